Background: an optimization exercise with open tools, aiming at small area. Do not read the settings as production practice.
In this exercise RTL edits were held to simulation tests only and were not proved equivalent to the original.
Runs are listed by start time; runs that overlapped did not see each other's results, and the first one shown may already differ from the original design.
The series may have gaps, and a smaller design here may also do less where the tests do not look.

==> flow/run.sh <==
#!/bin/bash
# synth_recipe.tcl (not shown) runs the flow's synth.tcl, then flattens the netlist and writes it again
# the make line also repeats each setting of config.mk as NAME=value (left out here)
make -C /OpenROAD-flow-scripts/flow DESIGN_CONFIG=/design/flow/config.mk WORK_HOME=/design/flow/orfs CLKGATE_MAP_FILE= SYNTH_SCRIPT=/design/flow/synth_recipe.tcl finish
==> flow/config.mk <==
export PLATFORM = sky130hd
export DESIGN_NAME = FFT
export DESIGN_NICKNAME = FFT
export VERILOG_FILES = /design/flow/design.v
export SDC_FILE = /design/flow/constraint.sdc
export NUM_CORES = 4
export LEC_CHECK = 0
export ABC_AREA = 1
export CAP_MARGIN = 20
export CORE_MARGIN = 2
export CORE_UTILIZATION = 40
export SLEW_MARGIN = 20
==> flow/constraint.sdc <==
create_clock -name core_clock -period 36.0 [get_ports {clk}]
set_input_delay 7.2000 -clock core_clock [delete_from_list [all_inputs] [get_ports {clk}]]
set_output_delay 7.2000 -clock core_clock [all_outputs]
set_load 0.01 [all_outputs]
==> flow/design.v <==
module FFT(
input clk,
input rst_n,
input in_valid,
input signed [11:0] din_r,
input signed [11:0] din_i,
output out_valid,
output signed [15:0] dout_r,
output signed [15:0] dout_i
);
reg [31:0] R [0:31];       
reg [7:0]  t;              
reg        ov;
wire run = in_valid | (t != 8'd0);
always @(posedge clk or negedge rst_n) begin
	if (!rst_n) begin
		t  <= 8'd0;
		ov <= 1'b0;
	end else begin
		if (run && t != 8'd150) t <= t + 8'd1;
		ov <= (t >= 8'd111) && (t <= 8'd142);
	end
end
assign out_valid = ov;
assign dout_r = R[15][31:16];
assign dout_i = R[15][15:0];
function [31:0] cadd(input [31:0] a, input [31:0] b);
	cadd = {a[31:16] + b[31:16], a[15:0] + b[15:0]};
endfunction
function [31:0] csub(input [31:0] a, input [31:0] b);
	csub = {a[31:16] - b[31:16], a[15:0] - b[15:0]};
endfunction
wire [31:0] din = {{4{din_r[11]}}, din_r, {4{din_i[11]}}, din_i};
wire [7:0] t2 = t - 8'd23;
wire [7:0] t3 = t - 8'd46;
wire [7:0] t3f = t - 8'd50;
wire [7:0] t4 = t - 8'd50;
wire [7:0] t4f = t - 8'd52;
wire [7:0] t5 = t - 8'd52;
wire [7:0] tB = t - 8'd84;
wire [7:0] tA = t - 8'd110;
wire s1_in = (t < 8'd16);
wire s1_bf = (t >= 8'd16) && (t < 8'd32);
wire bf2  = (t2 < 8'd32) && t2[3];
wire tw2  = bf2 && (t2[2:0] != 3'd0);
wire bf3  = (t3 < 8'd32) && t3[2];
wire tw3  = (t3f < 8'd32) && t3f[2] && (t3f[1:0] != 2'd0);
wire bf4  = (t4 < 8'd32) && t4[1];
wire w84  = (t4f < 8'd32) && t4f[1] && t4f[0];
wire bf5  = (t5 < 8'd32) && t5[0];
wire exB  = (tB < 8'd32) && tB[1] && !tB[3];
wire exA  = (tA < 8'd32) && tA[0] && !tA[4];
reg  [31:0] mz;
reg  [3:0]  mk;
always @(*) begin
	if (t < 8'd32) begin
		mz = csub(R[15], din);
		mk = t[3:0];
	end else if (t < 8'd55) begin
		mz = csub(R[30], R[22]);
		mk = {t2[2:0], 1'b0};
	end else begin
		mz = R[17];
		mk = {t3f[1:0], 2'b00};
	end
end
wire [31:0] mo;
Twiddle TW(.k(mk), .z(mz), .o(mo));
wire [31:0] c1 = cadd(R[15], din);
wire [31:0] d2 = csub(R[30], R[22]);
wire [31:0] c2 = cadd(R[30], R[22]);
wire [31:0] d3 = csub(R[17], R[13]);
wire [31:0] c3 = cadd(R[17], R[13]);
wire [31:0] fw3 = bf3 ? c3 : (tw3 ? mo : R[17]);
wire [31:0] d4 = csub(R[19], fw3);
wire [31:0] c4 = cadd(R[19], fw3);
wire [31:0] fw4 = bf4 ? c4 : (w84 ? {R[19][15:0], 16'd0 - R[19][31:16]} : R[19]);
wire [31:0] d5 = csub(R[20], fw4);
wire [31:0] c5 = cadd(R[20], fw4);
integer i;
always @(posedge clk) begin
	for (i = 1; i < 32; i = i + 1) R[i] <= R[i-1];
	R[0]  <= s1_in ? din : (s1_bf ? mo : R[31]);
	R[16] <= s1_bf ? c1 : R[15];
	R[23] <= bf2 ? (tw2 ? mo : d2) : R[22];
	R[31] <= bf2 ? c2 : (exA ? R[13] : R[30]);
	R[14] <= bf3 ? d3 : (exB ? R[19] : (exA ? R[30] : R[13]));
	R[18] <= bf4 ? d4 : fw3;
	R[20] <= bf5 ? d5 : (exB ? R[13] : fw4);
	R[21] <= bf5 ? c5 : R[20];
end
endmodule
module Twiddle(
	input  [3:0]  k,
	input  [31:0] z,
	output [31:0] o
);
	reg signed [7:0] wr, wi;
	always @(*) begin
		case (k)
			4'd1:  begin wr = 8'sd125;  wi = -8'sd25;  end
			4'd2:  begin wr = 8'sd118;  wi = -8'sd49;  end
			4'd3:  begin wr = 8'sd106;  wi = -8'sd72;  end
			4'd4:  begin wr = 8'sd90;   wi = -8'sd91;  end
			4'd5:  begin wr = 8'sd71;   wi = -8'sd107; end
			4'd6:  begin wr = 8'sd48;   wi = -8'sd119; end
			4'd7:  begin wr = 8'sd24;   wi = -8'sd126; end
			4'd8:  begin wr = 8'sd0;    wi = -8'sd128; end
			4'd9:  begin wr = -8'sd25;  wi = -8'sd126; end
			4'd10: begin wr = -8'sd49;  wi = -8'sd119; end
			4'd11: begin wr = -8'sd72;  wi = -8'sd107; end
			4'd12: begin wr = -8'sd91;  wi = -8'sd91;  end
			4'd13: begin wr = -8'sd107; wi = -8'sd72;  end
			4'd14: begin wr = -8'sd119; wi = -8'sd49;  end
			4'd15: begin wr = -8'sd126; wi = -8'sd25;  end
			default: begin wr = 8'sd0; wi = 8'sd0; end
		endcase
	end
	wire signed [15:0] a = z[31:16];
	wire signed [15:0] b = z[15:0];
	wire signed [23:0] pr = a * wr - b * wi;
	wire signed [23:0] pi = a * wi + b * wr;
	assign o = (k == 4'd0) ? z : {pr[22:7], pi[22:7]};
endmodule
==> qor.txt, run 1 <==
Initial antenna violation count = 7
Port Buf Inserts = 59
Detailed placer's ending HPWL = 133700 um
Tightest Pin Transition = 1.175 ns
Syn_nets = 7694
CP max-delay cell = o21ai_0
Die footprint = 149000 um^2
CP startpoint kind = input pin
Root Buffer = clkbuf_16
Final Wtd Congestion = 0.9400
Total Routed Length = 174900 um
Number of global-route vias before repair = 43750
Cell family with most CP delay = adder cells
# Post-CTS Setup Buffers = 0
Post-synth cell types = 69
DIE HEIGHT = 386.0 um
Final net count = 7725
Core Rows = 140
Minimum clock period = 19.83 ns
H-tree depth = 3
Clock Skews = 0.05946 ns
Setup crit end kind = flip-flop
Flop and latch count out of synthesis = 1033
Slew HR = 0.2081
Vias per inst = 5.107
P&R area growth vs syn = 11.27%
Tcrit/Tclk final = 0.5509
Placed insts = 8553
Final Hold Fails = 0
Worst path arrival time = 20.46 ns
Post-synth ARST share = 0.008712
Sequential area share after synthesis = 0.3550
Resize count post-CTS = 0
Final setup TNS = 0 ns
Setup violators final = 0
Num CTS Buffers = 105
Clock-pin slew on the worst setup and hold paths = 0.07 ns
Largest net degree at the start of global routing = 81
Post-Synthesis Cells = 6714
Status = complete, no violations
GRT Util Overall = 0.2354
Layout cells sized above 1 = 0.05880
Post-synth EDFFs = 0
DR iter-0 viols = 3892
Post-CTS Hold Buffers = 0
RSZ-0062 raised after global routing = false
CP Class = in2reg
DRC viols = 0
CTS Buffer Depth = 3
Core area = 145200 um^2
DRT Pass-1 Iters = 8
Starting Density = 0.4020
Vias = 44710
Buffers & Inverters on Critical Path = 12
TritonCTS clock tree = built
# IOs = 60
Final non-filler cell total = 8755
CP max FO = 11
Slew Limit Fails = 0
Critical Path RT = 36.62 ns
Fmax = 50.43 MHz
Detail Route Antenna Nets = 0
First-pass GRT wire length = 264500 um
Synthesized cell area = 58370 um^2
Worst-Skew Late Latency = 0.76 ns
Most frequent CP cell = nand2_1
Total of max-cap violations = 0
Synthesis Warnings = 3
Overflow left after global routing = 0
Chip width = 386.0 um
Delay of the slowest cell on the worst path = 0.78 ns
Hold crit path type = reg2reg
Mean Syn Cell Area = 8.694 um^2
Post-synth top flop = dfxtp_1
Clock sink count = 1033
Wire per inst = 19.98 um
-- cell families (layout without fill, tap and decap cells) --
logic type                 Yosys count  after routing  synth area share
DFF                               1033           1033            0.3550
buffers and inverters             1368           1491           0.08876
AOI/OAI and AO/OA                 1147           1147            0.1160
and+or+nand+nor                   1991           1991            0.1397
other                                0              1                 0
xor gates and xnor gates           222            222           0.03331
adders and majority gates          953            953            0.2672
-- metrics by stage --
stage,setup WS [ns],hold slack [ns],instance area (um^2),utilization
after floorplan,18.92,0.3096,58370,-
after global placement,15.66,0.3097,61140,0.4210
after detailed placement,15.40,0.3121,61140,0.4210
after CTS,16.12,0.2777,64930,0.4472
after global routing,15.30,0.2782,64950,0.4473
final,16.17,0.2946,64950,0.4473
-- per-layer routing --
layer / routed length [um] / up-vias / track usage / share of wire
met2: 76760 / 1625 / 0.3649 / 0.44
met4: 7221 / 2 / 0.09656 / 0.041
met1: 77480 / 21670 / 0.3256 / 0.44
met5: 13 / - / 0 / 0.000074
li1: - / 21100 / - / -
met3: 13420 / 320 / 0.03870 / 0.077
-- cell type report --
cell class	count	area, um^2
Timing Repair Buffer	128	1109
Fill cell	14030	80260
Multi-Input combinational cell	4313	32550
Inverter	1164	4372
Tap cell	1917	2399
Antenna cell	1	2.502
Clock buffer	135	2910
Sequential cell	1033	20720
Clock inverter	64	888.4
-- worst paths after layout --
| path | startpoint | to | slack, ns | depth (start not counted) |
|---|---|---|---|---|
| min in group asynchronous | rst_n | ov | 6.78 | 1 |
| worst min-delay path | R[21][15] | R[22][15] | 0.29 | 0 |
| worst min register to register | R[21][15] | R[22][15] | 0.29 | 0 |
| max in group asynchronous | rst_n | t[7] | 28.88 | 1 |
| worst max register to register | t[7] | R[20][14] | 22.30 | 61 |
| worst max-delay path | din_r[0] | R[21][15] | 16.17 | 66 |
-- sequential cells by signal (all words and copies together) (netlist names) --
name	flops
ov	1
R	1024
t	8
-- cell usage in the layout (no fill, tap or decap), drive strengths merged, types with 175 or more instances in the layout --
cell type  synthesis  routed
nand3            175     175
o21ai            426     426
nand2           1161    1161
ha               464     464
xor2             182     182
inv             1148    1168
fa               489     489
nor2             572     572
a21oi            353     353
dfxtp           1024    1024
-- Yosys cell counts, types with 9 or more instances --
library cell / n / area (um^2)
nor2_1: 565 / 2121
o21ai_2: 10 / 87.58
o21bai_1: 62 / 465.5
o221ai_1: 42 / 367.9
o32ai_1: 10 / 87.58
o211ai_1: 81 / 608.1
o31ai_1: 37 / 277.8
clkbuf_1: 162 / 608.1
dfxtp_1: 1024 / 20500
o21a_1: 13 / 97.59
or2_2: 21 / 131.4
clkinv_1: 16 / 60.06
a211oi_1: 15 / 112.6
dfrtp_1: 9 / 225.2
o22ai_1: 47 / 294.0
buf_2: 14 / 70.07
nand3_2: 14 / 140.1
a21oi_1: 350 / 1752
o21ai_0: 370 / 1852
xnor2_1: 40 / 350.3
fa_1: 489 / 9789
nor3_1: 26 / 130.1
inv_1: 1123 / 4215
and2_1: 10 / 62.56
a31oi_1: 18 / 112.6
ha_1: 464 / 5806
buf_1: 24 / 90.09
o21ai_1: 44 / 220.2
nand2_1: 1126 / 4227
nand2_2: 29 / 181.4
nand4_1: 10 / 62.56
nand3_1: 159 / 795.8
xor2_1: 182 / 1594
inv_2: 24 / 90.09
Power of run 1 is not shown: the default activity estimate is doubtful for this run.
==> run 2, diff against run 1 <==
==> flow/design.v (replaced) <==
module FFT(
input clk,
input rst_n,
input in_valid,
input signed [11:0] din_r,
input signed [11:0] din_i,
output out_valid,
output signed [15:0] dout_r,
output signed [15:0] dout_i
);
reg [31:0] R [0:31];       
reg [7:0]  t;              
reg        ov;             
reg        osel;           
wire run = in_valid | (t != 8'd0);
wire [7:0] tn = t + 8'd1;
wire [7:0] on1 = tn - 8'd103;
wire [7:0] on2 = tn - 8'd120;
always @(posedge clk or negedge rst_n) begin
	if (!rst_n) begin
		t    <= 8'd0;
		ov   <= 1'b0;
		osel <= 1'b0;
	end else begin
		if (run && t != 8'd160) t <= tn;
		ov   <= (on1 < 8'd16) || (on2 >= 8'd16 && on2 < 8'd32);
		osel <= (on1 < 8'd16) ? on1[0] : on2[0];
	end
end
assign out_valid = ov;
assign dout_r = osel ? R[23][31:16] : R[6][31:16];
assign dout_i = osel ? R[23][15:0]  : R[6][15:0];
function [15:0] radd(input [15:0] a, input [15:0] b, input ci);
	integer j;
	reg c;
	begin
		c = ci;
		for (j = 0; j < 16; j = j + 1) begin
			radd[j] = a[j] ^ b[j] ^ c;
			c = (a[j] & b[j]) | (a[j] & c) | (b[j] & c);
		end
	end
endfunction
function [31:0] cadd(input [31:0] a, input [31:0] b);
	cadd = {radd(a[31:16], b[31:16], 1'b0), radd(a[15:0], b[15:0], 1'b0)};
endfunction
function [31:0] csub(input [31:0] a, input [31:0] b);
	csub = {radd(a[31:16], ~b[31:16], 1'b1), radd(a[15:0], ~b[15:0], 1'b1)};
endfunction
wire [31:0] din = {{4{din_r[11]}}, din_r, {4{din_i[11]}}, din_i};
wire [7:0] t2  = t - 8'd24;
wire [7:0] t3  = t - 8'd47;
wire [7:0] t3f = t - 8'd51;
wire [7:0] t4  = t - 8'd51;
wire [7:0] t4f = t - 8'd53;
wire [7:0] t5  = t - 8'd53;
wire [7:0] tB  = t - 8'd85;
wire s1_in = (t < 8'd16);
wire s1_bf = (t >= 8'd16) && (t < 8'd32);
wire bf2  = (t2 < 8'd32) && t2[3];
wire bf3  = (t3 < 8'd32) && t3[2];
wire tw3  = (t3f < 8'd32) && t3f[2] && (t3f[1:0] != 2'd0);
wire bf4  = (t4 < 8'd32) && t4[1];
wire w84  = (t4f < 8'd32) && t4f[1] && t4f[0];
wire bf5  = (t5 < 8'd32) && t5[0];
wire exB  = (tB < 8'd32) && tB[1] && !tB[3];
wire [31:0] d1 = csub(R[15], din);
wire [31:0] d2 = csub(R[31], R[23]);
reg  [31:0] mz;
reg  [3:0]  mk;
always @(*) begin
	if (t < 8'd32) begin
		mz = d1;
		mk = t[3:0];
	end else if (t < 8'd56) begin
		mz = d2;
		mk = {t2[2:0], 1'b0};
	end else begin
		mz = R[18];
		mk = {t3f[1:0], 2'b00};
	end
end
wire [31:0] mo;
Twiddle TW(.k(mk), .z(mz), .o(mo));
wire [31:0] c1 = cadd(R[15], din);
wire [31:0] c2 = cadd(R[31], R[23]);
wire [31:0] d3 = csub(R[18], R[14]);
wire [31:0] c3 = cadd(R[18], R[14]);
wire [31:0] fw3 = bf3 ? c3 : (tw3 ? mo : R[18]);
wire [31:0] d4 = csub(R[20], fw3);
wire [31:0] c4 = cadd(R[20], fw3);
wire [31:0] fw4 = bf4 ? c4 : (w84 ? {R[20][15:0], radd(~R[20][31:16], 16'd0, 1'b1)} : R[20]);
wire [31:0] d5 = csub(R[21], fw4);
wire [31:0] c5 = cadd(R[21], fw4);
integer i;
always @(posedge clk) begin
	for (i = 1; i < 32; i = i + 1) R[i] <= R[i-1];
	R[0]  <= s1_in ? din : (s1_bf ? mo : (bf2 ? c2 : R[31]));
	R[16] <= s1_bf ? c1 : R[15];
	R[24] <= bf2 ? mo : R[23];
	R[15] <= bf3 ? d3 : (exB ? R[20] : R[14]);
	R[19] <= bf4 ? d4 : fw3;
	R[21] <= bf5 ? d5 : (exB ? R[14] : fw4);
	R[22] <= bf5 ? c5 : R[21];
end
endmodule
module Twiddle(
	input  [3:0]  k,
	input  [31:0] z,
	output [31:0] o
);
wire [15:0] a = z[31:16];
wire [15:0] b = z[15:0];
wire s1_000 = |{(k==4'd1),(k==4'd5),(k==4'd9),(k==4'd10),(k==4'd12),(k==4'd13),(k==4'd14)};
wire s2_000 = |{(k==4'd2),(k==4'd3),(k==4'd4),(k==4'd15)};
wire ng_000 = |{(k==4'd2),(k==4'd5),(k==4'd9),(k==4'd10)};
wire s1_001 = |{(k==4'd1),(k==4'd12),(k==4'd13)};
wire s2_001 = |{(k==4'd2),(k==4'd3),(k==4'd4),(k==4'd5),(k==4'd7),(k==4'd9),(k==4'd11),(k==4'd14)};
wire ng_001 = |{(k==4'd1),(k==4'd2),(k==4'd11)};
wire s1_002 = |{(k==4'd4),(k==4'd6),(k==4'd7),(k==4'd10),(k==4'd13)};
wire s2_002 = |{(k==4'd3),(k==4'd9),(k==4'd12)};
wire ng_002 = |{(k==4'd6),(k==4'd9)};
wire s1_003 = |{(k==4'd3),(k==4'd4),(k==4'd5),(k==4'd6),(k==4'd10),(k==4'd11)};
wire s2_003 = |{(k==4'd0),(k==4'd1),(k==4'd2),(k==4'd12),(k==4'd13),(k==4'd14),(k==4'd15)};
wire ng_003 = |{(k==4'd10),(k==4'd11),(k==4'd12),(k==4'd13),(k==4'd14),(k==4'd15)};
wire s1_010 = |{(k==4'd1),(k==4'd2),(k==4'd4),(k==4'd5),(k==4'd6),(k==4'd10),(k==4'd11),(k==4'd12),(k==4'd14),(k==4'd15)};
wire s2_010 = |{(k==4'd7),(k==4'd9)};
wire ng_010 = |{(k==4'd4),(k==4'd5),(k==4'd6),(k==4'd7),(k==4'd9),(k==4'd10),(k==4'd11),(k==4'd12)};
wire s1_011 = |{(k==4'd4),(k==4'd5),(k==4'd11),(k==4'd12)};
wire s2_011 = |{(k==4'd1),(k==4'd3),(k==4'd6),(k==4'd10),(k==4'd13),(k==4'd15)};
wire ng_011 = |{(k==4'd4),(k==4'd5),(k==4'd6),(k==4'd10),(k==4'd11),(k==4'd12)};
wire s1_012 = |{(k==4'd1),(k==4'd2),(k==4'd5),(k==4'd11),(k==4'd14),(k==4'd15)};
wire s2_012 = |{(k==4'd4),(k==4'd12)};
wire ng_012 = |{(k==4'd2),(k==4'd5),(k==4'd11),(k==4'd14)};
wire s1_013 = |{(k==4'd2),(k==4'd3),(k==4'd4),(k==4'd12),(k==4'd13),(k==4'd14)};
wire s2_013 = |{(k==4'd5),(k==4'd6),(k==4'd7),(k==4'd8),(k==4'd9),(k==4'd10),(k==4'd11)};
wire ng_013 = 1'b0;
wire s1_100 = |{(k==4'd1),(k==4'd2),(k==4'd4),(k==4'd5),(k==4'd6),(k==4'd10),(k==4'd11),(k==4'd12),(k==4'd14),(k==4'd15)};
wire s2_100 = |{(k==4'd7),(k==4'd9)};
wire ng_100 = |{(k==4'd1),(k==4'd2),(k==4'd14),(k==4'd15)};
wire s1_101 = |{(k==4'd4),(k==4'd5),(k==4'd11),(k==4'd12)};
wire s2_101 = |{(k==4'd1),(k==4'd3),(k==4'd6),(k==4'd10),(k==4'd13),(k==4'd15)};
wire ng_101 = |{(k==4'd3),(k==4'd13)};
wire s1_102 = |{(k==4'd2),(k==4'd5),(k==4'd11),(k==4'd14)};
wire s2_102 = |{(k==4'd1),(k==4'd4),(k==4'd12),(k==4'd15)};
wire ng_102 = |{(k==4'd1),(k==4'd15)};
wire s1_103 = |{(k==4'd2),(k==4'd3),(k==4'd13),(k==4'd14)};
wire s2_103 = |{(k==4'd4),(k==4'd5),(k==4'd6),(k==4'd7),(k==4'd8),(k==4'd9),(k==4'd10),(k==4'd11),(k==4'd12)};
wire ng_103 = |{(k==4'd2),(k==4'd3),(k==4'd4),(k==4'd5),(k==4'd6),(k==4'd7),(k==4'd8),(k==4'd9),(k==4'd10),(k==4'd11),(k==4'd12),(k==4'd13),(k==4'd14)};
wire s1_110 = |{(k==4'd1),(k==4'd5),(k==4'd9),(k==4'd10),(k==4'd12),(k==4'd13),(k==4'd14)};
wire s2_110 = |{(k==4'd2),(k==4'd3),(k==4'd4),(k==4'd15)};
wire ng_110 = |{(k==4'd2),(k==4'd5),(k==4'd9),(k==4'd10)};
wire s1_111 = |{(k==4'd1),(k==4'd12),(k==4'd13)};
wire s2_111 = |{(k==4'd2),(k==4'd3),(k==4'd4),(k==4'd5),(k==4'd7),(k==4'd9),(k==4'd11),(k==4'd14)};
wire ng_111 = |{(k==4'd1),(k==4'd2),(k==4'd11)};
wire s1_112 = |{(k==4'd4),(k==4'd6),(k==4'd7),(k==4'd10),(k==4'd13)};
wire s2_112 = |{(k==4'd3),(k==4'd9),(k==4'd12)};
wire ng_112 = |{(k==4'd6),(k==4'd9)};
wire s1_113 = |{(k==4'd3),(k==4'd4),(k==4'd5),(k==4'd6),(k==4'd10),(k==4'd11)};
wire s2_113 = |{(k==4'd0),(k==4'd1),(k==4'd2),(k==4'd12),(k==4'd13),(k==4'd14),(k==4'd15)};
wire ng_113 = |{(k==4'd10),(k==4'd11),(k==4'd12),(k==4'd13),(k==4'd14),(k==4'd15)};
wire n1 = ((s1_000&a[0]))^ng_000;
wire n2 = ((s1_000&a[1])|(s2_000&a[0]))^ng_000;
wire n3 = ((s1_000&a[2])|(s2_000&a[1]))^ng_000;
wire n4 = ((s1_000&a[3])|(s2_000&a[2]))^ng_000;
wire n5 = ((s1_000&a[4])|(s2_000&a[3]))^ng_000;
wire n6 = ((s1_000&a[5])|(s2_000&a[4]))^ng_000;
wire n7 = ((s1_000&a[6])|(s2_000&a[5]))^ng_000;
wire n8 = ((s1_000&a[7])|(s2_000&a[6]))^ng_000;
wire n9 = ((s1_000&a[8])|(s2_000&a[7]))^ng_000;
wire n10 = ((s1_000&a[9])|(s2_000&a[8]))^ng_000;
wire n11 = ((s1_000&a[10])|(s2_000&a[9]))^ng_000;
wire n12 = ((s1_000&a[11])|(s2_000&a[10]))^ng_000;
wire n13 = ((s1_000&a[12])|(s2_000&a[11]))^ng_000;
wire n14 = ((s1_000&a[13])|(s2_000&a[12]))^ng_000;
wire n15 = ((s1_000&a[14])|(s2_000&a[13]))^ng_000;
wire n16 = ((s1_000&a[15])|(s2_000&a[14]))^ng_000;
wire n17 = ((s1_000&a[15])|(s2_000&a[15]))^ng_000;
wire n18 = ~(((s1_000&a[15])|(s2_000&a[15]))^ng_000);
wire n19 = ((s1_001&a[0]))^ng_001;
wire n20 = ((s1_001&a[1])|(s2_001&a[0]))^ng_001;
wire n21 = ((s1_001&a[2])|(s2_001&a[1]))^ng_001;
wire n22 = ((s1_001&a[3])|(s2_001&a[2]))^ng_001;
wire n23 = ((s1_001&a[4])|(s2_001&a[3]))^ng_001;
wire n24 = ((s1_001&a[5])|(s2_001&a[4]))^ng_001;
wire n25 = ((s1_001&a[6])|(s2_001&a[5]))^ng_001;
wire n26 = ((s1_001&a[7])|(s2_001&a[6]))^ng_001;
wire n27 = ((s1_001&a[8])|(s2_001&a[7]))^ng_001;
wire n28 = ((s1_001&a[9])|(s2_001&a[8]))^ng_001;
wire n29 = ((s1_001&a[10])|(s2_001&a[9]))^ng_001;
wire n30 = ((s1_001&a[11])|(s2_001&a[10]))^ng_001;
wire n31 = ((s1_001&a[12])|(s2_001&a[11]))^ng_001;
wire n32 = ((s1_001&a[13])|(s2_001&a[12]))^ng_001;
wire n33 = ((s1_001&a[14])|(s2_001&a[13]))^ng_001;
wire n34 = ((s1_001&a[15])|(s2_001&a[14]))^ng_001;
wire n35 = ((s1_001&a[15])|(s2_001&a[15]))^ng_001;
wire n36 = ~(((s1_001&a[15])|(s2_001&a[15]))^ng_001);
wire n37 = ((s1_002&a[0]))^ng_002;
wire n38 = ((s1_002&a[1])|(s2_002&a[0]))^ng_002;
wire n39 = ((s1_002&a[2])|(s2_002&a[1]))^ng_002;
wire n40 = ((s1_002&a[3])|(s2_002&a[2]))^ng_002;
wire n41 = ((s1_002&a[4])|(s2_002&a[3]))^ng_002;
wire n42 = ((s1_002&a[5])|(s2_002&a[4]))^ng_002;
wire n43 = ((s1_002&a[6])|(s2_002&a[5]))^ng_002;
wire n44 = ((s1_002&a[7])|(s2_002&a[6]))^ng_002;
wire n45 = ((s1_002&a[8])|(s2_002&a[7]))^ng_002;
wire n46 = ((s1_002&a[9])|(s2_002&a[8]))^ng_002;
wire n47 = ((s1_002&a[10])|(s2_002&a[9]))^ng_002;
wire n48 = ((s1_002&a[11])|(s2_002&a[10]))^ng_002;
wire n49 = ((s1_002&a[12])|(s2_002&a[11]))^ng_002;
wire n50 = ((s1_002&a[13])|(s2_002&a[12]))^ng_002;
wire n51 = ((s1_002&a[14])|(s2_002&a[13]))^ng_002;
wire n52 = ((s1_002&a[15])|(s2_002&a[14]))^ng_002;
wire n53 = ((s1_002&a[15])|(s2_002&a[15]))^ng_002;
wire n54 = ~(((s1_002&a[15])|(s2_002&a[15]))^ng_002);
wire n55 = ((s1_003&a[0]))^ng_003;
wire n56 = ((s1_003&a[1])|(s2_003&a[0]))^ng_003;
wire n57 = ((s1_003&a[2])|(s2_003&a[1]))^ng_003;
wire n58 = ((s1_003&a[3])|(s2_003&a[2]))^ng_003;
wire n59 = ((s1_003&a[4])|(s2_003&a[3]))^ng_003;
wire n60 = ((s1_003&a[5])|(s2_003&a[4]))^ng_003;
wire n61 = ((s1_003&a[6])|(s2_003&a[5]))^ng_003;
wire n62 = ((s1_003&a[7])|(s2_003&a[6]))^ng_003;
wire n63 = ((s1_003&a[8])|(s2_003&a[7]))^ng_003;
wire n64 = ((s1_003&a[9])|(s2_003&a[8]))^ng_003;
wire n65 = ((s1_003&a[10])|(s2_003&a[9]))^ng_003;
wire n66 = ((s1_003&a[11])|(s2_003&a[10]))^ng_003;
wire n67 = ((s1_003&a[12])|(s2_003&a[11]))^ng_003;
wire n68 = ((s1_003&a[13])|(s2_003&a[12]))^ng_003;
wire n69 = ((s1_003&a[14])|(s2_003&a[13]))^ng_003;
wire n70 = ((s1_003&a[15])|(s2_003&a[14]))^ng_003;
wire n71 = ((s1_003&a[15])|(s2_003&a[15]))^ng_003;
wire n72 = ((s1_010&b[0]))^ng_010;
wire n73 = ((s1_010&b[1])|(s2_010&b[0]))^ng_010;
wire n74 = ((s1_010&b[2])|(s2_010&b[1]))^ng_010;
wire n75 = ((s1_010&b[3])|(s2_010&b[2]))^ng_010;
wire n76 = ((s1_010&b[4])|(s2_010&b[3]))^ng_010;
wire n77 = ((s1_010&b[5])|(s2_010&b[4]))^ng_010;
wire n78 = ((s1_010&b[6])|(s2_010&b[5]))^ng_010;
wire n79 = ((s1_010&b[7])|(s2_010&b[6]))^ng_010;
wire n80 = ((s1_010&b[8])|(s2_010&b[7]))^ng_010;
wire n81 = ((s1_010&b[9])|(s2_010&b[8]))^ng_010;
wire n82 = ((s1_010&b[10])|(s2_010&b[9]))^ng_010;
wire n83 = ((s1_010&b[11])|(s2_010&b[10]))^ng_010;
wire n84 = ((s1_010&b[12])|(s2_010&b[11]))^ng_010;
wire n85 = ((s1_010&b[13])|(s2_010&b[12]))^ng_010;
wire n86 = ((s1_010&b[14])|(s2_010&b[13]))^ng_010;
wire n87 = ((s1_010&b[15])|(s2_010&b[14]))^ng_010;
wire n88 = ((s1_010&b[15])|(s2_010&b[15]))^ng_010;
wire n89 = ~(((s1_010&b[15])|(s2_010&b[15]))^ng_010);
wire n90 = ((s1_011&b[0]))^ng_011;
wire n91 = ((s1_011&b[1])|(s2_011&b[0]))^ng_011;
wire n92 = ((s1_011&b[2])|(s2_011&b[1]))^ng_011;
wire n93 = ((s1_011&b[3])|(s2_011&b[2]))^ng_011;
wire n94 = ((s1_011&b[4])|(s2_011&b[3]))^ng_011;
wire n95 = ((s1_011&b[5])|(s2_011&b[4]))^ng_011;
wire n96 = ((s1_011&b[6])|(s2_011&b[5]))^ng_011;
wire n97 = ((s1_011&b[7])|(s2_011&b[6]))^ng_011;
wire n98 = ((s1_011&b[8])|(s2_011&b[7]))^ng_011;
wire n99 = ((s1_011&b[9])|(s2_011&b[8]))^ng_011;
wire n100 = ((s1_011&b[10])|(s2_011&b[9]))^ng_011;
wire n101 = ((s1_011&b[11])|(s2_011&b[10]))^ng_011;
wire n102 = ((s1_011&b[12])|(s2_011&b[11]))^ng_011;
wire n103 = ((s1_011&b[13])|(s2_011&b[12]))^ng_011;
wire n104 = ((s1_011&b[14])|(s2_011&b[13]))^ng_011;
wire n105 = ((s1_011&b[15])|(s2_011&b[14]))^ng_011;
wire n106 = ((s1_011&b[15])|(s2_011&b[15]))^ng_011;
wire n107 = ~(((s1_011&b[15])|(s2_011&b[15]))^ng_011);
wire n108 = ((s1_012&b[0]))^ng_012;
wire n109 = ((s1_012&b[1])|(s2_012&b[0]))^ng_012;
wire n110 = ((s1_012&b[2])|(s2_012&b[1]))^ng_012;
wire n111 = ((s1_012&b[3])|(s2_012&b[2]))^ng_012;
wire n112 = ((s1_012&b[4])|(s2_012&b[3]))^ng_012;
wire n113 = ((s1_012&b[5])|(s2_012&b[4]))^ng_012;
wire n114 = ((s1_012&b[6])|(s2_012&b[5]))^ng_012;
wire n115 = ((s1_012&b[7])|(s2_012&b[6]))^ng_012;
wire n116 = ((s1_012&b[8])|(s2_012&b[7]))^ng_012;
wire n117 = ((s1_012&b[9])|(s2_012&b[8]))^ng_012;
wire n118 = ((s1_012&b[10])|(s2_012&b[9]))^ng_012;
wire n119 = ((s1_012&b[11])|(s2_012&b[10]))^ng_012;
wire n120 = ((s1_012&b[12])|(s2_012&b[11]))^ng_012;
wire n121 = ((s1_012&b[13])|(s2_012&b[12]))^ng_012;
wire n122 = ((s1_012&b[14])|(s2_012&b[13]))^ng_012;
wire n123 = ((s1_012&b[15])|(s2_012&b[14]))^ng_012;
wire n124 = ((s1_012&b[15])|(s2_012&b[15]))^ng_012;
wire n125 = ~(((s1_012&b[15])|(s2_012&b[15]))^ng_012);
wire n126 = ((s1_013&b[0]))^ng_013;
wire n127 = ((s1_013&b[1])|(s2_013&b[0]))^ng_013;
wire n128 = ((s1_013&b[2])|(s2_013&b[1]))^ng_013;
wire n129 = ((s1_013&b[3])|(s2_013&b[2]))^ng_013;
wire n130 = ((s1_013&b[4])|(s2_013&b[3]))^ng_013;
wire n131 = ((s1_013&b[5])|(s2_013&b[4]))^ng_013;
wire n132 = ((s1_013&b[6])|(s2_013&b[5]))^ng_013;
wire n133 = ((s1_013&b[7])|(s2_013&b[6]))^ng_013;
wire n134 = ((s1_013&b[8])|(s2_013&b[7]))^ng_013;
wire n135 = ((s1_013&b[9])|(s2_013&b[8]))^ng_013;
wire n136 = ((s1_013&b[10])|(s2_013&b[9]))^ng_013;
wire n137 = ((s1_013&b[11])|(s2_013&b[10]))^ng_013;
wire n138 = ((s1_013&b[12])|(s2_013&b[11]))^ng_013;
wire n139 = ((s1_013&b[13])|(s2_013&b[12]))^ng_013;
wire n140 = ((s1_013&b[14])|(s2_013&b[13]))^ng_013;
wire n141 = ((s1_013&b[15])|(s2_013&b[14]))^ng_013;
wire n142 = ((s1_013&b[15])|(s2_013&b[15]))^ng_013;
wire n143 = ng_013^n126;
wire n144 = ng_013&n126;
wire n145 = ng_012^n108^n92;
wire n146 = (ng_012&n108)|(ng_012&n92)|(n108&n92);
wire n147 = n109^n93;
wire n148 = n109&n93;
wire n149 = n110^n94^n78;
wire n150 = (n110&n94)|(n110&n78)|(n94&n78);
wire n151 = ng_003^n55^n39;
wire n152 = (ng_003&n55)|(ng_003&n39)|(n55&n39);
wire n153 = n127^n111^n95;
wire n154 = (n127&n111)|(n127&n95)|(n111&n95);
wire n155 = n79^n56^n40;
wire n156 = (n79&n56)|(n79&n40)|(n56&n40);
wire n157 = n24^n8;
wire n158 = n24&n8;
wire n159 = n128^n112^n96;
wire n160 = (n128&n112)|(n128&n96)|(n112&n96);
wire n161 = n80^n57^n41;
wire n162 = (n80&n57)|(n80&n41)|(n57&n41);
wire n163 = n25^n9;
wire n164 = n25&n9;
wire n165 = n129^n113^n97;
wire n166 = (n129&n113)|(n129&n97)|(n113&n97);
wire n167 = n81^n58^n42;
wire n168 = (n81&n58)|(n81&n42)|(n58&n42);
wire n169 = n26^n10;
wire n170 = n26&n10;
wire n171 = n130^n114^n98;
wire n172 = (n130&n114)|(n130&n98)|(n114&n98);
wire n173 = n82^n59^n43;
wire n174 = (n82&n59)|(n82&n43)|(n59&n43);
wire n175 = n27^n11;
wire n176 = n27&n11;
wire n177 = n131^n115^n99;
wire n178 = (n131&n115)|(n131&n99)|(n115&n99);
wire n179 = n83^n60^n44;
wire n180 = (n83&n60)|(n83&n44)|(n60&n44);
wire n181 = n28^n12;
wire n182 = n28&n12;
wire n183 = n132^n116^n100;
wire n184 = (n132&n116)|(n132&n100)|(n116&n100);
wire n185 = n84^n61^n45;
wire n186 = (n84&n61)|(n84&n45)|(n61&n45);
wire n187 = n29^n13;
wire n188 = n29&n13;
wire n189 = n133^n117^n101;
wire n190 = (n133&n117)|(n133&n101)|(n117&n101);
wire n191 = n85^n62^n46;
wire n192 = (n85&n62)|(n85&n46)|(n62&n46);
wire n193 = n30^n14;
wire n194 = n30&n14;
wire n195 = n134^n118^n102;
wire n196 = (n134&n118)|(n134&n102)|(n118&n102);
wire n197 = n86^n63^n47;
wire n198 = (n86&n63)|(n86&n47)|(n63&n47);
wire n199 = n31^n15;
wire n200 = n31&n15;
wire n201 = n135^n119^n103;
wire n202 = (n135&n119)|(n135&n103)|(n119&n103);
wire n203 = n87^n64^n48;
wire n204 = (n87&n64)|(n87&n48)|(n64&n48);
wire n205 = n32^n16;
wire n206 = n32&n16;
wire n207 = n136^n120^n104;
wire n208 = (n136&n120)|(n136&n104)|(n120&n104);
wire n209 = n88^n65^n49;
wire n210 = (n88&n65)|(n88&n49)|(n65&n49);
wire n211 = n33^n17;
wire n212 = n33&n17;
wire n213 = n137^n121^n105;
wire n214 = (n137&n121)|(n137&n105)|(n121&n105);
wire n215 = n89^n66^n50;
wire n216 = (n89&n66)|(n89&n50)|(n66&n50);
wire n217 = n34^n18;
wire n218 = n34&n18;
wire n219 = 1'b1^n138^n122;
wire n220 = (1'b1&n138)|(1'b1&n122)|(n138&n122);
wire n221 = n106^n67^n51;
wire n222 = (n106&n67)|(n106&n51)|(n67&n51);
wire n223 = 1'b1^n139^n123;
wire n224 = (1'b1&n139)|(1'b1&n123)|(n139&n123);
wire n225 = n107^n68;
wire n226 = n107&n68;
wire n227 = ng_011^n90^n74;
wire n228 = (ng_011&n90)|(ng_011&n74)|(n90&n74);
wire n229 = n91^n75;
wire n230 = n91&n75;
wire n231 = n76^ng_002^n37;
wire n232 = (n76&ng_002)|(n76&n37)|(ng_002&n37);
wire n233 = n21^n5;
wire n234 = n21&n5;
wire n235 = n77^n38^n22;
wire n236 = (n77&n38)|(n77&n22)|(n38&n22);
wire n237 = n6^n147^n146;
wire n238 = (n6&n147)|(n6&n146)|(n147&n146);
wire n239 = n23^n7^n143;
wire n240 = (n23&n7)|(n23&n143)|(n7&n143);
wire n241 = n151^n149^n148;
wire n242 = (n151&n149)|(n151&n148)|(n149&n148);
wire n243 = n144^n157^n155;
wire n244 = (n144&n157)|(n144&n155)|(n157&n155);
wire n245 = n153^n152^n150;
wire n246 = (n153&n152)|(n153&n150)|(n152&n150);
wire n247 = n163^n161^n159;
wire n248 = (n163&n161)|(n163&n159)|(n161&n159);
wire n249 = n158^n156^n154;
wire n250 = (n158&n156)|(n158&n154)|(n156&n154);
wire n251 = n169^n167^n165;
wire n252 = (n169&n167)|(n169&n165)|(n167&n165);
wire n253 = n164^n162^n160;
wire n254 = (n164&n162)|(n164&n160)|(n162&n160);
wire n255 = n175^n173^n171;
wire n256 = (n175&n173)|(n175&n171)|(n173&n171);
wire n257 = n170^n168^n166;
wire n258 = (n170&n168)|(n170&n166)|(n168&n166);
wire n259 = n181^n179^n177;
wire n260 = (n181&n179)|(n181&n177)|(n179&n177);
wire n261 = n176^n174^n172;
wire n262 = (n176&n174)|(n176&n172)|(n174&n172);
wire n263 = n187^n185^n183;
wire n264 = (n187&n185)|(n187&n183)|(n185&n183);
wire n265 = n182^n180^n178;
wire n266 = (n182&n180)|(n182&n178)|(n180&n178);
wire n267 = n193^n191^n189;
wire n268 = (n193&n191)|(n193&n189)|(n191&n189);
wire n269 = n188^n186^n184;
wire n270 = (n188&n186)|(n188&n184)|(n186&n184);
wire n271 = n199^n197^n195;
wire n272 = (n199&n197)|(n199&n195)|(n197&n195);
wire n273 = n194^n192^n190;
wire n274 = (n194&n192)|(n194&n190)|(n192&n190);
wire n275 = n205^n203^n201;
wire n276 = (n205&n203)|(n205&n201)|(n203&n201);
wire n277 = n200^n198^n196;
wire n278 = (n200&n198)|(n200&n196)|(n198&n196);
wire n279 = n211^n209^n207;
wire n280 = (n211&n209)|(n211&n207)|(n209&n207);
wire n281 = n206^n204^n202;
wire n282 = (n206&n204)|(n206&n202)|(n204&n202);
wire n283 = n217^n215^n213;
wire n284 = (n217&n215)|(n217&n213)|(n215&n213);
wire n285 = n212^n210^n208;
wire n286 = (n212&n210)|(n212&n208)|(n210&n208);
wire n287 = n35^n221^n219;
wire n288 = (n35&n221)|(n35&n219)|(n221&n219);
wire n289 = n218^n216^n214;
wire n290 = (n218&n216)|(n218&n214)|(n216&n214);
wire n291 = n52^n36^n225;
wire n292 = (n52&n36)|(n52&n225)|(n36&n225);
wire n293 = n223^n222^n220;
wire n294 = (n223&n222)|(n223&n220)|(n222&n220);
wire n295 = n140^n124^n69;
wire n296 = (n140&n124)|(n140&n69)|(n124&n69);
wire n297 = n53^n226^n224;
wire n298 = (n53&n226)|(n53&n224)|(n226&n224);
wire n299 = 1'b1^n141^n125;
wire n300 = (1'b1&n141)|(1'b1&n125)|(n141&n125);
wire n301 = n70^n54;
wire n302 = n70&n54;
wire n303 = ng_010^n72;
wire n304 = ng_010&n72;
wire n305 = ng_001^n19;
wire n306 = ng_001&n19;
wire n307 = n20^n4^n229;
wire n308 = (n20&n4)|(n20&n229)|(n4&n229);
wire n309 = n145^n233^n231;
wire n310 = (n145&n233)|(n145&n231)|(n233&n231);
wire n311 = n237^n235^n234;
wire n312 = (n237&n235)|(n237&n234)|(n235&n234);
wire n313 = n241^n239^n238;
wire n314 = (n241&n239)|(n241&n238)|(n239&n238);
wire n315 = n245^n243^n242;
wire n316 = (n245&n243)|(n245&n242)|(n243&n242);
wire n317 = n249^n247^n246;
wire n318 = (n249&n247)|(n249&n246)|(n247&n246);
wire n319 = n253^n251^n250;
wire n320 = (n253&n251)|(n253&n250)|(n251&n250);
wire n321 = n257^n255^n254;
wire n322 = (n257&n255)|(n257&n254)|(n255&n254);
wire n323 = n261^n259^n258;
wire n324 = (n261&n259)|(n261&n258)|(n259&n258);
wire n325 = n265^n263^n262;
wire n326 = (n265&n263)|(n265&n262)|(n263&n262);
wire n327 = n269^n267^n266;
wire n328 = (n269&n267)|(n269&n266)|(n267&n266);
wire n329 = n273^n271^n270;
wire n330 = (n273&n271)|(n273&n270)|(n271&n270);
wire n331 = n277^n275^n274;
wire n332 = (n277&n275)|(n277&n274)|(n275&n274);
wire n333 = n281^n279^n278;
wire n334 = (n281&n279)|(n281&n278)|(n279&n278);
wire n335 = n285^n283^n282;
wire n336 = (n285&n283)|(n285&n282)|(n283&n282);
wire n337 = n289^n287^n286;
wire n338 = (n289&n287)|(n289&n286)|(n287&n286);
wire n339 = n293^n291^n290;
wire n340 = (n293&n291)|(n293&n290)|(n291&n290);
wire n341 = n297^n295^n294;
wire n342 = (n297&n295)|(n297&n294)|(n295&n294);
wire n343 = n301^n299^n298;
wire n344 = (n301&n299)|(n301&n298)|(n299&n298);
wire n345 = n142^n71^n302;
wire n346 = (n142&n71)|(n142&n302)|(n71&n302);
wire n347 = ng_000^n1;
wire n348 = ng_000&n1;
wire n349 = n73^n2^n304;
wire n350 = (n73&n2)|(n73&n304)|(n2&n304);
wire n351 = n3^n227^n305;
wire n352 = (n3&n227)|(n3&n305)|(n227&n305);
wire n353 = n228^n307^n306;
wire n354 = (n228&n307)|(n228&n306)|(n307&n306);
wire n355 = n230^n309^n308;
wire n356 = (n230&n309)|(n230&n308)|(n309&n308);
wire n357 = n232^n311^n310;
wire n358 = (n232&n311)|(n232&n310)|(n311&n310);
wire n359 = n236^n313^n312;
wire n360 = (n236&n313)|(n236&n312)|(n313&n312);
wire n361 = n240^n315^n314;
wire n362 = (n240&n315)|(n240&n314)|(n315&n314);
wire n363 = n244^n317^n316;
wire n364 = (n244&n317)|(n244&n316)|(n317&n316);
wire n365 = n248^n319^n318;
wire n366 = (n248&n319)|(n248&n318)|(n319&n318);
wire n367 = n252^n321^n320;
wire n368 = (n252&n321)|(n252&n320)|(n321&n320);
wire n369 = n256^n323^n322;
wire n370 = (n256&n323)|(n256&n322)|(n323&n322);
wire n371 = n260^n325^n324;
wire n372 = (n260&n325)|(n260&n324)|(n325&n324);
wire n373 = n264^n327^n326;
wire n374 = (n264&n327)|(n264&n326)|(n327&n326);
wire n375 = n268^n329^n328;
wire n376 = (n268&n329)|(n268&n328)|(n329&n328);
wire n377 = n272^n331^n330;
wire n378 = (n272&n331)|(n272&n330)|(n331&n330);
wire n379 = n276^n333^n332;
wire n380 = (n276&n333)|(n276&n332)|(n333&n332);
wire n381 = n280^n335^n334;
wire n382 = (n280&n335)|(n280&n334)|(n335&n334);
wire n383 = n284^n337^n336;
wire n384 = (n284&n337)|(n284&n336)|(n337&n336);
wire n385 = n288^n339^n338;
wire n386 = (n288&n339)|(n288&n338)|(n339&n338);
wire n387 = n292^n341^n340;
wire n388 = (n292&n341)|(n292&n340)|(n341&n340);
wire n389 = n296^n343^n342;
wire n390 = (n296&n343)|(n296&n342)|(n343&n342);
wire n391 = n300^n345^n344;
wire n392 = (n300&n345)|(n300&n344)|(n345&n344);
wire n393 = n347^n303;
wire n394 = n347&n303;
wire n395 = n348^n349^n394;
wire n396 = (n348&n349)|(n348&n394)|(n349&n394);
wire n397 = n350^n351^n396;
wire n398 = (n350&n351)|(n350&n396)|(n351&n396);
wire n399 = n352^n353^n398;
wire n400 = (n352&n353)|(n352&n398)|(n353&n398);
wire n401 = n354^n355^n400;
wire n402 = (n354&n355)|(n354&n400)|(n355&n400);
wire n403 = n356^n357^n402;
wire n404 = (n356&n357)|(n356&n402)|(n357&n402);
wire n405 = n358^n359^n404;
wire n406 = (n358&n359)|(n358&n404)|(n359&n404);
wire n407 = n360^n361^n406;
wire n408 = (n360&n361)|(n360&n406)|(n361&n406);
wire n409 = n362^n363^n408;
wire n410 = (n362&n363)|(n362&n408)|(n363&n408);
wire n411 = n364^n365^n410;
wire n412 = (n364&n365)|(n364&n410)|(n365&n410);
wire n413 = n366^n367^n412;
wire n414 = (n366&n367)|(n366&n412)|(n367&n412);
wire n415 = n368^n369^n414;
wire n416 = (n368&n369)|(n368&n414)|(n369&n414);
wire n417 = n370^n371^n416;
wire n418 = (n370&n371)|(n370&n416)|(n371&n416);
wire n419 = n372^n373^n418;
wire n420 = (n372&n373)|(n372&n418)|(n373&n418);
wire n421 = n374^n375^n420;
wire n422 = (n374&n375)|(n374&n420)|(n375&n420);
wire n423 = n376^n377^n422;
wire n424 = (n376&n377)|(n376&n422)|(n377&n422);
wire n425 = n378^n379^n424;
wire n426 = (n378&n379)|(n378&n424)|(n379&n424);
wire n427 = n380^n381^n426;
wire n428 = (n380&n381)|(n380&n426)|(n381&n426);
wire n429 = n382^n383^n428;
wire n430 = (n382&n383)|(n382&n428)|(n383&n428);
wire n431 = n384^n385^n430;
wire n432 = (n384&n385)|(n384&n430)|(n385&n430);
wire n433 = n386^n387^n432;
wire n434 = (n386&n387)|(n386&n432)|(n387&n432);
wire n435 = n388^n389^n434;
wire n436 = (n388&n389)|(n388&n434)|(n389&n434);
wire n437 = n390^n391^n436;
wire n438 = (n390&n391)|(n390&n436)|(n391&n436);
wire n439 = ((s1_100&a[0]))^ng_100;
wire n440 = ((s1_100&a[1])|(s2_100&a[0]))^ng_100;
wire n441 = ((s1_100&a[2])|(s2_100&a[1]))^ng_100;
wire n442 = ((s1_100&a[3])|(s2_100&a[2]))^ng_100;
wire n443 = ((s1_100&a[4])|(s2_100&a[3]))^ng_100;
wire n444 = ((s1_100&a[5])|(s2_100&a[4]))^ng_100;
wire n445 = ((s1_100&a[6])|(s2_100&a[5]))^ng_100;
wire n446 = ((s1_100&a[7])|(s2_100&a[6]))^ng_100;
wire n447 = ((s1_100&a[8])|(s2_100&a[7]))^ng_100;
wire n448 = ((s1_100&a[9])|(s2_100&a[8]))^ng_100;
wire n449 = ((s1_100&a[10])|(s2_100&a[9]))^ng_100;
wire n450 = ((s1_100&a[11])|(s2_100&a[10]))^ng_100;
wire n451 = ((s1_100&a[12])|(s2_100&a[11]))^ng_100;
wire n452 = ((s1_100&a[13])|(s2_100&a[12]))^ng_100;
wire n453 = ((s1_100&a[14])|(s2_100&a[13]))^ng_100;
wire n454 = ((s1_100&a[15])|(s2_100&a[14]))^ng_100;
wire n455 = ((s1_100&a[15])|(s2_100&a[15]))^ng_100;
wire n456 = ~(((s1_100&a[15])|(s2_100&a[15]))^ng_100);
wire n457 = ((s1_101&a[0]))^ng_101;
wire n458 = ((s1_101&a[1])|(s2_101&a[0]))^ng_101;
wire n459 = ((s1_101&a[2])|(s2_101&a[1]))^ng_101;
wire n460 = ((s1_101&a[3])|(s2_101&a[2]))^ng_101;
wire n461 = ((s1_101&a[4])|(s2_101&a[3]))^ng_101;
wire n462 = ((s1_101&a[5])|(s2_101&a[4]))^ng_101;
wire n463 = ((s1_101&a[6])|(s2_101&a[5]))^ng_101;
wire n464 = ((s1_101&a[7])|(s2_101&a[6]))^ng_101;
wire n465 = ((s1_101&a[8])|(s2_101&a[7]))^ng_101;
wire n466 = ((s1_101&a[9])|(s2_101&a[8]))^ng_101;
wire n467 = ((s1_101&a[10])|(s2_101&a[9]))^ng_101;
wire n468 = ((s1_101&a[11])|(s2_101&a[10]))^ng_101;
wire n469 = ((s1_101&a[12])|(s2_101&a[11]))^ng_101;
wire n470 = ((s1_101&a[13])|(s2_101&a[12]))^ng_101;
wire n471 = ((s1_101&a[14])|(s2_101&a[13]))^ng_101;
wire n472 = ((s1_101&a[15])|(s2_101&a[14]))^ng_101;
wire n473 = ((s1_101&a[15])|(s2_101&a[15]))^ng_101;
wire n474 = ~(((s1_101&a[15])|(s2_101&a[15]))^ng_101);
wire n475 = ((s1_102&a[0]))^ng_102;
wire n476 = ((s1_102&a[1])|(s2_102&a[0]))^ng_102;
wire n477 = ((s1_102&a[2])|(s2_102&a[1]))^ng_102;
wire n478 = ((s1_102&a[3])|(s2_102&a[2]))^ng_102;
wire n479 = ((s1_102&a[4])|(s2_102&a[3]))^ng_102;
wire n480 = ((s1_102&a[5])|(s2_102&a[4]))^ng_102;
wire n481 = ((s1_102&a[6])|(s2_102&a[5]))^ng_102;
wire n482 = ((s1_102&a[7])|(s2_102&a[6]))^ng_102;
wire n483 = ((s1_102&a[8])|(s2_102&a[7]))^ng_102;
wire n484 = ((s1_102&a[9])|(s2_102&a[8]))^ng_102;
wire n485 = ((s1_102&a[10])|(s2_102&a[9]))^ng_102;
wire n486 = ((s1_102&a[11])|(s2_102&a[10]))^ng_102;
wire n487 = ((s1_102&a[12])|(s2_102&a[11]))^ng_102;
wire n488 = ((s1_102&a[13])|(s2_102&a[12]))^ng_102;
wire n489 = ((s1_102&a[14])|(s2_102&a[13]))^ng_102;
wire n490 = ((s1_102&a[15])|(s2_102&a[14]))^ng_102;
wire n491 = ((s1_102&a[15])|(s2_102&a[15]))^ng_102;
wire n492 = ~(((s1_102&a[15])|(s2_102&a[15]))^ng_102);
wire n493 = ((s1_103&a[0]))^ng_103;
wire n494 = ((s1_103&a[1])|(s2_103&a[0]))^ng_103;
wire n495 = ((s1_103&a[2])|(s2_103&a[1]))^ng_103;
wire n496 = ((s1_103&a[3])|(s2_103&a[2]))^ng_103;
wire n497 = ((s1_103&a[4])|(s2_103&a[3]))^ng_103;
wire n498 = ((s1_103&a[5])|(s2_103&a[4]))^ng_103;
wire n499 = ((s1_103&a[6])|(s2_103&a[5]))^ng_103;
wire n500 = ((s1_103&a[7])|(s2_103&a[6]))^ng_103;
wire n501 = ((s1_103&a[8])|(s2_103&a[7]))^ng_103;
wire n502 = ((s1_103&a[9])|(s2_103&a[8]))^ng_103;
wire n503 = ((s1_103&a[10])|(s2_103&a[9]))^ng_103;
wire n504 = ((s1_103&a[11])|(s2_103&a[10]))^ng_103;
wire n505 = ((s1_103&a[12])|(s2_103&a[11]))^ng_103;
wire n506 = ((s1_103&a[13])|(s2_103&a[12]))^ng_103;
wire n507 = ((s1_103&a[14])|(s2_103&a[13]))^ng_103;
wire n508 = ((s1_103&a[15])|(s2_103&a[14]))^ng_103;
wire n509 = ((s1_103&a[15])|(s2_103&a[15]))^ng_103;
wire n510 = ((s1_110&b[0]))^ng_110;
wire n511 = ((s1_110&b[1])|(s2_110&b[0]))^ng_110;
wire n512 = ((s1_110&b[2])|(s2_110&b[1]))^ng_110;
wire n513 = ((s1_110&b[3])|(s2_110&b[2]))^ng_110;
wire n514 = ((s1_110&b[4])|(s2_110&b[3]))^ng_110;
wire n515 = ((s1_110&b[5])|(s2_110&b[4]))^ng_110;
wire n516 = ((s1_110&b[6])|(s2_110&b[5]))^ng_110;
wire n517 = ((s1_110&b[7])|(s2_110&b[6]))^ng_110;
wire n518 = ((s1_110&b[8])|(s2_110&b[7]))^ng_110;
wire n519 = ((s1_110&b[9])|(s2_110&b[8]))^ng_110;
wire n520 = ((s1_110&b[10])|(s2_110&b[9]))^ng_110;
wire n521 = ((s1_110&b[11])|(s2_110&b[10]))^ng_110;
wire n522 = ((s1_110&b[12])|(s2_110&b[11]))^ng_110;
wire n523 = ((s1_110&b[13])|(s2_110&b[12]))^ng_110;
wire n524 = ((s1_110&b[14])|(s2_110&b[13]))^ng_110;
wire n525 = ((s1_110&b[15])|(s2_110&b[14]))^ng_110;
wire n526 = ((s1_110&b[15])|(s2_110&b[15]))^ng_110;
wire n527 = ~(((s1_110&b[15])|(s2_110&b[15]))^ng_110);
wire n528 = ((s1_111&b[0]))^ng_111;
wire n529 = ((s1_111&b[1])|(s2_111&b[0]))^ng_111;
wire n530 = ((s1_111&b[2])|(s2_111&b[1]))^ng_111;
wire n531 = ((s1_111&b[3])|(s2_111&b[2]))^ng_111;
wire n532 = ((s1_111&b[4])|(s2_111&b[3]))^ng_111;
wire n533 = ((s1_111&b[5])|(s2_111&b[4]))^ng_111;
wire n534 = ((s1_111&b[6])|(s2_111&b[5]))^ng_111;
wire n535 = ((s1_111&b[7])|(s2_111&b[6]))^ng_111;
wire n536 = ((s1_111&b[8])|(s2_111&b[7]))^ng_111;
wire n537 = ((s1_111&b[9])|(s2_111&b[8]))^ng_111;
wire n538 = ((s1_111&b[10])|(s2_111&b[9]))^ng_111;
wire n539 = ((s1_111&b[11])|(s2_111&b[10]))^ng_111;
wire n540 = ((s1_111&b[12])|(s2_111&b[11]))^ng_111;
wire n541 = ((s1_111&b[13])|(s2_111&b[12]))^ng_111;
wire n542 = ((s1_111&b[14])|(s2_111&b[13]))^ng_111;
wire n543 = ((s1_111&b[15])|(s2_111&b[14]))^ng_111;
wire n544 = ((s1_111&b[15])|(s2_111&b[15]))^ng_111;
wire n545 = ~(((s1_111&b[15])|(s2_111&b[15]))^ng_111);
wire n546 = ((s1_112&b[0]))^ng_112;
wire n547 = ((s1_112&b[1])|(s2_112&b[0]))^ng_112;
wire n548 = ((s1_112&b[2])|(s2_112&b[1]))^ng_112;
wire n549 = ((s1_112&b[3])|(s2_112&b[2]))^ng_112;
wire n550 = ((s1_112&b[4])|(s2_112&b[3]))^ng_112;
wire n551 = ((s1_112&b[5])|(s2_112&b[4]))^ng_112;
wire n552 = ((s1_112&b[6])|(s2_112&b[5]))^ng_112;
wire n553 = ((s1_112&b[7])|(s2_112&b[6]))^ng_112;
wire n554 = ((s1_112&b[8])|(s2_112&b[7]))^ng_112;
wire n555 = ((s1_112&b[9])|(s2_112&b[8]))^ng_112;
wire n556 = ((s1_112&b[10])|(s2_112&b[9]))^ng_112;
wire n557 = ((s1_112&b[11])|(s2_112&b[10]))^ng_112;
wire n558 = ((s1_112&b[12])|(s2_112&b[11]))^ng_112;
wire n559 = ((s1_112&b[13])|(s2_112&b[12]))^ng_112;
wire n560 = ((s1_112&b[14])|(s2_112&b[13]))^ng_112;
wire n561 = ((s1_112&b[15])|(s2_112&b[14]))^ng_112;
wire n562 = ((s1_112&b[15])|(s2_112&b[15]))^ng_112;
wire n563 = ~(((s1_112&b[15])|(s2_112&b[15]))^ng_112);
wire n564 = ((s1_113&b[0]))^ng_113;
wire n565 = ((s1_113&b[1])|(s2_113&b[0]))^ng_113;
wire n566 = ((s1_113&b[2])|(s2_113&b[1]))^ng_113;
wire n567 = ((s1_113&b[3])|(s2_113&b[2]))^ng_113;
wire n568 = ((s1_113&b[4])|(s2_113&b[3]))^ng_113;
wire n569 = ((s1_113&b[5])|(s2_113&b[4]))^ng_113;
wire n570 = ((s1_113&b[6])|(s2_113&b[5]))^ng_113;
wire n571 = ((s1_113&b[7])|(s2_113&b[6]))^ng_113;
wire n572 = ((s1_113&b[8])|(s2_113&b[7]))^ng_113;
wire n573 = ((s1_113&b[9])|(s2_113&b[8]))^ng_113;
wire n574 = ((s1_113&b[10])|(s2_113&b[9]))^ng_113;
wire n575 = ((s1_113&b[11])|(s2_113&b[10]))^ng_113;
wire n576 = ((s1_113&b[12])|(s2_113&b[11]))^ng_113;
wire n577 = ((s1_113&b[13])|(s2_113&b[12]))^ng_113;
wire n578 = ((s1_113&b[14])|(s2_113&b[13]))^ng_113;
wire n579 = ((s1_113&b[15])|(s2_113&b[14]))^ng_113;
wire n580 = ((s1_113&b[15])|(s2_113&b[15]))^ng_113;
wire n581 = ng_113^n564;
wire n582 = ng_113&n564;
wire n583 = ng_112^n546^n530;
wire n584 = (ng_112&n546)|(ng_112&n530)|(n546&n530);
wire n585 = n547^n531;
wire n586 = n547&n531;
wire n587 = n548^n532^n516;
wire n588 = (n548&n532)|(n548&n516)|(n532&n516);
wire n589 = ng_103^n493^n477;
wire n590 = (ng_103&n493)|(ng_103&n477)|(n493&n477);
wire n591 = n565^n549^n533;
wire n592 = (n565&n549)|(n565&n533)|(n549&n533);
wire n593 = n517^n494^n478;
wire n594 = (n517&n494)|(n517&n478)|(n494&n478);
wire n595 = n462^n446;
wire n596 = n462&n446;
wire n597 = n566^n550^n534;
wire n598 = (n566&n550)|(n566&n534)|(n550&n534);
wire n599 = n518^n495^n479;
wire n600 = (n518&n495)|(n518&n479)|(n495&n479);
wire n601 = n463^n447;
wire n602 = n463&n447;
wire n603 = n567^n551^n535;
wire n604 = (n567&n551)|(n567&n535)|(n551&n535);
wire n605 = n519^n496^n480;
wire n606 = (n519&n496)|(n519&n480)|(n496&n480);
wire n607 = n464^n448;
wire n608 = n464&n448;
wire n609 = n568^n552^n536;
wire n610 = (n568&n552)|(n568&n536)|(n552&n536);
wire n611 = n520^n497^n481;
wire n612 = (n520&n497)|(n520&n481)|(n497&n481);
wire n613 = n465^n449;
wire n614 = n465&n449;
wire n615 = n569^n553^n537;
wire n616 = (n569&n553)|(n569&n537)|(n553&n537);
wire n617 = n521^n498^n482;
wire n618 = (n521&n498)|(n521&n482)|(n498&n482);
wire n619 = n466^n450;
wire n620 = n466&n450;
wire n621 = n570^n554^n538;
wire n622 = (n570&n554)|(n570&n538)|(n554&n538);
wire n623 = n522^n499^n483;
wire n624 = (n522&n499)|(n522&n483)|(n499&n483);
wire n625 = n467^n451;
wire n626 = n467&n451;
wire n627 = n571^n555^n539;
wire n628 = (n571&n555)|(n571&n539)|(n555&n539);
wire n629 = n523^n500^n484;
wire n630 = (n523&n500)|(n523&n484)|(n500&n484);
wire n631 = n468^n452;
wire n632 = n468&n452;
wire n633 = n572^n556^n540;
wire n634 = (n572&n556)|(n572&n540)|(n556&n540);
wire n635 = n524^n501^n485;
wire n636 = (n524&n501)|(n524&n485)|(n501&n485);
wire n637 = n469^n453;
wire n638 = n469&n453;
wire n639 = n573^n557^n541;
wire n640 = (n573&n557)|(n573&n541)|(n557&n541);
wire n641 = n525^n502^n486;
wire n642 = (n525&n502)|(n525&n486)|(n502&n486);
wire n643 = n470^n454;
wire n644 = n470&n454;
wire n645 = n574^n558^n542;
wire n646 = (n574&n558)|(n574&n542)|(n558&n542);
wire n647 = n526^n503^n487;
wire n648 = (n526&n503)|(n526&n487)|(n503&n487);
wire n649 = n471^n455;
wire n650 = n471&n455;
wire n651 = n575^n559^n543;
wire n652 = (n575&n559)|(n575&n543)|(n559&n543);
wire n653 = n527^n504^n488;
wire n654 = (n527&n504)|(n527&n488)|(n504&n488);
wire n655 = n472^n456;
wire n656 = n472&n456;
wire n657 = 1'b1^n576^n560;
wire n658 = (1'b1&n576)|(1'b1&n560)|(n576&n560);
wire n659 = n544^n505^n489;
wire n660 = (n544&n505)|(n544&n489)|(n505&n489);
wire n661 = 1'b1^n577^n561;
wire n662 = (1'b1&n577)|(1'b1&n561)|(n577&n561);
wire n663 = n545^n506;
wire n664 = n545&n506;
wire n665 = ng_111^n528^n512;
wire n666 = (ng_111&n528)|(ng_111&n512)|(n528&n512);
wire n667 = n529^n513;
wire n668 = n529&n513;
wire n669 = n514^ng_102^n475;
wire n670 = (n514&ng_102)|(n514&n475)|(ng_102&n475);
wire n671 = n459^n443;
wire n672 = n459&n443;
wire n673 = n515^n476^n460;
wire n674 = (n515&n476)|(n515&n460)|(n476&n460);
wire n675 = n444^n585^n584;
wire n676 = (n444&n585)|(n444&n584)|(n585&n584);
wire n677 = n461^n445^n581;
wire n678 = (n461&n445)|(n461&n581)|(n445&n581);
wire n679 = n589^n587^n586;
wire n680 = (n589&n587)|(n589&n586)|(n587&n586);
wire n681 = n582^n595^n593;
wire n682 = (n582&n595)|(n582&n593)|(n595&n593);
wire n683 = n591^n590^n588;
wire n684 = (n591&n590)|(n591&n588)|(n590&n588);
wire n685 = n601^n599^n597;
wire n686 = (n601&n599)|(n601&n597)|(n599&n597);
wire n687 = n596^n594^n592;
wire n688 = (n596&n594)|(n596&n592)|(n594&n592);
wire n689 = n607^n605^n603;
wire n690 = (n607&n605)|(n607&n603)|(n605&n603);
wire n691 = n602^n600^n598;
wire n692 = (n602&n600)|(n602&n598)|(n600&n598);
wire n693 = n613^n611^n609;
wire n694 = (n613&n611)|(n613&n609)|(n611&n609);
wire n695 = n608^n606^n604;
wire n696 = (n608&n606)|(n608&n604)|(n606&n604);
wire n697 = n619^n617^n615;
wire n698 = (n619&n617)|(n619&n615)|(n617&n615);
wire n699 = n614^n612^n610;
wire n700 = (n614&n612)|(n614&n610)|(n612&n610);
wire n701 = n625^n623^n621;
wire n702 = (n625&n623)|(n625&n621)|(n623&n621);
wire n703 = n620^n618^n616;
wire n704 = (n620&n618)|(n620&n616)|(n618&n616);
wire n705 = n631^n629^n627;
wire n706 = (n631&n629)|(n631&n627)|(n629&n627);
wire n707 = n626^n624^n622;
wire n708 = (n626&n624)|(n626&n622)|(n624&n622);
wire n709 = n637^n635^n633;
wire n710 = (n637&n635)|(n637&n633)|(n635&n633);
wire n711 = n632^n630^n628;
wire n712 = (n632&n630)|(n632&n628)|(n630&n628);
wire n713 = n643^n641^n639;
wire n714 = (n643&n641)|(n643&n639)|(n641&n639);
wire n715 = n638^n636^n634;
wire n716 = (n638&n636)|(n638&n634)|(n636&n634);
wire n717 = n649^n647^n645;
wire n718 = (n649&n647)|(n649&n645)|(n647&n645);
wire n719 = n644^n642^n640;
wire n720 = (n644&n642)|(n644&n640)|(n642&n640);
wire n721 = n655^n653^n651;
wire n722 = (n655&n653)|(n655&n651)|(n653&n651);
wire n723 = n650^n648^n646;
wire n724 = (n650&n648)|(n650&n646)|(n648&n646);
wire n725 = n473^n659^n657;
wire n726 = (n473&n659)|(n473&n657)|(n659&n657);
wire n727 = n656^n654^n652;
wire n728 = (n656&n654)|(n656&n652)|(n654&n652);
wire n729 = n490^n474^n663;
wire n730 = (n490&n474)|(n490&n663)|(n474&n663);
wire n731 = n661^n660^n658;
wire n732 = (n661&n660)|(n661&n658)|(n660&n658);
wire n733 = n578^n562^n507;
wire n734 = (n578&n562)|(n578&n507)|(n562&n507);
wire n735 = n491^n664^n662;
wire n736 = (n491&n664)|(n491&n662)|(n664&n662);
wire n737 = 1'b1^n579^n563;
wire n738 = (1'b1&n579)|(1'b1&n563)|(n579&n563);
wire n739 = n508^n492;
wire n740 = n508&n492;
wire n741 = ng_110^n510;
wire n742 = ng_110&n510;
wire n743 = ng_101^n457;
wire n744 = ng_101&n457;
wire n745 = n458^n442^n667;
wire n746 = (n458&n442)|(n458&n667)|(n442&n667);
wire n747 = n583^n671^n669;
wire n748 = (n583&n671)|(n583&n669)|(n671&n669);
wire n749 = n675^n673^n672;
wire n750 = (n675&n673)|(n675&n672)|(n673&n672);
wire n751 = n679^n677^n676;
wire n752 = (n679&n677)|(n679&n676)|(n677&n676);
wire n753 = n683^n681^n680;
wire n754 = (n683&n681)|(n683&n680)|(n681&n680);
wire n755 = n687^n685^n684;
wire n756 = (n687&n685)|(n687&n684)|(n685&n684);
wire n757 = n691^n689^n688;
wire n758 = (n691&n689)|(n691&n688)|(n689&n688);
wire n759 = n695^n693^n692;
wire n760 = (n695&n693)|(n695&n692)|(n693&n692);
wire n761 = n699^n697^n696;
wire n762 = (n699&n697)|(n699&n696)|(n697&n696);
wire n763 = n703^n701^n700;
wire n764 = (n703&n701)|(n703&n700)|(n701&n700);
wire n765 = n707^n705^n704;
wire n766 = (n707&n705)|(n707&n704)|(n705&n704);
wire n767 = n711^n709^n708;
wire n768 = (n711&n709)|(n711&n708)|(n709&n708);
wire n769 = n715^n713^n712;
wire n770 = (n715&n713)|(n715&n712)|(n713&n712);
wire n771 = n719^n717^n716;
wire n772 = (n719&n717)|(n719&n716)|(n717&n716);
wire n773 = n723^n721^n720;
wire n774 = (n723&n721)|(n723&n720)|(n721&n720);
wire n775 = n727^n725^n724;
wire n776 = (n727&n725)|(n727&n724)|(n725&n724);
wire n777 = n731^n729^n728;
wire n778 = (n731&n729)|(n731&n728)|(n729&n728);
wire n779 = n735^n733^n732;
wire n780 = (n735&n733)|(n735&n732)|(n733&n732);
wire n781 = n739^n737^n736;
wire n782 = (n739&n737)|(n739&n736)|(n737&n736);
wire n783 = n580^n509^n740;
wire n784 = (n580&n509)|(n580&n740)|(n509&n740);
wire n785 = ng_100^n439;
wire n786 = ng_100&n439;
wire n787 = n511^n440^n742;
wire n788 = (n511&n440)|(n511&n742)|(n440&n742);
wire n789 = n441^n665^n743;
wire n790 = (n441&n665)|(n441&n743)|(n665&n743);
wire n791 = n666^n745^n744;
wire n792 = (n666&n745)|(n666&n744)|(n745&n744);
wire n793 = n668^n747^n746;
wire n794 = (n668&n747)|(n668&n746)|(n747&n746);
wire n795 = n670^n749^n748;
wire n796 = (n670&n749)|(n670&n748)|(n749&n748);
wire n797 = n674^n751^n750;
wire n798 = (n674&n751)|(n674&n750)|(n751&n750);
wire n799 = n678^n753^n752;
wire n800 = (n678&n753)|(n678&n752)|(n753&n752);
wire n801 = n682^n755^n754;
wire n802 = (n682&n755)|(n682&n754)|(n755&n754);
wire n803 = n686^n757^n756;
wire n804 = (n686&n757)|(n686&n756)|(n757&n756);
wire n805 = n690^n759^n758;
wire n806 = (n690&n759)|(n690&n758)|(n759&n758);
wire n807 = n694^n761^n760;
wire n808 = (n694&n761)|(n694&n760)|(n761&n760);
wire n809 = n698^n763^n762;
wire n810 = (n698&n763)|(n698&n762)|(n763&n762);
wire n811 = n702^n765^n764;
wire n812 = (n702&n765)|(n702&n764)|(n765&n764);
wire n813 = n706^n767^n766;
wire n814 = (n706&n767)|(n706&n766)|(n767&n766);
wire n815 = n710^n769^n768;
wire n816 = (n710&n769)|(n710&n768)|(n769&n768);
wire n817 = n714^n771^n770;
wire n818 = (n714&n771)|(n714&n770)|(n771&n770);
wire n819 = n718^n773^n772;
wire n820 = (n718&n773)|(n718&n772)|(n773&n772);
wire n821 = n722^n775^n774;
wire n822 = (n722&n775)|(n722&n774)|(n775&n774);
wire n823 = n726^n777^n776;
wire n824 = (n726&n777)|(n726&n776)|(n777&n776);
wire n825 = n730^n779^n778;
wire n826 = (n730&n779)|(n730&n778)|(n779&n778);
wire n827 = n734^n781^n780;
wire n828 = (n734&n781)|(n734&n780)|(n781&n780);
wire n829 = n738^n783^n782;
wire n830 = (n738&n783)|(n738&n782)|(n783&n782);
wire n831 = n785^n741;
wire n832 = n785&n741;
wire n833 = n786^n787^n832;
wire n834 = (n786&n787)|(n786&n832)|(n787&n832);
wire n835 = n788^n789^n834;
wire n836 = (n788&n789)|(n788&n834)|(n789&n834);
wire n837 = n790^n791^n836;
wire n838 = (n790&n791)|(n790&n836)|(n791&n836);
wire n839 = n792^n793^n838;
wire n840 = (n792&n793)|(n792&n838)|(n793&n838);
wire n841 = n794^n795^n840;
wire n842 = (n794&n795)|(n794&n840)|(n795&n840);
wire n843 = n796^n797^n842;
wire n844 = (n796&n797)|(n796&n842)|(n797&n842);
wire n845 = n798^n799^n844;
wire n846 = (n798&n799)|(n798&n844)|(n799&n844);
wire n847 = n800^n801^n846;
wire n848 = (n800&n801)|(n800&n846)|(n801&n846);
wire n849 = n802^n803^n848;
wire n850 = (n802&n803)|(n802&n848)|(n803&n848);
wire n851 = n804^n805^n850;
wire n852 = (n804&n805)|(n804&n850)|(n805&n850);
wire n853 = n806^n807^n852;
wire n854 = (n806&n807)|(n806&n852)|(n807&n852);
wire n855 = n808^n809^n854;
wire n856 = (n808&n809)|(n808&n854)|(n809&n854);
wire n857 = n810^n811^n856;
wire n858 = (n810&n811)|(n810&n856)|(n811&n856);
wire n859 = n812^n813^n858;
wire n860 = (n812&n813)|(n812&n858)|(n813&n858);
wire n861 = n814^n815^n860;
wire n862 = (n814&n815)|(n814&n860)|(n815&n860);
wire n863 = n816^n817^n862;
wire n864 = (n816&n817)|(n816&n862)|(n817&n862);
wire n865 = n818^n819^n864;
wire n866 = (n818&n819)|(n818&n864)|(n819&n864);
wire n867 = n820^n821^n866;
wire n868 = (n820&n821)|(n820&n866)|(n821&n866);
wire n869 = n822^n823^n868;
wire n870 = (n822&n823)|(n822&n868)|(n823&n868);
wire n871 = n824^n825^n870;
wire n872 = (n824&n825)|(n824&n870)|(n825&n870);
wire n873 = n826^n827^n872;
wire n874 = (n826&n827)|(n826&n872)|(n827&n872);
wire n875 = n828^n829^n874;
wire n876 = (n828&n829)|(n828&n874)|(n829&n874);
assign o = {n437,n435,n433,n431,n429,n427,n425,n423,n421,n419,n417,n415,n413,n411,n409,n407, n875,n873,n871,n869,n867,n865,n863,n861,n859,n857,n855,n853,n851,n849,n847,n845};
endmodule
==> run 2 against run 1 <==
Register-to-register slack got worse by 2.0 ns; sequential share of layout area is 8.2 points higher; utilization grew 0.61 points; first-iteration DRC count shrank 31%; cell area decreased by 20%; area after synthesis fell by 21%; setup slack got worse by 2.1 ns; die area down 21%; via count fell by 30%; clock-buffer cell count is 4 lower; maximum frequency fell by 9.5%; wire length shrank 31%; critical path type unchanged; critical endpoint is now R[22][14].
==> qor.txt, run 2 <==
CP Class = in2reg
Tightest Pin Transition = 1.184 ns (+0.008912 ns)
Top flop regs = R: 1024 flops, t: 8 flops
Slew Limit Fails = 0 (unchanged)
Max reg flops = 1024 (unchanged)
CTS Buffer Depth = 3 (unchanged)
Worst-Skew Late Latency = 0.69 ns (-0.07 ns)
Final Hold Fails = 0 (unchanged)
Total Routed Length = 120500 um (-31%)
R2R depth = 49 (-20%)
Fmax = 45.63 MHz (-9.5%)
Hold crit path type = reg2reg
Most frequent cells in the layout = 1024 x dfxtp_1, 627 x inv_1, 609 x nand2_1
Most common cell in the synthesized netlist = dfxtp_1
Resize count post-CTS = 0 (unchanged)
Detailed placer's ending HPWL = 87930 um (-34%)
Post-synth EDFFs = 0 (unchanged)
DR iter-0 viols = 2686 (-31%)
H-tree depth = 3 (unchanged)
FF-to-FF setup slack = 20.32 ns (-1.98 ns)
Clock sink count = 1034 (+0.097%)
Setup violators final = 0 (unchanged)
Largest net degree at the start of global routing = 94 (+16%)
# Post-CTS Setup Buffers = 0 (unchanged)
Post-Synthesis Cells = 4557 (-32%)
Hold Crit Start = R[5][14]
Slew HR = 0.2105 (+0.002340)
Core area = 114200 um^2 (-21%)
Post-synth top flop = dfxtp_1
Largest reg by FF count = R
Chip width = 343.1 um (-11%)
Post-CTS Hold Buffers = 0 (unchanged)
Vias = 31180 (-30%)
# IOs = 60 (unchanged)
RSZ-0062 raised after global routing = false
Post-synth cell types = 49 (-29%)
DRC viols = 0 (unchanged)
Clock Skews = 0.02752 ns (-0.03194 ns)
Commonest non-fill, non-tap cell in the layout = dfxtp_1
GRT Util Overall = 0.2069 (-0.02851)
DIE HEIGHT = 343.1 um (-11%)
Wire per inst = 19.49 um (-2.4%)
Mean Syn Cell Area = 10.09 um^2 (+16%)
First-pass GRT wire length = 185200 um (-30%)
Flop and latch count out of synthesis = 1034 (+0.097%)
Yosys top cell by area = dfxtp_1
# diodes = 0 (-1)
Root Buffer = clkbuf_16
Most frequent CP cell = fa_1
Synth top area share = 0.4457 (+0.09454)
Initial antenna violation count = 1 (-6)
Synthesized cell area = 45990 um^2 (-21%)
CP startpoint kind = input pin
Vias per inst = 5.043 (-1.3%)
P&R area growth vs syn = 12.58%
TritonCTS clock tree = built
Final Wtd Congestion = 0.9517 (+1.2%)
Layout cells sized above 1 = 0.08201 (+0.02322)
Detail Route Antenna Nets = 0 (unchanged)
Worst setup endpoint = R[22][14]
Delay of the slowest cell on the worst path = 0.54 ns (-0.24 ns)
Most frequent cells after synthesis = 1024 x dfxtp_1, 631 x inv_1, 611 x nand2_1, 445 x fa_1, 285 x o21ai_0
Number of global-route vias before repair = 30490 (-30%)
Final net count = 5173 (-33%)
Final setup TNS = 0 ns (unchanged)
Status = complete, no violations
CP max FO = 16 (+5)
Total of max-cap violations = 0 (unchanged)
Clock-pin slew on the worst setup and hold paths = 0.07 ns (about the same)
Overflow left after global routing = 0 (unchanged)
Minimum clock period = 21.92 ns (+2.085 ns)
Critical Path RT = 36.53 ns (-0.09 ns)
RR Startpoint = R[23][0]
Starting Density = 0.4028 (+0.0007862)
Largest cells by area after synthesis = dfxtp_1 45%, fa_1 19%, inv_1 5.1%
Synthesis Warnings = 2 (-1)
Critical Path Source = din_i[0]
Tcrit/Tclk final = 0.6088 (+0.05791)
Post-synth ARST share = 0.009671 (+0.0009587)
Die footprint = 117700 um^2 (-21%)
Reg-to-Reg End = R[22][14]
Setup crit end kind = flip-flop
DRT Pass-1 Iters = 8 (unchanged)
Core Rows = 124 (-11%)
Port Buf Inserts = 59 (unchanged)
Syn_nets = 5141 (-33%)
Num CTS Buffers = 100 (-4.8%)
CP max-delay cell = fa_1
Worst path arrival time = 22.45 ns (+1.99 ns)
Sequential area share after synthesis = 0.4512 (+0.09612)
## run 2: cell count changes after synthesis, sizes merged, moves of 37 or more
cell / before / now
a21oi: 353 / 175
fa: 489 / 445
ha: 464 / 112
inv: 1148 / 652
nand2: 1161 / 625
nand3: 175 / 99
nor2: 572 / 146
o21ai: 426 / 311
o21bai: 62 / 1
o221ai: 42 / 4
o22ai: 47 / 252
o31ai: 37 / 0
xor2: 182 / 234
## run 2: layer usage
metal | wire length, um | GRT usage
met1 | 52500 | 0.2866
met2 | 53780 | 0.3206
met3 | 8925 | 0.03557
met4 | 5263 | 0.08552
met5 | 13 | 0
## run 2: how the worst min path moves through the flow
stage | endpoint | slack, ns | cells past startpoint
after floorplan | R[10][0] | 0.31 | 0
after global placement | R[4][27] | 0.31 | 0
after detailed placement | R[10][26] | 0.31 | 0
after CTS | R[1][0] | 0.32 | 0
after global routing | R[1][0] | 0.32 | 0
final | R[6][14] | 0.32 | 0
## run 2: cells by family after synthesis
| group | Yosys count | share of synthesized area |
|---|---|---|
| flops | 1034 | 0.4512 |
| simple gates | 927 | 0.08401 |
| compound gates | 878 | 0.1129 |
| buf+inv | 872 | 0.07201 |
| fa+ha+maj | 558 | 0.2244 |
| xor+xnor | 284 | 0.05457 |
| mux | 4 | 0.0009793 |
## run 2: cell type report
class	instances	area, um^2
clock buffer	131	2781
clock inverter	52	588.1
fill	10720	62410
sequential	1034	20750
timing repair buffer	145	1249
tap	1512	1892
inverter	657	2466
multi-input combinational	2651	22050
## run 2: per-stage QoR
stage / setup WS (ns) / hold WS, ns / utilization / std cells / instance area [um^2]
5_1_grt: 13.59 / 0.3151 / 0.4534 / 6182 / 51780
3_3_place_gp: 13.65 / 0.3095 / 0.4239 / 5999 / 48410
2_1_floorplan: 15.04 / 0.3096 / - / 4557 / 45990
6_report: 14.08 / 0.3206 / 0.4534 / 6182 / 51780
4_1_cts: 14.26 / 0.3179 / 0.4534 / 6182 / 51780
3_5_place_dp: 13.54 / 0.3121 / 0.4239 / 5999 / 48410
## run 2: worst max-delay path: cells and delay by family
kind | cells | cell delay (ns)
adder cells (fa/ha/maj) | 28 | 11.91
AO/OA/AOI/OAI | 8 | 1.44
buffers and inverters | 8 | 1.21
AND/OR/NAND/NOR | 4 | 0.47
XOR/XNOR | 1 | 0.17
Power of run 2 is not shown: default switching activity piles up to over one toggle a cycle in this logic, so the estimate is an artifact.
==> run 3, diff against run 2 <==
--- a/flow/design.v
+++ b/flow/design.v
@@ -47,6 +47,26 @@
 function [31:0] csub(input [31:0] a, input [31:0] b);
 	csub = {radd(a[31:16], ~b[31:16], 1'b1), radd(a[15:0], ~b[15:0], 1'b1)};
 endfunction
+function [15:0] nadd(input [15:0] a, input [15:0] b, input ci, input [4:0] w);
+	integer j;
+	reg c;
+	begin
+		c = ci;
+		for (j = 0; j < 16; j = j + 1) begin
+			if (j < w) begin
+				nadd[j] = a[j] ^ b[j] ^ c;
+				c = (a[j] & b[j]) | (a[j] & c) | (b[j] & c);
+			end else
+				nadd[j] = nadd[w - 1];
+		end
+	end
+endfunction
+function [31:0] nsum(input [31:0] a, input [31:0] b, input [4:0] w);
+	nsum = {nadd(a[31:16], b[31:16], 1'b0, w), nadd(a[15:0], b[15:0], 1'b0, w)};
+endfunction
+function [31:0] ndif(input [31:0] a, input [31:0] b, input [4:0] w);
+	ndif = {nadd(a[31:16], ~b[31:16], 1'b1, w), nadd(a[15:0], ~b[15:0], 1'b1, w)};
+endfunction
 wire [31:0] din = {{4{din_r[11]}}, din_r, {4{din_i[11]}}, din_i};
 wire [7:0] t2  = t - 8'd24;
 wire [7:0] t3  = t - 8'd47;
@@ -64,43 +84,41 @@
 wire w84  = (t4f < 8'd32) && t4f[1] && t4f[0];
 wire bf5  = (t5 < 8'd32) && t5[0];
 wire exB  = (tB < 8'd32) && tB[1] && !tB[3];
-wire [31:0] d1 = csub(R[15], din);
-wire [31:0] d2 = csub(R[31], R[23]);
-reg  [31:0] mz;
-reg  [3:0]  mk;
-always @(*) begin
-	if (t < 8'd32) begin
-		mz = d1;
-		mk = t[3:0];
-	end else if (t < 8'd56) begin
-		mz = d2;
-		mk = {t2[2:0], 1'b0};
-	end else begin
-		mz = R[18];
-		mk = {t3f[1:0], 2'b00};
-	end
-end
+wire [31:0] d1 = ndif(R[15], din, 5'd13);
+wire [31:0] d2 = ndif(R[31], R[23], 5'd15);
+wire m1 = (t < 8'd32);
+wire m2 = !m1 && (t < 8'd56);
+wire m3 = !m1 && !m2;
+wire [31:0] mz = ({32{m1}} & d1) | ({32{m2}} & d2) | ({32{m3}} & R[18]);
+wire [3:0]  mk = m1 ? t[3:0] : (m2 ? {t2[2:0], 1'b0} : {t3f[1:0], 2'b00});
 wire [31:0] mo;
 Twiddle TW(.k(mk), .z(mz), .o(mo));
-wire [31:0] c1 = cadd(R[15], din);
-wire [31:0] c2 = cadd(R[31], R[23]);
+wire [31:0] c1 = nsum(R[15], din, 5'd13);
+wire [31:0] c2 = nsum(R[31], R[23], 5'd15);
 wire [31:0] d3 = csub(R[18], R[14]);
 wire [31:0] c3 = cadd(R[18], R[14]);
-wire [31:0] fw3 = bf3 ? c3 : (tw3 ? mo : R[18]);
+wire p3 = !bf3 && !tw3;
+wire [31:0] fw3 = ({32{bf3}} & c3) | ({32{tw3}} & mo) | ({32{p3}} & R[18]);
 wire [31:0] d4 = csub(R[20], fw3);
 wire [31:0] c4 = cadd(R[20], fw3);
-wire [31:0] fw4 = bf4 ? c4 : (w84 ? {R[20][15:0], radd(~R[20][31:16], 16'd0, 1'b1)} : R[20]);
+wire p4 = !bf4 && !w84;
+wire [31:0] fw4 = ({32{bf4}} & c4) | ({32{w84}} & {R[20][15:0], radd(~R[20][31:16], 16'd0, 1'b1)}) | ({32{p4}} & R[20]);
 wire [31:0] d5 = csub(R[21], fw4);
 wire [31:0] c5 = cadd(R[21], fw4);
+wire s0_mo = s1_bf;
+wire s0_c2 = !s1_in && !s1_bf && bf2;
+wire s0_p  = !s1_in && !s1_bf && !bf2;
+wire s15_p = !bf3 && !exB;
+wire s21_p = !bf5 && !exB;
 integer i;
 always @(posedge clk) begin
 	for (i = 1; i < 32; i = i + 1) R[i] <= R[i-1];
-	R[0]  <= s1_in ? din : (s1_bf ? mo : (bf2 ? c2 : R[31]));
+	R[0]  <= ({32{s1_in}} & din) | ({32{s0_mo}} & mo) | ({32{s0_c2}} & c2) | ({32{s0_p}} & R[31]);
 	R[16] <= s1_bf ? c1 : R[15];
 	R[24] <= bf2 ? mo : R[23];
-	R[15] <= bf3 ? d3 : (exB ? R[20] : R[14]);
+	R[15] <= ({32{bf3}} & d3) | ({32{exB}} & R[20]) | ({32{s15_p}} & R[14]);
 	R[19] <= bf4 ? d4 : fw3;
-	R[21] <= bf5 ? d5 : (exB ? R[14] : fw4);
+	R[21] <= ({32{bf5}} & d5) | ({32{exB}} & R[14]) | ({32{s21_p}} & fw4);
 	R[22] <= bf5 ? c5 : R[21];
 end
 endmodule
==> run 3 against run 2 <==
Clock-buffer cell count down 3; highest routed layer is now met4; global-route usage is 1.3 points higher; synthesized cell count shrank 8.9%; critical endpoint is now R[21][14]; still clean on timing, DRC and antenna; wire length up 2.2%; setup slack lost 0.53 ns; non-clock buffer count decreased by 5; worst hold slack worse by 0.014 ns.
==> qor.txt, run 3 <==
CP max FO = 15 (-1)
Number of global-route vias before repair = 29800 (-2.3%)
CP Class = in2reg
Post-synth EDFFs = 0 (unchanged)
Largest reg by FF count = R
Minimum clock period = 22.45 ns (+0.5307 ns)
GRT Util Overall = 0.2202 (+0.01329)
Multi-input gate area = 20660 um^2 (-6.3%)
Post-synth ARST share = 0.009671 (unchanged)
RR Startpoint = t[5]
Synthesized cell area = 44560 um^2 (-3.1%)
Largest net degree at the start of global routing = 63 (-33%)
Hold Crit Start = R[8][20]
Delay of the slowest cell on the worst path = 0.66 ns (+0.12 ns)
Layout fillers = 10300 (-3.9%)
Worst-Skew Late Latency = 0.69 ns (about the same)
# Post-CTS Setup Buffers = 0 (unchanged)
Setup crit end kind = flip-flop
Vias per inst = 5.086 (+0.85%)
Worst path arrival time = 22.96 ns (+0.51 ns)
Fin util = 0.4567 (+0.003275)
Slew HR = 0.2913 (+0.08088)
R2R depth = 52 (+6.1%)
Sequential area share after synthesis = 0.4657 (+0.01450)
First-pass GRT wire length = 186600 um (+0.75%)
Chip width = 337.8 um (-1.6%)
Pre-CTS setup slack = 12.99 ns (-0.5533 ns)
Wire per inst = 21.29 um (+9.2%)
Final instance area = 50470 um^2 (-2.5%)
Most frequent CP cell = fa_1
Most frequent cells in the layout = 1024 x dfxtp_1, 655 x inv_1, 513 x nand2_1
Final Wtd Congestion = 0.9836 (+3.4%)
CP max-delay cell = fa_1
Post-CTS Hold Buffers = 0 (unchanged)
Final net count = 4810 (-7.0%)
Status = complete, no violations
Synth top area share = 0.4600 (+0.01433)
Top flop regs = R: 1024 flops, t: 8 flops
Setup violators final = 0 (unchanged)
Initial antenna violation count = 2 (+1)
Post-DP Area = 47030 um^2 (-2.8%)
RSZ-0062 raised after global routing = false
Detail Route Antenna Nets = 0 (unchanged)
Mean Syn Cell Area = 10.73 um^2 (+6.3%)
Fmax = 44.55 MHz (-2.4%)
Post-synth cell types = 54 (+10%)
Final Hold Fails = 0 (unchanged)
Flop and latch count out of synthesis = 1034 (unchanged)
Hold crit path type = reg2reg
Overflow left after global routing = 0 (unchanged)
Most common cell in the synthesized netlist = dfxtp_1
H-tree depth = 3 (unchanged)
DIE HEIGHT = 337.8 um (-1.6%)
Core Rows = 122 (-1.6%)
Total Routed Length = 123100 um (+2.2%)
P&R area growth vs syn = 13.27%
FF-to-FF setup slack = 20.31 ns (about the same)
Detailed placer's ending HPWL = 89010 um (+1.2%)
DRT Pass-1 Iters = 8 (unchanged)
WHS Path Cells = 0 (unchanged)
Num CTS Buffers = 96 (-4.0%)
Die footprint = 114100 um^2 (-3.1%)
Largest cells by area after synthesis = dfxtp_1 46%, fa_1 22%, inv_1 5.5%
Layout cells sized above 1 = 0.08060 (-0.001417)
Starting Density = 0.4032 (+0.0004251)
Vias = 29420 (-5.6%)
Hold endpoint = R[9][20]
Post-Synthesis Cells = 4153 (-8.9%)
Core area = 110500 um^2 (-3.2%)
TritonCTS clock tree = built
# IOs = 60 (unchanged)
DR iter-0 viols = 2574 (-4.2%)
CP startpoint kind = input pin
Total of max-cap violations = 0 (unchanged)
Clock-pin slew on the worst setup and hold paths = 0.06 ns (about the same)
Tcrit/Tclk final = 0.6235 (+0.01474)
Slew Limit Fails = 0 (unchanged)
Final setup TNS = 0 ns (unchanged)
Clock sink count = 1034 (unchanged)
Syn_nets = 4752 (-7.6%)
Max reg flops = 1024 (unchanged)
Final setup margin = 13.55 ns (-0.5307 ns)
Port Buf Inserts = 59 (unchanged)
CTS Buffer Depth = 3 (unchanged)
Synthesis Warnings = 2 (unchanged)
Tightest Pin Transition = 1.052 ns (-0.1324 ns)
Most frequent cells after synthesis = 1024 x dfxtp_1, 656 x inv_1, 514 x nand2_1, 485 x fa_1, 216 x o22ai_1
Yosys top cell by area = dfxtp_1
Post-synth top flop = dfxtp_1
Reg area = 20750 um^2 (unchanged)
Clock Skews = 0.04168 ns (+0.01417 ns)
Root Buffer = clkbuf_16
Reg-to-Reg End = R[21][31]
Commonest non-fill, non-tap cell in the layout = dfxtp_1
DRC viols = 0 (unchanged)
Resize count post-CTS = 0 (unchanged)
Critical Path RT = 36.51 ns (-0.02 ns)
run 3: changes by cell type in the layout (fill, tap and decap cells not counted), sizes merged, moves of 36 or more:
cell	change
nand2	-91
a21oi	-83
a221oi	+42
fa	+40
o21ai	-148
o22ai	-36
o211ai	-54
o221ai	+77
run 3: metrics by stage:
stage / hold slack (ns) / std cells
floorplan: 0.3096 / 4153
global placement: 0.3095 / 5601
detailed placement: 0.3121 / 5601
CTS: 0.3019 / 5781
global route: 0.3069 / 5781
finish: 0.3061 / 5784
run 3: worst max path at each step:
stage / slack, ns / from / cells after the start / endpoint
6_report: 13.55 / din_i[0] / 49 / R[21][14]
5_1_grt: 12.95 / din_i[0] / 50 / R[22][14]
4_1_cts: 13.70 / din_i[0] / 46 / R[21][14]
3_5_place_dp: 12.99 / din_i[0] / 46 / R[21][14]
3_3_place_gp: 13.16 / din_i[0] / 49 / R[21][15]
2_1_floorplan: 14.80 / din_i[0] / 46 / R[21][31]
run 3: critical path, delay by kind of cell:
family | cells | cell delay (ns)
xor+xnor | 1 | 0.18
buf+inv | 9 | 1.50
compound gates | 9 | 1.66
fa+ha+maj | 28 | 12.21
simple gates | 2 | 0.14
run 3: logic make-up (layout without fill, tap and decap cells):
group | after synthesis | in the layout | synth area share
AND/OR/NAND/NOR | 771 | 771 | 0.07300
multiplexers | 6 | 6 | 0.001516
AO/OA/AOI/OAI | 673 | 673 | 0.09721
buffers and inverters | 860 | 1000 | 0.07371
flip-flops | 1034 | 1034 | 0.4657
XOR/XNOR | 237 | 237 | 0.04658
other | 0 | 3 | 0
adder cells (fa/ha/maj) | 572 | 572 | 0.2423
run 3: final cells by class:
type	count	area share
Antenna cell	3	0.0001487
Clock buffer	128	0.05399
Clock inverter	52	0.01406
Inverter	680	0.05069
Multi-Input combinational cell	2259	0.4093
Sequential cell	1034	0.4111
Tap cell	1488	0.03689
Timing Repair Buffer	140	0.02375
run 3: per-layer routing:
metal,track usage,wire length (um)
met5,0,0
met4,0.1123,6762
met3,0.04457,10830
met2,0.3358,54110
met1,0.2971,51410
Power of run 3 is left out for the same reason.
==> run 4, diff against run 3 <==
--- a/flow/config.mk
+++ b/flow/config.mk
@@ -6,7 +6,10 @@
 export NUM_CORES = 4
 export LEC_CHECK = 0
 export ABC_AREA = 1
-export CAP_MARGIN = 20
+export CAP_MARGIN = 10
 export CORE_MARGIN = 2
 export CORE_UTILIZATION = 40
-export SLEW_MARGIN = 20
+export CTS_BUF_LIST = sky130_fd_sc_hd__clkbuf_16
+export CTS_CLUSTER_DIAMETER = 100
+export CTS_CLUSTER_SIZE = 22
+export SLEW_MARGIN = 10
==> run 4 against run 3 <==
Synthesized cell count unchanged; non-clock buffer count stayed put; final cell count is 2.1% lower; critical path depth unchanged; register-to-register slack better by 0.04 ns.
==> qor.txt, run 4 <==
Detailed placer's ending HPWL = 89010 um (unchanged)
Final net count = 4767 (-0.89%)
Clock-pin slew on the worst setup and hold paths = 0.10 ns (+0.04 ns)
Resize count post-CTS = 0 (unchanged)
Top flop regs = R: 1024 flops, t: 8 flops
Total of max-cap violations = 0 (unchanged)
Tcrit/Tclk final = 0.6229 (about the same)
Initial antenna violation count = 3 (+1)
DRC viols = 0 (unchanged)
Commonest non-fill, non-tap cell in the layout = dfxtp_1
Syn_nets = 4752 (unchanged)
Chip width = 337.8 um (unchanged)
Hold crit path type = reg2reg
Layout cells sized above 1 = 0.05702 (-0.02358)
Worst-Skew Late Latency = 0.67 ns (-0.02 ns)
Root Buffer = clkbuf_16
Final setup TNS = 0 ns (unchanged)
CTS Buffer Depth = 3 (unchanged)
Minimum clock period = 22.43 ns (-0.02160 ns)
CP Class = in2reg
Buffers & Inverters on Critical Path = 9 (unchanged)
Core Rows = 122 (unchanged)
Port Buf Inserts = 59 (unchanged)
Clock Skews = 0.04893 ns (+0.007246 ns)
Tightest Pin Transition = 1.137 ns (+0.08555 ns)
CP max-delay cell = fa_1
DRT Pass-1 Iters = 5 (-3)
Detail Route Antenna Nets = 0 (unchanged)
Overflow left after global routing = 0 (unchanged)
Status = complete, no violations
Post-Synthesis Cells = 4153 (unchanged)
DIE HEIGHT = 337.8 um (unchanged)
Most common cell in the synthesized netlist = dfxtp_1
CP startpoint kind = input pin
Total Routed Length = 121500 um (-1.3%)
# diodes = 0 (-3)
Vias per inst = 5.096 (+0.20%)
RSZ-0062 raised after global routing = false
H-tree depth = 2 (-1)
Slew HR = 0.2337 (-0.05764)
Yosys top cell by area = dfxtp_1
Setup violators final = 0 (unchanged)
Delay of the slowest cell on the worst path = 0.65 ns (about the same)
First-pass GRT wire length = 183400 um (-1.7%)
Most frequent cells in the layout = 1024 x dfxtp_1, 658 x inv_1, 513 x nand2_1
Post-synth top flop = dfxtp_1
Synthesized cell area = 44560 um^2 (unchanged)
Wire per inst = 21.45 um (+0.79%)
Fmax = 44.59 MHz (about the same)
Largest cells by area after synthesis = dfxtp_1 46%, fa_1 22%, inv_1 5.5%
Setup crit end kind = flip-flop
Vias = 28850 (-1.9%)
Largest net degree at the start of global routing = 63 (unchanged)
Post-CTS Hold Buffers = 0 (unchanged)
DR iter-0 viols = 2691 (+4.5%)
Die footprint = 114100 um^2 (unchanged)
GRT Util Overall = 0.2165 (-0.003742)
Num CTS Buffers = 53 (-45%)
Critical Path RT = 36.50 ns (about the same)
# Post-CTS Setup Buffers = 0 (unchanged)
TritonCTS clock tree = built
Sequential area share after synthesis = 0.4657 (unchanged)
Number of global-route vias before repair = 29000 (-2.7%)
Synthesis Warnings = 2 (unchanged)
Worst path arrival time = 22.93 ns (-0.03 ns)
Final Wtd Congestion = 0.9836 (unchanged)
Layout fillers = 10490 (+1.8%)
Largest reg by FF count = R
Slew Limit Fails = 0 (unchanged)
Flop and latch count out of synthesis = 1034 (unchanged)
P&R area growth vs syn = 8.747%
Most frequent CP cell = fa_1
Starting Density = 0.4032 (unchanged)
Post-synth cell types = 54 (unchanged)
# IOs = 60 (unchanged)
Core area = 110500 um^2 (unchanged)
Clock sink count = 1034 (unchanged)
Post-synth EDFFs = 0 (unchanged)
Most frequent cells after synthesis = 1024 x dfxtp_1, 656 x inv_1, 514 x nand2_1, 485 x fa_1, 216 x o22ai_1
Cell family with most CP delay = adder cells
Synth top area share = 0.4600 (unchanged)
Post-synth ARST share = 0.009671 (unchanged)
Mean Syn Cell Area = 10.73 um^2 (unchanged)
Final Hold Fails = 0 (unchanged)
CP max FO = 15 (unchanged)
Max reg flops = 1024 (unchanged)
-- run 4: cell types whose count changed in the layout (fill, tap and decap cells not counted), sizes merged --
cell      before  now
clkinv        34   12
bufinv        11    0
inv          676  675
clkinvlp      11    0
diode          3    0
clkbuf       128   54
-- run 4: worst paths after layout --
check / slack, ns / cells past startpoint / to / start
setup / recovery: 13.58 / 49 / R[21][14] / din_i[0]
hold / removal: 0.31 / 0 / R[17][13] / R[16][13]
setup reg to reg: 20.35 / 48 / R[21][14] / R[23][0]
hold reg to reg: 0.31 / 0 / R[17][13] / R[16][13]
max in group asynchronous: 28.75 / 1 / osel / rst_n
min in group asynchronous: 6.88 / 1 / t[5] / rst_n
-- run 4: per-layer routing --
| metal | GRT usage | share of wire |
|---|---|---|
| met3 | 0.03992 | 0.082 |
| met5 | 0 | 0.000066 |
| met2 | 0.3343 | 0.44 |
| met1 | 0.2940 | 0.42 |
| met4 | 0.1026 | 0.054 |
-- run 4: final cells by class --
| class | instances | area (um^2) | share of cell area |
|---|---|---|---|
| Timing Repair Buffer | 140 | 1199 | 0.02474 |
| Clock inverter | 7 | 75.07 | 0.001549 |
| Sequential cell | 1034 | 20750 | 0.4282 |
| Clock buffer | 54 | 1351 | 0.02789 |
| Tap cell | 1488 | 1862 | 0.03842 |
| Multi-Input combinational cell | 2259 | 20660 | 0.4264 |
| Inverter | 680 | 2559 | 0.05280 |
-- run 4: worst reg2reg max path: cells and delay by family, from the launching register on --
family                   cells  cell delay, ns
buffers and inverters        9            0.96
AO/OA/AOI/OAI                9            1.69
flip-flops                   1            0.41
XOR/XNOR                     1            0.18
adder cells (fa/ha/maj)     28           12.17
AND/OR/NAND/NOR              1            0.07
-- run 4: cell families (layout without fill, tap and decap cells) --
kind of cell,after synthesis,in the layout,synth area share
compound gates,673,673,0.09721
xor+xnor,237,237,0.04658
fa+ha+maj,572,572,0.2423
buf+inv,860,881,0.07371
flops,1034,1034,0.4657
mux,6,6,0.001516
simple gates,771,771,0.07300
-- run 4: stage by stage --
step                setup slack [ns]  instances    util  instance area [um^2]  hold WS [ns]
global route                   12.93       5662  0.4385                 48460        0.3043
floorplan                      14.80       4153       -                 44560        0.3096
finish                         13.58       5662  0.4385                 48460        0.3080
CTS                            13.70       5662  0.4385                 48460        0.3088
detailed placement             12.99       5601  0.4256                 47030        0.3121
global placement               13.16       5601  0.4256                 47030        0.3095
Power of run 4 is left out for the same reason.
==> run 5, diff against run 4 <==
--- a/flow/design.v
+++ b/flow/design.v
@@ -14,8 +14,6 @@
 reg        osel;           
 wire run = in_valid | (t != 8'd0);
 wire [7:0] tn = t + 8'd1;
-wire [7:0] on1 = tn - 8'd103;
-wire [7:0] on2 = tn - 8'd120;
 always @(posedge clk or negedge rst_n) begin
 	if (!rst_n) begin
 		t    <= 8'd0;
@@ -23,8 +21,8 @@
 		osel <= 1'b0;
 	end else begin
 		if (run && t != 8'd160) t <= tn;
-		ov   <= (on1 < 8'd16) || (on2 >= 8'd16 && on2 < 8'd32);
-		osel <= (on1 < 8'd16) ? on1[0] : on2[0];
+		ov   <= (t >= 8'd102 && t < 8'd118) || (t >= 8'd135 && t < 8'd151);
+		osel <= (t < 8'd118) ? t[0] : !t[0];
 	end
 end
 assign out_valid = ov;
@@ -68,29 +66,31 @@
 	ndif = {nadd(a[31:16], ~b[31:16], 1'b1, w), nadd(a[15:0], ~b[15:0], 1'b1, w)};
 endfunction
 wire [31:0] din = {{4{din_r[11]}}, din_r, {4{din_i[11]}}, din_i};
-wire [7:0] t2  = t - 8'd24;
-wire [7:0] t3  = t - 8'd47;
-wire [7:0] t3f = t - 8'd51;
-wire [7:0] t4  = t - 8'd51;
-wire [7:0] t4f = t - 8'd53;
-wire [7:0] t5  = t - 8'd53;
-wire [7:0] tB  = t - 8'd85;
+wire w_s1  = (t < 8'd32);
+wire w2    = (t >= 8'd24) && (t < 8'd56);
+wire w3    = (t >= 8'd47) && (t < 8'd79);
+wire w3f   = (t >= 8'd51) && (t < 8'd83);
+wire w5    = (t >= 8'd53) && (t < 8'd85);
+wire wB    = (t >= 8'd85) && (t < 8'd117);
+wire [2:0] u47 = t[2:0] + 3'd1;     
+wire [2:0] u51 = t[2:0] + 3'd5;     
+wire [3:0] u85 = t[3:0] + 4'd11;    
 wire s1_in = (t < 8'd16);
-wire s1_bf = (t >= 8'd16) && (t < 8'd32);
-wire bf2  = (t2 < 8'd32) && t2[3];
-wire bf3  = (t3 < 8'd32) && t3[2];
-wire tw3  = (t3f < 8'd32) && t3f[2] && (t3f[1:0] != 2'd0);
-wire bf4  = (t4 < 8'd32) && t4[1];
-wire w84  = (t4f < 8'd32) && t4f[1] && t4f[0];
-wire bf5  = (t5 < 8'd32) && t5[0];
-wire exB  = (tB < 8'd32) && tB[1] && !tB[3];
+wire s1_bf = w_s1 && t[4];
+wire bf2  = w2 && !t[3];
+wire bf3  = w3 && u47[2];
+wire tw3  = w3f && u51[2] && (u51[1:0] != 2'd0);
+wire bf4  = w3f && u51[1];
+wire w84  = w5 && (t[1:0] == 2'd0);
+wire bf5  = w5 && !t[0];
+wire exB  = wB && u85[1] && !u85[3];
 wire [31:0] d1 = ndif(R[15], din, 5'd13);
 wire [31:0] d2 = ndif(R[31], R[23], 5'd15);
-wire m1 = (t < 8'd32);
+wire m1 = w_s1;
 wire m2 = !m1 && (t < 8'd56);
 wire m3 = !m1 && !m2;
 wire [31:0] mz = ({32{m1}} & d1) | ({32{m2}} & d2) | ({32{m3}} & R[18]);
-wire [3:0]  mk = m1 ? t[3:0] : (m2 ? {t2[2:0], 1'b0} : {t3f[1:0], 2'b00});
+wire [3:0]  mk = m1 ? t[3:0] : (m2 ? {t[2:0], 1'b0} : {u51[1:0], 2'b00});
 wire [31:0] mo;
 Twiddle TW(.k(mk), .z(mz), .o(mo));
 wire [31:0] c1 = nsum(R[15], din, 5'd13);
==> run 5 against run 4 <==
Worst hold slack gained 0.0064 ns; still clean; final cell count decreased by 2.0%; setup slack better by 0.66 ns; synthesized cell count decreased by 2.5%; cell area down 0.63%; critical path type unchanged; sequential share of layout area increased by 0.28 points; clock skew is 0.021 ns lower; critical path depth down 1; register-to-register slack improved by 0.42 ns; maximum frequency is 3.1% higher.
==> qor.txt, run 5 <==
Mean Syn Cell Area = 10.92 um^2 (+1.8%)
H-tree depth = 2 (unchanged)
Minimum clock period = 21.76 ns (-0.6645 ns)
Layout fillers = 10310 (-1.7%)
Core Rows = 121 (-0.82%)
Post-Synthesis Cells = 4050 (-2.5%)
Final setup TNS = 0 ns (unchanged)
Setup violators final = 0 (unchanged)
DIE HEIGHT = 336.5 um (-0.37%)
Clock Skews = 0.02750 ns (-0.02143 ns)
Overflow left after global routing = 0 (unchanged)
Vias = 27790 (-3.7%)
Resize count post-CTS = 0 (unchanged)
Tcrit/Tclk final = 0.6045 (-0.01846)
Worst path arrival time = 22.30 ns (-0.63 ns)
Post-DP Area = 46590 um^2 (-0.94%)
Largest cells by area after synthesis = dfxtp_1 46%, fa_1 22%, inv_1 5.0%
DRT Pass-1 Iters = 5 (unchanged)
TritonCTS clock tree = built
Setup crit end kind = flip-flop
Most frequent cells in the layout = 1024 x dfxtp_1, 596 x inv_1, 485 x fa_1
Max layer used = met5
Number of global-route vias before repair = 28460 (-1.9%)
Status = complete, no violations
Total of max-cap violations = 0 (unchanged)
Sequential area share after synthesis = 0.4692 (+0.003491)
Root Buffer = clkbuf_16
Largest net degree at the start of global routing = 61 (-3.2%)
Chip width = 336.5 um (-0.37%)
Wire per inst = 19.70 um (-8.2%)
Yosys top cell by area = dfxtp_1
Synth top area share = 0.4635 (+0.003449)
GRT Util Overall = 0.1977 (-0.01875)
Port Buf Inserts = 59 (unchanged)
Die footprint = 113200 um^2 (-0.73%)
Delay of the slowest cell on the worst path = 0.61 ns (-0.04 ns)
Post-synth top flop = dfxtp_1
Wire length on met3 = 8013 um (-20%)
Most frequent cells after synthesis = 1024 x dfxtp_1, 595 x inv_1, 485 x fa_1, 451 x nand2_1, 246 x o22ai_1
Core area = 109300 um^2 (-1.1%)
# IOs = 60 (unchanged)
Top flop regs = R: 1024 flops, t: 8 flops
Most common cell in the synthesized netlist = dfxtp_1
RSZ-0062 raised after global routing = false
Critical Path Source = din_i[0]
CP Class = in2reg
Post-synth EDFFs = 0 (unchanged)
RR Startpoint = R[23][0]
First-pass GRT wire length = 170800 um (-6.8%)
Post-synth ARST share = 0.009671 (unchanged)
Buffers & Inverters on Critical Path = 9 (unchanged)
CP max FO = 16 (+1)
Layout cells sized above 1 = 0.05969 (+0.002671)
Clock sink count = 1034 (unchanged)
Starting Density = 0.4046 (+0.001425)
Cell family with most CP delay = adder cells
# Post-CTS Setup Buffers = 0 (unchanged)
CP startpoint kind = input pin
Max reg flops = 1024 (unchanged)
Critical Path RT = 36.54 ns (+0.04 ns)
Final Hold Fails = 0 (unchanged)
Metal-1 WL = 47380 um (-7.8%)
Clock-pin slew on the worst setup and hold paths = 0.09 ns (about the same)
DR iter-0 viols = 2448 (-9.0%)
Num CTS Buffers = 56 (+5.7%)
Final Wtd Congestion = 0.9566 (-2.7%)
Commonest non-fill, non-tap cell in the layout = dfxtp_1
Hold Crit Start = R[17][1]
Detail Route Antenna Nets = 0 (unchanged)
Slew Limit Fails = 0 (unchanged)
Slew HR = 0.2441 (+0.01038)
Total Routed Length = 109300 um (-10%)
DRC viols = 0 (unchanged)
CP max-delay cell = fa_1
Tightest Pin Transition = 1.127 ns (-0.01051 ns)
Detailed placer's ending HPWL = 80750 um (-9.3%)
Hold crit path type = reg2reg
Vias per inst = 5.009 (-1.7%)
P&R area growth vs syn = 8.869%
CTS Buffer Depth = 3 (unchanged)
Pre-CTS setup slack = 13.45 ns (+0.4643 ns)
DR WL met2 = 49530 um (-7.6%)
Syn_nets = 4647 (-2.2%)
Most frequent CP cell = fa_1
Post-CTS Hold Buffers = 0 (unchanged)
Fin util = 0.4405 (+0.002044)
Synthesized cell area = 44230 um^2 (-0.74%)
Final net count = 4656 (-2.3%)
Final setup margin = 14.24 ns (+0.6645 ns)
Final instance area = 48150 um^2 (-0.63%)
Initial antenna violation count = 7 (+4)
Largest reg by FF count = R
Worst-Skew Late Latency = 0.67 ns (about the same)
Flop and latch count out of synthesis = 1034 (unchanged)
Post-synth cell types = 54 (unchanged)
Synthesis Warnings = 2 (unchanged)
Fmax = 45.95 MHz (+3.1%)
==> run 5: kinds of logic after synthesis <==
family	Yosys count	share of synthesized area
buffers and inverters	804	0.06985
flip-flops	1034	0.4692
adder cells (fa/ha/maj)	570	0.2436
AO/OA/AOI/OAI	687	0.1002
AND/OR/NAND/NOR	708	0.06781
multiplexers	6	0.001528
XOR/XNOR	241	0.04789
==> run 5: final timing paths <==
path | to | slack, ns | cells after the start
min in group asynchronous | ov | 6.85 | 1
max in group asynchronous | osel | 28.80 | 1
hold / removal | R[18][1] | 0.31 | 0
setup / recovery | R[21][15] | 14.24 | 48
hold reg to reg | R[18][1] | 0.31 | 0
setup reg to reg | R[21][15] | 20.77 | 47
==> run 5: final cells by class <==
class | instances | area (um^2) | area share
Multi-Input combinational cell | 2212 | 20480 | 0.4254
Clock buffer | 57 | 1426 | 0.02962
Antenna cell | 1 | 2.502 | 0.00005197
Inverter | 616 | 2312 | 0.04802
Timing Repair Buffer | 139 | 1191 | 0.02474
Sequential cell | 1034 | 20750 | 0.4310
Tap cell | 1476 | 1847 | 0.03835
Clock inverter | 13 | 135.1 | 0.002806
==> run 5: metrics by stage <==
stage / hold WS [ns] / instances
6_report: 0.3143 / 5548
5_1_grt: 0.3161 / 5547
4_1_cts: 0.3156 / 5547
3_5_place_dp: 0.3121 / 5477
3_3_place_gp: 0.3095 / 5477
2_1_floorplan: 0.3096 / 4050
==> run 5: routing by layer <==
| metal | vias up | global-route usage |
|---|---|---|
| met4 | 10 | 0.07428 |
| li1 | 12860 | - |
| met1 | 13810 | 0.2671 |
| met5 | - | 0 |
| met2 | 937 | 0.3119 |
| met3 | 178 | 0.04222 |
Power of run 5 is left out for the same reason.
==> run 6, diff against run 5 <==
--- a/flow/config.mk
+++ b/flow/config.mk
@@ -8,8 +8,9 @@
 export ABC_AREA = 1
 export CAP_MARGIN = 10
 export CORE_MARGIN = 2
-export CORE_UTILIZATION = 40
+export CORE_UTILIZATION = 60
 export CTS_BUF_LIST = sky130_fd_sc_hd__clkbuf_16
 export CTS_CLUSTER_DIAMETER = 100
 export CTS_CLUSTER_SIZE = 22
+export PLACE_DENSITY = 0.75
 export SLEW_MARGIN = 10
==> run 6 against run 5 <==
Still clean on timing, DRC and antenna; critical path depth stayed put; wire length is 3.2% lower; utilization is 21 points higher; area after synthesis stayed put.
==> qor.txt, run 6 <==
Status = complete, no violations
Largest cells by area after synthesis = dfxtp_1 46%, fa_1 22%, inv_1 5.0%
Most frequent cells after synthesis = 1024 x dfxtp_1, 595 x inv_1, 485 x fa_1, 451 x nand2_1, 246 x o22ai_1
Worst path arrival time = 22.28 ns (-0.02 ns)
Worst-Skew Late Latency = 0.65 ns (-0.02 ns)
DRC viols = 0 (unchanged)
Fmax = 45.95 MHz (about the same)
Reg-to-Reg End = R[21][15]
Pre-CTS setup slack = 13.59 ns (+0.1362 ns)
Detail Route Antenna Nets = 0 (unchanged)
Overflow left after global routing = 0 (unchanged)
Delay of the slowest cell on the worst path = 0.57 ns (-0.04 ns)
TritonCTS clock tree = built
CP startpoint kind = input pin
Post-Synthesis Cells = 4050 (unchanged)
Post-synth top flop = dfxtp_1
Largest net degree at the start of global routing = 59 (-3.3%)
Total of max-cap violations = 0 (unchanged)
Final setup TNS = 0 ns (unchanged)
Tcrit/Tclk final = 0.6045 (about the same)
Hold Crit Start = R[19][27]
# IOs = 60 (unchanged)
Top flop regs = R: 1024 flops, t: 8 flops
Vias = 28390 (+2.2%)
Resize count post-CTS = 0 (unchanged)
Most common cell in the synthesized netlist = dfxtp_1
Chip width = 275.5 um (-18%)
# Post-CTS Setup Buffers = 0 (unchanged)
Post-synth cell types = 54 (unchanged)
RSZ-0062 raised after global routing = false
First-pass GRT wire length = 165000 um (-3.4%)
Hold crit path type = reg2reg
Synthesized cell area = 44230 um^2 (unchanged)
Initial antenna violation count = 2 (-5)
DR iter-0 viols = 2670 (+9.1%)
Synthesis Warnings = 2 (unchanged)
# diodes = 0 (-1)
Die footprint = 75900 um^2 (-33%)
Root Buffer = clkbuf_16
Clock-pin slew on the worst setup and hold paths = 0.10 ns (about the same)
Starting Density = 0.6062 (+0.2016)
WHS Path Cells = 0 (unchanged)
Tightest Pin Transition = 1.212 ns (+0.08521 ns)
Vias per inst = 5.651 (+13%)
Wire per inst = 21.06 um (+6.9%)
Sequential area share after synthesis = 0.4692 (unchanged)
CP max-delay cell = fa_1
RR Startpoint = R[23][0]
Post-synth EDFFs = 0 (unchanged)
Number of global-route vias before repair = 28960 (+1.7%)
Yosys top cell by area = dfxtp_1
Syn_nets = 4647 (unchanged)
Final Hold Fails = 0 (unchanged)
DIE HEIGHT = 275.5 um (-18%)
Clock sink count = 1034 (unchanged)
Final net count = 4651 (-0.11%)
Most frequent CP cell = fa_1
Num CTS Buffers = 55 (-1.8%)
Minimum clock period = 21.76 ns (+0.001000 ns)
H-tree depth = 2 (unchanged)
GRT Util Overall = 0.2867 (+0.08901)
Slew HR = 0.1910 (-0.05305)
Slew Limit Fails = 0 (unchanged)
Core Rows = 99 (-18%)
R2R depth = 47 (unchanged)
Setup violators final = 0 (unchanged)
Hold endpoint = R[20][27]
Setup crit end kind = flip-flop
CTS Buffer Depth = 3 (unchanged)
Port Buf Inserts = 59 (unchanged)
Commonest non-fill, non-tap cell in the layout = dfxtp_1
Post-CTS Hold Buffers = 0 (unchanged)
Clock Skews = 0.02557 ns (-0.001935 ns)
Detailed placer's ending HPWL = 77130 um (-4.5%)
CP Class = in2reg
Largest reg by FF count = R
Max reg flops = 1024 (unchanged)
Flop and latch count out of synthesis = 1034 (unchanged)
Final setup margin = 14.24 ns (-0.001000 ns)
CP max FO = 16 (unchanged)
Synth top area share = 0.4635 (unchanged)
FF-to-FF setup slack = 20.75 ns (-0.02 ns)
P&R area growth vs syn = 7.282%
Layout cells sized above 1 = 0.05732 (-0.002372)
DRT Pass-1 Iters = 8 (+3)
Final Wtd Congestion = 1.022 (+6.8%)
Critical Path RT = 36.52 ns (-0.02 ns)
Total Routed Length = 105800 um (-3.2%)
Mean Syn Cell Area = 10.92 um^2 (unchanged)
Post-synth ARST share = 0.009671 (unchanged)
Most frequent cells in the layout = 1024 x dfxtp_1, 596 x inv_1, 485 x fa_1
Core area = 72960 um^2 (-33%)
-- run 6: worst max-delay path by stage --
stage / from / endpoint / depth (start not counted)
6_report: din_i[0] / R[21][15] / 48
5_1_grt: din_i[0] / R[21][31] / 48
4_1_cts: din_i[0] / R[21][15] / 48
3_5_place_dp: din_i[0] / R[21][15] / 48
3_3_place_gp: din_i[0] / R[21][31] / 48
2_1_floorplan: din_i[0] / R[21][31] / 47
-- run 6: cell type report --
type / count / area [um^2]
fillers: 5567 / 25510
flip-flops and latches: 1034 / 20750
multi-input cells: 2212 / 20460
inverters: 616 / 2312
clock buffers: 56 / 1401
well taps: 959 / 1200
repair buffers: 135 / 1161
clock inverters: 12 / 158.9
-- run 6: per-stage QoR --
step / instances / hold slack (ns) / utilization / instance area (um^2)
floorplan: 4050 / 0.3096 / - / 44230
global placement: 4956 / 0.3095 / 0.6290 / 45890
detailed placement: 4956 / 0.3121 / 0.6290 / 45890
CTS: 5024 / 0.3217 / 0.6504 / 47450
global route: 5024 / 0.3233 / 0.6504 / 47450
finish: 5024 / 0.3191 / 0.6504 / 47450
-- run 6: cells by family after synthesis --
logic type | share of synthesized area
XOR/XNOR | 0.04789
multiplexers | 0.001528
AND/OR/NAND/NOR | 0.06781
AO/OA/AOI/OAI | 0.1002
flip-flops | 0.4692
buffers and inverters | 0.06985
adder cells (fa/ha/maj) | 0.2436
-- run 6: metal layers --
layer | track usage | up-vias | part of all wire
met2 | 0.4451 | 1243 | 0.45
met3 | 0.05890 | 321 | 0.083
met1 | 0.3839 | 13960 | 0.41
li1 | - | 12860 | -
met4 | 0.1465 | 2 | 0.058
met5 | 0 | - | 0.00018
-- run 6: worst max-delay path, delay by kind of cell --
family / cells / cell delay, ns
adder cells (fa/ha/maj): 29 / 12.10
XOR/XNOR: 1 / 0.19
AO/OA/AOI/OAI: 6 / 1.26
AND/OR/NAND/NOR: 3 / 0.21
buffers and inverters: 9 / 1.29
Power of run 6 is left out for the same reason.
==> run 7, diff against run 6 <==
==> flow/flow/run.sh (new file) <==
#!/bin/bash
# The standard layout, with Yosys's early ABC pass (in synth's "fine" step) skipped, so that
# the full adders written in the RTL reach extract_fa in their own polarity. The final ABC
# mapping, the registers and their names are as in the standard synthesis.
set -euo pipefail
bash standard.sh SYNTH_ARGS=-noabc finish > flow_make.log 2>&1
==> flow/standard.sh (new file) <==
#!/bin/bash
# synth_recipe.tcl (not shown) runs the flow's synth.tcl, then flattens the netlist and writes it again
# the make line also repeats each setting of config.mk as NAME=value (left out here)
make -C /OpenROAD-flow-scripts/flow DESIGN_CONFIG=/design/flow/config.mk WORK_HOME=/design/flow/orfs CLKGATE_MAP_FILE= SYNTH_SCRIPT=/design/flow/synth_recipe.tcl "${@:-finish}"
--- a/flow/config.mk
+++ b/flow/config.mk
@@ -8,9 +8,8 @@
 export ABC_AREA = 1
 export CAP_MARGIN = 10
 export CORE_MARGIN = 2
-export CORE_UTILIZATION = 60
+export CORE_UTILIZATION = 40
 export CTS_BUF_LIST = sky130_fd_sc_hd__clkbuf_16
 export CTS_CLUSTER_DIAMETER = 100
 export CTS_CLUSTER_SIZE = 22
-export PLACE_DENSITY = 0.75
 export SLEW_MARGIN = 10
removed: flow/run.sh
==> run 7 against run 6 <==
Maximum frequency down 2.7%; first-iteration DRC count down 19%; highest routed layer unchanged; clock-buffer cell count is 2 lower; via count fell by 5.5%.
==> qor.txt, run 7 <==
First-pass GRT wire length = 172500 um (+4.5%)
Largest net degree at the start of global routing = 56 (-5.1%)
CP max-delay cell = fa_1
Yosys top cell by area = dfxtp_1
TritonCTS clock tree = built
Compound-cell area share of the yosys netlist = 0.1016 (+0.001435)
RSZ-0062 raised after global routing = false
Initial antenna violation count = 4 (+2)
P&R area growth vs syn = 8.762%
Post-synth cell types = 52 (-3.7%)
Fmax = 44.73 MHz (-2.7%)
Core area = 107200 um^2 (+47%)
Post-synth ARST share = 0.009671 (unchanged)
Post-Synth Adder-Cell Area = 0.2598 (+0.01624)
Final net count = 4352 (-6.4%)
Setup violators final = 0 (unchanged)
DRC viols = 0 (unchanged)
Setup crit end kind = flip-flop
Post-synth top flop = dfxtp_1
Detailed placer's ending HPWL = 80130 um (+3.9%)
Min Hold Slack = 0.3127 ns (-0.006477 ns)
Overflow left after global routing = 0 (unchanged)
Commonest non-fill, non-tap cell in the layout = dfxtp_1
Core Rows = 120 (+21%)
DR iter-0 viols = 2176 (-19%)
Final setup TNS = 0 ns (unchanged)
Total of max-cap violations = 0 (unchanged)
Max reg flops = 1024 (unchanged)
Final instance area = 47080 um^2 (-0.79%)
Num CTS Buffers = 54 (-1.8%)
Post-synth EDFFs = 0 (unchanged)
Layout cells sized above 1 = 0.07162 (+0.01430)
Port Buf Inserts = 59 (unchanged)
Largest family of logic cells by synthesized area = adder cells
Wire per inst = 21.80 um (+3.5%)
Vias = 26820 (-5.5%)
Most frequent CP cell = fa_1
Number of global-route vias before repair = 27760 (-4.1%)
CTS Buffer Depth = 3 (unchanged)
Starting Density = 0.4038 (-0.2025)
Most frequent cells after synthesis = 1024 x dfxtp_1, 493 x fa_1, 410 x nand2_1, 292 x inv_1, 252 x o22ai_1
Tcrit/Tclk final = 0.6210 (+0.01654)
Worst-Skew Late Latency = 0.66 ns (about the same)
Xor/xnor share of the synthesized area = 0.04726 (-0.0006313)
Die footprint = 110900 um^2 (+46%)
Final Hold Fails = 0 (unchanged)
Synthesis Warnings = 2 (unchanged)
H-tree depth = 2 (unchanged)
Worst path arrival time = 22.89 ns (+0.61 ns)
FF-to-FF setup slack = 20.10 ns (-0.65 ns)
Slew Limit Fails = 0 (unchanged)
Hold crit path type = reg2reg
Mux contribution to synthesized area = 0.007805 (+0.006277)
Post-CTS Hold Buffers = 0 (unchanged)
CP startpoint kind = input pin
Critical Path RT = 36.53 ns (about the same)
Fin util = 0.4391 (-0.2112)
Status = complete, no violations
Clock sink count = 1034 (unchanged)
Synthesized cell area = 43280 um^2 (-2.1%)
Clock-pin slew on the worst setup and hold paths = 0.09 ns (about the same)
Delay of the slowest cell on the worst path = 0.58 ns (about the same)
Largest cells by area after synthesis = dfxtp_1 47%, fa_1 23%, xor2_1 3.8%
Mean Syn Cell Area = 11.70 um^2 (+7.1%)
Flop and latch count out of synthesis = 1034 (unchanged)
# Post-CTS Setup Buffers = 0 (unchanged)
Vias per inst = 5.226 (-7.5%)
Final Wtd Congestion = 0.8758 (-14%)
Syn_nets = 4331 (-6.8%)
Sequential area share after synthesis = 0.4794 (+0.01024)
RR Startpoint = R[31][16]
Hold endpoint = R[13][30]
Tightest Pin Transition = 1.038 ns (-0.1743 ns)
GRT Util Overall = 0.2038 (-0.08293)
CP Class = in2reg
Most frequent cells in the layout = 1024 x dfxtp_1, 493 x fa_1, 410 x nand2_1
Detail Route Antenna Nets = 0 (unchanged)
DRT Pass-1 Iters = 5 (-3)
Slew HR = 0.3081 (+0.1171)
Largest reg by FF count = R
Minimum clock period = 22.36 ns (+0.5956 ns)
# IOs = 60 (unchanged)
Clock Skews = 0.03835 ns (+0.01279 ns)
Post-Synthesis Cells = 3701 (-8.6%)
Total Routed Length = 111900 um (+5.7%)
Simple-Gate Fraction of Synth Area = 0.05949 (-0.008319)
DIE HEIGHT = 333.0 um (+21%)
Resize count post-CTS = 0 (unchanged)
Most common cell in the synthesized netlist = dfxtp_1
Reg-to-Reg End = R[22][15]
Root Buffer = clkbuf_16
Post-DP Area = 45630 um^2 (-0.57%)
WHS Path Cells = 0 (unchanged)
Chip width = 333.0 um (+21%)
CP max FO = 16 (unchanged)
Synth top area share = 0.4736 (+0.01012)
Top flop regs = R: 1024 flops, t: 8 flops
Hold Crit Start = R[12][30]
R2R depth = 43 (-8.5%)
run 7: cell families (layout without fill, tap and decap cells):
family / Yosys count / after routing
muxes: 30 / 30
buffers and inverters: 498 / 525
AOI/OAI and AO/OA: 709 / 709
adders and majority gates: 603 / 603
other: 0 / 1
xor gates and xnor gates: 232 / 232
and+or+nand+nor: 595 / 595
DFF: 1034 / 1034
run 7: layout make-up:
class	count	area (um^2)
Fill cell	9975	60130
Sequential cell	1034	20750
Multi-Input combinational cell	2169	20690
Tap cell	1403	1755
Clock buffer	54	1351
Timing Repair Buffer	146	1244
Inverter	317	1192
Clock inverter	8	93.84
Antenna cell	1	2.502
run 7: per-layer routing:
metal  global-route usage  up-vias  share of wire
li1                     -    12120              -
met1               0.2803    13380           0.43
met2               0.3184     1094           0.45
met3              0.04262      215          0.078
met4              0.07192        4          0.036
met5                    0        -        0.00021
run 7: metrics by stage:
stage,std cells,worst slack (ns)
6_report,5132,13.64
4_1_cts,5131,13.62
3_3_place_gp,5069,13.08
5_1_grt,5131,12.95
2_1_floorplan,3701,14.27
3_5_place_dp,5069,12.94
run 7: critical path, delay by kind of cell:
kind | cells | cell delay (ns)
XOR/XNOR | 1 | 0.19
AO/OA/AOI/OAI | 6 | 1.13
AND/OR/NAND/NOR | 3 | 0.22
adder cells (fa/ha/maj) | 29 | 13.28
buffers and inverters | 4 | 0.85
run 7: worst max path at each step:
stage | startpoint | endpoint | depth (start not counted)
3_3_place_gp | din_i[0] | R[22][31] | 43
2_1_floorplan | din_i[0] | R[22][15] | 41
3_5_place_dp | din_i[0] | R[22][31] | 43
6_report | din_i[0] | R[21][31] | 43
5_1_grt | din_i[0] | R[22][15] | 43
4_1_cts | din_i[0] | R[21][31] | 43
Power of run 7 is left out for the same reason.
==> run 8, diff against run 7 <==
--- a/flow/config.mk
+++ b/flow/config.mk
@@ -11,5 +11,5 @@
 export CORE_UTILIZATION = 40
 export CTS_BUF_LIST = sky130_fd_sc_hd__clkbuf_16
 export CTS_CLUSTER_DIAMETER = 100
-export CTS_CLUSTER_SIZE = 22
+export CTS_CLUSTER_SIZE = 27
 export SLEW_MARGIN = 10
==> run 8 against run 7 <==
Sequential share of layout area up 0.26 points; global-route usage about the same; first-iteration DRC count up 3.5%; final cell count down 0.25%; synthesized cell count unchanged; wire length down 0.15%; register-to-register slack worse by 0.02 ns; worst hold slack better by 0.0021 ns; sequential cell count unchanged; area after synthesis unchanged; clock skew up 0.0022 ns; clock-buffer cell count down 9; critical endpoint is now R[22][15]; highest routed layer unchanged.
==> qor.txt, run 8 <==
CTS Buffer Depth = 3 (unchanged)
Synthesis Warnings = 2 (unchanged)
Flop and latch count out of synthesis = 1034 (unchanged)
Largest cells by area after synthesis = dfxtp_1 47%, fa_1 23%, xor2_1 3.8%
Clock sink count = 1034 (unchanged)
GRT Util Overall = 0.2034 (-0.0004012)
Most common cell in the synthesized netlist = dfxtp_1
# Post-CTS Setup Buffers = 0 (unchanged)
Post-CTS Hold Buffers = 0 (unchanged)
Detail Route Antenna Nets = 0 (unchanged)
Die footprint = 110900 um^2 (unchanged)
Sequential area share after synthesis = 0.4794 (unchanged)
Fmax = 44.69 MHz (about the same)
Final Wtd Congestion = 0.8758 (unchanged)
Yosys top cell by area = dfxtp_1
Chip width = 333.0 um (unchanged)
Vias = 26710 (-0.39%)
FF-to-FF setup slack = 20.08 ns (-0.02 ns)
CP max FO = 16 (unchanged)
Detailed placer's ending HPWL = 80130 um (unchanged)
Most frequent cells after synthesis = 1024 x dfxtp_1, 493 x fa_1, 410 x nand2_1, 292 x inv_1, 252 x o22ai_1
DRC viols = 0 (unchanged)
Largest net degree at the start of global routing = 56 (unchanged)
# IOs = 60 (unchanged)
Largest reg by FF count = R
Max reg flops = 1024 (unchanged)
Final setup TNS = 0 ns (unchanged)
Initial antenna violation count = 7 (+3)
H-tree depth = 2 (unchanged)
Setup violators final = 0 (unchanged)
Synthesized cell area = 43280 um^2 (unchanged)
Wire per inst = 21.82 um (+0.10%)
Tcrit/Tclk final = 0.6215 (about the same)
Post-synth EDFFs = 0 (unchanged)
Post-Synthesis Cells = 3701 (unchanged)
DR iter-0 viols = 2253 (+3.5%)
Total Routed Length = 111700 um (-0.15%)
Resize count post-CTS = 0 (unchanged)
Top flop regs = R: 1024 flops, t: 8 flops
Most frequent CP cell = fa_1
Status = complete, no violations
DIE HEIGHT = 333.0 um (unchanged)
Critical Path RT = 36.53 ns (about the same)
Synth top area share = 0.4736 (unchanged)
Total of max-cap violations = 0 (unchanged)
Clock Skews = 0.04060 ns (+0.002242 ns)
Post-synth top flop = dfxtp_1
CP Class = in2reg
Layout cells sized above 1 = 0.06862 (-0.002998)
Slew Limit Fails = 0 (unchanged)
Mean Syn Cell Area = 11.70 um^2 (unchanged)
Worst-Skew Late Latency = 0.65 ns (about the same)
Post-synth ARST share = 0.009671 (unchanged)
Minimum clock period = 22.38 ns (+0.01790 ns)
First-pass GRT wire length = 171900 um (-0.34%)
DRT Pass-1 Iters = 5 (unchanged)
Delay of the slowest cell on the worst path = 0.58 ns (about the same)
Final net count = 4342 (-0.23%)
Hold crit path type = reg2reg
Root Buffer = clkbuf_16
Worst path arrival time = 22.91 ns (+0.02 ns)
Starting Density = 0.4038 (unchanged)
Core Rows = 120 (unchanged)
Setup crit end kind = flip-flop
Commonest non-fill, non-tap cell in the layout = dfxtp_1
Overflow left after global routing = 0 (unchanged)
TritonCTS clock tree = built
CP max-delay cell = fa_1
Slew HR = 0.3036 (-0.004506)
Layout fillers = 9997 (+0.22%)
Core area = 107200 um^2 (unchanged)
Num CTS Buffers = 44 (-19%)
Clock-pin slew on the worst setup and hold paths = 0.10 ns (about the same)
RSZ-0062 raised after global routing = false
Most frequent cells in the layout = 1024 x dfxtp_1, 493 x fa_1, 410 x nand2_1
# diodes = 0 (-1)
Fin util = 0.4366 (-0.002579)
Final Hold Fails = 0 (unchanged)
Tightest Pin Transition = 1.045 ns (+0.006758 ns)
Syn_nets = 4331 (unchanged)
CP startpoint kind = input pin
Post-synth cell types = 52 (unchanged)
Number of global-route vias before repair = 27590 (-0.62%)
Port Buf Inserts = 59 (unchanged)
Vias per inst = 5.219 (-0.14%)
P&R area growth vs syn = 8.123%
-- run 8: cell types whose count changed in the layout (fill, tap and decap cells not counted) --
cell       before  now
diode_2         1    0
clkinv_8        3    0
clkinv_1        5    6
inv_1         291  290
clkbuf_16      54   45
-- run 8: layer usage --
metal  vias up  routed length [um]  global-route usage
met2      1100               50270              0.3190
met3       225                8613             0.04058
met4         6                4163             0.07067
li1      12100                   -                   -
met1     13280               48620              0.2804
met5         -                  37                   0
-- run 8: worst paths after layout --
| kind | startpoint | end | cells past startpoint |
|---|---|---|---|
| setup reg to reg | R[31][16] | R[22][15] | 43 |
| hold / removal | R[11][11] | R[12][11] | 0 |
| setup / recovery | din_i[0] | R[22][15] | 43 |
| min in group asynchronous | rst_n | t[2] | 1 |
| max in group asynchronous | rst_n | osel | 1 |
| hold reg to reg | R[11][11] | R[12][11] | 0 |
-- run 8: layout make-up --
type                            count  area [um^2]  share of cell area
Clock inverter                      5        45.04           0.0009625
Inverter                          317         1192             0.02548
Multi-Input combinational cell   2169        20690              0.4420
Sequential cell                  1034        20750              0.4434
Timing Repair Buffer              146         1244             0.02657
Clock buffer                       45         1126             0.02406
Tap cell                         1403         1755             0.03751
-- run 8: critical path, delay by kind of cell --
| kind | cells | cell delay [ns] |
|---|---|---|
| xor+xnor | 1 | 0.18 |
| simple gates | 3 | 0.20 |
| fa+ha+maj | 29 | 13.25 |
| buf+inv | 4 | 0.88 |
| compound gates | 6 | 1.16 |
-- run 8: cell families (layout without fill, tap and decap cells) --
| group | after synthesis | count (layout) | synth area share |
|---|---|---|---|
| compound gates | 709 | 709 | 0.1016 |
| xor+xnor | 232 | 232 | 0.04726 |
| fa+ha+maj | 603 | 603 | 0.2598 |
| buf+inv | 498 | 513 | 0.04460 |
| flops | 1034 | 1034 | 0.4794 |
| mux | 30 | 30 | 0.007805 |
| simple gates | 595 | 595 | 0.05949 |
-- run 8: stage by stage --
step | cells | setup WS, ns | hold WS (ns) | cell area (um^2)
2_1_floorplan | 3701 | 14.27 | 0.3096 | 43280
3_3_place_gp | 5069 | 13.08 | 0.3097 | 45630
3_5_place_dp | 5069 | 12.94 | 0.3121 | 45630
4_1_cts | 5119 | 13.60 | 0.3209 | 46800
5_1_grt | 5119 | 12.94 | 0.3228 | 46800
6_report | 5119 | 13.63 | 0.3148 | 46800
Power of run 8 is left out for the same reason.
==> run 9, diff against run 8 <==
==> flow/flow/run.sh (replaced) <==
#!/bin/bash
# The standard layout, with two changes:
# - Yosys's early ABC pass (in synth's "fine" step) is skipped, so that the full adders written
#   in the RTL reach extract_fa in their own polarity. The final ABC mapping, the registers and
#   their names are as in the standard synthesis.
# - every port still gets its own buffer, but the smallest one (buf_1).
set -euo pipefail
bash standard.sh SYNTH_ARGS=-noabc "BUFFER_PORTS_ARGS=-buffer_cell sky130_fd_sc_hd__buf_1" finish > flow_make.log 2>&1
==> run 9 against run 8 <==
Clock-buffer cell count unchanged; synthesized cell count unchanged; maximum frequency increased by 1.3%; clock skew increased by 0.0082 ns; first-iteration DRC count decreased by 0.71%; register-to-register slack got worse by 0.08 ns; utilization decreased by 0.32 points; critical path type unchanged; global-route usage increased by 0.22 points; largest cell class unchanged; cell area decreased by 0.74%; setup slack improved by 0.28 ns.
==> qor.txt, run 9 <==
Status = complete, no violations
Setup crit end kind = flip-flop
Layout cells sized above 1 = 0.06837 (-0.0002507)
Yosys top cell by area = dfxtp_1
Critical Path RT = 36.50 ns (-0.03 ns)
WHS Path Cells = 0 (unchanged)
Post-CTS Hold Buffers = 0 (unchanged)
Post-synth cell types = 52 (unchanged)
P&R area growth vs syn = 7.328%
Synth top area share = 0.4736 (unchanged)
DR iter-0 viols = 2237 (-0.71%)
Hold endpoint = R[29][2]
Chip width = 333.0 um (unchanged)
Synthesis Warnings = 2 (unchanged)
Post-synth EDFFs = 0 (unchanged)
Synthesized cell area = 43280 um^2 (unchanged)
Commonest non-fill, non-tap cell in the layout = dfxtp_1
Delay of the slowest cell on the worst path = 0.61 ns (+0.03 ns)
DRC viols = 0 (unchanged)
Setup violators final = 0 (unchanged)
Most frequent CP cell = fa_1
Most frequent cells in the layout = 1024 x dfxtp_1, 493 x fa_1, 410 x nand2_1
Largest net degree at the start of global routing = 57 (+1.8%)
Core Rows = 120 (unchanged)
Number of global-route vias before repair = 27730 (+0.52%)
TritonCTS clock tree = built
Fmax = 45.27 MHz (+1.3%)
RR Startpoint = R[31][0]
Sequential area share after synthesis = 0.4794 (unchanged)
Hold crit path type = reg2reg
Largest reg by FF count = R
CP max-delay cell = fa_1
FF-to-FF setup slack = 20.00 ns (-0.08 ns)
DRT Pass-1 Iters = 5 (unchanged)
Worst-Skew Late Latency = 0.64 ns (about the same)
Layout fillers = 10010 (+0.15%)
Wire per inst = 22.09 um (+1.2%)
Post-Synthesis Cells = 3701 (unchanged)
Hold Crit Start = R[28][2]
Vias = 26900 (+0.70%)
Final setup TNS = 0 ns (unchanged)
Resize count post-CTS = 0 (unchanged)
Top flop regs = R: 1024 flops, t: 8 flops
Vias per inst = 5.251 (+0.62%)
Tcrit/Tclk final = 0.6136 (-0.007881)
Flop and latch count out of synthesis = 1034 (unchanged)
Num CTS Buffers = 44 (unchanged)
Post-synth top flop = dfxtp_1
CP max FO = 16 (unchanged)
Tightest Pin Transition = 1.041 ns (-0.003442 ns)
Final Wtd Congestion = 0.8811 (+0.61%)
Core area = 107200 um^2 (unchanged)
Largest cells by area after synthesis = dfxtp_1 47%, fa_1 23%, xor2_1 3.8%
Mean Syn Cell Area = 11.70 um^2 (unchanged)
H-tree depth = 2 (unchanged)
Clock Skews = 0.04878 ns (+0.008179 ns)
# Post-CTS Setup Buffers = 0 (unchanged)
Reg-to-Reg End = R[21][31]
Total of max-cap violations = 0 (unchanged)
Post-DP Area = 45270 um^2 (-0.79%)
Total Routed Length = 113200 um (+1.3%)
CP Class = in2reg
Slew Limit Fails = 0 (unchanged)
CTS Buffer Depth = 3 (unchanged)
Max reg flops = 1024 (unchanged)
Final instance area = 46460 um^2 (-0.74%)
Minimum clock period = 22.09 ns (-0.2837 ns)
DIE HEIGHT = 333.0 um (unchanged)
Clock sink count = 1034 (unchanged)
Root Buffer = clkbuf_16
R2R depth = 43 (unchanged)
GRT Util Overall = 0.2056 (+0.002221)
Post-synth ARST share = 0.009671 (unchanged)
Multi-input gate area = 20690 um^2 (unchanged)
Most frequent cells after synthesis = 1024 x dfxtp_1, 493 x fa_1, 410 x nand2_1, 292 x inv_1, 252 x o22ai_1
Clock-pin slew on the worst setup and hold paths = 0.10 ns (about the same)
Reg area = 20750 um^2 (unchanged)
Die footprint = 110900 um^2 (unchanged)
Slew HR = 0.3059 (+0.002295)
Detail Route Antenna Nets = 0 (unchanged)
CP startpoint kind = input pin
RSZ-0062 raised after global routing = false
Most common cell in the synthesized netlist = dfxtp_1
Syn_nets = 4331 (unchanged)
Initial antenna violation count = 15 (+8)
Final Hold Fails = 0 (unchanged)
Overflow left after global routing = 0 (unchanged)
Detailed placer's ending HPWL = 81100 um (+1.2%)
Final net count = 4343 (+0.023%)
First-pass GRT wire length = 173600 um (+0.94%)
Port Buf Inserts = 59 (unchanged)
Worst path arrival time = 22.59 ns (-0.32 ns)
# IOs = 60 (unchanged)
Starting Density = 0.4038 (unchanged)
[run 9: cell counts after synthesis]
Identical to the previous run, type by type.
[run 9: final cells by class]
type / instances / share of cell area
Antenna cell: 5 / 0.0002693
Clock buffer: 45 / 0.02424
Clock inverter: 3 / 0.001077
Inverter: 317 / 0.02567
Multi-Input combinational cell: 2169 / 0.4453
Sequential cell: 1034 / 0.4467
Tap cell: 1403 / 0.03779
Timing Repair Buffer: 147 / 0.01899
[run 9: cells by family after synthesis]
family	count (synthesis)	share of synthesized area
mux	30	0.007805
simple gates	595	0.05949
fa+ha+maj	603	0.2598
flops	1034	0.4794
compound gates	709	0.1016
buf+inv	498	0.04460
xor+xnor	232	0.04726
[run 9: critical path: cells and delay by family]
| kind | cells | cell delay (ns) |
|---|---|---|
| buf+inv | 4 | 0.54 |
| xor+xnor | 1 | 0.19 |
| simple gates | 3 | 0.23 |
| fa+ha+maj | 29 | 13.32 |
| compound gates | 6 | 1.13 |
[run 9: stage by stage]
step / cells / hold slack [ns] / setup WS [ns] / utilization
2_1_floorplan: 3701 / 0.3096 / 14.27 / -
3_3_place_gp: 5070 / 0.3097 / 13.43 / 0.4223
3_5_place_dp: 5070 / 0.3121 / 13.21 / 0.4223
4_1_cts: 5118 / 0.3037 / 13.86 / 0.4332
5_1_grt: 5119 / 0.3268 / 13.23 / 0.4333
6_report: 5123 / 0.2987 / 13.91 / 0.4333
[run 9: worst max-delay path by stage]
stage | start | slack, ns | end
final | din_i[0] | 13.91 | R[21][31]
after floorplan | din_i[0] | 14.27 | R[22][15]
after global routing | din_i[0] | 13.23 | R[21][31]
after global placement | din_i[0] | 13.43 | R[22][31]
after CTS | din_i[0] | 13.86 | R[21][31]
after detailed placement | din_i[0] | 13.21 | R[21][31]
[run 9: layer usage]
metal | share of wire | routed length [um] | vias up | global-route usage
met5 | 0.0016 | 183 | - | 0
met4 | 0.038 | 4289 | 28 | 0.07442
met3 | 0.075 | 8529 | 245 | 0.04326
met2 | 0.45 | 51110 | 1053 | 0.3222
met1 | 0.43 | 49040 | 13450 | 0.2810
li1 | - | - | 12120 | -
Power of run 9 is left out for the same reason.
==> run 10, diff against run 9 <==
==> flow/flow/run.sh (replaced) <==
#!/bin/bash
# The standard layout, with three changes:
# - Yosys's early ABC pass (in synth's "fine" step) is skipped, so that the full adders written
#   in the RTL reach extract_fa in their own polarity. The final ABC mapping, the registers and
#   their names are as in the standard synthesis.
# - every port still gets its own buffer, but the smallest one (buf_1).
# - after global routing, gates with timing slack are sized down (ORFS's RECOVER_POWER step).
set -euo pipefail
bash standard.sh SYNTH_ARGS=-noabc "BUFFER_PORTS_ARGS=-buffer_cell sky130_fd_sc_hd__buf_1" RECOVER_POWER=100 finish > flow_make.log 2>&1
==> run 10 against run 9 <==
Now fails the layout checks on capacitance limit, slew limit; synthesized cell count unchanged; final cell count unchanged; area after synthesis unchanged; sequential share of layout area about the same; register-to-register slack got worse by 0.55 ns; critical endpoint unchanged; worst hold slack got worse by 0.0022 ns.
==> qor.txt, run 10 <==
Worst path arrival time = 23.13 ns (+0.54 ns)
Clock Skews = 0.05234 ns (+0.003563 ns)
Post-synth ARST share = 0.009671 (unchanged)
Layout cells sized above 1 = 0.06380 (-0.004576)
CP max-delay cell = clkbuf_1
Commonest non-fill, non-tap cell in the layout = dfxtp_1
CP max FO = 16 (unchanged)
RSZ-0062 raised after global routing = false
Yosys top cell by area = dfxtp_1
# Post-CTS Setup Buffers = 0 (unchanged)
Core area = 107200 um^2 (unchanged)
Wire length on met3 = 9118 um (+6.9%)
Buffers & Inverters on Critical Path = 4 (unchanged)
Initial antenna violation count = 16 (+1)
Largest cells by area after synthesis = dfxtp_1 47%, fa_1 23%, xor2_1 3.8%
Core Rows = 120 (unchanged)
Syn_nets = 4331 (unchanged)
Post-Synthesis Cells = 3701 (unchanged)
Tightest Pin Transition = 2.632 ns (+1.590 ns)
Final Wtd Congestion = 0.8811 (unchanged)
GRT Util Overall = 0.2056 (unchanged)
Final net count = 4343 (unchanged)
Layout fillers = 10020 (+0.070%)
CP startpoint kind = input pin
Setup violators final = 0 (unchanged)
First-pass GRT wire length = 173600 um (unchanged)
Setup crit end kind = flip-flop
Final setup margin = 13.37 ns (-0.5350 ns)
Vias = 26870 (-0.12%)
Most frequent cells after synthesis = 1024 x dfxtp_1, 493 x fa_1, 410 x nand2_1, 292 x inv_1, 252 x o22ai_1
Mean Syn Cell Area = 11.70 um^2 (unchanged)
CTS Buffer Depth = 3 (unchanged)
Largest net degree at the start of global routing = 57 (unchanged)
Critical Path RT = 36.50 ns (about the same)
Overflow left after global routing = 0 (unchanged)
Slew HR = -0.7544 (-1.060)
Status = complete, but fails checks
Worst-Skew Late Latency = 0.65 ns (about the same)
Detail Route Antenna Nets = 0 (unchanged)
DIE HEIGHT = 333.0 um (unchanged)
Num CTS Buffers = 44 (unchanged)
Post-CTS Hold Buffers = 0 (unchanged)
Cell family with most CP delay = adder cells
Delay of the slowest cell on the worst path = 0.78 ns (+0.17 ns)
Post-synth EDFFs = 0 (unchanged)
Final setup TNS = 0 ns (unchanged)
DR iter-0 viols = 2312 (+3.4%)
CP Class = in2reg
Violated Checks = capacitance limit, slew limit
Metal-1 WL = 48310 um (-1.5%)
Vias per inst = 5.245 (-0.12%)
Hold crit path type = reg2reg
Root Buffer = clkbuf_16
DR WL met2 = 51170 um (+0.11%)
Post-synth cell types = 52 (unchanged)
Max layer used = met5
H-tree depth = 2 (unchanged)
Top flop regs = R: 1024 flops, t: 8 flops
Wire per inst = 22.09 um (about the same)
Fin util = 0.4331 (about the same)
Synthesis Warnings = 2 (unchanged)
Total Routed Length = 113200 um (about the same)
Synthesized cell area = 43280 um^2 (unchanged)
Fmax = 44.20 MHz (-2.4%)
Port Buf Inserts = 59 (unchanged)
Most frequent cells in the layout = 1024 x dfxtp_1, 493 x fa_1, 414 x nand2_1
Clock sink count = 1034 (unchanged)
Pre-CTS setup slack = 13.21 ns (unchanged)
Slew Limit Fails = 98 (+98)
DRT Pass-1 Iters = 6 (+1)
Post-synth top flop = dfxtp_1
TritonCTS clock tree = built
Final Hold Fails = 0 (unchanged)
Tcrit/Tclk final = 0.6285 (+0.01486)
Chip width = 333.0 um (unchanged)
Largest reg by FF count = R
Max reg flops = 1024 (unchanged)
Clock-pin slew on the worst setup and hold paths = 0.10 ns (about the same)
Die footprint = 110900 um^2 (unchanged)
Most frequent CP cell = fa_1
Starting Density = 0.4038 (unchanged)
Synth top area share = 0.4736 (unchanged)
DRC viols = 0 (unchanged)
Detailed placer's ending HPWL = 81100 um (unchanged)
Number of global-route vias before repair = 27730 (unchanged)
Total of max-cap violations = 3 (+3)
P&R area growth vs syn = 7.270% (about the same)
Min Hold Slack = 0.2965 ns (-0.002192 ns)
Minimum clock period = 22.63 ns (+0.5350 ns)
Flop and latch count out of synthesis = 1034 (unchanged)
Sequential area share after synthesis = 0.4794 (unchanged)
Resize count post-CTS = 0 (unchanged)
Most common cell in the synthesized netlist = dfxtp_1
# IOs = 60 (unchanged)
## run 10: worst paths after layout
kind | from | endpoint | cells after the start | slack [ns]
max | din_i[0] | R[21][31] | 44 | 13.37
min | R[28][2] | R[29][2] | 0 | 0.30
max reg2reg | R[31][0] | R[21][31] | 44 | 19.45
min reg2reg | R[28][2] | R[29][2] | 0 | 0.30
max in group asynchronous | rst_n | osel | 1 | 29.04
min in group asynchronous | rst_n | ov | 1 | 6.55
## run 10: cell families (layout without fill, tap and decap cells)
logic type / Yosys count / after routing / share of synthesized area
buffers and inverters: 498 / 512 / 0.04460
XOR/XNOR: 232 / 232 / 0.04726
AND/OR/NAND/NOR: 595 / 595 / 0.05949
AO/OA/AOI/OAI: 709 / 709 / 0.1016
other: 0 / 5 / 0
multiplexers: 30 / 30 / 0.007805
adder cells (fa/ha/maj): 603 / 603 / 0.2598
flip-flops: 1034 / 1034 / 0.4794
## run 10: cell type report
class	count	area (um^2)	area share
antenna	5	12.51	0.0002695
clock buffer	45	1126	0.02425
clock inverter	3	50.05	0.001078
inverter	317	1192	0.02568
multi-input combinational	2169	20680	0.4453
sequential	1034	20750	0.4469
tap	1403	1755	0.03781
timing repair buffer	147	867.1	0.01867
## run 10: worst reg2reg max path, delay by kind of cell, from the launching register on
family,cells,cell delay [ns]
simple gates,4,0.34
buf+inv,4,1.00
compound gates,7,1.42
xor+xnor,1,0.20
flops,1,0.41
fa+ha+maj,28,13.04
## run 10: through the flow
stage | instances | cell area, um^2
finish | 5123 | 46430
global route | 5119 | 46420
CTS | 5118 | 46440
detailed placement | 5070 | 45270
global placement | 5070 | 45270
floorplan | 3701 | 43280
## run 10: layer usage
layer	global-route usage	vias to the layer above
li1	-	12120
met1	0.2810	13370
met2	0.3222	1096
met3	0.04326	253
met4	0.07442	28
met5	0	-
Power of run 10 is left out for the same reason.
==> run 11, diff against run 10 <==
==> flow/flow/run.sh (replaced) <==
#!/bin/bash
# The standard layout, with two changes:
# - Yosys's early ABC pass (in synth's "fine" step) is skipped, so that the full adders written
#   in the RTL reach extract_fa in their own polarity. The final ABC mapping, the registers and
#   their names are as in the standard synthesis.
# - every port still gets its own buffer, but the smallest one (buf_1).
set -euo pipefail
bash standard.sh SYNTH_ARGS=-noabc "BUFFER_PORTS_ARGS=-buffer_cell sky130_fd_sc_hd__buf_1" finish > flow_make.log 2>&1
--- a/flow/config.mk
+++ b/flow/config.mk
@@ -8,8 +8,9 @@
 export ABC_AREA = 1
 export CAP_MARGIN = 10
 export CORE_MARGIN = 2
-export CORE_UTILIZATION = 40
+export CORE_UTILIZATION = 55
 export CTS_BUF_LIST = sky130_fd_sc_hd__clkbuf_16
 export CTS_CLUSTER_DIAMETER = 100
 export CTS_CLUSTER_SIZE = 27
+export PLACE_DENSITY = 0.7
 export SLEW_MARGIN = 10
==> run 11 against run 10 <==
The run now finishes clean; synthesized cell count is the same; maximum frequency grew 2.7%; wire length decreased by 4.5%; global-route usage up 6.5 points; clock-buffer cell count up 1; setup slack improved by 0.59 ns; register-to-register slack improved by 0.55 ns; cell area down 0.86%; utilization grew 16 points; critical endpoint is now R[22][15].
==> qor.txt, run 11 <==
Most frequent cells in the layout = 1024 x dfxtp_1, 493 x fa_1, 410 x nand2_1
Compound-cell area share of the yosys netlist = 0.1016 (unchanged)
CP max-delay cell = fa_1
Most frequent cells after synthesis = 1024 x dfxtp_1, 493 x fa_1, 410 x nand2_1, 292 x inv_1, 252 x o22ai_1
Port Buf Inserts = 59 (unchanged)
H-tree depth = 2 (unchanged)
Detail Route Antenna Nets = 0 (unchanged)
Vias = 27220 (+1.3%)
Multi-input gate area = 20700 um^2 (+0.12%)
Max reg flops = 1024 (unchanged)
Overflow left after global routing = 0 (unchanged)
Die footprint = 80960 um^2 (-27%)
DRT Pass-1 Iters = 8 (+2)
Resize count post-CTS = 0 (unchanged)
Flop and latch count out of synthesis = 1034 (unchanged)
Layout cells sized above 1 = 0.06870 (+0.004901)
Post-synth EDFFs = 0 (unchanged)
Yosys top cell by area = dfxtp_1
Post-synth ARST share = 0.009671 (unchanged)
Most frequent CP cell = fa_1
CP startpoint kind = input pin
Post-synth top flop = dfxtp_1
Worst-Skew Late Latency = 0.64 ns (about the same)
Clock-pin slew on the worst setup and hold paths = 0.10 ns (about the same)
DIE HEIGHT = 284.5 um (-15%)
Final Wtd Congestion = 0.8949 (+1.6%)
Chip width = 284.5 um (-15%)
Commonest non-fill, non-tap cell in the layout = dfxtp_1
DR iter-0 viols = 2823 (+22%)
Root Buffer = clkbuf_16
Critical Path RT = 36.51 ns (about the same)
Detailed placer's ending HPWL = 75800 um (-6.5%)
Minimum clock period = 22.03 ns (-0.5915 ns)
P&R area growth vs syn = 6.351%
Largest family of logic cells by synthesized area = adder cells
Synthesis Warnings = 2 (unchanged)
Largest net degree at the start of global routing = 63 (+11%)
Initial antenna violation count = 7 (-9)
Post-synth cell types = 52 (unchanged)
Largest reg by FF count = R
Sequential area share after synthesis = 0.4794 (unchanged)
TritonCTS clock tree = built
RSZ-0062 raised after global routing = false
Wire per inst = 22.72 um (+2.9%)
Largest cells by area after synthesis = dfxtp_1 47%, fa_1 23%, xor2_1 3.8%
Tcrit/Tclk final = 0.6121 (-0.01643)
Final setup TNS = 0 ns (unchanged)
Layout fillers = 6312 (-37%)
Simple-Gate Fraction of Synth Area = 0.05949 (unchanged)
Starting Density = 0.5569 (+0.1531)
Clock Skews = 0.03481 ns (-0.01753 ns)
Total Routed Length = 108100 um (-4.5%)
# Post-CTS Setup Buffers = 0 (unchanged)
Status = complete, no violations
Reg area = 20750 um^2 (unchanged)
# IOs = 60 (unchanged)
Final non-filler cell total = 4757 (-7.1%)
Syn_nets = 4331 (unchanged)
Post-Synthesis Cells = 3701 (unchanged)
Number of global-route vias before repair = 27940 (+0.76%)
Post-CTS Hold Buffers = 0 (unchanged)
Synth top area share = 0.4736 (unchanged)
CP Class = in2reg
Slew Limit Fails = 0 (-100%)
First-pass GRT wire length = 167800 um (-3.3%)
Top flop regs = R: 1024 flops, t: 8 flops
Delay of the slowest cell on the worst path = 0.56 ns (-0.22 ns)
Post-Synth Adder-Cell Area = 0.2598 (unchanged)
Setup crit end kind = flip-flop
Setup violators final = 0 (unchanged)
Vias per inst = 5.721 (+9.1%)
Clock sink count = 1034 (unchanged)
CTS Buffer Depth = 3 (unchanged)
Placed insts = 4699 (-7.3%)
DRC viols = 0 (unchanged)
Final Hold Fails = 0 (unchanged)
Synthesized cell area = 43280 um^2 (unchanged)
Mean Syn Cell Area = 11.70 um^2 (unchanged)
Most common cell in the synthesized netlist = dfxtp_1
GRT Util Overall = 0.2706 (+0.06502)
Num CTS Buffers = 45 (+2.3%)
Core area = 77720 um^2 (-28%)
Slew HR = 0.1952 (+0.9496)
CP max FO = 16 (unchanged)
Final net count = 4336 (-0.16%)
Tightest Pin Transition = 1.207 ns (-1.424 ns)
Worst path arrival time = 22.55 ns (-0.58 ns)
Total of max-cap violations = 0 (-3)
Mux contribution to synthesized area = 0.007805 (unchanged)
Fmax = 45.38 MHz (+2.7%)
Hold crit path type = reg2reg
Core Rows = 102 (-15%)
Xor/xnor share of the synthesized area = 0.04726 (unchanged)
## run 11: area by class of cell
class                           instances  share of cell area
Timing Repair Buffer                  139             0.01786
Tap cell                             1040             0.02827
Clock inverter                          7            0.002229
Clock buffer                           46             0.02501
Multi-Input combinational cell       2169              0.4497
Antenna cell                            5           0.0002718
Inverter                              317             0.02590
Sequential cell                      1034              0.4508
## run 11: worst max-delay path: cells and delay by family
kind	cells	cell delay (ns)
compound gates	7	1.37
fa+ha+maj	28	12.85
simple gates	4	0.33
buf+inv	4	0.52
xor+xnor	1	0.22
## run 11: kinds of logic (layout without fill, tap and decap cells)
group,after synthesis,count (layout)
flops,1034,1034
compound gates,709,709
fa+ha+maj,603,603
simple gates,595,595
buf+inv,498,509
xor+xnor,232,232
mux,30,30
other cells,0,5
## run 11: through the flow
step	area [um^2]	utilization	setup slack, ns	hold slack, ns
final	46030	0.5923	13.97	0.3194
after global routing	46020	0.5921	13.25	0.3225
after CTS	46020	0.5921	13.98	0.3163
after detailed placement	44770	0.5760	13.36	0.3121
after global placement	44770	0.5760	13.48	0.3097
after floorplan	43280	-	14.27	0.3096
## run 11: final timing paths
kind | slack, ns | depth (start not counted) | to | start
setup / recovery | 13.97 | 44 | R[22][15] | din_i[0]
hold / removal | 0.32 | 0 | R[13][8] | R[12][8]
setup reg to reg | 20.00 | 44 | R[22][15] | R[31][0]
hold reg to reg | 0.32 | 0 | R[13][8] | R[12][8]
max in group asynchronous | 29.03 | 1 | osel | rst_n
min in group asynchronous | 6.55 | 1 | osel | rst_n
## run 11: routing by layer
| metal | track usage | up-vias | wire [um] |
|---|---|---|---|
| met4 | 0.1070 | 2 | 4736 |
| met5 | 0 | - | 13 |
| met2 | 0.4282 | 1377 | 49740 |
| li1 | - | 12110 | - |
| met3 | 0.05610 | 310 | 10080 |
| met1 | 0.3665 | 13420 | 43490 |
Power of run 11 is left out for the same reason.
==> run 12, diff against run 11 <==
==> flow/flow/run.sh (replaced) <==
#!/bin/bash
# The standard layout (standard.sh), with these changes:
# - synthesis: Yosys's early ABC pass (in synth's "fine" step) is skipped (SYNTH_ARGS=-noabc), so
#   the full adders written in the RTL reach extract_fa in their own polarity; the final ABC
#   mapping uses flow/area.abc (area-only mapping) through flow/synth_wrap.tcl, which otherwise
#   runs synth_recipe.tcl unchanged, so the registers and their names are the standard ones.
# - every port still gets its own buffer, but the smallest one (buf_1).
set -euo pipefail
here=$(pwd)
bash standard.sh SYNTH_ARGS=-noabc \
  "BUFFER_PORTS_ARGS=-buffer_cell sky130_fd_sc_hd__buf_1" \
  SYNTH_SCRIPT="$here/flow/synth_wrap.tcl" \
  FLOW_SYNTH_TCL="$here/synth_recipe.tcl" \
  AREA_ABC_SCRIPT="$here/flow/area.abc" \
  finish > flow_make.log 2>&1
==> flow/flow/area.abc (new file) <==
strash
dch
map -a
strash
dch
map -a
topo
dnsize -c
==> flow/flow/synth_wrap.tcl (new file) <==
# The standard flow's synthesis script (synth_recipe.tcl, which sources ORFS's synth.tcl) with one change:
# the final ABC technology mapping runs flow/area.abc, an area-only mapping script, in place of
# ORFS's abc_area.script. Everything else (passes, flattening, renaming, registers) is unchanged.
proc abc {args} {
  set i [lsearch $args -script]
  if {$i >= 0} { set args [lreplace $args $i [expr {$i + 1}] -script $::env(AREA_ABC_SCRIPT)] }
  yosys abc {*}$args
}
source $::env(FLOW_SYNTH_TCL)
--- a/flow/config.mk
+++ b/flow/config.mk
@@ -8,9 +8,8 @@
 export ABC_AREA = 1
 export CAP_MARGIN = 10
 export CORE_MARGIN = 2
-export CORE_UTILIZATION = 55
+export CORE_UTILIZATION = 40
 export CTS_BUF_LIST = sky130_fd_sc_hd__clkbuf_16
 export CTS_CLUSTER_DIAMETER = 100
 export CTS_CLUSTER_SIZE = 27
-export PLACE_DENSITY = 0.7
 export SLEW_MARGIN = 10
==> run 12 against run 11 <==
Final cell count increased by 4.4%; wire length increased by 2.3%; global-route usage decreased by 6.1 points; sequential share of layout area increased by 0.11 points; sequential cell count unchanged; die area increased by 33%; first-iteration DRC count decreased by 18%; synthesized cell count decreased by 8.6%; worst hold slack got worse by 0.026 ns.
==> qor.txt, run 12 <==
GRT Util Overall = 0.2100 (-0.06059)
Largest cells by area after synthesis = dfxtp_1 49%, fa_1 24%, xor2_1 4.7%
Post-Synthesis Cells = 3383 (-8.6%)
Critical Path RT = 36.55 ns (+0.04 ns)
Most frequent cells after synthesis = 1024 x dfxtp_1, 493 x fa_1, 311 x clkinv_1, 249 x o22ai_1, 226 x xor2_1
First-pass GRT wire length = 169900 um (+1.2%)
CP Class = in2reg
Vias = 26080 (-4.2%)
Synthesis Warnings = 2 (unchanged)
Hold crit path type = reg2reg
Core Rows = 118 (+16%)
Wire per inst = 22.27 um (-2.0%)
DRC viols = 0 (unchanged)
Clock Skews = 0.05992 ns (+0.02511 ns)
Setup violators final = 0 (unchanged)
Slew HR = 0.2316 (+0.03640)
Total Routed Length = 110600 um (+2.3%)
Vias per inst = 5.254 (-8.2%)
RSZ-0062 raised after global routing = false
Most frequent cells in the layout = 1024 x dfxtp_1, 493 x fa_1, 309 x clkinv_1
Tightest Pin Transition = 1.145 ns (-0.06168 ns)
Mean Syn Cell Area = 12.38 um^2 (+5.9%)
Layout cells sized above 1 = 0.05830 (-0.01040)
H-tree depth = 2 (unchanged)
CP max FO = 16 (unchanged)
CTS Buffer Depth = 3 (unchanged)
Min Hold Slack = 0.2937 ns (-0.02577 ns)
Starting Density = 0.4042 (-0.1527)
Core area = 103600 um^2 (+33%)
Post-synth ARST share = 0.009671 (unchanged)
Clock sink count = 1034 (unchanged)
Num CTS Buffers = 46 (+2.2%)
DR iter-0 viols = 2324 (-18%)
Post-synth cell types = 33 (-37%)
Sequential area share after synthesis = 0.4953 (+0.01586)
Clock-pin slew on the worst setup and hold paths = 0.10 ns (about the same)
Worst path arrival time = 22.87 ns (+0.32 ns)
DRT Pass-1 Iters = 5 (-3)
Most common cell in the synthesized netlist = dfxtp_1
Chip width = 327.6 um (+15%)
Root Buffer = clkbuf_16
Max reg flops = 1024 (unchanged)
Largest reg by FF count = R
Setup crit end kind = flip-flop
Yosys top cell by area = dfxtp_1
Layout fillers = 9611 (+52%)
M2 GR Usage = 0.3321 (-0.09606)
Delay of the slowest cell on the worst path = 0.59 ns (+0.03 ns)
Die footprint = 107300 um^2 (+33%)
Synth top area share = 0.4893 (+0.01567)
Top flop regs = R: 1024 flops, t: 8 flops
Number of global-route vias before repair = 26780 (-4.2%)
Largest net degree at the start of global routing = 91 (+44%)
Post-CTS Hold Buffers = 0 (unchanged)
Final net count = 4206 (-3.0%)
Met1 usage = 0.2857 (-0.08087)
CP max-delay cell = fa_1
Slew Limit Fails = 0 (unchanged)
Resize count post-CTS = 0 (unchanged)
Minimum clock period = 22.31 ns (+0.2794 ns)
Final setup TNS = 0 ns (unchanged)
# Post-CTS Setup Buffers = 0 (unchanged)
Syn_nets = 4013 (-7.3%)
Fin util = 0.4431 (-0.1492)
Post-synth EDFFs = 0 (unchanged)
Detail Route Antenna Nets = 0 (unchanged)
# IOs = 60 (unchanged)
Initial antenna violation count = 2 (-5)
Final Wtd Congestion = 0.9913 (+11%)
Tcrit/Tclk final = 0.6198 (+0.007761)
Overflow left after global routing = 0 (unchanged)
Port Buf Inserts = 59 (unchanged)
TritonCTS clock tree = built
Total of max-cap violations = 0 (unchanged)
Commonest non-fill, non-tap cell in the layout = dfxtp_1
GR Util met3 = 0.03207 (-0.02403)
Most frequent CP cell = fa_1
Post-synth top flop = dfxtp_1
Worst-Skew Late Latency = 0.64 ns (about the same)
Fmax = 44.81 MHz (-1.3%)
CP startpoint kind = input pin
Gr busiest metal = met2
Synthesized cell area = 41900 um^2 (-3.2%)
DIE HEIGHT = 327.6 um (+15%)
Final Hold Fails = 0 (unchanged)
# diodes = 0 (-5)
Flop and latch count out of synthesis = 1034 (unchanged)
Status = complete, no violations
P&R area growth vs syn = 9.607%
Detailed placer's ending HPWL = 80530 um (+6.2%)
==> run 12: final timing paths <==
path                                 from        end  slack [ns]  cells after the start
worst max register to register       t[5]  R[21][15]       18.23                     48
min in group asynchronous           rst_n         ov        6.54                      1
worst min register to register  R[19][30]  R[20][30]        0.29                      0
worst max-delay path             din_i[0]  R[22][31]       13.69                     42
max in group asynchronous           rst_n       osel       29.05                      1
worst min-delay path            R[19][30]  R[20][30]        0.29                      0
==> run 12: final cells by class <==
cell class	instances	area, um^2	share of cell area
flip-flops and latches	1034	20750	0.4519
clock buffers	47	1176	0.02561
multi-input cells	2034	20080	0.4373
well taps	1380	1727	0.03760
clock inverters	10	108.9	0.002370
inverters	311	1167	0.02542
repair buffers	149	909.6	0.01981
==> run 12: through the flow <==
stage / cells / instance area [um^2] / worst slack (ns)
CTS: 4965 / 45920 / 13.67
floorplan: 3383 / 41900 / 13.53
finish: 4965 / 45920 / 13.69
global route: 4965 / 45920 / 12.94
detailed placement: 4908 / 44640 / 13.04
global placement: 4908 / 44640 / 13.14
==> run 12: cells by family (layout without fill, tap and decap cells) <==
family | count (synthesis) | count (layout) | share of synthesized area
compound gates | 765 | 765 | 0.1133
xor+xnor | 241 | 241 | 0.05038
fa+ha+maj | 603 | 603 | 0.2684
buf+inv | 315 | 517 | 0.02822
flops | 1034 | 1034 | 0.4953
mux | 30 | 30 | 0.008063
simple gates | 395 | 395 | 0.03640
==> run 12: worst max-delay path: cells and delay by family <==
kind | cells | cell delay [ns]
xor+xnor | 2 | 0.36
buf+inv | 3 | 0.49
compound gates | 9 | 1.83
fa+ha+maj | 28 | 12.96
==> run 12: layer usage <==
| layer | vias up | routed length [um] |
|---|---|---|
| met1 | 13120 | 47010 |
| met5 | - | 13 |
| met4 | 2 | 5804 |
| met2 | 976 | 50200 |
| met3 | 220 | 7544 |
| li1 | 11770 | - |
Power of run 12 is left out for the same reason.
==> run 13, diff against run 12 <==
--- a/flow/design.v
+++ b/flow/design.v
@@ -21,13 +21,13 @@
 		osel <= 1'b0;
 	end else begin
 		if (run && t != 8'd160) t <= tn;
-		ov   <= (t >= 8'd102 && t < 8'd118) || (t >= 8'd135 && t < 8'd151);
-		osel <= (t < 8'd118) ? t[0] : !t[0];
+		ov   <= (t >= 8'd106 && t < 8'd122) || (t >= 8'd139 && t < 8'd155);
+		osel <= (t < 8'd122) ? t[0] : !t[0];
 	end
 end
 assign out_valid = ov;
-assign dout_r = osel ? R[23][31:16] : R[6][31:16];
-assign dout_i = osel ? R[23][15:0]  : R[6][15:0];
+assign dout_r = osel ? R[27][31:16] : R[10][31:16];
+assign dout_i = osel ? R[27][15:0]  : R[10][15:0];
 function [15:0] radd(input [15:0] a, input [15:0] b, input ci);
 	integer j;
 	reg c;
@@ -68,58 +68,55 @@
 wire [31:0] din = {{4{din_r[11]}}, din_r, {4{din_i[11]}}, din_i};
 wire w_s1  = (t < 8'd32);
 wire w2    = (t >= 8'd24) && (t < 8'd56);
-wire w3    = (t >= 8'd47) && (t < 8'd79);
-wire w3f   = (t >= 8'd51) && (t < 8'd83);
-wire w5    = (t >= 8'd53) && (t < 8'd85);
-wire wB    = (t >= 8'd85) && (t < 8'd117);
-wire [2:0] u47 = t[2:0] + 3'd1;     
-wire [2:0] u51 = t[2:0] + 3'd5;     
-wire [3:0] u85 = t[3:0] + 4'd11;    
+wire w3    = (t >= 8'd52) && (t < 8'd84);
+wire w4    = (t >= 8'd56) && (t < 8'd88);
+wire w5    = (t >= 8'd58) && (t < 8'd90);
+wire wB    = (t >= 8'd90) && (t < 8'd122);
+wire [3:0] u90 = t[3:0] + 4'd6;     
 wire s1_in = (t < 8'd16);
 wire s1_bf = w_s1 && t[4];
 wire bf2  = w2 && !t[3];
-wire bf3  = w3 && u47[2];
-wire tw3  = w3f && u51[2] && (u51[1:0] != 2'd0);
-wire bf4  = w3f && u51[1];
-wire w84  = w5 && (t[1:0] == 2'd0);
-wire bf5  = w5 && !t[0];
-wire exB  = wB && u85[1] && !u85[3];
+wire bf3  = w3 && !t[2];
+wire bf4  = w4 && t[1];
+wire w84  = w5 && (t[1:0] == 2'd1);
+wire bf5  = w5 && t[0];
+wire exB  = wB && u90[1] && !u90[3];
 wire [31:0] d1 = ndif(R[15], din, 5'd13);
 wire [31:0] d2 = ndif(R[31], R[23], 5'd15);
+wire [31:0] d3 = csub(R[23], R[19]);
 wire m1 = w_s1;
 wire m2 = !m1 && (t < 8'd56);
 wire m3 = !m1 && !m2;
-wire [31:0] mz = ({32{m1}} & d1) | ({32{m2}} & d2) | ({32{m3}} & R[18]);
-wire [3:0]  mk = m1 ? t[3:0] : (m2 ? {t[2:0], 1'b0} : {u51[1:0], 2'b00});
+wire [31:0] mz = ({32{m1}} & d1) | ({32{m2}} & d2) | ({32{m3}} & d3);
+wire [3:0]  mk = m1 ? t[3:0] : (m2 ? {t[2:0], 1'b0} : {t[1:0], 2'b00});
 wire [31:0] mo;
 Twiddle TW(.k(mk), .z(mz), .o(mo));
 wire [31:0] c1 = nsum(R[15], din, 5'd13);
 wire [31:0] c2 = nsum(R[31], R[23], 5'd15);
-wire [31:0] d3 = csub(R[18], R[14]);
-wire [31:0] c3 = cadd(R[18], R[14]);
-wire p3 = !bf3 && !tw3;
-wire [31:0] fw3 = ({32{bf3}} & c3) | ({32{tw3}} & mo) | ({32{p3}} & R[18]);
-wire [31:0] d4 = csub(R[20], fw3);
-wire [31:0] c4 = cadd(R[20], fw3);
+wire [31:0] c3 = cadd(R[23], R[19]);
+wire [31:0] fw3 = bf3 ? c3 : R[23];
+wire [31:0] d4 = csub(R[25], fw3);
+wire [31:0] c4 = cadd(R[25], fw3);
 wire p4 = !bf4 && !w84;
-wire [31:0] fw4 = ({32{bf4}} & c4) | ({32{w84}} & {R[20][15:0], radd(~R[20][31:16], 16'd0, 1'b1)}) | ({32{p4}} & R[20]);
-wire [31:0] d5 = csub(R[21], fw4);
-wire [31:0] c5 = cadd(R[21], fw4);
+wire [31:0] fw4 = ({32{bf4}} & c4) | ({32{w84}} & {R[25][15:0], radd(~R[25][31:16], 16'd0, 1'b1)}) | ({32{p4}} & R[25]);
+wire [31:0] d5 = csub(R[26], fw4);
+wire [31:0] c5 = cadd(R[26], fw4);
 wire s0_mo = s1_bf;
 wire s0_c2 = !s1_in && !s1_bf && bf2;
 wire s0_p  = !s1_in && !s1_bf && !bf2;
-wire s15_p = !bf3 && !exB;
-wire s21_p = !bf5 && !exB;
+wire s20_p = !bf3 && !exB;
+wire s24_d = !bf2 && bf4;
+wire s24_p = !bf2 && !bf4;
+wire s26_p = !bf5 && !exB;
 integer i;
 always @(posedge clk) begin
 	for (i = 1; i < 32; i = i + 1) R[i] <= R[i-1];
 	R[0]  <= ({32{s1_in}} & din) | ({32{s0_mo}} & mo) | ({32{s0_c2}} & c2) | ({32{s0_p}} & R[31]);
 	R[16] <= s1_bf ? c1 : R[15];
-	R[24] <= bf2 ? mo : R[23];
-	R[15] <= ({32{bf3}} & d3) | ({32{exB}} & R[20]) | ({32{s15_p}} & R[14]);
-	R[19] <= bf4 ? d4 : fw3;
-	R[21] <= ({32{bf5}} & d5) | ({32{exB}} & R[14]) | ({32{s21_p}} & fw4);
-	R[22] <= bf5 ? c5 : R[21];
+	R[20] <= ({32{bf3}} & mo) | ({32{exB}} & R[25]) | ({32{s20_p}} & R[19]);
+	R[24] <= ({32{bf2}} & mo) | ({32{s24_d}} & d4) | ({32{s24_p}} & fw3);
+	R[26] <= ({32{bf5}} & d5) | ({32{exB}} & R[19]) | ({32{s26_p}} & fw4);
+	R[27] <= bf5 ? c5 : R[26];
 end
 endmodule
 module Twiddle(
@@ -129,196 +126,262 @@
 );
 wire [15:0] a = z[31:16];
 wire [15:0] b = z[15:0];
+wire [15:0] na = ~a;
+wire [15:0] nb = ~b;
 wire s1_000 = |{(k==4'd1),(k==4'd5),(k==4'd9),(k==4'd10),(k==4'd12),(k==4'd13),(k==4'd14)};
 wire s2_000 = |{(k==4'd2),(k==4'd3),(k==4'd4),(k==4'd15)};
 wire ng_000 = |{(k==4'd2),(k==4'd5),(k==4'd9),(k==4'd10)};
+wire p1_000 = |{(k==4'd1),(k==4'd12),(k==4'd13),(k==4'd14)};
+wire n1_000 = |{(k==4'd5),(k==4'd9),(k==4'd10)};
+wire p2_000 = |{(k==4'd3),(k==4'd4),(k==4'd15)};
+wire n2_000 = |{(k==4'd2)};
 wire s1_001 = |{(k==4'd1),(k==4'd12),(k==4'd13)};
 wire s2_001 = |{(k==4'd2),(k==4'd3),(k==4'd4),(k==4'd5),(k==4'd7),(k==4'd9),(k==4'd11),(k==4'd14)};
 wire ng_001 = |{(k==4'd1),(k==4'd2),(k==4'd11)};
+wire p1_001 = |{(k==4'd12),(k==4'd13)};
+wire n1_001 = |{(k==4'd1)};
+wire p2_001 = |{(k==4'd3),(k==4'd4),(k==4'd5),(k==4'd7),(k==4'd9),(k==4'd14)};
+wire n2_001 = |{(k==4'd2),(k==4'd11)};
 wire s1_002 = |{(k==4'd4),(k==4'd6),(k==4'd7),(k==4'd10),(k==4'd13)};
 wire s2_002 = |{(k==4'd3),(k==4'd9),(k==4'd12)};
 wire ng_002 = |{(k==4'd6),(k==4'd9)};
+wire p1_002 = |{(k==4'd4),(k==4'd7),(k==4'd10),(k==4'd13)};
+wire n1_002 = |{(k==4'd6)};
+wire p2_002 = |{(k==4'd3),(k==4'd12)};
+wire n2_002 = |{(k==4'd9)};
 wire s1_003 = |{(k==4'd3),(k==4'd4),(k==4'd5),(k==4'd6),(k==4'd10),(k==4'd11)};
 wire s2_003 = |{(k==4'd0),(k==4'd1),(k==4'd2),(k==4'd12),(k==4'd13),(k==4'd14),(k==4'd15)};
 wire ng_003 = |{(k==4'd10),(k==4'd11),(k==4'd12),(k==4'd13),(k==4'd14),(k==4'd15)};
+wire p1_003 = |{(k==4'd3),(k==4'd4),(k==4'd5),(k==4'd6)};
+wire n1_003 = |{(k==4'd10),(k==4'd11)};
+wire p2_003 = |{(k==4'd0),(k==4'd1),(k==4'd2)};
+wire n2_003 = |{(k==4'd12),(k==4'd13),(k==4'd14),(k==4'd15)};
 wire s1_010 = |{(k==4'd1),(k==4'd2),(k==4'd4),(k==4'd5),(k==4'd6),(k==4'd10),(k==4'd11),(k==4'd12),(k==4'd14),(k==4'd15)};
 wire s2_010 = |{(k==4'd7),(k==4'd9)};
 wire ng_010 = |{(k==4'd4),(k==4'd5),(k==4'd6),(k==4'd7),(k==4'd9),(k==4'd10),(k==4'd11),(k==4'd12)};
+wire p1_010 = |{(k==4'd1),(k==4'd2),(k==4'd14),(k==4'd15)};
+wire n1_010 = |{(k==4'd4),(k==4'd5),(k==4'd6),(k==4'd10),(k==4'd11),(k==4'd12)};
+wire p2_010 = 1'b0;
+wire n2_010 = |{(k==4'd7),(k==4'd9)};
 wire s1_011 = |{(k==4'd4),(k==4'd5),(k==4'd11),(k==4'd12)};
 wire s2_011 = |{(k==4'd1),(k==4'd3),(k==4'd6),(k==4'd10),(k==4'd13),(k==4'd15)};
 wire ng_011 = |{(k==4'd4),(k==4'd5),(k==4'd6),(k==4'd10),(k==4'd11),(k==4'd12)};
+wire p1_011 = 1'b0;
+wire n1_011 = |{(k==4'd4),(k==4'd5),(k==4'd11),(k==4'd12)};
+wire p2_011 = |{(k==4'd1),(k==4'd3),(k==4'd13),(k==4'd15)};
+wire n2_011 = |{(k==4'd6),(k==4'd10)};
 wire s1_012 = |{(k==4'd1),(k==4'd2),(k==4'd5),(k==4'd11),(k==4'd14),(k==4'd15)};
 wire s2_012 = |{(k==4'd4),(k==4'd12)};
 wire ng_012 = |{(k==4'd2),(k==4'd5),(k==4'd11),(k==4'd14)};
+wire p1_012 = |{(k==4'd1),(k==4'd15)};
+wire n1_012 = |{(k==4'd2),(k==4'd5),(k==4'd11),(k==4'd14)};
+wire p2_012 = |{(k==4'd4),(k==4'd12)};
+wire n2_012 = 1'b0;
 wire s1_013 = |{(k==4'd2),(k==4'd3),(k==4'd4),(k==4'd12),(k==4'd13),(k==4'd14)};
 wire s2_013 = |{(k==4'd5),(k==4'd6),(k==4'd7),(k==4'd8),(k==4'd9),(k==4'd10),(k==4'd11)};
 wire ng_013 = 1'b0;
+wire p1_013 = |{(k==4'd2),(k==4'd3),(k==4'd4),(k==4'd12),(k==4'd13),(k==4'd14)};
+wire n1_013 = 1'b0;
+wire p2_013 = |{(k==4'd5),(k==4'd6),(k==4'd7),(k==4'd8),(k==4'd9),(k==4'd10),(k==4'd11)};
+wire n2_013 = 1'b0;
 wire s1_100 = |{(k==4'd1),(k==4'd2),(k==4'd4),(k==4'd5),(k==4'd6),(k==4'd10),(k==4'd11),(k==4'd12),(k==4'd14),(k==4'd15)};
 wire s2_100 = |{(k==4'd7),(k==4'd9)};
 wire ng_100 = |{(k==4'd1),(k==4'd2),(k==4'd14),(k==4'd15)};
+wire p1_100 = |{(k==4'd4),(k==4'd5),(k==4'd6),(k==4'd10),(k==4'd11),(k==4'd12)};
+wire n1_100 = |{(k==4'd1),(k==4'd2),(k==4'd14),(k==4'd15)};
+wire p2_100 = |{(k==4'd7),(k==4'd9)};
+wire n2_100 = 1'b0;
 wire s1_101 = |{(k==4'd4),(k==4'd5),(k==4'd11),(k==4'd12)};
 wire s2_101 = |{(k==4'd1),(k==4'd3),(k==4'd6),(k==4'd10),(k==4'd13),(k==4'd15)};
 wire ng_101 = |{(k==4'd3),(k==4'd13)};
+wire p1_101 = |{(k==4'd4),(k==4'd5),(k==4'd11),(k==4'd12)};
+wire n1_101 = 1'b0;
+wire p2_101 = |{(k==4'd1),(k==4'd6),(k==4'd10),(k==4'd15)};
+wire n2_101 = |{(k==4'd3),(k==4'd13)};
 wire s1_102 = |{(k==4'd2),(k==4'd5),(k==4'd11),(k==4'd14)};
 wire s2_102 = |{(k==4'd1),(k==4'd4),(k==4'd12),(k==4'd15)};
 wire ng_102 = |{(k==4'd1),(k==4'd15)};
+wire p1_102 = |{(k==4'd2),(k==4'd5),(k==4'd11),(k==4'd14)};
+wire n1_102 = 1'b0;
+wire p2_102 = |{(k==4'd4),(k==4'd12)};
+wire n2_102 = |{(k==4'd1),(k==4'd15)};
 wire s1_103 = |{(k==4'd2),(k==4'd3),(k==4'd13),(k==4'd14)};
 wire s2_103 = |{(k==4'd4),(k==4'd5),(k==4'd6),(k==4'd7),(k==4'd8),(k==4'd9),(k==4'd10),(k==4'd11),(k==4'd12)};
 wire ng_103 = |{(k==4'd2),(k==4'd3),(k==4'd4),(k==4'd5),(k==4'd6),(k==4'd7),(k==4'd8),(k==4'd9),(k==4'd10),(k==4'd11),(k==4'd12),(k==4'd13),(k==4'd14)};
+wire p1_103 = 1'b0;
+wire n1_103 = |{(k==4'd2),(k==4'd3),(k==4'd13),(k==4'd14)};
+wire p2_103 = 1'b0;
+wire n2_103 = |{(k==4'd4),(k==4'd5),(k==4'd6),(k==4'd7),(k==4'd8),(k==4'd9),(k==4'd10),(k==4'd11),(k==4'd12)};
 wire s1_110 = |{(k==4'd1),(k==4'd5),(k==4'd9),(k==4'd10),(k==4'd12),(k==4'd13),(k==4'd14)};
 wire s2_110 = |{(k==4'd2),(k==4'd3),(k==4'd4),(k==4'd15)};
 wire ng_110 = |{(k==4'd2),(k==4'd5),(k==4'd9),(k==4'd10)};
+wire p1_110 = |{(k==4'd1),(k==4'd12),(k==4'd13),(k==4'd14)};
+wire n1_110 = |{(k==4'd5),(k==4'd9),(k==4'd10)};
+wire p2_110 = |{(k==4'd3),(k==4'd4),(k==4'd15)};
+wire n2_110 = |{(k==4'd2)};
 wire s1_111 = |{(k==4'd1),(k==4'd12),(k==4'd13)};
 wire s2_111 = |{(k==4'd2),(k==4'd3),(k==4'd4),(k==4'd5),(k==4'd7),(k==4'd9),(k==4'd11),(k==4'd14)};
 wire ng_111 = |{(k==4'd1),(k==4'd2),(k==4'd11)};
+wire p1_111 = |{(k==4'd12),(k==4'd13)};
+wire n1_111 = |{(k==4'd1)};
+wire p2_111 = |{(k==4'd3),(k==4'd4),(k==4'd5),(k==4'd7),(k==4'd9),(k==4'd14)};
+wire n2_111 = |{(k==4'd2),(k==4'd11)};
 wire s1_112 = |{(k==4'd4),(k==4'd6),(k==4'd7),(k==4'd10),(k==4'd13)};
 wire s2_112 = |{(k==4'd3),(k==4'd9),(k==4'd12)};
 wire ng_112 = |{(k==4'd6),(k==4'd9)};
+wire p1_112 = |{(k==4'd4),(k==4'd7),(k==4'd10),(k==4'd13)};
+wire n1_112 = |{(k==4'd6)};
+wire p2_112 = |{(k==4'd3),(k==4'd12)};
+wire n2_112 = |{(k==4'd9)};
 wire s1_113 = |{(k==4'd3),(k==4'd4),(k==4'd5),(k==4'd6),(k==4'd10),(k==4'd11)};
 wire s2_113 = |{(k==4'd0),(k==4'd1),(k==4'd2),(k==4'd12),(k==4'd13),(k==4'd14),(k==4'd15)};
 wire ng_113 = |{(k==4'd10),(k==4'd11),(k==4'd12),(k==4'd13),(k==4'd14),(k==4'd15)};
-wire n1 = ((s1_000&a[0]))^ng_000;
-wire n2 = ((s1_000&a[1])|(s2_000&a[0]))^ng_000;
-wire n3 = ((s1_000&a[2])|(s2_000&a[1]))^ng_000;
-wire n4 = ((s1_000&a[3])|(s2_000&a[2]))^ng_000;
-wire n5 = ((s1_000&a[4])|(s2_000&a[3]))^ng_000;
-wire n6 = ((s1_000&a[5])|(s2_000&a[4]))^ng_000;
-wire n7 = ((s1_000&a[6])|(s2_000&a[5]))^ng_000;
-wire n8 = ((s1_000&a[7])|(s2_000&a[6]))^ng_000;
-wire n9 = ((s1_000&a[8])|(s2_000&a[7]))^ng_000;
-wire n10 = ((s1_000&a[9])|(s2_000&a[8]))^ng_000;
-wire n11 = ((s1_000&a[10])|(s2_000&a[9]))^ng_000;
-wire n12 = ((s1_000&a[11])|(s2_000&a[10]))^ng_000;
-wire n13 = ((s1_000&a[12])|(s2_000&a[11]))^ng_000;
-wire n14 = ((s1_000&a[13])|(s2_000&a[12]))^ng_000;
-wire n15 = ((s1_000&a[14])|(s2_000&a[13]))^ng_000;
-wire n16 = ((s1_000&a[15])|(s2_000&a[14]))^ng_000;
-wire n17 = ((s1_000&a[15])|(s2_000&a[15]))^ng_000;
-wire n18 = ~(((s1_000&a[15])|(s2_000&a[15]))^ng_000);
-wire n19 = ((s1_001&a[0]))^ng_001;
-wire n20 = ((s1_001&a[1])|(s2_001&a[0]))^ng_001;
-wire n21 = ((s1_001&a[2])|(s2_001&a[1]))^ng_001;
-wire n22 = ((s1_001&a[3])|(s2_001&a[2]))^ng_001;
-wire n23 = ((s1_001&a[4])|(s2_001&a[3]))^ng_001;
-wire n24 = ((s1_001&a[5])|(s2_001&a[4]))^ng_001;
-wire n25 = ((s1_001&a[6])|(s2_001&a[5]))^ng_001;
-wire n26 = ((s1_001&a[7])|(s2_001&a[6]))^ng_001;
-wire n27 = ((s1_001&a[8])|(s2_001&a[7]))^ng_001;
-wire n28 = ((s1_001&a[9])|(s2_001&a[8]))^ng_001;
-wire n29 = ((s1_001&a[10])|(s2_001&a[9]))^ng_001;
-wire n30 = ((s1_001&a[11])|(s2_001&a[10]))^ng_001;
-wire n31 = ((s1_001&a[12])|(s2_001&a[11]))^ng_001;
-wire n32 = ((s1_001&a[13])|(s2_001&a[12]))^ng_001;
-wire n33 = ((s1_001&a[14])|(s2_001&a[13]))^ng_001;
-wire n34 = ((s1_001&a[15])|(s2_001&a[14]))^ng_001;
-wire n35 = ((s1_001&a[15])|(s2_001&a[15]))^ng_001;
-wire n36 = ~(((s1_001&a[15])|(s2_001&a[15]))^ng_001);
-wire n37 = ((s1_002&a[0]))^ng_002;
-wire n38 = ((s1_002&a[1])|(s2_002&a[0]))^ng_002;
-wire n39 = ((s1_002&a[2])|(s2_002&a[1]))^ng_002;
-wire n40 = ((s1_002&a[3])|(s2_002&a[2]))^ng_002;
-wire n41 = ((s1_002&a[4])|(s2_002&a[3]))^ng_002;
-wire n42 = ((s1_002&a[5])|(s2_002&a[4]))^ng_002;
-wire n43 = ((s1_002&a[6])|(s2_002&a[5]))^ng_002;
-wire n44 = ((s1_002&a[7])|(s2_002&a[6]))^ng_002;
-wire n45 = ((s1_002&a[8])|(s2_002&a[7]))^ng_002;
-wire n46 = ((s1_002&a[9])|(s2_002&a[8]))^ng_002;
-wire n47 = ((s1_002&a[10])|(s2_002&a[9]))^ng_002;
-wire n48 = ((s1_002&a[11])|(s2_002&a[10]))^ng_002;
-wire n49 = ((s1_002&a[12])|(s2_002&a[11]))^ng_002;
-wire n50 = ((s1_002&a[13])|(s2_002&a[12]))^ng_002;
-wire n51 = ((s1_002&a[14])|(s2_002&a[13]))^ng_002;
-wire n52 = ((s1_002&a[15])|(s2_002&a[14]))^ng_002;
-wire n53 = ((s1_002&a[15])|(s2_002&a[15]))^ng_002;
-wire n54 = ~(((s1_002&a[15])|(s2_002&a[15]))^ng_002);
-wire n55 = ((s1_003&a[0]))^ng_003;
-wire n56 = ((s1_003&a[1])|(s2_003&a[0]))^ng_003;
-wire n57 = ((s1_003&a[2])|(s2_003&a[1]))^ng_003;
-wire n58 = ((s1_003&a[3])|(s2_003&a[2]))^ng_003;
-wire n59 = ((s1_003&a[4])|(s2_003&a[3]))^ng_003;
-wire n60 = ((s1_003&a[5])|(s2_003&a[4]))^ng_003;
-wire n61 = ((s1_003&a[6])|(s2_003&a[5]))^ng_003;
-wire n62 = ((s1_003&a[7])|(s2_003&a[6]))^ng_003;
-wire n63 = ((s1_003&a[8])|(s2_003&a[7]))^ng_003;
-wire n64 = ((s1_003&a[9])|(s2_003&a[8]))^ng_003;
-wire n65 = ((s1_003&a[10])|(s2_003&a[9]))^ng_003;
-wire n66 = ((s1_003&a[11])|(s2_003&a[10]))^ng_003;
-wire n67 = ((s1_003&a[12])|(s2_003&a[11]))^ng_003;
-wire n68 = ((s1_003&a[13])|(s2_003&a[12]))^ng_003;
-wire n69 = ((s1_003&a[14])|(s2_003&a[13]))^ng_003;
-wire n70 = ((s1_003&a[15])|(s2_003&a[14]))^ng_003;
-wire n71 = ((s1_003&a[15])|(s2_003&a[15]))^ng_003;
-wire n72 = ((s1_010&b[0]))^ng_010;
-wire n73 = ((s1_010&b[1])|(s2_010&b[0]))^ng_010;
-wire n74 = ((s1_010&b[2])|(s2_010&b[1]))^ng_010;
-wire n75 = ((s1_010&b[3])|(s2_010&b[2]))^ng_010;
-wire n76 = ((s1_010&b[4])|(s2_010&b[3]))^ng_010;
-wire n77 = ((s1_010&b[5])|(s2_010&b[4]))^ng_010;
-wire n78 = ((s1_010&b[6])|(s2_010&b[5]))^ng_010;
-wire n79 = ((s1_010&b[7])|(s2_010&b[6]))^ng_010;
-wire n80 = ((s1_010&b[8])|(s2_010&b[7]))^ng_010;
-wire n81 = ((s1_010&b[9])|(s2_010&b[8]))^ng_010;
-wire n82 = ((s1_010&b[10])|(s2_010&b[9]))^ng_010;
-wire n83 = ((s1_010&b[11])|(s2_010&b[10]))^ng_010;
-wire n84 = ((s1_010&b[12])|(s2_010&b[11]))^ng_010;
-wire n85 = ((s1_010&b[13])|(s2_010&b[12]))^ng_010;
-wire n86 = ((s1_010&b[14])|(s2_010&b[13]))^ng_010;
-wire n87 = ((s1_010&b[15])|(s2_010&b[14]))^ng_010;
-wire n88 = ((s1_010&b[15])|(s2_010&b[15]))^ng_010;
-wire n89 = ~(((s1_010&b[15])|(s2_010&b[15]))^ng_010);
-wire n90 = ((s1_011&b[0]))^ng_011;
-wire n91 = ((s1_011&b[1])|(s2_011&b[0]))^ng_011;
-wire n92 = ((s1_011&b[2])|(s2_011&b[1]))^ng_011;
-wire n93 = ((s1_011&b[3])|(s2_011&b[2]))^ng_011;
-wire n94 = ((s1_011&b[4])|(s2_011&b[3]))^ng_011;
-wire n95 = ((s1_011&b[5])|(s2_011&b[4]))^ng_011;
-wire n96 = ((s1_011&b[6])|(s2_011&b[5]))^ng_011;
-wire n97 = ((s1_011&b[7])|(s2_011&b[6]))^ng_011;
-wire n98 = ((s1_011&b[8])|(s2_011&b[7]))^ng_011;
-wire n99 = ((s1_011&b[9])|(s2_011&b[8]))^ng_011;
-wire n100 = ((s1_011&b[10])|(s2_011&b[9]))^ng_011;
-wire n101 = ((s1_011&b[11])|(s2_011&b[10]))^ng_011;
-wire n102 = ((s1_011&b[12])|(s2_011&b[11]))^ng_011;
-wire n103 = ((s1_011&b[13])|(s2_011&b[12]))^ng_011;
-wire n104 = ((s1_011&b[14])|(s2_011&b[13]))^ng_011;
-wire n105 = ((s1_011&b[15])|(s2_011&b[14]))^ng_011;
-wire n106 = ((s1_011&b[15])|(s2_011&b[15]))^ng_011;
-wire n107 = ~(((s1_011&b[15])|(s2_011&b[15]))^ng_011);
-wire n108 = ((s1_012&b[0]))^ng_012;
-wire n109 = ((s1_012&b[1])|(s2_012&b[0]))^ng_012;
-wire n110 = ((s1_012&b[2])|(s2_012&b[1]))^ng_012;
-wire n111 = ((s1_012&b[3])|(s2_012&b[2]))^ng_012;
-wire n112 = ((s1_012&b[4])|(s2_012&b[3]))^ng_012;
-wire n113 = ((s1_012&b[5])|(s2_012&b[4]))^ng_012;
-wire n114 = ((s1_012&b[6])|(s2_012&b[5]))^ng_012;
-wire n115 = ((s1_012&b[7])|(s2_012&b[6]))^ng_012;
-wire n116 = ((s1_012&b[8])|(s2_012&b[7]))^ng_012;
-wire n117 = ((s1_012&b[9])|(s2_012&b[8]))^ng_012;
-wire n118 = ((s1_012&b[10])|(s2_012&b[9]))^ng_012;
-wire n119 = ((s1_012&b[11])|(s2_012&b[10]))^ng_012;
-wire n120 = ((s1_012&b[12])|(s2_012&b[11]))^ng_012;
-wire n121 = ((s1_012&b[13])|(s2_012&b[12]))^ng_012;
-wire n122 = ((s1_012&b[14])|(s2_012&b[13]))^ng_012;
-wire n123 = ((s1_012&b[15])|(s2_012&b[14]))^ng_012;
-wire n124 = ((s1_012&b[15])|(s2_012&b[15]))^ng_012;
-wire n125 = ~(((s1_012&b[15])|(s2_012&b[15]))^ng_012);
-wire n126 = ((s1_013&b[0]))^ng_013;
-wire n127 = ((s1_013&b[1])|(s2_013&b[0]))^ng_013;
-wire n128 = ((s1_013&b[2])|(s2_013&b[1]))^ng_013;
-wire n129 = ((s1_013&b[3])|(s2_013&b[2]))^ng_013;
-wire n130 = ((s1_013&b[4])|(s2_013&b[3]))^ng_013;
-wire n131 = ((s1_013&b[5])|(s2_013&b[4]))^ng_013;
-wire n132 = ((s1_013&b[6])|(s2_013&b[5]))^ng_013;
-wire n133 = ((s1_013&b[7])|(s2_013&b[6]))^ng_013;
-wire n134 = ((s1_013&b[8])|(s2_013&b[7]))^ng_013;
-wire n135 = ((s1_013&b[9])|(s2_013&b[8]))^ng_013;
-wire n136 = ((s1_013&b[10])|(s2_013&b[9]))^ng_013;
-wire n137 = ((s1_013&b[11])|(s2_013&b[10]))^ng_013;
-wire n138 = ((s1_013&b[12])|(s2_013&b[11]))^ng_013;
-wire n139 = ((s1_013&b[13])|(s2_013&b[12]))^ng_013;
-wire n140 = ((s1_013&b[14])|(s2_013&b[13]))^ng_013;
-wire n141 = ((s1_013&b[15])|(s2_013&b[14]))^ng_013;
-wire n142 = ((s1_013&b[15])|(s2_013&b[15]))^ng_013;
+wire p1_113 = |{(k==4'd3),(k==4'd4),(k==4'd5),(k==4'd6)};
+wire n1_113 = |{(k==4'd10),(k==4'd11)};
+wire p2_113 = |{(k==4'd0),(k==4'd1),(k==4'd2)};
+wire n2_113 = |{(k==4'd12),(k==4'd13),(k==4'd14),(k==4'd15)};
+wire n1 = (p1_000&a[0])|(n1_000&na[0])|n2_000;
+wire n2 = (p1_000&a[1])|(n1_000&na[1])|(p2_000&a[0])|(n2_000&na[0]);
+wire n3 = (p1_000&a[2])|(n1_000&na[2])|(p2_000&a[1])|(n2_000&na[1]);
+wire n4 = (p1_000&a[3])|(n1_000&na[3])|(p2_000&a[2])|(n2_000&na[2]);
+wire n5 = (p1_000&a[4])|(n1_000&na[4])|(p2_000&a[3])|(n2_000&na[3]);
+wire n6 = (p1_000&a[5])|(n1_000&na[5])|(p2_000&a[4])|(n2_000&na[4]);
+wire n7 = (p1_000&a[6])|(n1_000&na[6])|(p2_000&a[5])|(n2_000&na[5]);
+wire n8 = (p1_000&a[7])|(n1_000&na[7])|(p2_000&a[6])|(n2_000&na[6]);
+wire n9 = (p1_000&a[8])|(n1_000&na[8])|(p2_000&a[7])|(n2_000&na[7]);
+wire n10 = (p1_000&a[9])|(n1_000&na[9])|(p2_000&a[8])|(n2_000&na[8]);
+wire n11 = (p1_000&a[10])|(n1_000&na[10])|(p2_000&a[9])|(n2_000&na[9]);
+wire n12 = (p1_000&a[11])|(n1_000&na[11])|(p2_000&a[10])|(n2_000&na[10]);
+wire n13 = (p1_000&a[12])|(n1_000&na[12])|(p2_000&a[11])|(n2_000&na[11]);
+wire n14 = (p1_000&a[13])|(n1_000&na[13])|(p2_000&a[12])|(n2_000&na[12]);
+wire n15 = (p1_000&a[14])|(n1_000&na[14])|(p2_000&a[13])|(n2_000&na[13]);
+wire n16 = (p1_000&a[15])|(n1_000&na[15])|(p2_000&a[14])|(n2_000&na[14]);
+wire n17 = (p1_000&a[15])|(n1_000&na[15])|(p2_000&a[15])|(n2_000&na[15]);
+wire n18 = ~((p1_000&a[15])|(n1_000&na[15])|(p2_000&a[15])|(n2_000&na[15]));
+wire n19 = (p1_001&a[0])|(n1_001&na[0])|n2_001;
+wire n20 = (p1_001&a[1])|(n1_001&na[1])|(p2_001&a[0])|(n2_001&na[0]);
+wire n21 = (p1_001&a[2])|(n1_001&na[2])|(p2_001&a[1])|(n2_001&na[1]);
+wire n22 = (p1_001&a[3])|(n1_001&na[3])|(p2_001&a[2])|(n2_001&na[2]);
+wire n23 = (p1_001&a[4])|(n1_001&na[4])|(p2_001&a[3])|(n2_001&na[3]);
+wire n24 = (p1_001&a[5])|(n1_001&na[5])|(p2_001&a[4])|(n2_001&na[4]);
+wire n25 = (p1_001&a[6])|(n1_001&na[6])|(p2_001&a[5])|(n2_001&na[5]);
+wire n26 = (p1_001&a[7])|(n1_001&na[7])|(p2_001&a[6])|(n2_001&na[6]);
+wire n27 = (p1_001&a[8])|(n1_001&na[8])|(p2_001&a[7])|(n2_001&na[7]);
+wire n28 = (p1_001&a[9])|(n1_001&na[9])|(p2_001&a[8])|(n2_001&na[8]);
+wire n29 = (p1_001&a[10])|(n1_001&na[10])|(p2_001&a[9])|(n2_001&na[9]);
+wire n30 = (p1_001&a[11])|(n1_001&na[11])|(p2_001&a[10])|(n2_001&na[10]);
+wire n31 = (p1_001&a[12])|(n1_001&na[12])|(p2_001&a[11])|(n2_001&na[11]);
+wire n32 = (p1_001&a[13])|(n1_001&na[13])|(p2_001&a[12])|(n2_001&na[12]);
+wire n33 = (p1_001&a[14])|(n1_001&na[14])|(p2_001&a[13])|(n2_001&na[13]);
+wire n34 = (p1_001&a[15])|(n1_001&na[15])|(p2_001&a[14])|(n2_001&na[14]);
+wire n35 = (p1_001&a[15])|(n1_001&na[15])|(p2_001&a[15])|(n2_001&na[15]);
+wire n36 = ~((p1_001&a[15])|(n1_001&na[15])|(p2_001&a[15])|(n2_001&na[15]));
+wire n37 = (p1_002&a[0])|(n1_002&na[0])|n2_002;
+wire n38 = (p1_002&a[1])|(n1_002&na[1])|(p2_002&a[0])|(n2_002&na[0]);
+wire n39 = (p1_002&a[2])|(n1_002&na[2])|(p2_002&a[1])|(n2_002&na[1]);
+wire n40 = (p1_002&a[3])|(n1_002&na[3])|(p2_002&a[2])|(n2_002&na[2]);
+wire n41 = (p1_002&a[4])|(n1_002&na[4])|(p2_002&a[3])|(n2_002&na[3]);
+wire n42 = (p1_002&a[5])|(n1_002&na[5])|(p2_002&a[4])|(n2_002&na[4]);
+wire n43 = (p1_002&a[6])|(n1_002&na[6])|(p2_002&a[5])|(n2_002&na[5]);
+wire n44 = (p1_002&a[7])|(n1_002&na[7])|(p2_002&a[6])|(n2_002&na[6]);
+wire n45 = (p1_002&a[8])|(n1_002&na[8])|(p2_002&a[7])|(n2_002&na[7]);
+wire n46 = (p1_002&a[9])|(n1_002&na[9])|(p2_002&a[8])|(n2_002&na[8]);
+wire n47 = (p1_002&a[10])|(n1_002&na[10])|(p2_002&a[9])|(n2_002&na[9]);
+wire n48 = (p1_002&a[11])|(n1_002&na[11])|(p2_002&a[10])|(n2_002&na[10]);
+wire n49 = (p1_002&a[12])|(n1_002&na[12])|(p2_002&a[11])|(n2_002&na[11]);
+wire n50 = (p1_002&a[13])|(n1_002&na[13])|(p2_002&a[12])|(n2_002&na[12]);
+wire n51 = (p1_002&a[14])|(n1_002&na[14])|(p2_002&a[13])|(n2_002&na[13]);
+wire n52 = (p1_002&a[15])|(n1_002&na[15])|(p2_002&a[14])|(n2_002&na[14]);
+wire n53 = (p1_002&a[15])|(n1_002&na[15])|(p2_002&a[15])|(n2_002&na[15]);
+wire n54 = ~((p1_002&a[15])|(n1_002&na[15])|(p2_002&a[15])|(n2_002&na[15]));
+wire n55 = (p1_003&a[0])|(n1_003&na[0])|n2_003;
+wire n56 = (p1_003&a[1])|(n1_003&na[1])|(p2_003&a[0])|(n2_003&na[0]);
+wire n57 = (p1_003&a[2])|(n1_003&na[2])|(p2_003&a[1])|(n2_003&na[1]);
+wire n58 = (p1_003&a[3])|(n1_003&na[3])|(p2_003&a[2])|(n2_003&na[2]);
+wire n59 = (p1_003&a[4])|(n1_003&na[4])|(p2_003&a[3])|(n2_003&na[3]);
+wire n60 = (p1_003&a[5])|(n1_003&na[5])|(p2_003&a[4])|(n2_003&na[4]);
+wire n61 = (p1_003&a[6])|(n1_003&na[6])|(p2_003&a[5])|(n2_003&na[5]);
+wire n62 = (p1_003&a[7])|(n1_003&na[7])|(p2_003&a[6])|(n2_003&na[6]);
+wire n63 = (p1_003&a[8])|(n1_003&na[8])|(p2_003&a[7])|(n2_003&na[7]);
+wire n64 = (p1_003&a[9])|(n1_003&na[9])|(p2_003&a[8])|(n2_003&na[8]);
+wire n65 = (p1_003&a[10])|(n1_003&na[10])|(p2_003&a[9])|(n2_003&na[9]);
+wire n66 = (p1_003&a[11])|(n1_003&na[11])|(p2_003&a[10])|(n2_003&na[10]);
+wire n67 = (p1_003&a[12])|(n1_003&na[12])|(p2_003&a[11])|(n2_003&na[11]);
+wire n68 = (p1_003&a[13])|(n1_003&na[13])|(p2_003&a[12])|(n2_003&na[12]);
+wire n69 = (p1_003&a[14])|(n1_003&na[14])|(p2_003&a[13])|(n2_003&na[13]);
+wire n70 = (p1_003&a[15])|(n1_003&na[15])|(p2_003&a[14])|(n2_003&na[14]);
+wire n71 = (p1_003&a[15])|(n1_003&na[15])|(p2_003&a[15])|(n2_003&na[15]);
+wire n72 = (p1_010&b[0])|(n1_010&nb[0])|n2_010;
+wire n73 = (p1_010&b[1])|(n1_010&nb[1])|(p2_010&b[0])|(n2_010&nb[0]);
+wire n74 = (p1_010&b[2])|(n1_010&nb[2])|(p2_010&b[1])|(n2_010&nb[1]);
+wire n75 = (p1_010&b[3])|(n1_010&nb[3])|(p2_010&b[2])|(n2_010&nb[2]);
+wire n76 = (p1_010&b[4])|(n1_010&nb[4])|(p2_010&b[3])|(n2_010&nb[3]);
+wire n77 = (p1_010&b[5])|(n1_010&nb[5])|(p2_010&b[4])|(n2_010&nb[4]);
+wire n78 = (p1_010&b[6])|(n1_010&nb[6])|(p2_010&b[5])|(n2_010&nb[5]);
+wire n79 = (p1_010&b[7])|(n1_010&nb[7])|(p2_010&b[6])|(n2_010&nb[6]);
+wire n80 = (p1_010&b[8])|(n1_010&nb[8])|(p2_010&b[7])|(n2_010&nb[7]);
+wire n81 = (p1_010&b[9])|(n1_010&nb[9])|(p2_010&b[8])|(n2_010&nb[8]);
+wire n82 = (p1_010&b[10])|(n1_010&nb[10])|(p2_010&b[9])|(n2_010&nb[9]);
+wire n83 = (p1_010&b[11])|(n1_010&nb[11])|(p2_010&b[10])|(n2_010&nb[10]);
+wire n84 = (p1_010&b[12])|(n1_010&nb[12])|(p2_010&b[11])|(n2_010&nb[11]);
+wire n85 = (p1_010&b[13])|(n1_010&nb[13])|(p2_010&b[12])|(n2_010&nb[12]);
+wire n86 = (p1_010&b[14])|(n1_010&nb[14])|(p2_010&b[13])|(n2_010&nb[13]);
+wire n87 = (p1_010&b[15])|(n1_010&nb[15])|(p2_010&b[14])|(n2_010&nb[14]);
+wire n88 = (p1_010&b[15])|(n1_010&nb[15])|(p2_010&b[15])|(n2_010&nb[15]);
+wire n89 = ~((p1_010&b[15])|(n1_010&nb[15])|(p2_010&b[15])|(n2_010&nb[15]));
+wire n90 = (p1_011&b[0])|(n1_011&nb[0])|n2_011;
+wire n91 = (p1_011&b[1])|(n1_011&nb[1])|(p2_011&b[0])|(n2_011&nb[0]);
+wire n92 = (p1_011&b[2])|(n1_011&nb[2])|(p2_011&b[1])|(n2_011&nb[1]);
+wire n93 = (p1_011&b[3])|(n1_011&nb[3])|(p2_011&b[2])|(n2_011&nb[2]);
+wire n94 = (p1_011&b[4])|(n1_011&nb[4])|(p2_011&b[3])|(n2_011&nb[3]);
+wire n95 = (p1_011&b[5])|(n1_011&nb[5])|(p2_011&b[4])|(n2_011&nb[4]);
+wire n96 = (p1_011&b[6])|(n1_011&nb[6])|(p2_011&b[5])|(n2_011&nb[5]);
+wire n97 = (p1_011&b[7])|(n1_011&nb[7])|(p2_011&b[6])|(n2_011&nb[6]);
+wire n98 = (p1_011&b[8])|(n1_011&nb[8])|(p2_011&b[7])|(n2_011&nb[7]);
+wire n99 = (p1_011&b[9])|(n1_011&nb[9])|(p2_011&b[8])|(n2_011&nb[8]);
+wire n100 = (p1_011&b[10])|(n1_011&nb[10])|(p2_011&b[9])|(n2_011&nb[9]);
+wire n101 = (p1_011&b[11])|(n1_011&nb[11])|(p2_011&b[10])|(n2_011&nb[10]);
+wire n102 = (p1_011&b[12])|(n1_011&nb[12])|(p2_011&b[11])|(n2_011&nb[11]);
+wire n103 = (p1_011&b[13])|(n1_011&nb[13])|(p2_011&b[12])|(n2_011&nb[12]);
+wire n104 = (p1_011&b[14])|(n1_011&nb[14])|(p2_011&b[13])|(n2_011&nb[13]);
+wire n105 = (p1_011&b[15])|(n1_011&nb[15])|(p2_011&b[14])|(n2_011&nb[14]);
+wire n106 = (p1_011&b[15])|(n1_011&nb[15])|(p2_011&b[15])|(n2_011&nb[15]);
+wire n107 = ~((p1_011&b[15])|(n1_011&nb[15])|(p2_011&b[15])|(n2_011&nb[15]));
+wire n108 = (p1_012&b[0])|(n1_012&nb[0])|n2_012;
+wire n109 = (p1_012&b[1])|(n1_012&nb[1])|(p2_012&b[0])|(n2_012&nb[0]);
+wire n110 = (p1_012&b[2])|(n1_012&nb[2])|(p2_012&b[1])|(n2_012&nb[1]);
+wire n111 = (p1_012&b[3])|(n1_012&nb[3])|(p2_012&b[2])|(n2_012&nb[2]);
+wire n112 = (p1_012&b[4])|(n1_012&nb[4])|(p2_012&b[3])|(n2_012&nb[3]);
+wire n113 = (p1_012&b[5])|(n1_012&nb[5])|(p2_012&b[4])|(n2_012&nb[4]);
+wire n114 = (p1_012&b[6])|(n1_012&nb[6])|(p2_012&b[5])|(n2_012&nb[5]);
+wire n115 = (p1_012&b[7])|(n1_012&nb[7])|(p2_012&b[6])|(n2_012&nb[6]);
+wire n116 = (p1_012&b[8])|(n1_012&nb[8])|(p2_012&b[7])|(n2_012&nb[7]);
+wire n117 = (p1_012&b[9])|(n1_012&nb[9])|(p2_012&b[8])|(n2_012&nb[8]);
+wire n118 = (p1_012&b[10])|(n1_012&nb[10])|(p2_012&b[9])|(n2_012&nb[9]);
+wire n119 = (p1_012&b[11])|(n1_012&nb[11])|(p2_012&b[10])|(n2_012&nb[10]);
+wire n120 = (p1_012&b[12])|(n1_012&nb[12])|(p2_012&b[11])|(n2_012&nb[11]);
+wire n121 = (p1_012&b[13])|(n1_012&nb[13])|(p2_012&b[12])|(n2_012&nb[12]);
+wire n122 = (p1_012&b[14])|(n1_012&nb[14])|(p2_012&b[13])|(n2_012&nb[13]);
+wire n123 = (p1_012&b[15])|(n1_012&nb[15])|(p2_012&b[14])|(n2_012&nb[14]);
+wire n124 = (p1_012&b[15])|(n1_012&nb[15])|(p2_012&b[15])|(n2_012&nb[15]);
+wire n125 = ~((p1_012&b[15])|(n1_012&nb[15])|(p2_012&b[15])|(n2_012&nb[15]));
+wire n126 = (p1_013&b[0])|(n1_013&nb[0])|n2_013;
+wire n127 = (p1_013&b[1])|(n1_013&nb[1])|(p2_013&b[0])|(n2_013&nb[0]);
+wire n128 = (p1_013&b[2])|(n1_013&nb[2])|(p2_013&b[1])|(n2_013&nb[1]);
+wire n129 = (p1_013&b[3])|(n1_013&nb[3])|(p2_013&b[2])|(n2_013&nb[2]);
+wire n130 = (p1_013&b[4])|(n1_013&nb[4])|(p2_013&b[3])|(n2_013&nb[3]);
+wire n131 = (p1_013&b[5])|(n1_013&nb[5])|(p2_013&b[4])|(n2_013&nb[4]);
+wire n132 = (p1_013&b[6])|(n1_013&nb[6])|(p2_013&b[5])|(n2_013&nb[5]);
+wire n133 = (p1_013&b[7])|(n1_013&nb[7])|(p2_013&b[6])|(n2_013&nb[6]);
+wire n134 = (p1_013&b[8])|(n1_013&nb[8])|(p2_013&b[7])|(n2_013&nb[7]);
+wire n135 = (p1_013&b[9])|(n1_013&nb[9])|(p2_013&b[8])|(n2_013&nb[8]);
+wire n136 = (p1_013&b[10])|(n1_013&nb[10])|(p2_013&b[9])|(n2_013&nb[9]);
+wire n137 = (p1_013&b[11])|(n1_013&nb[11])|(p2_013&b[10])|(n2_013&nb[10]);
+wire n138 = (p1_013&b[12])|(n1_013&nb[12])|(p2_013&b[11])|(n2_013&nb[11]);
+wire n139 = (p1_013&b[13])|(n1_013&nb[13])|(p2_013&b[12])|(n2_013&nb[12]);
+wire n140 = (p1_013&b[14])|(n1_013&nb[14])|(p2_013&b[13])|(n2_013&nb[13]);
+wire n141 = (p1_013&b[15])|(n1_013&nb[15])|(p2_013&b[14])|(n2_013&nb[14]);
+wire n142 = (p1_013&b[15])|(n1_013&nb[15])|(p2_013&b[15])|(n2_013&nb[15]);
 wire n143 = ng_013^n126;
 wire n144 = ng_013&n126;
 wire n145 = ng_012^n108^n92;
@@ -615,148 +678,148 @@
 wire n436 = (n388&n389)|(n388&n434)|(n389&n434);
 wire n437 = n390^n391^n436;
 wire n438 = (n390&n391)|(n390&n436)|(n391&n436);
-wire n439 = ((s1_100&a[0]))^ng_100;
-wire n440 = ((s1_100&a[1])|(s2_100&a[0]))^ng_100;
-wire n441 = ((s1_100&a[2])|(s2_100&a[1]))^ng_100;
-wire n442 = ((s1_100&a[3])|(s2_100&a[2]))^ng_100;
-wire n443 = ((s1_100&a[4])|(s2_100&a[3]))^ng_100;
-wire n444 = ((s1_100&a[5])|(s2_100&a[4]))^ng_100;
-wire n445 = ((s1_100&a[6])|(s2_100&a[5]))^ng_100;
-wire n446 = ((s1_100&a[7])|(s2_100&a[6]))^ng_100;
-wire n447 = ((s1_100&a[8])|(s2_100&a[7]))^ng_100;
-wire n448 = ((s1_100&a[9])|(s2_100&a[8]))^ng_100;
-wire n449 = ((s1_100&a[10])|(s2_100&a[9]))^ng_100;
-wire n450 = ((s1_100&a[11])|(s2_100&a[10]))^ng_100;
-wire n451 = ((s1_100&a[12])|(s2_100&a[11]))^ng_100;
-wire n452 = ((s1_100&a[13])|(s2_100&a[12]))^ng_100;
-wire n453 = ((s1_100&a[14])|(s2_100&a[13]))^ng_100;
-wire n454 = ((s1_100&a[15])|(s2_100&a[14]))^ng_100;
-wire n455 = ((s1_100&a[15])|(s2_100&a[15]))^ng_100;
-wire n456 = ~(((s1_100&a[15])|(s2_100&a[15]))^ng_100);
-wire n457 = ((s1_101&a[0]))^ng_101;
-wire n458 = ((s1_101&a[1])|(s2_101&a[0]))^ng_101;
-wire n459 = ((s1_101&a[2])|(s2_101&a[1]))^ng_101;
-wire n460 = ((s1_101&a[3])|(s2_101&a[2]))^ng_101;
-wire n461 = ((s1_101&a[4])|(s2_101&a[3]))^ng_101;
-wire n462 = ((s1_101&a[5])|(s2_101&a[4]))^ng_101;
-wire n463 = ((s1_101&a[6])|(s2_101&a[5]))^ng_101;
-wire n464 = ((s1_101&a[7])|(s2_101&a[6]))^ng_101;
-wire n465 = ((s1_101&a[8])|(s2_101&a[7]))^ng_101;
-wire n466 = ((s1_101&a[9])|(s2_101&a[8]))^ng_101;
-wire n467 = ((s1_101&a[10])|(s2_101&a[9]))^ng_101;
-wire n468 = ((s1_101&a[11])|(s2_101&a[10]))^ng_101;
-wire n469 = ((s1_101&a[12])|(s2_101&a[11]))^ng_101;
-wire n470 = ((s1_101&a[13])|(s2_101&a[12]))^ng_101;
-wire n471 = ((s1_101&a[14])|(s2_101&a[13]))^ng_101;
-wire n472 = ((s1_101&a[15])|(s2_101&a[14]))^ng_101;
-wire n473 = ((s1_101&a[15])|(s2_101&a[15]))^ng_101;
-wire n474 = ~(((s1_101&a[15])|(s2_101&a[15]))^ng_101);
-wire n475 = ((s1_102&a[0]))^ng_102;
-wire n476 = ((s1_102&a[1])|(s2_102&a[0]))^ng_102;
-wire n477 = ((s1_102&a[2])|(s2_102&a[1]))^ng_102;
-wire n478 = ((s1_102&a[3])|(s2_102&a[2]))^ng_102;
-wire n479 = ((s1_102&a[4])|(s2_102&a[3]))^ng_102;
-wire n480 = ((s1_102&a[5])|(s2_102&a[4]))^ng_102;
-wire n481 = ((s1_102&a[6])|(s2_102&a[5]))^ng_102;
-wire n482 = ((s1_102&a[7])|(s2_102&a[6]))^ng_102;
-wire n483 = ((s1_102&a[8])|(s2_102&a[7]))^ng_102;
-wire n484 = ((s1_102&a[9])|(s2_102&a[8]))^ng_102;
-wire n485 = ((s1_102&a[10])|(s2_102&a[9]))^ng_102;
-wire n486 = ((s1_102&a[11])|(s2_102&a[10]))^ng_102;
-wire n487 = ((s1_102&a[12])|(s2_102&a[11]))^ng_102;
-wire n488 = ((s1_102&a[13])|(s2_102&a[12]))^ng_102;
-wire n489 = ((s1_102&a[14])|(s2_102&a[13]))^ng_102;
-wire n490 = ((s1_102&a[15])|(s2_102&a[14]))^ng_102;
-wire n491 = ((s1_102&a[15])|(s2_102&a[15]))^ng_102;
-wire n492 = ~(((s1_102&a[15])|(s2_102&a[15]))^ng_102);
-wire n493 = ((s1_103&a[0]))^ng_103;
-wire n494 = ((s1_103&a[1])|(s2_103&a[0]))^ng_103;
-wire n495 = ((s1_103&a[2])|(s2_103&a[1]))^ng_103;
-wire n496 = ((s1_103&a[3])|(s2_103&a[2]))^ng_103;
-wire n497 = ((s1_103&a[4])|(s2_103&a[3]))^ng_103;
-wire n498 = ((s1_103&a[5])|(s2_103&a[4]))^ng_103;
-wire n499 = ((s1_103&a[6])|(s2_103&a[5]))^ng_103;
-wire n500 = ((s1_103&a[7])|(s2_103&a[6]))^ng_103;
-wire n501 = ((s1_103&a[8])|(s2_103&a[7]))^ng_103;
-wire n502 = ((s1_103&a[9])|(s2_103&a[8]))^ng_103;
-wire n503 = ((s1_103&a[10])|(s2_103&a[9]))^ng_103;
-wire n504 = ((s1_103&a[11])|(s2_103&a[10]))^ng_103;
-wire n505 = ((s1_103&a[12])|(s2_103&a[11]))^ng_103;
-wire n506 = ((s1_103&a[13])|(s2_103&a[12]))^ng_103;
-wire n507 = ((s1_103&a[14])|(s2_103&a[13]))^ng_103;
-wire n508 = ((s1_103&a[15])|(s2_103&a[14]))^ng_103;
-wire n509 = ((s1_103&a[15])|(s2_103&a[15]))^ng_103;
-wire n510 = ((s1_110&b[0]))^ng_110;
-wire n511 = ((s1_110&b[1])|(s2_110&b[0]))^ng_110;
-wire n512 = ((s1_110&b[2])|(s2_110&b[1]))^ng_110;
-wire n513 = ((s1_110&b[3])|(s2_110&b[2]))^ng_110;
-wire n514 = ((s1_110&b[4])|(s2_110&b[3]))^ng_110;
-wire n515 = ((s1_110&b[5])|(s2_110&b[4]))^ng_110;
-wire n516 = ((s1_110&b[6])|(s2_110&b[5]))^ng_110;
-wire n517 = ((s1_110&b[7])|(s2_110&b[6]))^ng_110;
-wire n518 = ((s1_110&b[8])|(s2_110&b[7]))^ng_110;
-wire n519 = ((s1_110&b[9])|(s2_110&b[8]))^ng_110;
-wire n520 = ((s1_110&b[10])|(s2_110&b[9]))^ng_110;
-wire n521 = ((s1_110&b[11])|(s2_110&b[10]))^ng_110;
-wire n522 = ((s1_110&b[12])|(s2_110&b[11]))^ng_110;
-wire n523 = ((s1_110&b[13])|(s2_110&b[12]))^ng_110;
-wire n524 = ((s1_110&b[14])|(s2_110&b[13]))^ng_110;
-wire n525 = ((s1_110&b[15])|(s2_110&b[14]))^ng_110;
-wire n526 = ((s1_110&b[15])|(s2_110&b[15]))^ng_110;
-wire n527 = ~(((s1_110&b[15])|(s2_110&b[15]))^ng_110);
-wire n528 = ((s1_111&b[0]))^ng_111;
-wire n529 = ((s1_111&b[1])|(s2_111&b[0]))^ng_111;
-wire n530 = ((s1_111&b[2])|(s2_111&b[1]))^ng_111;
-wire n531 = ((s1_111&b[3])|(s2_111&b[2]))^ng_111;
-wire n532 = ((s1_111&b[4])|(s2_111&b[3]))^ng_111;
-wire n533 = ((s1_111&b[5])|(s2_111&b[4]))^ng_111;
-wire n534 = ((s1_111&b[6])|(s2_111&b[5]))^ng_111;
-wire n535 = ((s1_111&b[7])|(s2_111&b[6]))^ng_111;
-wire n536 = ((s1_111&b[8])|(s2_111&b[7]))^ng_111;
-wire n537 = ((s1_111&b[9])|(s2_111&b[8]))^ng_111;
-wire n538 = ((s1_111&b[10])|(s2_111&b[9]))^ng_111;
-wire n539 = ((s1_111&b[11])|(s2_111&b[10]))^ng_111;
-wire n540 = ((s1_111&b[12])|(s2_111&b[11]))^ng_111;
-wire n541 = ((s1_111&b[13])|(s2_111&b[12]))^ng_111;
-wire n542 = ((s1_111&b[14])|(s2_111&b[13]))^ng_111;
-wire n543 = ((s1_111&b[15])|(s2_111&b[14]))^ng_111;
-wire n544 = ((s1_111&b[15])|(s2_111&b[15]))^ng_111;
-wire n545 = ~(((s1_111&b[15])|(s2_111&b[15]))^ng_111);
-wire n546 = ((s1_112&b[0]))^ng_112;
-wire n547 = ((s1_112&b[1])|(s2_112&b[0]))^ng_112;
-wire n548 = ((s1_112&b[2])|(s2_112&b[1]))^ng_112;
-wire n549 = ((s1_112&b[3])|(s2_112&b[2]))^ng_112;
-wire n550 = ((s1_112&b[4])|(s2_112&b[3]))^ng_112;
-wire n551 = ((s1_112&b[5])|(s2_112&b[4]))^ng_112;
-wire n552 = ((s1_112&b[6])|(s2_112&b[5]))^ng_112;
-wire n553 = ((s1_112&b[7])|(s2_112&b[6]))^ng_112;
-wire n554 = ((s1_112&b[8])|(s2_112&b[7]))^ng_112;
-wire n555 = ((s1_112&b[9])|(s2_112&b[8]))^ng_112;
-wire n556 = ((s1_112&b[10])|(s2_112&b[9]))^ng_112;
-wire n557 = ((s1_112&b[11])|(s2_112&b[10]))^ng_112;
-wire n558 = ((s1_112&b[12])|(s2_112&b[11]))^ng_112;
-wire n559 = ((s1_112&b[13])|(s2_112&b[12]))^ng_112;
-wire n560 = ((s1_112&b[14])|(s2_112&b[13]))^ng_112;
-wire n561 = ((s1_112&b[15])|(s2_112&b[14]))^ng_112;
-wire n562 = ((s1_112&b[15])|(s2_112&b[15]))^ng_112;
-wire n563 = ~(((s1_112&b[15])|(s2_112&b[15]))^ng_112);
-wire n564 = ((s1_113&b[0]))^ng_113;
-wire n565 = ((s1_113&b[1])|(s2_113&b[0]))^ng_113;
-wire n566 = ((s1_113&b[2])|(s2_113&b[1]))^ng_113;
-wire n567 = ((s1_113&b[3])|(s2_113&b[2]))^ng_113;
-wire n568 = ((s1_113&b[4])|(s2_113&b[3]))^ng_113;
-wire n569 = ((s1_113&b[5])|(s2_113&b[4]))^ng_113;
-wire n570 = ((s1_113&b[6])|(s2_113&b[5]))^ng_113;
-wire n571 = ((s1_113&b[7])|(s2_113&b[6]))^ng_113;
-wire n572 = ((s1_113&b[8])|(s2_113&b[7]))^ng_113;
-wire n573 = ((s1_113&b[9])|(s2_113&b[8]))^ng_113;
-wire n574 = ((s1_113&b[10])|(s2_113&b[9]))^ng_113;
-wire n575 = ((s1_113&b[11])|(s2_113&b[10]))^ng_113;
-wire n576 = ((s1_113&b[12])|(s2_113&b[11]))^ng_113;
-wire n577 = ((s1_113&b[13])|(s2_113&b[12]))^ng_113;
-wire n578 = ((s1_113&b[14])|(s2_113&b[13]))^ng_113;
-wire n579 = ((s1_113&b[15])|(s2_113&b[14]))^ng_113;
-wire n580 = ((s1_113&b[15])|(s2_113&b[15]))^ng_113;
+wire n439 = (p1_100&a[0])|(n1_100&na[0])|n2_100;
+wire n440 = (p1_100&a[1])|(n1_100&na[1])|(p2_100&a[0])|(n2_100&na[0]);
+wire n441 = (p1_100&a[2])|(n1_100&na[2])|(p2_100&a[1])|(n2_100&na[1]);
+wire n442 = (p1_100&a[3])|(n1_100&na[3])|(p2_100&a[2])|(n2_100&na[2]);
+wire n443 = (p1_100&a[4])|(n1_100&na[4])|(p2_100&a[3])|(n2_100&na[3]);
+wire n444 = (p1_100&a[5])|(n1_100&na[5])|(p2_100&a[4])|(n2_100&na[4]);
+wire n445 = (p1_100&a[6])|(n1_100&na[6])|(p2_100&a[5])|(n2_100&na[5]);
+wire n446 = (p1_100&a[7])|(n1_100&na[7])|(p2_100&a[6])|(n2_100&na[6]);
+wire n447 = (p1_100&a[8])|(n1_100&na[8])|(p2_100&a[7])|(n2_100&na[7]);
+wire n448 = (p1_100&a[9])|(n1_100&na[9])|(p2_100&a[8])|(n2_100&na[8]);
+wire n449 = (p1_100&a[10])|(n1_100&na[10])|(p2_100&a[9])|(n2_100&na[9]);
+wire n450 = (p1_100&a[11])|(n1_100&na[11])|(p2_100&a[10])|(n2_100&na[10]);
+wire n451 = (p1_100&a[12])|(n1_100&na[12])|(p2_100&a[11])|(n2_100&na[11]);
+wire n452 = (p1_100&a[13])|(n1_100&na[13])|(p2_100&a[12])|(n2_100&na[12]);
+wire n453 = (p1_100&a[14])|(n1_100&na[14])|(p2_100&a[13])|(n2_100&na[13]);
+wire n454 = (p1_100&a[15])|(n1_100&na[15])|(p2_100&a[14])|(n2_100&na[14]);
+wire n455 = (p1_100&a[15])|(n1_100&na[15])|(p2_100&a[15])|(n2_100&na[15]);
+wire n456 = ~((p1_100&a[15])|(n1_100&na[15])|(p2_100&a[15])|(n2_100&na[15]));
+wire n457 = (p1_101&a[0])|(n1_101&na[0])|n2_101;
+wire n458 = (p1_101&a[1])|(n1_101&na[1])|(p2_101&a[0])|(n2_101&na[0]);
+wire n459 = (p1_101&a[2])|(n1_101&na[2])|(p2_101&a[1])|(n2_101&na[1]);
+wire n460 = (p1_101&a[3])|(n1_101&na[3])|(p2_101&a[2])|(n2_101&na[2]);
+wire n461 = (p1_101&a[4])|(n1_101&na[4])|(p2_101&a[3])|(n2_101&na[3]);
+wire n462 = (p1_101&a[5])|(n1_101&na[5])|(p2_101&a[4])|(n2_101&na[4]);
+wire n463 = (p1_101&a[6])|(n1_101&na[6])|(p2_101&a[5])|(n2_101&na[5]);
+wire n464 = (p1_101&a[7])|(n1_101&na[7])|(p2_101&a[6])|(n2_101&na[6]);
+wire n465 = (p1_101&a[8])|(n1_101&na[8])|(p2_101&a[7])|(n2_101&na[7]);
+wire n466 = (p1_101&a[9])|(n1_101&na[9])|(p2_101&a[8])|(n2_101&na[8]);
+wire n467 = (p1_101&a[10])|(n1_101&na[10])|(p2_101&a[9])|(n2_101&na[9]);
+wire n468 = (p1_101&a[11])|(n1_101&na[11])|(p2_101&a[10])|(n2_101&na[10]);
+wire n469 = (p1_101&a[12])|(n1_101&na[12])|(p2_101&a[11])|(n2_101&na[11]);
+wire n470 = (p1_101&a[13])|(n1_101&na[13])|(p2_101&a[12])|(n2_101&na[12]);
+wire n471 = (p1_101&a[14])|(n1_101&na[14])|(p2_101&a[13])|(n2_101&na[13]);
+wire n472 = (p1_101&a[15])|(n1_101&na[15])|(p2_101&a[14])|(n2_101&na[14]);
+wire n473 = (p1_101&a[15])|(n1_101&na[15])|(p2_101&a[15])|(n2_101&na[15]);
+wire n474 = ~((p1_101&a[15])|(n1_101&na[15])|(p2_101&a[15])|(n2_101&na[15]));
+wire n475 = (p1_102&a[0])|(n1_102&na[0])|n2_102;
+wire n476 = (p1_102&a[1])|(n1_102&na[1])|(p2_102&a[0])|(n2_102&na[0]);
+wire n477 = (p1_102&a[2])|(n1_102&na[2])|(p2_102&a[1])|(n2_102&na[1]);
+wire n478 = (p1_102&a[3])|(n1_102&na[3])|(p2_102&a[2])|(n2_102&na[2]);
+wire n479 = (p1_102&a[4])|(n1_102&na[4])|(p2_102&a[3])|(n2_102&na[3]);
+wire n480 = (p1_102&a[5])|(n1_102&na[5])|(p2_102&a[4])|(n2_102&na[4]);
+wire n481 = (p1_102&a[6])|(n1_102&na[6])|(p2_102&a[5])|(n2_102&na[5]);
+wire n482 = (p1_102&a[7])|(n1_102&na[7])|(p2_102&a[6])|(n2_102&na[6]);
+wire n483 = (p1_102&a[8])|(n1_102&na[8])|(p2_102&a[7])|(n2_102&na[7]);
+wire n484 = (p1_102&a[9])|(n1_102&na[9])|(p2_102&a[8])|(n2_102&na[8]);
+wire n485 = (p1_102&a[10])|(n1_102&na[10])|(p2_102&a[9])|(n2_102&na[9]);
+wire n486 = (p1_102&a[11])|(n1_102&na[11])|(p2_102&a[10])|(n2_102&na[10]);
+wire n487 = (p1_102&a[12])|(n1_102&na[12])|(p2_102&a[11])|(n2_102&na[11]);
+wire n488 = (p1_102&a[13])|(n1_102&na[13])|(p2_102&a[12])|(n2_102&na[12]);
+wire n489 = (p1_102&a[14])|(n1_102&na[14])|(p2_102&a[13])|(n2_102&na[13]);
+wire n490 = (p1_102&a[15])|(n1_102&na[15])|(p2_102&a[14])|(n2_102&na[14]);
+wire n491 = (p1_102&a[15])|(n1_102&na[15])|(p2_102&a[15])|(n2_102&na[15]);
+wire n492 = ~((p1_102&a[15])|(n1_102&na[15])|(p2_102&a[15])|(n2_102&na[15]));
+wire n493 = (p1_103&a[0])|(n1_103&na[0])|n2_103;
+wire n494 = (p1_103&a[1])|(n1_103&na[1])|(p2_103&a[0])|(n2_103&na[0]);
+wire n495 = (p1_103&a[2])|(n1_103&na[2])|(p2_103&a[1])|(n2_103&na[1]);
+wire n496 = (p1_103&a[3])|(n1_103&na[3])|(p2_103&a[2])|(n2_103&na[2]);
+wire n497 = (p1_103&a[4])|(n1_103&na[4])|(p2_103&a[3])|(n2_103&na[3]);
+wire n498 = (p1_103&a[5])|(n1_103&na[5])|(p2_103&a[4])|(n2_103&na[4]);
+wire n499 = (p1_103&a[6])|(n1_103&na[6])|(p2_103&a[5])|(n2_103&na[5]);
+wire n500 = (p1_103&a[7])|(n1_103&na[7])|(p2_103&a[6])|(n2_103&na[6]);
+wire n501 = (p1_103&a[8])|(n1_103&na[8])|(p2_103&a[7])|(n2_103&na[7]);
+wire n502 = (p1_103&a[9])|(n1_103&na[9])|(p2_103&a[8])|(n2_103&na[8]);
+wire n503 = (p1_103&a[10])|(n1_103&na[10])|(p2_103&a[9])|(n2_103&na[9]);
+wire n504 = (p1_103&a[11])|(n1_103&na[11])|(p2_103&a[10])|(n2_103&na[10]);
+wire n505 = (p1_103&a[12])|(n1_103&na[12])|(p2_103&a[11])|(n2_103&na[11]);
+wire n506 = (p1_103&a[13])|(n1_103&na[13])|(p2_103&a[12])|(n2_103&na[12]);
+wire n507 = (p1_103&a[14])|(n1_103&na[14])|(p2_103&a[13])|(n2_103&na[13]);
+wire n508 = (p1_103&a[15])|(n1_103&na[15])|(p2_103&a[14])|(n2_103&na[14]);
+wire n509 = (p1_103&a[15])|(n1_103&na[15])|(p2_103&a[15])|(n2_103&na[15]);
+wire n510 = (p1_110&b[0])|(n1_110&nb[0])|n2_110;
+wire n511 = (p1_110&b[1])|(n1_110&nb[1])|(p2_110&b[0])|(n2_110&nb[0]);
+wire n512 = (p1_110&b[2])|(n1_110&nb[2])|(p2_110&b[1])|(n2_110&nb[1]);
+wire n513 = (p1_110&b[3])|(n1_110&nb[3])|(p2_110&b[2])|(n2_110&nb[2]);
+wire n514 = (p1_110&b[4])|(n1_110&nb[4])|(p2_110&b[3])|(n2_110&nb[3]);
+wire n515 = (p1_110&b[5])|(n1_110&nb[5])|(p2_110&b[4])|(n2_110&nb[4]);
+wire n516 = (p1_110&b[6])|(n1_110&nb[6])|(p2_110&b[5])|(n2_110&nb[5]);
+wire n517 = (p1_110&b[7])|(n1_110&nb[7])|(p2_110&b[6])|(n2_110&nb[6]);
+wire n518 = (p1_110&b[8])|(n1_110&nb[8])|(p2_110&b[7])|(n2_110&nb[7]);
+wire n519 = (p1_110&b[9])|(n1_110&nb[9])|(p2_110&b[8])|(n2_110&nb[8]);
+wire n520 = (p1_110&b[10])|(n1_110&nb[10])|(p2_110&b[9])|(n2_110&nb[9]);
+wire n521 = (p1_110&b[11])|(n1_110&nb[11])|(p2_110&b[10])|(n2_110&nb[10]);
+wire n522 = (p1_110&b[12])|(n1_110&nb[12])|(p2_110&b[11])|(n2_110&nb[11]);
+wire n523 = (p1_110&b[13])|(n1_110&nb[13])|(p2_110&b[12])|(n2_110&nb[12]);
+wire n524 = (p1_110&b[14])|(n1_110&nb[14])|(p2_110&b[13])|(n2_110&nb[13]);
+wire n525 = (p1_110&b[15])|(n1_110&nb[15])|(p2_110&b[14])|(n2_110&nb[14]);
+wire n526 = (p1_110&b[15])|(n1_110&nb[15])|(p2_110&b[15])|(n2_110&nb[15]);
+wire n527 = ~((p1_110&b[15])|(n1_110&nb[15])|(p2_110&b[15])|(n2_110&nb[15]));
+wire n528 = (p1_111&b[0])|(n1_111&nb[0])|n2_111;
+wire n529 = (p1_111&b[1])|(n1_111&nb[1])|(p2_111&b[0])|(n2_111&nb[0]);
+wire n530 = (p1_111&b[2])|(n1_111&nb[2])|(p2_111&b[1])|(n2_111&nb[1]);
+wire n531 = (p1_111&b[3])|(n1_111&nb[3])|(p2_111&b[2])|(n2_111&nb[2]);
+wire n532 = (p1_111&b[4])|(n1_111&nb[4])|(p2_111&b[3])|(n2_111&nb[3]);
+wire n533 = (p1_111&b[5])|(n1_111&nb[5])|(p2_111&b[4])|(n2_111&nb[4]);
+wire n534 = (p1_111&b[6])|(n1_111&nb[6])|(p2_111&b[5])|(n2_111&nb[5]);
+wire n535 = (p1_111&b[7])|(n1_111&nb[7])|(p2_111&b[6])|(n2_111&nb[6]);
+wire n536 = (p1_111&b[8])|(n1_111&nb[8])|(p2_111&b[7])|(n2_111&nb[7]);
+wire n537 = (p1_111&b[9])|(n1_111&nb[9])|(p2_111&b[8])|(n2_111&nb[8]);
+wire n538 = (p1_111&b[10])|(n1_111&nb[10])|(p2_111&b[9])|(n2_111&nb[9]);
+wire n539 = (p1_111&b[11])|(n1_111&nb[11])|(p2_111&b[10])|(n2_111&nb[10]);
+wire n540 = (p1_111&b[12])|(n1_111&nb[12])|(p2_111&b[11])|(n2_111&nb[11]);
+wire n541 = (p1_111&b[13])|(n1_111&nb[13])|(p2_111&b[12])|(n2_111&nb[12]);
+wire n542 = (p1_111&b[14])|(n1_111&nb[14])|(p2_111&b[13])|(n2_111&nb[13]);
+wire n543 = (p1_111&b[15])|(n1_111&nb[15])|(p2_111&b[14])|(n2_111&nb[14]);
+wire n544 = (p1_111&b[15])|(n1_111&nb[15])|(p2_111&b[15])|(n2_111&nb[15]);
+wire n545 = ~((p1_111&b[15])|(n1_111&nb[15])|(p2_111&b[15])|(n2_111&nb[15]));
+wire n546 = (p1_112&b[0])|(n1_112&nb[0])|n2_112;
+wire n547 = (p1_112&b[1])|(n1_112&nb[1])|(p2_112&b[0])|(n2_112&nb[0]);
+wire n548 = (p1_112&b[2])|(n1_112&nb[2])|(p2_112&b[1])|(n2_112&nb[1]);
+wire n549 = (p1_112&b[3])|(n1_112&nb[3])|(p2_112&b[2])|(n2_112&nb[2]);
+wire n550 = (p1_112&b[4])|(n1_112&nb[4])|(p2_112&b[3])|(n2_112&nb[3]);
+wire n551 = (p1_112&b[5])|(n1_112&nb[5])|(p2_112&b[4])|(n2_112&nb[4]);
+wire n552 = (p1_112&b[6])|(n1_112&nb[6])|(p2_112&b[5])|(n2_112&nb[5]);
+wire n553 = (p1_112&b[7])|(n1_112&nb[7])|(p2_112&b[6])|(n2_112&nb[6]);
+wire n554 = (p1_112&b[8])|(n1_112&nb[8])|(p2_112&b[7])|(n2_112&nb[7]);
+wire n555 = (p1_112&b[9])|(n1_112&nb[9])|(p2_112&b[8])|(n2_112&nb[8]);
+wire n556 = (p1_112&b[10])|(n1_112&nb[10])|(p2_112&b[9])|(n2_112&nb[9]);
+wire n557 = (p1_112&b[11])|(n1_112&nb[11])|(p2_112&b[10])|(n2_112&nb[10]);
+wire n558 = (p1_112&b[12])|(n1_112&nb[12])|(p2_112&b[11])|(n2_112&nb[11]);
+wire n559 = (p1_112&b[13])|(n1_112&nb[13])|(p2_112&b[12])|(n2_112&nb[12]);
+wire n560 = (p1_112&b[14])|(n1_112&nb[14])|(p2_112&b[13])|(n2_112&nb[13]);
+wire n561 = (p1_112&b[15])|(n1_112&nb[15])|(p2_112&b[14])|(n2_112&nb[14]);
+wire n562 = (p1_112&b[15])|(n1_112&nb[15])|(p2_112&b[15])|(n2_112&nb[15]);
+wire n563 = ~((p1_112&b[15])|(n1_112&nb[15])|(p2_112&b[15])|(n2_112&nb[15]));
+wire n564 = (p1_113&b[0])|(n1_113&nb[0])|n2_113;
+wire n565 = (p1_113&b[1])|(n1_113&nb[1])|(p2_113&b[0])|(n2_113&nb[0]);
+wire n566 = (p1_113&b[2])|(n1_113&nb[2])|(p2_113&b[1])|(n2_113&nb[1]);
+wire n567 = (p1_113&b[3])|(n1_113&nb[3])|(p2_113&b[2])|(n2_113&nb[2]);
+wire n568 = (p1_113&b[4])|(n1_113&nb[4])|(p2_113&b[3])|(n2_113&nb[3]);
+wire n569 = (p1_113&b[5])|(n1_113&nb[5])|(p2_113&b[4])|(n2_113&nb[4]);
+wire n570 = (p1_113&b[6])|(n1_113&nb[6])|(p2_113&b[5])|(n2_113&nb[5]);
+wire n571 = (p1_113&b[7])|(n1_113&nb[7])|(p2_113&b[6])|(n2_113&nb[6]);
+wire n572 = (p1_113&b[8])|(n1_113&nb[8])|(p2_113&b[7])|(n2_113&nb[7]);
+wire n573 = (p1_113&b[9])|(n1_113&nb[9])|(p2_113&b[8])|(n2_113&nb[8]);
+wire n574 = (p1_113&b[10])|(n1_113&nb[10])|(p2_113&b[9])|(n2_113&nb[9]);
+wire n575 = (p1_113&b[11])|(n1_113&nb[11])|(p2_113&b[10])|(n2_113&nb[10]);
+wire n576 = (p1_113&b[12])|(n1_113&nb[12])|(p2_113&b[11])|(n2_113&nb[11]);
+wire n577 = (p1_113&b[13])|(n1_113&nb[13])|(p2_113&b[12])|(n2_113&nb[12]);
+wire n578 = (p1_113&b[14])|(n1_113&nb[14])|(p2_113&b[13])|(n2_113&nb[13]);
+wire n579 = (p1_113&b[15])|(n1_113&nb[15])|(p2_113&b[14])|(n2_113&nb[14]);
+wire n580 = (p1_113&b[15])|(n1_113&nb[15])|(p2_113&b[15])|(n2_113&nb[15]);
 wire n581 = ng_113^n564;
 wire n582 = ng_113&n564;
 wire n583 = ng_112^n546^n530;
==> run 13 against run 12 <==
Clock-buffer cell count is 2 lower; non-clock buffer count rose by 2; sequential share of layout area grew 0.68 points; global-route usage rose by 1.0 points; first-iteration DRC count increased by 17%; area after synthesis down 1.4%; critical path depth down 1; wire length increased by 4.7%; worst hold slack gained 0.026 ns; highest routed layer unchanged.
==> qor.txt, run 13 <==
Status = complete, no violations
H-tree depth = 2 (unchanged)
Reg-to-Reg End = R[20][15]
# IOs = 60 (unchanged)
Hold endpoint = R[21][19]
Total Routed Length = 115800 um (+4.7%)
Syn_nets = 3992 (-0.52%)
Slew HR = 0.2277 (-0.003928)
Num CTS Buffers = 44 (-4.3%)
FF-to-FF setup slack = 20.12 ns (+1.89 ns)
Root Buffer = clkbuf_16
Layout cells sized above 1 = 0.05451 (-0.003784)
Max reg flops = 1024 (unchanged)
Final net count = 4185 (-0.50%)
Fin util = 0.4434 (about the same)
Final Wtd Congestion = 0.9920 (about the same)
Tcrit/Tclk final = 0.5889 (-0.03089)
R2R depth = 45 (-6.3%)
Wire per inst = 23.42 um (+5.2%)
Clock-pin slew on the worst setup and hold paths = 0.10 ns (about the same)
Mean Syn Cell Area = 12.23 um^2 (-1.3%)
DRC viols = 0 (unchanged)
Minimum clock period = 21.20 ns (-1.112 ns)
Synth top area share = 0.4963 (+0.006995)
Post-synth cell types = 29 (-12%)
Core Rows = 117 (-0.85%)
DIE HEIGHT = 325.4 um (-0.70%)
Post-Synthesis Cells = 3378 (-0.15%)
Most frequent cells in the layout = 1024 x dfxtp_1, 493 x fa_1, 317 x clkinv_1
Top flop regs = R: 1024 flops, t: 8 flops
Vias = 26880 (+3.1%)
Post-synth ARST share = 0.009671 (unchanged)
Flop and latch count out of synthesis = 1034 (unchanged)
# diodes = 0 (unchanged)
Setup crit end kind = flip-flop
Total of max-cap violations = 0 (unchanged)
Commonest non-fill, non-tap cell in the layout = dfxtp_1
Number of global-route vias before repair = 27340 (+2.1%)
Final Hold Fails = 0 (unchanged)
Layout fillers = 9470 (-1.5%)
Setup violators final = 0 (unchanged)
Critical Path RT = 36.50 ns (-0.05 ns)
Delay of the slowest cell on the worst path = 0.54 ns (-0.05 ns)
Slew Limit Fails = 0 (unchanged)
Sequential area share after synthesis = 0.5023 (+0.007081)
Clock sink count = 1034 (unchanged)
Die footprint = 105900 um^2 (-1.4%)
Starting Density = 0.4048 (+0.0005918)
DR iter-0 viols = 2724 (+17%)
Most common cell in the synthesized netlist = dfxtp_1
Detailed placer's ending HPWL = 84700 um (+5.2%)
Largest net degree at the start of global routing = 67 (-26%)
RR Startpoint = t[4]
Overflow left after global routing = 0 (unchanged)
Chip width = 325.4 um (-0.70%)
Final setup TNS = 0 ns (unchanged)
Hold Crit Start = R[20][19]
Vias per inst = 5.436 (+3.5%)
Resize count post-CTS = 0 (unchanged)
Detail Route Antenna Nets = 0 (unchanged)
Yosys top cell by area = dfxtp_1
DRT Pass-1 Iters = 7 (+2)
Most frequent CP cell = fa_1
Cell family with most CP delay = adder cells
# Post-CTS Setup Buffers = 0 (unchanged)
Buffers & Inverters on Critical Path = 3 (unchanged)
Post-CTS Hold Buffers = 0 (unchanged)
Clock Skews = 0.03011 ns (-0.02981 ns)
Post-synth top flop = dfxtp_1
RSZ-0062 raised after global routing = false
Most frequent cells after synthesis = 1024 x dfxtp_1, 493 x fa_1, 318 x clkinv_1, 288 x nand2_1, 247 x o21ai_0
CP Class = in2reg
CP max FO = 15 (-1)
CTS Buffer Depth = 3 (unchanged)
Post-synth EDFFs = 0 (unchanged)
Largest cells by area after synthesis = dfxtp_1 50%, fa_1 24%, o221ai_1 3.7%
GRT Util Overall = 0.2200 (+0.01001)
Largest reg by FF count = R
Synthesized cell area = 41310 um^2 (-1.4%)
Worst-Skew Late Latency = 0.63 ns (about the same)
CP max-delay cell = fa_1
Hold crit path type = reg2reg
First-pass GRT wire length = 175600 um (+3.3%)
WHS Path Cells = 0 (unchanged)
P&R area growth vs syn = 9.514% (about the same)
Worst path arrival time = 21.70 ns (-1.17 ns)
Synthesis Warnings = 2 (unchanged)
TritonCTS clock tree = built
Initial antenna violation count = 5 (+3)
Fmax = 47.17 MHz (+5.2%)
Core area = 102000 um^2 (-1.6%)
Tightest Pin Transition = 1.157 ns (+0.01173 ns)
CP startpoint kind = input pin
Port Buf Inserts = 59 (unchanged)
==> run 13: changes by cell type after synthesis, sizes merged, moves of 21 or more <==
cell,change
a22oi,+37
nand2,+70
nor2,+31
o211ai,+21
o21ai,+44
o221ai,+111
o22ai,-151
xor2,-200
==> run 13: cell families (layout without fill, tap and decap cells) <==
logic type,Yosys count,in the layout,synth area share
and+or+nand+nor,496,496,0.04601
buffers and inverters,322,521,0.02926
muxes,32,32,0.008724
adders and majority gates,587,587,0.2674
AOI/OAI and AO/OA,869,869,0.1382
xor gates and xnor gates,38,38,0.008057
DFF,1034,1034,0.5023
==> run 13: layout make-up <==
type / count / area, um^2 / share of cell area
Multi-Input combinational cell: 2022 / 19430 / 0.4296
Inverter: 318 / 1194 / 0.02639
Clock buffer: 45 / 1126 / 0.02489
Timing Repair Buffer: 151 / 924.6 / 0.02044
Tap cell: 1368 / 1712 / 0.03784
Sequential cell: 1034 / 20750 / 0.4587
Clock inverter: 7 / 96.34 / 0.002130
==> run 13: worst max-delay path by stage <==
stage | startpoint | to | slack (ns) | cells past startpoint
after floorplan | din_i[0] | R[20][15] | 14.74 | 39
after global placement | din_i[0] | R[20][15] | 14.16 | 41
after detailed placement | din_i[0] | R[20][15] | 14.08 | 41
after CTS | din_i[0] | R[20][15] | 14.77 | 41
after global routing | din_i[0] | R[20][15] | 14.16 | 41
final | din_i[0] | R[20][15] | 14.80 | 41
==> run 13: routing by layer <==
metal  GRT usage  share of wire  up-vias
li1            -              -    12030
met1      0.2887           0.41    13270
met2      0.3468           0.45     1239
met3     0.05250          0.086      340
met4     0.09622          0.051        2
met5           0       0.000086        -
==> run 13: through the flow <==
step	setup slack (ns)	instance area, um^2	std cells	hold slack, ns
final	14.80	45240	4945	0.3198
after global routing	14.16	45240	4945	0.3301
after CTS	14.77	45220	4944	0.3250
after detailed placement	14.08	43990	4892	0.3121
after global placement	14.16	43990	4892	0.3095
after floorplan	14.74	41310	3378	0.3096
Power of run 13 is left out for the same reason.
==> run 14, diff against run 13 <==
--- a/flow/flow/run.sh
+++ b/flow/flow/run.sh
@@ -2,7 +2,7 @@
 # The standard layout (standard.sh), with these changes:
 # - synthesis: Yosys's early ABC pass (in synth's "fine" step) is skipped (SYNTH_ARGS=-noabc), so
 #   the full adders written in the RTL reach extract_fa in their own polarity; the final ABC
-#   mapping uses flow/area.abc (area-only mapping) through flow/synth_wrap.tcl, which otherwise
+#   mapping uses flow/area.abc (area-oriented amap mapping) through flow/synth_wrap.tcl, which otherwise
 #   runs synth_recipe.tcl unchanged, so the registers and their names are the standard ones.
 # - every port still gets its own buffer, but the smallest one (buf_1).
 set -euo pipefail
==> flow/flow/area.abc (replaced) <==
strash
dch -f
amap
topo
dnsize -c
==> flow/flow/synth_wrap.tcl (replaced) <==
# The standard flow's synthesis script (synth_recipe.tcl, which sources ORFS's synth.tcl) with one change:
# the final ABC technology mapping runs flow/area.abc, an area-oriented mapping script (amap), in place of
# ORFS's abc_area.script. Everything else (passes, flattening, renaming, registers) is unchanged.
proc abc {args} {
  set i [lsearch $args -script]
  if {$i >= 0} { set args [lreplace $args $i [expr {$i + 1}] -script $::env(AREA_ABC_SCRIPT)] }
  yosys abc {*}$args
}
source $::env(FLOW_SYNTH_TCL)
==> run 14 against run 13 <==
Critical path type unchanged; synthesized cell count shrank 2.5%; clock skew up 0.0046 ns; critical endpoint is now R[24][15]; maximum frequency fell by 3.5%.
==> qor.txt, run 14 <==
Synthesis Warnings = 2 (unchanged)
Worst-Skew Late Latency = 0.64 ns (about the same)
Total of max-cap violations = 0 (unchanged)
DIE HEIGHT = 324.2 um (-0.35%)
Most frequent CP cell = fa_1
Minimum clock period = 21.97 ns (+0.7669 ns)
Port Buf Inserts = 59 (unchanged)
Clock-pin slew on the worst setup and hold paths = 0.10 ns (about the same)
DRC viols = 0 (unchanged)
Post-synth ARST share = 0.009671 (unchanged)
CTS Buffer Depth = 3 (unchanged)
Delay of the slowest cell on the worst path = 0.82 ns (+0.28 ns)
Mean Syn Cell Area = 12.45 um^2 (+1.8%)
CP max FO = 16 (+1)
Final net count = 4095 (-2.2%)
Detailed placer's ending HPWL = 84410 um (-0.34%)
Most frequent cells after synthesis = 1024 x dfxtp_1, 493 x fa_1, 380 x clkinv_1, 254 x nor2_1, 215 x o22ai_1
Sequential area share after synthesis = 0.5059 (+0.003601)
CP max-delay cell = nor2_1
Slew Limit Fails = 0 (unchanged)
Commonest non-fill, non-tap cell in the layout = dfxtp_1
Resize count post-CTS = 0 (unchanged)
Synthesized cell area = 41010 um^2 (-0.71%)
Largest net degree at the start of global routing = 66 (-1.5%)
DRT Pass-1 Iters = 9 (+2)
Chip width = 324.2 um (-0.35%)
Most common cell in the synthesized netlist = dfxtp_1
Min Hold Slack = 0.2997 ns (-0.02008 ns)
Root Buffer = clkbuf_16
Post-DP Area = 43670 um^2 (-0.73%)
Final non-filler cell total = 4860 (-1.7%)
Setup violators final = 0 (unchanged)
Flop and latch count out of synthesis = 1034 (unchanged)
Overflow left after global routing = 0 (unchanged)
# IOs = 60 (unchanged)
Number of global-route vias before repair = 27650 (+1.1%)
Synth top area share = 0.4998 (+0.003558)
Post-Synthesis Cells = 3295 (-2.5%)
CP Class = in2reg
Core Rows = 117 (unchanged)
Hold crit path type = reg2reg
Worst path arrival time = 22.45 ns (+0.75 ns)
Clock Skews = 0.03472 ns (+0.004611 ns)
Tcrit/Tclk final = 0.6102 (+0.02130)
Clock sink count = 1034 (unchanged)
Wire per inst = 24.38 um (+4.1%)
Setup crit end kind = flip-flop
Largest cells by area after synthesis = dfxtp_1 50%, fa_1 24%, o221ai_1 4.2%
Vias per inst = 5.638 (+3.7%)
Post-synth EDFFs = 0 (unchanged)
Post-synth top flop = dfxtp_1
Status = complete, no violations
P&R area growth vs syn = 9.622% (about the same)
Layout cells sized above 1 = 0.04786 (-0.006650)
Post-CTS Hold Buffers = 0 (unchanged)
Detail Route Antenna Nets = 0 (unchanged)
First-pass GRT wire length = 178800 um (+1.9%)
Max reg flops = 1024 (unchanged)
Slew HR = 0.1850 (-0.04269)
Tightest Pin Transition = 1.221 ns (+0.06396 ns)
Syn_nets = 3909 (-2.1%)
Fmax = 45.52 MHz (-3.5%)
Post-synth cell types = 33 (+14%)
GRT Util Overall = 0.2296 (+0.009554)
Total Routed Length = 118500 um (+2.3%)
H-tree depth = 2 (unchanged)
Placed insts = 4801 (-1.9%)
Top flop regs = R: 1024 flops, t: 8 flops
RSZ-0062 raised after global routing = false
Final setup TNS = 0 ns (unchanged)
Yosys top cell by area = dfxtp_1
Die footprint = 105100 um^2 (-0.71%)
TritonCTS clock tree = built
Final Hold Fails = 0 (unchanged)
Initial antenna violation count = 6 (+1)
Largest reg by FF count = R
DR iter-0 viols = 3189 (+17%)
Final instance area = 44960 um^2 (-0.61%)
Vias = 27400 (+1.9%)
Critical Path RT = 36.48 ns (-0.02 ns)
Final Wtd Congestion = 0.9968 (+0.48%)
Most frequent cells in the layout = 1024 x dfxtp_1, 493 x fa_1, 376 x clkinv_1
Starting Density = 0.4031 (-0.001725)
Core area = 101700 um^2 (-0.29%)
# Post-CTS Setup Buffers = 0 (unchanged)
Num CTS Buffers = 46 (+4.5%)
CP startpoint kind = input pin
[run 14: path summary, 6_finish.rpt]
path	cells past startpoint	endpoint	startpoint	slack [ns]
worst max-delay path	39	R[24][15]	din_i[0]	14.03
worst min-delay path	0	R[18][16]	R[17][16]	0.30
worst max register to register	44	R[24][15]	t[7]	19.09
worst min register to register	0	R[18][16]	R[17][16]	0.30
max in group asynchronous	1	osel	rst_n	29.04
min in group asynchronous	1	t[7]	rst_n	6.54
[run 14: final cells by class]
class | count | area, um^2
well taps | 1368 | 1712
inverters | 380 | 1428
clock inverters | 9 | 101.3
fillers | 9427 | 56780
flip-flops and latches | 1034 | 20750
diodes | 3 | 7.507
clock buffers | 47 | 1176
multi-input cells | 1877 | 18940
repair buffers | 142 | 844.6
[run 14: worst max-delay path: cells and delay by family]
kind / cells / cell delay (ns)
simple gates: 3 / 0.94
compound gates: 7 / 1.27
fa+ha+maj: 27 / 12.25
buf+inv: 2 / 0.75
[run 14: kinds of logic (layout without fill, tap and decap cells)]
logic type,Yosys count,after routing,synth area share
flip-flops,1034,1034,0.5059
AO/OA/AOI/OAI,875,875,0.1502
adder cells (fa/ha/maj),587,587,0.2693
AND/OR/NAND/NOR,414,414,0.03920
buffers and inverters,384,578,0.03514
XOR/XNOR,1,1,0.0002136
other,0,3,0
[run 14: routing by layer]
layer | wire length, um | global-route usage | up-vias
li1 | - | - | 12010
met1 | 47480 | 0.2997 | 13610
met2 | 53160 | 0.3604 | 1438
met3 | 11750 | 0.05790 | 333
met4 | 6019 | 0.1037 | 12
met5 | 86 | 0 | -
[run 14: metrics by stage]
step	utilization	setup slack [ns]
2_1_floorplan	-	14.78
3_3_place_gp	0.4293	13.50
3_5_place_dp	0.4293	13.40
4_1_cts	0.4418	14.13
5_1_grt	0.4419	13.43
6_report	0.4419	14.03
Power of run 14 is left out for the same reason.
==> run 15, diff against run 14 <==
--- a/flow/flow/run.sh
+++ b/flow/flow/run.sh
@@ -2,7 +2,7 @@
 # The standard layout (standard.sh), with these changes:
 # - synthesis: Yosys's early ABC pass (in synth's "fine" step) is skipped (SYNTH_ARGS=-noabc), so
 #   the full adders written in the RTL reach extract_fa in their own polarity; the final ABC
-#   mapping uses flow/area.abc (area-oriented amap mapping) through flow/synth_wrap.tcl, which otherwise
+#   mapping uses flow/area.abc (area-only mapping) through flow/synth_wrap.tcl, which otherwise
 #   runs synth_recipe.tcl unchanged, so the registers and their names are the standard ones.
 # - every port still gets its own buffer, but the smallest one (buf_1).
 set -euo pipefail
==> flow/flow/area.abc (replaced) <==
strash
dch
map -a
strash
dch
map -a
topo
dnsize -c
==> flow/flow/synth_wrap.tcl (replaced) <==
# The standard flow's synthesis script (synth_recipe.tcl, which sources ORFS's synth.tcl) with one change:
# the final ABC technology mapping runs flow/area.abc, an area-only mapping script, in place of
# ORFS's abc_area.script. Everything else (passes, flattening, renaming, registers) is unchanged.
proc abc {args} {
  set i [lsearch $args -script]
  if {$i >= 0} { set args [lreplace $args $i [expr {$i + 1}] -script $::env(AREA_ABC_SCRIPT)] }
  yosys abc {*}$args
}
source $::env(FLOW_SYNTH_TCL)
--- a/flow/config.mk
+++ b/flow/config.mk
@@ -12,4 +12,5 @@
 export CTS_BUF_LIST = sky130_fd_sc_hd__clkbuf_16
 export CTS_CLUSTER_DIAMETER = 100
 export CTS_CLUSTER_SIZE = 27
+export GPL_TIMING_DRIVEN = 0
 export SLEW_MARGIN = 10
==> run 15 against run 14 <==
Still clean; synthesized cell count is 2.5% higher; setup slack got worse by 0.85 ns; utilization rose by 0.30 points; global-route usage fell by 1.9 points; maximum frequency shrank 3.7%; sequential cell count did not move; die area increased by 0.71%; area after synthesis up 0.72%; wire length fell by 6.6%; sequential share of layout area fell by 0.44 points; highest routed layer unchanged.
==> qor.txt, run 15 <==
Status = complete, no violations
DR iter-0 viols = 3012 (-5.6%)
Reg-to-Reg End = R[20][15]
Post-Synth Adder-Cell Area = 0.2674 (-0.001917)
Setup crit end kind = flip-flop
Post-synth EDFFs = 0 (unchanged)
WHS Path Cells = 0 (unchanged)
Detailed placer's ending HPWL = 81140 um (-3.9%)
Tightest Pin Transition = 1.384 ns (+0.1630 ns)
Worst setup endpoint = R[20][15]
Top flop regs = R: 1024 flops, t: 8 flops
Compound-cell area share of the yosys netlist = 0.1382 (-0.01197)
Core Rows = 117 (unchanged)
Largest cells by area after synthesis = dfxtp_1 50%, fa_1 24%, o221ai_1 3.7%
# IOs = 60 (unchanged)
RR Startpoint = t[4]
Simple-Gate Fraction of Synth Area = 0.04601 (+0.006809)
Chip width = 325.4 um (+0.35%)
Final net count = 4137 (+1.0%)
Commonest non-fill, non-tap cell in the layout = dfxtp_1
Starting Density = 0.4048 (+0.001725)
Post-Synthesis Cells = 3378 (+2.5%)
Worst-Skew Late Latency = 0.64 ns (about the same)
R2R depth = 44 (unchanged)
Largest net degree at the start of global routing = 67 (+1.5%)
Final setup TNS = 0 ns (unchanged)
Post-CTS Hold Buffers = 0 (unchanged)
Initial antenna violation count = 2 (-4)
P&R area growth vs syn = 9.884%
DIE HEIGHT = 325.4 um (+0.35%)
Critical Path Source = din_i[0]
Most frequent CP cell = fa_1
Final Wtd Congestion = 0.9805 (-1.6%)
CP max-delay cell = nor2_1
Detail Route Antenna Nets = 0 (unchanged)
Syn_nets = 3992 (+2.1%)
Yosys top cell by area = dfxtp_1
Slew Limit Fails = 0 (unchanged)
Reg area = 20750 um^2 (unchanged)
CTS Buffer Depth = 3 (unchanged)
Setup violators final = 0 (unchanged)
Layout cells sized above 1 = 0.05241 (+0.004543)
# Post-CTS Setup Buffers = 0 (unchanged)
Synth top area share = 0.4963 (-0.003558)
Layout fillers = 9525 (+1.0%)
Num CTS Buffers = 45 (-2.2%)
Core area = 102000 um^2 (+0.29%)
DRC viols = 0 (unchanged)
Slew HR = 0.07384 (-0.1112)
GRT Util Overall = 0.2103 (-0.01931)
Post-synth cell types = 29 (-12%)
Wire per inst = 22.60 um (-7.3%)
CP Class = in2reg
Clock sink count = 1034 (unchanged)
Total Routed Length = 110700 um (-6.6%)
# diodes = 0 (-3)
Number of global-route vias before repair = 26600 (-3.8%)
Port Buf Inserts = 59 (unchanged)
Largest reg by FF count = R
Critical Path RT = 36.55 ns (+0.07 ns)
RSZ-0062 raised after global routing = false
Resize count post-CTS = 0 (unchanged)
Clock-pin slew on the worst setup and hold paths = 0.10 ns (about the same)
Post-synth top flop = dfxtp_1
Largest family of logic cells by synthesized area = adder cells
Max reg flops = 1024 (unchanged)
CP startpoint kind = input pin
Overflow left after global routing = 0 (unchanged)
Flop and latch count out of synthesis = 1034 (unchanged)
Worst path arrival time = 23.37 ns (+0.92 ns)
Minimum clock period = 22.82 ns (+0.8505 ns)
Die footprint = 105900 um^2 (+0.71%)
Root Buffer = clkbuf_16
Post-synth ARST share = 0.009671 (unchanged)
Most frequent cells after synthesis = 1024 x dfxtp_1, 493 x fa_1, 318 x clkinv_1, 288 x nand2_1, 247 x o21ai_0
Sequential area share after synthesis = 0.5023 (-0.003601)
Delay of the slowest cell on the worst path = 0.97 ns (+0.15 ns)
FF-to-FF setup slack = 17.43 ns (-1.66 ns)
CP max FO = 15 (-1)
Tcrit/Tclk final = 0.6339 (+0.02363)
Fin util = 0.4448 (+0.002950)
First-pass GRT wire length = 169600 um (-5.2%)
Most common cell in the synthesized netlist = dfxtp_1
Most frequent cells in the layout = 1024 x dfxtp_1, 493 x fa_1, 311 x clkinv_1
Final Hold Fails = 0 (unchanged)
DRT Pass-1 Iters = 9 (unchanged)
Hold crit path type = reg2reg
Total of max-cap violations = 0 (unchanged)
Mean Syn Cell Area = 12.23 um^2 (-1.8%)
Clock Skews = 0.04081 ns (+0.006087 ns)
Xor/xnor share of the synthesized area = 0.008057 (+0.007844)
Fmax = 43.82 MHz (-3.7%)
Vias per inst = 5.453 (-3.3%)
Vias = 26710 (-2.5%)
Synthesis Warnings = 2 (unchanged)
Synthesized cell area = 41310 um^2 (+0.72%)
H-tree depth = 2 (unchanged)
TritonCTS clock tree = built
Mux contribution to synthesized area = 0.008724 (+0.008724)
Multi-input gate area = 19580 um^2 (+3.4%)
[run 15: cell count changes after synthesis, moves of 21 or more]
cell	change
a222oi_1	-88
nand2_1	+158
o211ai_1	+27
mux2_2	+32
o221ai_1	-21
o21ai_0	+91
a22oi_1	+124
o22ai_1	-117
xor2_1	+25
nor2_1	-72
clkinv_1	-62
o22a_1	-37
[run 15: kinds of logic (layout without fill, tap and decap cells)]
kind of cell	Yosys count	count (layout)
AOI/OAI and AO/OA	869	869
adders and majority gates	587	587
buffers and inverters	322	474
and+or+nand+nor	496	496
DFF	1034	1034
xor gates and xnor gates	38	38
muxes	32	32
[run 15: final cells by class]
cell class                 count  area share
buffer                         4   0.0003308
sequential                  1034      0.4572
clock inverter                 9    0.001709
inverter                     318     0.02655
timing repair buffer          98     0.02043
clock buffer                  45     0.02481
tap                         1368     0.03771
multi-input combinational   2022      0.4313
[run 15: worst min path at each step]
stage,startpoint,end,slack [ns]
2_1_floorplan,R[9][0],R[10][0],0.31
3_3_place_gp,R[24][18],R[25][18],0.31
3_5_place_dp,R[9][23],R[10][23],0.31
4_1_cts,R[18][10],R[19][10],0.31
5_1_grt,R[29][15],R[30][15],0.31
6_report,R[29][15],R[30][15],0.31
[run 15: per-stage QoR]
step / std cells / cell area (um^2) / setup slack [ns] / hold WS (ns)
4_1_cts: 4897 / 45360 / 13.29 / 0.3125
3_3_place_gp: 4805 / 43240 / 12.29 / 0.3097
3_5_place_dp: 4843 / 44160 / 12.58 / 0.3121
5_1_grt: 4898 / 45390 / 12.67 / 0.3138
6_report: 4898 / 45390 / 13.18 / 0.3148
2_1_floorplan: 3378 / 41310 / 14.74 / 0.3096
[run 15: metal layers]
metal	vias to the layer above	wire, um	track usage
met5	-	13	0
met4	2	4639	0.07307
met3	316	10050	0.04421
met2	1309	49180	0.3283
met1	13140	46830	0.2898
li1	11940	-	-
[run 15: critical path, delay by kind of cell]
family / cells / cell delay (ns)
buffers and inverters: 2 / 0.99
AO/OA/AOI/OAI: 6 / 0.89
adder cells (fa/ha/maj): 27 / 12.48
AND/OR/NAND/NOR: 1 / 0.97
XOR/XNOR: 4 / 0.81
Power of run 15 is left out for the same reason.
==> run 16, diff against run 15 <==
--- a/flow/flow/run.sh
+++ b/flow/flow/run.sh
@@ -2,7 +2,7 @@
 # The standard layout (standard.sh), with these changes:
 # - synthesis: Yosys's early ABC pass (in synth's "fine" step) is skipped (SYNTH_ARGS=-noabc), so
 #   the full adders written in the RTL reach extract_fa in their own polarity; the final ABC
-#   mapping uses flow/area.abc (area-only mapping) through flow/synth_wrap.tcl, which otherwise
+#   mapping uses flow/area.abc (area-oriented amap mapping) through flow/synth_wrap.tcl, which otherwise
 #   runs synth_recipe.tcl unchanged, so the registers and their names are the standard ones.
 # - every port still gets its own buffer, but the smallest one (buf_1).
 set -euo pipefail
==> flow/flow/area.abc (replaced) <==
strash
dch -f
amap
topo
dnsize -c
==> flow/flow/synth_wrap.tcl (replaced) <==
# The standard flow's synthesis script (synth_recipe.tcl, which sources ORFS's synth.tcl) with one change:
# the final ABC technology mapping runs flow/area.abc, an area-oriented mapping script (amap), in place of
# ORFS's abc_area.script. Everything else (passes, flattening, renaming, registers) is unchanged.
proc abc {args} {
  set i [lsearch $args -script]
  if {$i >= 0} { set args [lreplace $args $i [expr {$i + 1}] -script $::env(AREA_ABC_SCRIPT)] }
  yosys abc {*}$args
}
source $::env(FLOW_SYNTH_TCL)
--- a/flow/config.mk
+++ b/flow/config.mk
@@ -11,6 +11,5 @@
 export CORE_UTILIZATION = 40
 export CTS_BUF_LIST = sky130_fd_sc_hd__clkbuf_16
 export CTS_CLUSTER_DIAMETER = 100
-export CTS_CLUSTER_SIZE = 27
-export GPL_TIMING_DRIVEN = 0
+export CTS_CLUSTER_SIZE = 30
 export SLEW_MARGIN = 10
==> run 16 against run 15 <==
Clock skew fell by 0.012 ns; synthesized cell count fell by 2.5%; first-iteration DRC count rose by 1.2%; maximum frequency rose by 3.9%; utilization fell by 0.46 points; final cell count fell by 1.0%; sequential cell count did not move; non-clock buffer count rose by 40; cell area fell by 1.3%; via count rose by 2.4%.
==> qor.txt, run 16 <==
Sequential area share after synthesis = 0.5059 (+0.003601)
CP Class = in2reg
Max reg flops = 1024 (unchanged)
Pre-CTS setup slack = 13.40 ns (+0.8215 ns)
FF-to-FF setup slack = 19.17 ns (+1.74 ns)
Placed insts = 4801 (-0.87%)
Clock-pin slew on the worst setup and hold paths = 0.11 ns (about the same)
WHS Path Cells = 0 (unchanged)
Final non-filler cell total = 4849 (-1.0%)
Resize count post-CTS = 0 (unchanged)
Commonest non-fill, non-tap cell in the layout = dfxtp_1
Status = complete, no violations
# Post-CTS Setup Buffers = 0 (unchanged)
Initial antenna violation count = 6 (+4)
Most frequent CP cell = fa_1
Chip width = 324.2 um (-0.35%)
Clock Skews = 0.02907 ns (-0.01174 ns)
R2R depth = 44 (unchanged)
Critical Path RT = 36.47 ns (-0.08 ns)
Core area = 101700 um^2 (-0.29%)
Syn_nets = 3909 (-2.1%)
Wire per inst = 24.38 um (+7.8%)
Mean Syn Cell Area = 12.45 um^2 (+1.8%)
# IOs = 60 (unchanged)
Post-synth top flop = dfxtp_1
Fmax = 45.54 MHz (+3.9%)
Top flop regs = R: 1024 flops, t: 8 flops
Largest cells by area after synthesis = dfxtp_1 50%, fa_1 24%, o221ai_1 4.2%
Layout cells sized above 1 = 0.04568 (-0.006731)
Detailed placer's ending HPWL = 84410 um (+4.0%)
DR iter-0 viols = 3047 (+1.2%)
Final setup TNS = 0 ns (unchanged)
Largest net degree at the start of global routing = 66 (-1.5%)
Overflow left after global routing = 0 (unchanged)
Slew Limit Fails = 0 (unchanged)
Post-Synthesis Cells = 3295 (-2.5%)
Die footprint = 105100 um^2 (-0.71%)
P&R area growth vs syn = 9.207%
Largest reg by FF count = R
GRT Util Overall = 0.2295 (+0.01925)
Hold Crit Start = R[18][23]
Worst-Skew Late Latency = 0.63 ns (about the same)
Synthesis Warnings = 2 (unchanged)
RR Startpoint = t[7]
Final setup margin = 14.04 ns (+0.8583 ns)
Post-DP Area = 43670 um^2 (-1.1%)
Synth top area share = 0.4998 (+0.003558)
Post-CTS Hold Buffers = 0 (unchanged)
Number of global-route vias before repair = 27550 (+3.6%)
Hold crit path type = reg2reg
Final Hold Fails = 0 (unchanged)
CP max-delay cell = nor2_1
Flop and latch count out of synthesis = 1034 (unchanged)
Core Rows = 117 (unchanged)
# diodes = 0 (unchanged)
First-pass GRT wire length = 178600 um (+5.3%)
Starting Density = 0.4031 (-0.001725)
Detail Route Antenna Nets = 0 (unchanged)
Post-synth cell types = 33 (+14%)
Most frequent cells after synthesis = 1024 x dfxtp_1, 493 x fa_1, 380 x clkinv_1, 254 x nor2_1, 215 x o22ai_1
Synthesized cell area = 41010 um^2 (-0.71%)
Most frequent cells in the layout = 1024 x dfxtp_1, 493 x fa_1, 377 x clkinv_1
Setup violators final = 0 (unchanged)
Setup crit end kind = flip-flop
Final instance area = 44790 um^2 (-1.3%)
H-tree depth = 2 (unchanged)
DRT Pass-1 Iters = 7 (-2)
Num CTS Buffers = 41 (-8.9%)
DIE HEIGHT = 324.2 um (-0.35%)
Yosys top cell by area = dfxtp_1
RSZ-0062 raised after global routing = false
CP startpoint kind = input pin
Root Buffer = clkbuf_16
Clock sink count = 1034 (unchanged)
Port Buf Inserts = 59 (unchanged)
DRC viols = 0 (unchanged)
Worst path arrival time = 22.43 ns (-0.94 ns)
Final Wtd Congestion = 0.9968 (+1.7%)
Most common cell in the synthesized netlist = dfxtp_1
Total of max-cap violations = 0 (unchanged)
Final net count = 4090 (-1.1%)
Tightest Pin Transition = 1.215 ns (-0.1694 ns)
CP max FO = 16 (+1)
TritonCTS clock tree = built
Delay of the slowest cell on the worst path = 0.82 ns (-0.15 ns)
Hold endpoint = R[19][23]
Total Routed Length = 118200 um (+6.8%)
Vias per inst = 5.637 (+3.4%)
Tcrit/Tclk final = 0.6100 (-0.02384)
Vias = 27340 (+2.4%)
Reg-to-Reg End = R[24][15]
Post-synth EDFFs = 0 (unchanged)
Post-synth ARST share = 0.009671 (unchanged)
Slew HR = 0.1893 (+0.1155)
Minimum clock period = 21.96 ns (-0.8583 ns)
CTS Buffer Depth = 3 (unchanged)
-- run 16: changes by cell type in the layout (fill, tap and decap cells not counted), sizes merged, moves of 21 or more --
cell    before  now
a222oi       0   88
a22oi      151   27
buf        102  142
clkinv     320  379
mux2        32    0
nand2      288  130
nor2       182  254
o211ai      31    4
o21ai      247  156
o221ai     176  197
o22a         0   37
o22ai       98  215
xor2        26    1
-- run 16: logic make-up after synthesis --
kind of cell / count (synthesis) / synth area share
XOR/XNOR: 1 / 0.0002136
AND/OR/NAND/NOR: 414 / 0.03920
adder cells (fa/ha/maj): 587 / 0.2693
buffers and inverters: 384 / 0.03514
flip-flops: 1034 / 0.5059
AO/OA/AOI/OAI: 875 / 0.1502
-- run 16: worst max-delay path by stage --
stage	start	endpoint	depth (start not counted)
after CTS	din_i[0]	R[24][15]	39
after detailed placement	din_i[0]	R[24][15]	39
after global placement	din_i[0]	R[24][15]	39
after global routing	din_r[0]	R[24][15]	39
after floorplan	din_i[0]	R[20][15]	38
final	din_i[0]	R[24][15]	39
-- run 16: through the flow --
step           hold slack (ns)    util
6_report                0.3246  0.4402
5_1_grt                 0.3314  0.4402
4_1_cts                 0.3257  0.4402
3_5_place_dp            0.3121  0.4293
3_3_place_gp            0.3096  0.4293
2_1_floorplan           0.3096       -
-- run 16: area by class of cell --
type                    count  area [um^2]
clock buffers              41         1026
fillers                  9424        56950
inverters                 380         1428
well taps                1368         1712
repair buffers            142        844.6
multi-input cells        1877        18940
flip-flops and latches   1034        20750
clock inverters             7        88.84
-- run 16: layer usage --
metal,vias up,wire length (um),GRT usage
met3,340,11750,0.05915
li1,11970,-,-
met2,1446,53210,0.3610
met4,14,6056,0.1026
met1,13560,47080,0.2985
met5,-,103,0
-- run 16: critical path: cells and delay by family --
kind | cells | cell delay (ns)
adders and majority gates | 27 | 12.24
and+or+nand+nor | 3 | 0.94
buffers and inverters | 2 | 0.76
AOI/OAI and AO/OA | 7 | 1.27
Power of run 16 is left out for the same reason.
==> run 17, diff against run 16 <==
--- a/flow/config.mk
+++ b/flow/config.mk
@@ -6,10 +6,10 @@
 export NUM_CORES = 4
 export LEC_CHECK = 0
 export ABC_AREA = 1
-export CAP_MARGIN = 10
+export CAP_MARGIN = 0
 export CORE_MARGIN = 2
 export CORE_UTILIZATION = 40
 export CTS_BUF_LIST = sky130_fd_sc_hd__clkbuf_16
 export CTS_CLUSTER_DIAMETER = 100
-export CTS_CLUSTER_SIZE = 30
-export SLEW_MARGIN = 10
+export CTS_CLUSTER_SIZE = 27
+export SLEW_MARGIN = 0
==> run 17 against run 16 <==
Clock skew up 0.0057 ns; wire length up 0.25%; sequential share of layout area down 0.18 points; final cell count up 0.23%; clock-buffer cell count up 6.
==> qor.txt, run 17 <==
Slew Limit Fails = 0 (unchanged)
TritonCTS clock tree = built
Flop and latch count out of synthesis = 1034 (unchanged)
Final Wtd Congestion = 0.9968 (unchanged)
Tightest Pin Transition = 1.221 ns (+0.006482 ns)
Final net count = 4095 (+0.12%)
Overflow left after global routing = 0 (unchanged)
Hold endpoint = R[18][16]
Synthesis Warnings = 2 (unchanged)
Port Buf Inserts = 59 (unchanged)
Yosys top cell by area = dfxtp_1
Post-Synthesis Cells = 3295 (unchanged)
First-pass GRT wire length = 178800 um (+0.12%)
Wire per inst = 24.38 um (about the same)
Number of global-route vias before repair = 27650 (+0.36%)
Hold crit path type = reg2reg
Sequential area share after synthesis = 0.5059 (unchanged)
Simple-Gate Fraction of Synth Area = 0.03920 (unchanged)
Starting Density = 0.4031 (unchanged)
DR iter-0 viols = 3189 (+4.7%)
Worst path arrival time = 22.45 ns (+0.02 ns)
Total Routed Length = 118500 um (+0.25%)
CP max FO = 16 (unchanged)
Most common cell in the synthesized netlist = dfxtp_1
Final setup TNS = 0 ns (unchanged)
Post-synth cell types = 33 (unchanged)
Vias = 27400 (+0.24%)
GRT Util Overall = 0.2296 (about the same)
Largest cells by area after synthesis = dfxtp_1 50%, fa_1 24%, o221ai_1 4.2%
CTS Buffer Depth = 3 (unchanged)
Syn_nets = 3909 (unchanged)
Mux contribution to synthesized area = 0 (unchanged)
Final non-filler cell total = 4860 (+0.23%)
Setup crit end kind = flip-flop
Largest reg by FF count = R
Synthesized cell area = 41010 um^2 (unchanged)
Critical Path Source = din_i[0]
Clock Skews = 0.03472 ns (+0.005653 ns)
Clock sink count = 1034 (unchanged)
Final instance area = 44960 um^2 (+0.38%)
Largest family of logic cells by synthesized area = adder cells
Slew HR = 0.1850 (-0.004326)
Core area = 101700 um^2 (unchanged)
Post-synth ARST share = 0.009671 (unchanged)
Mean Syn Cell Area = 12.45 um^2 (unchanged)
Detail Route Antenna Nets = 0 (unchanged)
Xor/xnor share of the synthesized area = 0.0002136 (unchanged)
Total of max-cap violations = 0 (unchanged)
# Post-CTS Setup Buffers = 0 (unchanged)
R2R depth = 44 (unchanged)
Num CTS Buffers = 46 (+12%)
Placed insts = 4801 (unchanged)
Root Buffer = clkbuf_16
FF-to-FF setup slack = 19.09 ns (-0.08 ns)
Detailed placer's ending HPWL = 84410 um (unchanged)
Delay of the slowest cell on the worst path = 0.82 ns (about the same)
DIE HEIGHT = 324.2 um (unchanged)
DRT Pass-1 Iters = 9 (+2)
Core Rows = 117 (unchanged)
Reg-to-Reg End = R[24][15]
H-tree depth = 2 (unchanged)
DRC viols = 0 (unchanged)
Final Hold Fails = 0 (unchanged)
Fmax = 45.52 MHz (about the same)
# IOs = 60 (unchanged)
Max reg flops = 1024 (unchanged)
Worst-Skew Late Latency = 0.64 ns (about the same)
RR Startpoint = t[7]
Synth top area share = 0.4998 (unchanged)
Most frequent cells in the layout = 1024 x dfxtp_1, 493 x fa_1, 376 x clkinv_1
Tcrit/Tclk final = 0.6102 (about the same)
Post-synth top flop = dfxtp_1
Initial antenna violation count = 6 (unchanged)
Most frequent cells after synthesis = 1024 x dfxtp_1, 493 x fa_1, 380 x clkinv_1, 254 x nor2_1, 215 x o22ai_1
CP max-delay cell = nor2_1
Clock-pin slew on the worst setup and hold paths = 0.10 ns (about the same)
CP Class = in2reg
Top flop regs = R: 1024 flops, t: 8 flops
Layout cells sized above 1 = 0.04786 (+0.002188)
Post-Synth Adder-Cell Area = 0.2693 (unchanged)
Hold Crit Start = R[17][16]
Minimum clock period = 21.97 ns (+0.007800 ns)
Post-synth EDFFs = 0 (unchanged)
Compound-cell area share of the yosys netlist = 0.1502 (unchanged)
Most frequent CP cell = fa_1
Post-DP Area = 43670 um^2 (unchanged)
Commonest non-fill, non-tap cell in the layout = dfxtp_1
Status = complete, no violations
Largest net degree at the start of global routing = 66 (unchanged)
P&R area growth vs syn = 9.622%
Vias per inst = 5.638 (about the same)
Resize count post-CTS = 0 (unchanged)
Critical Path RT = 36.48 ns (about the same)
Die footprint = 105100 um^2 (unchanged)
Chip width = 324.2 um (unchanged)
Layout fillers = 9427 (+0.032%)
Post-CTS Hold Buffers = 0 (unchanged)
RSZ-0062 raised after global routing = false
WHS Path Cells = 0 (unchanged)
Setup violators final = 0 (unchanged)
CP startpoint kind = input pin
==> run 17: cell types whose count changed in the layout (fill, tap and decap cells not counted) <==
cell,delta
clkbuf_16,+6
diode_2,+3
inv_6,+3
clkinv_4,+2
bufinv_16,-1
clkinv_1,-1
clkinv_16,+1
clkinv_8,-1
clkinvlp_4,-1
inv_1,+1
inv_12,-1
inv_16,+1
inv_8,-1
==> run 17: layer usage <==
| layer | track usage | vias to the layer above | share of wire |
|---|---|---|---|
| met4 | 0.1037 | 12 | 0.051 |
| met1 | 0.2997 | 13610 | 0.40 |
| met3 | 0.05790 | 333 | 0.099 |
| met2 | 0.3604 | 1438 | 0.45 |
| li1 | - | 12010 | - |
| met5 | 0 | - | 0.00073 |
==> run 17: critical path, delay by kind of cell <==
| kind | cells | cell delay, ns |
|---|---|---|
| adder cells (fa/ha/maj) | 27 | 12.25 |
| AO/OA/AOI/OAI | 7 | 1.27 |
| AND/OR/NAND/NOR | 3 | 0.94 |
| buffers and inverters | 2 | 0.75 |
==> run 17: stage by stage <==
stage                 util  hold slack, ns  setup slack, ns
floorplan                -          0.3096            14.78
global placement    0.4293          0.3096            13.50
detailed placement  0.4293          0.3121            13.40
CTS                 0.4418          0.3017            14.13
global route        0.4419          0.2945            13.43
finish              0.4419          0.2997            14.03
==> run 17: how the worst max path moves through the flow <==
stage                           end  slack [ns]
after global routing      R[24][15]       13.43
after global placement    R[24][15]       13.50
after CTS                 R[24][15]       14.13
after floorplan           R[20][15]       14.78
after detailed placement  R[24][15]       13.40
final                     R[24][15]       14.03
==> run 17: cells by family (layout without fill, tap and decap cells) <==
kind of cell | after synthesis | count (layout)
buffers and inverters | 384 | 578
xor gates and xnor gates | 1 | 1
adders and majority gates | 587 | 587
DFF | 1034 | 1034
other | 0 | 3
AOI/OAI and AO/OA | 875 | 875
and+or+nand+nor | 414 | 414
==> run 17: area by class of cell <==
cell class,count,area (um^2),share of cell area
sequential,1034,20750,0.4616
multi-input combinational,1877,18940,0.4213
tap,1368,1712,0.03807
inverter,380,1428,0.03175
clock buffer,47,1176,0.02616
timing repair buffer,142,844.6,0.01878
clock inverter,9,101.3,0.002254
antenna,3,7.507,0.0001670
Power of run 17 is left out for the same reason.
==> run 18, diff against run 17 <==
--- a/flow/design.v
+++ b/flow/design.v
@@ -98,9 +98,9 @@
 wire [31:0] d4 = csub(R[25], fw3);
 wire [31:0] c4 = cadd(R[25], fw3);
 wire p4 = !bf4 && !w84;
-wire [31:0] fw4 = ({32{bf4}} & c4) | ({32{w84}} & {R[25][15:0], radd(~R[25][31:16], 16'd0, 1'b1)}) | ({32{p4}} & R[25]);
-wire [31:0] d5 = csub(R[26], fw4);
-wire [31:0] c5 = cadd(R[26], fw4);
+wire [31:0] fw4 = ({32{bf4}} & c4) | ({32{w84}} & {R[25][15:0], ~R[25][31:16]}) | ({32{p4}} & R[25]);
+wire [31:0] d5 = {radd(R[26][31:16], ~fw4[31:16], 1'b1), radd(R[26][15:0], ~fw4[15:0], !w84)};
+wire [31:0] c5 = {radd(R[26][31:16], fw4[31:16], 1'b0), radd(R[26][15:0], fw4[15:0], w84)};
 wire s0_mo = s1_bf;
 wire s0_c2 = !s1_in && !s1_bf && bf2;
 wire s0_p  = !s1_in && !s1_bf && !bf2;
--- a/flow/config.mk
+++ b/flow/config.mk
@@ -6,10 +6,10 @@
 export NUM_CORES = 4
 export LEC_CHECK = 0
 export ABC_AREA = 1
-export CAP_MARGIN = 0
+export CAP_MARGIN = 10
 export CORE_MARGIN = 2
 export CORE_UTILIZATION = 40
 export CTS_BUF_LIST = sky130_fd_sc_hd__clkbuf_16
 export CTS_CLUSTER_DIAMETER = 100
-export CTS_CLUSTER_SIZE = 27
-export SLEW_MARGIN = 0
+export CTS_CLUSTER_SIZE = 30
+export SLEW_MARGIN = 10
==> run 18 against run 17 <==
Clock skew fell by 0.0091 ns; critical path depth is 4 lower; still clean on timing, DRC and antenna; wire length shrank 3.9%; worst hold slack improved by 0.019 ns; non-clock buffer count fell by 1; cell area shrank 0.70%; setup slack improved by 0.55 ns; critical endpoint is now R[20][31]; sequential share of layout area is 0.32 points higher; area after synthesis down 0.36%; largest cell class unchanged; die area fell by 0.36%; via count shrank 1.5%; final cell count shrank 0.82%.
==> qor.txt, run 18 <==
# IOs = 60 (unchanged)
Core Rows = 117 (unchanged)
CTS Buffer Depth = 3 (unchanged)
Sequential area share after synthesis = 0.5078 (+0.001843)
Detail Route Antenna Nets = 0 (unchanged)
Max layer used = met5
RR Startpoint = t[7]
CP startpoint kind = input pin
Clock-pin slew on the worst setup and hold paths = 0.12 ns (+0.02 ns)
Metal-1 WL = 46190 um (-2.7%)
CP max FO = 15 (-1)
Syn_nets = 3864 (-1.2%)
Die footprint = 104700 um^2 (-0.36%)
Layout cells sized above 1 = 0.04466 (-0.003201)
Resize count post-CTS = 0 (unchanged)
R2R depth = 41 (-6.8%)
Critical Path Source = din_i[0]
Slew HR = 0.1769 (-0.008093)
Root Buffer = clkbuf_16
Setup crit end kind = flip-flop
CP max-delay cell = nor2_1
Top flop regs = R: 1024 flops, t: 8 flops
Commonest non-fill, non-tap cell in the layout = dfxtp_1
Vias per inst = 5.597 (-0.73%)
Post-synth cell types = 36 (+9.1%)
Delay of the slowest cell on the worst path = 0.84 ns (+0.02 ns)
Detailed placer's ending HPWL = 81580 um (-3.4%)
Final Wtd Congestion = 0.9633 (-3.4%)
Total of max-cap violations = 0 (unchanged)
Final net count = 4044 (-1.2%)
Fmax = 46.68 MHz (+2.5%)
CP Class = in2reg
Largest net degree at the start of global routing = 55 (-17%)
Max reg flops = 1024 (unchanged)
Hold endpoint = R[23][15]
Critical Path RT = 36.48 ns (about the same)
Mean Syn Cell Area = 12.52 um^2 (+0.58%)
TritonCTS clock tree = built
DR WL met2 = 51190 um (-3.7%)
DRC viols = 0 (unchanged)
Worst-Skew Late Latency = 0.62 ns (-0.02 ns)
Num CTS Buffers = 41 (-11%)
P&R area growth vs syn = 9.253%
Post-synth EDFFs = 0 (unchanged)
Final setup TNS = 0 ns (unchanged)
Synthesis Warnings = 2 (unchanged)
FF-to-FF setup slack = 18.49 ns (-0.60 ns)
Clock sink count = 1034 (unchanged)
GRT Util Overall = 0.2197 (-0.009854)
DR iter-0 viols = 3262 (+2.3%)
Core area = 101600 um^2 (-0.14%)
First-pass GRT wire length = 172600 um (-3.5%)
Vias = 26980 (-1.5%)
Synthesized cell area = 40860 um^2 (-0.36%)
Buffers & Inverters on Critical Path = 2 (unchanged)
Port Buf Inserts = 59 (unchanged)
Tightest Pin Transition = 1.227 ns (+0.005866 ns)
Clock Skews = 0.02564 ns (-0.009080 ns)
Starting Density = 0.4022 (-0.0008847)
Flop and latch count out of synthesis = 1034 (unchanged)
DRT Pass-1 Iters = 11 (+2)
Most frequent CP cell = fa_1
Final Hold Fails = 0 (unchanged)
Overflow left after global routing = 0 (unchanged)
WHS Path Cells = 0 (unchanged)
Hold Crit Start = R[22][15]
Synth top area share = 0.5017 (+0.001821)
Chip width = 323.6 um (-0.18%)
Hold crit path type = reg2reg
Wire per inst = 23.63 um (-3.1%)
Minimum clock period = 21.42 ns (-0.5451 ns)
Total Routed Length = 113900 um (-3.9%)
Post-Synthesis Cells = 3264 (-0.94%)
DIE HEIGHT = 323.6 um (-0.18%)
Reg-to-Reg End = R[20][31]
H-tree depth = 2 (unchanged)
Most frequent cells in the layout = 1024 x dfxtp_1, 496 x fa_1, 380 x clkinv_1
Initial antenna violation count = 7 (+1)
Most frequent cells after synthesis = 1024 x dfxtp_1, 496 x fa_1, 383 x clkinv_1, 233 x nor2_1, 212 x o22ai_1
Setup violators final = 0 (unchanged)
# Post-CTS Setup Buffers = 0 (unchanged)
Post-synth top flop = dfxtp_1
Worst path arrival time = 21.91 ns (-0.54 ns)
Post-synth ARST share = 0.009671 (unchanged)
Cell family with most CP delay = adder cells
Largest cells by area after synthesis = dfxtp_1 50%, fa_1 24%, clkinv_1 3.5%
Yosys top cell by area = dfxtp_1
Status = complete, no violations
Most common cell in the synthesized netlist = dfxtp_1
Number of global-route vias before repair = 27230 (-1.5%)
Tcrit/Tclk final = 0.5951 (-0.01514)
Slew Limit Fails = 0 (unchanged)
Post-CTS Hold Buffers = 0 (unchanged)
Largest reg by FF count = R
Wire length on met3 = 11580 um (-1.5%)
RSZ-0062 raised after global routing = false
## run 18: changes by cell type in the layout (fill, tap and decap cells not counted), moves of 8 or more
cell	delta
o221ai_1	-35
a222oi_1	+22
nand2_1	-19
ha_1	-17
nor2_1	-16
o21ai_0	+15
o22a_1	+13
nor2_2	-8
o211ai_1	+8
## run 18: logic make-up after synthesis
| family | Yosys count | synth area share |
|---|---|---|
| AO/OA/AOI/OAI | 887 | 0.1528 |
| adder cells (fa/ha/maj) | 573 | 0.2666 |
| XOR/XNOR | 5 | 0.001072 |
| buffers and inverters | 387 | 0.03555 |
| AND/OR/NAND/NOR | 378 | 0.03625 |
| flip-flops | 1034 | 0.5078 |
## run 18: how the worst max path moves through the flow
stage                     end  depth (start not counted)
detailed placement  R[24][15]                         35
CTS                 R[20][31]                         35
global route        R[20][31]                         35
global placement    R[20][31]                         35
floorplan           R[20][14]                         34
finish              R[20][31]                         35
## run 18: metal layers
layer / GRT usage / vias to the layer above
met4: 0.08302 / 4
li1: - / 11890
met2: 0.3464 / 1497
met5: 0 / -
met1: 0.2952 / 13290
met3: 0.05045 / 300
## run 18: area by class of cell
cell class                 count  area, um^2
inverter                     383        1439
fill                        9546       56950
timing repair buffer         141       837.1
antenna                        4       10.01
tap                         1368        1712
sequential                  1034       20750
clock inverter                 6       87.58
multi-input combinational   1843       18780
clock buffer                  41        1026
## run 18: through the flow
| stage | worst slack, ns | hold WS (ns) | cells | util | instance area (um^2) |
|---|---|---|---|---|---|
| 5_1_grt | 13.95 | 0.3270 | 4816 | 0.4393 | 44640 |
| 6_report | 14.58 | 0.3191 | 4820 | 0.4394 | 44650 |
| 3_5_place_dp | 13.93 | 0.3121 | 4769 | 0.4284 | 43520 |
| 4_1_cts | 14.61 | 0.3248 | 4816 | 0.4393 | 44640 |
| 3_3_place_gp | 14.12 | 0.3095 | 4769 | 0.4284 | 43520 |
| 2_1_floorplan | 15.28 | 0.3096 | 3264 | - | 40860 |
## run 18: worst reg2reg max path, delay by kind of cell (launching register included)
kind            cells  cell delay, ns
compound gates      7            2.00
fa+ha+maj          19            8.98
buf+inv             7            2.39
flops               1            0.48
simple gates        8            3.57
Power of run 18 is left out for the same reason.
==> run 19, diff against run 18 <==
--- a/flow/design.v
+++ b/flow/design.v
@@ -81,20 +81,17 @@
 wire w84  = w5 && (t[1:0] == 2'd1);
 wire bf5  = w5 && t[0];
 wire exB  = wB && u90[1] && !u90[3];
-wire [31:0] d1 = ndif(R[15], din, 5'd13);
-wire [31:0] d2 = ndif(R[31], R[23], 5'd15);
-wire [31:0] d3 = csub(R[23], R[19]);
 wire m1 = w_s1;
 wire m2 = !m1 && (t < 8'd56);
 wire m3 = !m1 && !m2;
-wire [31:0] mz = ({32{m1}} & d1) | ({32{m2}} & d2) | ({32{m3}} & d3);
+wire [31:0] mx = ({32{m1}} & R[15]) | ({32{m2}} & R[31]) | ({32{m3}} & R[23]);
+wire [31:0] my = ({32{m1}} & din)   | ({32{m2}} & R[23]) | ({32{m3}} & R[19]);
+wire [31:0] mz = csub(mx, my);
 wire [3:0]  mk = m1 ? t[3:0] : (m2 ? {t[2:0], 1'b0} : {t[1:0], 2'b00});
 wire [31:0] mo;
 Twiddle TW(.k(mk), .z(mz), .o(mo));
-wire [31:0] c1 = nsum(R[15], din, 5'd13);
-wire [31:0] c2 = nsum(R[31], R[23], 5'd15);
-wire [31:0] c3 = cadd(R[23], R[19]);
-wire [31:0] fw3 = bf3 ? c3 : R[23];
+wire [31:0] ms = cadd(mx, my);
+wire [31:0] fw3 = bf3 ? ms : R[23];
 wire [31:0] d4 = csub(R[25], fw3);
 wire [31:0] c4 = cadd(R[25], fw3);
 wire p4 = !bf4 && !w84;
@@ -111,8 +108,8 @@
 integer i;
 always @(posedge clk) begin
 	for (i = 1; i < 32; i = i + 1) R[i] <= R[i-1];
-	R[0]  <= ({32{s1_in}} & din) | ({32{s0_mo}} & mo) | ({32{s0_c2}} & c2) | ({32{s0_p}} & R[31]);
-	R[16] <= s1_bf ? c1 : R[15];
+	R[0]  <= ({32{s1_in}} & din) | ({32{s0_mo}} & mo) | ({32{s0_c2}} & ms) | ({32{s0_p}} & R[31]);
+	R[16] <= s1_bf ? ms : R[15];
 	R[20] <= ({32{bf3}} & mo) | ({32{exB}} & R[25]) | ({32{s20_p}} & R[19]);
 	R[24] <= ({32{bf2}} & mo) | ({32{s24_d}} & d4) | ({32{s24_p}} & fw3);
 	R[26] <= ({32{bf5}} & d5) | ({32{exB}} & R[19]) | ({32{s26_p}} & fw4);
==> run 19 against run 18 <==
Wire length fell by 3.3%; cell area fell by 4.5%; area after synthesis fell by 4.6%; largest cell class unchanged.
==> qor.txt, run 19 <==
CTS Buffer Depth = 3 (unchanged)
Vias per inst = 5.837 (+4.3%)
H-tree depth = 2 (unchanged)
Total Routed Length = 110100 um (-3.3%)
Fmax = 44.95 MHz (-3.7%)
Detailed placer's ending HPWL = 75560 um (-7.4%)
DR iter-0 viols = 3438 (+5.4%)
Most frequent cells in the layout = 1024 x dfxtp_1, 400 x fa_1, 350 x clkinv_1
Slew HR = 0.1432 (-0.03374)
Detail Route Antenna Nets = 0 (unchanged)
Setup violators final = 0 (unchanged)
Clock sink count = 1034 (unchanged)
Root Buffer = clkbuf_16
# diodes = 0 (-4)
Synthesis Warnings = 2 (unchanged)
Layout fillers = 8932 (-6.4%)
Buffers & Inverters on Critical Path = 3 (+1)
Final setup TNS = 0 ns (unchanged)
Core area = 96570 um^2 (-5.0%)
Total of max-cap violations = 0 (unchanged)
Tightest Pin Transition = 1.277 ns (+0.05030 ns)
CP max-delay cell = fa_1
Flop and latch count out of synthesis = 1034 (unchanged)
CP Class = in2reg
Cell family with most CP delay = adder cells
Post-synth EDFFs = 0 (unchanged)
First-pass GRT wire length = 167200 um (-3.1%)
Most frequent CP cell = fa_1
Largest reg by FF count = R
DRC viols = 0 (unchanged)
Status = complete, no violations
Overflow left after global routing = 0 (unchanged)
DRT Pass-1 Iters = 10 (-1)
Reg-to-Reg End = R[0][15]
Slew Limit Fails = 0 (unchanged)
GRT Util Overall = 0.2208 (+0.001104)
R2R depth = 50 (+22%)
Largest cells by area after synthesis = dfxtp_1 53%, fa_1 21%, o221ai_1 4.7%
Setup crit end kind = flip-flop
Initial antenna violation count = 2 (-5)
Clock Skews = 0.02904 ns (+0.003400 ns)
Top flop regs = R: 1024 flops, t: 8 flops
CP startpoint kind = input pin
Tcrit/Tclk final = 0.6179 (+0.02281)
WHS Path Cells = 0 (unchanged)
Hold Crit Start = R[14][28]
DIE HEIGHT = 316.2 um (-2.3%)
Final net count = 3716 (-8.1%)
Commonest non-fill, non-tap cell in the layout = dfxtp_1
Minimum clock period = 22.24 ns (+0.8212 ns)
Critical Path RT = 36.54 ns (+0.06 ns)
Layout cells sized above 1 = 0.04641 (+0.001747)
P&R area growth vs syn = 9.415%
Core Rows = 114 (-2.6%)
# IOs = 60 (unchanged)
Number of global-route vias before repair = 26350 (-3.2%)
Yosys top cell by area = dfxtp_1
Largest net degree at the start of global routing = 64 (+16%)
Final Hold Fails = 0 (unchanged)
Reg area = 20750 um^2 (unchanged)
Die footprint = 99960 um^2 (-4.6%)
Resize count post-CTS = 0 (unchanged)
Vias = 26310 (-2.5%)
Chip width = 316.2 um (-2.3%)
Most frequent cells after synthesis = 1024 x dfxtp_1, 400 x fa_1, 354 x clkinv_1, 209 x o221ai_1, 157 x a222oi_1
Post-CTS Hold Buffers = 0 (unchanged)
Post-synth cell types = 34 (-5.6%)
Clock-pin slew on the worst setup and hold paths = 0.12 ns (about the same)
Most common cell in the synthesized netlist = dfxtp_1
RSZ-0062 raised after global routing = false
Delay of the slowest cell on the worst path = 0.89 ns (+0.05 ns)
Wire per inst = 24.43 um (+3.4%)
Num CTS Buffers = 41 (unchanged)
RR Startpoint = t[7]
Synth top area share = 0.5259 (+0.02425)
Post-synth ARST share = 0.009671 (unchanged)
Syn_nets = 3550 (-8.1%)
Hold crit path type = reg2reg
Post-Synthesis Cells = 3058 (-6.3%)
Hold endpoint = R[15][28]
Multi-input gate area = 17060 um^2 (-9.2%)
Final Wtd Congestion = 0.9358 (-2.9%)
# Post-CTS Setup Buffers = 0 (unchanged)
Port Buf Inserts = 59 (unchanged)
Worst path arrival time = 22.79 ns (+0.88 ns)
TritonCTS clock tree = built
Starting Density = 0.4037 (+0.001438)
Synthesized cell area = 38980 um^2 (-4.6%)
CP max FO = 15 (unchanged)
Worst-Skew Late Latency = 0.65 ns (+0.03 ns)
Mean Syn Cell Area = 12.75 um^2 (+1.8%)
Post-synth top flop = dfxtp_1
Max reg flops = 1024 (unchanged)
FF-to-FF setup slack = 17.92 ns (-0.57 ns)
Sequential area share after synthesis = 0.5323 (+0.02455)
==> run 19: cell count changes in the layout (fill, tap and decap cells not counted), moves of 28 or more <==
| cell | previous run | this run |
|---|---|---|
| o221ai_1 | 162 | 209 |
| fa_1 | 496 | 400 |
| nor2_1 | 221 | 121 |
| o21ai_0 | 171 | 80 |
| nand2_1 | 109 | 137 |
| o22ai_1 | 212 | 151 |
| a22oi_1 | 20 | 87 |
| a222oi_1 | 110 | 157 |
| clkinv_1 | 380 | 350 |
| a21oi_1 | 111 | 80 |
==> run 19: stage by stage <==
step / instances / utilization / setup slack (ns) / hold WS (ns) / area, um^2
6_report: 4508 / 0.4417 / 13.76 / 0.3135 / 42650
5_1_grt: 4508 / 0.4417 / 13.00 / 0.3214 / 42650
4_1_cts: 4508 / 0.4417 / 13.75 / 0.3206 / 42650
3_5_place_dp: 4457 / 0.4292 / 13.04 / 0.3121 / 41450
3_3_place_gp: 4457 / 0.4292 / 13.21 / 0.3096 / 41450
2_1_floorplan: 3058 / - / 13.33 / 0.3096 / 38980
==> run 19: layout make-up <==
| class | instances | share of cell area |
|---|---|---|
| sequential | 1034 | 0.4865 |
| clock inverter | 8 | 0.002904 |
| inverter | 354 | 0.03118 |
| timing repair buffer | 123 | 0.01675 |
| tap | 1276 | 0.03743 |
| multi-input combinational | 1670 | 0.3999 |
| clock buffer | 43 | 0.02523 |
==> run 19: how the worst max path moves through the flow <==
stage                    end      from  cells after the start
finish              R[0][15]  din_i[0]                     42
global placement    R[0][15]  din_i[0]                     42
CTS                 R[0][15]  din_i[0]                     42
global route        R[0][15]  din_i[0]                     42
floorplan           R[0][15]      t[5]                     45
detailed placement  R[0][15]  din_i[0]                     42
==> run 19: cells by family after synthesis <==
family / share of synthesized area
DFF: 0.5323
AOI/OAI and AO/OA: 0.1733
adders and majority gates: 0.2263
buffers and inverters: 0.03409
and+or+nand+nor: 0.03313
xor gates and xnor gates: 0.0008989
==> run 19: layer usage <==
metal,track usage,vias up,share of wire
met2,0.3393,1431,0.44
li1,-,11510,-
met3,0.04801,316,0.095
met4,0.08137,2,0.039
met1,0.3071,13050,0.43
met5,0,-,0.00010
Power of run 19 is left out for the same reason.
==> run 20, diff against run 19 <==
--- a/flow/design.v
+++ b/flow/design.v
@@ -21,13 +21,13 @@
 		osel <= 1'b0;
 	end else begin
 		if (run && t != 8'd160) t <= tn;
-		ov   <= (t >= 8'd106 && t < 8'd122) || (t >= 8'd139 && t < 8'd155);
-		osel <= (t < 8'd122) ? t[0] : !t[0];
+		ov   <= (t >= 8'd110 && t < 8'd126) || (t >= 8'd143 && t < 8'd159);
+		osel <= (t < 8'd126) ? t[0] : !t[0];
 	end
 end
 assign out_valid = ov;
-assign dout_r = osel ? R[27][31:16] : R[10][31:16];
-assign dout_i = osel ? R[27][15:0]  : R[10][15:0];
+assign dout_r = osel ? R[31][31:16] : R[14][31:16];
+assign dout_i = osel ? R[31][15:0]  : R[14][15:0];
 function [15:0] radd(input [15:0] a, input [15:0] b, input ci);
 	integer j;
 	reg c;
@@ -68,52 +68,51 @@
 wire [31:0] din = {{4{din_r[11]}}, din_r, {4{din_i[11]}}, din_i};
 wire w_s1  = (t < 8'd32);
 wire w2    = (t >= 8'd24) && (t < 8'd56);
-wire w3    = (t >= 8'd52) && (t < 8'd84);
-wire w4    = (t >= 8'd56) && (t < 8'd88);
-wire w5    = (t >= 8'd58) && (t < 8'd90);
-wire wB    = (t >= 8'd90) && (t < 8'd122);
-wire [3:0] u90 = t[3:0] + 4'd6;     
+wire w3    = (t >= 8'd56) && (t < 8'd88);
+wire w4    = (t >= 8'd60) && (t < 8'd92);
+wire w5    = (t >= 8'd62) && (t < 8'd94);
+wire wB    = (t >= 8'd94) && (t < 8'd126);
+wire [3:0] u94 = t[3:0] + 4'd2;     
 wire s1_in = (t < 8'd16);
 wire s1_bf = w_s1 && t[4];
 wire bf2  = w2 && !t[3];
-wire bf3  = w3 && !t[2];
+wire bf3  = w3 && t[2];
 wire bf4  = w4 && t[1];
 wire w84  = w5 && (t[1:0] == 2'd1);
 wire bf5  = w5 && t[0];
-wire exB  = wB && u90[1] && !u90[3];
+wire exB  = wB && u94[1] && !u94[3];
 wire m1 = w_s1;
 wire m2 = !m1 && (t < 8'd56);
 wire m3 = !m1 && !m2;
-wire [31:0] mx = ({32{m1}} & R[15]) | ({32{m2}} & R[31]) | ({32{m3}} & R[23]);
-wire [31:0] my = ({32{m1}} & din)   | ({32{m2}} & R[23]) | ({32{m3}} & R[19]);
+wire [31:0] mx = ({32{s1_bf}} & R[15]) | ({32{m2}} & R[31]) | ({32{m3}} & R[27]);
+wire [31:0] my = m1 ? din : R[23];
 wire [31:0] mz = csub(mx, my);
 wire [3:0]  mk = m1 ? t[3:0] : (m2 ? {t[2:0], 1'b0} : {t[1:0], 2'b00});
 wire [31:0] mo;
 Twiddle TW(.k(mk), .z(mz), .o(mo));
 wire [31:0] ms = cadd(mx, my);
-wire [31:0] fw3 = bf3 ? ms : R[23];
-wire [31:0] d4 = csub(R[25], fw3);
-wire [31:0] c4 = cadd(R[25], fw3);
+wire [31:0] fw3 = bf3 ? ms : R[27];
+wire [31:0] d4 = csub(R[29], fw3);
+wire [31:0] c4 = cadd(R[29], fw3);
 wire p4 = !bf4 && !w84;
-wire [31:0] fw4 = ({32{bf4}} & c4) | ({32{w84}} & {R[25][15:0], ~R[25][31:16]}) | ({32{p4}} & R[25]);
-wire [31:0] d5 = {radd(R[26][31:16], ~fw4[31:16], 1'b1), radd(R[26][15:0], ~fw4[15:0], !w84)};
-wire [31:0] c5 = {radd(R[26][31:16], fw4[31:16], 1'b0), radd(R[26][15:0], fw4[15:0], w84)};
+wire [31:0] fw4 = ({32{bf4}} & c4) | ({32{w84}} & {R[29][15:0], ~R[29][31:16]}) | ({32{p4}} & R[29]);
+wire [31:0] d5 = {radd(R[30][31:16], ~fw4[31:16], 1'b1), radd(R[30][15:0], ~fw4[15:0], !w84)};
+wire [31:0] c5 = {radd(R[30][31:16], fw4[31:16], 1'b0), radd(R[30][15:0], fw4[15:0], w84)};
 wire s0_mo = s1_bf;
-wire s0_c2 = !s1_in && !s1_bf && bf2;
+wire s0_ms = s1_in || bf2;
 wire s0_p  = !s1_in && !s1_bf && !bf2;
-wire s20_p = !bf3 && !exB;
-wire s24_d = !bf2 && bf4;
-wire s24_p = !bf2 && !bf4;
-wire s26_p = !bf5 && !exB;
+wire s24_m = bf2 || bf3;
+wire s24_p = !s24_m && !exB;
+wire s30_p = !bf5 && !exB;
 integer i;
 always @(posedge clk) begin
 	for (i = 1; i < 32; i = i + 1) R[i] <= R[i-1];
-	R[0]  <= ({32{s1_in}} & din) | ({32{s0_mo}} & mo) | ({32{s0_c2}} & ms) | ({32{s0_p}} & R[31]);
+	R[0]  <= ({32{s0_mo}} & mo) | ({32{s0_ms}} & ms) | ({32{s0_p}} & R[31]);
 	R[16] <= s1_bf ? ms : R[15];
-	R[20] <= ({32{bf3}} & mo) | ({32{exB}} & R[25]) | ({32{s20_p}} & R[19]);
-	R[24] <= ({32{bf2}} & mo) | ({32{s24_d}} & d4) | ({32{s24_p}} & fw3);
-	R[26] <= ({32{bf5}} & d5) | ({32{exB}} & R[19]) | ({32{s26_p}} & fw4);
-	R[27] <= bf5 ? c5 : R[26];
+	R[24] <= ({32{s24_m}} & mo) | ({32{exB}} & R[29]) | ({32{s24_p}} & R[23]);
+	R[28] <= bf4 ? d4 : fw3;
+	R[30] <= ({32{bf5}} & d5) | ({32{exB}} & R[23]) | ({32{s30_p}} & fw4);
+	R[31] <= bf5 ? c5 : R[30];
 end
 endmodule
 module Twiddle(
==> run 20 against run 19 <==
Clock skew is 0.0047 ns higher; worst hold slack better by 0.0032 ns; register-to-register slack better by 1.0 ns; clock-buffer cell count is 2 higher; cell area is 1.2% lower; maximum frequency is 3.3% higher; critical endpoint is now R[24][31]; largest cell class unchanged.
==> qor.txt, run 20 <==
Compound-cell area share of the yosys netlist = 0.1689 (-0.004369)
Chip width = 314.2 um (-0.64%)
Setup violators final = 0 (unchanged)
Post-synth top flop = dfxtp_1
Vias = 25620 (-2.6%)
Clock sink count = 1034 (unchanged)
Synth top area share = 0.5328 (+0.006875)
Num CTS Buffers = 43 (+4.9%)
Post-Synth Adder-Cell Area = 0.2293 (+0.002958)
Most common cell in the synthesized netlist = dfxtp_1
Top flop regs = R: 1024 flops, t: 8 flops
Post-CTS Hold Buffers = 0 (unchanged)
Final instance area = 42120 um^2 (-1.2%)
Delay of the slowest cell on the worst path = 0.86 ns (-0.03 ns)
Xor/xnor share of the synthesized area = 0.0009105 (+0.00001175)
Post-synth cell types = 30 (-12%)
Total of max-cap violations = 0 (unchanged)
Tcrit/Tclk final = 0.5984 (-0.01953)
Simple-Gate Fraction of Synth Area = 0.03092 (-0.002201)
R2R depth = 44 (-12%)
Layout cells sized above 1 = 0.04419 (-0.002219)
DIE HEIGHT = 314.2 um (-0.64%)
Vias per inst = 5.780 (-0.99%)
Worst path arrival time = 22.04 ns (-0.75 ns)
Largest cells by area after synthesis = dfxtp_1 53%, fa_1 21%, a222oi_1 4.3%
Final setup TNS = 0 ns (unchanged)
Final Hold Fails = 0 (unchanged)
Initial antenna violation count = 1 (-1)
RR Startpoint = t[6]
Clock Skews = 0.03373 ns (+0.004687 ns)
FF-to-FF setup slack = 18.97 ns (+1.05 ns)
Critical Path RT = 36.49 ns (-0.05 ns)
Final net count = 3650 (-1.8%)
H-tree depth = 2 (unchanged)
Root Buffer = clkbuf_16
Syn_nets = 3486 (-1.8%)
First-pass GRT wire length = 164600 um (-1.5%)
Worst setup endpoint = R[24][31]
Flop and latch count out of synthesis = 1034 (unchanged)
DRC viols = 0 (unchanged)
GRT Util Overall = 0.2217 (+0.0008777)
# diodes = 0 (unchanged)
Number of global-route vias before repair = 25560 (-3.0%)
Detail Route Antenna Nets = 0 (unchanged)
DR iter-0 viols = 4181 (+22%)
Mean Syn Cell Area = 12.85 um^2 (+0.82%)
Wire per inst = 24.44 um (about the same)
Status = complete, no violations
Detailed placer's ending HPWL = 77180 um (+2.1%)
Sequential area share after synthesis = 0.5393 (+0.006959)
Overflow left after global routing = 0 (unchanged)
Starting Density = 0.4044 (+0.0007066)
Worst-Skew Late Latency = 0.64 ns (about the same)
Largest family of logic cells by synthesized area = adder cells
CP max FO = 15 (unchanged)
DRT Pass-1 Iters = 11 (+1)
Post-synth EDFFs = 0 (unchanged)
P&R area growth vs syn = 9.459% (about the same)
CTS Buffer Depth = 3 (unchanged)
Largest reg by FF count = R
# Post-CTS Setup Buffers = 0 (unchanged)
Slew HR = 0.2703 (+0.1272)
CP Class = in2reg
RSZ-0062 raised after global routing = false
Post-synth ARST share = 0.009671 (unchanged)
Clock-pin slew on the worst setup and hold paths = 0.11 ns (about the same)
Post-DP Area = 40860 um^2 (-1.4%)
Yosys top cell by area = dfxtp_1
Tightest Pin Transition = 1.094 ns (-0.1828 ns)
Total Routed Length = 108400 um (-1.6%)
Minimum clock period = 21.54 ns (-0.7032 ns)
Most frequent cells after synthesis = 1024 x dfxtp_1, 400 x fa_1, 315 x clkinv_1, 198 x nor2_1, 167 x a222oi_1
Most frequent CP cell = fa_1
Core area = 95150 um^2 (-1.5%)
Mux contribution to synthesized area = 0 (unchanged)
CP max-delay cell = fa_1
Resize count post-CTS = 0 (unchanged)
Die footprint = 98690 um^2 (-1.3%)
Final Wtd Congestion = 0.9924 (+6.0%)
Max reg flops = 1024 (unchanged)
Post-Synthesis Cells = 2994 (-2.1%)
Slew Limit Fails = 0 (unchanged)
Commonest non-fill, non-tap cell in the layout = dfxtp_1
Port Buf Inserts = 59 (unchanged)
Core Rows = 113 (-0.88%)
Critical Path Source = din_i[0]
Fmax = 46.42 MHz (+3.3%)
Reg-to-Reg End = R[24][31]
Setup crit end kind = flip-flop
Largest net degree at the start of global routing = 49 (-23%)
Synthesized cell area = 38480 um^2 (-1.3%)
TritonCTS clock tree = built
Synthesis Warnings = 2 (unchanged)
Hold crit path type = reg2reg
# IOs = 60 (unchanged)
CP startpoint kind = input pin
Most frequent cells in the layout = 1024 x dfxtp_1, 400 x fa_1, 312 x clkinv_1
Layout fillers = 8725 (-2.3%)
[run 20: cell count changes in the layout (fill, tap and decap cells not counted), moves of 23 or more]
cell	previous run	this run
a21oi_1	80	131
nand3_1	28	5
o22a_1	54	115
clkinv_1	350	312
o221ai_1	209	147
o22ai_1	151	121
nor2_1	121	181
nand2_1	137	87
a22oi_1	87	39
o21ai_0	80	123
[run 20: cell type report]
cell class	instances	area [um^2]	share of cell area
clock buffer	45	1126	0.02674
clock inverter	10	127.6	0.003030
inverter	315	1182	0.02807
multi-input combinational	1645	16680	0.3959
sequential	1034	20750	0.4927
tap	1265	1583	0.03758
timing repair buffer	119	671.9	0.01595
[run 20: per-layer routing]
metal  wire length [um]  vias to the layer above  GRT usage
li1                   -                    11180          -
met1              45810                    12670     0.3112
met2              45790                     1463     0.3274
met3              10630                      310    0.04809
met4               6117                        2     0.1028
met5                 13                        -          0
[run 20: metrics by stage]
stage | hold slack, ns | worst slack [ns] | std cells | utilization
5_1_grt | 0.3172 | 13.95 | 4433 | 0.4426
6_report | 0.3166 | 14.46 | 4433 | 0.4426
3_5_place_dp | 0.3121 | 13.81 | 4378 | 0.4294
2_1_floorplan | 0.3096 | 15.08 | 2994 | -
3_3_place_gp | 0.3096 | 13.98 | 4378 | 0.4294
4_1_cts | 0.3189 | 14.53 | 4433 | 0.4426
[run 20: kinds of logic after synthesis]
kind of cell	count (synthesis)
DFF	1034
AOI/OAI and AO/OA	869
adders and majority gates	465
buffers and inverters	315
and+or+nand+nor	307
xor gates and xnor gates	4
[run 20: critical path, delay by kind of cell]
family          cells  cell delay (ns)
fa+ha+maj          27            12.53
compound gates      7             1.37
buf+inv             2             0.57
xor+xnor            1             0.21
simple gates        2             0.13
[run 20: worst min path at each step]
stage          cells after the start  endpoint  slack (ns)      from
2_1_floorplan                      0  R[10][0]        0.31   R[9][0]
3_3_place_gp                       0  R[3][17]        0.31  R[2][17]
3_5_place_dp                       0  R[23][8]        0.31  R[22][8]
4_1_cts                            0  R[29][4]        0.32  R[28][4]
5_1_grt                            0  R[26][8]        0.32  R[25][8]
6_report                           0  R[29][4]        0.32  R[28][4]
Power of run 20 is left out for the same reason.

-- static timing again, ports no longer ideal --
How much do the figures lean on ideal ports? The routed layouts below were timed once more, with nothing changed but the port constraints. Step 1 sets driving cells, clkbuf_16 on the clock port and buf_2 on the other inputs (assumed; they add their load-dependent delay and slew). Step 2 moves the port delays by t, midway between the first and last clock arrival at a register: inputs arrive t later, outputs are due t later. That takes back most of the time a late clock gives input paths. a / b / c = ideal ports / drivers / drivers and shift; a / b = the first two.
run	shift t [ns]	setup WS [ns]	worst register clock-pin slew, ns
run 1	0.794	16.169 / 16.169 / 15.375	0.07 / 0.07
run 2	0.749	14.084 / 14.127 / 13.378	0.07 / 0.07
run 3	0.737	13.553 / 13.578 / 12.841	0.07 / 0.07
run 4	0.714	13.575 / 13.599 / 12.885	0.10 / 0.10
run 5	0.716	14.239 / 14.093 / 13.377	0.10 / 0.10
run 6	0.697	14.238 / 14.228 / 13.531	0.10 / 0.10
run 7	0.696	13.643 / 13.668 / 12.973	0.10 / 0.10
run 8	0.691	13.625 / 13.653 / 12.962	0.11 / 0.11
run 9	0.680	13.909 / 13.942 / 13.262	0.12 / 0.12
run 10	0.682	13.374 / 13.407 / 12.725	0.11 / 0.11
run 11	0.687	13.965 / 14.000 / 13.313	0.12 / 0.12
run 12	0.683	13.686 / 13.713 / 13.030	0.12 / 0.12
run 13	0.683	14.798 / 14.845 / 14.161	0.11 / 0.11
run 14	0.680	14.031 / 14.073 / 13.393	0.11 / 0.11
run 15	0.685	13.181 / 13.221 / 12.536	0.11 / 0.11
run 16	0.683	14.039 / 14.083 / 13.400	0.12 / 0.12
run 17	0.680	14.031 / 14.073 / 13.393	0.11 / 0.11
run 18	0.667	14.576 / 14.599 / 13.931	0.12 / 0.12
run 19	0.699	13.755 / 13.776 / 13.078	0.12 / 0.12
run 20	0.693	14.458 / 14.509 / 13.816	0.11 / 0.11
For run 5, which loses most, drivers alone change the setup slack by -0.146 ns; drivers and shift together by -0.862 ns.
